This is an optimization exercise on Yosys and OpenROAD, whose aim is small area, not a production implementation.
At most, simulation tests tie the RTL to the original design; equivalence was not proved.
The runs stand in the order in which they began. Some may have run side by side, so a run need not build on the results above it, and the first need not be the original design.
The series may have gaps, and a smaller design here may also do less where the tests do not look.
Only the layout flow was run in runs 1 to 5, 7, 8, 12, 16 to 18, 20, 22, 24, 25, 27, 28 and 30; the RTL was not checked for function there.
Power figures rest on the tool's default switching activity, not on a simulated workload.

==> flow/design.v <==
module ALU (
    input [15:0] A,
    input [15:0] B,
    input [2:0] ALU_CTRL,
    output reg [15:0] ALU_OUT,
    output FLAG
);
always @(*) begin
    case(ALU_CTRL)
    3'd0 : ALU_OUT=A+B;
    3'd1 : ALU_OUT=A-B;
    3'd2 : ALU_OUT=~A;
    3'd3 : ALU_OUT=A<<B;
    3'd4 : ALU_OUT=A>>B;
    3'd5 : ALU_OUT=A&B;
    3'd6 : ALU_OUT=A|B;
    3'd7 : ALU_OUT=(A>B)?(16'd1):(16'd0);
    default : ALU_OUT=A+B;
    endcase
end
assign FLAG = (ALU_OUT==16'd0)?(1'd1):(1'd0);
endmodule
module ALUCU (
    input [4-1:0] OPcode,
    input [2-1:0] ALU_OPcode,
    output reg[3-1:0] ALU_CTRL
);
wire [6-1:0] internal_op_line ;
assign internal_op_line = {ALU_OPcode , OPcode };
always @(internal_op_line) begin
    casex (internal_op_line)
    6'b10xxxx : ALU_CTRL=3'd0;
    6'b01xxxx : ALU_CTRL=3'd1;
    6'b000010 : ALU_CTRL=3'd0;
    6'b000011 : ALU_CTRL=3'd1;
    6'b000100 : ALU_CTRL=3'd2;
    6'b000101 : ALU_CTRL=3'd3;
    6'b000110 : ALU_CTRL=3'd4;
    6'b000111 : ALU_CTRL=3'd5;
    6'b001000 : ALU_CTRL=3'd6;
    6'b001001 : ALU_CTRL=3'd7;
        default: ALU_CTRL=3'd0;
    endcase
end
endmodule
module CONTROL_UNIT (
    input  [4-1:0] OPcode,
    output reg [8:0] CONTROL_PIPE,
    output reg [2-1:0] ALU_OP 
);                
    always @(*) begin
        case(OPcode) 
            4'b0000:   
            begin
                CONTROL_PIPE[5] = 1'b0;
                CONTROL_PIPE[4] = 1'b1;
                CONTROL_PIPE[6] = 1'b1;
                CONTROL_PIPE[7] = 1'b1;
                CONTROL_PIPE[2] = 1'b1;
                CONTROL_PIPE[3] = 1'b0;
                CONTROL_PIPE[1] = 1'b0;
                CONTROL_PIPE[8] = 1'b0;
                ALU_OP = 2'b10;
                CONTROL_PIPE[0] = 1'b0;   
            end
            4'b0001:   
            begin
                CONTROL_PIPE[5] = 1'b0;
                CONTROL_PIPE[4] = 1'b1;
                CONTROL_PIPE[6] = 1'b0;
                CONTROL_PIPE[7] = 1'b0;
                CONTROL_PIPE[2] = 1'b0;
                CONTROL_PIPE[3] = 1'b1;
                CONTROL_PIPE[1] = 1'b0;
                CONTROL_PIPE[8] = 1'b0;
                ALU_OP = 2'b10;
                CONTROL_PIPE[0] = 1'b0;   
            end
            4'b0010:   
            begin
                CONTROL_PIPE[5] = 1'b1;
                CONTROL_PIPE[4] = 1'b0;
                CONTROL_PIPE[6] = 1'b0;
                CONTROL_PIPE[7] = 1'b1;
                CONTROL_PIPE[2] = 1'b0;
                CONTROL_PIPE[3] = 1'b0;
                CONTROL_PIPE[1] = 1'b0;
                CONTROL_PIPE[8] = 1'b0;
                ALU_OP = 2'b00;
                CONTROL_PIPE[0] = 1'b0;   
            end
            4'b0011:   
            begin
                CONTROL_PIPE[5] = 1'b1;
                CONTROL_PIPE[4] = 1'b0;
                CONTROL_PIPE[6] = 1'b0;
                CONTROL_PIPE[7] = 1'b1;
                CONTROL_PIPE[2] = 1'b0;
                CONTROL_PIPE[3] = 1'b0;
                CONTROL_PIPE[1] = 1'b0;
                CONTROL_PIPE[8] = 1'b0;
                ALU_OP = 2'b00;
                CONTROL_PIPE[0] = 1'b0;   
            end
            4'b0100:   
            begin
                CONTROL_PIPE[5] = 1'b1;
                CONTROL_PIPE[4] = 1'b0;
                CONTROL_PIPE[6] = 1'b0;
                CONTROL_PIPE[7] = 1'b1;
                CONTROL_PIPE[2] = 1'b0;
                CONTROL_PIPE[3] = 1'b0;
                CONTROL_PIPE[1] = 1'b0;
                CONTROL_PIPE[8] = 1'b0;
                ALU_OP = 2'b00;
                CONTROL_PIPE[0] = 1'b0;   
            end
            4'b0101:   
            begin
                CONTROL_PIPE[5] = 1'b1;
                CONTROL_PIPE[4] = 1'b0;
                CONTROL_PIPE[6] = 1'b0;
                CONTROL_PIPE[7] = 1'b1;
                CONTROL_PIPE[2] = 1'b0;
                CONTROL_PIPE[3] = 1'b0;
                CONTROL_PIPE[1] = 1'b0;
                CONTROL_PIPE[8] = 1'b0;
                ALU_OP = 2'b00;
                CONTROL_PIPE[0] = 1'b0;   
            end
            4'b0110:   
            begin
                CONTROL_PIPE[5] = 1'b1;
                CONTROL_PIPE[4] = 1'b0;
                CONTROL_PIPE[6] = 1'b0;
                CONTROL_PIPE[7] = 1'b1;
                CONTROL_PIPE[2] = 1'b0;
                CONTROL_PIPE[3] = 1'b0;
                CONTROL_PIPE[1] = 1'b0;
                CONTROL_PIPE[8] = 1'b0;
                ALU_OP = 2'b00;
                CONTROL_PIPE[0] = 1'b0;   
            end
            4'b0111:   
            begin
                CONTROL_PIPE[5] = 1'b1;
                CONTROL_PIPE[4] = 1'b0;
                CONTROL_PIPE[6] = 1'b0;
                CONTROL_PIPE[7] = 1'b1;
                CONTROL_PIPE[2] = 1'b0;
                CONTROL_PIPE[3] = 1'b0;
                CONTROL_PIPE[1] = 1'b0;
                CONTROL_PIPE[8] = 1'b0;
                ALU_OP = 2'b00;
                CONTROL_PIPE[0] = 1'b0;   
            end
            4'b1000:   
            begin
                CONTROL_PIPE[5] = 1'b1;
                CONTROL_PIPE[4] = 1'b0;
                CONTROL_PIPE[6] = 1'b0;
                CONTROL_PIPE[7] = 1'b1;
                CONTROL_PIPE[2] = 1'b0;
                CONTROL_PIPE[3] = 1'b0;
                CONTROL_PIPE[1] = 1'b0;
                CONTROL_PIPE[8] = 1'b0;
                ALU_OP = 2'b00;
                CONTROL_PIPE[0] = 1'b0;   
            end
            4'b1001:   
            begin
                CONTROL_PIPE[5] = 1'b1;
                CONTROL_PIPE[4] = 1'b0;
                CONTROL_PIPE[6] = 1'b0;
                CONTROL_PIPE[7] = 1'b1;
                CONTROL_PIPE[2] = 1'b0;
                CONTROL_PIPE[3] = 1'b0;
                CONTROL_PIPE[1] = 1'b0;
                CONTROL_PIPE[8] = 1'b0;
                ALU_OP = 2'b00;
                CONTROL_PIPE[0] = 1'b0;   
            end
            4'b1011:   
            begin
                CONTROL_PIPE[5] = 1'b0;
                CONTROL_PIPE[4] = 1'b0;
                CONTROL_PIPE[6] = 1'b0;
                CONTROL_PIPE[7] = 1'b0;
                CONTROL_PIPE[2] = 1'b0;
                CONTROL_PIPE[3] = 1'b0;
                CONTROL_PIPE[1] = 1'b1;
                CONTROL_PIPE[8] = 1'b0;
                ALU_OP = 2'b01;
                CONTROL_PIPE[0] = 1'b0;   
            end
            4'b1100:   
            begin
                CONTROL_PIPE[5] = 1'b0;
                CONTROL_PIPE[4] = 1'b0;
                CONTROL_PIPE[6] = 1'b0;
                CONTROL_PIPE[7] = 1'b0;
                CONTROL_PIPE[2] = 1'b0;
                CONTROL_PIPE[3] = 1'b0;
                CONTROL_PIPE[1] = 1'b0;
                CONTROL_PIPE[8] = 1'b1;
                ALU_OP = 2'b01;
                CONTROL_PIPE[0] = 1'b0;   
            end
            4'b1101:   
            begin
                CONTROL_PIPE[5] = 1'b0;
                CONTROL_PIPE[4] = 1'b0;
                CONTROL_PIPE[6] = 1'b0;
                CONTROL_PIPE[7] = 1'b0;
                CONTROL_PIPE[2] = 1'b0;
                CONTROL_PIPE[3] = 1'b0;
                CONTROL_PIPE[1] = 1'b0;
                CONTROL_PIPE[8] = 1'b0;
                ALU_OP = 2'b00;
                CONTROL_PIPE[0] = 1'b1;   
            end   
            default: begin
                CONTROL_PIPE[5] = 1'b1;
                CONTROL_PIPE[4] = 1'b0;
                CONTROL_PIPE[6] = 1'b0;
                CONTROL_PIPE[7] = 1'b1;
                CONTROL_PIPE[2] = 1'b0;
                CONTROL_PIPE[3] = 1'b0;
                CONTROL_PIPE[1] = 1'b0;
                CONTROL_PIPE[8] = 1'b0;
                ALU_OP = 2'b00;
                CONTROL_PIPE[0] = 1'b0; 
            end
        endcase
    end
endmodule
module REG_FILE_MODULE (
    input clk,
    input rst,
    input reg_write_en,
    input [15:0] reg_write_data,
    input [3-1:0] reg_write_addr,
    input [3-1:0] reg_read_addr1,
    input [3-1:0] reg_read_addr2,
    output [15:0] reg_read_data1,
    output [15:0] reg_read_data2
);
reg [15:0] reg_array [8-1:0];
integer i;
always @(posedge clk) begin
    if (rst) begin
        for (i=0;i<(8);i=i+1) reg_array[i] <= 16'd0;  
    end
    else if(reg_write_en) reg_array[reg_write_addr]<=reg_write_data;
end
assign reg_read_data1=reg_array[reg_read_addr1];
assign reg_read_data2=reg_array[reg_read_addr2];
endmodule
module DATA_CONTROL (
    input clk,
    input rst,
    input wire [8:0] CONTROL_PIPE,
    output [16-1:0] PC_OUT,
    input  [16-1:0] INSTR_IN,
    output DMEM_WRITE_ENABLE,
    output DMEM_READ_ENABLE,
    output [16-1:0] DMEM_ADDR,
    output [16-1:0] DMEM_WRITE_DATA,
    input  [16-1:0] DMEM_READ_DATA,
    input [2-1:0] ALU_OPcode,
    output [4-1:0] OPcode
);  
    reg [16-1:0] pc_current;     
    wire [16-1:0] pc_exception;  
    wire [16-1:0] pc_next;
    wire [16-1:0] pc_jump_shift;
    wire [16-1:0] pc_bne;
    wire [16-1:0] pc_beq;
    wire [16-1:0]ext_im;
    wire [16-1:0] instruction;
    wire [16-1:0] mem_read_data;
    wire [3-1:0]write_addr;  
    wire [16-1:0] write_data;
    wire [16-1:0] read_data1;  
    wire [16-1:0] read_data2;
    wire [3-1:0] read_addr1; 
    wire [3-1:0] read_addr2;
    wire [16-1:0] second_data;
    wire [16-1:0]alu_out;
    wire [2:0] alu_control;
    wire flag;
    wire jump;
    wire beq;
    wire dat_mem_read_en;
    wire dat_mem_write_en;
    wire alu_src;
    wire reg_dst;
    wire mem_to_reg;
    wire write_enable;
    wire bne;
    assign jump = CONTROL_PIPE[0];
    assign beq  = CONTROL_PIPE[1];
    assign dat_mem_read_en= CONTROL_PIPE[2];
    assign dat_mem_write_en= CONTROL_PIPE[3];
    assign alu_src=CONTROL_PIPE[4];
    assign reg_dst=CONTROL_PIPE[5];
    assign mem_to_reg = CONTROL_PIPE[6];
    assign write_enable = CONTROL_PIPE[7];
    assign bne = CONTROL_PIPE[8];
    assign pc_next=pc_current+16'd2;  
    assign ext_im={{(16-6){instruction[6-1]}},instruction[6-1:0]};  
    assign pc_jump_shift = {pc_next[15:13],instruction[11:0],1'd0};  
    assign pc_bne = (bne&(~flag)==1'd1)?(pc_next + {ext_im[14:0],1'b0}):(pc_beq);  
    assign pc_beq = (beq&flag==1'd1)?(pc_next + {ext_im[14:0],1'b0}):(pc_next);  
    assign pc_exception=(jump == 1'b1) ? pc_jump_shift :  pc_bne;  
    assign second_data=(alu_src)?(ext_im):(read_data2);
    assign write_addr = (reg_dst==1'd1)?(instruction[5:3]):(instruction[8:6]);
    assign write_data=(mem_to_reg==1'd1)?(mem_read_data):(alu_out);
    assign OPcode = instruction[15:12];
    assign read_addr1=instruction[11:9];  
    assign read_addr2=instruction[8:6];
    always @(posedge clk) begin   
        if (rst) pc_current <= 16'd0;  
        else pc_current <= pc_exception;  
    end
    assign PC_OUT = pc_current;
    assign instruction = INSTR_IN;
    REG_FILE_MODULE gpr(
        .clk(clk),
        .rst(rst),
        .reg_write_en(write_enable),
        .reg_write_addr(write_addr),  
        .reg_write_data(write_data),  
        .reg_read_addr1(read_addr1),
        .reg_read_addr2(read_addr2),
        .reg_read_data1(read_data1),
        .reg_read_data2(read_data2)
    );
    ALU alu(
        .A(read_data1),
        .B(second_data),
        .ALU_CTRL(alu_control),
        .ALU_OUT(alu_out),
        .FLAG(flag)
    );
    ALUCU alucu(
        .OPcode(OPcode),
        .ALU_OPcode(ALU_OPcode),
        .ALU_CTRL(alu_control)
    );
    assign DMEM_WRITE_ENABLE = dat_mem_write_en;
    assign DMEM_READ_ENABLE = dat_mem_read_en;
    assign DMEM_ADDR = alu_out;
    assign DMEM_WRITE_DATA = read_data2;
    assign mem_read_data = (dat_mem_read_en==1'b1)?(DMEM_READ_DATA):(16'd0);
endmodule
module top_module (
    input clk,
    input rst,
    output [16-1:0] imem_addr,
    input  [16-1:0] imem_data,
    output dmem_we,
    output dmem_re,
    output [16-1:0] dmem_addr,
    output [16-1:0] dmem_wdata,
    input  [16-1:0] dmem_rdata
);
    wire [8:0] control_pipe;
    wire [2-1:0] alu_op_code;
    wire [4-1:0] opcode;
    DATA_CONTROL control(
        .clk(clk),
        .rst(rst),
        .PC_OUT(imem_addr),
        .INSTR_IN(imem_data),
        .DMEM_WRITE_ENABLE(dmem_we),
        .DMEM_READ_ENABLE(dmem_re),
        .DMEM_ADDR(dmem_addr),
        .DMEM_WRITE_DATA(dmem_wdata),
        .DMEM_READ_DATA(dmem_rdata),
        .CONTROL_PIPE(control_pipe),
        .ALU_OPcode(alu_op_code),
        .OPcode(opcode)
    );
    CONTROL_UNIT cu(
        .OPcode(opcode),
        .CONTROL_PIPE(control_pipe),
        .ALU_OP(alu_op_code)
    );
endmodule
==> flow/run.sh <==
#!/bin/bash
# synth_recipe.tcl (not shown) runs the flow's synth.tcl, then flattens the netlist and writes it again
# the make line also repeats each setting of config.mk as NAME=value (left out here)
make -C /OpenROAD-flow-scripts/flow DESIGN_CONFIG=/design/flow/config.mk WORK_HOME=/design/flow/orfs CLKGATE_MAP_FILE= SYNTH_SCRIPT=/design/flow/synth_recipe.tcl finish
==> flow/config.mk <==
export PLATFORM = sky130hd
export DESIGN_NAME = top_module
export DESIGN_NICKNAME = top_module
export VERILOG_FILES = /design/flow/design.v
export SDC_FILE = /design/flow/constraint.sdc
export NUM_CORES = 4
export LEC_CHECK = 0
export CAP_MARGIN = 20
export CORE_MARGIN = 2
export CORE_UTILIZATION = 40
export PLACE_DENSITY = 0.6
export SLEW_MARGIN = 20
==> flow/constraint.sdc <==
create_clock -name core_clock -period 6.5 [get_ports {clk}]
set_input_delay 1.3000 -clock core_clock [delete_from_list [all_inputs] [get_ports {clk}]]
set_output_delay 1.3000 -clock core_clock [all_outputs]
set_load 0.01 [all_outputs]
==> out/metrics.yaml, run 1 <==
r2r_slack_ns: 1.01
synthFlopType: "edfxtp_1"
multi_input_area_sq_um: 8310
holdPathEnd: "control.pc_current[15]$_SDFF_PP0_"
synth_edf_count: 128
die_h_um: 183
synth_area_leaders: "edfxtp_1 30%, mux4_2 8.8%, nor2_1 7.1%"
clkLatencyLatePin_ns: 0.42
yosysWarnings: 5
hold_path_class: "flip-flop to flip-flop"
grt_start_max_net_pins: 37
cp_cell_sequence: "buf_12 -> buf_12 -> buf_8 -> mux4_2 -> mux2_2 -> o21ai_2 -> ha_1 -> or4_4 -> a21oi_2 -> or3_4 -> a221oi_4 -> buf_4 -> a221o_1 -> a211o_1 -> dlygate4sd2_1"
yosysSeqAreaShare_pct: 32.5
fin_cells: 2108
cts_tree: "built"
cpMostUsedCell: "buf_12"
seq_area_sq_um: 4140
start_util_pct: 40.5
placed_cells: 2052
slowest_stage: "or4_4"
die_area_sq_um: 33300
yosysUniqueCellTypes: 88
cp-start-kind: "input port"
fill_cells: 2816
die_w_um: 183
place.gp.congestion: 0.999
grt_pass1_vias: 12739
cp.arrival_ns: 5.10
slew_violations: 0
setup_tns_ns: 0
status: "no timing/DRC/antenna violations"
wire_per_inst_um: 24.7
drv_cap: 0
final_core_util_pct: 55.2
fin_worst_skew_ns: 0.00785
tightest_slew_ns: 1.13
cts_buffers: 17
yosys.area.top_type_share_pct: 30.1
n_antenna_cell: 0
rr_worst_depth: 21
drt_iter0_drc: 1374
syn_area_per_cell_sq_um: 9.46
reg2reg_from: "control.gpr.reg_array[4][7]$_SDFFCE_PN0P_"
antenna_left: 0
setup_viol: 0
path_clk_slew_ns: 0.06
hold_viol: 0
crit_start: "imem_data[6]"
clockBufferDepth: 2
period_needed_ns: 6.40
syn-num-nets: 1448
relSlewSlack_pct: 24.3
placementRows: 65
synth_area_sq_um: 12800
cts_root_buf: "clkbuf_16"
synth_seq_cells: 143
hold_buffers: 0
wirelength_um: 52000
power.density_nw_per_um2: 237
crit_type: "input port to output pin"
portBuffers: 82
synth_top_cell_by_area: "edfxtp_1"
r2r_end: "control.pc_current[8]$_SDFF_PP0_"
cp_max_fo: 12
irDropWorstVdd_mv: 0.185
dpl-instance-area_sq_um: 16100
drt_first_pass_iters: 8
setup_slack_ns: 0.0950
viasPerCell: 6.07
critical-path-max-stage-delay_ns: 0.57
grt_usage_pct: 30.8
fmax_mhz: 156
synthCells: 1348
top_level_ports: 84
async_flop_share_pct: 0
min_delay_path_depth: 3
place_ws_ns: -0.631
clock-sinks: 143
final_nets: 1795
cp.required_ns: 5.20
p_leak_nw: 7.18
vias: 12803
end_kind: "output pin"
post-route-period-util_pct: 98.5
dp_hpwl_um: 39600
drive_gt1_share_pct: 31.7
final_design_area_no_fill_sq_um: 17400
grt_pass1_wl_um: 77000
core_area_sq_um: 31500
h-tree-depth: 4
syn_to_final_growth_pct: 36.1
route.detailed.drc: 0
grt_antenna_before_repair: 0
overflow: 0
hold_path.startpoint: "control.pc_current[15]$_SDFF_PP0_"
## logic make-up after synthesis
logic type	Yosys count	synth area share (%)
simple gates	472	17.3
mux	166	18.4
other cells	1	0.0294
xor+xnor	42	2.88
buf+inv	153	5.53
compound gates	305	16.8
flops	143	32.5
fa+ha+maj	66	6.65
## layout by cell type, fill, tap and decap left out, types with 15 or more instances in the layout
| cell type | instances |
|---|---|
| buf_4 | 322 |
| nor2_1 | 241 |
| a211oi_1 | 15 |
| xnor2_1 | 29 |
| clkdlybuf4s50_1 | 65 |
| nor3_1 | 19 |
| dfxtp_1 | 15 |
| o21ai_0 | 31 |
| clkbuf_16 | 19 |
| mux4_2 | 50 |
| edfxtp_1 | 128 |
| ha_1 | 56 |
| nor2b_1 | 16 |
| a21oi_1 | 59 |
| inv_1 | 58 |
| nand3_1 | 25 |
| nand2b_1 | 18 |
| mux2_2 | 24 |
| o22ai_1 | 23 |
| nand2_1 | 67 |
| mux2i_1 | 85 |
## how the worst max path moves through the flow
stage                                             to  cells past startpoint  slack, ns
global placement                        dmem_addr[9]                     18      -0.58
detailed placement                      dmem_addr[9]                     17      -0.63
finish                                 dmem_addr[13]                     15        0.1
global route                           dmem_addr[13]                     19      -0.02
CTS                                    dmem_addr[13]                     18       0.01
floorplan           control.pc_current[2]$_SDFF_PP0_                     23      -0.07
## layout make-up
| type | count | share of cell area (%) |
|---|---|---|
| inverters | 62 | 1.39 |
| clock buffers | 17 | 2.45 |
| repair buffers | 419 | 20.2 |
| clock inverters | 13 | 1.36 |
| well taps | 402 | 2.90 |
| multi-input cells | 1052 | 47.8 |
| flip-flops and latches | 143 | 23.9 |
## worst max-delay path, delay by kind of cell
family | cells | cell delay (ns)
buffers and inverters | 5 | 0.85
adder cells (fa/ha/maj) | 1 | 0.29
multiplexers | 2 | 0.85
AND/OR/NAND/NOR | 2 | 0.73
AO/OA/AOI/OAI | 5 | 1.06
## metrics by stage
step / power, mW / hold slack [ns]
3_3_place_gp: 2.89 / 0.650
6_report: 4.11 / 0.681
3_5_place_dp: 2.90 / 0.664
5_1_grt: 4.27 / 0.731
2_1_floorplan: 2.05 / 0.688
4_1_cts: 4.03 / 0.684
## per-layer routing
metal	vias up	global-route usage [%]	wire length, um
met5	-	0	0
met4	0	16.5	3000
met3	160	3.75	4130
met2	658	52.3	25100
met1	6251	38.4	19700
li1	5734	-	-
## what timing repair did
| item | 4_1_cts | 5_1_grt |
|---|---|---|
| resized for setup | 60 | 40 |
| buffers inserted | 6 | 18 |
| setup endpoints to repair | 28 | 25 |
| pin swaps | 9 | 12 |
| gates cloned | 0 | 2 |
## where the power goes
group	leakage (nW)	internal [mW]	switching [mW]
sequential	1.45	1.07	0.0448
combinational	5.41	0.872	1.02
clock	0.320	0.719	0.387
total	7.18	2.66	1.45
## cell usage after synthesis (15+ instances only)
| cell | instances |
|---|---|
| clkbuf_1 | 50 |
| nor2b_1 | 20 |
| nor2_1 | 243 |
| nand3_1 | 25 |
| ha_1 | 63 |
| mux2_2 | 26 |
| dfxtp_1 | 15 |
| o21ai_0 | 42 |
| o22ai_1 | 25 |
| mux4_2 | 50 |
| a21oi_1 | 63 |
| nand2b_1 | 21 |
| buf_2 | 21 |
| o221ai_1 | 15 |
| inv_1 | 60 |
| mux2i_1 | 86 |
| nor3_1 | 20 |
| edfxtp_1 | 128 |
| xnor2_1 | 29 |
| a211oi_1 | 19 |
| nand2_1 | 67 |
## flip-flops by register name (all words and copies together) (netlist names)
signal                 count
control.pc_current        15
control.gpr.reg_array    128
==> run 2, diff against run 1 <==
==> flow/design.v (replaced) <==
module REG_FILE_MODULE (
    input clk,
    input [7:0] we,           
    input [15:0] wd,
    input [7:0] ra1,          
    input [7:0] ra2,          
    output [15:0] rd1,
    output [15:0] rd2
);
reg [15:0] r0, r1, r2, r3, r4, r5, r6, r7;
always @(posedge clk) begin
    if (we[0]) r0 <= wd;
    if (we[1]) r1 <= wd;
    if (we[2]) r2 <= wd;
    if (we[3]) r3 <= wd;
    if (we[4]) r4 <= wd;
    if (we[5]) r5 <= wd;
    if (we[6]) r6 <= wd;
    if (we[7]) r7 <= wd;
end
assign rd1 = ({16{ra1[0]}} & r0) | ({16{ra1[1]}} & r1) | ({16{ra1[2]}} & r2) | ({16{ra1[3]}} & r3)
           | ({16{ra1[4]}} & r4) | ({16{ra1[5]}} & r5) | ({16{ra1[6]}} & r6) | ({16{ra1[7]}} & r7);
assign rd2 = ({16{ra2[0]}} & r0) | ({16{ra2[1]}} & r1) | ({16{ra2[2]}} & r2) | ({16{ra2[3]}} & r3)
           | ({16{ra2[4]}} & r4) | ({16{ra2[5]}} & r5) | ({16{ra2[6]}} & r6) | ({16{ra2[7]}} & r7);
endmodule
module top_module (
    input clk,
    input rst,
    output [15:0] imem_addr,
    input  [15:0] imem_data,
    output dmem_we,
    output dmem_re,
    output [15:0] dmem_addr,
    output [15:0] dmem_wdata,
    input  [15:0] dmem_rdata
);
    wire [15:0] ins = imem_data;
    wire [3:0] op = ins[15:12];
    wire [2:0] rs = ins[11:9];
    wire [2:0] rt = ins[8:6];
    wire [2:0] rd = ins[5:3];
    wire [15:0] sx = {{10{ins[5]}}, ins[5:0]};
    reg [15:1] pc;
    assign imem_addr = {pc, 1'b0};
    wire is_lw  = (op == 4'b0000);
    wire is_sw  = (op == 4'b0001);
    wire is_sub = (op == 4'b0011);
    wire is_not = (op == 4'b0100);
    wire is_shl = (op == 4'b0101);
    wire is_shr = (op == 4'b0110);
    wire is_and = (op == 4'b0111);
    wire is_or  = (op == 4'b1000);
    wire is_gt  = (op == 4'b1001);
    wire is_beq = (op == 4'b1011);
    wire is_bne = (op == 4'b1100);
    wire is_j   = (op == 4'b1101);
    wire is_mem = is_lw | is_sw;
    wire is_add = (op == 4'b0010) | (op == 4'b1010) | (op == 4'b1110) | (op == 4'b1111);
    wire wen = ~(is_sw | is_beq | is_bne | is_j);
    wire [15:0] a, b;
    wire [15:0] wd;
    wire [2:0] wa = is_lw ? rt : rd;
    wire [7:0] we, ra1, ra2;
    genvar g;
    generate for (g = 0; g < 8; g = g + 1) begin : dec
        assign we[g]  = rst | (wen & (wa == g));
        assign ra1[g] = (rs == g);
        assign ra2[g] = (rt == g);
    end endgenerate
    REG_FILE_MODULE gpr (
        .clk(clk), .we(we), .wd(wd), .ra1(ra1), .ra2(ra2), .rd1(a), .rd2(b)
    );
    wire sub = is_sub | is_gt;
    wire [15:0] bop = is_mem ? sx : b;
    wire [16:0] sum = {1'b0, a} + {1'b0, bop ^ {16{sub}}} + {16'd0, sub};
    wire eq = (a == b);
    wire gt = sum[16] & ~eq;       
    wire [15:0] arev, shin, shl, shrr;
    generate for (g = 0; g < 16; g = g + 1) begin : rev
        assign arev[g] = a[15-g];
        assign shrr[g] = shl[15-g];
    end endgenerate
    assign shin = is_shr ? arev : a;
    assign shl = shin << b[3:0];
    wire big = |b[15:4];
    wire [15:0] res =
          ({16{is_add | is_mem | is_sub}} & sum[15:0])
        | ({16{is_not}} & ~a)
        | ({16{is_shl & ~big}} & shl)
        | ({16{is_shr & ~big}} & shrr)
        | ({16{is_and}} & (a & b))
        | ({16{is_or}} & (a | b))
        | {15'd0, is_gt & gt};
    assign wd = rst ? 16'd0 : (is_lw ? dmem_rdata : res);
    assign dmem_we = is_sw;
    assign dmem_re = is_lw;
    assign dmem_addr = sum[15:0];
    assign dmem_wdata = b;
    wire taken = (is_beq & eq) | (is_bne & ~eq);
    wire [15:1] pcn = pc + (taken ? sx[14:0] : 15'd0) + 15'd1;
    always @(posedge clk) begin
        if (rst) pc <= 15'd0;
        else if (is_j) pc <= {pcn[15:13], ins[11:0]};
        else pc <= pcn;
    end
endmodule
==> run 2 against run 1 <==
  * Still clean
  * Cell area decreased by 18%
  * Critical path depth increased by 10
  * Flip-flop and latch count unchanged
  * Die area decreased by 14%
  * Register-to-register slack improved by 0.32 ns
  * Sequential share of layout area increased by 5.3 points
  * Clock power decreased by 6%
  * Global-route usage decreased by 4.8 points
  * Worst setup slack improved by 0.016 ns
  * Total power increased by 12%
  * Combinational power increased by about 20%
  * Routed wire length decreased by 28%
==> out/metrics.yaml, run 2 <==
p_leak_nw: 5.82  # -19%
hold_viol: 0  # unchanged
yosysUniqueCellTypes: 102  # +16%
placementRows: 60  # -7.7%
critical-path-max-stage-delay_ns: 0.41  # -0.16 ns
slowest_stage: "clkdlybuf4s50_1"
clockBufferDepth: 2  # unchanged
grt_usage_pct: 26.1  # -4.8 points
setup_slack_ns: 0.111  # +0.0156 ns
relSlewSlack_pct: 28.3  # +4.0 points
vias: 9714  # -24%
place_ws_ns: -0.582  # +0.0492 ns
p_comb_share_pct: 48.8  # +2.7 points
synth_area_sq_um: 11000  # -14%
cp_max_fo: 6  # -6
syn-num-nets: 1125  # -22%
synth_seq_cells: 143  # unchanged
synth_edf_count: 128  # unchanged
antenna_left: 0  # unchanged
tightest_slew_ns: 1.05  # -0.0871 ns
timing.critical_path.buf_inv: 6  # +1
power.density_nw_per_um2: 326  # +37%
drt_iter0_drc: 858  # -38%
layout_common_cells: "199 x buf_4, 128 x edfxtp_1, 82 x a21oi_1"
cpMostUsedCell: "buf_4"
yosysWarnings: 2  # -3
die_h_um: 169  # -7.2%
syn_to_final_growth_pct: 29.6
p_int_mw: 2.91  # +9.6%
fmax_mhz: 157  # +0.24%
irDropWorstVdd_mv: 0.173  # -6.2%
hold_buffers: 0  # unchanged
synthFlopType: "edfxtp_1"
synthCells: 1028  # -24%
grt_antenna_before_repair: 0  # unchanged
cts_buffers: 17  # unchanged
setup_viol: 0  # unchanged
synth_top_cell_by_area: "edfxtp_1"
cp-start-kind: "input port"
route.detailed.drc: 0  # unchanged
viasPerCell: 5.97  # -1.6%
period_needed_ns: 6.39  # -0.0156 ns
wirelength_um: 37200  # -28%
dp_hpwl_um: 28400  # -28%
crit_type: "input port to flip-flop"
post-route-period-util_pct: 98.3  # -0.24 points
sequentialPowerShare_pct: 28.7  # +1.7 points
yosys.area.top_type_share_pct: 35.1  # +5.0 points
grt_pass1_vias: 9708  # -24%
async_flop_share_pct: 0  # unchanged
h-tree-depth: 4  # unchanged
status: "no timing/DRC/antenna violations"
die_area_sq_um: 28700  # -14%
drv_cap: 0  # unchanged
yosysSeqAreaShare_pct: 37.8  # +5.4 points
n_antenna_cell: 0  # unchanged
overflow: 0  # unchanged
grt_start_max_net_pins: 28  # -24%
drt_first_pass_iters: 5  # -3
portBuffers: 82  # unchanged
total_power_mw: 4.62  # +12%
drive_gt1_share_pct: 29.3  # -2.4 points
place.gp.congestion: 0.967  # -3.2%
top_level_ports: 84  # unchanged
cp.required_ns: 6.82  # +1.62 ns
power.share.switching_pct: 36.9  # +1.6 points
synth.most_common_cell: "edfxtp_1"
cp_top_family: "compound AO/OA/AOI/OAI gates"
mostFrequentLayoutCell: "buf_4"
core_area_sq_um: 27000  # -14%
path_clk_slew_ns: 0.08  # +0.02 ns
end_kind: "flip-flop"
final_nets: 1369  # -24%
clkLatencyLatePin_ns: 0.43  # about the same
synth_top_cells_by_count: "128 x edfxtp_1, 84 x a21oi_1, 65 x nand2_1, 61 x ha_1, 59 x inv_1"
wire_per_inst_um: 22.9  # -7.2%
grt_pass1_wl_um: 56200  # -27%
synth_area_leaders: "edfxtp_1 35%, mux4_2 7.4%, ha_1 7.0%"
die_w_um: 169  # -7.2%
syn_area_per_cell_sq_um: 10.7  # +13%
final_design_area_no_fill_sq_um: 14200  # -18%
hold_path_class: "flip-flop to flip-flop"
hold_ws_ns: 0.581  # -0.0993 ns
p_sw_mw: 1.71  # +17%
cts_root_buf: "clkbuf_16"
slew_violations: 0  # unchanged
start_util_pct: 40.6  # +0.11 points
fin_worst_skew_ns: 0.0136  # +0.00577 ns
cp.arrival_ns: 6.70  # +1.60 ns
pwr-share-clk_pct: 22.5  # -4.4 points
cts_tree: "built"
dpl-instance-area_sq_um: 13300  # -17%
clock-sinks: 143  # unchanged
## run 2: what timing repair did
item | 4_1_cts | 5_1_grt
setup endpoints to repair | 13 | 27
pin swaps | 6 | 14
hold endpoints to repair | 0 | 0
cloned | 0 | 0
gates resized for setup | 22 | 32
setup buffers | 10 | 3
## run 2: worst paths after layout
kind,from,to,slack [ns],depth (start not counted)
hold reg to reg,pc[1]$_SDFF_PP0_,pc[1]$_SDFF_PP0_,0.58,3
setup reg to reg,gpr.r4[7]$_DFFE_PP_,pc[14]$_SDFF_PP0_,1.33,23
setup / recovery,imem_data[6],pc[14]$_SDFF_PP0_,0.11,25
hold / removal,pc[1]$_SDFF_PP0_,pc[1]$_SDFF_PP0_,0.58,3
## run 2: layer usage
metal | up-vias | routed length, um | GRT usage, %
met5 | - | 0 | 0
met4 | 0 | 1490 | 10.9
met3 | 80 | 2700 | 3.10
met2 | 454 | 17500 | 43.1
met1 | 4719 | 15500 | 34.8
li1 | 4461 | - | -
## run 2: area by class of cell
class | count | area (sq um)
fillers | 2382 | 12800
multi-input cells | 762 | 6360
flip-flops and latches | 143 | 4140
repair buffers | 287 | 2400
well taps | 341 | 427
clock buffers | 17 | 425
inverters | 61 | 238
clock inverters | 15 | 195
## run 2: kinds of logic after synthesis
kind of cell	count (synthesis)	share of synthesized area [%]
buffers and inverters	123	5.70
XOR/XNOR	37	2.96
AO/OA/AOI/OAI	305	19.0
other	1	0.0342
flip-flops	143	37.8
adder cells (fa/ha/maj)	63	7.33
AND/OR/NAND/NOR	259	12.7
multiplexers	97	14.4
## run 2: power groups by stage
stage / Sequential [mW] / Clock (mW) / Combinational, mW
5_1_grt: 1.34 / 1.09 / 2.41
2_1_floorplan: 1.31 / 0 / 1.10
4_1_cts: 1.32 / 1.06 / 2.19
3_3_place_gp: 1.33 / 0 / 2.10
3_5_place_dp: 1.34 / 0 / 2.11
6_report: 1.33 / 1.04 / 2.26
## run 2: stage by stage
step	TNS, ns	cells	utilization, %
after floorplan	0	1028	-
after global placement	-4.11	1581	49.5
after detailed placement	-5.95	1581	49.5
after CTS	-0.472	1623	52.2
after global routing	-0.0570	1626	52.7
final	0	1626	52.7
## run 2: tightest hold or removal path: cells and delay by family, from the launching register on
kind | cells | cell delay, ns
buf+inv | 1 | 0.05
compound gates | 1 | 0.05
flops | 1 | 0.32
fa+ha+maj | 1 | 0.12
==> run 3, diff against run 2 <==
--- a/flow/config.mk
+++ b/flow/config.mk
@@ -7,6 +7,7 @@
 export LEC_CHECK = 0
-export CAP_MARGIN = 20
+export CAP_MARGIN = 0
 export CORE_MARGIN = 2
-export CORE_UTILIZATION = 40
-export PLACE_DENSITY = 0.6
-export SLEW_MARGIN = 20
+export CORE_UTILIZATION = 60
+export GPL_TIMING_DRIVEN = 0
+export PLACE_DENSITY = 0.75
+export SLEW_MARGIN = 0
==> run 3 against run 2 <==
  * Non-clock buffer count down 120
  * Fmax shrank 0.12%
  * Critical path depth shrank 8
  * Sequential power is essentially flat
  * Area after synthesis did not move
  * Largest power group unchanged
==> out/metrics.yaml, run 3 <==
wirelength_um: 38600  # +3.8%
route.detailed.drc: 0  # unchanged
tightest_slew_ns: 1.37  # +0.325 ns
period_needed_ns: 6.40  # +0.00779 ns
grt_antenna_before_repair: 0  # unchanged
syn_to_final_growth_pct: 22.0
synth_area_sq_um: 11000  # unchanged
overflow: 0  # unchanged
yosysWarnings: 2  # unchanged
grt_pass1_vias: 9515  # -2.0%
yosys.area.top_type_share_pct: 35.1  # unchanged
power.density_nw_per_um2: 325  # about the same
placementRows: 49  # -18%
die_w_um: 139  # -18%
die_area_sq_um: 19400  # -33%
fmax_mhz: 156  # -0.12%
layout_common_cells: "128 x edfxtp_1, 79 x a21oi_1, 66 x clkdlybuf4s50_1"
mostFrequentLayoutCell: "edfxtp_1"
dp_hpwl_um: 28500  # +0.31%
grt_pass1_wl_um: 56800  # +1.1%
path_clk_slew_ns: 0.07  # about the same
irDropWorstVdd_mv: 0.370  # +110%
portBuffers: 80  # -2.4%
antenna_left: 0  # unchanged
syn_area_per_cell_sq_um: 10.7  # unchanged
core_area_sq_um: 18000  # -33%
post-route-period-util_pct: 98.4  # +0.12 points
cts_tree: "built"
status: "no timing/DRC/antenna violations"
synth_seq_cells: 143  # unchanged
cts_root_buf: "clkbuf_16"
place_ws_ns: -1.91  # -1.33 ns
fill_cells: 1249  # -48%
synthAdderAreaFrac_pct: 7.33  # unchanged
setup_viol: 0  # unchanged
h-tree-depth: 4  # unchanged
synthCells: 1028  # unchanged
synth_xor_area_share_pct: 2.96  # unchanged
fin_worst_skew_ns: 0.0107  # -0.00290 ns
hold_viol: 0  # unchanged
drv_cap: 0  # unchanged
synth_top_cells_by_count: "128 x edfxtp_1, 84 x a21oi_1, 65 x nand2_1, 61 x ha_1, 59 x inv_1"
cp.arrival_ns: 5.10  # -1.60 ns
synth.most_common_cell: "edfxtp_1"
synth-compound-area-share_pct: 19.0  # unchanged
vias: 9874  # +1.6%
clock-sinks: 143  # unchanged
wire_per_inst_um: 27.7  # +21%
final_core_util_pct: 74.4  # +22 points
synth_area_leaders: "edfxtp_1 35%, mux4_2 7.4%, ha_1 7.0%"
grt_start_max_net_pins: 18  # -36%
p_leak_nw: 5.28  # -9.3%
end_kind: "output pin"
start_util_pct: 61.0  # +20 points
yosysUniqueCellTypes: 102  # unchanged
final_nets: 1249  # -8.8%
cts_buffers: 17  # unchanged
viasPerCell: 7.08  # +19%
drive_gt1_share_pct: 22.1  # -7.3 points
cp.required_ns: 5.20  # -1.62 ns
place.gp.congestion: 1.03  # +6.3%
synthFlopType: "edfxtp_1"
setup_slack_ns: 0.103  # -0.00779 ns
clockBufferDepth: 2  # unchanged
crit_type: "input port to output pin"
async_flop_share_pct: 0  # unchanged
top_level_ports: 84  # unchanged
synth_mux_area_share_pct: 14.4  # unchanged
clkLatencyLatePin_ns: 0.43  # about the same
synth_top_family_by_area: "compound AO/OA/AOI/OAI gates"
die_h_um: 139  # -18%
synth_edf_count: 128  # unchanged
drt_iter0_drc: 1220  # +42%
hold_path_class: "flip-flop to flip-flop"
slew_violations: 0  # unchanged
drt_first_pass_iters: 9  # +4
cp-start-kind: "input port"
yosysSeqAreaShare_pct: 37.8  # unchanged
n_antenna_cell: 0  # unchanged
grt_usage_pct: 39.4  # +13 points
relSlewSlack_pct: 7.94  # -20 points
synth_top_cell_by_area: "edfxtp_1"
syn-num-nets: 1125  # unchanged
rsz0062_at_grt: "yes"
synth-simple-area-share_pct: 12.7  # unchanged
cp_max_fo: 10  # +4
run 3: cell counts after synthesis:
No cell type changed its count.
run 3: metrics by stage:
step           cells  hold WS, ns  total power [mW]  TNS [ns]  instance area [sq um]
3_3_place_gp    1337        0.569              3.09   -105.15                  12000
6_report        1394        0.589              4.34         0                  13400
5_1_grt         1394        0.627              4.49    -0.190                  13400
4_1_cts         1386        0.591              4.22         0                  13200
3_5_place_dp    1345        0.579              3.14   -117.41                  12200
2_1_floorplan   1028        0.596              2.41         0                  11000
run 3: cell families (layout without fill, tap and decap cells):
logic type / count (synthesis) / count (layout)
flip-flops: 143 / 143
multiplexers: 97 / 97
other: 1 / 1
AO/OA/AOI/OAI: 305 / 305
AND/OR/NAND/NOR: 259 / 259
buffers and inverters: 123 / 260
adder cells (fa/ha/maj): 63 / 63
XOR/XNOR: 37 / 37
run 3: path summary, 6_finish.rpt:
| kind | slack, ns | endpoint | from | cells past startpoint |
|---|---|---|---|---|
| setup / recovery | 0.10 | dmem_addr[14] | imem_data[10] | 17 |
| hold / removal | 0.59 | pc[1]$_SDFF_PP0_ | pc[1]$_SDFF_PP0_ | 3 |
| setup reg to reg | 0.95 | pc[14]$_SDFF_PP0_ | gpr.r2[0]$_DFFE_PP_ | 19 |
| hold reg to reg | 0.59 | pc[1]$_SDFF_PP0_ | pc[1]$_SDFF_PP0_ | 3 |
run 3: area by class of cell:
type | count | area [sq um] | share of cell area (%)
inverter | 61 | 248 | 1.85
clock buffer | 17 | 425 | 3.18
sequential | 143 | 4140 | 31.0
buffer | 60 | 483 | 3.62
timing repair buffer | 107 | 1090 | 8.14
multi-input combinational | 762 | 6500 | 48.6
tap | 229 | 287 | 2.15
clock inverter | 15 | 188 | 1.41
run 3: critical path, stage by stage:
cell and delay (ns):
clkdlybuf4s50_1 0.49, buf_4 0.23, buf_4 0.20, nor3b_1 0.26, a21oi_1 0.15, o22ai_4 0.29
inv_1 0.18, fa_2 0.40, nor2b_2 0.15, o21ai_2 0.09, a21boi_2 0.20, o21ai_2 0.12
a211oi_2 0.26, buf_4 0.17, o31ai_4 0.07, xnor2_2 0.23, dlygate4sd2_1 0.30
run 3: timing repair:
action	4_1_cts	5_1_grt
pin swaps	8	10
hold endpoints to repair	0	0
setup buffers	10	9
setup endpoints to repair	131	17
hold buffers	0	0
resized for setup	90	37
run 3: metal layers:
metal / GRT usage, % / share of wire (%) / up-vias
li1: - / - / 4234
met4: 20.1 / 5.2 / 0
met1: 49.9 / 36 / 4723
met3: 8.91 / 12 / 161
met2: 63.7 / 47 / 756
met5: 0 / 0 / -
run 3: power by group:
group	internal, mW	switching, mW
sequential	1.24	0.0923
combinational	0.849	1.16
clock	0.556	0.449
==> run 4, diff against run 3 <==
--- a/flow/config.mk
+++ b/flow/config.mk
@@ -7,7 +7,7 @@
 export LEC_CHECK = 0
-export CAP_MARGIN = 0
+export CAP_MARGIN = 20
 export CORE_MARGIN = 2
-export CORE_UTILIZATION = 60
+export CORE_UTILIZATION = 40
 export GPL_TIMING_DRIVEN = 0
-export PLACE_DENSITY = 0.75
-export SLEW_MARGIN = 0
+export PLACE_DENSITY = 0.6
+export SLEW_MARGIN = 20
==> run 4 against run 3 <==
  * Fmax grew 0.57%
  * Critical path depth grew 4
  * Die area grew 48%
  * Worst hold slack lost 0.0040 ns
  * First-iteration DRC count shrank 17%
  * Total power grew 4.1%
  * Critical endpoint is now pc[15]$_SDFF_PP0_
  * Final cell count grew 8.5%
  * Largest cell class unchanged
  * Clock power is essentially flat
  * Synthesized cell count is the same
  * Sequential share of layout area shrank 0.58 points
  * Utilization shrank 24 points
  * Clock-buffer cell count is the same
==> out/metrics.yaml, run 4 <==
relSlewSlack_pct: 30.4  # +22 points
cp_max_fo: 10  # unchanged
fin_cells: 1512  # +8.5%
clock-sinks: 143  # unchanged
synth_top_cells_by_count: "128 x edfxtp_1, 84 x a21oi_1, 65 x nand2_1, 61 x ha_1, 59 x inv_1"
r2r_slack_ns: 0.86  # -0.09 ns
yosysWarnings: 2  # unchanged
wirelength_um: 39500  # +2.3%
synth-simple-area-share_pct: 12.7  # unchanged
min_delay_path_depth: 3  # unchanged
synthFlopType: "edfxtp_1"
start_util_pct: 40.6  # -20 points
grt_usage_pct: 27.5  # -12 points
yosys.area.top_type_share_pct: 35.1  # unchanged
post-route-period-util_pct: 97.9  # -0.56 points
seq_area_sq_um: 4140  # unchanged
end_kind: "flip-flop"
dp_hpwl_um: 29400  # +3.4%
async_flop_share_pct: 0  # unchanged
core_area_sq_um: 27000  # +50%
grt_pass1_wl_um: 57900  # +2.0%
syn_area_per_cell_sq_um: 10.7  # unchanged
clkLatencyLatePin_ns: 0.44  # about the same
fill_cells: 2417  # +94%
hold_path_class: "flip-flop to flip-flop"
clockBufferDepth: 2  # unchanged
synth-compound-area-share_pct: 19.0  # unchanged
die_w_um: 169  # +22%
synth_area_leaders: "edfxtp_1 35%, mux4_2 7.4%, ha_1 7.0%"
crit_end: "pc[15]$_SDFF_PP0_"
antenna_left: 0  # unchanged
tightest_slew_ns: 1.04  # -0.337 ns
synthCells: 1028  # unchanged
cts_root_buf: "clkbuf_16"
grt_start_max_net_pins: 17  # -1
hold_buffers: 0  # unchanged
crit_start: "imem_data[10]"
top_level_ports: 84  # unchanged
h-tree-depth: 4  # unchanged
vias: 9504  # -3.7%
yosysUniqueCellTypes: 102  # unchanged
synth_mux_area_share_pct: 14.4  # unchanged
overflow: 0  # unchanged
placementRows: 60  # +22%
die_h_um: 169  # +22%
path_clk_slew_ns: 0.08  # about the same
status: "no timing/DRC/antenna violations"
drive_gt1_share_pct: 23.4  # +1.3 points
grt_pass1_vias: 9407  # -1.1%
synth_area_sq_um: 11000  # unchanged
fin_worst_skew_ns: 0.0168  # +0.00612 ns
synth_seq_cells: 143  # unchanged
syn-num-nets: 1125  # unchanged
setup_viol: 0  # unchanged
p_leak_nw: 5.30  # +0.36%
multi_input_area_sq_um: 6610  # +1.8%
viasPerCell: 6.29  # -11%
r2r_end: "gpr.r0[12]$_DFFE_PP_"
synth_top_cell_by_area: "edfxtp_1"
power.density_nw_per_um2: 332  # +2.1%
slew_violations: 0  # unchanged
hold_viol: 0  # unchanged
syn_to_final_growth_pct: 24.3
rr_worst_depth: 31  # +12
yosysSeqAreaShare_pct: 37.8  # unchanged
n_antenna_cell: 0  # unchanged
die_area_sq_um: 28700  # +48%
cp.required_ns: 6.79  # +1.59 ns
cp-start-kind: "input port"
layout_common_cells: "128 x edfxtp_1, 80 x a21oi_1, 68 x clkdlybuf4s50_1"
synth_top_family_by_area: "compound AO/OA/AOI/OAI gates"
place.gp.congestion: 0.957  # -7.0%
placed_cells: 1451  # +7.9%
fmax_mhz: 157  # +0.57%
grt_antenna_before_repair: 0  # unchanged
irDropWorstVdd_mv: 0.147  # -60%
drt_first_pass_iters: 5  # -4
wire_per_inst_um: 26.1  # -5.6%
cp.arrival_ns: 6.65  # +1.55 ns
reg2reg_from: "gpr.r5[0]$_DFFE_PP_"
synthAdderAreaFrac_pct: 7.33  # unchanged
period_needed_ns: 6.36  # -0.0364 ns
cts_buffers: 17  # unchanged
synth_edf_count: 128  # unchanged
route.detailed.drc: 0  # unchanged
synth_xor_area_share_pct: 2.96  # unchanged
final_core_util_pct: 50.5  # -24 points
final_nets: 1255  # +0.48%
mostFrequentLayoutCell: "edfxtp_1"
synth.most_common_cell: "edfxtp_1"
drv_cap: 0  # unchanged
portBuffers: 80  # unchanged
cts_tree: "built"
drt_iter0_drc: 1012  # -17%
crit_type: "input port to flip-flop"
## run 4: logic make-up (layout without fill, tap and decap cells)
logic type | count (synthesis) | count (layout)
adder cells (fa/ha/maj) | 63 | 63
XOR/XNOR | 37 | 37
other | 1 | 1
flip-flops | 143 | 143
buffers and inverters | 123 | 266
AND/OR/NAND/NOR | 259 | 259
AO/OA/AOI/OAI | 305 | 305
multiplexers | 97 | 97
## run 4: critical path: stages
cell and delay (ns):
clkdlybuf4s50_1 0.52, buf_4 0.22, nor2_1 0.14, a221oi_2 0.76, ha_1 0.38, nor4_2 0.31, nand4_1 0.29, a31o_2 0.37
nand3_1 0.09, ha_1 0.18, inv_1 0.06, fa_1 0.42, a21o_1 0.18, a21oi_1 0.21, o21ai_0 0.11, a21o_1 0.22
a21oi_2 0.21, o211ai_1 0.19, a41oi_1 0.27, xnor2_1 0.14, nor2_1 0.06
## run 4: area by class of cell
class	instances	area share (%)
buffer	60	3.58
clock buffer	17	3.12
clock inverter	15	1.42
inverter	61	1.79
multi-input combinational	762	48.6
sequential	143	30.4
tap	341	3.13
timing repair buffer	113	7.94
## run 4: report_power, final
group | internal, mW | switching (mW)
clock | 0.587 | 0.443
combinational | 0.960 | 1.21
sequential | 1.24 | 0.0828
total | 2.79 | 1.73
## run 4: worst min path at each step
stage	from	to	slack (ns)
4_1_cts	pc[1]$_SDFF_PP0_	pc[1]$_SDFF_PP0_	0.59
2_1_floorplan	pc[1]$_SDFF_PP0_	pc[1]$_SDFF_PP0_	0.60
3_5_place_dp	pc[1]$_SDFF_PP0_	pc[1]$_SDFF_PP0_	0.58
6_report	pc[1]$_SDFF_PP0_	pc[1]$_SDFF_PP0_	0.58
5_1_grt	pc[1]$_SDFF_PP0_	pc[1]$_SDFF_PP0_	0.63
3_3_place_gp	pc[1]$_SDFF_PP0_	pc[1]$_SDFF_PP0_	0.58
## run 4: timing repair
item | CTS | global route
buffers inserted | 22 | 9
resized for setup | 103 | 32
pin swaps | 9 | 12
setup endpoints to repair | 131 | 26
## run 4: metrics by stage
| step | worst slack (ns) | area, sq um | total power [mW] | hold slack [ns] | setup TNS (ns) |
|---|---|---|---|---|---|
| 4_1_cts | 0.00427 | 13400 | 4.41 | 0.591 | 0 |
| 6_report | 0.139 | 13600 | 4.52 | 0.585 | 0 |
| 5_1_grt | -0.0120 | 13600 | 4.72 | 0.632 | -0.0248 |
| 3_3_place_gp | -2.05 | 12200 | 3.13 | 0.581 | -134.03 |
| 2_1_floorplan | 0.445 | 11000 | 2.41 | 0.596 | 0 |
| 3_5_place_dp | -2.07 | 12300 | 3.16 | 0.580 | -128.33 |
## run 4: layer usage
metal / vias up / track usage [%] / wire length, um
met5: - / 0 / 0
met4: 0 / 11.3 / 1580
met3: 89 / 5.81 / 3360
met2: 493 / 45.5 / 18600
met1: 4676 / 35.2 / 16000
li1: 4246 / - / -
==> run 5, diff against run 4 <==
==> flow/flow/run.sh (new file) <==
#!/bin/bash
# Standard ORFS layout, except that the final ABC mapping in synthesis uses an
# area-oriented script (flow/area.abc). Everything before ABC (and so every
# register and its cell type) is the standard synthesis.
set -euo pipefail
HERE=$(pwd)
sed "s#SYNTH_SCRIPT=[^ ]*#SYNTH_SCRIPT=$HERE/flow/synth_area.tcl ADDER_MAP_FILE= SYNTH_OPERATIONS_ARGS=-noshare#" standard.sh > standard_area.sh
export AREA_ABC_SCRIPT=$HERE/flow/area.abc
bash standard_area.sh "$@" > flow_make.log 2>&1
==> flow/flow/area.abc (new file) <==
strash
dch
amap
==> flow/flow/synth_area.tcl (new file) <==
# synth_recipe.tcl with the final abc call redirected to an area script.
proc synth {args} { yosys synth -nofsm -noshare {*}$args }
proc abc {args} {
  set i [lsearch -exact $args -script]
  if { $i >= 0 } { lset args [expr { $i + 1 }] $::env(AREA_ABC_SCRIPT) }
  yosys abc {*}$args
}
source $::env(SCRIPTS_DIR)/synth.tcl
# left out here: clear keep_hierarchy, flatten, clean up, hide names made inside functions, write 1_2_yosys.v
==> flow/standard.sh (new file) <==
#!/bin/bash
# synth_recipe.tcl (not shown) runs the flow's synth.tcl, then flattens the netlist and writes it again
# the make line also repeats each setting of config.mk as NAME=value (left out here)
make -C /OpenROAD-flow-scripts/flow DESIGN_CONFIG=/design/flow/config.mk WORK_HOME=/design/flow/orfs CLKGATE_MAP_FILE= SYNTH_SCRIPT=/design/flow/synth_recipe.tcl "${@:-finish}"
removed: flow/run.sh
==> run 5 against run 4 <==
  * Highest routed layer unchanged
  * Die area down 19%
  * Sequential share of layout area is 1.9 points higher
  * Clock skew down 0.0029 ns
  * Utilization rose by 8.4 points
  * The layout now fails its checks (negative setup slack)
  * Non-clock buffer count grew 23
  * Cell area decreased by 5.9%
  * Critical path depth up 6
  * Clock power barely moved
==> out/metrics.yaml, run 5 <==
synth.most_common_cell: "clkinv_1"
final_design_area_no_fill_sq_um: 12800  # -5.9%
post-route-period-util_pct: 102  # +4.2 points
synth_top_cell_by_area: "edfxtp_1"
overflow: 0  # unchanged
portBuffers: 82  # +2.5%
top_level_ports: 84  # unchanged
slowest_stage: "nor4_4"
cp.arrival_ns: 5.33  # -1.32 ns
fin_worst_skew_ns: 0.0139  # -0.00294 ns
fmax_mhz: 151  # -4.1%
wire_per_inst_um: 23.2  # -11%
synthFlopType: "edfxtp_1"
syn_area_per_cell_sq_um: 8.40  # -21%
clockBufferDepth: 2  # unchanged
power.density_nw_per_um2: 278  # -16%
irDropWorstVdd_mv: 0.256  # +74%
cp-start-kind: "input port"
placementRows: 54  # -10%
start_util_pct: 40.5  # -0.10 points
relSlewSlack_pct: 34.5  # +4.1 points
drt_iter0_drc: 1080  # +6.7%
grt_antenna_before_repair: 0  # unchanged
hold_buffers: 0  # unchanged
dp_hpwl_um: 21000  # -29%
route.detailed.drc: 0  # unchanged
async_flop_share_pct: 0  # unchanged
yosysWarnings: 2  # unchanged
synth_seq_cells: 143  # unchanged
mostFrequentLayoutCell: "clkinv_1"
dpl-instance-area_sq_um: 10600  # -14%
vias: 9814  # +3.3%
hold_path_class: "flip-flop to flip-flop"
n_antenna_cell: 0  # unchanged
drive_gt1_share_pct: 22.4  # -0.98 points
viasPerCell: 6.29  # about the same
drt_first_pass_iters: 7  # +2
grt_start_max_net_pins: 26  # +9
antenna_left: 0  # unchanged
grt_usage_pct: 30.3  # +2.8 points
hold_viol: 0  # unchanged
yosys.area.top_type_share_pct: 43.6  # +8.5 points
cts_buffers: 17  # unchanged
slew_violations: 0  # unchanged
period_needed_ns: 6.63  # +0.270 ns
synth_area_sq_um: 8820  # -19%
syn_to_final_growth_pct: 45.3
cts_root_buf: "clkbuf_16"
clkLatencyLatePin_ns: 0.43  # about the same
grt_pass1_vias: 9010  # -4.2%
status: "finished with violations"
die_area_sq_um: 23300  # -19%
synthCells: 1050  # +2.1%
placed_cells: 1422  # -2.0%
h-tree-depth: 4  # unchanged
violations: "negative setup slack"
tightest_slew_ns: 0.974  # -0.0622 ns
cts_tree: "built"
rsz0062_at_grt: "yes"
cp.required_ns: 5.20  # -1.59 ns
grt_pass1_wl_um: 53700  # -7.4%
end_kind: "output pin"
cp_max_fo: 6  # -4
yosysSeqAreaShare_pct: 47.0  # +9.2 points
synth_top_cells_by_count: "192 x clkinv_1, 176 x o22ai_1, 153 x nor2_1, 128 x edfxtp_1, 61 x a21oi_1"
layout_common_cells: "176 x clkinv_1, 165 x o22ai_1, 144 x nor2_1"
die_w_um: 152  # -10%
yosysUniqueCellTypes: 40  # -61%
die_h_um: 152  # -10%
wirelength_um: 36100  # -8.6%
synth_area_leaders: "edfxtp_1 44%, o22ai_1 12%, clkinv_1 8.2%"
fin_cells: 1560  # +3.2%
final_nets: 1301  # +3.7%
syn-num-nets: 1084  # -3.6%
place.gp.congestion: 0.918  # -4.0%
p_leak_nw: 4.38  # -17%
crit_type: "input port to output pin"
setup_viol: 2  # +2
cpMostUsedCell: "a21oi_2"
critical-path-max-stage-delay_ns: 0.49  # -0.27 ns
setup_slack_ns: -0.131  # -0.270 ns
clock-sinks: 143  # unchanged
synth_edf_count: 128  # unchanged
drv_cap: 0  # unchanged
path_clk_slew_ns: 0.07  # about the same
core_area_sq_um: 21800  # -19%
==> run 5: cell type report <==
type,count,area [sq um]
Tap cell,280,350
Multi-Input combinational cell,716,5020
Clock buffer,18,429
Sequential cell,143,4140
Timing Repair inverter,1,5.00
Clock inverter,14,201
Fill cell,1907,8940
Buffer,1,7.51
Timing Repair Buffer,195,1850
Inverter,192,808
==> run 5: kinds of logic after synthesis <==
kind of cell           Yosys count  share of synthesized area (%)
DFF                            143                           47.0
buffers and inverters          193                           8.26
and+or+nand+nor                323                           16.3
AOI/OAI and AO/OA              390                           28.4
other                            1                         0.0425
==> run 5: through the flow <==
step | setup WS (ns) | total power, mW | utilization (%) | TNS, ns | hold slack, ns
5_1_grt | -0.277 | 3.70 | 58.9 | -0.697 | 0.676
3_3_place_gp | -3.13 | 2.26 | 47.3 | -318.88 | 0.617
3_5_place_dp | -2.87 | 2.30 | 48.7 | -187.65 | 0.640
2_1_floorplan | -0.237 | 1.87 | - | -0.262 | 0.627
4_1_cts | -0.0170 | 3.47 | 57.7 | -0.0170 | 0.653
6_report | -0.131 | 3.56 | 58.9 | -0.152 | 0.635
==> run 5: timing repair <==
action | CTS | global route
setup endpoints to repair | 112 | 23
pin swaps | 40 | 12
gates resized for setup | 141 | 47
buffers inserted | 88 | 15
cloned | 3 | 0
==> run 5: worst paths after layout <==
check	startpoint	endpoint	slack (ns)	depth (start not counted)
setup reg to reg	gpr.r7[1]$_DFFE_PP_	pc[14]$_SDFF_PP0_	1.12	26
hold / removal	pc[13]$_SDFF_PP0_	pc[14]$_SDFF_PP0_	0.63	2
setup / recovery	imem_data[6]	dmem_addr[15]	-0.13	27
hold reg to reg	pc[13]$_SDFF_PP0_	pc[14]$_SDFF_PP0_	0.63	2
==> run 5: worst max-delay path: cells and delay by family <==
family	cells	cell delay, ns
buffers and inverters	4	0.50
AND/OR/NAND/NOR	9	1.36
AO/OA/AOI/OAI	14	2.16
==> run 5: power breakdown <==
part           internal, mW  switching (mW)
combinational         0.520           0.802
clock                 0.650           0.408
sequential             1.14          0.0337
==> run 5: metal layers <==
layer	part of all wire [%]	routed length, um	track usage (%)
met1	41	14700	42.5
met2	44	16000	45.2
met3	11	4120	7.31
met4	3.5	1270	12.3
met5	0	0	0
==> run 6, diff against run 5 <==
==> flow/design.v (replaced) <==
module ALU_ADD (
    input [15:0] a,
    input [15:0] b,
    input ci,
    output [15:0] s,
    output co
);
wire [17:0] t = {1'b0, a, 1'b1} + {1'b0, b, ci};
assign s = t[16:1];
assign co = t[17];
endmodule
module ALU_SHIFT (
    input [15:0] a,
    input [3:0] n,
    input right,
    output [15:0] y           
);
wire [15:0] arev;
genvar g;
generate for (g = 0; g < 16; g = g + 1) begin : rev
    assign arev[g] = a[15-g];
end endgenerate
wire [15:0] x = right ? arev : a;
assign y = x << n;
endmodule
module ALU_RESULT (
    input [15:0] a,
    input [15:0] b,
    input [15:0] sum,
    input [15:0] sh,
    input [15:0] ld,
    input gt,
    input s_sum, s_not, s_shl, s_shr, s_and, s_or, s_gt, s_ld,
    output [15:0] y
);
wire [15:0] shrev;
genvar g;
generate for (g = 0; g < 16; g = g + 1) begin : rev
    assign shrev[g] = sh[15-g];
end endgenerate
assign y = ({16{s_sum}} & sum)
         | ({16{s_not}} & ~a)
         | ({16{s_shl}} & sh)
         | ({16{s_shr}} & shrev)
         | ({16{s_and}} & (a & b))
         | ({16{s_or}} & (a | b))
         | ({16{s_ld}} & ld)
         | {15'd0, s_gt & gt};
endmodule
module REG_FILE_MODULE (
    input clk,
    input [7:0] we,           
    input [15:0] wd,
    output [127:0] q          
);
reg [15:0] r0, r1, r2, r3, r4, r5, r6, r7;
always @(posedge clk) begin
    if (we[0]) r0 <= wd;
    if (we[1]) r1 <= wd;
    if (we[2]) r2 <= wd;
    if (we[3]) r3 <= wd;
    if (we[4]) r4 <= wd;
    if (we[5]) r5 <= wd;
    if (we[6]) r6 <= wd;
    if (we[7]) r7 <= wd;
end
assign q = {r7, r6, r5, r4, r3, r2, r1, r0};
endmodule
module RD_PORT (
    input [127:0] q,
    input [7:0] sel,
    output [15:0] d
);
integer i;
reg [15:0] t;
always @(*) begin
    t = 16'd0;
    for (i = 0; i < 8; i = i + 1) t = t | ({16{sel[i]}} & q[i*16 +: 16]);
end
assign d = t;
endmodule
module top_module (
    input clk,
    input rst,
    output [15:0] imem_addr,
    input  [15:0] imem_data,
    output dmem_we,
    output dmem_re,
    output [15:0] dmem_addr,
    output [15:0] dmem_wdata,
    input  [15:0] dmem_rdata
);
    wire [15:0] ins = imem_data;
    wire [3:0] op = ins[15:12];
    wire [2:0] rs = ins[11:9];
    wire [2:0] rt = ins[8:6];
    wire [2:0] rd = ins[5:3];
    wire [15:0] sx = {{10{ins[5]}}, ins[5:0]};
    reg [15:1] pc;
    assign imem_addr = {pc, 1'b0};
    wire is_lw  = (op == 4'b0000);
    wire is_sw  = (op == 4'b0001);
    wire is_sub = (op == 4'b0011);
    wire is_not = (op == 4'b0100);
    wire is_shl = (op == 4'b0101);
    wire is_shr = (op == 4'b0110);
    wire is_and = (op == 4'b0111);
    wire is_or  = (op == 4'b1000);
    wire is_gt  = (op == 4'b1001);
    wire is_beq = (op == 4'b1011);
    wire is_bne = (op == 4'b1100);
    wire is_j   = (op == 4'b1101);
    wire is_mem = is_lw | is_sw;
    wire is_add = (op == 4'b0010) | (op == 4'b1010) | (op == 4'b1110) | (op == 4'b1111);
    wire wen = ~(is_sw | is_beq | is_bne | is_j);
    wire [127:0] q;
    wire [15:0] a, b, wd;
    wire [2:0] wa = is_lw ? rt : rd;
    wire [7:0] we, ra1, ra2;
    genvar g;
    generate for (g = 0; g < 8; g = g + 1) begin : dec
        assign we[g]  = rst | (wen & (wa == g));
        assign ra1[g] = (rs == g);
        assign ra2[g] = (rt == g);
    end endgenerate
    REG_FILE_MODULE gpr (.clk(clk), .we(we), .wd(wd), .q(q));
    RD_PORT rp1 (.q(q), .sel(ra1), .d(a));
    RD_PORT rp2 (.q(q), .sel(ra2), .d(b));
    wire sub = is_sub | is_gt;
    wire [15:0] sum;
    wire co;
    ALU_ADD add (.a(a), .b((is_mem ? sx : b) ^ {16{sub}}), .ci(sub), .s(sum), .co(co));
    wire eq = (a == b);
    wire gt = co & ~eq;            
    wire [15:0] sh;
    ALU_SHIFT shf (.a(a), .n(b[3:0]), .right(is_shr), .y(sh));
    wire big = |b[15:4];
    wire nr = ~rst;
    ALU_RESULT resm (
        .a(a), .b(b), .sum(sum), .sh(sh), .ld(dmem_rdata), .gt(gt),
        .s_sum(nr & (is_add | is_sub)), .s_not(nr & is_not),
        .s_shl(nr & is_shl & ~big), .s_shr(nr & is_shr & ~big),
        .s_and(nr & is_and), .s_or(nr & is_or), .s_gt(nr & is_gt), .s_ld(nr & is_lw),
        .y(wd)
    );
    assign dmem_we = is_sw;
    assign dmem_re = is_lw;
    assign dmem_addr = sum;
    assign dmem_wdata = b;
    wire taken = (is_beq & eq) | (is_bne & ~eq);
    wire [16:0] pct = {1'b0, pc, 1'b1} + {1'b0, taken ? sx[14:0] : 15'd0, 1'b1};
    wire [15:1] pcn = pct[15:1];
    always @(posedge clk) begin
        if (rst) pc <= 15'd0;
        else if (is_j) pc <= {pcn[15:13], ins[11:0]};
        else pc <= pcn;
    end
endmodule
==> flow/run.sh (new file) <==
#!/bin/bash
# synth_recipe.tcl (not shown) runs the flow's synth.tcl, then flattens the netlist and writes it again
# the make line also repeats each setting of config.mk as NAME=value (left out here)
make -C /OpenROAD-flow-scripts/flow DESIGN_CONFIG=/design/flow/config.mk WORK_HOME=/design/flow/orfs CLKGATE_MAP_FILE= SYNTH_SCRIPT=/design/flow/synth_recipe.tcl finish
--- a/flow/config.mk
+++ b/flow/config.mk
@@ -13 +13,2 @@
 export SLEW_MARGIN = 20
+export SYNTH_HIERARCHICAL = 1
removed: flow/flow/run.sh
removed: flow/flow/area.abc
removed: flow/flow/synth_area.tcl
removed: flow/standard.sh
==> run 6 against run 5 <==
  * The run now finishes clean
  * Critical endpoint unchanged
  * Combinational power up 52%
  * First-iteration DRC count is 10% higher
  * Area after synthesis increased by 14%
  * Critical path type unchanged
  * Fmax grew 4.7%
  * Clock power fell by 9%
  * Critical path depth fell by 12
  * Highest routed layer unchanged
  * Non-clock buffer count is 3 higher
  * Global-route usage fell by 3.6 points
==> out/metrics.yaml, run 6 <==
status: "no timing/DRC/antenna violations"
synth_edf_count: 128  # unchanged
grt_pass1_vias: 8583  # -4.7%
end_kind: "output pin"
pwr-share-clk_pct: 21.9  # -7.9 points
dp_hpwl_um: 25000  # +19%
critical-path-max-stage-delay_ns: 0.57  # +0.08 ns
wl_met2_um: 16900  # +5.2%
synth_top_cells_by_count: "141 x a22oi_1, 128 x edfxtp_1, 57 x a21oi_1, 55 x nor2_1, 44 x nand2_1"
portBuffers: 74  # -9.8%
start_util_pct: 41.1  # +0.52 points
final_nets: 1153  # -11%
synth_top_cell_by_area: "edfxtp_1"
rsz0062_at_grt: "no"
wirelength_um: 35500  # -1.7%
drt_first_pass_iters: 8  # +1
fmax_mhz: 158  # +4.7%
syn_area_per_cell_sq_um: 10.6  # +26%
top_level_ports: 84  # unchanged
cp-start-kind: "input port"
p_leak_nw: 4.57  # +4.3%
yosysSeqAreaShare_pct: 41.3  # -5.7 points
hold_ws_ns: 0.602  # -0.0323 ns
viasPerCell: 6.29  # about the same
yosysWarnings: 9  # +7
core_area_sq_um: 24500  # +12%
cp.arrival_ns: 5.03  # -0.30 ns
mostFrequentLayoutCell: "a22oi_1"
hold_buffers: 0  # unchanged
drt_iter0_drc: 1193  # +10%
power.share.switching_pct: 38.7  # +3.7 points
vias: 8964  # -8.7%
cp_max_fo: 10  # +4
clock-sinks: 143  # unchanged
wl_met3_um: 3080  # -25%
cts_root_buf: "clkbuf_16"
die_w_um: 162  # +6.5%
grt_pass1_wl_um: 52200  # -2.7%
irDropWorstVdd_mv: 0.170  # -34%
cp_cell_sequence: "clkdlybuf4s15_2 -> inv_1 -> and3_1 -> buf_6 -> buf_6 -> a22oi_1 -> nand4_1 -> a21oi_1 -> xnor2_1 -> ha_1 -> nand4_1 -> or2_2 -> o21bai_1 -> xnor2_2 -> clkdlybuf4s50_1"
power.density_nw_per_um2: 361  # +30%
synthFlopType: "edfxtp_1"
n_antenna_cell: 0  # unchanged
syn-num-nets: 1012  # -6.6%
grt_start_max_net_pins: 17  # -35%
dpl-instance-area_sq_um: 11300  # +6.8%
clkLatencyLatePin_ns: 0.43  # about the same
syn_to_final_growth_pct: 22.2
grt_antenna_before_repair: 0  # unchanged
route.detailed.drc: 0  # unchanged
synth_seq_cells: 143  # unchanged
die_area_sq_um: 26400  # +14%
yosysUniqueCellTypes: 82  # +110%
final_design_area_no_fill_sq_um: 12300  # -4.2%
grt_usage_pct: 26.6  # -3.6 points
highest_layer: "met4"
relSlewSlack_pct: 39.6  # +5.0 points
crit_type: "input port to output pin"
antenna_left: 0  # unchanged
slew_violations: 0  # unchanged
drive_gt1_share_pct: 18.5  # -4.0 points
synth.most_common_cell: "a22oi_1"
synth_area_leaders: "edfxtp_1 38%, a22oi_1 11%, ha_1 3.7%"
place.gp.congestion: 0.941  # +2.4%
async_flop_share_pct: 0  # unchanged
layout_common_cells: "141 x a22oi_1, 128 x edfxtp_1, 70 x clkdlybuf4s50_1"
slowest_stage: "clkdlybuf4s50_1"
cts_tree: "built"
drv_cap: 0  # unchanged
cts_buffers: 17  # unchanged
synth_area_sq_um: 10000  # +14%
placementRows: 57  # +5.6%
path_clk_slew_ns: 0.07  # about the same
hold_path_class: "flip-flop to flip-flop"
post-route-period-util_pct: 97.4  # -4.6 points
hold_viol: 0  # unchanged
met1Wirelength_um: 14500  # -1.2%
period_needed_ns: 6.33  # -0.299 ns
sequentialPowerShare_pct: 32.6  # -0.5 points
setup_viol: 0  # -2
wire_per_inst_um: 24.9  # +7.6%
die_h_um: 162  # +6.5%
h-tree-depth: 4  # unchanged
p_comb_share_pct: 45.5  # +8.3 points
clockBufferDepth: 2  # unchanged
p_int_mw: 2.71  # +17%
tightest_slew_ns: 0.899  # -0.0744 ns
overflow: 0  # unchanged
synthCells: 946  # -9.9%
fin_worst_skew_ns: 0.0159  # +0.00201 ns
cp.required_ns: 5.20  # about the same
p_sw_mw: 1.71  # +38%
yosys.area.top_type_share_pct: 38.3  # -5.3 points
[run 6: cell count changes after synthesis, moves of 19 or more]
| cell | change |
|---|---|
| ha_1 | +30 |
| o21ai_0 | -43 |
| xor2_1 | +25 |
| a22oi_1 | +122 |
| nand4_1 | +34 |
| a21o_1 | +19 |
| nor4_1 | -33 |
| clkinv_1 | -191 |
| xnor2_1 | +31 |
| o22ai_1 | -175 |
| nor2_1 | -98 |
| buf_6 | +33 |
[run 6: worst paths after layout]
kind,slack (ns),end,from,cells after the start
hold reg to reg,0.60,pc[1]$_SDFF_PP0_,pc[1]$_SDFF_PP0_,3
hold / removal,0.60,pc[1]$_SDFF_PP0_,pc[1]$_SDFF_PP0_,3
setup / recovery,0.17,dmem_addr[15],imem_data[6],15
setup reg to reg,1.75,pc[15]$_SDFF_PP0_,gpr.r6[6]$_DFFE_PP_,16
[run 6: per-module statistics from Yosys, one instance, submodules excluded]
module           cells  flip-flops and latches  cell area [sq um]
top_module         301                      15               2140
ALU_ADD            107                       0                815
REG_FILE_MODULE    128                     128               3840
RD_PORT             96                       0                779
ALU_SHIFT          109                       0                985
ALU_RESULT         109                       0                704
[run 6: power by group through the flow]
stage	Clock (mW)	Combinational (mW)	Sequential (mW)
2_1_floorplan	0	1.12	1.43
3_3_place_gp	0	1.84	1.45
3_5_place_dp	0	1.84	1.46
4_1_cts	0.969	1.90	1.44
5_1_grt	1.01	2.13	1.47
6_report	0.968	2.01	1.44
[run 6: cell families after synthesis]
kind of cell | synth area share (%)
buffers and inverters | 6.91
muxes | 5.77
xor gates and xnor gates | 4.88
other | 0.0373
DFF | 41.3
AOI/OAI and AO/OA | 24.2
and+or+nand+nor | 12.9
adders and majority gates | 4.14
[run 6: metrics by stage]
step	TNS (ns)	setup WS [ns]	power [mW]	cells	util [%]
after detailed placement	-14.58	-1.01	3.30	1348	46.2
after global routing	0	0.0107	4.61	1424	50.2
after global placement	-15.33	-1.05	3.28	1344	45.7
final	0	0.168	4.42	1424	50.2
after CTS	0	0.00193	4.31	1396	49.2
after floorplan	0	0.914	2.55	946	-
[run 6: final cells by class]
| type | instances | area, sq um |
|---|---|---|
| plain buffers | 76 | 618 |
| clock buffers | 18 | 429 |
| clock inverters | 14 | 149 |
| fillers | 2246 | 12200 |
| inverters | 18 | 72.6 |
| multi-input cells | 708 | 5320 |
| flip-flops and latches | 143 | 4140 |
| well taps | 324 | 405 |
| repair buffers | 123 | 1140 |
[run 6: metal layers]
metal / up-vias / global-route usage (%)
met1: 4366 / 35.5
met4: 0 / 9.21
li1: 4067 / -
met2: 459 / 43.8
met5: - / 0
met3: 72 / 4.71
[run 6: worst max-delay path, delay by kind of cell]
kind	cells	cell delay [ns]
buffers and inverters	5	1.27
AND/OR/NAND/NOR	4	1.03
AO/OA/AOI/OAI	3	0.76
adder cells (fa/ha/maj)	1	0.39
XOR/XNOR	2	0.26
[run 6: what timing repair did]
action,4_1_cts,5_1_grt
setup endpoints to repair,19,15
resized for setup,11,8
setup buffers,17,28
endpoints found under the hold margin,0,0
pin swaps,15,11
==> run 7, diff against run 6 <==
--- a/flow/design.v
+++ b/flow/design.v
@@ -5,3 +5,4 @@
     output [15:0] s,
-    output co
+    output co,
+    output eq
 );
@@ -10,2 +11,3 @@
 assign co = t[17];
+assign eq = &(a ^ b);
 endmodule
@@ -52,2 +54,3 @@
     input [7:0] we,           
+    input [7:0] hold,         
     input [15:0] wd,
@@ -57,10 +60,10 @@
 always @(posedge clk) begin
-    if (we[0]) r0 <= wd;
-    if (we[1]) r1 <= wd;
-    if (we[2]) r2 <= wd;
-    if (we[3]) r3 <= wd;
-    if (we[4]) r4 <= wd;
-    if (we[5]) r5 <= wd;
-    if (we[6]) r6 <= wd;
-    if (we[7]) r7 <= wd;
+    r0 <= ({16{we[0]}} & wd) | ({16{hold[0]}} & r0);
+    r1 <= ({16{we[1]}} & wd) | ({16{hold[1]}} & r1);
+    r2 <= ({16{we[2]}} & wd) | ({16{hold[2]}} & r2);
+    r3 <= ({16{we[3]}} & wd) | ({16{hold[3]}} & r3);
+    r4 <= ({16{we[4]}} & wd) | ({16{hold[4]}} & r4);
+    r5 <= ({16{we[5]}} & wd) | ({16{hold[5]}} & r5);
+    r6 <= ({16{we[6]}} & wd) | ({16{hold[6]}} & r6);
+    r7 <= ({16{we[7]}} & wd) | ({16{hold[7]}} & r7);
 end
@@ -118,3 +121,3 @@
     wire [2:0] wa = is_lw ? rt : rd;
-    wire [7:0] we, ra1, ra2;
+    wire [7:0] we, hold, ra1, ra2;
     genvar g;
@@ -122,2 +125,3 @@
         assign we[g]  = rst | (wen & (wa == g));
+        assign hold[g] = ~rst & ~(wen & (wa == g));
         assign ra1[g] = (rs == g);
@@ -125,10 +129,9 @@
     end endgenerate
-    REG_FILE_MODULE gpr (.clk(clk), .we(we), .wd(wd), .q(q));
+    REG_FILE_MODULE gpr (.clk(clk), .we(we), .hold(hold), .wd(wd), .q(q));
     RD_PORT rp1 (.q(q), .sel(ra1), .d(a));
     RD_PORT rp2 (.q(q), .sel(ra2), .d(b));
-    wire sub = is_sub | is_gt;
+    wire sub = ~(is_add | is_mem);
     wire [15:0] sum;
-    wire co;
-    ALU_ADD add (.a(a), .b((is_mem ? sx : b) ^ {16{sub}}), .ci(sub), .s(sum), .co(co));
-    wire eq = (a == b);
+    wire co, eq;
+    ALU_ADD add (.a(a), .b((is_mem ? sx : b) ^ {16{sub}}), .ci(sub), .s(sum), .co(co), .eq(eq));
     wire gt = co & ~eq;            
==> flow/flow/run.sh (new file) <==
#!/bin/bash
# The standard layout (standard.sh) with three changes:
#  - synthesis: no full-adder extraction or Kogge-Stone adders, and the final
#    ABC mapping is for area (flow/area.abc) except for the modules in
#    SPEED_MODULES, which keep ORFS's own ABC script. Every step before ABC,
#    and so every register and its cell type, is the standard synthesis's;
#  - every port still gets a buffer, but a sky130_fd_sc_hd__buf_1.
# Output of the make run: flow_make.log (ORFS's own logs under orfs/logs).
set -euo pipefail
HERE=$(pwd)
sed "s#SYNTH_SCRIPT=[^ ]*#SYNTH_SCRIPT=$HERE/flow/synth_area.tcl ADDER_MAP_FILE= SYNTH_OPERATIONS_ARGS=-noshare#" standard.sh > standard_area.sh
export AREA_ABC_SCRIPT=$HERE/flow/area.abc
export SPEED_MODULES=""
export BUFFER_PORTS_ARGS="-buffer_cell sky130_fd_sc_hd__buf_1"
bash standard_area.sh "$@" > flow_make.log 2>&1
==> flow/flow/area.abc (new file) <==
strash
dch
amap
==> flow/flow/synth_area.tcl (new file) <==
# synth_recipe.tcl with the final abc call split: ORFS's script for the
# modules in SPEED_MODULES, then the area script for everything left.
proc synth {args} { yosys synth -nofsm -noshare {*}$args }
proc abc {args} {
  foreach m $::env(SPEED_MODULES) {
    yosys abc {*}$args $m
  }
  set i [lsearch -exact $args -script]
  if { $i >= 0 } { lset args [expr { $i + 1 }] $::env(AREA_ABC_SCRIPT) }
  yosys abc {*}$args
}
source $::env(SCRIPTS_DIR)/synth.tcl
# left out here: clear keep_hierarchy, flatten, clean up, hide names made inside functions, write 1_2_yosys.v
==> flow/standard.sh (new file) <==
#!/bin/bash
# synth_recipe.tcl (not shown) runs the flow's synth.tcl, then flattens the netlist and writes it again
# the make line also repeats each setting of config.mk as NAME=value (left out here)
make -C /OpenROAD-flow-scripts/flow DESIGN_CONFIG=/design/flow/config.mk WORK_HOME=/design/flow/orfs CLKGATE_MAP_FILE= SYNTH_SCRIPT=/design/flow/synth_recipe.tcl "${@:-finish}"
--- a/flow/config.mk
+++ b/flow/config.mk
@@ -10,2 +10,3 @@
 export CORE_UTILIZATION = 40
+export CTS_BUF_LIST = sky130_fd_sc_hd__clkbuf_8
 export GPL_TIMING_DRIVEN = 0
removed: flow/run.sh
==> run 7 against run 6 <==
  * Now fails the layout checks on negative setup slack
  * Worst setup slack worse by 0.21 ns
  * Clock skew is 0.0042 ns higher
  * Final cell count is 14% higher
  * Die area is 18% lower
  * Synthesized cell count is 20% higher
  * Total power is 26% lower
  * Non-clock buffer count is 16 lower
  * Global-route usage is 2.9 points higher
  * Utilization is 4.6 points higher
  * Worst hold slack worse by 0.11 ns
==> out/metrics.yaml, run 7 <==
clkLatencyLatePin_ns: 0.46  # +0.03 ns
syn-num-nets: 1168  # +15%
top_level_ports: 84  # unchanged
final_nets: 1374  # +19%
place.gp.congestion: 0.931  # -1.1%
n_antenna_cell: 0  # unchanged
crit_type: "input port to output pin"
status: "finished with violations"
start_util_pct: 40.7  # -0.35 points
fin_worst_skew_ns: 0.0201  # +0.00417 ns
cp-start-kind: "input port"
end_kind: "output pin"
async_flop_share_pct: 0  # unchanged
setup_slack_ns: -0.0441  # -0.212 ns
grt_start_max_net_pins: 24  # +7
vias: 10075  # +12%
yosys.area.top_type_share_pct: 34.8  # -3.5 points
die_w_um: 148  # -9.2%
setup_tns_ns: -0.0710  # -0.0710 ns
relSlewSlack_pct: 30.6  # -8.9 points
p_comb_share_pct: 41.5  # -4.0 points
placementRows: 52  # -8.8%
min_delay_path_depth: 2  # -1
fmax_mhz: 153  # -3.2%
cts_root_buf: "clkbuf_8"
yosysUniqueCellTypes: 36  # -56%
dp_hpwl_um: 22500  # -9.9%
synthFlopType: "dfxtp_1"
synth_edf_count: 0  # -100%
cts_buffers: 17  # unchanged
viasPerCell: 6.21  # -1.4%
clockBufferDepth: 2  # unchanged
drt_iter0_drc: 1067  # -11%
grt_usage_pct: 29.5  # +2.9 points
cp.required_ns: 5.20  # about the same
p_leak_nw: 4.00  # -12%
power.density_nw_per_um2: 296  # -18%
h-tree-depth: 4  # unchanged
cp_max_fo: 10  # unchanged
busiest_layer: "met2"
p_sw_mw: 1.41  # -18%
globalRouteMet3Util_pct: 4.60  # -0.11 points
drt_first_pass_iters: 5  # -3
hold_ws_ns: 0.488  # -0.115 ns
synth_area_leaders: "dfxtp_1 35%, o21ai_0 12%, nand2_1 8.8%"
rr_worst_depth: 28  # +12
grtUsageMet1_pct: 39.9  # +4.3 points
synth_top_cells_by_count: "198 x o21ai_0, 194 x nand2_1, 143 x dfxtp_1, 87 x nor2_1"
synth.most_common_cell: "o21ai_0"
power.share.switching_pct: 42.9  # +4.2 points
syn_to_final_growth_pct: 34.7
synth_area_sq_um: 8240  # -18%
irDropWorstVdd_mv: 0.130  # -24%
synthCells: 1134  # +20%
grtUsageMet2_pct: 47.4  # +3.5 points
path_clk_slew_ns: 0.08  # about the same
setup_viol: 3  # +3
synth_top_cell_by_area: "dfxtp_1"
wirelength_um: 33000  # -7.0%
antenna_left: 0  # unchanged
overflow: 0  # unchanged
syn_area_per_cell_sq_um: 7.26  # -32%
cts_tree: "built"
period_needed_ns: 6.54  # +0.212 ns
post-route-period-util_pct: 101  # +3.3 points
die_area_sq_um: 21800  # -18%
hold_viol: 0  # unchanged
wire_per_inst_um: 20.3  # -18%
final_core_util_pct: 54.8  # +4.6 points
fill_cells: 1979  # -12%
grt_pass1_vias: 9067  # +5.6%
clock-sinks: 143  # unchanged
tightest_slew_ns: 1.04  # +0.141 ns
layout_common_cells: "190 x nand2_1, 180 x o21ai_0, 143 x dfxtp_1"
slew_violations: 0  # unchanged
hold_path_class: "flip-flop to flip-flop"
yosysSeqAreaShare_pct: 34.8  # -6.5 points
drv_cap: 0  # unchanged
grt_pass1_wl_um: 50900  # -2.5%
portBuffers: 82  # +11%
violations: "negative setup slack"
sequentialPowerShare_pct: 36.0  # +3.4 points
route.detailed.drc: 0  # unchanged
mostFrequentLayoutCell: "nand2_1"
p_int_mw: 1.87  # -31%
yosysWarnings: 9  # unchanged
synth_seq_cells: 143  # unchanged
cp.arrival_ns: 5.24  # +0.21 ns
core_area_sq_um: 20200  # -17%
pwr-share-clk_pct: 22.5  # +0.6 points
drive_gt1_share_pct: 21.2  # +2.8 points
die_h_um: 148  # -9.2%
grt_antenna_before_repair: 0  # unchanged
-- run 7: cell count changes after synthesis, moves of 27 or more --
cell / change
nor2_1: +32
o22ai_1: +33
xnor2_1: -31
dfxtp_1: +128
clkinv_1: +77
ha_1: -30
a22oi_1: -63
nand4_1: -27
a22o_1: +36
o21ai_0: +182
edfxtp_1: -128
buf_6: -33
a221oi_1: +44
nand2_1: +150
-- run 7: repair_timing --
action / 4_1_cts / 5_1_grt
gates resized for setup: 94 / 79
endpoints found under the setup margin: 100 / 13
gates cloned: 4 / 1
hold buffers: 0 / 0
buffers inserted: 43 / 43
pin swaps: 24 / 35
-- run 7: power groups by stage --
| stage | clock (mW) | combinational [mW] | sequential, mW |
|---|---|---|---|
| final | 0.740 | 1.36 | 1.18 |
| after global routing | 0.784 | 1.47 | 1.20 |
| after CTS | 0.751 | 1.20 | 1.17 |
| after detailed placement | 0 | 1.08 | 1.18 |
| after global placement | 0 | 1.06 | 1.17 |
| after floorplan | 0 | 0.722 | 1.15 |
-- run 7: final timing paths --
kind                                          from  slack, ns            endpoint
worst min register to register  gpr.r0[14]$_DFF_P_       0.49  gpr.r0[14]$_DFF_P_
worst max-delay path                  imem_data[7]      -0.04       dmem_addr[15]
worst max register to register  gpr.r1[14]$_DFF_P_       1.26   pc[15]$_SDFF_PP0_
worst min-delay path            gpr.r0[14]$_DFF_P_       0.49  gpr.r0[14]$_DFF_P_
-- run 7: cells by family (layout without fill, tap and decap cells) --
family	Yosys count	after routing	synth area share, %
AO/OA/AOI/OAI	529	529	42.1
buffers and inverters	79	293	3.65
flip-flops	143	143	34.8
other	1	1	0.0455
AND/OR/NAND/NOR	382	387	19.5
-- run 7: Yosys stat by module (local to each module, per instance) --
| module | cells inside | times used | flip-flops and latches | area [sq um] |
|---|---|---|---|---|
| ALU_ADD | 108 | 1 | 0 | 508 |
| ALU_SHIFT | 94 | 1 | 0 | 578 |
| top_module | 256 | 1 | 15 | 1550 |
| RD_PORT | 80 | 2 | 0 | 601 |
| ALU_RESULT | 108 | 1 | 0 | 626 |
| REG_FILE_MODULE | 408 | 1 | 128 | 3770 |
-- run 7: critical path, cell delays in order --
cell	delay [ns]
buf_4	0.17
clkinv_4	0.11
nor3_4	0.05
buf_4	0.18
buf_4	0.15
a22oi_1	0.47
nand3_4	0.24
o22ai_2	0.23
o22ai_2	0.11
o21ai_2	0.29
clkinv_2	0.15
a31oi_4	0.25
o2111ai_4	0.18
inv_2	0.12
nor2_2	0.06
a311oi_4	0.33
o221a_1	0.33
o221ai_2	0.12
nand2_1	0.08
o21a_1	0.17
clkbuf_2	0.15
-- run 7: routing by layer --
metal	wire length, um	part of all wire [%]
met1	14600	44
met2	14900	45
met3	2380	7.2
met4	1130	3.4
met5	0	0
-- run 7: per-stage QoR --
stage / power (mW) / worst slack (ns) / cell area, sq um / std cells
after global placement: 2.23 / -2.71 / 9000 / 1486
after global routing: 3.45 / -0.103 / 11100 / 1623
after floorplan: 1.88 / 0.0323 / 8350 / 1134
after detailed placement: 2.25 / -2.53 / 9170 / 1499
after CTS: 3.12 / 0.0130 / 10500 / 1578
final: 3.28 / -0.0441 / 11100 / 1623
-- run 7: final cells by class --
class	count	area [sq um]	area share, %
flip-flops and latches	143	2860	25.8
clock inverters	15	174	1.57
clock buffers	17	234	2.11
inverters	78	320	2.89
plain buffers	1	7.51	0.0677
well taps	270	338	3.05
multi-input cells	917	6000	54.1
repair buffers	182	1160	10.5
==> run 8, diff against run 7 <==
==> flow/flow/area.abc (replaced) <==
strash
dch
amap
topo
upsize -D 4500
dnsize -D 4500
==> run 8 against run 7 <==
  * Now clean on timing, DRC and antenna
  * Worst hold slack better by 0.00054 ns
  * Non-clock buffer count is 12 lower
  * Final cell count is 0.74% lower
  * Clock-buffer cell count stayed put
  * Global-route usage is 0.50 points higher
  * Via count hardly changed
  * Critical path depth stayed put
  * Clock power is 3.0% lower
  * Area after synthesis stayed put
  * Cell area is 0.33% lower
  * Critical path type unchanged
  * Critical endpoint unchanged
  * Largest cell class unchanged
==> out/metrics.yaml, run 8 <==
fin_cells: 1611  # -0.74%
p_comb_share_pct: 41.1  # -0.4 points
syn_to_final_growth_pct: 34.2
drt_first_pass_iters: 7  # +2
total_power_mw: 3.23  # -1.6%
synth_top_cells_by_count: "198 x o21ai_0, 194 x nand2_1, 143 x dfxtp_1, 87 x nor2_1"
die_area_sq_um: 21800  # unchanged
placed_cells: 1500  # +0.067%
n_antenna_cell: 0  # unchanged
synth_edf_count: 0  # unchanged
overflow: 0  # unchanged
synth_area_leaders: "dfxtp_1 35%, o21ai_0 12%, nand2_1 8.8%"
syn-num-nets: 1168  # unchanged
wirelength_um: 34100  # +3.3%
vias: 10081  # +0.060%
synth_area_sq_um: 8240  # unchanged
yosysWarnings: 9  # unchanged
fmax_mhz: 157  # +2.5%
dpl-instance-area_sq_um: 9180  # about the same
grt_antenna_before_repair: 0  # unchanged
synthCells: 1134  # unchanged
period_needed_ns: 6.38  # -0.160 ns
place.gp.congestion: 0.930  # -0.13%
cts_buffers: 17  # unchanged
status: "no timing/DRC/antenna violations"
min_delay_path_depth: 2  # unchanged
final_nets: 1362  # -0.87%
yosysSeqAreaShare_pct: 34.8  # unchanged
synth_seq_cells: 143  # unchanged
cp-start-kind: "input port"
timing.critical_path.buf_inv: 8  # +1
setup_viol: 0  # -3
p_leak_nw: 3.94  # -1.6%
r2r_end: "pc[15]$_SDFF_PP0_"
hold_ws_ns: 0.488  # +0.000545 ns
top_level_ports: 84  # unchanged
holdPathEnd: "gpr.r5[14]$_DFF_P_"
relSlewSlack_pct: 33.2  # +2.5 points
synth.most_common_cell: "o21ai_0"
p_int_mw: 1.82  # -2.8%
cts_root_buf: "clkbuf_8"
rr_worst_depth: 28  # unchanged
wire_per_inst_um: 21.2  # +4.1%
cts_tree: "built"
clkLatencyLatePin_ns: 0.46  # about the same
grt_pass1_vias: 9134  # +0.74%
yosys.area.top_type_share_pct: 34.8  # unchanged
drt_iter0_drc: 1051  # -1.5%
sequentialPowerShare_pct: 36.7  # +0.7 points
antenna_left: 0  # unchanged
placementRows: 52  # unchanged
portBuffers: 82  # unchanged
p_sw_mw: 1.41  # +0.13%
start_util_pct: 40.7  # unchanged
cp.required_ns: 5.20  # about the same
path_clk_slew_ns: 0.08  # about the same
grt_start_max_net_pins: 24  # unchanged
cp.arrival_ns: 5.08  # -0.16 ns
end_kind: "output pin"
setup_slack_ns: 0.116  # +0.160 ns
layout_common_cells: "190 x nand2_1, 178 x o21ai_0, 143 x dfxtp_1"
async_flop_share_pct: 0  # unchanged
die_w_um: 148  # unchanged
synth_top_cell_by_area: "dfxtp_1"
synthFlopType: "dfxtp_1"
setup_tns_ns: 0  # +0.0710 ns
slowest_stage: "nor3_4"
clockBufferDepth: 2  # unchanged
drive_gt1_share_pct: 20.0  # -1.2 points
die_h_um: 148  # unchanged
hold_viol: 0  # unchanged
grt_usage_pct: 30.0  # +0.50 points
clock-sinks: 143  # unchanged
fin_worst_skew_ns: 0.0223  # +0.00217 ns
hold_buffers: 0  # unchanged
h-tree-depth: 4  # unchanged
power.share.switching_pct: 43.6  # +0.74 points
grt_pass1_wl_um: 51300  # +0.85%
cp_cell_sequence: "buf_2 -> clkinv_2 -> nor3_4 -> buf_4 -> buf_4 -> a221oi_1 -> nand3_2 -> nand2_1 -> o21ai_2 -> clkinv_2 -> a31oi_4 -> o2111ai_4 -> inv_2 -> nor2_1 -> a311oi_2 -> buf_4 -> o221a_4 -> o221ai_1 -> nand2_1 -> o21a_1 -> buf_1"
hold_path.startpoint: "gpr.r5[14]$_DFF_P_"
syn_area_per_cell_sq_um: 7.26  # unchanged
viasPerCell: 6.26  # +0.80%
mostFrequentLayoutCell: "nand2_1"
cpMostUsedCell: "buf_4"
cp_max_fo: 7  # -3
yosysUniqueCellTypes: 36  # unchanged
final_core_util_pct: 54.6  # -0.18 points
crit_type: "input port to output pin"
fill_cells: 1988  # +0.45%
r2r_slack_ns: 1.27  # about the same
critical-path-max-stage-delay_ns: 0.39  # -0.08 ns
core_area_sq_um: 20200  # unchanged
irDropWorstVdd_mv: 0.141  # +8.4%
cp_top_family: "buffers and inverters"
tightest_slew_ns: 1.00  # -0.0382 ns
post-route-period-util_pct: 98.2  # -2.5 points
final_design_area_no_fill_sq_um: 11100  # -0.33%
reg2reg_from: "gpr.r1[13]$_DFF_P_"
drv_cap: 0  # unchanged
place_ws_ns: -2.49  # +0.0380 ns
power.density_nw_per_um2: 292  # -1.2%
pwr-share-clk_pct: 22.2  # -0.3 points
dp_hpwl_um: 22400  # -0.40%
hold_path_class: "flip-flop to flip-flop"
slew_violations: 0  # unchanged
route.detailed.drc: 0  # unchanged
-- run 8: changes by cell type in the layout (fill, tap and decap cells not counted), sizes merged --
cell	delta
bufinv	-1
clkinv	+1
clkinvlp	-1
buf	-12
inv	+1
-- run 8: final cells by class --
cell class	instances	area [sq um]	share of cell area [%]
well taps	270	338	3.06
plain buffers	1	7.51	0.0679
clock inverters	15	169	1.53
flip-flops and latches	143	2860	25.9
repair buffers	170	1050	9.46
inverters	78	324	2.93
clock buffers	17	234	2.12
multi-input cells	917	6080	55.0
-- run 8: how the worst max path moves through the flow --
stage | to | startpoint | cells after the start
after detailed placement | pc[15]$_SDFF_PP0_ | imem_data[6] | 31
after global placement | pc[15]$_SDFF_PP0_ | imem_data[9] | 28
final | dmem_addr[15] | imem_data[10] | 21
after floorplan | pc[15]$_SDFF_PP0_ | imem_data[9] | 27
after global routing | pc[15]$_SDFF_PP0_ | imem_data[7] | 31
after CTS | dmem_addr[15] | imem_data[7] | 20
-- run 8: logic make-up after synthesis --
family / Yosys count / share of synthesized area [%]
other cells: 1 / 0.0455
compound gates: 529 / 42.1
buf+inv: 79 / 3.65
simple gates: 382 / 19.5
flops: 143 / 34.8
-- run 8: per-module statistics from Yosys, one instance, submodules excluded --
module           times used  cells
ALU_SHIFT                 1     94
RD_PORT                   2     80
ALU_RESULT                1    108
top_module                1    256
ALU_ADD                   1    108
REG_FILE_MODULE           1    408
-- run 8: power groups by stage --
stage               sequential, mW  combinational [mW]  clock (mW)
finish                        1.19                1.33       0.718
global route                  1.20                1.43       0.771
CTS                           1.17                1.17       0.728
detailed placement            1.17                1.07           0
global placement              1.17                1.05           0
floorplan                     1.15               0.722           0
-- run 8: per-layer routing --
metal	global-route usage (%)	wire length, um	vias to the layer above
met1	40.3	14500	4687
li1	-	-	4774
met4	9.57	981	0
met5	0	0	-
met2	49.4	15800	524
met3	5.06	2760	96
-- run 8: timing repair --
| item | in CTS | in global routing |
|---|---|---|
| cloned | 4 | 1 |
| setup buffers | 45 | 29 |
| resized for setup | 79 | 107 |
| setup endpoints to repair | 100 | 13 |
| pin swaps | 20 | 36 |
-- run 8: worst reg2reg max path: cells and delay by family (launching register included) --
family,cells,cell delay (ns)
buffers and inverters,1,0.09
AOI/OAI and AO/OA,11,2.32
DFF,1,0.33
and+or+nand+nor,16,2.36
==> run 9, diff against run 8 <==
--- a/flow/design.v
+++ b/flow/design.v
@@ -54,3 +54,2 @@
     input [7:0] we,           
-    input [7:0] hold,         
     input [15:0] wd,
@@ -60,10 +59,10 @@
 always @(posedge clk) begin
-    r0 <= ({16{we[0]}} & wd) | ({16{hold[0]}} & r0);
-    r1 <= ({16{we[1]}} & wd) | ({16{hold[1]}} & r1);
-    r2 <= ({16{we[2]}} & wd) | ({16{hold[2]}} & r2);
-    r3 <= ({16{we[3]}} & wd) | ({16{hold[3]}} & r3);
-    r4 <= ({16{we[4]}} & wd) | ({16{hold[4]}} & r4);
-    r5 <= ({16{we[5]}} & wd) | ({16{hold[5]}} & r5);
-    r6 <= ({16{we[6]}} & wd) | ({16{hold[6]}} & r6);
-    r7 <= ({16{we[7]}} & wd) | ({16{hold[7]}} & r7);
+    if (we[0]) r0 <= wd;
+    if (we[1]) r1 <= wd;
+    if (we[2]) r2 <= wd;
+    if (we[3]) r3 <= wd;
+    if (we[4]) r4 <= wd;
+    if (we[5]) r5 <= wd;
+    if (we[6]) r6 <= wd;
+    if (we[7]) r7 <= wd;
 end
@@ -121,3 +120,3 @@
     wire [2:0] wa = is_lw ? rt : rd;
-    wire [7:0] we, hold, ra1, ra2;
+    wire [7:0] we, ra1, ra2;
     genvar g;
@@ -125,3 +124,2 @@
         assign we[g]  = rst | (wen & (wa == g));
-        assign hold[g] = ~rst & ~(wen & (wa == g));
         assign ra1[g] = (rs == g);
@@ -129,3 +127,3 @@
     end endgenerate
-    REG_FILE_MODULE gpr (.clk(clk), .we(we), .hold(hold), .wd(wd), .q(q));
+    REG_FILE_MODULE gpr (.clk(clk), .we(we), .wd(wd), .q(q));
     RD_PORT rp1 (.q(q), .sel(ra1), .d(a));
==> run 9 against run 8 <==
  * Fmax grew 0.22%
  * Cell area shrank 0.41%
  * Worst hold slack gained 0.11 ns
  * Flip-flop and latch count is the same
  * Final cell count shrank 18%
  * Sequential power is essentially flat
  * Via count shrank 13%
  * Area after synthesis grew 0.17%
  * Critical path type unchanged
  * Critical endpoint unchanged
  * Largest cell class unchanged
==> out/metrics.yaml, run 9 <==
wirelength_um: 32100  # -5.9%
period_needed_ns: 6.37  # -0.0139 ns
async_flop_share_pct: 0  # unchanged
path_clk_slew_ns: 0.11  # +0.03 ns
drv_cap: 0  # unchanged
synth_top_cell_by_area: "edfxtp_1"
top_level_ports: 84  # unchanged
r2r_slack_ns: 1.28  # about the same
grt_pass1_vias: 8079  # -12%
clkLatencyLatePin_ns: 0.47  # about the same
wl_met2_um: 15600  # -1.7%
relSlewSlack_pct: 34.4  # +1.2 points
core_area_sq_um: 20200  # unchanged
h-tree-depth: 4  # unchanged
syn-num-nets: 874  # -25%
synth_area_sq_um: 8250  # +0.17%
hold_ws_ns: 0.599  # +0.110 ns
cp.required_ns: 5.20  # about the same
total_power_mw: 3.01  # -6.8%
post-route-period-util_pct: 98.0  # -0.21 points
synth_edf_count: 128  # +128
yosysWarnings: 9  # unchanged
tightest_slew_ns: 0.980  # -0.0220 ns
hold_path_class: "flip-flop to flip-flop"
die_w_um: 148  # about the same
multi_input_area_sq_um: 4750  # -22%
p_leak_nw: 3.82  # -3.1%
drive_gt1_share_pct: 25.4  # +5.4 points
synth.most_common_cell: "edfxtp_1"
final_design_area_no_fill_sq_um: 11000  # -0.41%
die_area_sq_um: 21800  # +0.16%
n_antenna_cell: 0  # unchanged
cts_root_buf: "clkbuf_8"
fin_worst_skew_ns: 0.0194  # -0.00285 ns
placementRows: 52  # unchanged
synth_top_cells_by_count: "128 x edfxtp_1, 79 x a22oi_1, 79 x nor2_1, 74 x o21ai_0, 67 x nand2_1"
layout_common_cells: "128 x edfxtp_1, 85 x buf_4, 74 x buf_1"
clock-sinks: 143  # unchanged
route.detailed.drc: 0  # unchanged
final_nets: 1078  # -21%
wl_met3_um: 2680  # -3.1%
cp.arrival_ns: 5.07  # about the same
status: "no timing/DRC/antenna violations"
overflow: 0  # unchanged
cts_tree: "built"
synth_area_leaders: "edfxtp_1 47%, a22oi_1 7.2%, o21ai_0 4.5%"
grt_start_max_net_pins: 23  # -4.2%
drt_first_pass_iters: 7  # unchanged
dp_hpwl_um: 21100  # -5.7%
vias: 8782  # -13%
grt_pass1_wl_um: 46300  # -9.8%
viasPerCell: 6.62  # +5.8%
yosysSeqAreaShare_pct: 50.2  # +15 points
drt_iter0_drc: 750  # -29%
dpl-instance-area_sq_um: 9350  # +1.8%
synthCells: 840  # -26%
yosys.area.top_type_share_pct: 46.6  # +12 points
fill_cells: 1797  # -9.6%
setup_viol: 0  # unchanged
end_kind: "output pin"
place_ws_ns: -2.54  # -0.0504 ns
fmax_mhz: 157  # +0.22%
cp-start-kind: "input port"
irDropWorstVdd_mv: 0.138  # -2.4%
setup_tns_ns: 0  # unchanged
cts_buffers: 17  # unchanged
grt_usage_pct: 28.0  # -2.0 points
grt_antenna_before_repair: 0  # unchanged
fin_cells: 1327  # -18%
highest_layer: "met4"
clockBufferDepth: 2  # unchanged
cp_max_fo: 7  # unchanged
portBuffers: 82  # unchanged
crit_type: "input port to output pin"
hold_viol: 0  # unchanged
cp_cell_sequence: "buf_2 -> clkinv_4 -> nor3_4 -> buf_4 -> a22oi_1 -> nand3_4 -> o22ai_1 -> o22ai_1 -> nand2_1 -> o21ai_2 -> clkinv_1 -> a31oi_4 -> o2111ai_2 -> inv_2 -> nor2_1 -> a311oi_2 -> buf_4 -> o221a_4 -> o221ai_2 -> nand2_1 -> o21a_1 -> buf_2"
place.gp.congestion: 0.923  # -0.67%
synthFlopType: "edfxtp_1"
slew_violations: 0  # unchanged
critical-path-max-stage-delay_ns: 0.31  # -0.08 ns
yosysUniqueCellTypes: 38  # +5.6%
final_core_util_pct: 54.4  # -0.22 points
syn_to_final_growth_pct: 33.4
mostFrequentLayoutCell: "edfxtp_1"
die_h_um: 148  # about the same
synth_seq_cells: 143  # unchanged
setup_slack_ns: 0.130  # +0.0139 ns
start_util_pct: 40.8  # +0.068 points
hold_buffers: 0  # unchanged
placed_cells: 1214  # -19%
wire_per_inst_um: 24.2  # +14%
syn_area_per_cell_sq_um: 9.82  # +35%
power.density_nw_per_um2: 273  # -6.5%
antenna_left: 0  # unchanged
met1Wirelength_um: 12600  # -13%
slowest_stage: "a31oi_4"
seq_area_sq_um: 4140  # +45%
-- run 9: changes by cell type in the layout (fill, tap and decap cells not counted), moves of 14 or more --
cell / delta
o21ai_0: -136
dfxtp_1: -128
o21ai_2: +14
nand2_1: -129
edfxtp_1: +128
clkinv_1: -30
-- run 9: per-layer routing --
metal  global-route usage (%)  vias up
met5                        0        -
met3                     4.81      128
met1                     35.6     4236
li1                         -     3938
met2                     47.3      480
met4                     11.5        0
-- run 9: kinds of logic (layout without fill, tap and decap cells) --
| group | Yosys count | count (layout) | synth area share, % |
|---|---|---|---|
| other | 1 | 1 | 0.0454 |
| flip-flops | 143 | 143 | 50.2 |
| AND/OR/NAND/NOR | 247 | 252 | 13.3 |
| buffers and inverters | 49 | 261 | 2.27 |
| AO/OA/AOI/OAI | 400 | 400 | 34.1 |
-- run 9: critical path, delay by kind of cell --
| kind | cells | cell delay (ns) |
|---|---|---|
| and+or+nand+nor | 5 | 0.75 |
| AOI/OAI and AO/OA | 10 | 1.78 |
| buffers and inverters | 7 | 1.22 |
-- run 9: timing repair --
item / 4_1_cts / 5_1_grt
pin swaps: 20 / 32
cloned: 3 / 2
endpoints found under the hold margin: 0 / 0
buffers inserted: 42 / 34
resized for setup: 73 / 84
endpoints found under the setup margin: 108 / 13
-- run 9: where the power goes --
part           internal (mW)  switching (mW)  leakage, nW  total, mW
sequential              1.16          0.0672         1.46       1.22
clock                  0.300           0.433        0.212      0.733
combinational          0.358           0.695         2.14       1.05
total                   1.81            1.19         3.82       3.01
-- run 9: cell type report --
cell class / count / area share, %
Clock inverter: 15 / 1.72
Multi-Input combinational cell: 653 / 43.1
Sequential cell: 143 / 37.6
Inverter: 48 / 1.90
Tap cell: 270 / 3.07
Timing Repair Buffer: 180 / 10.4
Clock buffer: 17 / 2.12
Buffer: 1 / 0.0682
-- run 9: final timing paths --
kind / depth (start not counted) / end / from
worst max-delay path: 22 / dmem_addr[15] / imem_data[8]
worst min-delay path: 2 / pc[14]$_SDFF_PP0_ / pc[13]$_SDFF_PP0_
worst max register to register: 24 / pc[15]$_SDFF_PP0_ / gpr.r1[12]$_DFFE_PP_
worst min register to register: 2 / pc[14]$_SDFF_PP0_ / pc[13]$_SDFF_PP0_
-- run 9: Yosys stat by module, one instance, submodules excluded --
module	copies in the design	flip-flops and latches
ALU_RESULT	1	0
ALU_SHIFT	1	0
ALU_ADD	1	0
RD_PORT	2	0
REG_FILE_MODULE	1	128
top_module	1	15
==> run 10, diff against run 9 <==
--- a/flow/config.mk
+++ b/flow/config.mk
@@ -14,2 +14 @@
 export SLEW_MARGIN = 20
-export SYNTH_HIERARCHICAL = 1
==> run 10 against run 9 <==
  * Now fails the layout checks on negative setup slack
  * Global-route usage rose by 3.5 points
  * Worst setup slack worse by 0.32 ns
  * Combinational power rose by 47%
  * Final cell count rose by 11%
  * Total power up 18%
  * Register-to-register slack got worse by 0.39 ns
==> out/metrics.yaml, run 10 <==
die_w_um: 151  # +2.6%
yosysWarnings: 3  # -6
n_antenna_cell: 0  # unchanged
drv_cap: 0  # unchanged
placementRows: 53  # +1.9%
async_flop_share_pct: 0  # unchanged
drt_first_pass_iters: 6  # -1
post-route-period-util_pct: 103  # +4.9 points
grt_antenna_before_repair: 0  # unchanged
cts_root_buf: "clkbuf_8"
drive_gt1_share_pct: 27.7  # +2.3 points
hold_ws_ns: 0.643  # +0.0440 ns
relSlewSlack_pct: 29.2  # -5.2 points
synthCells: 950  # +13%
grt_pass1_wl_um: 52500  # +13%
irDropWorstVdd_mv: 0.149  # +8.5%
core_area_sq_um: 21200  # +4.5%
synthAdderAreaFrac_pct: 0  # unchanged
setup_slack_ns: -0.189  # -0.319 ns
clock-sinks: 143  # unchanged
crit_type: "input port to output pin"
synth_xor_area_share_pct: 0  # unchanged
cts_buffers: 17  # unchanged
violations: "negative setup slack"
synth-compound-area-share_pct: 30.7  # -3.4 points
dp_hpwl_um: 23000  # +8.7%
path_clk_slew_ns: 0.09  # -0.02 ns
slew_violations: 0  # unchanged
end_kind: "output pin"
antenna_left: 0  # unchanged
wirelength_um: 36900  # +15%
synth_top_cell_by_area: "edfxtp_1"
mostFrequentLayoutCell: "clkinv_1"
cp.required_ns: 5.20  # about the same
die_h_um: 151  # +2.6%
overflow: 0  # unchanged
top_level_ports: 84  # unchanged
fin_worst_skew_ns: 0.0215  # +0.00213 ns
hold_viol: 0  # unchanged
clockBufferDepth: 2  # unchanged
synth_top_family_by_area: "compound AO/OA/AOI/OAI gates"
grt_usage_pct: 31.5  # +3.5 points
cp_max_fo: 6  # -1
tightest_slew_ns: 1.06  # +0.0781 ns
syn_area_per_cell_sq_um: 9.16  # -6.8%
p_leak_nw: 4.16  # +9.0%
yosys.area.top_type_share_pct: 44.2  # -2.4 points
layout_common_cells: "139 x clkinv_1, 128 x edfxtp_1, 108 x nor2_1"
grt_start_max_net_pins: 22  # -4.3%
hold_path_class: "flip-flop to flip-flop"
die_area_sq_um: 22900  # +5.3%
synth-simple-area-share_pct: 14.6  # +1.3 points
synth_area_leaders: "edfxtp_1 44%, o22ai_1 6.4%, clkinv_1 6.3%"
synth_seq_cells: 143  # unchanged
place_ws_ns: -1.97  # +0.571 ns
rsz0062_at_grt: "yes"
yosysSeqAreaShare_pct: 47.6  # -2.6 points
cts_tree: "built"
power.density_nw_per_um2: 297  # +8.7%
syn_to_final_growth_pct: 37.2
status: "finished with violations"
synthFlopType: "edfxtp_1"
clkLatencyLatePin_ns: 0.47  # about the same
fmax_mhz: 149  # -4.8%
syn-num-nets: 984  # +13%
drt_iter0_drc: 1138  # +52%
cp-start-kind: "input port"
final_nets: 1217  # +13%
vias: 9571  # +9.0%
synth_edf_count: 128  # unchanged
route.detailed.drc: 0  # unchanged
wire_per_inst_um: 25.1  # +3.8%
grt_pass1_vias: 8741  # +8.2%
synth_mux_area_share_pct: 0  # unchanged
period_needed_ns: 6.69  # +0.319 ns
h-tree-depth: 4  # unchanged
place.gp.congestion: 0.967  # +4.7%
start_util_pct: 41.1  # +0.34 points
synth_area_sq_um: 8700  # +5.4%
yosysUniqueCellTypes: 59  # +55%
cp.arrival_ns: 5.39  # +0.32 ns
portBuffers: 82  # unchanged
synth_top_cells_by_count: "147 x clkinv_1, 128 x edfxtp_1, 126 x nor2_1, 89 x o22ai_1, 58 x a21oi_1"
setup_viol: 5  # +5
synth.most_common_cell: "clkinv_1"
viasPerCell: 6.51  # -1.7%
[run 10: cell types whose count changed after synthesis, moves of 27 or more]
cell,change
clkinv_1,+99
a22oi_1,-64
o22ai_1,+50
nor2_1,+47
a221oi_1,-39
a22o_1,-32
a222oi_1,+27
o221ai_1,+27
[run 10: power by group]
| part | switching (mW) | internal [mW] |
|---|---|---|
| combinational | 0.957 | 0.581 |
| clock | 0.427 | 0.323 |
| sequential | 0.0545 | 1.20 |
| total | 1.44 | 2.11 |
[run 10: timing repair]
action                                  4_1_cts  5_1_grt
hold buffers                                  0        0
pin swaps                                    45       46
endpoints found under the setup margin       88       24
gates cloned                                  3        0
resized for setup                           133       72
setup buffers                                85       34
[run 10: routing by layer]
metal	part of all wire (%)	GRT usage (%)	wire [um]
met1	37	40.2	13700
met2	46	50.9	16900
met3	12	6.35	4340
met4	5.5	15.7	2050
met5	0	0	0
[run 10: through the flow]
| step | total power [mW] | cell area [sq um] | setup TNS, ns | util [%] | std cells |
|---|---|---|---|---|---|
| 2_1_floorplan | 1.99 | 8740 | -0.0250 | - | 950 |
| 3_3_place_gp | 2.36 | 9400 | -102.89 | 44.4 | 1307 |
| 4_1_cts | 3.38 | 11400 | -0.261 | 54.0 | 1440 |
| 6_report | 3.54 | 11900 | -0.525 | 56.4 | 1471 |
| 5_1_grt | 3.68 | 11900 | -1.89 | 56.4 | 1471 |
| 3_5_place_dp | 2.39 | 9750 | -96.45 | 46.1 | 1321 |
[run 10: worst paths after layout]
check	from	endpoint	slack, ns	depth (start not counted)
setup / recovery	imem_data[10]	dmem_addr[15]	-0.19	24
hold reg to reg	pc[13]$_SDFF_PP0_	pc[14]$_SDFF_PP0_	0.64	3
hold / removal	pc[13]$_SDFF_PP0_	pc[14]$_SDFF_PP0_	0.64	3
setup reg to reg	gpr.r0[14]$_DFFE_PP_	pc[15]$_SDFF_PP0_	0.89	28
[run 10: logic make-up after synthesis]
| family | Yosys count |
|---|---|
| buf+inv | 160 |
| simple gates | 267 |
| other cells | 1 |
| flops | 143 |
| compound gates | 379 |
[run 10: area by class of cell]
type | count | area, sq um
inverters | 159 | 652
multi-input cells | 649 | 4810
clock buffers | 17 | 234
flip-flops and latches | 143 | 4140
repair inverters | 1 | 6.26
plain buffers | 1 | 7.51
clock inverters | 15 | 161
fillers | 1849 | 9220
repair buffers | 211 | 1570
well taps | 275 | 344
[run 10: worst max-delay path, stage by stage]
cell	delay [ns]
buf_4	0.16
clkinv_2	0.13
nor3_4	0.08
buf_4	0.18
a222oi_1	0.40
o221ai_2	0.26
nor3_4	0.37
inv_2	0.10
nand2_1	0.11
clkinv_1	0.10
a21oi_2	0.20
o21ai_4	0.10
a21oi_2	0.16
o22ai_2	0.10
nand2_1	0.13
o21ai_2	0.08
clkinv_2	0.09
o22ai_4	0.08
a221oi_4	0.41
nor2_2	0.08
a2111oi_4	0.31
nor2_2	0.08
a21oi_2	0.20
buf_2	0.17
==> run 11, diff against run 10 <==
==> flow/flow/area.abc (replaced) <==
strash
dch
amap
--- a/flow/config.mk
+++ b/flow/config.mk
@@ -14 +14,2 @@
 export SLEW_MARGIN = 20
+export SYNTH_HIERARCHICAL = 1
==> run 11 against run 10 <==
  * Routed wire length is 14% lower
  * Largest cell class unchanged
  * Global-route usage is 2.7 points lower
  * Register-to-register slack better by 0.44 ns
  * Area after synthesis is 5.1% lower
  * Critical path type unchanged
  * Die area is 5.0% lower
  * Fmax is 5.2% higher
  * The run now finishes clean
  * Critical path depth is 3 lower
  * Utilization is 2.1 points lower
==> out/metrics.yaml, run 11 <==
status: "no timing/DRC/antenna violations"
placementRows: 52  # -1.9%
synth-compound-area-share_pct: 34.1  # +3.4 points
top_level_ports: 84  # unchanged
route.detailed.drc: 0  # unchanged
end_kind: "output pin"
async_flop_share_pct: 0  # unchanged
fmax_mhz: 157  # +5.2%
portBuffers: 82  # unchanged
overflow: 0  # unchanged
synth_top_family_by_area: "compound AO/OA/AOI/OAI gates"
drive_gt1_share_pct: 23.6  # -4.1 points
hold_viol: 0  # unchanged
synth_mux_area_share_pct: 0  # unchanged
synth_top_cells_by_count: "128 x edfxtp_1, 79 x a22oi_1, 79 x nor2_1, 74 x o21ai_0, 67 x nand2_1"
grt_pass1_vias: 8191  # -6.3%
post-route-period-util_pct: 97.8  # -5.1 points
dp_hpwl_um: 21200  # -7.8%
clockBufferDepth: 2  # unchanged
n_antenna_cell: 0  # unchanged
synth_xor_area_share_pct: 0  # unchanged
cp.arrival_ns: 5.06  # -0.33 ns
synth_top_cell_by_area: "edfxtp_1"
fill_cells: 1789  # -3.2%
drv_cap: 0  # unchanged
path_clk_slew_ns: 0.09  # about the same
placed_cells: 1216  # -7.9%
power.density_nw_per_um2: 271  # -8.8%
layout_common_cells: "128 x edfxtp_1, 77 x buf_4, 74 x buf_1"
period_needed_ns: 6.36  # -0.331 ns
die_h_um: 148  # -2.5%
yosysSeqAreaShare_pct: 50.2  # +2.6 points
wire_per_inst_um: 23.9  # -4.7%
hold_path_class: "flip-flop to flip-flop"
antenna_left: 0  # unchanged
synthCells: 840  # -12%
drt_first_pass_iters: 5  # -1
relSlewSlack_pct: 34.7  # +5.5 points
synth-simple-area-share_pct: 13.3  # -1.3 points
yosys.area.top_type_share_pct: 46.6  # +2.4 points
syn_area_per_cell_sq_um: 9.82  # +7.3%
crit_type: "input port to output pin"
grt_start_max_net_pins: 23  # +4.5%
grt_pass1_wl_um: 47600  # -9.3%
setup_viol: 0  # -5
irDropWorstVdd_mv: 0.122  # -18%
clock-sinks: 143  # unchanged
setup_tns_ns: 0  # +0.525 ns
grt_usage_pct: 28.7  # -2.7 points
start_util_pct: 40.8  # -0.34 points
grt_antenna_before_repair: 0  # unchanged
cp-start-kind: "input port"
wirelength_um: 31700  # -14%
synth_area_leaders: "edfxtp_1 47%, a22oi_1 7.2%, o21ai_0 4.5%"
p_leak_nw: 3.79  # -8.8%
synthFlopType: "edfxtp_1"
synth.most_common_cell: "edfxtp_1"
yosysWarnings: 9  # +6
yosysUniqueCellTypes: 38  # -36%
cp.required_ns: 5.20  # about the same
slew_violations: 0  # unchanged
core_area_sq_um: 20200  # -4.3%
synthAdderAreaFrac_pct: 0  # unchanged
synth_seq_cells: 143  # unchanged
fin_cells: 1324  # -10%
drt_iter0_drc: 883  # -22%
hold_buffers: 0  # unchanged
syn-num-nets: 874  # -11%
syn_to_final_growth_pct: 33.1
dpl-instance-area_sq_um: 9380  # -3.8%
synth_edf_count: 128  # unchanged
final_nets: 1075  # -12%
synth_area_sq_um: 8250  # -5.1%
cts_buffers: 17  # unchanged
place.gp.congestion: 0.934  # -3.4%
final_design_area_no_fill_sq_um: 11000  # -8.0%
h-tree-depth: 4  # unchanged
cp_max_fo: 9  # +3
die_w_um: 148  # -2.5%
clkLatencyLatePin_ns: 0.46  # about the same
cts_tree: "built"
vias: 8755  # -8.5%
tightest_slew_ns: 0.976  # -0.0825 ns
die_area_sq_um: 21800  # -5.0%
mostFrequentLayoutCell: "edfxtp_1"
cts_root_buf: "clkbuf_8"
viasPerCell: 6.61  # +1.6%
fin_worst_skew_ns: 0.0220  # +0.000428 ns
## run 11: changes by cell type after synthesis, moves of 32 or more
cell / change
clkinv_1: -99
o22ai_1: -50
a221oi_1: +39
nor2_1: -47
a22o_1: +32
a22oi_1: +64
## run 11: cell families (layout without fill, tap and decap cells)
logic type	count (synthesis)	in the layout
other cells	1	1
simple gates	247	252
flops	143	143
buf+inv	49	258
compound gates	400	400
## run 11: layer usage
metal  wire length [um]  vias up  share of wire [%]  GRT usage (%)
li1                   -     3926                  -              -
met1              12200     4253                 39           37.4
met2              15400      495                 49           48.5
met3               2990       81                9.4           4.14
met4               1110        0                3.5           11.5
met5                  0        -                  0              0
## run 11: metrics by stage
step                      setup WS, ns  util [%]  hold slack, ns  total power, mW
final                            0.141      54.3           0.599             2.97
after global routing           -0.0372      54.3           0.651             3.11
after CTS                       0.0158      52.3           0.630             2.89
after detailed placement         -2.70      46.3           0.612             2.08
after global placement           -2.73      44.5           0.581             2.04
after floorplan                 0.0202         -           0.618             1.77
## run 11: path summary, 6_finish.rpt
| check | end | from | depth (start not counted) | slack [ns] |
|---|---|---|---|---|
| worst max register to register | pc[15]$_SDFF_PP0_ | gpr.r1[14]$_DFFE_PP_ | 26 | 1.33 |
| worst min register to register | pc[14]$_SDFF_PP0_ | pc[13]$_SDFF_PP0_ | 2 | 0.60 |
| worst min-delay path | pc[14]$_SDFF_PP0_ | pc[13]$_SDFF_PP0_ | 2 | 0.60 |
| worst max-delay path | dmem_addr[15] | imem_data[10] | 21 | 0.14 |
## run 11: area by class of cell
cell class | instances | area (sq um) | area share (%)
Sequential cell | 143 | 4140 | 37.7
Multi-Input combinational cell | 653 | 4690 | 42.7
Tap cell | 270 | 338 | 3.08
Buffer | 1 | 7.51 | 0.0684
Inverter | 48 | 209 | 1.90
Clock inverter | 15 | 170 | 1.55
Clock buffer | 17 | 234 | 2.13
Timing Repair Buffer | 177 | 1190 | 10.8
## run 11: where the power goes
part | switching (mW) | leakage, nW | internal (mW) | total, mW
logic | 0.680 | 2.12 | 0.349 | 1.03
registers | 0.0667 | 1.46 | 1.16 | 1.22
clock network | 0.347 | 0.208 | 0.377 | 0.724
## run 11: timing repair
item,4_1_cts,5_1_grt
pin swaps,21,16
setup buffers,54,17
gates cloned,3,2
endpoints found under the setup margin,109,15
gates resized for setup,73,68
## run 11: worst max-delay path, cell delays in order
cell and delay (ns):
buf_2 0.24, clkinv_2 0.19, nor3_2 0.31, buf_4 0.24
buf_6 0.18, a22oi_1 0.08, nand3_1 0.28, nand2_1 0.14
o21ai_1 0.20, clkinv_1 0.21, a31oi_4 0.28, o2111ai_4 0.14
inv_2 0.09, nor2_1 0.05, a311oi_2 0.23, buf_4 0.17
o221a_4 0.20, o221ai_2 0.10, nand2_1 0.09, o21a_1 0.15
buf_2 0.16
## run 11: modules after synthesis, one instance, submodules excluded
module           cells inside  flops+latches
REG_FILE_MODULE           128            128
top_module                242             15
ALU_RESULT                108              0
RD_PORT                    80              0
ALU_SHIFT                  94              0
ALU_ADD                   108              0
==> run 12, diff against run 11 <==
--- a/flow/design.v
+++ b/flow/design.v
@@ -151,9 +151,25 @@
     wire taken = (is_beq & eq) | (is_bne & ~eq);
-    wire [16:0] pct = {1'b0, pc, 1'b1} + {1'b0, taken ? sx[14:0] : 15'd0, 1'b1};
-    wire [15:1] pcn = pct[15:1];
+    wire [15:1] pc_seq, pc_br;
+    PC_NEXT pcn (.pc(pc), .imm(ins[5:0]), .seq(pc_seq), .br(pc_br));
     always @(posedge clk) begin
         if (rst) pc <= 15'd0;
-        else if (is_j) pc <= {pcn[15:13], ins[11:0]};
-        else pc <= pcn;
+        else if (is_j) pc <= {pc_seq[15:13], ins[11:0]};
+        else if (taken) pc <= pc_br;
+        else pc <= pc_seq;
     end
 endmodule
+module PC_NEXT (
+    input [15:1] pc,
+    input [5:0] imm,
+    output [15:1] seq,
+    output [15:1] br
+);
+wire [8:0] hi = pc[15:7];
+wire [8:0] hi_inc = hi + 9'd1;
+wire [8:0] hi_dec = hi - 9'd1;
+wire [6:0] lo_seq = {1'b0, pc[6:1]} + 7'd1;
+wire [7:0] lo_brt = {1'b0, pc[6:1], 1'b1} + {1'b0, imm, 1'b1};
+wire [6:0] lo_br = lo_brt[7:1];
+assign seq = {lo_seq[6] ? hi_inc : hi, lo_seq[5:0]};
+assign br = {(lo_br[6] & ~imm[5]) ? hi_inc : ((~lo_br[6] & imm[5]) ? hi_dec : hi), lo_br[5:0]};
+endmodule
==> run 12 against run 11 <==
  * Cell area grew 1.6%
  * Sequential share of layout area shrank 0.59 points
  * Flip-flop and latch count unchanged
  * Non-clock buffer count unchanged
  * Register-to-register slack improved by 0.29 ns
  * Highest routed layer unchanged
  * Critical endpoint is now dmem_addr[13]
  * Clock power decreased by 2%
  * Largest power group unchanged
  * Worst hold slack better by 0.094 ns
  * Die area up 3.2%
  * Critical path type unchanged
==> out/metrics.yaml, run 12 <==
status: "no timing/DRC/antenna violations"
tightest_slew_ns: 1.11  # +0.133 ns
antenna_left: 0  # unchanged
hold_buffers: 0  # unchanged
cp.arrival_ns: 5.07  # about the same
setup_viol: 0  # unchanged
hold_viol: 0  # unchanged
synth_area_leaders: "edfxtp_1 45%, a22oi_1 7.1%, a221oi_1 4.9%"
final_core_util_pct: 53.2  # -1.0 points
viasPerCell: 6.54  # -1.2%
syn_area_per_cell_sq_um: 9.49  # -3.4%
wire_per_inst_um: 23.9  # -0.31%
die_w_um: 150  # +1.6%
yosysUniqueCellTypes: 38  # unchanged
clockBufferDepth: 2  # unchanged
syn_to_final_growth_pct: 30.9
wirelength_um: 33100  # +4.4%
power.density_nw_per_um2: 271  # about the same
cp.required_ns: 5.20  # about the same
clkLatencyLatePin_ns: 0.46  # about the same
fin_worst_skew_ns: 0.0157  # -0.00630 ns
n_antenna_cell: 0  # unchanged
fmax_mhz: 157  # -0.24%
portBuffers: 82  # unchanged
drt_first_pass_iters: 7  # +2
final_nets: 1133  # +5.4%
yosys.area.top_type_share_pct: 45.1  # -1.5 points
cts_buffers: 17  # unchanged
route.detailed.drc: 0  # unchanged
top_level_ports: 84  # unchanged
period_needed_ns: 6.37  # +0.0153 ns
grt_start_max_net_pins: 26  # +13%
synth_edf_count: 128  # unchanged
rsz0062_at_grt: "yes"
drive_gt1_share_pct: 20.5  # -3.1 points
crit_type: "input port to output pin"
cp_max_fo: 7  # -2
grt_antenna_before_repair: 0  # unchanged
grt_pass1_wl_um: 48100  # +1.1%
cp-start-kind: "input port"
cp_top_family: "compound AO/OA/AOI/OAI gates"
relSlewSlack_pct: 25.8  # -8.9 points
clock-sinks: 143  # unchanged
p_leak_nw: 3.85  # +1.6%
hold_path.startpoint: "pc[1]$_SDFF_PP0_"
path_clk_slew_ns: 0.08  # about the same
cts_root_buf: "clkbuf_8"
hold_path_class: "flip-flop to flip-flop"
post-route-period-util_pct: 98.1  # +0.23 points
h-tree-depth: 4  # unchanged
synth_seq_cells: 143  # unchanged
synth.most_common_cell: "edfxtp_1"
yosysSeqAreaShare_pct: 48.6  # -1.6 points
yosysWarnings: 9  # unchanged
dp_hpwl_um: 22300  # +5.5%
total_power_mw: 3.02  # +1.6%
final_design_area_no_fill_sq_um: 11200  # +1.6%
placementRows: 53  # +1.9%
end_kind: "output pin"
mostFrequentLayoutCell: "edfxtp_1"
vias: 9066  # +3.6%
synthFlopType: "edfxtp_1"
synth_area_sq_um: 8520  # +3.3%
hold_ws_ns: 0.693  # +0.0938 ns
place.gp.congestion: 0.989  # +5.9%
grt_pass1_vias: 8268  # +0.94%
cpMostUsedCell: "buf_4"
die_area_sq_um: 22500  # +3.2%
cp_cell_sequence: "buf_4 -> inv_8 -> nor3_4 -> buf_4 -> buf_4 -> a22o_1 -> a221oi_1 -> nand3_2 -> a22oi_1 -> nor2_1 -> a21oi_1 -> nand2_1 -> o21ai_0 -> clkinv_1 -> nand4_1 -> nor2_1 -> a311oi_2 -> o221a_1 -> buf_4 -> nor2_1 -> a21oi_2 -> buf_1"
crit_start: "imem_data[6]"
cts_tree: "built"
start_util_pct: 40.7  # -0.12 points
die_h_um: 150  # +1.6%
reg2reg_from: "gpr.r1[1]$_DFFE_PP_"
grt_usage_pct: 29.0  # +0.28 points
dpl-instance-area_sq_um: 9620  # +2.6%
synth_top_cells_by_count: "128 x edfxtp_1, 93 x nor2_1, 81 x a22oi_1, 76 x o21ai_0, 71 x nand2_1"
irDropWorstVdd_mv: 0.114  # -7.1%
layout_common_cells: "128 x edfxtp_1, 91 x nor2_1, 74 x buf_1"
synthCells: 898  # +6.9%
drv_cap: 0  # unchanged
overflow: 0  # unchanged
syn-num-nets: 932  # +6.6%
drt_iter0_drc: 805  # -8.8%
timing.critical_path.buf_inv: 7  # -1
critical-path-max-stage-delay_ns: 0.32  # about the same
synth_top_cell_by_area: "edfxtp_1"
slowest_stage: "o221a_1"
setup_tns_ns: 0  # unchanged
async_flop_share_pct: 0  # unchanged
slew_violations: 0  # unchanged
core_area_sq_um: 21000  # +3.6%
==> run 12: timing repair <==
action                                  CTS  global route
pin swaps                                21            10
cloned                                    3             2
gates resized for setup                  59            44
buffers inserted                         61            11
endpoints found under the setup margin   93             7
==> run 12: path summary, 6_finish.rpt <==
kind / end / slack (ns) / cells past startpoint
worst min register to register: pc[1]$_SDFF_PP0_ / 0.69 / 3
worst max-delay path: dmem_addr[13] / 0.13 / 22
worst min-delay path: pc[1]$_SDFF_PP0_ / 0.69 / 3
worst max register to register: gpr.r6[15]$_DFFE_PP_ / 1.62 / 23
==> run 12: cell type report <==
type                            instances  area (sq um)
Buffer                                  1          7.51
Clock buffer                           17           234
Clock inverter                         15           159
Fill cell                            1882          9800
Inverter                               59           245
Multi-Input combinational cell        700          4790
Sequential cell                       143          4140
Tap cell                              275           344
Timing Repair Buffer                  177          1230
==> run 12: modules after synthesis (local to each module, per instance) <==
module           copies in the design  cells  flip-flops and latches
REG_FILE_MODULE                     1    128                     128
top_module                          1    179                      15
ALU_RESULT                          1    108                       0
RD_PORT                             2     80                       0
PC_NEXT                             1    121                       0
ALU_SHIFT                           1     94                       0
ALU_ADD                             1    108                       0
==> run 12: metal layers <==
layer | up-vias | part of all wire, % | GRT usage [%]
li1 | 4148 | - | -
met1 | 4307 | 38 | 35.7
met2 | 485 | 47 | 48.3
met3 | 126 | 9.5 | 5.70
met4 | 0 | 5.3 | 15.2
met5 | - | 0 | 0
==> run 12: logic make-up after synthesis <==
group | count (synthesis) | synth area share [%]
AOI/OAI and AO/OA | 426 | 34.8
buffers and inverters | 60 | 2.69
DFF | 143 | 48.6
other | 1 | 0.0440
and+or+nand+nor | 268 | 13.8
==> run 12: power by group <==
| group | switching, mW | leakage, nW | total (mW) | internal, mW |
|---|---|---|---|---|
| clock | 0.361 | 0.194 | 0.706 | 0.345 |
| combinational | 0.726 | 2.20 | 1.10 | 0.369 |
| sequential | 0.0684 | 1.46 | 1.22 | 1.15 |
| total | 1.16 | 3.85 | 3.02 | 1.87 |
==> run 12: stage by stage <==
stage / cells / setup slack, ns
floorplan: 898 / 0.109
global placement: 1255 / -1.87
detailed placement: 1278 / -1.67
CTS: 1374 / 0.00122
global route: 1387 / -0.0792
finish: 1387 / 0.126
==> run 12: worst min-delay path, stage by stage (launching register included) <==
cell and delay, ns:
dfxtp_1 0.35, clkinv_1 0.08, o22ai_1 0.07, a21oi_1 0.15
==> run 13, diff against run 12 <==
--- a/flow/design.v
+++ b/flow/design.v
@@ -151,25 +151,9 @@
     wire taken = (is_beq & eq) | (is_bne & ~eq);
-    wire [15:1] pc_seq, pc_br;
-    PC_NEXT pcn (.pc(pc), .imm(ins[5:0]), .seq(pc_seq), .br(pc_br));
+    wire [16:0] pct = {1'b0, pc, 1'b1} + {1'b0, taken ? sx[14:0] : 15'd0, 1'b1};
+    wire [15:1] pcn = pct[15:1];
     always @(posedge clk) begin
         if (rst) pc <= 15'd0;
-        else if (is_j) pc <= {pc_seq[15:13], ins[11:0]};
-        else if (taken) pc <= pc_br;
-        else pc <= pc_seq;
+        else if (is_j) pc <= {pcn[15:13], ins[11:0]};
+        else pc <= pcn;
     end
 endmodule
-module PC_NEXT (
-    input [15:1] pc,
-    input [5:0] imm,
-    output [15:1] seq,
-    output [15:1] br
-);
-wire [8:0] hi = pc[15:7];
-wire [8:0] hi_inc = hi + 9'd1;
-wire [8:0] hi_dec = hi - 9'd1;
-wire [6:0] lo_seq = {1'b0, pc[6:1]} + 7'd1;
-wire [7:0] lo_brt = {1'b0, pc[6:1], 1'b1} + {1'b0, imm, 1'b1};
-wire [6:0] lo_br = lo_brt[7:1];
-assign seq = {lo_seq[6] ? hi_inc : hi, lo_seq[5:0]};
-assign br = {(lo_br[6] & ~imm[5]) ? hi_inc : ((~lo_br[6] & imm[5]) ? hi_dec : hi), lo_br[5:0]};
-endmodule
--- a/flow/config.mk
+++ b/flow/config.mk
@@ -9,6 +9,6 @@
 export CORE_MARGIN = 2
-export CORE_UTILIZATION = 40
+export CORE_UTILIZATION = 55
 export CTS_BUF_LIST = sky130_fd_sc_hd__clkbuf_8
 export GPL_TIMING_DRIVEN = 0
-export PLACE_DENSITY = 0.6
+export PLACE_DENSITY = 0.7
 export SLEW_MARGIN = 20
==> run 13 against run 12 <==
  * Now fails the layout checks on negative setup slack
  * Worst setup slack got worse by 0.20 ns
  * Fmax decreased by 3.0%
  * Global-route usage increased by 14 points
  * First-iteration DRC count increased by 97%
  * Sequential power about the same
  * Critical path depth decreased by 1
  * Final cell count decreased by 11%
  * Clock power about the same
  * Combinational power about the same
  * Cell area decreased by 3.5%
  * Die area decreased by 29%
  * Largest power group unchanged
==> out/metrics.yaml, run 13 <==
hold_buffers: 0  # unchanged
timing.critical_path.buf_inv: 5  # -2
setup_slack_ns: -0.0742  # -0.200 ns
power.density_nw_per_um2: 283  # +4.4%
hold_path_class: "flip-flop to flip-flop"
p_comb_share_pct: 36.6  # +0.4 points
irDropWorstVdd_mv: 0.173  # +52%
final_nets: 1068  # -5.7%
synth_area_leaders: "edfxtp_1 47%, a22oi_1 7.2%, o21ai_0 4.5%"
wl_met3_um: 5690  # +81%
post-route-period-util_pct: 101  # +3.1 points
yosysWarnings: 9  # unchanged
synthFlopType: "edfxtp_1"
route.detailed.drc: 0  # unchanged
grt_pass1_vias: 8419  # +1.8%
top_level_ports: 84  # unchanged
cp.depth: 21  # -4.5%
slowest_stage: "a311oi_2"
vias: 9572  # +5.6%
p_sw_mw: 1.22  # +5.7%
cp_cell_sequence: "clkbuf_4 -> clkinv_4 -> nor3_4 -> buf_4 -> a22oi_2 -> nand3_4 -> o22ai_1 -> o22ai_1 -> nand2_1 -> o21ai_2 -> o21ai_2 -> a31oi_4 -> o2111ai_2 -> inv_2 -> nor2_1 -> a311oi_2 -> o221a_1 -> o221ai_2 -> nand2_1 -> o21a_1 -> clkbuf_2"
cp_max_fo: 7  # unchanged
multi_input_area_sq_um: 4740  # -0.97%
drt_iter0_drc: 1582  # +97%
power.share.switching_pct: 40.1  # +1.9 points
r2r_end: "pc[15]$_SDFF_PP0_"
mostFrequentLayoutCell: "edfxtp_1"
path_clk_slew_ns: 0.09  # about the same
crit_start: "imem_data[8]"
highest_layer: "met4"
yosysSeqAreaShare_pct: 50.2  # +1.6 points
start_util_pct: 56.6  # +16 points
status: "finished with violations"
yosys.area.top_type_share_pct: 46.6  # +1.5 points
placementRows: 44  # -17%
clkLatencyLatePin_ns: 0.48  # +0.02 ns
cp_top_family: "compound AO/OA/AOI/OAI gates"
n_antenna_cell: 0  # unchanged
synth_area_sq_um: 8250  # -3.2%
die_w_um: 126  # -16%
synth.most_common_cell: "edfxtp_1"
grt_antenna_before_repair: 0  # unchanged
clockBufferDepth: 2  # unchanged
fin_worst_skew_ns: 0.0200  # +0.00433 ns
reg2reg_from: "gpr.r1[14]$_DFFE_PP_"
cts_buffers: 17  # unchanged
critical-path-max-stage-delay_ns: 0.37  # +0.05 ns
cts_root_buf: "clkbuf_8"
cp.arrival_ns: 5.27  # +0.20 ns
antenna_left: 0  # unchanged
async_flop_share_pct: 0  # unchanged
sequentialPowerShare_pct: 40.3  # about the same
syn_area_per_cell_sq_um: 9.82  # +3.5%
final_core_util_pct: 73.7  # +21 points
drt_first_pass_iters: 9  # +2
viasPerCell: 7.78  # +19%
crit_type: "input port to output pin"
end_kind: "output pin"
p_leak_nw: 3.74  # -2.9%
wl_met2_um: 15300  # -2.2%
grt_pass1_wl_um: 50800  # +5.6%
place.gp.congestion: 0.968  # -2.2%
relSlewSlack_pct: 26.9  # +1.0 points
h-tree-depth: 4  # unchanged
clock-sinks: 143  # unchanged
violations: "negative setup slack"
seq_area_sq_um: 4140  # unchanged
slew_violations: 0  # unchanged
fill_cells: 974  # -48%
synth_edf_count: 128  # unchanged
cts_tree: "built"
met1Wirelength_um: 12100  # -3.6%
hold_viol: 0  # unchanged
p_int_mw: 1.82  # -2.4%
overflow: 0  # unchanged
fmax_mhz: 152  # -3.0%
wire_per_inst_um: 29.3  # +23%
crit_end: "dmem_addr[15]"
wirelength_um: 36100  # +9.0%
yosysUniqueCellTypes: 38  # unchanged
dp_hpwl_um: 22000  # -1.6%
grt_start_max_net_pins: 22  # -15%
hold_ws_ns: 0.626  # -0.0668 ns
cp-start-kind: "input port"
grt_usage_pct: 42.6  # +14 points
die_area_sq_um: 16000  # -29%
syn-num-nets: 874  # -6.2%
die_h_um: 126  # -16%
synth_seq_cells: 143  # unchanged
rr_worst_depth: 25  # +8.7%
synthCells: 840  # -6.5%
drive_gt1_share_pct: 23.9  # +3.4 points
layout_common_cells: "128 x edfxtp_1, 76 x buf_4, 75 x buf_1"
tightest_slew_ns: 1.09  # -0.0156 ns
period_needed_ns: 6.57  # +0.200 ns
r2r_slack_ns: 1.20  # -0.42 ns
pwr-share-clk_pct: 23.1  # -0.3 points
setup_viol: 2  # +2
core_area_sq_um: 14600  # -30%
cp.required_ns: 5.20  # about the same
syn_to_final_growth_pct: 30.4
portBuffers: 82  # unchanged
synth_top_cell_by_area: "edfxtp_1"
synth_top_cells_by_count: "128 x edfxtp_1, 79 x a22oi_1, 79 x nor2_1, 74 x o21ai_0, 67 x nand2_1"
drv_cap: 0  # unchanged
-- run 13: cells by family (layout without fill, tap and decap cells) --
kind of cell | after synthesis | in the layout | share of synthesized area [%]
AOI/OAI and AO/OA | 400 | 400 | 34.1
buffers and inverters | 49 | 251 | 2.27
DFF | 143 | 143 | 50.2
other | 1 | 1 | 0.0454
and+or+nand+nor | 247 | 252 | 13.3
-- run 13: layout make-up --
type                       instances  area share, %
multi-input combinational        653           44.1
clock buffer                      17           2.17
buffer                             1         0.0698
inverter                          48           1.97
tap                              184           2.14
timing repair buffer             170           9.69
sequential                       143           38.5
clock inverter                    15           1.38
-- run 13: power by group through the flow --
stage / combinational [mW] / sequential [mW] / clock, mW
2_1_floorplan: 0.550 / 1.22 / 0
5_1_grt: 1.16 / 1.24 / 0.743
3_3_place_gp: 0.831 / 1.23 / 0
6_report: 1.11 / 1.23 / 0.703
4_1_cts: 0.944 / 1.22 / 0.700
3_5_place_dp: 0.870 / 1.23 / 0
-- run 13: per-module statistics from Yosys, one instance, submodules excluded --
| module | area [sq um] | flops+latches |
|---|---|---|
| REG_FILE_MODULE | 3840 | 128 |
| RD_PORT | 601 | 0 |
| ALU_SHIFT | 578 | 0 |
| ALU_ADD | 508 | 0 |
| top_module | 1500 | 15 |
| ALU_RESULT | 626 | 0 |
-- run 13: metal layers --
metal,track usage [%],vias up
met5,0,-
met4,25.6,0
met3,15.4,276
met2,63.3,928
met1,53.5,4463
li1,-,3905
-- run 13: worst min-delay path: cells and delay by family (launching register included) --
family / cells / cell delay (ns)
flops: 1 / 0.36
compound gates: 2 / 0.14
simple gates: 1 / 0.09
-- run 13: through the flow --
stage	power [mW]	setup WS, ns	instance area [sq um]	instances	setup TNS [ns]
final	3.05	-0.0742	10800	1231	-0.0793
after global routing	3.14	-0.159	10800	1231	-0.533
after CTS	2.86	-0.0492	10200	1202	-0.0833
after detailed placement	2.10	-2.54	9300	1131	-151.45
after global placement	2.06	-2.66	8890	1106	-168.73
after floorplan	1.77	0.0202	8350	840	0
-- run 13: how the worst min path moves through the flow --
stage | endpoint | cells after the start | start | slack [ns]
2_1_floorplan | pc[15]$_SDFF_PP0_ | 2 | pc[15]$_SDFF_PP0_ | 0.62
3_3_place_gp | pc[15]$_SDFF_PP0_ | 3 | pc[15]$_SDFF_PP0_ | 0.59
3_5_place_dp | pc[15]$_SDFF_PP0_ | 3 | pc[15]$_SDFF_PP0_ | 0.62
4_1_cts | pc[15]$_SDFF_PP0_ | 3 | pc[15]$_SDFF_PP0_ | 0.63
5_1_grt | pc[15]$_SDFF_PP0_ | 3 | pc[15]$_SDFF_PP0_ | 0.65
6_report | pc[15]$_SDFF_PP0_ | 3 | pc[15]$_SDFF_PP0_ | 0.63
-- run 13: timing repair --
action                     CTS  global route
pin swaps                   16            23
gates resized for setup     61            85
setup buffers               35            28
setup endpoints to repair  109            12
cloned                       4             1
==> run 14, diff against run 13 <==
--- a/flow/config.mk
+++ b/flow/config.mk
@@ -9,6 +9,7 @@
 export CORE_MARGIN = 2
-export CORE_UTILIZATION = 55
-export CTS_BUF_LIST = sky130_fd_sc_hd__clkbuf_8
+export CORE_UTILIZATION = 40
+export CTS_BUF_LIST = sky130_fd_sc_hd__clkbuf_4 sky130_fd_sc_hd__clkbuf_8
+export CTS_CLUSTER_SIZE = 8
 export GPL_TIMING_DRIVEN = 0
-export PLACE_DENSITY = 0.7
+export PLACE_DENSITY = 0.6
 export SLEW_MARGIN = 20
==> run 14 against run 13 <==
  * Now clean on timing, DRC and antenna
  * Utilization is 19 points lower
  * Final cell count is 7.6% higher
  * Combinational power is 7% lower
  * Die area is 36% higher
  * First-iteration DRC count is 42% lower
  * Cell area is 2.1% higher
  * Area after synthesis stayed put
  * Sequential power hardly changed
  * Clock skew is 0.00051 ns higher
  * Fmax is 3.4% higher
  * Global-route usage is 14 points lower
  * Critical endpoint is now dmem_addr[14]
  * Largest power group unchanged
  * Highest routed layer unchanged
==> out/metrics.yaml, run 14 <==
placementRows: 52  # +18%
relSlewSlack_pct: 32.7  # +5.8 points
mostFrequentLayoutCell: "edfxtp_1"
synth_seq_cells: 143  # unchanged
syn_to_final_growth_pct: 33.1
drv_cap: 0  # unchanged
clockBufferDepth: 2  # unchanged
die_w_um: 148  # +17%
post-route-period-util_pct: 97.8  # -3.3 points
slew_violations: 0  # unchanged
synth_top_cells_by_count: "128 x edfxtp_1, 79 x a22oi_1, 79 x nor2_1, 74 x o21ai_0, 67 x nand2_1"
place_ws_ns: -2.70  # -0.156 ns
grt_usage_pct: 28.8  # -14 points
cts_tree: "built"
min_delay_path_depth: 2  # -1
drt_iter0_drc: 913  # -42%
hold_viol: 0  # unchanged
die_area_sq_um: 21800  # +36%
irDropWorstVdd_mv: 0.123  # -29%
r2r_end: "pc[15]$_SDFF_PP0_"
route.detailed.drc: 0  # unchanged
core_area_sq_um: 20200  # +39%
hold_path_class: "flip-flop to flip-flop"
grt_pass1_vias: 8192  # -2.7%
setup_slack_ns: 0.141  # +0.216 ns
syn_area_per_cell_sq_um: 9.82  # unchanged
status: "no timing/DRC/antenna violations"
yosysWarnings: 9  # unchanged
path_clk_slew_ns: 0.09  # about the same
wire_per_inst_um: 24.0  # -18%
h-tree-depth: 4  # unchanged
holdPathEnd: "pc[14]$_SDFF_PP0_"
hold_ws_ns: 0.599  # -0.0269 ns
die_h_um: 148  # +17%
grt_pass1_wl_um: 47600  # -6.3%
yosys.area.top_type_share_pct: 46.6  # unchanged
yosysSeqAreaShare_pct: 50.2  # unchanged
fin_worst_skew_ns: 0.0205  # +0.000509 ns
top_level_ports: 84  # unchanged
cp.required_ns: 5.20  # about the same
synthCells: 840  # unchanged
synth_top_cell_by_area: "edfxtp_1"
cts_buffers: 17  # unchanged
async_flop_share_pct: 0  # unchanged
fin_cells: 1324  # +7.6%
cts_root_buf: "clkbuf_8"
fill_cells: 1787  # +83%
antenna_left: 0  # unchanged
cp-start-kind: "input port"
synth_edf_count: 128  # unchanged
place.gp.congestion: 0.934  # -3.5%
yosysUniqueCellTypes: 38  # unchanged
portBuffers: 82  # unchanged
synth.most_common_cell: "edfxtp_1"
overflow: 0  # unchanged
dp_hpwl_um: 21200  # -3.7%
clkLatencyLatePin_ns: 0.46  # -0.02 ns
reg2reg_from: "gpr.r1[14]$_DFFE_PP_"
wirelength_um: 31800  # -12%
crit_type: "input port to output pin"
final_nets: 1075  # +0.66%
setup_viol: 0  # -2
vias: 8746  # -8.6%
syn-num-nets: 874  # unchanged
synth_area_sq_um: 8250  # unchanged
clock-sinks: 143  # unchanged
p_leak_nw: 3.79  # +1.3%
rr_worst_depth: 26  # +4.0%
drt_first_pass_iters: 5  # -4
start_util_pct: 40.8  # -16 points
viasPerCell: 6.61  # -15%
r2r_slack_ns: 1.33  # +0.13 ns
hold_path.startpoint: "pc[13]$_SDFF_PP0_"
fmax_mhz: 157  # +3.4%
tightest_slew_ns: 1.01  # -0.0868 ns
cp.arrival_ns: 5.06  # -0.21 ns
layout_common_cells: "128 x edfxtp_1, 77 x buf_4, 74 x buf_1"
n_antenna_cell: 0  # unchanged
synth_area_leaders: "edfxtp_1 47%, a22oi_1 7.2%, o21ai_0 4.5%"
end_kind: "output pin"
synthFlopType: "edfxtp_1"
drive_gt1_share_pct: 23.8  # -0.064 points
cp_max_fo: 11  # +4
grt_start_max_net_pins: 23  # +4.5%
period_needed_ns: 6.36  # -0.216 ns
grt_antenna_before_repair: 0  # unchanged
placed_cells: 1216  # +7.5%
power.density_nw_per_um2: 272  # -3.8%
run 14: cell types whose count changed in the layout (fill, tap and decap cells not counted), moves of 4 or more:
cell and change:
o21ai_4 -6, buf_12 +5, inv_6 -5, nand3_1 +5, nand3_2 -5, buf_2 +4
buf_8 +4, clkinv_4 +4, inv_8 -4
run 14: cells by family (layout without fill, tap and decap cells):
logic type	count (synthesis)	in the layout	synth area share (%)
AO/OA/AOI/OAI	400	400	34.1
buffers and inverters	49	258	2.27
flip-flops	143	143	50.2
other	1	1	0.0454
AND/OR/NAND/NOR	247	252	13.3
run 14: Yosys stat by module, one instance, submodules excluded:
module           times used  area, sq um
ALU_ADD                   1          508
ALU_SHIFT                 1          578
top_module                1         1500
RD_PORT                   2          601
ALU_RESULT                1          626
REG_FILE_MODULE           1         3840
run 14: stage by stage:
step / setup TNS, ns / instance area [sq um] / util, % / total power [mW]
2_1_floorplan: 0 / 8350 / - / 1.77
3_3_place_gp: -182.03 / 9000 / 44.5 / 2.04
3_5_place_dp: -171.34 / 9380 / 46.3 / 2.08
4_1_cts: 0 / 10600 / 52.3 / 2.90
5_1_grt: -0.0684 / 11000 / 54.3 / 3.12
6_report: 0 / 11000 / 54.3 / 2.99
run 14: routing by layer:
metal  track usage, %  vias to the layer above  wire length, um
met3             4.14                       76             3090
met1             37.4                     4225            12200
met4             11.5                        0             1080
met5                0                        -                0
li1                 -                     3924                -
met2             48.5                      521            15400
run 14: layout make-up:
type                       instances  area (sq um)  share of cell area, %
buffer                             1          7.51                 0.0683
sequential                       143          4140                   37.7
inverter                          48           209                   1.90
clock buffer                      19           249                   2.27
timing repair buffer             177          1190                   10.8
clock inverter                    13           163                   1.48
multi-input combinational        653          4690                   42.7
tap                              270           338                   3.07
run 14: critical path: stages:
cell and delay [ns]:
buf_4 0.17, inv_4 0.13, nor3_4 0.06, buf_4 0.17
buf_12 0.15, a221oi_4 0.40, nand3_4 0.22, o22ai_1 0.23
o22ai_1 0.12, nand2_1 0.11, o21ai_2 0.09, o21ai_0 0.36
a31oi_4 0.09, o2111ai_4 0.22, inv_2 0.06, nor2_1 0.13
a311oi_2 0.06, buf_4 0.17, o221a_4 0.24, o21ai_1 0.16
nand2_1 0.07, o21ai_1 0.16, buf_2 0.18
run 14: worst max path at each step:
stage	from	to
2_1_floorplan	imem_data[6]	dmem_addr[14]
3_3_place_gp	imem_data[9]	pc[14]$_SDFF_PP0_
3_5_place_dp	imem_data[6]	pc[14]$_SDFF_PP0_
4_1_cts	imem_data[7]	pc[12]$_SDFF_PP0_
5_1_grt	imem_data[8]	pc[15]$_SDFF_PP0_
6_report	imem_data[7]	dmem_addr[14]
run 14: repair_timing:
item,4_1_cts,5_1_grt
hold buffers,0,0
resized for setup,73,68
endpoints found under the setup margin,109,15
setup buffers,54,17
pin swaps,21,16
gates cloned,3,2
run 14: report_power, final:
group          internal (mW)  leakage, nW  total [mW]  switching (mW)
clock                  0.389        0.207       0.739           0.350
sequential              1.16         1.46        1.22          0.0666
combinational          0.349         2.12        1.03           0.681
==> run 15, diff against run 14 <==
--- a/flow/design.v
+++ b/flow/design.v
@@ -53,3 +53,4 @@
     input clk,
-    input [7:0] we,           
+    input [7:0] wel,          
+    input [7:0] weh,          
     input [15:0] wd,
@@ -59,10 +60,18 @@
 always @(posedge clk) begin
-    if (we[0]) r0 <= wd;
-    if (we[1]) r1 <= wd;
-    if (we[2]) r2 <= wd;
-    if (we[3]) r3 <= wd;
-    if (we[4]) r4 <= wd;
-    if (we[5]) r5 <= wd;
-    if (we[6]) r6 <= wd;
-    if (we[7]) r7 <= wd;
+    if (wel[0]) r0[7:0] <= wd[7:0];
+    if (weh[0]) r0[15:8] <= wd[15:8];
+    if (wel[1]) r1[7:0] <= wd[7:0];
+    if (weh[1]) r1[15:8] <= wd[15:8];
+    if (wel[2]) r2[7:0] <= wd[7:0];
+    if (weh[2]) r2[15:8] <= wd[15:8];
+    if (wel[3]) r3[7:0] <= wd[7:0];
+    if (weh[3]) r3[15:8] <= wd[15:8];
+    if (wel[4]) r4[7:0] <= wd[7:0];
+    if (weh[4]) r4[15:8] <= wd[15:8];
+    if (wel[5]) r5[7:0] <= wd[7:0];
+    if (weh[5]) r5[15:8] <= wd[15:8];
+    if (wel[6]) r6[7:0] <= wd[7:0];
+    if (weh[6]) r6[15:8] <= wd[15:8];
+    if (wel[7]) r7[7:0] <= wd[7:0];
+    if (weh[7]) r7[15:8] <= wd[15:8];
 end
@@ -71,13 +80,26 @@
 module RD_PORT (
-    input [127:0] q,
+    input [63:0] q,           
     input [7:0] sel,
-    output [15:0] d
+    output [7:0] d
 );
 integer i;
-reg [15:0] t;
+reg [7:0] t;
 always @(*) begin
-    t = 16'd0;
-    for (i = 0; i < 8; i = i + 1) t = t | ({16{sel[i]}} & q[i*16 +: 16]);
+    t = 8'd0;
+    for (i = 0; i < 8; i = i + 1) t = t | ({8{sel[i]}} & q[i*8 +: 8]);
 end
 assign d = t;
+endmodule
+module DEC3 (
+    input [2:0] a,
+    output [7:0] y
+);
+assign y = 8'd1 << a;
+endmodule
+module DEC3E (
+    input [2:0] a,
+    input en,
+    output [7:0] y
+);
+assign y = {8{en}} & (8'd1 << a);
 endmodule
@@ -120,12 +142,20 @@
     wire [2:0] wa = is_lw ? rt : rd;
-    wire [7:0] we, ra1, ra2;
+    wire [7:0] wsell, wselh, ra1l, ra1h, ra2l, ra2h;
+    DEC3E dwl (.a(wa), .en(wen), .y(wsell));
+    DEC3E dwh (.a(wa), .en(wen), .y(wselh));
+    DEC3 d1l (.a(rs), .y(ra1l));
+    DEC3 d1h (.a(rs), .y(ra1h));
+    DEC3 d2l (.a(rt), .y(ra2l));
+    DEC3 d2h (.a(rt), .y(ra2h));
+    REG_FILE_MODULE gpr (.clk(clk), .wel(wsell | {8{rst}}), .weh(wselh | {8{rst}}), .wd(wd), .q(q));
+    wire [63:0] ql, qh;
     genvar g;
-    generate for (g = 0; g < 8; g = g + 1) begin : dec
-        assign we[g]  = rst | (wen & (wa == g));
-        assign ra1[g] = (rs == g);
-        assign ra2[g] = (rt == g);
+    generate for (g = 0; g < 8; g = g + 1) begin : split
+        assign ql[g*8 +: 8] = q[g*16 +: 8];
+        assign qh[g*8 +: 8] = q[g*16 + 8 +: 8];
     end endgenerate
-    REG_FILE_MODULE gpr (.clk(clk), .we(we), .wd(wd), .q(q));
-    RD_PORT rp1 (.q(q), .sel(ra1), .d(a));
-    RD_PORT rp2 (.q(q), .sel(ra2), .d(b));
+    RD_PORT rp1l (.q(ql), .sel(ra1l), .d(a[7:0]));
+    RD_PORT rp1h (.q(qh), .sel(ra1h), .d(a[15:8]));
+    RD_PORT rp2l (.q(ql), .sel(ra2l), .d(b[7:0]));
+    RD_PORT rp2h (.q(qh), .sel(ra2h), .d(b[15:8]));
     wire sub = ~(is_add | is_mem);
==> flow/flow/run.sh (replaced) <==
#!/bin/bash
# The standard layout (standard.sh) with two changes:
#  - synthesis (flow/synth_area.tcl): no full-adder extraction or Kogge-Stone
#    adders, and the final ABC mapping is for area: flow/area.abc, or the
#    script ABC_MODULE_SCRIPTS names for a module. Every step before ABC, and
#    so every register and its cell type, is the standard synthesis's;
#  - every port still gets a buffer, but a sky130_fd_sc_hd__buf_1.
# Output of the make run: flow_make.log (ORFS's own logs under orfs/logs).
set -euo pipefail
HERE=$(pwd)
sed "s#SYNTH_SCRIPT=[^ ]*#SYNTH_SCRIPT=$HERE/flow/synth_area.tcl ADDER_MAP_FILE= SYNTH_OPERATIONS_ARGS=-noshare#" standard.sh > standard_area.sh
export AREA_ABC_SCRIPT=$HERE/flow/area.abc
export ABC_MODULE_SCRIPTS="ALU_RESULT:$HERE/flow/nfa.abc RD_PORT:$HERE/flow/amap2.abc"
export BUFFER_PORTS_ARGS="-buffer_cell sky130_fd_sc_hd__buf_1"
bash standard_area.sh "$@" > flow_make.log 2>&1
==> flow/flow/amap2.abc (new file) <==
strash
ifraig
scorr
dc2
dch -f
amap
==> flow/flow/nfa.abc (new file) <==
&get -n
&st
&dch
&nf -a -R 1000
&put
==> flow/flow/synth_area.tcl (replaced) <==
# synth_recipe.tcl with the final abc call replaced: each module listed in
# ABC_MODULE_SCRIPTS (module:script pairs) is mapped with its own script,
# then everything left with AREA_ABC_SCRIPT.
proc synth {args} { yosys synth -nofsm -noshare {*}$args }
proc abc_with_script {script argv sel} {
  set i [lsearch -exact $argv -script]
  if { $i >= 0 } { lset argv [expr { $i + 1 }] $script }
  yosys abc {*}$argv {*}$sel
}
proc abc {args} {
  if { [info exists ::env(ABC_MODULE_SCRIPTS)] } {
    foreach pair $::env(ABC_MODULE_SCRIPTS) {
      lassign [split $pair :] m s
      abc_with_script $s $args [list $m]
    }
  }
  abc_with_script $::env(AREA_ABC_SCRIPT) $args {}
}
source $::env(SCRIPTS_DIR)/synth.tcl
# left out here: clear keep_hierarchy, flatten, clean up, hide names made inside functions, write 1_2_yosys.v
--- a/flow/config.mk
+++ b/flow/config.mk
@@ -10,4 +10,3 @@
 export CORE_UTILIZATION = 40
-export CTS_BUF_LIST = sky130_fd_sc_hd__clkbuf_4 sky130_fd_sc_hd__clkbuf_8
-export CTS_CLUSTER_SIZE = 8
+export CTS_BUF_LIST = sky130_fd_sc_hd__clkbuf_8
 export GPL_TIMING_DRIVEN = 0
==> run 15 against run 14 <==
  * Global-route usage increased by 0.29 points
  * Critical path depth decreased by 4
  * Utilization decreased by 2.1 points
  * Sequential power about the same
  * Worst hold slack improved by 0.0088 ns
  * Critical path type unchanged
  * Largest cell class unchanged
==> out/metrics.yaml, run 15 <==
status: "no timing/DRC/antenna violations"
rr_worst_depth: 23  # -12%
clkLatencyLatePin_ns: 0.47  # about the same
wirelength_um: 33200  # +4.2%
yosysUniqueCellTypes: 37  # -2.6%
synth_area_sq_um: 8440  # +2.2%
hold_ws_ns: 0.608  # +0.00876 ns
wire_per_inst_um: 24.1  # +0.52%
final_design_area_no_fill_sq_um: 10900  # -0.68%
hold_path_class: "flip-flop to flip-flop"
placementRows: 53  # +1.9%
holdPathEnd: "pc[15]$_SDFF_PP0_"
grt_pass1_wl_um: 47900  # +0.72%
fmax_mhz: 157  # about the same
synth_edf_count: 128  # unchanged
cp.required_ns: 5.20  # about the same
place.gp.congestion: 0.923  # -1.2%
core_area_sq_um: 20900  # +3.2%
grt_antenna_before_repair: 1  # +1
cts_tree: "built"
seq_area_sq_um: 4140  # unchanged
r2r_slack_ns: 1.24  # -0.09 ns
drt_iter0_drc: 1673  # +83%
yosysSeqAreaShare_pct: 49.1  # -1.1 points
synthCells: 899  # +7.0%
crit_type: "input port to output pin"
reg2reg_from: "gpr.r3[12]$_DFFE_PP_"
setup_viol: 0  # unchanged
dpl-instance-area_sq_um: 9340  # -0.37%
yosysWarnings: 9  # unchanged
slew_violations: 0  # unchanged
syn_to_final_growth_pct: 29.3
start_util_pct: 40.4  # -0.39 points
post-route-period-util_pct: 97.9  # about the same
synthFlopType: "edfxtp_1"
fill_cells: 1904  # +6.5%
yosys.area.top_type_share_pct: 45.6  # -1.0 points
vias: 9084  # +3.9%
route.detailed.drc: 0  # unchanged
p_leak_nw: 3.71  # -2.1%
grt_pass1_vias: 8006  # -2.3%
cts_root_buf: "clkbuf_8"
hold_viol: 0  # unchanged
synth_seq_cells: 143  # unchanged
total_power_mw: 3.05  # +2.0%
dp_hpwl_um: 21400  # +1.1%
drt_first_pass_iters: 12  # +7
clock-sinks: 143  # unchanged
cp_max_fo: 12  # +1
syn_area_per_cell_sq_um: 9.38  # -4.5%
fin_cells: 1373  # +3.7%
portBuffers: 82  # unchanged
async_flop_share_pct: 0  # unchanged
mostFrequentLayoutCell: "edfxtp_1"
irDropWorstVdd_mv: 0.165  # +34%
period_needed_ns: 6.36  # +0.00336 ns
drv_cap: 0  # unchanged
min_delay_path_depth: 3  # +1
top_level_ports: 84  # unchanged
synth_top_cells_by_count: "128 x edfxtp_1, 98 x nand2_1, 94 x nor2_1, 72 x o21ai_0, 67 x clkinv_1"
final_nets: 1119  # +4.1%
synth_area_leaders: "edfxtp_1 46%, a222oi_1 5.7%, a22oi_1 5.2%"
layout_common_cells: "128 x edfxtp_1, 96 x nand2_1, 87 x nor2_1"
die_h_um: 149  # +1.1%
die_w_um: 149  # +1.1%
syn-num-nets: 933  # +6.8%
hold_path.startpoint: "pc[15]$_SDFF_PP0_"
cp-start-kind: "input port"
overflow: 0  # unchanged
drive_gt1_share_pct: 19.5  # -4.3 points
tightest_slew_ns: 1.14  # +0.136 ns
n_antenna_cell: 0  # unchanged
multi_input_area_sq_um: 4750  # +1.3%
path_clk_slew_ns: 0.08  # about the same
critical-path-max-stage-delay_ns: 0.54  # +0.14 ns
fin_worst_skew_ns: 0.0289  # +0.00835 ns
relSlewSlack_pct: 23.1  # -9.6 points
antenna_left: 0  # unchanged
placed_cells: 1265  # +4.0%
setup_tns_ns: 0  # unchanged
viasPerCell: 6.62  # +0.16%
power.density_nw_per_um2: 280  # +2.7%
cp.arrival_ns: 5.06  # about the same
end_kind: "output pin"
cp_cell_sequence: "buf_8 -> nor3_4 -> a22oi_1 -> nand3_4 -> o22ai_2 -> o22ai_2 -> nand2_1 -> o21ai_2 -> clkinv_1 -> a31oi_4 -> o2111ai_2 -> inv_2 -> nor2_1 -> a311oi_2 -> o221a_1 -> o221ai_2 -> nand2_1 -> o21a_1 -> clkbuf_2"
cts_buffers: 17  # unchanged
h-tree-depth: 4  # unchanged
synth.most_common_cell: "edfxtp_1"
slowest_stage: "nor3_4"
clockBufferDepth: 2  # unchanged
r2r_end: "pc[15]$_SDFF_PP0_"
die_area_sq_um: 22300  # +2.2%
grt_usage_pct: 29.0  # +0.29 points
synth_top_cell_by_area: "edfxtp_1"
grt_start_max_net_pins: 39  # +70%
==> run 15: what timing repair did <==
item,CTS,global route
hold buffers,0,0
setup buffers,44,28
gates cloned,4,0
setup endpoints to repair,109,14
resized for setup,116,44
pin swaps,29,22
endpoints found under the hold margin,0,0
==> run 15: cell type report <==
| cell class | instances | share of cell area [%] |
|---|---|---|
| Multi-Input combinational cell | 692 | 43.5 |
| Timing Repair Buffer | 163 | 8.73 |
| Sequential cell | 143 | 38.0 |
| Tap cell | 275 | 3.15 |
| Buffer | 1 | 0.0688 |
| Clock buffer | 17 | 2.14 |
| Clock inverter | 15 | 1.78 |
| Inverter | 67 | 2.64 |
==> run 15: how the worst max path moves through the flow <==
stage | startpoint | end | cells past startpoint
after CTS | imem_data[6] | pc[15]$_SDFF_PP0_ | 28
after floorplan | imem_data[7] | dmem_addr[14] | 18
after global routing | imem_data[6] | dmem_addr[15] | 21
after global placement | imem_data[6] | pc[12]$_SDFF_PP0_ | 25
final | imem_data[8] | dmem_addr[15] | 19
after detailed placement | imem_data[6] | pc[14]$_SDFF_PP0_ | 27
==> run 15: power by group <==
group	switching, mW	internal [mW]	total, mW	leakage, nW
clock network	0.368	0.417	0.785	0.214
logic	0.708	0.339	1.05	2.04
registers	0.0628	1.16	1.22	1.46
total	1.14	1.91	3.05	3.71
==> run 15: cells by family (layout without fill, tap and decap cells) <==
logic type / Yosys count / after routing / synth area share (%)
AOI/OAI and AO/OA: 348 / 348 / 29.4
and+or+nand+nor: 339 / 343 / 18.3
DFF: 143 / 143 / 49.1
buffers and inverters: 68 / 263 / 3.07
other: 1 / 1 / 0.0444
==> run 15: modules after synthesis (local to each module, per instance) <==
module / cells / copies in the design / area [sq um] / flops+latches
REG_FILE_MODULE: 128 / 1 / 3840 / 128
top_module: 236 / 1 / 1420 / 15
ALU_RESULT: 97 / 1 / 607 / 0
ALU_SHIFT: 94 / 1 / 578 / 0
ALU_ADD: 108 / 1 / 508 / 0
RD_PORT: 40 / 4 / 287 / 0
DEC3E: 16 / 2 / 62.6 / 0
DEC3: 11 / 4 / 51.3 / 0
==> run 15: routing by layer <==
metal | vias to the layer above | GRT usage [%] | part of all wire, %
met5 | - | 0 | 0.039
met4 | 2 | 11.3 | 3.6
met1 | 4273 | 39.8 | 38
met2 | 650 | 45.3 | 45
li1 | 4073 | - | -
met3 | 86 | 5.93 | 13
==> run 15: per-stage QoR <==
step	setup WS (ns)	util [%]
floorplan	0.0715	-
global placement	-2.39	43.5
detailed placement	-2.31	44.7
CTS	0.000560	50.6
global route	-0.0915	52.2
finish	0.138	52.2
==> run 15: critical path, delay by kind of cell <==
kind                   cells  cell delay, ns
AOI/OAI and AO/OA         10            2.12
buffers and inverters      4            0.57
and+or+nand+nor            5            1.04
==> run 16, diff against run 15 <==
--- a/flow/design.v
+++ b/flow/design.v
@@ -84,9 +84,19 @@
 );
-integer i;
-reg [7:0] t;
-always @(*) begin
-    t = 8'd0;
-    for (i = 0; i < 8; i = i + 1) t = t | ({8{sel[i]}} & q[i*8 +: 8]);
-end
-assign d = t;
+genvar g;
+generate for (g = 0; g < 8; g = g + 1) begin : rbit
+    wire n0, n1, n2;
+    AOI222 x0 (.a1(sel[0]), .a2(q[0*8+g]), .b1(sel[1]), .b2(q[1*8+g]), .c1(sel[2]), .c2(q[2*8+g]), .y(n0));
+    AOI222 x1 (.a1(sel[3]), .a2(q[3*8+g]), .b1(sel[4]), .b2(q[4*8+g]), .c1(sel[5]), .c2(q[5*8+g]), .y(n1));
+    AOI22  x2 (.a1(sel[6]), .a2(q[6*8+g]), .b1(sel[7]), .b2(q[7*8+g]), .y(n2));
+    NAND3  x3 (.a(n0), .b(n1), .c(n2), .y(d[g]));
+end endgenerate
+endmodule
+module AOI222 (input a1, a2, b1, b2, c1, c2, output y);
+assign y = ~((a1 & a2) | (b1 & b2) | (c1 & c2));
+endmodule
+module AOI22 (input a1, a2, b1, b2, output y);
+assign y = ~((a1 & a2) | (b1 & b2));
+endmodule
+module NAND3 (input a, b, c, output y);
+assign y = ~(a & b & c);
 endmodule
==> run 16 against run 15 <==
  * Register-to-register slack better by 0.12 ns
  * First-iteration DRC count shrank 12%
  * Combinational power is essentially flat
  * Sequential share of layout area up 0.29 points
  * Critical path depth fell by 1
  * Cell area is 0.77% lower
  * Sequential power about the same
  * Synthesized cell count down 3.6%
  * Fmax up 0.64%
  * Critical path type unchanged
==> out/metrics.yaml, run 16 <==
placementRows: 52  # -1.9%
mostFrequentLayoutCell: "edfxtp_1"
tightest_slew_ns: 1.06  # -0.0855 ns
synth_top_cell_by_area: "edfxtp_1"
dpl-instance-area_sq_um: 9130  # -2.3%
drt_first_pass_iters: 8  # -4
yosys.area.top_type_share_pct: 46.1  # +0.57 points
cp_max_fo: 11  # -1
layout_common_cells: "128 x edfxtp_1, 88 x nor2_1, 80 x buf_4, 80 x a222oi_1, 74 x buf_1"
cp_cell_sequence: "clkbuf_4 -> clkinv_2 -> nor3_4 -> buf_4 -> a222oi_1 -> nand3_2 -> o21ai_2 -> o21ai_1 -> a31oi_4 -> o2111ai_2 -> inv_2 -> nor2_1 -> a311oi_2 -> o221a_1 -> o221ai_2 -> nand2_1 -> o21a_1 -> clkbuf_2"
relSlewSlack_pct: 28.8  # +5.8 points
status: "no timing/DRC/antenna violations"
yosysUniqueCellTypes: 37  # unchanged
irDropWorstVdd_mv: 0.135  # -18%
hold_viol: 0  # unchanged
grt_antenna_before_repair: 0  # -1
synthFlopType: "edfxtp_1"
start_util_pct: 40.9  # +0.52 points
cp_top_family: "compound AO/OA/AOI/OAI gates"
n_antenna_cell: 0  # unchanged
hold_path_class: "flip-flop to flip-flop"
synth.most_common_cell: "edfxtp_1"
synthCells: 867  # -3.6%
drt_iter0_drc: 1470  # -12%
highest_layer: "met4"
slew_violations: 0  # unchanged
slowest_stage: "a222oi_1"
yosysSeqAreaShare_pct: 49.7  # +0.62 points
setup_viol: 0  # unchanged
die_w_um: 148  # -0.61%
met1Wirelength_um: 12600  # +0.25%
fin_worst_skew_ns: 0.0283  # -0.000557 ns
cp.arrival_ns: 5.02  # -0.04 ns
wirelength_um: 32200  # -2.9%
syn-num-nets: 901  # -3.4%
syn_to_final_growth_pct: 30.0
synth_seq_cells: 143  # unchanged
die_h_um: 148  # -0.61%
cts_root_buf: "clkbuf_8"
portBuffers: 82  # unchanged
dp_hpwl_um: 21500  # +0.45%
wire_per_inst_um: 24.1  # -0.36%
synth_area_leaders: "edfxtp_1 46%, a222oi_1 9.6%, a22oi_1 6.0%"
total_power_mw: 2.97  # -2.5%
viasPerCell: 6.69  # +1.1%
cp-start-kind: "input port"
post-route-period-util_pct: 97.3  # -0.62 points
clockBufferDepth: 2  # unchanged
p_leak_nw: 3.71  # about the same
synth_edf_count: 128  # unchanged
antenna_left: 0  # unchanged
place.gp.congestion: 0.958  # +3.7%
grt_start_max_net_pins: 39  # unchanged
core_area_sq_um: 20400  # -2.5%
async_flop_share_pct: 0  # unchanged
fmax_mhz: 158  # +0.64%
syn_area_per_cell_sq_um: 9.61  # +2.4%
top_level_ports: 84  # unchanged
fill_cells: 1812  # -4.8%
cp.required_ns: 5.20  # about the same
crit_type: "input port to output pin"
overflow: 0  # unchanged
route.detailed.drc: 0  # unchanged
critical-path-max-stage-delay_ns: 0.47  # -0.07 ns
power.density_nw_per_um2: 275  # -1.8%
drv_cap: 0  # unchanged
timing.critical_path.buf_inv: 5  # +1
synth_area_sq_um: 8330  # -1.2%
end_kind: "output pin"
final_nets: 1089  # -2.7%
grt_pass1_wl_um: 47200  # -1.5%
final_design_area_no_fill_sq_um: 10800  # -0.77%
cts_tree: "built"
clock-sinks: 143  # unchanged
die_area_sq_um: 22000  # -1.2%
synth_top_cells_by_count: "128 x edfxtp_1, 94 x nor2_1, 80 x a222oi_1, 72 x o21ai_0"
grt_pass1_vias: 8125  # +1.5%
period_needed_ns: 6.32  # -0.0406 ns
grt_usage_pct: 28.4  # -0.61 points
clkLatencyLatePin_ns: 0.48  # about the same
wl_met2_um: 14900  # -0.42%
h-tree-depth: 4  # unchanged
yosysWarnings: 8  # -1
drive_gt1_share_pct: 21.7  # +2.2 points
cts_buffers: 17  # unchanged
path_clk_slew_ns: 0.10  # +0.02 ns
wl_met3_um: 3480  # -21%
vias: 8954  # -1.4%
[run 16: cell count changes in the layout (fill, tap and decap cells not counted), moves of 4 or more]
cell	delta
a22o_1	-20
a221oi_4	-4
nand3_1	+9
a221oi_1	-16
a22oi_1	+7
nand3_2	+11
nand2_1	-36
o21ai_1	-7
o21ai_0	+4
inv_6	+4
a222oi_1	+32
nand4_1	-17
[run 16: final timing paths]
check | from | end | slack (ns) | cells after the start
worst max-delay path | imem_data[9] | dmem_addr[15] | 0.18 | 18
worst min-delay path | pc[15]$_SDFF_PP0_ | pc[15]$_SDFF_PP0_ | 0.62 | 3
worst max register to register | gpr.r0[12]$_DFFE_PP_ | pc[15]$_SDFF_PP0_ | 1.36 | 23
worst min register to register | pc[15]$_SDFF_PP0_ | pc[15]$_SDFF_PP0_ | 0.62 | 3
[run 16: tightest hold or removal path, stage by stage (launching register included)]
cell      delay [ns]
dfxtp_1         0.36
a21oi_1         0.09
nor2_1          0.08
a211oi_1        0.05
[run 16: power by group]
group / internal [mW] / total (mW) / switching, mW
clock network: 0.315 / 0.715 / 0.400
registers: 1.15 / 1.21 / 0.0598
logic: 0.336 / 1.04 / 0.708
[run 16: cell families after synthesis]
kind of cell    synth area share [%]
compound gates                  30.2
buf+inv                         3.11
flops                           49.7
other cells                   0.0450
simple gates                    17.0
[run 16: modules after synthesis, one instance, submodules excluded, excerpt]
module | flip-flops and latches | area, sq um
ALU_RESULT | 0 | 607
top_module | 15 | 1420
ALU_SHIFT | 0 | 578
AOI22 | 0 | 7.51
ALU_ADD | 0 | 508
AOI222 | 0 | 10.0
REG_FILE_MODULE | 128 | 3840
NAND3 | 0 | 5.00
DEC3 | 0 | 51.3
DEC3E | 0 | 62.6
[run 16: area by class of cell]
type                    count  area (sq um)  share of cell area (%)
multi-input cells         660          4690                    43.3
flip-flops and latches    143          4140                    38.3
repair buffers            165           981                    9.06
well taps                 270           338                    3.12
inverters                  67           289                    2.67
clock buffers              17           234                    2.16
clock inverters            15           144                    1.33
plain buffers               1          7.51                  0.0693
[run 16: stage by stage]
step	cells	utilization, %	setup TNS [ns]	setup slack, ns	hold slack [ns]
2_1_floorplan	867	-	0	0.00270	0.618
3_3_place_gp	1219	44.1	-181.96	-2.30	0.605
3_5_place_dp	1225	44.8	-142.44	-2.14	0.614
4_1_cts	1307	50.9	0	0.0175	0.625
5_1_grt	1338	53.2	-0.138	-0.0513	0.669
6_report	1338	53.2	0	0.179	0.617
[run 16: layer usage]
metal	global-route usage [%]	vias up
met5	0	-
met4	11.0	0
met3	5.34	91
met2	45.7	582
met1	38.4	4281
li1	-	4000
[run 16: repair_timing]
item | in CTS | in global routing
cloned | 4 | 0
setup buffers | 46 | 31
pin swaps | 28 | 29
resized for setup | 116 | 56
hold endpoints to repair | 0 | 0
setup endpoints to repair | 113 | 14
hold buffers | 0 | 0
==> run 17, diff against run 16 <==
--- a/flow/flow/run.sh
+++ b/flow/flow/run.sh
@@ -1,3 +1,3 @@
 #!/bin/bash
-# The standard layout (standard.sh) with two changes:
+# The standard layout (standard.sh) with these changes:
 #  - synthesis (flow/synth_area.tcl): no full-adder extraction or Kogge-Stone
@@ -7,2 +7,3 @@
 #  - every port still gets a buffer, but a sky130_fd_sc_hd__buf_1.
+#  - clock tree synthesis without dummy loads (CTS_ARGS below).
 # Output of the make run: flow_make.log (ORFS's own logs under orfs/logs).
@@ -14,2 +15,3 @@
 export BUFFER_PORTS_ARGS="-buffer_cell sky130_fd_sc_hd__buf_1"
+export CTS_ARGS="-sink_clustering_enable -repair_clock_nets -dont_use_dummy_load -buf_list sky130_fd_sc_hd__clkbuf_8"
 bash standard_area.sh "$@" > flow_make.log 2>&1
--- a/flow/config.mk
+++ b/flow/config.mk
@@ -10,3 +10,2 @@
 export CORE_UTILIZATION = 40
-export CTS_BUF_LIST = sky130_fd_sc_hd__clkbuf_8
 export GPL_TIMING_DRIVEN = 0
==> run 17 against run 16 <==
  * Still clean on timing, DRC and antenna
  * Total power decreased by 6.3%
  * Combinational power is essentially flat
  * Routed wire length down 1.1%
  * Non-clock buffer count up 3
  * Sequential power barely moved
  * Global-route usage fell by 0.15 points
  * Flip-flop and latch count is the same
  * Critical endpoint unchanged
  * Highest routed layer unchanged
==> out/metrics.yaml, run 17 <==
synth_area_sq_um: 8330  # unchanged
clockBufferDepth: 2  # unchanged
start_util_pct: 40.9  # unchanged
hold_viol: 0  # unchanged
vias: 8968  # +0.16%
end_kind: "output pin"
yosys.area.top_type_share_pct: 46.1  # unchanged
n_antenna_cell: 0  # unchanged
power.density_nw_per_um2: 260  # -5.2%
drv_cap: 0  # unchanged
syn_area_per_cell_sq_um: 9.61  # unchanged
cts_tree: "built"
place_ws_ns: -2.14  # unchanged
irDropWorstVdd_mv: 0.137  # +1.6%
r2r_end: "pc[15]$_SDFF_PP0_"
rsz0062_at_grt: "yes"
hold_buffers: 0  # unchanged
synth_edf_count: 128  # unchanged
cp_max_fo: 11  # unchanged
cp.required_ns: 5.20  # about the same
placed_cells: 1225  # unchanged
syn_to_final_growth_pct: 28.5
grt_pass1_vias: 8111  # -0.17%
grt_pass1_wl_um: 47100  # -0.33%
async_flop_share_pct: 0  # unchanged
dp_hpwl_um: 21500  # unchanged
wire_per_inst_um: 24.0  # -0.24%
viasPerCell: 6.76  # +1.1%
antenna_left: 0  # unchanged
drt_first_pass_iters: 9  # +1
final_nets: 1092  # +0.28%
highest_layer: "met4"
reg2reg_from: "gpr.r3[12]$_DFFE_PP_"
fin_worst_skew_ns: 0.0468  # +0.0185 ns
synth_seq_cells: 143  # unchanged
clkLatencyLatePin_ns: 0.46  # -0.02 ns
slew_violations: 0  # unchanged
rr_worst_depth: 23  # unchanged
synth_area_leaders: "edfxtp_1 46%, a222oi_1 9.6%, a22oi_1 6.0%"
hold_path_class: "flip-flop to flip-flop"
place.gp.congestion: 0.958  # unchanged
path_clk_slew_ns: 0.10  # about the same
synthFlopType: "edfxtp_1"
crit_type: "input port to output pin"
die_area_sq_um: 22000  # unchanged
final_core_util_pct: 52.6  # -0.60 points
mostFrequentLayoutCell: "edfxtp_1"
final_design_area_no_fill_sq_um: 10700  # -1.1%
synthCells: 867  # unchanged
grt_antenna_before_repair: 0  # unchanged
tightest_slew_ns: 1.06  # +0.00354 ns
syn-num-nets: 901  # unchanged
route.detailed.drc: 0  # unchanged
die_h_um: 148  # unchanged
period_needed_ns: 6.36  # +0.0365 ns
p_leak_nw: 3.66  # -1.4%
met1Wirelength_um: 12300  # -2.8%
yosysWarnings: 8  # unchanged
setup_viol: 0  # unchanged
cts_buffers: 17  # unchanged
synth.most_common_cell: "edfxtp_1"
wirelength_um: 31800  # -1.1%
cp.arrival_ns: 5.06  # +0.04 ns
cp-start-kind: "input port"
yosysUniqueCellTypes: 37  # unchanged
drt_iter0_drc: 1718  # +17%
fin_cells: 1326  # -0.90%
r2r_slack_ns: 1.36  # about the same
core_area_sq_um: 20400  # unchanged
post-route-period-util_pct: 97.8  # +0.56 points
crit_start: "imem_data[10]"
crit_end: "dmem_addr[15]"
synth_top_cell_by_area: "edfxtp_1"
grt_start_max_net_pins: 39  # unchanged
die_w_um: 148  # unchanged
top_level_ports: 84  # unchanged
synth_top_cells_by_count: "128 x edfxtp_1, 94 x nor2_1, 80 x a222oi_1, 72 x o21ai_0"
status: "no timing/DRC/antenna violations"
wl_met2_um: 14700  # -1.3%
relSlewSlack_pct: 28.6  # -0.24 points
dpl-instance-area_sq_um: 9130  # unchanged
overflow: 0  # unchanged
placementRows: 52  # unchanged
setup_slack_ns: 0.142  # -0.0365 ns
wl_met3_um: 3640  # +4.7%
portBuffers: 82  # unchanged
yosysSeqAreaShare_pct: 49.7  # unchanged
grt_usage_pct: 28.3  # -0.15 points
hold_ws_ns: 0.615  # -0.00215 ns
clock-sinks: 143  # unchanged
drive_gt1_share_pct: 20.7  # -0.98 points
layout_common_cells: "128 x edfxtp_1, 88 x nor2_1, 82 x buf_4"
h-tree-depth: 4  # unchanged
cts_root_buf: "clkbuf_8"
fmax_mhz: 157  # -0.57%
==> run 17: cell types whose count changed in the layout (fill, tap and decap cells not counted), moves of 2 or more <==
cell     before  now
inv_6         5    0
inv_4         5    2
inv_8         4    1
buf_12        0    2
buf_4        80   82
nand3_1      35   33
nand3_2      16   18
==> run 17: worst min path at each step <==
stage               slack [ns]                 to         startpoint  cells after the start
detailed placement        0.61  pc[15]$_SDFF_PP0_  pc[15]$_SDFF_PP0_                      3
CTS                       0.63  pc[15]$_SDFF_PP0_  pc[15]$_SDFF_PP0_                      3
finish                    0.61  pc[15]$_SDFF_PP0_  pc[15]$_SDFF_PP0_                      3
global route              0.67  pc[15]$_SDFF_PP0_  pc[15]$_SDFF_PP0_                      3
global placement          0.61  pc[15]$_SDFF_PP0_  pc[15]$_SDFF_PP0_                      3
floorplan                 0.62  pc[15]$_SDFF_PP0_  pc[15]$_SDFF_PP0_                      2
==> run 17: modules after synthesis, one instance, submodules excluded, a selection <==
module / times used / flops+latches / cells / cell area, sq um
top_module: 1 / 15 / 236 / 1420
REG_FILE_MODULE: 1 / 128 / 128 / 3840
AOI222: 64 / 0 / 1 / 10.0
ALU_RESULT: 1 / 0 / 97 / 607
ALU_SHIFT: 1 / 0 / 94 / 578
NAND3: 32 / 0 / 1 / 5.00
DEC3E: 2 / 0 / 16 / 62.6
DEC3: 4 / 0 / 11 / 51.3
AOI22: 32 / 0 / 1 / 7.51
ALU_ADD: 1 / 0 / 108 / 508
==> run 17: area by class of cell <==
| cell class | count | area (sq um) |
|---|---|---|
| clock buffer | 17 | 234 |
| fill | 1825 | 9660 |
| tap | 270 | 338 |
| timing repair buffer | 168 | 1020 |
| inverter | 67 | 290 |
| multi-input combinational | 660 | 4680 |
| buffer | 1 | 7.51 |
| sequential | 143 | 4140 |
==> run 17: repair_timing <==
item	in CTS	in global routing
endpoints found under the setup margin	124	16
resized for setup	114	58
cloned	4	0
pin swaps	28	31
setup buffers	46	34
==> run 17: power by group <==
group	switching (mW)	internal [mW]	total, mW
Clock	0.300	0.230	0.531
Sequential	0.0593	1.16	1.22
Combinational	0.704	0.336	1.04
Total	1.06	1.72	2.79
==> run 17: metrics by stage <==
step	TNS, ns	power [mW]
6_report	0	2.79
5_1_grt	-0.0706	2.91
4_1_cts	0	2.69
3_5_place_dp	-142.44	2.08
3_3_place_gp	-181.96	2.07
2_1_floorplan	0	1.77
==> run 17: layer usage <==
metal	vias up	track usage (%)
met4	0	10.4
met2	564	45.9
met3	85	4.72
met1	4336	38.4
met5	-	0
li1	3983	-
==> run 17: critical path: stages <==
cell	delay (ns)
clkbuf_4	0.26
nor3_2	0.66
a222oi_1	0.25
nand3_1	0.36
nand2_1	0.17
o21ai_2	0.12
clkinv_2	0.11
a31oi_4	0.24
o2111ai_2	0.19
clkinv_1	0.11
nor2_1	0.06
a311oi_2	0.31
o221a_1	0.32
o221ai_1	0.15
nand2_1	0.10
o21a_1	0.16
clkbuf_2	0.16
==> run 17: logic make-up after synthesis <==
logic type / count (synthesis) / share of synthesized area [%]
AND/OR/NAND/NOR: 307 / 17.0
buffers and inverters: 68 / 3.11
other: 1 / 0.0450
AO/OA/AOI/OAI: 348 / 30.2
flip-flops: 143 / 49.7
==> run 18, diff against run 17 <==
--- a/flow/flow/run.sh
+++ b/flow/flow/run.sh
@@ -8,2 +8,4 @@
 #  - clock tree synthesis without dummy loads (CTS_ARGS below).
+#  - after the timing repair on global routing, downsize gates off the critical
+#    paths (RECOVER_POWER).
 # Output of the make run: flow_make.log (ORFS's own logs under orfs/logs).
@@ -16,2 +18,3 @@
 export CTS_ARGS="-sink_clustering_enable -repair_clock_nets -dont_use_dummy_load -buf_list sky130_fd_sc_hd__clkbuf_8"
+export RECOVER_POWER=100
 bash standard_area.sh "$@" > flow_make.log 2>&1
==> run 18 against run 17 <==
  * Clock skew unchanged
  * Worst hold slack unchanged
  * Highest routed layer unchanged
  * Worst setup slack unchanged
  * Area after synthesis unchanged
  * Still clean on timing, DRC and antenna
  * Global-route usage unchanged
  * Total power unchanged
==> out/metrics.yaml, run 18 <==
slew_violations: 0  # unchanged
synth_seq_cells: 143  # unchanged
cp-start-kind: "input port"
cp_max_fo: 11  # unchanged
cpMostUsedCell: "nand2_1"
clockBufferDepth: 2  # unchanged
dp_hpwl_um: 21500  # unchanged
fin_worst_skew_ns: 0.0468  # unchanged
period_needed_ns: 6.36  # unchanged
power.density_nw_per_um2: 260  # unchanged
grt_usage_pct: 28.3  # unchanged
synthCells: 867  # unchanged
drv_cap: 0  # unchanged
grt_pass1_wl_um: 47100  # unchanged
h-tree-depth: 4  # unchanged
p_leak_nw: 3.66  # unchanged
tightest_slew_ns: 1.06  # unchanged
setup_viol: 0  # unchanged
die_h_um: 148  # unchanged
start_util_pct: 40.9  # unchanged
yosysWarnings: 8  # unchanged
overflow: 0  # unchanged
portBuffers: 82  # unchanged
die_area_sq_um: 22000  # unchanged
end_kind: "output pin"
hold_viol: 0  # unchanged
clkLatencyLatePin_ns: 0.46  # about the same
crit_end: "dmem_addr[15]"
yosysUniqueCellTypes: 37  # unchanged
fmax_mhz: 157  # unchanged
grt_pass1_vias: 8111  # unchanged
viasPerCell: 6.76  # unchanged
clock-sinks: 143  # unchanged
wire_per_inst_um: 24.0  # about the same
yosys.area.top_type_share_pct: 46.1  # unchanged
slowest_stage: "nor3_2"
syn_area_per_cell_sq_um: 9.61  # unchanged
antenna_left: 0  # unchanged
crit_type: "input port to output pin"
relSlewSlack_pct: 28.6  # unchanged
final_nets: 1092  # unchanged
wirelength_um: 31800  # about the same
status: "no timing/DRC/antenna violations"
hold_path_class: "flip-flop to flip-flop"
drive_gt1_share_pct: 20.7  # unchanged
cts_buffers: 17  # unchanged
final_design_area_no_fill_sq_um: 10700  # unchanged
crit_start: "imem_data[10]"
r2r_end: "pc[15]$_SDFF_PP0_"
place.gp.congestion: 0.958  # unchanged
route.detailed.drc: 0  # unchanged
hold_path.startpoint: "pc[15]$_SDFF_PP0_"
total_power_mw: 2.79  # unchanged
reg2reg_from: "gpr.r3[12]$_DFFE_PP_"
drt_first_pass_iters: 9  # unchanged
cts_tree: "built"
synth_area_sq_um: 8330  # unchanged
path_clk_slew_ns: 0.10  # about the same
placementRows: 52  # unchanged
core_area_sq_um: 20400  # unchanged
die_w_um: 148  # unchanged
layout_common_cells: "128 x edfxtp_1, 88 x nor2_1, 82 x buf_4"
hold_ws_ns: 0.615  # unchanged
synth_edf_count: 128  # unchanged
cp.arrival_ns: 5.06  # about the same
cp_cell_sequence: "clkbuf_4 -> nor3_2 -> a222oi_1 -> nand3_1 -> nand2_1 -> o21ai_2 -> clkinv_2 -> a31oi_4 -> o2111ai_2 -> clkinv_1 -> nor2_1 -> a311oi_2 -> o221a_1 -> o221ai_1 -> nand2_1 -> o21a_1 -> clkbuf_2"
post-route-period-util_pct: 97.8  # unchanged
top_level_ports: 84  # unchanged
vias: 8968  # unchanged
dpl-instance-area_sq_um: 9130  # unchanged
grt_start_max_net_pins: 39  # unchanged
syn-num-nets: 901  # unchanged
irDropWorstVdd_mv: 0.137  # unchanged
synth_top_cells_by_count: "128 x edfxtp_1, 94 x nor2_1, 80 x a222oi_1, 72 x o21ai_0"
synth_area_leaders: "edfxtp_1 46%, a222oi_1 9.6%, a22oi_1 6.0%"
syn_to_final_growth_pct: 28.5  # unchanged
critical-path-max-stage-delay_ns: 0.66  # about the same
cp.required_ns: 5.20  # about the same
drt_iter0_drc: 1718  # unchanged
yosysSeqAreaShare_pct: 49.7  # unchanged
grt_antenna_before_repair: 0  # unchanged
hold_buffers: 0  # unchanged
synth.most_common_cell: "edfxtp_1"
r2r_slack_ns: 1.36  # about the same
async_flop_share_pct: 0  # unchanged
rsz0062_at_grt: "yes"
n_antenna_cell: 0  # unchanged
mostFrequentLayoutCell: "edfxtp_1"
synthFlopType: "edfxtp_1"
rr_worst_depth: 23  # unchanged
synth_top_cell_by_area: "edfxtp_1"
cts_root_buf: "clkbuf_8"
## run 18: cells by family (layout without fill, tap and decap cells)
logic type	Yosys count	count (layout)	synth area share, %
flip-flops	143	143	49.7
AO/OA/AOI/OAI	348	348	30.2
AND/OR/NAND/NOR	307	311	17.0
buffers and inverters	68	253	3.11
other	1	1	0.0450
## run 18: Yosys stat by module, one instance, submodules excluded, excerpt
module / flip-flops and latches / cell area, sq um / times used
top_module: 15 / 1420 / 1
NAND3: 0 / 5.00 / 32
DEC3: 0 / 51.3 / 4
ALU_ADD: 0 / 508 / 1
AOI22: 0 / 7.51 / 32
REG_FILE_MODULE: 128 / 3840 / 1
DEC3E: 0 / 62.6 / 2
AOI222: 0 / 10.0 / 64
ALU_RESULT: 0 / 607 / 1
ALU_SHIFT: 0 / 578 / 1
## run 18: metrics by stage
step | util (%) | cells | setup WS (ns) | TNS [ns]
floorplan | - | 867 | 0.00270 | 0
global placement | 44.1 | 1219 | -2.30 | -181.96
detailed placement | 44.8 | 1225 | -2.14 | -142.44
CTS | 50.2 | 1292 | 0.0124 | 0
global route | 52.6 | 1326 | -0.0533 | -0.0706
finish | 52.6 | 1326 | 0.142 | 0
## run 18: worst min path at each step
| stage | to | slack [ns] | cells after the start |
|---|---|---|---|
| 6_report | pc[15]$_SDFF_PP0_ | 0.61 | 3 |
| 2_1_floorplan | pc[15]$_SDFF_PP0_ | 0.62 | 2 |
| 5_1_grt | pc[15]$_SDFF_PP0_ | 0.67 | 3 |
| 3_5_place_dp | pc[15]$_SDFF_PP0_ | 0.61 | 3 |
| 4_1_cts | pc[15]$_SDFF_PP0_ | 0.63 | 3 |
| 3_3_place_gp | pc[15]$_SDFF_PP0_ | 0.61 | 3 |
## run 18: layout make-up
type,count,area (sq um)
plain buffers,1,7.51
clock buffers,17,234
fillers,1825,9660
inverters,67,290
multi-input cells,660,4680
flip-flops and latches,143,4140
well taps,270,338
repair buffers,168,1020
## run 18: critical path, delay by kind of cell
kind	cells	cell delay (ns)
compound gates	8	1.74
simple gates	5	1.35
buf+inv	4	0.64
## run 18: routing by layer
layer / routed length, um / GRT usage, % / up-vias
li1: - / - / 3983
met1: 12300 / 38.4 / 4336
met2: 14700 / 45.9 / 564
met3: 3640 / 4.72 / 85
met4: 1200 / 10.4 / 0
met5: 0 / 0 / -
## run 18: power breakdown
group,total (mW),leakage (nW),internal (mW),switching [mW]
Combinational,1.04,2.07,0.336,0.704
Sequential,1.22,1.46,1.16,0.0593
Clock,0.531,0.122,0.230,0.300
Total,2.79,3.66,1.72,1.06
## run 18: repair_timing
item	4_1_cts	5_1_grt
buffers inserted	46	34
resized for setup	114	58
pin swaps	28	31
setup endpoints to repair	124	16
cloned	4	0
==> run 19, diff against run 18 <==
--- a/flow/design.v
+++ b/flow/design.v
@@ -84,19 +84,9 @@
 );
-genvar g;
-generate for (g = 0; g < 8; g = g + 1) begin : rbit
-    wire n0, n1, n2;
-    AOI222 x0 (.a1(sel[0]), .a2(q[0*8+g]), .b1(sel[1]), .b2(q[1*8+g]), .c1(sel[2]), .c2(q[2*8+g]), .y(n0));
-    AOI222 x1 (.a1(sel[3]), .a2(q[3*8+g]), .b1(sel[4]), .b2(q[4*8+g]), .c1(sel[5]), .c2(q[5*8+g]), .y(n1));
-    AOI22  x2 (.a1(sel[6]), .a2(q[6*8+g]), .b1(sel[7]), .b2(q[7*8+g]), .y(n2));
-    NAND3  x3 (.a(n0), .b(n1), .c(n2), .y(d[g]));
-end endgenerate
-endmodule
-module AOI222 (input a1, a2, b1, b2, c1, c2, output y);
-assign y = ~((a1 & a2) | (b1 & b2) | (c1 & c2));
-endmodule
-module AOI22 (input a1, a2, b1, b2, output y);
-assign y = ~((a1 & a2) | (b1 & b2));
-endmodule
-module NAND3 (input a, b, c, output y);
-assign y = ~(a & b & c);
+integer i;
+reg [7:0] t;
+always @(*) begin
+    t = 8'd0;
+    for (i = 0; i < 8; i = i + 1) t = t | ({8{sel[i]}} & q[i*8 +: 8]);
+end
+assign d = t;
 endmodule
--- a/flow/flow/run.sh
+++ b/flow/flow/run.sh
@@ -8,4 +8,2 @@
 #  - clock tree synthesis without dummy loads (CTS_ARGS below).
-#  - after the timing repair on global routing, downsize gates off the critical
-#    paths (RECOVER_POWER).
 # Output of the make run: flow_make.log (ORFS's own logs under orfs/logs).
@@ -18,3 +16,2 @@
 export CTS_ARGS="-sink_clustering_enable -repair_clock_nets -dont_use_dummy_load -buf_list sky130_fd_sc_hd__clkbuf_8"
-export RECOVER_POWER=100
 bash standard_area.sh "$@" > flow_make.log 2>&1
==> run 19 against run 18 <==
  * Sequential power hardly changed
  * Flip-flop and latch count is the same
  * Total power down 0.43%
  * Cell area down 0.16%
  * Clock-buffer cell count unchanged
  * Clock power down 0.9%
  * Sequential share of layout area up 0.063 points
  * Clock skew decreased by 0.020 ns
  * Critical path depth rose by 4
  * Non-clock buffer count fell by 6
  * Worst setup slack better by 0.033 ns
  * Utilization fell by 1.4 points
  * Largest power group unchanged
  * Highest routed layer unchanged
==> out/metrics.yaml, run 19 <==
cp_cell_sequence: "buf_6 -> inv_4 -> nor3_4 -> a22oi_1 -> nand3_4 -> o22ai_1 -> nor2_1 -> a21oi_1 -> nand2_1 -> o21ai_2 -> o21ai_2 -> a31oi_4 -> o2111ai_2 -> inv_2 -> nor2_1 -> a311oi_2 -> o221a_1 -> o221ai_2 -> nand2_1 -> o21a_1 -> clkbuf_2"
reg2reg_from: "gpr.r0[11]$_DFFE_PP_"
grt_usage_pct: 28.9  # +0.61 points
hold_buffers: 0  # unchanged
syn-num-nets: 933  # +3.6%
clkLatencyLatePin_ns: 0.45  # about the same
synth_top_cells_by_count: "128 x edfxtp_1, 98 x nand2_1, 94 x nor2_1, 72 x o21ai_0, 67 x clkinv_1"
p_comb_share_pct: 37.1  # -0.2 points
clockBufferDepth: 2  # unchanged
overflow: 0  # unchanged
min_delay_path_depth: 3  # unchanged
timing.critical_path.buf_inv: 4  # unchanged
yosys.area.top_type_share_pct: 45.6  # -0.57 points
synth-compound-area-share_pct: 29.4  # -0.73 points
p_sw_mw: 1.06  # -0.40%
cts_buffers: 17  # unchanged
synth_xor_area_share_pct: 0  # unchanged
hold_path_class: "flip-flop to flip-flop"
slowest_stage: "a22oi_1"
cp_top_family: "compound AO/OA/AOI/OAI gates"
synth.most_common_cell: "edfxtp_1"
route.detailed.drc: 0  # unchanged
power.share.switching_pct: 38.2  # about the same
syn_area_per_cell_sq_um: 9.38  # -2.3%
mostFrequentLayoutCell: "edfxtp_1"
synthFlopType: "edfxtp_1"
viasPerCell: 6.66  # -1.5%
synthAdderAreaFrac_pct: 0  # unchanged
synth-simple-area-share_pct: 18.3  # +1.4 points
hold_viol: 0  # unchanged
layout_common_cells: "128 x edfxtp_1, 97 x nand2_1, 88 x nor2_1"
post-route-period-util_pct: 97.3  # -0.51 points
cp_max_fo: 12  # +1
drt_first_pass_iters: 6  # -3
r2r_slack_ns: 1.31  # -0.05 ns
cp.required_ns: 5.20  # about the same
synth_top_cell_by_area: "edfxtp_1"
grt_pass1_vias: 7974  # -1.7%
end_kind: "output pin"
wirelength_um: 33000  # +3.6%
async_flop_share_pct: 0  # unchanged
yosysUniqueCellTypes: 37  # unchanged
final_core_util_pct: 51.2  # -1.4 points
synth_top_family_by_area: "compound AO/OA/AOI/OAI gates"
die_area_sq_um: 22300  # +1.2%
synthCells: 899  # +3.7%
rr_worst_depth: 24  # +4.3%
path_clk_slew_ns: 0.07  # -0.03 ns
cp-start-kind: "input port"
crit_start: "imem_data[6]"
h-tree-depth: 4  # unchanged
slew_violations: 0  # unchanged
dp_hpwl_um: 21400  # -0.45%
pwr-share-clk_pct: 19.0  # about the same
critical-path-max-stage-delay_ns: 0.52  # -0.14 ns
die_h_um: 149  # +0.61%
status: "no timing/DRC/antenna violations"
tightest_slew_ns: 1.20  # +0.140 ns
power.density_nw_per_um2: 260  # -0.27%
p_int_mw: 1.71  # -0.45%
p_leak_nw: 3.62  # -1.1%
sequentialPowerShare_pct: 43.9  # +0.3 points
drv_cap: 0  # unchanged
final_nets: 1120  # +2.6%
synth_area_leaders: "edfxtp_1 46%, a222oi_1 5.7%, a22oi_1 5.2%"
placementRows: 53  # +1.9%
period_needed_ns: 6.32  # -0.0330 ns
yosysSeqAreaShare_pct: 49.1  # -0.62 points
grt_pass1_wl_um: 47700  # +1.4%
hold_ws_ns: 0.605  # -0.0101 ns
hold_path.startpoint: "pc[15]$_SDFF_PP0_"
clock-sinks: 143  # unchanged
core_area_sq_um: 20900  # +2.6%
fin_worst_skew_ns: 0.0269  # -0.0199 ns
cp.arrival_ns: 5.02  # -0.04 ns
synth_edf_count: 128  # unchanged
vias: 9049  # +0.90%
setup_slack_ns: 0.175  # +0.0330 ns
start_util_pct: 40.4  # -0.52 points
wire_per_inst_um: 24.3  # +1.1%
yosysWarnings: 9  # +1
fmax_mhz: 158  # +0.52%
n_antenna_cell: 0  # unchanged
die_w_um: 149  # +0.61%
crit_type: "input port to output pin"
antenna_left: 0  # unchanged
cts_tree: "built"
grt_start_max_net_pins: 39  # unchanged
syn_to_final_growth_pct: 26.7
rsz0062_at_grt: "yes"
portBuffers: 82  # unchanged
relSlewSlack_pct: 19.2  # -9.4 points
synth_mux_area_share_pct: 0  # unchanged
synth_area_sq_um: 8440  # +1.3%
place_ws_ns: -2.31  # -0.170 ns
synth_seq_cells: 143  # unchanged
place.gp.congestion: 0.923  # -3.6%
grt_antenna_before_repair: 0  # unchanged
r2r_end: "pc[15]$_SDFF_PP0_"
cts_root_buf: "clkbuf_8"
cp.depth: 21  # +4
drive_gt1_share_pct: 18.3  # -2.5 points
holdPathEnd: "pc[15]$_SDFF_PP0_"
top_level_ports: 84  # unchanged
irDropWorstVdd_mv: 0.136  # -0.86%
drt_iter0_drc: 1586  # -7.7%
setup_viol: 0  # unchanged
==> run 19: cell types whose count changed after synthesis, sizes merged, moves of 16 or more <==
cell    previous run  this run
a22o               1        21
nand4             17        33
nand2             62        98
a222oi            80        48
a221oi             1        21
nand3             51        31
==> run 19: worst max-delay path by stage <==
stage                              endpoint  slack (ns)
after global routing          dmem_addr[15]       -0.08
after detailed placement  pc[14]$_SDFF_PP0_       -2.31
after global placement    pc[12]$_SDFF_PP0_       -2.39
after CTS                     dmem_addr[15]       0.001
final                         dmem_addr[15]        0.18
after floorplan               dmem_addr[14]        0.07
==> run 19: cells by family after synthesis <==
family / Yosys count
AOI/OAI and AO/OA: 348
and+or+nand+nor: 339
DFF: 143
other: 1
buffers and inverters: 68
==> run 19: Yosys stat by module (local to each module, per instance) <==
module	cell area, sq um	copies in the design	flops+latches	cells inside
ALU_ADD	508	1	0	108
DEC3E	62.6	2	0	16
ALU_RESULT	607	1	0	97
ALU_SHIFT	578	1	0	94
DEC3	51.3	4	0	11
RD_PORT	287	4	0	40
top_module	1420	1	15	236
REG_FILE_MODULE	3840	1	128	128
==> run 19: worst min-delay path: stages, from the launching register on <==
cell and delay [ns]:
dfxtp_1 0.35, a21oi_1 0.09, nor2_1 0.08, a211oi_1 0.04
==> run 19: repair_timing <==
action,in CTS,in global routing
gates resized for setup,117,31
setup endpoints to repair,117,14
pin swaps,29,21
buffers inserted,47,24
hold endpoints to repair,0,0
gates cloned,4,2
==> run 19: stage by stage <==
| stage | setup TNS (ns) | power, mW | instances | cell area (sq um) |
|---|---|---|---|---|
| 3_5_place_dp | -148.41 | 2.09 | 1265 | 9340 |
| 4_1_cts | 0 | 2.69 | 1333 | 10400 |
| 2_1_floorplan | 0 | 1.77 | 899 | 8440 |
| 3_3_place_gp | -171.42 | 2.07 | 1256 | 9100 |
| 5_1_grt | -0.330 | 2.90 | 1359 | 10700 |
| 6_report | 0 | 2.77 | 1359 | 10700 |
==> run 19: routing by layer <==
| layer | up-vias | track usage (%) | wire length [um] |
|---|---|---|---|
| met5 | - | 0 | 0 |
| met1 | 4252 | 39.2 | 12900 |
| met3 | 81 | 6.76 | 4060 |
| met4 | 0 | 11.8 | 1120 |
| li1 | 4068 | - | - |
| met2 | 648 | 44.7 | 14900 |
==> run 19: cell type report <==
class,instances,area (sq um)
repair buffers,162,945
fillers,1923,10200
clock buffers,17,234
multi-input cells,694,4730
inverters,67,285
plain buffers,1,7.51
flip-flops and latches,143,4140
well taps,275,344
==> run 19: power by group through the flow <==
stage	logic [mW]	clock network [mW]	registers [mW]
after floorplan	0.554	0	1.22
after global placement	0.846	0	1.23
after detailed placement	0.857	0	1.23
after CTS	0.946	0.534	1.21
after global routing	1.10	0.573	1.23
final	1.03	0.526	1.22
==> run 20, diff against run 19 <==
--- a/flow/design.v
+++ b/flow/design.v
@@ -84,9 +84,19 @@
 );
-integer i;
-reg [7:0] t;
-always @(*) begin
-    t = 8'd0;
-    for (i = 0; i < 8; i = i + 1) t = t | ({8{sel[i]}} & q[i*8 +: 8]);
-end
-assign d = t;
+genvar g;
+generate for (g = 0; g < 8; g = g + 1) begin : rbit
+    wire n0, n1, n2;
+    AOI222 x0 (.a1(sel[0]), .a2(q[0*8+g]), .b1(sel[1]), .b2(q[1*8+g]), .c1(sel[2]), .c2(q[2*8+g]), .y(n0));
+    AOI222 x1 (.a1(sel[3]), .a2(q[3*8+g]), .b1(sel[4]), .b2(q[4*8+g]), .c1(sel[5]), .c2(q[5*8+g]), .y(n1));
+    AOI22  x2 (.a1(sel[6]), .a2(q[6*8+g]), .b1(sel[7]), .b2(q[7*8+g]), .y(n2));
+    NAND3  x3 (.a(n0), .b(n1), .c(n2), .y(d[g]));
+end endgenerate
+endmodule
+module AOI222 (input a1, a2, b1, b2, c1, c2, output y);
+assign y = ~((a1 & a2) | (b1 & b2) | (c1 & c2));
+endmodule
+module AOI22 (input a1, a2, b1, b2, output y);
+assign y = ~((a1 & a2) | (b1 & b2));
+endmodule
+module NAND3 (input a, b, c, output y);
+assign y = ~(a & b & c);
 endmodule
--- a/flow/flow/run.sh
+++ b/flow/flow/run.sh
@@ -16,2 +16,3 @@
 export CTS_ARGS="-sink_clustering_enable -repair_clock_nets -dont_use_dummy_load -buf_list sky130_fd_sc_hd__clkbuf_8"
+export SETUP_MOVE_SEQUENCE="unbuffer,sizeup,swap"
 bash standard_area.sh "$@" > flow_make.log 2>&1
==> run 20 against run 19 <==
  * Now fails the layout checks on negative setup slack
  * Worst setup slack worse by 0.21 ns
  * Die area down 1.2%
  * First-iteration DRC count down 15%
  * Global-route usage down 2.1 points
  * Utilization down 1.5 points
  * Via count down 5.8%
==> out/metrics.yaml, run 20 <==
setup_tns_ns: -0.0321  # -0.0321 ns
synth_area_leaders: "edfxtp_1 46%, a222oi_1 9.6%, a22oi_1 6.0%"
dpl-instance-area_sq_um: 9130  # -2.3%
grtUsageMet2_pct: 44.7  # -0.047 points
die_h_um: 148  # -0.61%
final_core_util_pct: 49.7  # -1.5 points
yosysWarnings: 8  # -1
irDropWorstVdd_mv: 0.139  # +2.8%
cts_root_buf: "clkbuf_8"
drv_cap: 0  # unchanged
end_kind: "output pin"
p_leak_nw: 3.21  # -11%
hold_ws_ns: 0.615  # +0.0105 ns
grtUsageMet1_pct: 35.7  # -3.5 points
min_delay_path_depth: 3  # unchanged
mostFrequentLayoutCell: "edfxtp_1"
wire_per_inst_um: 24.2  # -0.40%
tightest_slew_ns: 1.06  # -0.141 ns
busiest_layer: "met2"
setup_viol: 1  # +1
reg2reg_from: "gpr.r3[0]$_DFFE_PP_"
globalRouteMet3Util_pct: 4.39  # -2.4 points
crit_type: "input port to output pin"
yosysUniqueCellTypes: 37  # unchanged
power.density_nw_per_um2: 269  # +3.7%
vias: 8524  # -5.8%
async_flop_share_pct: 0  # unchanged
placed_cells: 1225  # -3.2%
fin_worst_skew_ns: 0.0454  # +0.0186 ns
grt_start_max_net_pins: 39  # unchanged
cpMostUsedCell: "o21ai_4"
grt_pass1_vias: 7835  # -1.7%
syn-num-nets: 901  # -3.4%
cts_tree: "built"
relSlewSlack_pct: 28.7  # +9.5 points
synth_top_cells_by_count: "128 x edfxtp_1, 94 x nor2_1, 80 x a222oi_1, 72 x o21ai_0"
layout_common_cells: "128 x edfxtp_1, 85 x nor2_1, 80 x a222oi_1"
cp.arrival_ns: 5.23  # +0.21 ns
syn_area_per_cell_sq_um: 9.61  # +2.4%
antenna_left: 0  # unchanged
r2r_slack_ns: 1.11  # -0.20 ns
clockBufferDepth: 2  # unchanged
start_util_pct: 40.9  # +0.52 points
rr_worst_depth: 23  # -4.2%
synth_area_sq_um: 8330  # -1.2%
yosys.area.top_type_share_pct: 46.1  # +0.57 points
drt_iter0_drc: 1352  # -15%
final_design_area_no_fill_sq_um: 10100  # -5.3%
grt_antenna_before_repair: 0  # unchanged
placementRows: 52  # -1.9%
hold_path.startpoint: "pc[15]$_SDFF_PP0_"
synth_top_cell_by_area: "edfxtp_1"
holdPathEnd: "pc[15]$_SDFF_PP0_"
route.detailed.drc: 0  # unchanged
cts_buffers: 17  # unchanged
dp_hpwl_um: 21500  # +0.45%
grt_usage_pct: 26.8  # -2.1 points
period_needed_ns: 6.53  # +0.207 ns
hold_path_class: "flip-flop to flip-flop"
viasPerCell: 6.86  # +3.1%
h-tree-depth: 4  # unchanged
synthCells: 867  # -3.6%
critical-path-max-stage-delay_ns: 0.57  # +0.05 ns
die_area_sq_um: 22000  # -1.2%
place_ws_ns: -2.14  # +0.170 ns
clock-sinks: 143  # unchanged
portBuffers: 82  # unchanged
post-route-period-util_pct: 100  # +3.2 points
yosysSeqAreaShare_pct: 49.7  # +0.62 points
violations: "negative setup slack"
hold_viol: 0  # unchanged
r2r_end: "pc[14]$_SDFF_PP0_"
rsz0062_at_grt: "yes"
cp-start-kind: "input port"
die_w_um: 148  # -0.61%
n_antenna_cell: 0  # unchanged
synthFlopType: "edfxtp_1"
overflow: 0  # unchanged
cp_max_fo: 23  # +11
syn_to_final_growth_pct: 21.5
fin_cells: 1242  # -8.6%
synth.most_common_cell: "edfxtp_1"
final_nets: 1008  # -10%
synth_edf_count: 128  # unchanged
synth_seq_cells: 143  # unchanged
status: "finished with violations"
drt_first_pass_iters: 8  # +2
clkLatencyLatePin_ns: 0.45  # about the same
setup_slack_ns: -0.0321  # -0.207 ns
cp.required_ns: 5.20  # about the same
slowest_stage: "a222oi_1"
total_power_mw: 2.72  # -1.8%
grt_pass1_wl_um: 44800  # -6.1%
path_clk_slew_ns: 0.10  # +0.03 ns
cp_cell_sequence: "buf_16 -> clkinv_8 -> nor3_4 -> a222oi_1 -> nand3_4 -> o22ai_4 -> nor2_2 -> a21oi_2 -> nand2_2 -> o21ai_4 -> o21ai_4 -> a31oi_4 -> o2111ai_2 -> inv_2 -> nor2_4 -> a311oi_4 -> o221a_4 -> o221ai_2 -> nand2_1 -> o21a_1 -> buf_6"
wirelength_um: 30000  # -9.0%
slew_violations: 0  # unchanged
drive_gt1_share_pct: 14.1  # -4.2 points
core_area_sq_um: 20400  # -2.5%
top_level_ports: 84  # unchanged
fmax_mhz: 153  # -3.2%
place.gp.congestion: 0.958  # +3.7%
## run 20: cell types whose count changed after synthesis
cell,delta
a221oi_1,-20
nand3_1,+20
nand4_1,-16
nand2_1,-36
a22oi_1,+8
a22o_1,-20
a222oi_1,+32
## run 20: how the worst max path moves through the flow
stage / slack (ns) / to / startpoint
floorplan: 0.003 / dmem_addr[14] / imem_data[7]
global placement: -2.30 / pc[15]$_SDFF_PP0_ / imem_data[7]
detailed placement: -2.14 / pc[15]$_SDFF_PP0_ / imem_data[14]
CTS: 0.005 / dmem_addr[15] / imem_data[8]
global route: -0.18 / dmem_addr[15] / imem_data[7]
finish: -0.03 / dmem_addr[15] / imem_data[7]
## run 20: worst max-delay path: cells and delay by family
kind / cells / cell delay, ns
AO/OA/AOI/OAI: 11 / 2.61
buffers and inverters: 4 / 0.48
AND/OR/NAND/NOR: 6 / 0.79
## run 20: final cells by class
| class | instances | area (sq um) |
|---|---|---|
| Multi-Input combinational cell | 656 | 4650 |
| Sequential cell | 143 | 4140 |
| Clock buffer | 17 | 234 |
| Inverter | 67 | 317 |
| Tap cell | 270 | 338 |
| Timing Repair Buffer | 88 | 434 |
| Fill cell | 1872 | 10200 |
| Buffer | 1 | 7.51 |
## run 20: timing repair
action | CTS | global route
endpoints found under the setup margin | 124 | 15
pin swaps | 21 | 26
hold buffers | 0 | 0
setup buffers | 0 | 0
gates resized for setup | 125 | 69
## run 20: power breakdown
group	leakage, nW	internal [mW]	switching [mW]	total [mW]
Clock	0.122	0.231	0.293	0.523
Combinational	1.63	0.299	0.691	0.989
Sequential	1.46	1.16	0.0564	1.21
Total	3.21	1.69	1.04	2.72
## run 20: cells by family (layout without fill, tap and decap cells)
family,after synthesis,after routing,share of synthesized area [%]
AOI/OAI and AO/OA,348,348,30.2
buffers and inverters,68,173,3.11
DFF,143,143,49.7
other,1,1,0.0450
and+or+nand+nor,307,307,17.0
## run 20: per-module statistics from Yosys, one instance, submodules excluded, a selection
module           area (sq um)  flip-flops and latches
ALU_SHIFT                 578                       0
AOI22                    7.51                       0
top_module               1420                      15
ALU_RESULT                607                       0
DEC3                     51.3                       0
AOI222                   10.0                       0
REG_FILE_MODULE          3840                     128
DEC3E                    62.6                       0
NAND3                    5.00                       0
ALU_ADD                   508                       0
## run 20: layer usage
layer,wire length (um),up-vias,part of all wire [%]
li1,-,3820,-
met1,12000,4132,40
met2,14400,505,48
met3,2860,67,9.5
met4,831,0,2.8
met5,0,-,0
==> run 21, diff against run 20 <==
--- a/flow/design.v
+++ b/flow/design.v
@@ -12,2 +12,9 @@
 assign eq = &(a ^ b);
+endmodule
+module ADDR_ADD (
+    input [15:0] a,
+    input [5:0] imm,
+    output [15:0] s
+);
+assign s = a + {{10{imm[5]}}, imm};
 endmodule
@@ -170,6 +177,8 @@
     RD_PORT rp2h (.q(qh), .sel(ra2h), .d(b[15:8]));
-    wire sub = ~(is_add | is_mem);
+    wire sub = ~is_add;
     wire [15:0] sum;
     wire co, eq;
-    ALU_ADD add (.a(a), .b((is_mem ? sx : b) ^ {16{sub}}), .ci(sub), .s(sum), .co(co), .eq(eq));
+    ALU_ADD add (.a(a), .b(b ^ {16{sub}}), .ci(sub), .s(sum), .co(co), .eq(eq));
+    wire [15:0] maddr;
+    ADDR_ADD aadd (.a(a), .imm(ins[5:0]), .s(maddr));
     wire gt = co & ~eq;            
@@ -188,3 +197,3 @@
     assign dmem_re = is_lw;
-    assign dmem_addr = sum;
+    assign dmem_addr = maddr;
     assign dmem_wdata = b;
==> run 21 against run 20 <==
  * Now clean on timing, DRC and antenna
  * Flip-flop and latch count is the same
  * Synthesized cell count is 9.7% higher
  * First-iteration DRC count is 22% lower
  * Routed wire length decreased by 4.7%
  * Utilization down 1.3 points
  * Combinational power shrank 11%
  * Clock power is essentially flat
  * Register-to-register slack improved by 0.14 ns
  * Non-clock buffer count fell by 2
  * Via count rose by 0.56%
  * Clock-buffer cell count stayed put
  * Global-route usage down 2.4 points
  * Largest power group unchanged
==> out/metrics.yaml, run 21 <==
grt_start_max_net_pins: 38  # -2.6%
start_util_pct: 41.1  # +0.20 points
viasPerCell: 6.45  # -6.0%
cp-start-kind: "input port"
cp.arrival_ns: 5.02  # -0.21 ns
syn_area_per_cell_sq_um: 9.15  # -4.8%
dp_hpwl_um: 20900  # -2.8%
fmax_mhz: 158  # +3.4%
p_sw_mw: 0.955  # -8.1%
hold_path_class: "flip-flop to flip-flop"
total_power_mw: 2.59  # -5.0%
wirelength_um: 28600  # -4.7%
wire_per_inst_um: 21.5  # -11%
cts_setup_buffers: 0  # unchanged
synth.most_common_cell: "edfxtp_1"
relSlewSlack_pct: 23.7  # -5.0 points
grt_pass1_wl_um: 42200  # -5.8%
top_level_ports: 84  # unchanged
syn-num-nets: 985  # +9.3%
yosys.area.top_type_share_pct: 44.2  # -1.9 points
yosysWarnings: 8  # unchanged
p_int_mw: 1.63  # -3.0%
drv_cap: 0  # unchanged
fin_worst_skew_ns: 0.0321  # -0.0133 ns
p_comb_share_pct: 34.0  # -2.3 points
hold_buffers: 0  # unchanged
crit_type: "input port to output pin"
n_antenna_cell: 0  # unchanged
grt_pass1_vias: 7455  # -4.9%
synth_area_leaders: "edfxtp_1 44%, a222oi_1 9.2%, o21ai_0 5.5%"
clockBufferDepth: 2  # unchanged
hold_viol: 0  # unchanged
synthCells: 951  # +9.7%
sequentialPowerShare_pct: 45.9  # +1.4 points
synth_seq_cells: 143  # unchanged
cts_buffers: 17  # unchanged
die_area_sq_um: 22900  # +4.3%
period_needed_ns: 6.32  # -0.214 ns
clock-sinks: 143  # unchanged
dpl-instance-area_sq_um: 9410  # +3.0%
grt_antenna_before_repair: 0  # unchanged
synth_top_cell_by_area: "edfxtp_1"
clkLatencyLatePin_ns: 0.45  # about the same
r2r_slack_ns: 1.25  # +0.14 ns
synth_area_sq_um: 8700  # +4.4%
rsz0062_at_grt: "yes"
yosysSeqAreaShare_pct: 47.6  # -2.1 points
placementRows: 53  # +1.9%
cp.required_ns: 5.20  # about the same
status: "no timing/DRC/antenna violations"
cts_root_buf: "clkbuf_8"
slew_violations: 0  # unchanged
portBuffers: 82  # unchanged
yosysUniqueCellTypes: 39  # +5.4%
overflow: 0  # unchanged
power.share.switching_pct: 36.9  # -1.3 points
drt_iter0_drc: 1056  # -22%
layout_common_cells: "128 x edfxtp_1, 111 x nor2_1, 90 x o21ai_0"
synth_top_cells_by_count: "128 x edfxtp_1, 114 x nor2_1, 96 x o21ai_0, 83 x nand2_1, 80 x a222oi_1"
fill_cells: 2034  # +8.7%
final_design_area_no_fill_sq_um: 10200  # +1.2%
antenna_left: 0  # unchanged
end_kind: "output pin"
place.gp.congestion: 0.874  # -8.7%
grt_usage_pct: 24.5  # -2.4 points
synthFlopType: "edfxtp_1"
core_area_sq_um: 21200  # +3.9%
drt_first_pass_iters: 9  # +1
post-route-period-util_pct: 97.2  # -3.3 points
route.detailed.drc: 0  # unchanged
drive_gt1_share_pct: 10.1  # -4.0 points
mostFrequentLayoutCell: "edfxtp_1"
syn_to_final_growth_pct: 17.8
die_w_um: 151  # +2.1%
pwr-share-clk_pct: 20.1  # +0.9 points
vias: 8572  # +0.56%
irDropWorstVdd_mv: 0.105  # -25%
path_clk_slew_ns: 0.08  # -0.02 ns
synth_edf_count: 128  # unchanged
cp_max_fo: 11  # -52%
setup_viol: 0  # -1
async_flop_share_pct: 0  # unchanged
die_h_um: 151  # +2.1%
tightest_slew_ns: 1.14  # +0.0825 ns
final_nets: 1090  # +8.1%
power.density_nw_per_um2: 253  # -6.1%
h-tree-depth: 4  # unchanged
cts_tree: "built"
p_leak_nw: 3.30  # +2.9%
## run 21: timing repair
item	CTS	global route
endpoints found under the setup margin	103	43
cloned	0	0
resized for setup	96	41
pin swaps	4	16
## run 21: logic make-up after synthesis
logic type | after synthesis | synth area share [%]
AND/OR/NAND/NOR | 356 | 18.6
other | 1 | 0.0431
flip-flops | 143 | 47.6
buffers and inverters | 74 | 3.24
AO/OA/AOI/OAI | 377 | 30.5
## run 21: through the flow
stage               instances  hold slack, ns  util [%]  setup TNS (ns)  worst slack, ns
CTS                      1329           0.573      47.5        -0.00248         -0.00248
global placement         1308           0.559      44.2         -110.60            -2.20
finish                   1329           0.568      48.4               0            0.182
detailed placement       1312           0.566      44.5         -116.98            -2.16
floorplan                 951           0.558         -               0            0.224
global route             1329           0.610      48.4         -0.0798          -0.0423
## run 21: per-layer routing
| metal | vias up | share of wire, % | routed length [um] | track usage (%) |
|---|---|---|---|---|
| li1 | 4103 | - | - | - |
| met1 | 4024 | 44 | 12500 | 34.5 |
| met2 | 412 | 46 | 13100 | 39.0 |
| met3 | 33 | 8.7 | 2480 | 3.71 |
| met4 | 0 | 2.0 | 572 | 7.48 |
| met5 | - | 0 | 0 | 0 |
## run 21: layout make-up
cell class                 instances  area, sq um  share of cell area (%)
clock buffer                      17          234                    2.28
timing repair buffer              86          388                    3.79
buffer                             1         7.51                  0.0733
sequential                       143         4140                    40.5
inverter                          73          288                    2.81
multi-input combinational        734         4840                    47.2
tap                              275          344                    3.36
## run 21: path summary, 6_finish.rpt
path,cells after the start,to,startpoint
max,18,dmem_addr[15],imem_data[10]
min,2,pc[14]$_SDFF_PP0_,pc[13]$_SDFF_PP0_
max reg2reg,24,pc[15]$_SDFF_PP0_,gpr.r0[3]$_DFFE_PP_
min reg2reg,2,pc[14]$_SDFF_PP0_,pc[13]$_SDFF_PP0_
## run 21: power by group through the flow
stage	logic (mW)	registers (mW)	clock network (mW)
after floorplan	0.559	1.19	0
after global placement	0.804	1.20	0
after detailed placement	0.812	1.20	0
after CTS	0.843	1.19	0.532
after global routing	0.966	1.20	0.566
final	0.880	1.19	0.521
## run 21: modules after synthesis, one instance, submodules excluded, excerpt
module	cells inside	flops+latches	times used
top_module	229	15	1
AOI22	1	0	32
DEC3	11	0	4
DEC3E	16	0	2
ALU_SHIFT	94	0	1
REG_FILE_MODULE	128	128	1
AOI222	1	0	64
ALU_ADD	108	0	1
## run 21: worst max-delay path, stage by stage
cell,delay [ns]
buf_6,0.21
nor3_2,0.15
a222oi_1,0.63
nand3_2,0.37
nand2_1,0.22
o21ai_1,0.14
o21ai_2,0.23
a31oi_2,0.15
clkinv_1,0.08
a31oi_2,0.12
or4_1,0.42
o2111a_1,0.18
o311ai_2,0.27
nand2_1,0.10
o21ai_0,0.11
nand2_1,0.07
o21ai_0,0.08
buf_1,0.18
==> run 22, diff against run 21 <==
--- a/flow/design.v
+++ b/flow/design.v
@@ -12,9 +12,2 @@
 assign eq = &(a ^ b);
-endmodule
-module ADDR_ADD (
-    input [15:0] a,
-    input [5:0] imm,
-    output [15:0] s
-);
-assign s = a + {{10{imm[5]}}, imm};
 endmodule
@@ -177,8 +170,6 @@
     RD_PORT rp2h (.q(qh), .sel(ra2h), .d(b[15:8]));
-    wire sub = ~is_add;
+    wire sub = ~(is_add | is_mem);
     wire [15:0] sum;
     wire co, eq;
-    ALU_ADD add (.a(a), .b(b ^ {16{sub}}), .ci(sub), .s(sum), .co(co), .eq(eq));
-    wire [15:0] maddr;
-    ADDR_ADD aadd (.a(a), .imm(ins[5:0]), .s(maddr));
+    ALU_ADD add (.a(a), .b((is_mem ? sx : b) ^ {16{sub}}), .ci(sub), .s(sum), .co(co), .eq(eq));
     wire gt = co & ~eq;            
@@ -197,3 +188,3 @@
     assign dmem_re = is_lw;
-    assign dmem_addr = maddr;
+    assign dmem_addr = sum;
     assign dmem_wdata = b;
--- a/flow/flow/run.sh
+++ b/flow/flow/run.sh
@@ -16,3 +16,3 @@
 export CTS_ARGS="-sink_clustering_enable -repair_clock_nets -dont_use_dummy_load -buf_list sky130_fd_sc_hd__clkbuf_8"
-export SETUP_MOVE_SEQUENCE="unbuffer,sizeup,swap"
+export SETUP_MOVE_SEQUENCE="unbuffer,sizeup,swap,buffer"
 bash standard_area.sh "$@" > flow_make.log 2>&1
==> run 22 against run 21 <==
  * Cell area rose by 2.1%
  * Clock-buffer cell count did not move
  * Via count rose by 1.5%
  * Flip-flop and latch count did not move
  * Utilization rose by 2.9 points
  * Still clean
  * Highest routed layer unchanged
  * Synthesized cell count fell by 8.8%
  * Worst setup slack got worse by 0.083 ns
  * Largest power group unchanged
  * Final cell count fell by 3.3%
  * Total power rose by 6.8%
  * Sequential power barely moved
  * Sequential share of layout area fell by 0.81 points
==> out/metrics.yaml, run 22 <==
status: "no timing/DRC/antenna violations"
core_area_sq_um: 20400  # -3.7%
setup_viol: 0  # unchanged
final_core_util_pct: 51.3  # +2.9 points
syn_area_per_cell_sq_um: 9.61  # +5.1%
synthCells: 867  # -8.8%
die_w_um: 148  # -2.1%
yosysSeqAreaShare_pct: 49.7  # +2.1 points
rr_worst_depth: 23  # -4.2%
synth_area_sq_um: 8330  # -4.2%
grt_usage_pct: 27.2  # +2.8 points
power.density_nw_per_um2: 264  # +4.6%
synth.most_common_cell: "edfxtp_1"
async_flop_share_pct: 0  # unchanged
busiest_layer: "met2"
drt_first_pass_iters: 7  # -2
hold_viol: 0  # unchanged
reg2reg_from: "gpr.r0[2]$_DFFE_PP_"
mostFrequentLayoutCell: "edfxtp_1"
crit_end: "dmem_addr[15]"
clockBufferDepth: 2  # unchanged
place_ws_ns: -2.14  # +0.0123 ns
setup_tns_ns: 0  # unchanged
synth_seq_cells: 143  # unchanged
grt_pass1_wl_um: 45400  # +7.6%
fill_cells: 1826  # -10%
synth_top_cells_by_count: "128 x edfxtp_1, 94 x nor2_1, 80 x a222oi_1, 72 x o21ai_0"
fmax_mhz: 156  # -1.3%
globalRouteMet3Util_pct: 3.83  # +0.12 points
grt_pass1_vias: 7909  # +6.1%
grt_start_max_net_pins: 39  # +2.6%
place.gp.congestion: 0.958  # +9.6%
total_power_mw: 2.76  # +6.8%
placementRows: 52  # -1.9%
seq_area_sq_um: 4140  # unchanged
cts_tree: "built"
r2r_slack_ns: 1.09  # -0.16 ns
layout_common_cells: "128 x edfxtp_1, 86 x nor2_1, 80 x a222oi_1"
synth_edf_count: 128  # unchanged
dp_hpwl_um: 21500  # +2.9%
yosysUniqueCellTypes: 37  # -5.1%
grtUsageMet2_pct: 45.0  # +6.1 points
wire_per_inst_um: 23.9  # +11%
cts_root_buf: "clkbuf_8"
start_util_pct: 40.9  # -0.20 points
clock-sinks: 143  # unchanged
r2r_end: "pc[15]$_SDFF_PP0_"
path_clk_slew_ns: 0.10  # +0.02 ns
relSlewSlack_pct: 28.2  # +4.6 points
drv_cap: 0  # unchanged
cp.required_ns: 5.20  # about the same
vias: 8702  # +1.5%
syn_to_final_growth_pct: 25.5
portBuffers: 82  # unchanged
top_level_ports: 84  # unchanged
die_area_sq_um: 22000  # -4.1%
hold_path_class: "flip-flop to flip-flop"
antenna_left: 0  # unchanged
yosysWarnings: 8  # unchanged
yosys.area.top_type_share_pct: 46.1  # +1.9 points
min_delay_path_depth: 3  # +1
route.detailed.drc: 0  # unchanged
setup_slack_ns: 0.0980  # -0.0835 ns
fin_worst_skew_ns: 0.0461  # +0.0140 ns
wirelength_um: 30700  # +7.2%
end_kind: "output pin"
p_leak_nw: 3.41  # +3.5%
post-route-period-util_pct: 98.5  # +1.3 points
crit_start: "imem_data[6]"
clkLatencyLatePin_ns: 0.45  # about the same
drt_iter0_drc: 1518  # +44%
cp.arrival_ns: 5.10  # +0.08 ns
tightest_slew_ns: 1.07  # -0.0759 ns
grtUsageMet1_pct: 36.8  # +2.3 points
overflow: 0  # unchanged
synth_area_leaders: "edfxtp_1 46%, a222oi_1 9.6%, a22oi_1 6.0%"
cts_buffers: 17  # unchanged
h-tree-depth: 4  # unchanged
crit_type: "input port to output pin"
drive_gt1_share_pct: 17.5  # +7.5 points
multi_input_area_sq_um: 4640  # -4.1%
cp_max_fo: 22  # +11
n_antenna_cell: 0  # unchanged
slew_violations: 0  # unchanged
cp-start-kind: "input port"
irDropWorstVdd_mv: 0.140  # +34%
period_needed_ns: 6.40  # +0.0835 ns
grt_antenna_before_repair: 0  # unchanged
synth_top_cell_by_area: "edfxtp_1"
final_nets: 1051  # -3.6%
synthFlopType: "edfxtp_1"
syn-num-nets: 901  # -8.5%
viasPerCell: 6.77  # +5.0%
die_h_um: 148  # -2.1%
## run 22: changes by cell type after synthesis, sizes merged, moves of 2 or more
cell | before | now
nor2 | 114 | 94
a211oi | 1 | 3
or2 | 25 | 21
o311ai | 2 | 0
o22ai | 28 | 37
a22oi | 61 | 67
clkinv | 73 | 67
a21oi | 60 | 48
nand2 | 83 | 62
o21ai | 96 | 72
o21a | 8 | 2
a31oi | 6 | 4
## run 22: timing repair
item	CTS	global route
resized for setup	121	63
endpoints found under the setup margin	124	14
endpoints found under the hold margin	0	0
gates cloned	0	0
setup buffers	25	18
hold buffers	0	0
pin swaps	27	24
## run 22: worst max-delay path, stage by stage
cell	delay, ns
buf_16	0.14
clkinv_8	0.07
nor3_4	0.04
buf_6	0.12
a222oi_1	0.59
nand3_4	0.40
o22ai_4	0.27
o22ai_2	0.12
o21ai_2	0.22
clkinv_2	0.13
a31oi_4	0.26
o2111ai_4	0.15
inv_2	0.10
nor2_2	0.04
a311oi_2	0.26
o221a_2	0.32
o221ai_2	0.13
nand2_1	0.09
o21a_1	0.18
buf_6	0.12
## run 22: layout make-up
cell class                 instances  share of cell area, %
buffer                             1                 0.0718
tap                              270                   3.23
clock buffer                      17                   2.24
multi-input combinational        656                   44.4
sequential                       143                   39.6
inverter                          67                   2.96
timing repair buffer             131                   7.47
## run 22: worst min path at each step
stage / start / end / slack (ns)
2_1_floorplan: pc[15]$_SDFF_PP0_ / pc[15]$_SDFF_PP0_ / 0.62
3_3_place_gp: pc[15]$_SDFF_PP0_ / pc[15]$_SDFF_PP0_ / 0.61
3_5_place_dp: pc[15]$_SDFF_PP0_ / pc[15]$_SDFF_PP0_ / 0.61
4_1_cts: pc[15]$_SDFF_PP0_ / pc[15]$_SDFF_PP0_ / 0.63
5_1_grt: pc[15]$_SDFF_PP0_ / pc[15]$_SDFF_PP0_ / 0.67
6_report: pc[15]$_SDFF_PP0_ / pc[15]$_SDFF_PP0_ / 0.61
## run 22: logic make-up after synthesis
group / share of synthesized area (%)
other cells: 0.0450
flops: 49.7
buf+inv: 3.11
simple gates: 17.0
compound gates: 30.2
## run 22: power by group
group / switching (mW) / leakage, nW / internal, mW / total [mW]
clock: 0.297 / 0.122 / 0.230 / 0.527
combinational: 0.697 / 1.83 / 0.327 / 1.02
sequential: 0.0573 / 1.46 / 1.16 / 1.21
## run 22: modules after synthesis, one instance, submodules excluded, a selection
module | area, sq um | times used
AOI222 | 10.0 | 64
ALU_SHIFT | 578 | 1
ALU_ADD | 508 | 1
ALU_RESULT | 607 | 1
DEC3 | 51.3 | 4
AOI22 | 7.51 | 32
DEC3E | 62.6 | 2
REG_FILE_MODULE | 3840 | 1
NAND3 | 5.00 | 32
top_module | 1420 | 1
## run 22: metal layers
| metal | up-vias | part of all wire [%] |
|---|---|---|
| met5 | - | 0 |
| met4 | 0 | 3.4 |
| met3 | 85 | 9.7 |
| met2 | 537 | 47 |
| met1 | 4175 | 39 |
| li1 | 3905 | - |
## run 22: through the flow
stage / instances / hold slack (ns) / instance area, sq um
global route: 1285 / 0.670 / 10500
finish: 1285 / 0.614 / 10500
detailed placement: 1225 / 0.614 / 9130
CTS: 1267 / 0.625 / 10000
global placement: 1219 / 0.605 / 8980
floorplan: 867 / 0.618 / 8330
==> run 23, diff against run 22 <==
--- a/flow/design.v
+++ b/flow/design.v
@@ -12,2 +12,9 @@
 assign eq = &(a ^ b);
+endmodule
+module ADDR_ADD (
+    input [15:0] a,
+    input [5:0] imm,
+    output [15:0] s
+);
+assign s = a + {{10{imm[5]}}, imm};
 endmodule
@@ -170,6 +177,8 @@
     RD_PORT rp2h (.q(qh), .sel(ra2h), .d(b[15:8]));
-    wire sub = ~(is_add | is_mem);
+    wire sub = ~is_add;
     wire [15:0] sum;
     wire co, eq;
-    ALU_ADD add (.a(a), .b((is_mem ? sx : b) ^ {16{sub}}), .ci(sub), .s(sum), .co(co), .eq(eq));
+    ALU_ADD add (.a(a), .b(b ^ {16{sub}}), .ci(sub), .s(sum), .co(co), .eq(eq));
+    wire [15:0] maddr;
+    ADDR_ADD aadd (.a(a), .imm(ins[5:0]), .s(maddr));
     wire gt = co & ~eq;            
@@ -188,3 +197,3 @@
     assign dmem_re = is_lw;
-    assign dmem_addr = sum;
+    assign dmem_addr = maddr;
     assign dmem_wdata = b;
--- a/flow/flow/run.sh
+++ b/flow/flow/run.sh
@@ -8,2 +8,3 @@
 #  - clock tree synthesis without dummy loads (CTS_ARGS below).
+#  - timing repair by resizing and pin swaps only (SETUP_MOVE_SEQUENCE).
 # Output of the make run: flow_make.log (ORFS's own logs under orfs/logs).
@@ -16,3 +17,3 @@
 export CTS_ARGS="-sink_clustering_enable -repair_clock_nets -dont_use_dummy_load -buf_list sky130_fd_sc_hd__clkbuf_8"
-export SETUP_MOVE_SEQUENCE="unbuffer,sizeup,swap,buffer"
+export SETUP_MOVE_SEQUENCE="unbuffer,sizeup,swap"
 bash standard_area.sh "$@" > flow_make.log 2>&1
==> run 23 against run 22 <==
  * Still clean on timing, DRC and antenna
  * Final cell count rose by 3.4%
  * Via count fell by 1.5%
  * Utilization fell by 2.9 points
  * Die area rose by 4.3%
  * Sequential share of layout area rose by 0.81 points
  * Clock power fell by 1%
  * First-iteration DRC count fell by 30%
  * Critical path depth fell by 2
  * Non-clock buffer count fell by 45
  * Flip-flop and latch count did not move
  * Routed wire length fell by 6.7%
  * Combinational power fell by 14%
  * Critical endpoint unchanged
  * Largest power group unchanged
  * Highest routed layer unchanged
==> out/metrics.yaml, run 23 <==
die_area_sq_um: 22900  # +4.3%
die_w_um: 151  # +2.1%
cts_root_buf: "clkbuf_8"
relSlewSlack_pct: 23.7  # -4.6 points
vias: 8572  # -1.5%
slew_violations: 0  # unchanged
hold_ws_ns: 0.568  # -0.0464 ns
synth_edf_count: 128  # unchanged
die_h_um: 151  # +2.1%
wire_per_inst_um: 21.5  # -9.8%
start_util_pct: 41.1  # +0.20 points
p_comb_share_pct: 34.0  # -3.1 points
layout_common_cells: "128 x edfxtp_1, 111 x nor2_1, 90 x o21ai_0"
yosysSeqAreaShare_pct: 47.6  # -2.1 points
rsz0062_at_grt: "yes"
drv_cap: 0  # unchanged
cp_max_fo: 11  # -50%
cts_tree: "built"
portBuffers: 82  # unchanged
viasPerCell: 6.45  # -4.8%
place.gp.congestion: 0.874  # -8.7%
clkLatencyLatePin_ns: 0.45  # about the same
p_sw_mw: 0.955  # -9.1%
crit_type: "input port to output pin"
clock-sinks: 143  # unchanged
cp-start-kind: "input port"
dp_hpwl_um: 20900  # -2.8%
p_leak_nw: 3.30  # -3.4%
hold_buffers: 0  # unchanged
synth_seq_cells: 143  # unchanged
synth.most_common_cell: "edfxtp_1"
p_int_mw: 1.63  # -4.7%
hold_viol: 0  # unchanged
synthFlopType: "edfxtp_1"
cts_buffers: 17  # unchanged
grt_antenna_before_repair: 0  # unchanged
period_needed_ns: 6.32  # -0.0835 ns
cp_top_family: "compound AO/OA/AOI/OAI gates"
grt_start_max_net_pins: 38  # -2.6%
total_power_mw: 2.59  # -6.4%
path_clk_slew_ns: 0.08  # -0.02 ns
tightest_slew_ns: 1.14  # +0.0759 ns
fin_cells: 1329  # +3.4%
grt_pass1_wl_um: 42200  # -7.1%
post-route-period-util_pct: 97.2  # -1.3 points
hold_path_class: "flip-flop to flip-flop"
placementRows: 53  # +1.9%
sequentialPowerShare_pct: 45.9  # +2.0 points
end_kind: "output pin"
top_level_ports: 84  # unchanged
dpl-instance-area_sq_um: 9410  # +3.0%
synth_area_sq_um: 8700  # +4.4%
yosysUniqueCellTypes: 39  # +5.4%
drt_iter0_drc: 1056  # -30%
placed_cells: 1312  # +7.1%
grt_usage_pct: 24.5  # -2.8 points
async_flop_share_pct: 0  # unchanged
final_core_util_pct: 48.4  # -2.9 points
cpMostUsedCell: "nand2_1"
synth_area_leaders: "edfxtp_1 44%, a222oi_1 9.2%, o21ai_0 5.5%"
setup_slack_ns: 0.182  # +0.0835 ns
yosys.area.top_type_share_pct: 44.2  # -1.9 points
synthCells: 951  # +9.7%
syn_area_per_cell_sq_um: 9.15  # -4.8%
slowest_stage: "a222oi_1"
final_nets: 1090  # +3.7%
irDropWorstVdd_mv: 0.105  # -25%
place_ws_ns: -2.16  # -0.0123 ns
setup_viol: 0  # unchanged
grt_pass1_vias: 7455  # -5.7%
setup_tns_ns: 0  # unchanged
wirelength_um: 28600  # -6.7%
antenna_left: 0  # unchanged
clockBufferDepth: 2  # unchanged
syn_to_final_growth_pct: 17.8
drt_first_pass_iters: 9  # +2
n_antenna_cell: 0  # unchanged
power.density_nw_per_um2: 253  # -4.4%
yosysWarnings: 8  # unchanged
synth_top_cell_by_area: "edfxtp_1"
syn-num-nets: 985  # +9.3%
timing.critical_path.buf_inv: 3  # -3
cp.arrival_ns: 5.02  # -0.08 ns
status: "no timing/DRC/antenna violations"
pwr-share-clk_pct: 20.1  # +1.0 points
route.detailed.drc: 0  # unchanged
synth_top_cells_by_count: "128 x edfxtp_1, 114 x nor2_1, 96 x o21ai_0, 83 x nand2_1, 80 x a222oi_1"
core_area_sq_um: 21200  # +3.9%
cp_cell_sequence: "buf_6 -> nor3_2 -> a222oi_1 -> nand3_2 -> nand2_1 -> o21ai_1 -> o21ai_2 -> a31oi_2 -> clkinv_1 -> a31oi_2 -> or4_1 -> o2111a_1 -> o311ai_2 -> nand2_1 -> o21ai_0 -> nand2_1 -> o21ai_0 -> buf_1"
critical-path-max-stage-delay_ns: 0.63  # +0.04 ns
power.share.switching_pct: 36.9  # -1.1 points
mostFrequentLayoutCell: "edfxtp_1"
cts_setup_buffers: 0  # -100%
fmax_mhz: 158  # +1.3%
fin_worst_skew_ns: 0.0321  # -0.0140 ns
cp.required_ns: 5.20  # about the same
final_design_area_no_fill_sq_um: 10200  # -2.0%
h-tree-depth: 4  # unchanged
overflow: 0  # unchanged
drive_gt1_share_pct: 10.1  # -7.5 points
-- run 23: logic make-up after synthesis --
logic type,after synthesis,share of synthesized area (%)
buf+inv,74,3.24
flops,143,47.6
simple gates,356,18.6
compound gates,377,30.5
other cells,1,0.0431
-- run 23: per-layer routing --
metal  part of all wire [%]  vias up  global-route usage [%]
met5                      0        -                       0
met4                    2.0        0                    7.48
met3                    8.7       33                    3.71
met2                     46      412                    39.0
met1                     44     4024                    34.5
li1                       -     4103                       -
-- run 23: what timing repair did --
item                       CTS  global route
setup endpoints to repair  103            43
gates resized for setup     96            41
pin swaps                    4            16
-- run 23: worst min-delay path, stage by stage (launching register included) --
cell,delay (ns)
dfxtp_1,0.33
nand2_1,0.11
a311oi_1,0.09
-- run 23: final timing paths --
kind,from,end,slack [ns],depth (start not counted)
max,imem_data[10],dmem_addr[15],0.18,18
min,pc[13]$_SDFF_PP0_,pc[14]$_SDFF_PP0_,0.57,2
max reg2reg,gpr.r0[3]$_DFFE_PP_,pc[15]$_SDFF_PP0_,1.25,24
min reg2reg,pc[13]$_SDFF_PP0_,pc[14]$_SDFF_PP0_,0.57,2
-- run 23: power groups by stage --
stage                     Sequential [mW]  Clock, mW  Combinational (mW)
after detailed placement             1.20          0               0.812
final                                1.19      0.521               0.880
after CTS                            1.19      0.532               0.843
after global placement               1.20          0               0.804
after global routing                 1.20      0.566               0.966
after floorplan                      1.19          0               0.559
-- run 23: cell type report --
cell class,instances,area (sq um)
flip-flops and latches,143,4140
inverters,73,288
multi-input cells,734,4840
repair buffers,86,388
clock buffers,17,234
plain buffers,1,7.51
well taps,275,344
fillers,2034,10900
-- run 23: Yosys stat by module (local to each module, per instance), a selection --
module | flip-flops and latches | area [sq um]
REG_FILE_MODULE | 128 | 3840
top_module | 15 | 1350
ALU_RESULT | 0 | 607
ALU_SHIFT | 0 | 578
ALU_ADD | 0 | 508
ADDR_ADD | 0 | 439
DEC3E | 0 | 62.6
DEC3 | 0 | 51.3
AOI222 | 0 | 10.0
AOI22 | 0 | 7.51
NAND3 | 0 | 5.00
==> run 24, diff against run 23 <==
--- a/flow/design.v
+++ b/flow/design.v
@@ -60,4 +60,3 @@
     input clk,
-    input [7:0] wel,          
-    input [7:0] weh,          
+    input [7:0] we,           
     input [15:0] wd,
@@ -67,18 +66,10 @@
 always @(posedge clk) begin
-    if (wel[0]) r0[7:0] <= wd[7:0];
-    if (weh[0]) r0[15:8] <= wd[15:8];
-    if (wel[1]) r1[7:0] <= wd[7:0];
-    if (weh[1]) r1[15:8] <= wd[15:8];
-    if (wel[2]) r2[7:0] <= wd[7:0];
-    if (weh[2]) r2[15:8] <= wd[15:8];
-    if (wel[3]) r3[7:0] <= wd[7:0];
-    if (weh[3]) r3[15:8] <= wd[15:8];
-    if (wel[4]) r4[7:0] <= wd[7:0];
-    if (weh[4]) r4[15:8] <= wd[15:8];
-    if (wel[5]) r5[7:0] <= wd[7:0];
-    if (weh[5]) r5[15:8] <= wd[15:8];
-    if (wel[6]) r6[7:0] <= wd[7:0];
-    if (weh[6]) r6[15:8] <= wd[15:8];
-    if (wel[7]) r7[7:0] <= wd[7:0];
-    if (weh[7]) r7[15:8] <= wd[15:8];
+    if (we[0]) r0 <= wd;
+    if (we[1]) r1 <= wd;
+    if (we[2]) r2 <= wd;
+    if (we[3]) r3 <= wd;
+    if (we[4]) r4 <= wd;
+    if (we[5]) r5 <= wd;
+    if (we[6]) r6 <= wd;
+    if (we[7]) r7 <= wd;
 end
@@ -87,12 +78,12 @@
 module RD_PORT (
-    input [63:0] q,           
+    input [127:0] q,
     input [7:0] sel,
-    output [7:0] d
+    output [15:0] d
 );
 genvar g;
-generate for (g = 0; g < 8; g = g + 1) begin : rbit
+generate for (g = 0; g < 16; g = g + 1) begin : rbit
     wire n0, n1, n2;
-    AOI222 x0 (.a1(sel[0]), .a2(q[0*8+g]), .b1(sel[1]), .b2(q[1*8+g]), .c1(sel[2]), .c2(q[2*8+g]), .y(n0));
-    AOI222 x1 (.a1(sel[3]), .a2(q[3*8+g]), .b1(sel[4]), .b2(q[4*8+g]), .c1(sel[5]), .c2(q[5*8+g]), .y(n1));
-    AOI22  x2 (.a1(sel[6]), .a2(q[6*8+g]), .b1(sel[7]), .b2(q[7*8+g]), .y(n2));
+    AOI222 x0 (.a1(sel[0]), .a2(q[0*16+g]), .b1(sel[1]), .b2(q[1*16+g]), .c1(sel[2]), .c2(q[2*16+g]), .y(n0));
+    AOI222 x1 (.a1(sel[3]), .a2(q[3*16+g]), .b1(sel[4]), .b2(q[4*16+g]), .c1(sel[5]), .c2(q[5*16+g]), .y(n1));
+    AOI22  x2 (.a1(sel[6]), .a2(q[6*16+g]), .b1(sel[7]), .b2(q[7*16+g]), .y(n2));
     NAND3  x3 (.a(n0), .b(n1), .c(n2), .y(d[g]));
@@ -108,15 +99,2 @@
 assign y = ~(a & b & c);
-endmodule
-module DEC3 (
-    input [2:0] a,
-    output [7:0] y
-);
-assign y = 8'd1 << a;
-endmodule
-module DEC3E (
-    input [2:0] a,
-    input en,
-    output [7:0] y
-);
-assign y = {8{en}} & (8'd1 << a);
 endmodule
@@ -159,20 +137,12 @@
     wire [2:0] wa = is_lw ? rt : rd;
-    wire [7:0] wsell, wselh, ra1l, ra1h, ra2l, ra2h;
-    DEC3E dwl (.a(wa), .en(wen), .y(wsell));
-    DEC3E dwh (.a(wa), .en(wen), .y(wselh));
-    DEC3 d1l (.a(rs), .y(ra1l));
-    DEC3 d1h (.a(rs), .y(ra1h));
-    DEC3 d2l (.a(rt), .y(ra2l));
-    DEC3 d2h (.a(rt), .y(ra2h));
-    REG_FILE_MODULE gpr (.clk(clk), .wel(wsell | {8{rst}}), .weh(wselh | {8{rst}}), .wd(wd), .q(q));
-    wire [63:0] ql, qh;
+    wire [7:0] we, ra1, ra2;
     genvar g;
-    generate for (g = 0; g < 8; g = g + 1) begin : split
-        assign ql[g*8 +: 8] = q[g*16 +: 8];
-        assign qh[g*8 +: 8] = q[g*16 + 8 +: 8];
+    generate for (g = 0; g < 8; g = g + 1) begin : dec
+        assign we[g]  = rst | (wen & (wa == g));
+        assign ra1[g] = (rs == g);
+        assign ra2[g] = (rt == g);
     end endgenerate
-    RD_PORT rp1l (.q(ql), .sel(ra1l), .d(a[7:0]));
-    RD_PORT rp1h (.q(qh), .sel(ra1h), .d(a[15:8]));
-    RD_PORT rp2l (.q(ql), .sel(ra2l), .d(b[7:0]));
-    RD_PORT rp2h (.q(qh), .sel(ra2h), .d(b[15:8]));
+    REG_FILE_MODULE gpr (.clk(clk), .we(we), .wd(wd), .q(q));
+    RD_PORT rp1 (.q(q), .sel(ra1), .d(a));
+    RD_PORT rp2 (.q(q), .sel(ra2), .d(b));
     wire sub = ~is_add;
==> run 24 against run 23 <==
  * Combinational power grew 5.8%
  * Sequential share of layout area shrank 0.31 points
  * Register-to-register slack gained 0.10 ns
  * Routed wire length grew 4.3%
  * Critical path depth grew 1
  * First-iteration DRC count grew 21%
  * Non-clock buffer count grew 19
  * Critical endpoint unchanged
  * Largest power group unchanged
==> out/metrics.yaml, run 24 <==
path_clk_slew_ns: 0.08  # about the same
power.density_nw_per_um2: 255  # +0.90%
grt_usage_pct: 26.4  # +1.9 points
period_needed_ns: 6.31  # -0.0129 ns
drive_gt1_share_pct: 16.2  # +6.1 points
place.gp.congestion: 0.912  # +4.3%
crit_type: "input port to output pin"
route.detailed.drc: 0  # unchanged
grtUsageMet2_pct: 39.9  # +0.95 points
synth_top_cell_by_area: "edfxtp_1"
irDropWorstVdd_mv: 0.185  # +77%
cp.arrival_ns: 5.01  # about the same
post-route-period-util_pct: 97.0  # -0.20 points
cts_tree: "built"
globalRouteMet3Util_pct: 5.23  # +1.5 points
p_leak_nw: 3.41  # +3.2%
drv_cap: 0  # unchanged
placementRows: 53  # unchanged
top_level_ports: 84  # unchanged
grt_pass1_vias: 7454  # -0.013%
slew_violations: 0  # unchanged
wirelength_um: 29800  # +4.3%
yosys.area.top_type_share_pct: 45.5  # +1.3 points
setup_tns_ns: 0  # unchanged
busiest_layer: "met2"
total_power_mw: 2.63  # +1.7%
status: "no timing/DRC/antenna violations"
cts_setup_buffers: 0  # unchanged
synth_top_cells_by_count: "128 x edfxtp_1, 97 x o21ai_0, 89 x nor2_1, 80 x a222oi_1, 71 x nand2_1"
critical-path-max-stage-delay_ns: 0.44  # -0.19 ns
dpl-instance-area_sq_um: 9550  # +1.6%
synthFlopType: "edfxtp_1"
cp_max_fo: 10  # -1
cp.depth: 19  # +1
syn-num-nets: 915  # -7.1%
cts_root_buf: "clkbuf_8"
rsz0062_at_grt: "yes"
n_antenna_cell: 0  # unchanged
drt_first_pass_iters: 7  # -2
layout_common_cells: "128 x edfxtp_1, 83 x nor2_1, 80 x a222oi_1"
synth_area_sq_um: 8440  # -2.9%
tightest_slew_ns: 1.03  # -0.109 ns
vias: 8513  # -0.69%
die_w_um: 149  # -1.4%
grt_antenna_before_repair: 0  # unchanged
synth_area_leaders: "edfxtp_1 46%, a222oi_1 9.5%, o21ai_0 5.8%"
dp_hpwl_um: 21200  # +1.5%
grtUsageMet1_pct: 38.3  # +3.8 points
mostFrequentLayoutCell: "edfxtp_1"
syn_area_per_cell_sq_um: 9.58  # +4.8%
synth.most_common_cell: "edfxtp_1"
hold_path_class: "flip-flop to flip-flop"
async_flop_share_pct: 0  # unchanged
synthCells: 881  # -7.4%
cp-start-kind: "input port"
final_design_area_no_fill_sq_um: 10300  # +0.78%
wire_per_inst_um: 23.4  # +8.5%
portBuffers: 82  # unchanged
relSlewSlack_pct: 31.2  # +7.5 points
grt_pass1_wl_um: 43900  # +4.0%
viasPerCell: 6.66  # +3.3%
min_delay_path_depth: 3  # +1
die_h_um: 149  # -1.4%
fin_worst_skew_ns: 0.0320  # -0.0000719 ns
timing.critical_path.buf_inv: 5  # +2
grt_start_max_net_pins: 35  # -7.9%
syn_to_final_growth_pct: 22.3
hold_viol: 0  # unchanged
yosysSeqAreaShare_pct: 49.1  # +1.4 points
synth_edf_count: 128  # unchanged
yosysWarnings: 8  # unchanged
overflow: 0  # unchanged
cp_cell_sequence: "clkbuf_4 -> clkinvlp_4 -> nor3_2 -> buf_4 -> buf_6 -> a222oi_1 -> nand3_2 -> nand2_2 -> o21ai_1 -> o311ai_2 -> a31oi_4 -> or4_1 -> o2111a_2 -> o311ai_4 -> nand2_1 -> o21ai_0 -> nand2_1 -> o21ai_0 -> buf_1"
cp_top_family: "compound AO/OA/AOI/OAI gates"
cts_buffers: 17  # unchanged
clock-sinks: 143  # unchanged
fmax_mhz: 159  # +0.20%
end_kind: "output pin"
h-tree-depth: 4  # unchanged
die_area_sq_um: 22300  # -2.9%
start_util_pct: 40.4  # -0.70 points
slowest_stage: "a222oi_1"
cp.required_ns: 5.20  # about the same
core_area_sq_um: 20900  # -1.3%
antenna_left: 0  # unchanged
clockBufferDepth: 2  # unchanged
setup_viol: 0  # unchanged
drt_iter0_drc: 1282  # +21%
synth_seq_cells: 143  # unchanged
rr_worst_depth: 23  # -4.2%
final_nets: 1039  # -4.7%
yosysUniqueCellTypes: 39  # unchanged
clkLatencyLatePin_ns: 0.45  # about the same
-- run 24: cell count changes in the layout (fill, tap and decap cells not counted), sizes merged, moves of 5 or more --
cell / delta
nor2: -25
nor3: -19
buf: +18
or2: -14
clkinv: -12
nand2: -12
a22oi: -11
o221a: +10
inv: +5
-- run 24: area by class of cell --
class | count | area [sq um]
Timing Repair Buffer | 105 | 602
Clock buffer | 17 | 234
Buffer | 1 | 7.51
Fill cell | 1946 | 10600
Inverter | 66 | 274
Tap cell | 275 | 344
Multi-Input combinational cell | 671 | 4720
Sequential cell | 143 | 4140
-- run 24: path summary, 6_finish.rpt --
path	startpoint	endpoint	slack (ns)
worst max-delay path	imem_data[9]	dmem_addr[15]	0.19
worst min-delay path	pc[15]$_SDFF_PP0_	pc[15]$_SDFF_PP0_	0.62
worst max register to register	gpr.r3[13]$_DFFE_PP_	pc[15]$_SDFF_PP0_	1.35
worst min register to register	pc[15]$_SDFF_PP0_	pc[15]$_SDFF_PP0_	0.62
-- run 24: per-module statistics from Yosys (local to each module, per instance), a selection --
| module | cells | times used | area [sq um] | flops+latches |
|---|---|---|---|---|
| REG_FILE_MODULE | 128 | 1 | 3840 | 128 |
| top_module | 235 | 1 | 1430 | 15 |
| ALU_RESULT | 97 | 1 | 607 | 0 |
| ALU_SHIFT | 94 | 1 | 578 | 0 |
| ALU_ADD | 108 | 1 | 508 | 0 |
| ADDR_ADD | 91 | 1 | 439 | 0 |
| AOI222 | 1 | 64 | 10.0 | 0 |
| AOI22 | 1 | 32 | 7.51 | 0 |
| NAND3 | 1 | 32 | 5.00 | 0 |
-- run 24: per-layer routing --
| metal | vias up | part of all wire, % | routed length (um) |
|---|---|---|---|
| li1 | 3926 | - | - |
| met1 | 4058 | 43 | 12800 |
| met2 | 484 | 44 | 13100 |
| met3 | 45 | 11 | 3240 |
| met4 | 0 | 2.1 | 625 |
| met5 | - | 0 | 0 |
-- run 24: cells by family after synthesis --
kind of cell    Yosys count  synth area share, %
compound gates          388                 32.8
simple gates            282                 15.1
flops                   143                 49.1
buf+inv                  67                 3.02
other cells               1               0.0444
-- run 24: power by group --
| part | switching, mW | leakage, nW | internal [mW] |
|---|---|---|---|
| combinational | 0.639 | 1.81 | 0.292 |
| clock | 0.283 | 0.122 | 0.230 |
| sequential | 0.0510 | 1.48 | 1.14 |
-- run 24: worst min-delay path, delay by kind of cell, from the launching register on --
family	cells	cell delay (ns)
simple gates	1	0.09
compound gates	2	0.14
flops	1	0.35
-- run 24: per-stage QoR --
step           hold WS, ns  std cells  utilization (%)  setup slack [ns]
6_report             0.617       1278             49.4             0.194
5_1_grt              0.659       1278             49.4           -0.0307
4_1_cts              0.616       1278             47.7           0.00594
3_5_place_dp         0.596       1261             45.7             -2.11
3_3_place_gp         0.585       1238             43.8             -2.62
2_1_floorplan        0.618        881                -            0.0321
-- run 24: repair_timing --
action,4_1_cts,5_1_grt
endpoints found under the setup margin,91,51
resized for setup,54,93
hold buffers,0,0
pin swaps,15,56
==> run 25, diff against run 24 <==
--- a/flow/design.v
+++ b/flow/design.v
@@ -60,3 +60,4 @@
     input clk,
-    input [7:0] we,           
+    input [7:0] wel,          
+    input [7:0] weh,          
     input [15:0] wd,
@@ -66,10 +67,18 @@
 always @(posedge clk) begin
-    if (we[0]) r0 <= wd;
-    if (we[1]) r1 <= wd;
-    if (we[2]) r2 <= wd;
-    if (we[3]) r3 <= wd;
-    if (we[4]) r4 <= wd;
-    if (we[5]) r5 <= wd;
-    if (we[6]) r6 <= wd;
-    if (we[7]) r7 <= wd;
+    if (wel[0]) r0[7:0] <= wd[7:0];
+    if (weh[0]) r0[15:8] <= wd[15:8];
+    if (wel[1]) r1[7:0] <= wd[7:0];
+    if (weh[1]) r1[15:8] <= wd[15:8];
+    if (wel[2]) r2[7:0] <= wd[7:0];
+    if (weh[2]) r2[15:8] <= wd[15:8];
+    if (wel[3]) r3[7:0] <= wd[7:0];
+    if (weh[3]) r3[15:8] <= wd[15:8];
+    if (wel[4]) r4[7:0] <= wd[7:0];
+    if (weh[4]) r4[15:8] <= wd[15:8];
+    if (wel[5]) r5[7:0] <= wd[7:0];
+    if (weh[5]) r5[15:8] <= wd[15:8];
+    if (wel[6]) r6[7:0] <= wd[7:0];
+    if (weh[6]) r6[15:8] <= wd[15:8];
+    if (wel[7]) r7[7:0] <= wd[7:0];
+    if (weh[7]) r7[15:8] <= wd[15:8];
 end
@@ -78,12 +87,12 @@
 module RD_PORT (
-    input [127:0] q,
+    input [63:0] q,           
     input [7:0] sel,
-    output [15:0] d
+    output [7:0] d
 );
 genvar g;
-generate for (g = 0; g < 16; g = g + 1) begin : rbit
+generate for (g = 0; g < 8; g = g + 1) begin : rbit
     wire n0, n1, n2;
-    AOI222 x0 (.a1(sel[0]), .a2(q[0*16+g]), .b1(sel[1]), .b2(q[1*16+g]), .c1(sel[2]), .c2(q[2*16+g]), .y(n0));
-    AOI222 x1 (.a1(sel[3]), .a2(q[3*16+g]), .b1(sel[4]), .b2(q[4*16+g]), .c1(sel[5]), .c2(q[5*16+g]), .y(n1));
-    AOI22  x2 (.a1(sel[6]), .a2(q[6*16+g]), .b1(sel[7]), .b2(q[7*16+g]), .y(n2));
+    AOI222 x0 (.a1(sel[0]), .a2(q[0*8+g]), .b1(sel[1]), .b2(q[1*8+g]), .c1(sel[2]), .c2(q[2*8+g]), .y(n0));
+    AOI222 x1 (.a1(sel[3]), .a2(q[3*8+g]), .b1(sel[4]), .b2(q[4*8+g]), .c1(sel[5]), .c2(q[5*8+g]), .y(n1));
+    AOI22  x2 (.a1(sel[6]), .a2(q[6*8+g]), .b1(sel[7]), .b2(q[7*8+g]), .y(n2));
     NAND3  x3 (.a(n0), .b(n1), .c(n2), .y(d[g]));
@@ -99,2 +108,22 @@
 assign y = ~(a & b & c);
+endmodule
+module DEC3 (
+    input [2:0] a,
+    input [2:0] an,           
+    output [7:0] y
+);
+genvar k;
+generate for (k = 0; k < 8; k = k + 1) begin : d
+    AND3 g (.a(k & 1 ? a[0] : an[0]), .b(k & 2 ? a[1] : an[1]), .c(k & 4 ? a[2] : an[2]), .y(y[k]));
+end endgenerate
+endmodule
+module AND3 (input a, b, c, output y);
+assign y = a & b & c;
+endmodule
+module DEC3E (
+    input [2:0] a,
+    input en,
+    output [7:0] y
+);
+assign y = {8{en}} & (8'd1 << a);
 endmodule
@@ -137,12 +166,20 @@
     wire [2:0] wa = is_lw ? rt : rd;
-    wire [7:0] we, ra1, ra2;
+    wire [7:0] wsell, wselh, ra1l, ra1h, ra2l, ra2h;
+    DEC3E dwl (.a(wa), .en(wen), .y(wsell));
+    DEC3E dwh (.a(wa), .en(wen), .y(wselh));
+    DEC3 d1l (.a(rs), .an(~rs), .y(ra1l));
+    DEC3 d1h (.a(rs), .an(~rs), .y(ra1h));
+    DEC3 d2l (.a(rt), .an(~rt), .y(ra2l));
+    DEC3 d2h (.a(rt), .an(~rt), .y(ra2h));
+    REG_FILE_MODULE gpr (.clk(clk), .wel(wsell | {8{rst}}), .weh(wselh | {8{rst}}), .wd(wd), .q(q));
+    wire [63:0] ql, qh;
     genvar g;
-    generate for (g = 0; g < 8; g = g + 1) begin : dec
-        assign we[g]  = rst | (wen & (wa == g));
-        assign ra1[g] = (rs == g);
-        assign ra2[g] = (rt == g);
+    generate for (g = 0; g < 8; g = g + 1) begin : split
+        assign ql[g*8 +: 8] = q[g*16 +: 8];
+        assign qh[g*8 +: 8] = q[g*16 + 8 +: 8];
     end endgenerate
-    REG_FILE_MODULE gpr (.clk(clk), .we(we), .wd(wd), .q(q));
-    RD_PORT rp1 (.q(q), .sel(ra1), .d(a));
-    RD_PORT rp2 (.q(q), .sel(ra2), .d(b));
+    RD_PORT rp1l (.q(ql), .sel(ra1l), .d(a[7:0]));
+    RD_PORT rp1h (.q(qh), .sel(ra1h), .d(a[15:8]));
+    RD_PORT rp2l (.q(ql), .sel(ra2l), .d(b[7:0]));
+    RD_PORT rp2h (.q(qh), .sel(ra2h), .d(b[15:8]));
     wire sub = ~is_add;
==> run 25 against run 24 <==
  * Cell area is 3.0% lower
  * Synthesized cell count is 7.0% higher
  * Non-clock buffer count is 20 lower
  * Worst setup slack better by 0.15 ns
  * Area after synthesis is 3.2% higher
  * Critical path depth stayed put
  * First-iteration DRC count is 4.9% lower
  * Sequential share of layout area is 1.2 points higher
  * Clock skew is 0.0034 ns higher
==> out/metrics.yaml, run 25 <==
status: "no timing/DRC/antenna violations"
mostFrequentLayoutCell: "edfxtp_1"
r2r_end: "pc[15]$_SDFF_PP0_"
setup_viol: 0  # unchanged
antenna_left: 0  # unchanged
wirelength_um: 28100  # -5.8%
cts_buffers: 17  # unchanged
setup_slack_ns: 0.348  # +0.154 ns
fin_worst_skew_ns: 0.0354  # +0.00336 ns
die_h_um: 152  # +1.5%
viasPerCell: 6.38  # -4.3%
clockBufferDepth: 2  # unchanged
hold_ws_ns: 0.565  # -0.0512 ns
syn_to_final_growth_pct: 15.0
cp-start-kind: "input port"
path_clk_slew_ns: 0.08  # about the same
yosysWarnings: 8  # unchanged
fin_cells: 1320  # +3.3%
place.gp.congestion: 0.963  # +5.7%
period_needed_ns: 6.15  # -0.154 ns
tightest_slew_ns: 1.12  # +0.0843 ns
met1Wirelength_um: 12200  # -5.0%
irDropWorstVdd_mv: 0.134  # -28%
syn_area_per_cell_sq_um: 9.24  # -3.6%
drv_cap: 0  # unchanged
multi_input_area_sq_um: 4640  # -1.6%
grt_pass1_wl_um: 42000  # -4.4%
fill_cells: 2023  # +4.0%
crit_type: "input port to output pin"
syn-num-nets: 977  # +6.8%
r2r_slack_ns: 1.41  # +0.06 ns
min_delay_path_depth: 2  # -1
drt_iter0_drc: 1219  # -4.9%
synth_area_sq_um: 8710  # +3.2%
cp_top_family: "compound AO/OA/AOI/OAI gates"
reg2reg_from: "gpr.r0[11]$_DFFE_PP_"
final_nets: 1081  # +4.0%
rr_worst_depth: 26  # +13%
portBuffers: 82  # unchanged
top_level_ports: 84  # unchanged
hold_viol: 0  # unchanged
yosysUniqueCellTypes: 40  # +2.6%
hold_path_class: "flip-flop to flip-flop"
total_power_mw: 2.57  # -2.2%
grt_antenna_before_repair: 0  # unchanged
vias: 8415  # -1.2%
drt_first_pass_iters: 6  # -1
layout_common_cells: "128 x edfxtp_1, 108 x nor2_1, 80 x a222oi_1"
p_leak_nw: 3.35  # -1.7%
relSlewSlack_pct: 24.9  # -6.3 points
grt_usage_pct: 24.3  # -2.0 points
h-tree-depth: 4  # unchanged
slew_violations: 0  # unchanged
dp_hpwl_um: 21000  # -0.97%
synth_top_cells_by_count: "128 x edfxtp_1, 115 x nor2_1, 93 x o21ai_0, 80 x a222oi_1, 80 x nand2_1"
wl_met2_um: 12400  # -5.5%
clock-sinks: 143  # unchanged
hold_buffers: 0  # unchanged
synthCells: 943  # +7.0%
synth_top_cell_by_area: "edfxtp_1"
synth_area_leaders: "edfxtp_1 44%, a222oi_1 9.2%, o21ai_0 5.3%"
yosys.area.top_type_share_pct: 44.1  # -1.4 points
wl_met3_um: 2730  # -16%
end_kind: "output pin"
synth_seq_cells: 143  # unchanged
seq_area_sq_um: 4140  # unchanged
async_flop_share_pct: 0  # unchanged
holdPathEnd: "pc[14]$_SDFF_PP0_"
power.density_nw_per_um2: 257  # +0.80%
die_area_sq_um: 23000  # +3.1%
start_util_pct: 41.0  # +0.63 points
grt_pass1_vias: 7390  # -0.86%
die_w_um: 152  # +1.5%
timing.critical_path.buf_inv: 4  # -1
synth.most_common_cell: "edfxtp_1"
fmax_mhz: 163  # +2.5%
core_area_sq_um: 21200  # +1.6%
post-route-period-util_pct: 94.6  # -2.4 points
cts_root_buf: "clkbuf_8"
clkLatencyLatePin_ns: 0.45  # about the same
cp_max_fo: 10  # unchanged
cp_cell_sequence: "buf_6 -> inv_4 -> and3_4 -> a222oi_1 -> nand3_2 -> nand2_1 -> o21ai_0 -> o21ai_0 -> a31oi_4 -> clkinv_1 -> a31oi_1 -> or4_1 -> o2111a_2 -> o311ai_4 -> nand2_1 -> o21ai_2 -> nand2_1 -> o21ai_0 -> buf_2"
drive_gt1_share_pct: 9.86  # -6.3 points
placementRows: 53  # unchanged
highest_layer: "met4"
yosysSeqAreaShare_pct: 47.6  # -1.5 points
route.detailed.drc: 0  # unchanged
placed_cells: 1303  # +3.3%
wire_per_inst_um: 21.3  # -8.8%
cp.required_ns: 5.20  # about the same
cp.arrival_ns: 4.85  # -0.16 ns
place_ws_ns: -2.21  # -0.101 ns
grt_start_max_net_pins: 38  # +8.6%
critical-path-max-stage-delay_ns: 0.46  # +0.02 ns
cts_tree: "built"
hold_path.startpoint: "pc[13]$_SDFF_PP0_"
synthFlopType: "edfxtp_1"
synth_edf_count: 128  # unchanged
slowest_stage: "a222oi_1"
overflow: 0  # unchanged
n_antenna_cell: 0  # unchanged
## run 25: how the worst max path moves through the flow
stage / from / cells past startpoint / slack [ns] / end
detailed placement: imem_data[8] / 26 / -2.21 / pc[15]$_SDFF_PP0_
finish: imem_data[9] / 19 / 0.35 / dmem_addr[15]
global placement: imem_data[8] / 26 / -2.19 / pc[15]$_SDFF_PP0_
global route: imem_data[8] / 28 / -0.03 / pc[15]$_SDFF_PP0_
floorplan: imem_data[6] / 24 / 0.17 / pc[15]$_SDFF_PP0_
CTS: imem_data[8] / 29 / -0.08 / pc[15]$_SDFF_PP0_
## run 25: cell type report
| cell class | instances | area share [%] |
|---|---|---|
| sequential | 143 | 41.4 |
| inverter | 68 | 2.70 |
| tap | 275 | 3.44 |
| buffer | 1 | 0.0750 |
| multi-input combinational | 731 | 46.4 |
| timing repair buffer | 85 | 3.70 |
| clock buffer | 17 | 2.34 |
## run 25: cells by family after synthesis
group,after synthesis,synth area share [%]
flops,143,47.6
compound gates,377,30.5
simple gates,353,18.9
other cells,1,0.0431
buf+inv,69,3.02
## run 25: per-layer routing
layer,up-vias,global-route usage (%)
li1,4066,-
met4,0,7.96
met1,3866,34.6
met2,439,37.8
met5,-,0
met3,44,4.19
## run 25: where the power goes
| part | switching (mW) | internal, mW | leakage (nW) |
|---|---|---|---|
| clock | 0.286 | 0.230 | 0.122 |
| combinational | 0.600 | 0.270 | 1.75 |
| sequential | 0.0511 | 1.14 | 1.47 |
| total | 0.937 | 1.64 | 3.35 |
## run 25: worst reg2reg max path, cell delays in order, from the launching register on
cell      delay (ns)
edfxtp_1        0.40
a222oi_1        0.52
nand3_2         0.25
nor2_1          0.15
a21oi_1         0.08
nand2_1         0.13
o21ai_1         0.12
or2_1           0.26
nor3_1          0.19
nand2_1         0.12
nor3_4          0.34
inv_2           0.08
o22ai_4         0.23
nor2b_1         0.10
nand2_1         0.09
o21ai_0         0.13
o21ai_1         0.28
a31oi_2         0.18
nor4_2          0.28
nor3_2          0.10
nor3_2          0.15
a31oi_1         0.12
nor2_1          0.16
inv_2           0.06
o211ai_1        0.19
o21ai_0         0.11
nor2b_1         0.13
## run 25: timing repair
action / in CTS / in global routing
endpoints found under the setup margin: 102 / 60
pin swaps: 8 / 42
resized for setup: 46 / 83
buffers inserted: 0 / 0
## run 25: through the flow
| stage | area (sq um) | TNS (ns) | util [%] |
|---|---|---|---|
| 5_1_grt | 10000 | -0.0299 | 47.2 |
| 4_1_cts | 9790 | -0.0766 | 46.1 |
| 3_3_place_gp | 9360 | -116.08 | 44.1 |
| 3_5_place_dp | 9410 | -118.70 | 44.3 |
| 2_1_floorplan | 8710 | 0 | - |
| 6_report | 10000 | 0 | 47.2 |
## run 25: modules after synthesis, one instance, submodules excluded, a selection
| module | area (sq um) | cells | flops+latches | times used |
|---|---|---|---|---|
| ADDR_ADD | 439 | 91 | 0 | 1 |
| AOI222 | 10.0 | 1 | 0 | 64 |
| ALU_SHIFT | 578 | 94 | 0 | 1 |
| AND3 | 6.26 | 1 | 0 | 32 |
| ALU_RESULT | 607 | 97 | 0 | 1 |
| ALU_ADD | 508 | 108 | 0 | 1 |
| REG_FILE_MODULE | 3840 | 128 | 128 | 1 |
==> run 26, diff against run 25 <==
--- a/flow/design.v
+++ b/flow/design.v
@@ -111,12 +111,5 @@
     input [2:0] a,
-    input [2:0] an,           
     output [7:0] y
 );
-genvar k;
-generate for (k = 0; k < 8; k = k + 1) begin : d
-    AND3 g (.a(k & 1 ? a[0] : an[0]), .b(k & 2 ? a[1] : an[1]), .c(k & 4 ? a[2] : an[2]), .y(y[k]));
-end endgenerate
-endmodule
-module AND3 (input a, b, c, output y);
-assign y = a & b & c;
+assign y = 8'd1 << a;
 endmodule
@@ -169,6 +162,6 @@
     DEC3E dwh (.a(wa), .en(wen), .y(wselh));
-    DEC3 d1l (.a(rs), .an(~rs), .y(ra1l));
-    DEC3 d1h (.a(rs), .an(~rs), .y(ra1h));
-    DEC3 d2l (.a(rt), .an(~rt), .y(ra2l));
-    DEC3 d2h (.a(rt), .an(~rt), .y(ra2h));
+    DEC3 d1l (.a(rs), .y(ra1l));
+    DEC3 d1h (.a(rs), .y(ra1h));
+    DEC3 d2l (.a(rt), .y(ra2l));
+    DEC3 d2h (.a(rt), .y(ra2h));
     REG_FILE_MODULE gpr (.clk(clk), .wel(wsell | {8{rst}}), .weh(wselh | {8{rst}}), .wd(wd), .q(q));
--- a/flow/config.mk
+++ b/flow/config.mk
@@ -11,3 +11,3 @@
 export GPL_TIMING_DRIVEN = 0
-export PLACE_DENSITY = 0.6
+export PLACE_DENSITY = 0.72
 export SLEW_MARGIN = 20
==> run 26 against run 25 <==
  * Still clean on timing, DRC and antenna
  * Combinational power rose by 2%
  * Clock power fell by 1%
  * Clock-buffer cell count did not move
  * Largest cell class unchanged
  * Highest routed layer unchanged
==> out/metrics.yaml, run 26 <==
route.detailed.drc: 0  # unchanged
die_area_sq_um: 22900  # -0.14%
clock-sinks: 143  # unchanged
grt_pass1_vias: 7688  # +4.0%
yosysUniqueCellTypes: 39  # -2.5%
vias: 8801  # +4.6%
tightest_slew_ns: 1.06  # -0.0595 ns
portBuffers: 82  # unchanged
synth_seq_cells: 143  # unchanged
start_util_pct: 41.1  # +0.070 points
core_area_sq_um: 21200  # -0.31%
grt_pass1_wl_um: 42400  # +0.99%
cp.required_ns: 6.53  # +1.33 ns
viasPerCell: 6.62  # +3.8%
grt_antenna_before_repair: 0  # unchanged
crit_type: "input port to flip-flop"
antenna_left: 0  # unchanged
synth.most_common_cell: "edfxtp_1"
hold_viol: 0  # unchanged
syn-num-nets: 985  # +0.82%
p_leak_nw: 3.34  # -0.31%
dp_hpwl_um: 20600  # -2.0%
cp_top_family: "compound AO/OA/AOI/OAI gates"
power.density_nw_per_um2: 251  # -2.3%
post-route-period-util_pct: 95.7  # +1.0 points
grt_usage_pct: 24.5  # +0.23 points
final_nets: 1091  # +0.93%
n_antenna_cell: 0  # unchanged
drv_cap: 0  # unchanged
clkLatencyLatePin_ns: 0.46  # about the same
fmax_mhz: 161  # -1.1%
irDropWorstVdd_mv: 0.114  # -15%
synth_area_sq_um: 8700  # -0.14%
grtUsageMet1_pct: 32.3  # -2.3 points
fill_cells: 1893  # -6.4%
setup_viol: 0  # unchanged
slowest_stage: "a222oi_1"
drt_first_pass_iters: 9  # +3
cp-start-kind: "input port"
globalRouteMet3Util_pct: 6.29  # +2.1 points
overflow: 0  # unchanged
total_power_mw: 2.59  # +0.45%
setup_slack_ns: 0.281  # -0.0664 ns
placementRows: 53  # unchanged
synth_top_cells_by_count: "128 x edfxtp_1, 114 x nor2_1, 96 x o21ai_0, 83 x nand2_1, 80 x a222oi_1"
synth_top_cell_by_area: "edfxtp_1"
end_kind: "flip-flop"
synth_area_leaders: "edfxtp_1 44%, a222oi_1 9.2%, o21ai_0 5.5%"
place.gp.congestion: 0.928  # -3.6%
async_flop_share_pct: 0  # unchanged
status: "no timing/DRC/antenna violations"
h-tree-depth: 4  # unchanged
grtUsageMet2_pct: 38.9  # +1.1 points
slew_violations: 0  # unchanged
syn_to_final_growth_pct: 18.4
hold_path_class: "flip-flop to flip-flop"
yosysWarnings: 8  # unchanged
grt_start_max_net_pins: 38  # unchanged
cp_cell_sequence: "buf_8 -> clkinv_2 -> nor3_4 -> a222oi_1 -> nand3_4 -> nor2_1 -> a21oi_1 -> o21ai_0 -> clkinv_1 -> a31oi_2 -> o2111ai_1 -> clkinv_1 -> nor2_1 -> a311oi_1 -> o221a_1 -> o221ai_1 -> o21a_1 -> a222oi_1 -> nand4_1"
wire_per_inst_um: 21.5  # +1.1%
layout_common_cells: "128 x edfxtp_1, 106 x nor2_1, 87 x o21ai_0"
wirelength_um: 28600  # +1.8%
die_h_um: 151  # about the same
synth_edf_count: 128  # unchanged
yosysSeqAreaShare_pct: 47.6  # +0.068 points
dpl-instance-area_sq_um: 9410  # about the same
cp.arrival_ns: 6.25  # +1.40 ns
cts_tree: "built"
fin_cells: 1330  # +0.76%
busiest_layer: "met2"
synthFlopType: "edfxtp_1"
drt_iter0_drc: 1330  # +9.1%
cts_buffers: 17  # unchanged
path_clk_slew_ns: 0.08  # about the same
drive_gt1_share_pct: 11.5  # +1.6 points
final_design_area_no_fill_sq_um: 10300  # +2.8%
yosys.area.top_type_share_pct: 44.2  # +0.063 points
cts_root_buf: "clkbuf_8"
cp_max_fo: 22  # +12
placed_cells: 1313  # +0.77%
syn_area_per_cell_sq_um: 9.15  # -0.98%
die_w_um: 151  # about the same
critical-path-max-stage-delay_ns: 0.60  # +0.14 ns
timing.critical_path.buf_inv: 4  # unchanged
period_needed_ns: 6.22  # +0.0664 ns
fin_worst_skew_ns: 0.0339  # -0.00146 ns
relSlewSlack_pct: 28.8  # +3.9 points
top_level_ports: 84  # unchanged
clockBufferDepth: 2  # unchanged
place_ws_ns: -1.89  # +0.314 ns
synthCells: 951  # +0.85%
hold_buffers: 0  # unchanged
mostFrequentLayoutCell: "edfxtp_1"
==> run 26: changes by cell type after synthesis, sizes merged <==
cell    previous run  this run
o21ai             93        96
nor2             115       114
nor3              12        45
nand2             80        83
and3              32         0
o22ai             31        28
clkinv            68        73
==> run 26: area by class of cell <==
cell class | count | area (sq um) | area share, %
buffer | 1 | 7.51 | 0.0729
clock buffer | 17 | 234 | 2.27
inverter | 73 | 302 | 2.93
multi-input combinational | 734 | 4860 | 47.2
sequential | 143 | 4140 | 40.2
tap | 275 | 344 | 3.34
timing repair buffer | 87 | 403 | 3.91
==> run 26: final timing paths <==
path | cells past startpoint | startpoint | slack [ns] | end
max | 19 | imem_data[7] | 0.28 | gpr.r6[15]$_DFFE_PP_
min | 2 | pc[13]$_SDFF_PP0_ | 0.58 | pc[14]$_SDFF_PP0_
max reg2reg | 16 | gpr.r0[0]$_DFFE_PP_ | 1.20 | gpr.r6[15]$_DFFE_PP_
min reg2reg | 2 | pc[13]$_SDFF_PP0_ | 0.58 | pc[14]$_SDFF_PP0_
==> run 26: report_power, final <==
part / switching (mW) / internal, mW
logic: 0.616 / 0.269
registers: 0.0530 / 1.14
clock network: 0.281 / 0.230
==> run 26: cell families (layout without fill, tap and decap cells) <==
| kind of cell | after synthesis | after routing | synth area share (%) |
|---|---|---|---|
| buffers and inverters | 74 | 178 | 3.24 |
| flip-flops | 143 | 143 | 47.6 |
| other | 1 | 1 | 0.0431 |
| AND/OR/NAND/NOR | 356 | 356 | 18.6 |
| AO/OA/AOI/OAI | 377 | 377 | 30.5 |
==> run 26: metrics by stage <==
step | setup TNS (ns) | util [%] | hold WS [ns]
floorplan | 0 | - | 0.558
global placement | -89.41 | 44.2 | 0.538
detailed placement | -99.56 | 44.5 | 0.569
CTS | -0.0614 | 47.5 | 0.575
global route | -0.197 | 48.7 | 0.627
finish | 0 | 48.7 | 0.585
==> run 26: modules after synthesis, one instance, submodules excluded, excerpt <==
| module | times used | cell area (sq um) | flops+latches |
|---|---|---|---|
| REG_FILE_MODULE | 1 | 3840 | 128 |
| ADDR_ADD | 1 | 439 | 0 |
| DEC3 | 4 | 51.3 | 0 |
| ALU_SHIFT | 1 | 578 | 0 |
| top_module | 1 | 1350 | 15 |
| AOI22 | 32 | 7.51 | 0 |
| AOI222 | 64 | 10.0 | 0 |
| NAND3 | 32 | 5.00 | 0 |
| ALU_ADD | 1 | 508 | 0 |
| ALU_RESULT | 1 | 607 | 0 |
==> run 26: worst reg2reg max path, cell delays in order (launching register included) <==
cell and delay (ns):
edfxtp_1 0.39, a222oi_1 0.58, nand3_4 0.39, a21oi_1 0.30
nand2_1 0.09, o21ai_1 0.15, o21ai_0 0.22, a31oi_2 0.39
o2111ai_1 0.25, clkinv_1 0.12, nor2_1 0.05, a311oi_1 0.42
o221a_1 0.35, o221ai_1 0.14, o21a_1 0.21, a222oi_1 0.38
nand4_1 0.44
==> run 26: routing by layer <==
layer | share of wire, % | vias up | wire, um
li1 | - | 4100 | -
met4 | 3.3 | 0 | 947
met5 | 0 | - | 0
met3 | 13 | 73 | 3590
met1 | 39 | 4068 | 11100
met2 | 45 | 560 | 13000
==> run 26: timing repair <==
action,in CTS,in global routing
pin swaps,0,42
resized for setup,100,66
endpoints found under the setup margin,95,52
buffers inserted,0,0
==> run 27, diff against run 26 <==
--- a/flow/design.v
+++ b/flow/design.v
@@ -24,11 +24,40 @@
     input right,
-    output [15:0] y           
-);
-wire [15:0] arev;
+    output [15:0] yn          
+);
+wire rn = ~right;
+wire [3:0] nn = ~n;
+wire [15:0] xn, y1, y2n, y3;
 genvar g;
-generate for (g = 0; g < 16; g = g + 1) begin : rev
-    assign arev[g] = a[15-g];
-end endgenerate
-wire [15:0] x = right ? arev : a;
-assign y = x << n;
+generate for (g = 0; g < 16; g = g + 1) begin : st
+    MUXI m0 (.s(right), .sn(rn), .d0(a[g]), .d1(a[15-g]), .yn(xn[g]));
+    if (g >= 1) begin : s1
+        MUXI m1 (.s(n[0]), .sn(nn[0]), .d0(xn[g]), .d1(xn[g-1]), .yn(y1[g]));
+    end else begin : z1
+        NOR2 z (.a(n[0]), .b(xn[g]), .y(y1[g]));
+    end
+    if (g >= 2) begin : s2
+        MUXI m2 (.s(n[1]), .sn(nn[1]), .d0(y1[g]), .d1(y1[g-2]), .yn(y2n[g]));
+    end else begin : z2
+        NAND2 z (.a(nn[1]), .b(y1[g]), .y(y2n[g]));
+    end
+    if (g >= 4) begin : s4
+        MUXI m4 (.s(n[2]), .sn(nn[2]), .d0(y2n[g]), .d1(y2n[g-4]), .yn(y3[g]));
+    end else begin : z4
+        NOR2 z (.a(n[2]), .b(y2n[g]), .y(y3[g]));
+    end
+    if (g >= 8) begin : s8
+        MUXI m8 (.s(n[3]), .sn(nn[3]), .d0(y3[g]), .d1(y3[g-8]), .yn(yn[g]));
+    end else begin : z8
+        NAND2 z (.a(nn[3]), .b(y3[g]), .y(yn[g]));
+    end
+end endgenerate
+endmodule
+module MUXI (input s, sn, d0, d1, output yn);
+assign yn = ~((s | d0) & (sn | d1));
+endmodule
+module NOR2 (input a, b, output y);
+assign y = ~(a | b);
+endmodule
+module NAND2 (input a, b, output y);
+assign y = ~(a & b);
 endmodule
@@ -38,3 +67,3 @@
     input [15:0] sum,
-    input [15:0] sh,
+    input [15:0] shn,         
     input [15:0] ld,
@@ -44,2 +73,3 @@
 );
+wire [15:0] sh = ~shn;
 wire [15:0] shrev;
@@ -111,5 +141,12 @@
     input [2:0] a,
+    input [2:0] an,           
     output [7:0] y
 );
-assign y = 8'd1 << a;
+genvar k;
+generate for (k = 0; k < 8; k = k + 1) begin : d
+    AND3 g (.a(k & 1 ? a[0] : an[0]), .b(k & 2 ? a[1] : an[1]), .c(k & 4 ? a[2] : an[2]), .y(y[k]));
+end endgenerate
+endmodule
+module AND3 (input a, b, c, output y);
+assign y = a & b & c;
 endmodule
@@ -162,6 +199,6 @@
     DEC3E dwh (.a(wa), .en(wen), .y(wselh));
-    DEC3 d1l (.a(rs), .y(ra1l));
-    DEC3 d1h (.a(rs), .y(ra1h));
-    DEC3 d2l (.a(rt), .y(ra2l));
-    DEC3 d2h (.a(rt), .y(ra2h));
+    DEC3 d1l (.a(rs), .an(~rs), .y(ra1l));
+    DEC3 d1h (.a(rs), .an(~rs), .y(ra1h));
+    DEC3 d2l (.a(rt), .an(~rt), .y(ra2l));
+    DEC3 d2h (.a(rt), .an(~rt), .y(ra2h));
     REG_FILE_MODULE gpr (.clk(clk), .wel(wsell | {8{rst}}), .weh(wselh | {8{rst}}), .wd(wd), .q(q));
@@ -184,4 +221,4 @@
     wire gt = co & ~eq;            
-    wire [15:0] sh;
-    ALU_SHIFT shf (.a(a), .n(b[3:0]), .right(is_shr), .y(sh));
+    wire [15:0] shn;
+    ALU_SHIFT shf (.a(a), .n(b[3:0]), .right(is_shr), .yn(shn));
     wire big = |b[15:4];
@@ -189,3 +226,3 @@
     ALU_RESULT resm (
-        .a(a), .b(b), .sum(sum), .sh(sh), .ld(dmem_rdata), .gt(gt),
+        .a(a), .b(b), .sum(sum), .shn(shn), .ld(dmem_rdata), .gt(gt),
         .s_sum(nr & (is_add | is_sub)), .s_not(nr & is_not),
--- a/flow/flow/run.sh
+++ b/flow/flow/run.sh
@@ -14,3 +14,3 @@
 export AREA_ABC_SCRIPT=$HERE/flow/area.abc
-export ABC_MODULE_SCRIPTS="ALU_RESULT:$HERE/flow/nfa.abc RD_PORT:$HERE/flow/amap2.abc"
+export ABC_MODULE_SCRIPTS="ALU_RESULT:$HERE/flow/nfa2.abc"
 export BUFFER_PORTS_ARGS="-buffer_cell sky130_fd_sc_hd__buf_1"
==> flow/flow/nfa2.abc (new file) <==
&get -n
&st
&synch2
&nf -a -R 1000
&put
--- a/flow/config.mk
+++ b/flow/config.mk
@@ -11,3 +11,3 @@
 export GPL_TIMING_DRIVEN = 0
-export PLACE_DENSITY = 0.72
+export PLACE_DENSITY = 0.6
 export SLEW_MARGIN = 20
removed: flow/flow/amap2.abc
removed: flow/flow/nfa.abc
==> run 27 against run 26 <==
  * Still clean on timing, DRC and antenna
  * Utilization is 0.88 points lower
  * Sequential power hardly changed
  * Fmax is 2.8% lower
  * Total power is 1.4% higher
  * Synthesized cell count is 0.21% higher
  * First-iteration DRC count is 1.1% lower
  * Sequential share of layout area is 0.87 points higher
  * Largest power group unchanged
  * Highest routed layer unchanged
==> out/metrics.yaml, run 27 <==
status: "no timing/DRC/antenna violations"
setup_tns_ns: 0  # unchanged
cp_cell_sequence: "buf_8 -> inv_4 -> and3_2 -> a222oi_1 -> nand3_2 -> nand2_4 -> o21ai_4 -> o21ai_4 -> a31oi_4 -> inv_2 -> a31oi_4 -> or4_1 -> o2111a_2 -> o311ai_4 -> nand2_2 -> o21ai_2 -> nand2_1 -> o21ai_1 -> buf_2"
cp-start-kind: "input port"
end_kind: "output pin"
fin_cells: 1330  # unchanged
irDropWorstVdd_mv: 0.0988  # -13%
yosys.area.top_type_share_pct: 44.5  # +0.26 points
dp_hpwl_um: 20800  # +1.2%
synth_top_cells_by_count: "128 x edfxtp_1, 107 x o21ai_0, 105 x nand2_1, 103 x nor2_1, 79 x a222oi_1"
cp_max_fo: 10  # -55%
wl_met2_um: 13200  # +1.5%
final_nets: 1091  # unchanged
synth_seq_cells: 143  # unchanged
synthFlopType: "edfxtp_1"
drv_cap: 0  # unchanged
grt_antenna_before_repair: 0  # unchanged
mostFrequentLayoutCell: "edfxtp_1"
slew_violations: 0  # unchanged
clockBufferDepth: 2  # unchanged
clock-sinks: 143  # unchanged
portBuffers: 82  # unchanged
cp.arrival_ns: 5.10  # -1.15 ns
n_antenna_cell: 0  # unchanged
grt_pass1_wl_um: 42200  # -0.47%
drive_gt1_share_pct: 10.7  # -0.76 points
hold_path_class: "flip-flop to flip-flop"
rsz0062_at_grt: "yes"
overflow: 0  # unchanged
slowest_stage: "a222oi_1"
met1Wirelength_um: 12500  # +13%
fin_worst_skew_ns: 0.0316  # -0.00234 ns
grt_start_max_net_pins: 38  # unchanged
wirelength_um: 28700  # about the same
synth_area_sq_um: 8650  # -0.59%
die_w_um: 151  # -0.29%
hold_viol: 0  # unchanged
path_clk_slew_ns: 0.09  # about the same
synth.most_common_cell: "edfxtp_1"
cts_root_buf: "clkbuf_8"
syn-num-nets: 987  # +0.20%
route.detailed.drc: 0  # unchanged
synthCells: 953  # +0.21%
grt_usage_pct: 24.7  # +0.15 points
cts_setup_buffers: 0  # unchanged
top_level_ports: 84  # unchanged
setup_viol: 0  # unchanged
die_h_um: 151  # -0.29%
yosysWarnings: 8  # unchanged
relSlewSlack_pct: 27.5  # -1.3 points
period_needed_ns: 6.40  # +0.177 ns
die_area_sq_um: 22800  # -0.57%
hold_ws_ns: 0.569  # -0.0160 ns
p_leak_nw: 3.39  # +1.7%
yosysSeqAreaShare_pct: 47.9  # +0.28 points
wire_per_inst_um: 21.5  # about the same
h-tree-depth: 4  # unchanged
place.gp.congestion: 0.931  # +0.27%
vias: 8579  # -2.5%
critical-path-max-stage-delay_ns: 0.65  # +0.05 ns
post-route-period-util_pct: 98.4  # +2.7 points
grt_pass1_vias: 7501  # -2.4%
clkLatencyLatePin_ns: 0.45  # about the same
drt_iter0_drc: 1315  # -1.1%
synth_top_cell_by_area: "edfxtp_1"
syn_area_per_cell_sq_um: 9.07  # -0.80%
drt_first_pass_iters: 9  # unchanged
cts_tree: "built"
antenna_left: 0  # unchanged
place_ws_ns: -2.32  # -0.421 ns
hold_path.startpoint: "pc[13]$_SDFF_PP0_"
final_core_util_pct: 47.8  # -0.88 points
yosysUniqueCellTypes: 35  # -10%
reg2reg_from: "gpr.r0[2]$_DFFE_PP_"
synth_area_leaders: "edfxtp_1 44%, a222oi_1 9.1%, o21ai_0 6.2%"
placed_cells: 1313  # unchanged
core_area_sq_um: 21100  # -0.31%
syn_to_final_growth_pct: 16.6
placementRows: 53  # unchanged
async_flop_share_pct: 0  # unchanged
crit_type: "input port to output pin"
tightest_slew_ns: 1.08  # +0.0204 ns
start_util_pct: 41.0  # -0.11 points
highest_layer: "met4"
synth_edf_count: 128  # unchanged
setup_slack_ns: 0.104  # -0.177 ns
power.density_nw_per_um2: 260  # +3.6%
crit_start: "imem_data[9]"
fmax_mhz: 156  # -2.8%
wl_met3_um: 2440  # -32%
viasPerCell: 6.45  # -2.5%
cp.required_ns: 5.20  # -1.33 ns
layout_common_cells: "128 x edfxtp_1, 100 x nand2_1, 93 x nor2_1"
cts_buffers: 17  # unchanged
run 27: what timing repair did:
| item | 4_1_cts | 5_1_grt |
|---|---|---|
| pin swaps | 14 | 45 |
| gates resized for setup | 60 | 90 |
| hold buffers | 0 | 0 |
| setup endpoints to repair | 101 | 37 |
run 27: path summary, 6_finish.rpt:
kind	to	slack [ns]	cells after the start
worst max-delay path	dmem_addr[15]	0.10	19
worst min register to register	pc[14]$_SDFF_PP0_	0.57	2
worst max register to register	gpr.r7[0]$_DFFE_PP_	1.22	19
worst min-delay path	pc[14]$_SDFF_PP0_	0.57	2
run 27: kinds of logic after synthesis:
family	after synthesis	share of synthesized area, %
AO/OA/AOI/OAI	396	31.0
other	1	0.0434
buffers and inverters	71	3.13
AND/OR/NAND/NOR	342	17.9
flip-flops	143	47.9
run 27: worst max-delay path: cells and delay by family:
| family | cells | cell delay (ns) |
|---|---|---|
| compound gates | 9 | 1.82 |
| buf+inv | 4 | 0.42 |
| simple gates | 6 | 1.52 |
run 27: area by class of cell:
type	count	area (sq um)
flip-flops and latches	143	4140
multi-input cells	739	4670
inverters	70	285
fillers	2026	11000
repair buffers	85	390
plain buffers	1	7.51
clock buffers	17	234
well taps	275	344
run 27: Yosys stat by module (local to each module, per instance), a selection:
| module | flops+latches | times used | cells inside |
|---|---|---|---|
| ALU_SHIFT | 0 | 1 | 5 |
| ADDR_ADD | 0 | 1 | 91 |
| NOR2 | 0 | 5 | 1 |
| NAND2 | 0 | 10 | 1 |
| MUXI | 0 | 65 | 1 |
| AOI22 | 0 | 32 | 1 |
| ALU_ADD | 0 | 1 | 108 |
| AOI222 | 0 | 64 | 1 |
| REG_FILE_MODULE | 128 | 1 | 128 |
| AND3 | 0 | 32 | 1 |
| ALU_RESULT | 0 | 1 | 116 |
run 27: through the flow:
step	total power, mW	cell area [sq um]
6_report	2.62	10100
5_1_grt	2.77	10100
4_1_cts	2.56	9770
3_5_place_dp	2.03	9350
3_3_place_gp	2.02	9300
2_1_floorplan	1.77	8650
run 27: report_power, final:
group / total [mW] / switching (mW) / internal (mW)
Sequential: 1.20 / 0.0538 / 1.14
Clock: 0.509 / 0.279 / 0.230
Combinational: 0.916 / 0.635 / 0.281
Total: 2.62 / 0.968 / 1.65
run 27: metal layers:
layer / track usage [%] / up-vias
met1: 34.3 / 4068
li1: - / 4083
met4: 7.48 / 0
met5: 0 / -
met2: 38.8 / 392
met3: 5.39 / 36
==> run 28, diff against run 27 <==
--- a/flow/design.v
+++ b/flow/design.v
@@ -24,40 +24,11 @@
     input right,
-    output [15:0] yn          
-);
-wire rn = ~right;
-wire [3:0] nn = ~n;
-wire [15:0] xn, y1, y2n, y3;
+    output [15:0] y           
+);
+wire [15:0] arev;
 genvar g;
-generate for (g = 0; g < 16; g = g + 1) begin : st
-    MUXI m0 (.s(right), .sn(rn), .d0(a[g]), .d1(a[15-g]), .yn(xn[g]));
-    if (g >= 1) begin : s1
-        MUXI m1 (.s(n[0]), .sn(nn[0]), .d0(xn[g]), .d1(xn[g-1]), .yn(y1[g]));
-    end else begin : z1
-        NOR2 z (.a(n[0]), .b(xn[g]), .y(y1[g]));
-    end
-    if (g >= 2) begin : s2
-        MUXI m2 (.s(n[1]), .sn(nn[1]), .d0(y1[g]), .d1(y1[g-2]), .yn(y2n[g]));
-    end else begin : z2
-        NAND2 z (.a(nn[1]), .b(y1[g]), .y(y2n[g]));
-    end
-    if (g >= 4) begin : s4
-        MUXI m4 (.s(n[2]), .sn(nn[2]), .d0(y2n[g]), .d1(y2n[g-4]), .yn(y3[g]));
-    end else begin : z4
-        NOR2 z (.a(n[2]), .b(y2n[g]), .y(y3[g]));
-    end
-    if (g >= 8) begin : s8
-        MUXI m8 (.s(n[3]), .sn(nn[3]), .d0(y3[g]), .d1(y3[g-8]), .yn(yn[g]));
-    end else begin : z8
-        NAND2 z (.a(nn[3]), .b(y3[g]), .y(yn[g]));
-    end
-end endgenerate
-endmodule
-module MUXI (input s, sn, d0, d1, output yn);
-assign yn = ~((s | d0) & (sn | d1));
-endmodule
-module NOR2 (input a, b, output y);
-assign y = ~(a | b);
-endmodule
-module NAND2 (input a, b, output y);
-assign y = ~(a & b);
+generate for (g = 0; g < 16; g = g + 1) begin : rev
+    assign arev[g] = a[15-g];
+end endgenerate
+wire [15:0] x = right ? arev : a;
+assign y = x << n;
 endmodule
@@ -67,3 +38,3 @@
     input [15:0] sum,
-    input [15:0] shn,         
+    input [15:0] sh,
     input [15:0] ld,
@@ -73,3 +44,2 @@
 );
-wire [15:0] sh = ~shn;
 wire [15:0] shrev;
@@ -154,6 +124,14 @@
     input [2:0] a,
+    input [2:0] an,           
     input en,
+    input rst,
     output [7:0] y
 );
-assign y = {8{en}} & (8'd1 << a);
+genvar k;
+generate for (k = 0; k < 8; k = k + 1) begin : d
+    A41O g (.a1(k & 1 ? a[0] : an[0]), .a2(k & 2 ? a[1] : an[1]), .a3(k & 4 ? a[2] : an[2]), .a4(en), .b1(rst), .y(y[k]));
+end endgenerate
+endmodule
+module A41O (input a1, a2, a3, a4, b1, output y);
+assign y = (a1 & a2 & a3 & a4) | b1;
 endmodule
@@ -197,4 +175,4 @@
     wire [7:0] wsell, wselh, ra1l, ra1h, ra2l, ra2h;
-    DEC3E dwl (.a(wa), .en(wen), .y(wsell));
-    DEC3E dwh (.a(wa), .en(wen), .y(wselh));
+    DEC3E dwl (.a(wa), .an(~wa), .en(wen), .rst(rst), .y(wsell));
+    DEC3E dwh (.a(wa), .an(~wa), .en(wen), .rst(rst), .y(wselh));
     DEC3 d1l (.a(rs), .an(~rs), .y(ra1l));
@@ -203,3 +181,3 @@
     DEC3 d2h (.a(rt), .an(~rt), .y(ra2h));
-    REG_FILE_MODULE gpr (.clk(clk), .wel(wsell | {8{rst}}), .weh(wselh | {8{rst}}), .wd(wd), .q(q));
+    REG_FILE_MODULE gpr (.clk(clk), .wel(wsell), .weh(wselh), .wd(wd), .q(q));
     wire [63:0] ql, qh;
@@ -221,4 +199,4 @@
     wire gt = co & ~eq;            
-    wire [15:0] shn;
-    ALU_SHIFT shf (.a(a), .n(b[3:0]), .right(is_shr), .yn(shn));
+    wire [15:0] sh;
+    ALU_SHIFT shf (.a(a), .n(b[3:0]), .right(is_shr), .y(sh));
     wire big = |b[15:4];
@@ -226,3 +204,3 @@
     ALU_RESULT resm (
-        .a(a), .b(b), .sum(sum), .shn(shn), .ld(dmem_rdata), .gt(gt),
+        .a(a), .b(b), .sum(sum), .sh(sh), .ld(dmem_rdata), .gt(gt),
         .s_sum(nr & (is_add | is_sub)), .s_not(nr & is_not),
--- a/flow/flow/run.sh
+++ b/flow/flow/run.sh
@@ -14,3 +14,3 @@
 export AREA_ABC_SCRIPT=$HERE/flow/area.abc
-export ABC_MODULE_SCRIPTS="ALU_RESULT:$HERE/flow/nfa2.abc"
+export ABC_MODULE_SCRIPTS="ALU_RESULT:$HERE/flow/nfa.abc RD_PORT:$HERE/flow/amap2.abc"
 export BUFFER_PORTS_ARGS="-buffer_cell sky130_fd_sc_hd__buf_1"
==> flow/flow/amap2.abc (new file) <==
strash
ifraig
scorr
dc2
dch -f
amap
==> flow/flow/nfa.abc (new file) <==
&get -n
&st
&dch
&nf -a -R 1000
&put
removed: flow/flow/nfa2.abc
==> run 28 against run 27 <==
  * Flip-flop and latch count is the same
  * Utilization shrank 0.65 points
  * Combinational power shrank 4.3%
  * Fmax grew 2.9%
  * Final cell count shrank 3.8%
  * Total power shrank 1.5%
  * Clock skew grew 0.018 ns
  * Largest cell class unchanged
  * Largest power group unchanged
==> out/metrics.yaml, run 28 <==
antenna_left: 0  # unchanged
irDropWorstVdd_mv: 0.114  # +15%
hold_path_class: "flip-flop to flip-flop"
grt_usage_pct: 24.4  # -0.25 points
slowest_stage: "a222oi_1"
yosysUniqueCellTypes: 40  # +14%
fin_worst_skew_ns: 0.0495  # +0.0178 ns
p_leak_nw: 3.36  # -0.94%
synth_area_leaders: "edfxtp_1 44%, a222oi_1 9.3%, o21ai_0 5.3%"
globalRouteMet3Util_pct: 4.58  # -0.81 points
cp.required_ns: 5.20  # about the same
top_level_ports: 84  # unchanged
relSlewSlack_pct: 24.4  # -3.2 points
final_nets: 1040  # -4.7%
cts_tree: "built"
overflow: 0  # unchanged
wirelength_um: 28200  # -1.5%
setup_viol: 0  # unchanged
syn-num-nets: 935  # -5.3%
cts_root_buf: "clkbuf_8"
period_needed_ns: 6.22  # -0.178 ns
sequentialPowerShare_pct: 46.1  # +0.4 points
hold_viol: 0  # unchanged
p_int_mw: 1.64  # -1.0%
synth_top_cell_by_area: "edfxtp_1"
status: "no timing/DRC/antenna violations"
n_antenna_cell: 0  # unchanged
power.share.switching_pct: 36.6  # -0.33 points
grt_start_max_net_pins: 35  # -7.9%
synth_top_cells_by_count: "128 x edfxtp_1, 92 x o21ai_0, 86 x nor2_1, 80 x a222oi_1, 70 x nand2_1"
dpl-instance-area_sq_um: 9360  # +0.17%
async_flop_share_pct: 0  # unchanged
clkLatencyLatePin_ns: 0.47  # +0.02 ns
yosysSeqAreaShare_pct: 47.9  # about the same
drt_first_pass_iters: 9  # unchanged
total_power_mw: 2.58  # -1.5%
clockBufferDepth: 2  # unchanged
timing.critical_path.buf_inv: 4  # unchanged
yosysWarnings: 8  # unchanged
cp-start-kind: "input port"
multi_input_area_sq_um: 4610  # -1.4%
placementRows: 53  # unchanged
grtUsageMet2_pct: 38.2  # -0.61 points
h-tree-depth: 4  # unchanged
drt_iter0_drc: 1013  # -23%
cts_setup_buffers: 0  # unchanged
dp_hpwl_um: 21100  # +1.4%
wire_per_inst_um: 22.1  # +2.5%
synthFlopType: "edfxtp_1"
slew_violations: 0  # unchanged
vias: 8350  # -2.7%
yosys.area.top_type_share_pct: 44.4  # about the same
holdPathEnd: "pc[14]$_SDFF_PP0_"
cp.arrival_ns: 4.92  # -0.18 ns
die_area_sq_um: 22800  # about the same
grtUsageMet1_pct: 33.3  # -0.97 points
grt_pass1_wl_um: 41800  # -0.90%
start_util_pct: 40.9  # -0.099 points
r2r_end: "gpr.r5[15]$_DFFE_PP_"
cp_top_family: "compound AO/OA/AOI/OAI gates"
p_comb_share_pct: 34.0  # -0.9 points
layout_common_cells: "128 x edfxtp_1, 81 x nor2_1, 80 x a222oi_1"
die_h_um: 151  # about the same
route.detailed.drc: 0  # unchanged
portBuffers: 82  # unchanged
setup_tns_ns: 0  # unchanged
p_sw_mw: 0.945  # -2.4%
synthCells: 901  # -5.5%
pwr-share-clk_pct: 20.0  # +0.6 points
fmax_mhz: 161  # +2.9%
hold_path.startpoint: "pc[13]$_SDFF_PP0_"
die_w_um: 151  # about the same
fill_cells: 2024  # -0.099%
synth.most_common_cell: "edfxtp_1"
syn_area_per_cell_sq_um: 9.60  # +5.8%
core_area_sq_um: 21200  # +0.31%
synth_area_sq_um: 8650  # about the same
min_delay_path_depth: 2  # unchanged
busiest_layer: "met2"
clock-sinks: 143  # unchanged
syn_to_final_growth_pct: 15.3
mostFrequentLayoutCell: "edfxtp_1"
reg2reg_from: "gpr.r0[0]$_DFFE_PP_"
r2r_slack_ns: 1.33  # +0.11 ns
grt_pass1_vias: 7541  # +0.53%
crit_type: "input port to output pin"
post-route-period-util_pct: 95.7  # -2.7 points
power.density_nw_per_um2: 259  # -0.49%
synth_seq_cells: 143  # unchanged
end_kind: "output pin"
cp_max_fo: 9  # -1
synth_edf_count: 128  # unchanged
viasPerCell: 6.53  # +1.2%
final_core_util_pct: 47.2  # -0.65 points
place.gp.congestion: 0.937  # +0.73%
seq_area_sq_um: 4140  # unchanged
drv_cap: 0  # unchanged
tightest_slew_ns: 1.13  # +0.0574 ns
cts_buffers: 17  # unchanged
drive_gt1_share_pct: 10.5  # -0.25 points
rsz0062_at_grt: "yes"
rr_worst_depth: 18  # -1
cp_cell_sequence: "clkbuf_4 -> inv_4 -> and3_4 -> a222oi_1 -> nand3_2 -> nand2_2 -> o21ai_2 -> o21ai_2 -> a31oi_4 -> clkinv_1 -> a31oi_2 -> or4_1 -> o2111a_2 -> o311ai_2 -> nand2_1 -> o21ai_1 -> nand2_1 -> o21ai_0 -> buf_2"
grt_antenna_before_repair: 0  # unchanged
path_clk_slew_ns: 0.10  # about the same
final_design_area_no_fill_sq_um: 9970  # -1.0%
critical-path-max-stage-delay_ns: 0.54  # -0.11 ns
-- run 28: routing by layer --
layer  routed length (um)  vias to the layer above
met1                12200                     3901
li1                     -                     4009
met2                12500                      381
met5                    0                        -
met4                 1040                        0
met3                 2430                       59
-- run 28: cells by family after synthesis --
group | share of synthesized area, %
AO/OA/AOI/OAI | 33.2
buffers and inverters | 2.99
flip-flops | 47.9
other | 0.0433
AND/OR/NAND/NOR | 15.9
-- run 28: how the worst max path moves through the flow --
stage	cells past startpoint	slack, ns	from	end
6_report	19	0.28	imem_data[11]	dmem_addr[15]
5_1_grt	21	-0.01	imem_data[7]	gpr.r3[15]$_DFFE_PP_
4_1_cts	19	0.008	imem_data[11]	dmem_addr[15]
3_5_place_dp	27	-2.38	imem_data[6]	pc[15]$_SDFF_PP0_
3_3_place_gp	27	-2.31	imem_data[6]	pc[15]$_SDFF_PP0_
2_1_floorplan	26	0.24	imem_data[6]	pc[15]$_SDFF_PP0_
-- run 28: worst reg2reg max path, stage by stage (launching register included) --
cell	delay [ns]
edfxtp_1	0.39
a222oi_1	0.55
nand3_4	0.37
nor2_1	0.20
a21oi_1	0.08
nand2_1	0.13
o21ai_2	0.11
o21ai_1	0.41
a31oi_2	0.22
o2111ai_1	0.41
clkinv_1	0.19
nor2_1	0.18
a311oi_2	0.09
o221a_1	0.30
o221ai_1	0.21
nand2_1	0.10
o21a_1	0.12
a222oi_1	0.33
nand4_1	0.37
-- run 28: repair_timing --
action	4_1_cts	5_1_grt
resized for setup	53	73
pin swaps	11	35
hold buffers	0	0
setup endpoints to repair	111	44
-- run 28: through the flow --
step           cells  hold WS (ns)  worst slack [ns]
2_1_floorplan    901         0.558             0.243
3_3_place_gp    1258         0.545             -2.31
3_5_place_dp    1262         0.553             -2.38
4_1_cts         1279         0.567           0.00793
5_1_grt         1279         0.584           -0.0103
6_report        1279         0.570             0.282
-- run 28: final cells by class --
type	count	area share, %
clock buffer	17	2.35
tap	275	3.45
buffer	1	0.0753
sequential	143	41.5
timing repair buffer	86	3.71
multi-input combinational	690	46.2
inverter	67	2.67
-- run 28: power groups by stage --
stage	Clock, mW	Combinational [mW]	Sequential [mW]
finish	0.515	0.877	1.19
floorplan	0	0.559	1.19
global route	0.565	0.962	1.20
CTS	0.530	0.839	1.19
global placement	0	0.809	1.20
detailed placement	0	0.815	1.20
-- run 28: per-module statistics from Yosys, one instance, submodules excluded, a selection --
module      cell area, sq um  flops+latches  times used
AOI222                  10.0              0          64
ALU_ADD                  508              0           1
top_module              1270             15           1
NAND3                   5.00              0          32
ALU_SHIFT                578              0           1
ADDR_ADD                 439              0           1
A41O                    10.0              0          16
AOI22                   7.51              0          32
AND3                    6.26              0          32
ALU_RESULT               607              0           1
==> run 29, diff against run 28 <==
--- a/flow/design.v
+++ b/flow/design.v
@@ -24,11 +24,40 @@
     input right,
-    output [15:0] y           
-);
-wire [15:0] arev;
+    output [15:0] yn          
+);
+wire rn = ~right;
+wire [3:0] nn = ~n;
+wire [15:0] xn, y1, y2n, y3;
 genvar g;
-generate for (g = 0; g < 16; g = g + 1) begin : rev
-    assign arev[g] = a[15-g];
-end endgenerate
-wire [15:0] x = right ? arev : a;
-assign y = x << n;
+generate for (g = 0; g < 16; g = g + 1) begin : st
+    MUXI m0 (.s(right), .sn(rn), .d0(a[g]), .d1(a[15-g]), .yn(xn[g]));
+    if (g >= 1) begin : s1
+        MUXI m1 (.s(n[0]), .sn(nn[0]), .d0(xn[g]), .d1(xn[g-1]), .yn(y1[g]));
+    end else begin : z1
+        NOR2 z (.a(n[0]), .b(xn[g]), .y(y1[g]));
+    end
+    if (g >= 2) begin : s2
+        MUXI m2 (.s(n[1]), .sn(nn[1]), .d0(y1[g]), .d1(y1[g-2]), .yn(y2n[g]));
+    end else begin : z2
+        NAND2 z (.a(nn[1]), .b(y1[g]), .y(y2n[g]));
+    end
+    if (g >= 4) begin : s4
+        MUXI m4 (.s(n[2]), .sn(nn[2]), .d0(y2n[g]), .d1(y2n[g-4]), .yn(y3[g]));
+    end else begin : z4
+        NOR2 z (.a(n[2]), .b(y2n[g]), .y(y3[g]));
+    end
+    if (g >= 8) begin : s8
+        MUXI m8 (.s(n[3]), .sn(nn[3]), .d0(y3[g]), .d1(y3[g-8]), .yn(yn[g]));
+    end else begin : z8
+        NAND2 z (.a(nn[3]), .b(y3[g]), .y(yn[g]));
+    end
+end endgenerate
+endmodule
+module MUXI (input s, sn, d0, d1, output yn);
+assign yn = ~((s | d0) & (sn | d1));
+endmodule
+module NOR2 (input a, b, output y);
+assign y = ~(a | b);
+endmodule
+module NAND2 (input a, b, output y);
+assign y = ~(a & b);
 endmodule
@@ -38,3 +67,3 @@
     input [15:0] sum,
-    input [15:0] sh,
+    input [15:0] shn,         
     input [15:0] ld,
@@ -44,2 +73,3 @@
 );
+wire [15:0] sh = ~shn;
 wire [15:0] shrev;
@@ -199,4 +229,4 @@
     wire gt = co & ~eq;            
-    wire [15:0] sh;
-    ALU_SHIFT shf (.a(a), .n(b[3:0]), .right(is_shr), .y(sh));
+    wire [15:0] shn;
+    ALU_SHIFT shf (.a(a), .n(b[3:0]), .right(is_shr), .yn(shn));
     wire big = |b[15:4];
@@ -204,3 +234,3 @@
     ALU_RESULT resm (
-        .a(a), .b(b), .sum(sum), .sh(sh), .ld(dmem_rdata), .gt(gt),
+        .a(a), .b(b), .sum(sum), .shn(shn), .ld(dmem_rdata), .gt(gt),
         .s_sum(nr & (is_add | is_sub)), .s_not(nr & is_not),
--- a/flow/flow/run.sh
+++ b/flow/flow/run.sh
@@ -14,3 +14,3 @@
 export AREA_ABC_SCRIPT=$HERE/flow/area.abc
-export ABC_MODULE_SCRIPTS="ALU_RESULT:$HERE/flow/nfa.abc RD_PORT:$HERE/flow/amap2.abc"
+export ABC_MODULE_SCRIPTS="ALU_RESULT:$HERE/flow/nfa2.abc"
 export BUFFER_PORTS_ARGS="-buffer_cell sky130_fd_sc_hd__buf_1"
==> flow/flow/nfa2.abc (new file) <==
&get -n
&st
&synch2
&nf -a -R 1000
&put
removed: flow/flow/amap2.abc
removed: flow/flow/nfa.abc
==> run 29 against run 28 <==
  * Still clean on timing, DRC and antenna
  * Clock-buffer cell count unchanged
  * Area after synthesis decreased by 0.74%
  * Register-to-register slack got worse by 0.14 ns
  * First-iteration DRC count increased by 11%
  * Total power increased by 1.1%
  * Clock skew decreased by 0.0042 ns
  * Combinational power increased by 2%
  * Non-clock buffer count unchanged
  * Critical path depth increased by 3
  * Global-route usage decreased by 0.13 points
  * Sequential power about the same
  * Largest power group unchanged
  * Highest routed layer unchanged
==> out/metrics.yaml, run 29 <==
setup_viol: 0  # unchanged
h-tree-depth: 4  # unchanged
cp.depth: 22  # +3
grt_start_max_net_pins: 35  # unchanged
cts_tree: "built"
synthCells: 911  # +1.1%
end_kind: "flip-flop"
drv_cap: 0  # unchanged
synth_top_cell_by_area: "edfxtp_1"
cts_buffers: 17  # unchanged
grt_antenna_before_repair: 1  # +1
yosysSeqAreaShare_pct: 48.3  # +0.36 points
yosys.area.top_type_share_pct: 44.8  # +0.33 points
cp_cell_sequence: "buf_4 -> inv_4 -> and3_4 -> a222oi_1 -> nand3_4 -> a21oi_4 -> nand2_1 -> o21ai_4 -> o21ai_2 -> a31oi_4 -> o2111ai_2 -> clkinv_1 -> nor2_1 -> a311oi_2 -> o221a_1 -> o221ai_1 -> nand2_1 -> o21ai_0 -> nor2b_1 -> a222oi_1 -> o2111a_2 -> o211ai_1"
setup_slack_ns: 0.169  # -0.113 ns
clkLatencyLatePin_ns: 0.46  # about the same
grt_pass1_vias: 7518  # -0.30%
die_w_um: 151  # -0.36%
syn_area_per_cell_sq_um: 9.43  # -1.8%
cp_max_fo: 22  # +13
grt_usage_pct: 24.3  # -0.13 points
fmax_mhz: 158  # -1.8%
overflow: 0  # unchanged
cp_top_family: "compound AO/OA/AOI/OAI gates"
mostFrequentLayoutCell: "edfxtp_1"
wl_met2_um: 12600  # +0.97%
clock-sinks: 143  # unchanged
drt_iter0_drc: 1124  # +11%
cts_root_buf: "clkbuf_8"
wire_per_inst_um: 21.6  # -2.1%
slowest_stage: "a222oi_1"
relSlewSlack_pct: 25.0  # +0.60 points
seq_area_sq_um: 4140  # unchanged
multi_input_area_sq_um: 4570  # -0.87%
drt_first_pass_iters: 7  # -2
n_antenna_cell: 0  # unchanged
slew_violations: 0  # unchanged
fill_cells: 1974  # -2.5%
wl_met3_um: 2110  # -13%
crit_type: "input port to flip-flop"
top_level_ports: 84  # unchanged
async_flop_share_pct: 0  # unchanged
die_area_sq_um: 22700  # -0.71%
synth.most_common_cell: "edfxtp_1"
synth_seq_cells: 143  # unchanged
power.density_nw_per_um2: 263  # +1.5%
viasPerCell: 6.50  # -0.42%
die_h_um: 151  # -0.36%
layout_common_cells: "128 x edfxtp_1, 93 x nand2_1, 89 x o21ai_0"
placementRows: 53  # unchanged
start_util_pct: 40.9  # -0.046 points
hold_path_class: "flip-flop to flip-flop"
synth_top_cells_by_count: "128 x edfxtp_1, 106 x o21ai_0, 95 x nand2_1, 79 x a222oi_1"
clockBufferDepth: 2  # unchanged
route.detailed.drc: 0  # unchanged
highest_layer: "met4"
p_leak_nw: 3.37  # +0.29%
place.gp.congestion: 0.880  # -6.1%
place_ws_ns: -2.24  # +0.149 ns
synth_area_leaders: "edfxtp_1 45%, a222oi_1 9.2%, o21ai_0 6.2%"
irDropWorstVdd_mv: 0.117  # +3.2%
cp-start-kind: "input port"
synth_edf_count: 128  # unchanged
portBuffers: 82  # unchanged
path_clk_slew_ns: 0.08  # -0.02 ns
rr_worst_depth: 19  # +1
yosysWarnings: 8  # unchanged
fin_worst_skew_ns: 0.0453  # -0.00416 ns
min_delay_path_depth: 2  # unchanged
antenna_left: 0  # unchanged
period_needed_ns: 6.33  # +0.113 ns
cp.arrival_ns: 6.41  # +1.49 ns
final_core_util_pct: 47.3  # +0.11 points
core_area_sq_um: 21000  # -0.63%
vias: 8380  # +0.36%
synth_area_sq_um: 8590  # -0.74%
cp.required_ns: 6.58  # +1.38 ns
drive_gt1_share_pct: 10.7  # +0.19 points
post-route-period-util_pct: 97.4  # +1.7 points
hold_viol: 0  # unchanged
syn_to_final_growth_pct: 15.7
final_nets: 1050  # +0.96%
grt_pass1_wl_um: 41600  # -0.60%
tightest_slew_ns: 1.12  # -0.0132 ns
syn-num-nets: 945  # +1.1%
status: "no timing/DRC/antenna violations"
critical-path-max-stage-delay_ns: 0.59  # +0.05 ns
met1Wirelength_um: 12100  # -0.81%
synthFlopType: "edfxtp_1"
hold_buffers: 0  # unchanged
timing.critical_path.buf_inv: 3  # -1
dp_hpwl_um: 20800  # -1.4%
wirelength_um: 27900  # -1.3%
yosysUniqueCellTypes: 36  # -10%
cts_setup_buffers: 0  # unchanged
==> run 29: changes by cell type in the layout (fill, tap and decap cells not counted), sizes merged, moves of 3 or more <==
cell	previous run	this run
a21oi	61	50
a22oi	50	33
a31oi	6	21
nand2	70	95
nand4	18	2
nor2	86	74
nor3	11	8
o21ai	92	106
o22a	17	0
o22ai	31	74
o32ai	5	1
==> run 29: Yosys stat by module, one instance, submodules excluded, a selection <==
module	flops+latches	cells	area (sq um)	copies in the design
AND3	0	1	6.26	32
NAND2	0	1	3.75	10
top_module	15	207	1270	1
A41O	0	1	10.0	16
NOR2	0	1	3.75	5
ALU_RESULT	0	116	639	1
NAND3	0	1	5.00	32
ADDR_ADD	0	91	439	1
REG_FILE_MODULE	128	128	3840	1
==> run 29: path summary, 6_finish.rpt <==
check | to | slack [ns] | startpoint
setup / recovery | gpr.r3[0]$_DFFE_PP_ | 0.17 | imem_data[6]
hold / removal | pc[14]$_SDFF_PP0_ | 0.58 | pc[13]$_SDFF_PP0_
setup reg to reg | gpr.r3[0]$_DFFE_PP_ | 1.19 | gpr.r0[2]$_DFFE_PP_
hold reg to reg | pc[14]$_SDFF_PP0_ | 0.58 | pc[13]$_SDFF_PP0_
==> run 29: final cells by class <==
type                    count  area share (%)
repair buffers             86            3.63
multi-input cells         698            46.0
well taps                 275            3.46
flip-flops and latches    143            41.7
inverters                  69            2.78
plain buffers               1          0.0756
clock buffers              17            2.36
==> run 29: metal layers <==
layer / vias up / global-route usage (%)
li1: 4024 / -
met4: 0 / 11.2
met5: - / 0
met1: 3962 / 32.5
met3: 42 / 4.24
met2: 352 / 38.4
==> run 29: worst min-delay path: stages (launching register included) <==
cell and delay (ns):
dfxtp_1 0.33, nand2_1 0.11, a311oi_1 0.09
==> run 29: power by group <==
part           switching (mW)  total, mW  internal, mW  leakage (nW)
registers              0.0562       1.20          1.14          1.46
logic                   0.617      0.892         0.275          1.79
clock network           0.287      0.517         0.230         0.122
==> run 29: kinds of logic after synthesis <==
logic type / count (synthesis) / share of synthesized area, %
AOI/OAI and AO/OA: 414 / 33.7
and+or+nand+nor: 283 / 14.9
other: 1 / 0.0437
buffers and inverters: 70 / 3.10
DFF: 143 / 48.3
==> run 29: what timing repair did <==
action	4_1_cts	5_1_grt
endpoints found under the setup margin	87	19
pin swaps	17	46
gates resized for setup	64	70
==> run 29: through the flow <==
stage / setup TNS, ns / instance area (sq um) / power (mW) / instances / hold slack [ns]
4_1_cts: -0.0271 / 9730 / 2.58 / 1289 / 0.579
5_1_grt: -0.0187 / 9930 / 2.76 / 1289 / 0.609
2_1_floorplan: 0 / 8590 / 1.78 / 911 / 0.558
6_report: 0 / 9930 / 2.61 / 1289 / 0.579
3_5_place_dp: -113.77 / 9290 / 2.03 / 1272 / 0.558
3_3_place_gp: -109.84 / 9240 / 2.02 / 1268 / 0.554
==> run 30, diff against run 29 <==
--- a/flow/design.v
+++ b/flow/design.v
@@ -20,2 +20,24 @@
 endmodule
+module PC_INC (
+    input [15:1] pc,
+    input [5:0] imm,
+    input taken,
+    output [15:1] n
+);
+wire [5:0] x = taken ? imm : 6'd0;
+wire sgn = taken & imm[5];
+wire [6:0] lo = {1'b0, pc[6:1]} + {1'b0, x} + 7'd1;
+wire inc = lo[6] & ~sgn;
+wire dec = ~lo[6] & sgn;
+wire [9:0] ci, bi;
+assign ci[0] = inc;
+assign bi[0] = dec;
+genvar g;
+generate for (g = 0; g < 9; g = g + 1) begin : hi
+    assign n[g+7] = pc[g+7] ^ ci[g] ^ bi[g];
+    assign ci[g+1] = ci[g] & pc[g+7];
+    assign bi[g+1] = bi[g] & ~pc[g+7];
+end endgenerate
+assign n[6:1] = lo[5:0];
+endmodule
 module ALU_SHIFT (
@@ -24,40 +46,11 @@
     input right,
-    output [15:0] yn          
-);
-wire rn = ~right;
-wire [3:0] nn = ~n;
-wire [15:0] xn, y1, y2n, y3;
-genvar g;
-generate for (g = 0; g < 16; g = g + 1) begin : st
-    MUXI m0 (.s(right), .sn(rn), .d0(a[g]), .d1(a[15-g]), .yn(xn[g]));
-    if (g >= 1) begin : s1
-        MUXI m1 (.s(n[0]), .sn(nn[0]), .d0(xn[g]), .d1(xn[g-1]), .yn(y1[g]));
-    end else begin : z1
-        NOR2 z (.a(n[0]), .b(xn[g]), .y(y1[g]));
-    end
-    if (g >= 2) begin : s2
-        MUXI m2 (.s(n[1]), .sn(nn[1]), .d0(y1[g]), .d1(y1[g-2]), .yn(y2n[g]));
-    end else begin : z2
-        NAND2 z (.a(nn[1]), .b(y1[g]), .y(y2n[g]));
-    end
-    if (g >= 4) begin : s4
-        MUXI m4 (.s(n[2]), .sn(nn[2]), .d0(y2n[g]), .d1(y2n[g-4]), .yn(y3[g]));
-    end else begin : z4
-        NOR2 z (.a(n[2]), .b(y2n[g]), .y(y3[g]));
-    end
-    if (g >= 8) begin : s8
-        MUXI m8 (.s(n[3]), .sn(nn[3]), .d0(y3[g]), .d1(y3[g-8]), .yn(yn[g]));
-    end else begin : z8
-        NAND2 z (.a(nn[3]), .b(y3[g]), .y(yn[g]));
-    end
-end endgenerate
-endmodule
-module MUXI (input s, sn, d0, d1, output yn);
-assign yn = ~((s | d0) & (sn | d1));
-endmodule
-module NOR2 (input a, b, output y);
-assign y = ~(a | b);
-endmodule
-module NAND2 (input a, b, output y);
-assign y = ~(a & b);
+    output [15:0] y           
+);
+wire [15:0] arev;
+genvar g;
+generate for (g = 0; g < 16; g = g + 1) begin : rev
+    assign arev[g] = a[15-g];
+end endgenerate
+wire [15:0] x = right ? arev : a;
+assign y = x << n;
 endmodule
@@ -67,3 +60,3 @@
     input [15:0] sum,
-    input [15:0] shn,         
+    input [15:0] sh,
     input [15:0] ld,
@@ -73,3 +66,2 @@
 );
-wire [15:0] sh = ~shn;
 wire [15:0] shrev;
@@ -183,3 +175,2 @@
     wire [2:0] rd = ins[5:3];
-    wire [15:0] sx = {{10{ins[5]}}, ins[5:0]};
     reg [15:1] pc;
@@ -229,4 +220,4 @@
     wire gt = co & ~eq;            
-    wire [15:0] shn;
-    ALU_SHIFT shf (.a(a), .n(b[3:0]), .right(is_shr), .yn(shn));
+    wire [15:0] sh;
+    ALU_SHIFT shf (.a(a), .n(b[3:0]), .right(is_shr), .y(sh));
     wire big = |b[15:4];
@@ -234,3 +225,3 @@
     ALU_RESULT resm (
-        .a(a), .b(b), .sum(sum), .shn(shn), .ld(dmem_rdata), .gt(gt),
+        .a(a), .b(b), .sum(sum), .sh(sh), .ld(dmem_rdata), .gt(gt),
         .s_sum(nr & (is_add | is_sub)), .s_not(nr & is_not),
@@ -245,4 +236,4 @@
     wire taken = (is_beq & eq) | (is_bne & ~eq);
-    wire [16:0] pct = {1'b0, pc, 1'b1} + {1'b0, taken ? sx[14:0] : 15'd0, 1'b1};
-    wire [15:1] pcn = pct[15:1];
+    wire [15:1] pcn;
+    PC_INC pci (.pc(pc), .imm(ins[5:0]), .taken(taken), .n(pcn));
     always @(posedge clk) begin
--- a/flow/flow/run.sh
+++ b/flow/flow/run.sh
@@ -14,3 +14,3 @@
 export AREA_ABC_SCRIPT=$HERE/flow/area.abc
-export ABC_MODULE_SCRIPTS="ALU_RESULT:$HERE/flow/nfa2.abc"
+export ABC_MODULE_SCRIPTS="ALU_RESULT:$HERE/flow/nfa.abc RD_PORT:$HERE/flow/amap2.abc"
 export BUFFER_PORTS_ARGS="-buffer_cell sky130_fd_sc_hd__buf_1"
==> flow/flow/amap2.abc (new file) <==
strash
ifraig
scorr
dc2
dch -f
amap
==> flow/flow/nfa.abc (new file) <==
&get -n
&st
&dch
&nf -a -R 1000
&put
removed: flow/flow/nfa2.abc
==> run 30 against run 29 <==
  * Sequential share of layout area is 1.4 points lower
  * Total power rose by 3.5%
  * Via count is 0.25% higher
  * Critical endpoint is now pc[15]$_SDFF_PP0_
  * Final cell count rose by 0.16%
  * Clock power shrank 2%
  * Register-to-register slack lost 0.14 ns
  * Clock-buffer cell count did not move
  * Utilization rose by 1.5 points
  * First-iteration DRC count rose by 15%
==> out/metrics.yaml, run 30 <==
syn_area_per_cell_sq_um: 9.49  # +0.65%
wire_per_inst_um: 22.2  # +2.7%
cp.arrival_ns: 6.67  # +0.26 ns
dp_hpwl_um: 21400  # +2.6%
slew_violations: 0  # unchanged
fin_worst_skew_ns: 0.0381  # -0.00719 ns
core_area_sq_um: 21100  # +0.32%
yosys.area.top_type_share_pct: 44.7  # -0.091 points
path_clk_slew_ns: 0.09  # about the same
grt_usage_pct: 25.2  # +0.91 points
status: "no timing/DRC/antenna violations"
final_core_util_pct: 48.7  # +1.5 points
final_nets: 1052  # +0.19%
async_flop_share_pct: 0  # unchanged
drt_first_pass_iters: 8  # +1
synth_top_cells_by_count: "128 x edfxtp_1, 95 x o21ai_0, 91 x nor2_1, 80 x a222oi_1, 78 x nand2_1"
wirelength_um: 28700  # +2.9%
yosysSeqAreaShare_pct: 48.2  # -0.098 points
relSlewSlack_pct: 46.3  # +21 points
place.gp.congestion: 0.896  # +1.9%
synthFlopType: "edfxtp_1"
grt_pass1_wl_um: 43400  # +4.4%
setup_viol: 0  # unchanged
critical-path-max-stage-delay_ns: 0.46  # -0.13 ns
placed_cells: 1273  # +0.079%
synth.most_common_cell: "edfxtp_1"
cts_buffers: 17  # unchanged
synth_area_sq_um: 8610  # +0.20%
clockBufferDepth: 2  # unchanged
synthCells: 907  # -0.44%
synth_area_leaders: "edfxtp_1 45%, a222oi_1 9.3%, o21ai_0 5.5%"
hold_path_class: "flip-flop to flip-flop"
fmax_mhz: 158  # about the same
crit_type: "input port to flip-flop"
cts_setup_buffers: 0  # unchanged
rsz0062_at_grt: "yes"
cts_tree: "built"
synth_seq_cells: 143  # unchanged
power.density_nw_per_um2: 263  # about the same
synth_edf_count: 128  # unchanged
syn_to_final_growth_pct: 19.4
drive_gt1_share_pct: 15.7  # +5.1 points
cp_max_fo: 10  # -55%
syn-num-nets: 941  # -0.42%
h-tree-depth: 4  # unchanged
start_util_pct: 40.8  # -0.045 points
grt_pass1_vias: 7757  # +3.2%
die_w_um: 151  # about the same
drv_cap: 0  # unchanged
grt_antenna_before_repair: 0  # -1
post-route-period-util_pct: 97.3  # about the same
cp.required_ns: 6.85  # +0.27 ns
top_level_ports: 84  # unchanged
overflow: 0  # unchanged
drt_iter0_drc: 1289  # +15%
synth_top_cell_by_area: "edfxtp_1"
die_h_um: 151  # about the same
slowest_stage: "a222oi_1"
final_design_area_no_fill_sq_um: 10300  # +3.4%
setup_tns_ns: 0  # unchanged
mostFrequentLayoutCell: "edfxtp_1"
cts_root_buf: "clkbuf_8"
placementRows: 53  # unchanged
cpMostUsedCell: "nand2_2"
hold_viol: 0  # unchanged
viasPerCell: 6.51  # about the same
clkLatencyLatePin_ns: 0.44  # -0.02 ns
clock-sinks: 143  # unchanged
die_area_sq_um: 22700  # +0.19%
tightest_slew_ns: 0.804  # -0.317 ns
grt_start_max_net_pins: 26  # -26%
yosysWarnings: 8  # unchanged
dpl-instance-area_sq_um: 9410  # +1.2%
vias: 8401  # +0.25%
fin_cells: 1291  # +0.16%
yosysUniqueCellTypes: 41  # +14%
antenna_left: 0  # unchanged
period_needed_ns: 6.33  # -0.00486 ns
route.detailed.drc: 0  # unchanged
end_kind: "flip-flop"
n_antenna_cell: 0  # unchanged
cp-start-kind: "input port"
irDropWorstVdd_mv: 0.105  # -11%
layout_common_cells: "128 x edfxtp_1, 80 x a222oi_1, 76 x nor2_1"
portBuffers: 82  # unchanged
p_leak_nw: 3.52  # +4.5%
## run 30: changes by cell type after synthesis, moves of 9 or more
cell | previous run | this run
o221a_1 | 11 | 2
o21ai_0 | 106 | 95
nand4_1 | 2 | 17
a31oi_1 | 21 | 5
o22a_1 | 0 | 17
a22oi_1 | 33 | 56
nor2_1 | 74 | 91
o22ai_1 | 74 | 32
nand2_1 | 95 | 78
## run 30: worst max-delay path: cells and delay by family
kind,cells,cell delay [ns]
AOI/OAI and AO/OA,10,1.53
and+or+nand+nor,22,3.35
buffers and inverters,6,0.49
## run 30: timing repair
item                       in CTS  in global routing
resized for setup              76                129
hold buffers                    0                  0
pin swaps                      27                 75
setup endpoints to repair      98                 44
## run 30: cell families (layout without fill, tap and decap cells)
logic type	count (synthesis)	in the layout	share of synthesized area, %
buffers and inverters	72	181	3.18
other	1	1	0.0436
AND/OR/NAND/NOR	302	302	16.2
AO/OA/AOI/OAI	389	389	32.4
flip-flops	143	143	48.2
## run 30: layout make-up
cell class	instances	area [sq um]
fill	1996	10800
buffer	1	7.51
multi-input combinational	692	4740
timing repair buffer	92	492
inverter	71	315
tap	275	344
sequential	143	4140
clock buffer	17	234
## run 30: layer usage
layer | wire length [um] | share of wire [%] | GRT usage (%) | vias up
met5 | 0 | 0 | 0 | -
met4 | 878 | 3.1 | 9.63 | 0
met3 | 2450 | 8.5 | 4.06 | 57
met2 | 12900 | 45 | 39.6 | 426
met1 | 12400 | 43 | 35.1 | 3913
li1 | - | - | - | 4005
## run 30: metrics by stage
stage	power [mW]	worst slack, ns	hold WS [ns]
after floorplan	1.81	-0.0491	0.657
after global placement	2.09	-1.83	0.633
after detailed placement	2.11	-1.82	0.636
after CTS	2.64	0.00129	0.645
after global routing	2.86	-0.152	0.742
final	2.70	0.174	0.699
## run 30: report_power, final
group / total [mW] / internal, mW / switching, mW
logic: 0.976 / 0.308 / 0.668
registers: 1.22 / 1.16 / 0.0595
clock network: 0.509 / 0.230 / 0.279
total: 2.70 / 1.69 / 1.01
## run 30: path summary, 6_finish.rpt
check	start	slack, ns	cells past startpoint	to
max	imem_data[8]	0.17	38	pc[15]$_SDFF_PP0_
min	pc[7]$_SDFF_PP0_	0.70	3	pc[7]$_SDFF_PP0_
max reg2reg	gpr.r0[2]$_DFFE_PP_	1.05	34	pc[15]$_SDFF_PP0_
min reg2reg	pc[7]$_SDFF_PP0_	0.70	3	pc[7]$_SDFF_PP0_
## run 30: Yosys stat by module (local to each module, per instance), a selection
module / flops+latches / cells inside
AOI222: 0 / 1
REG_FILE_MODULE: 128 / 128
A41O: 0 / 1
AND3: 0 / 1
ALU_SHIFT: 0 / 94
ALU_RESULT: 0 / 97
PC_INC: 0 / 87
top_module: 15 / 126
NAND3: 0 / 1
ALU_ADD: 0 / 108
ADDR_ADD: 0 / 91
AOI22: 0 / 1
==> run 31, diff against run 30 <==
==> flow/design.v: back to that of run 29 <==
--- a/flow/flow/run.sh
+++ b/flow/flow/run.sh
@@ -14,3 +14,3 @@
 export AREA_ABC_SCRIPT=$HERE/flow/area.abc
-export ABC_MODULE_SCRIPTS="ALU_RESULT:$HERE/flow/nfa.abc RD_PORT:$HERE/flow/amap2.abc"
+export ABC_MODULE_SCRIPTS="ALU_RESULT:$HERE/flow/nfa2.abc"
 export BUFFER_PORTS_ARGS="-buffer_cell sky130_fd_sc_hd__buf_1"
==> flow/flow/nfa2.abc (new file) <==
&get -n
&st
&synch2
&nf -a -R 1000
&put
--- a/flow/config.mk
+++ b/flow/config.mk
@@ -9,3 +9,3 @@
 export CORE_MARGIN = 2
-export CORE_UTILIZATION = 40
+export CORE_UTILIZATION = 47
 export GPL_TIMING_DRIVEN = 0
removed: flow/flow/amap2.abc
removed: flow/flow/nfa.abc
==> run 31 against run 30 <==
  * Critical path type unchanged
  * Still clean on timing, DRC and antenna
  * First-iteration DRC count is 6.1% lower
  * Global-route usage is 2.4 points higher
  * Die area is 15% lower
  * Critical endpoint is now gpr.r4[0]$_DFFE_PP_
  * Worst hold slack worse by 0.13 ns
==> out/metrics.yaml, run 31 <==
status: "no timing/DRC/antenna violations"
overflow: 0  # unchanged
synth_top_cell_by_area: "edfxtp_1"
hold_ws_ns: 0.569  # -0.129 ns
core_area_sq_um: 18000  # -15%
drive_gt1_share_pct: 12.7  # -3.0 points
final_core_util_pct: 55.7  # +7.0 points
antenna_left: 0  # unchanged
drt_iter0_drc: 1210  # -6.1%
p_leak_nw: 3.41  # -3.3%
path_clk_slew_ns: 0.09  # about the same
hold_viol: 0  # unchanged
h-tree-depth: 4  # unchanged
clock-sinks: 143  # unchanged
setup_viol: 0  # unchanged
final_nets: 1049  # -0.29%
drt_first_pass_iters: 9  # +1
place.gp.congestion: 0.943  # +5.2%
cp-start-kind: "input port"
start_util_pct: 47.8  # +7.0 points
synthFlopType: "edfxtp_1"
wirelength_um: 27300  # -4.8%
clkLatencyLatePin_ns: 0.45  # about the same
yosysSeqAreaShare_pct: 48.3  # +0.098 points
synth_edf_count: 128  # unchanged
yosys.area.top_type_share_pct: 44.8  # +0.091 points
cp.arrival_ns: 6.31  # -0.36 ns
drv_cap: 0  # unchanged
synthCells: 911  # +0.44%
cp.required_ns: 6.54  # -0.31 ns
cts_buffers: 17  # unchanged
post-route-period-util_pct: 96.4  # -0.91 points
syn_to_final_growth_pct: 16.6
slew_violations: 0  # unchanged
irDropWorstVdd_mv: 0.155  # +48%
synth_area_leaders: "edfxtp_1 45%, a222oi_1 9.2%, o21ai_0 6.2%"
setup_tns_ns: 0  # unchanged
viasPerCell: 6.69  # +2.8%
mostFrequentLayoutCell: "edfxtp_1"
clockBufferDepth: 2  # unchanged
top_level_ports: 84  # unchanged
cts_setup_buffers: 0  # unchanged
tightest_slew_ns: 1.23  # +0.427 ns
hold_path_class: "flip-flop to flip-flop"
synth_seq_cells: 143  # unchanged
critical-path-max-stage-delay_ns: 0.61  # +0.15 ns
power.density_nw_per_um2: 263  # about the same
cp_top_family: "compound AO/OA/AOI/OAI gates"
portBuffers: 82  # unchanged
wire_per_inst_um: 22.0  # -1.0%
synth_top_cells_by_count: "128 x edfxtp_1, 106 x o21ai_0, 95 x nand2_1, 79 x a222oi_1"
crit_type: "input port to flip-flop"
die_area_sq_um: 19400  # -15%
dpl-instance-area_sq_um: 9230  # -1.8%
yosysUniqueCellTypes: 36  # -12%
synth.most_common_cell: "edfxtp_1"
vias: 8306  # -1.1%
timing.critical_path.buf_inv: 4  # -2
grt_pass1_vias: 7393  # -4.7%
cp_cell_sequence: "buf_6 -> clkinvlp_4 -> and3_4 -> a222oi_1 -> nand3_4 -> a21oi_4 -> nand2_1 -> o21ai_4 -> clkinv_1 -> a31oi_4 -> o2111ai_4 -> clkinv_1 -> nor2_1 -> a311oi_2 -> o221a_1 -> o221ai_2 -> nand2_1 -> o21ai_0 -> nor2b_1 -> a222oi_1 -> o2111a_1 -> o211ai_1"
slowest_stage: "a222oi_1"
cts_root_buf: "clkbuf_8"
grt_usage_pct: 27.6  # +2.4 points
n_antenna_cell: 0  # unchanged
cp_max_fo: 20  # +10
grt_antenna_before_repair: 0  # unchanged
relSlewSlack_pct: 17.9  # -28 points
synth_area_sq_um: 8590  # -0.20%
placementRows: 49  # -7.5%
grt_pass1_wl_um: 41500  # -4.3%
die_h_um: 139  # -7.6%
final_design_area_no_fill_sq_um: 10000  # -2.6%
syn_area_per_cell_sq_um: 9.43  # -0.64%
end_kind: "flip-flop"
cts_tree: "built"
dp_hpwl_um: 20000  # -6.5%
period_needed_ns: 6.27  # -0.0592 ns
grt_start_max_net_pins: 35  # +35%
layout_common_cells: "128 x edfxtp_1, 88 x nand2_1, 81 x o21ai_0"
yosysWarnings: 8  # unchanged
syn-num-nets: 945  # +0.43%
async_flop_share_pct: 0  # unchanged
route.detailed.drc: 0  # unchanged
die_w_um: 139  # -7.6%
fmax_mhz: 160  # +0.94%
fin_worst_skew_ns: 0.0337  # -0.00438 ns
run 31: report_power, final:
group | leakage (nW) | switching, mW | total, mW | internal (mW)
clock | 0.122 | 0.283 | 0.513 | 0.230
sequential | 1.46 | 0.0561 | 1.20 | 1.14
combinational | 1.83 | 0.633 | 0.919 | 0.286
run 31: logic make-up after synthesis:
group / Yosys count / share of synthesized area [%]
buf+inv: 70 / 3.10
other cells: 1 / 0.0437
compound gates: 414 / 33.7
flops: 143 / 48.3
simple gates: 283 / 14.9
run 31: cell type report:
cell class / instances / area (sq um)
multi-input combinational: 698 / 4700
clock buffer: 17 / 234
sequential: 143 / 4140
fill: 1686 / 7950
buffer: 1 / 7.51
inverter: 69 / 275
tap: 229 / 287
timing repair buffer: 85 / 360
run 31: worst reg2reg max path, cell delays in order (launching register included):
cell       delay (ns)
edfxtp_1         0.40
a222oi_1         0.63
nand3_4          0.38
a21oi_4          0.30
nand2_1          0.16
o21ai_4          0.12
clkinv_1         0.15
a31oi_4          0.30
o2111ai_4        0.17
clkinv_1         0.11
nor2_1           0.05
a311oi_2         0.39
o221a_1          0.33
o221ai_2         0.12
nand2_1          0.09
o21ai_0          0.07
nor2b_1          0.13
a222oi_1         0.34
o2111a_1         0.27
o211ai_1         0.31
run 31: metrics by stage:
stage                     power, mW  instances  worst slack (ns)
final                          2.63       1242             0.233
after global routing           2.78       1242           -0.0290
after CTS                      2.56       1242           -0.0305
after detailed placement       2.03       1225             -2.27
after global placement         2.02       1222             -2.23
after floorplan                1.78        911            0.0610
run 31: per-module statistics from Yosys, one instance, submodules excluded, a selection:
module	flops+latches	cell area (sq um)	copies in the design	cells inside
top_module	15	1270	1	207
MUXI	0	6.26	65	1
A41O	0	10.0	16	1
ALU_ADD	0	508	1	108
ADDR_ADD	0	439	1	91
AOI22	0	7.51	32	1
AND3	0	6.26	32	1
NAND2	0	3.75	10	1
NOR2	0	3.75	5	1
REG_FILE_MODULE	128	3840	1	128
ALU_RESULT	0	639	1	116
ALU_SHIFT	0	18.8	1	5
AOI222	0	10.0	64	1
NAND3	0	5.00	32	1
run 31: routing by layer:
metal	vias up	GRT usage, %	wire, um	part of all wire (%)
met4	0	8.51	502	1.8
met2	365	42.1	12400	45
met3	26	4.42	2020	7.4
li1	4020	-	-	-
met1	3895	40.7	12400	45
met5	-	0	0	0
run 31: worst paths after layout:
path / startpoint / end / slack [ns] / cells after the start
max reg2reg: gpr.r0[1]$_DFFE_PP_ / gpr.r4[0]$_DFFE_PP_ / 1.28 / 19
min reg2reg: pc[13]$_SDFF_PP0_ / pc[14]$_SDFF_PP0_ / 0.57 / 2
max: imem_data[8] / gpr.r4[0]$_DFFE_PP_ / 0.23 / 22
min: pc[13]$_SDFF_PP0_ / pc[14]$_SDFF_PP0_ / 0.57 / 2
run 31: timing repair:
item / 4_1_cts / 5_1_grt
gates resized for setup: 53 / 116
endpoints found under the setup margin: 77 / 37
pin swaps: 10 / 60
hold buffers: 0 / 0
gates cloned: 0 / 0
==> run 32, diff against run 31 <==
--- a/flow/config.mk
+++ b/flow/config.mk
@@ -7,8 +7,8 @@
 export LEC_CHECK = 0
-export CAP_MARGIN = 20
+export CAP_MARGIN = 10
 export CORE_MARGIN = 2
-export CORE_UTILIZATION = 47
+export CORE_UTILIZATION = 40
 export GPL_TIMING_DRIVEN = 0
 export PLACE_DENSITY = 0.6
-export SLEW_MARGIN = 20
+export SLEW_MARGIN = 10
 export SYNTH_HIERARCHICAL = 1
==> run 32 against run 31 <==
  * Flip-flop and latch count is the same
  * Via count grew 2.0%
  * Fmax shrank 0.84%
  * Routed wire length grew 2.4%
  * Die area grew 17%
  * Area after synthesis is the same
  * Worst setup slack lost 0.053 ns
  * Clock power is essentially flat
  * Clock-buffer cell count is the same
  * Total power shrank 0.74%
  * Global-route usage shrank 3.4 points
  * Worst hold slack gained 0.023 ns
  * Critical path type unchanged
  * Critical endpoint is now gpr.r5[0]$_DFFE_PP_
  * Highest routed layer unchanged
==> out/metrics.yaml, run 32 <==
grt_pass1_wl_um: 41400  # -0.18%
relSlewSlack_pct: 17.2  # -0.71 points
dp_hpwl_um: 20800  # +4.4%
grt_antenna_before_repair: 1  # +1
async_flop_share_pct: 0  # unchanged
clock-sinks: 143  # unchanged
fin_cells: 1288  # +3.7%
drv_cap: 0  # unchanged
slew_violations: 0  # unchanged
r2r_slack_ns: 1.18  # -0.10 ns
vias: 8471  # +2.0%
clockBufferDepth: 2  # unchanged
irDropWorstVdd_mv: 0.112  # -27%
tightest_slew_ns: 1.24  # +0.00604 ns
drt_first_pass_iters: 9  # unchanged
fmax_mhz: 158  # -0.84%
post-route-period-util_pct: 97.2  # +0.82 points
setup_viol: 0  # unchanged
synth_top_cells_by_count: "128 x edfxtp_1, 106 x o21ai_0, 95 x nand2_1, 79 x a222oi_1"
start_util_pct: 40.9  # -7.0 points
die_h_um: 151  # +8.2%
crit_type: "input port to flip-flop"
placementRows: 53  # +8.2%
core_area_sq_um: 21000  # +17%
cp-start-kind: "input port"
hold_path_class: "flip-flop to flip-flop"
yosysSeqAreaShare_pct: 48.3  # unchanged
grt_usage_pct: 24.2  # -3.4 points
wirelength_um: 28000  # +2.4%
power.density_nw_per_um2: 263  # about the same
cts_tree: "built"
total_power_mw: 2.61  # -0.74%
cp.arrival_ns: 6.40  # +0.09 ns
yosysWarnings: 8  # unchanged
die_w_um: 151  # +8.2%
syn_to_final_growth_pct: 15.7
yosys.area.top_type_share_pct: 44.8  # unchanged
overflow: 0  # unchanged
synth_edf_count: 128  # unchanged
hold_buffers: 0  # unchanged
viasPerCell: 6.58  # -1.7%
route.detailed.drc: 0  # unchanged
synth.most_common_cell: "edfxtp_1"
syn_area_per_cell_sq_um: 9.43  # unchanged
status: "no timing/DRC/antenna violations"
layout_common_cells: "128 x edfxtp_1, 91 x nand2_1, 90 x o21ai_0"
synth_top_cell_by_area: "edfxtp_1"
grt_pass1_vias: 7451  # +0.78%
period_needed_ns: 6.32  # +0.0532 ns
hold_viol: 0  # unchanged
yosysUniqueCellTypes: 36  # unchanged
synth_area_sq_um: 8590  # unchanged
cts_setup_buffers: 0  # unchanged
cts_buffers: 17  # unchanged
synthFlopType: "edfxtp_1"
p_leak_nw: 3.38  # -0.84%
clkLatencyLatePin_ns: 0.46  # about the same
path_clk_slew_ns: 0.08  # about the same
n_antenna_cell: 0  # unchanged
h-tree-depth: 4  # unchanged
synthCells: 911  # unchanged
final_core_util_pct: 47.3  # -8.4 points
syn-num-nets: 945  # unchanged
cp.required_ns: 6.58  # +0.04 ns
drive_gt1_share_pct: 10.8  # -2.0 points
setup_tns_ns: 0  # unchanged
wire_per_inst_um: 21.7  # -1.2%
placed_cells: 1271  # +3.8%
synth_area_leaders: "edfxtp_1 45%, a222oi_1 9.2%, o21ai_0 6.2%"
cp_max_fo: 22  # +10%
fin_worst_skew_ns: 0.0426  # +0.00892 ns
drt_iter0_drc: 1003  # -17%
grt_start_max_net_pins: 35  # unchanged
cts_root_buf: "clkbuf_8"
synth_seq_cells: 143  # unchanged
top_level_ports: 84  # unchanged
place.gp.congestion: 0.880  # -6.7%
die_area_sq_um: 22700  # +17%
final_nets: 1049  # unchanged
portBuffers: 82  # unchanged
end_kind: "flip-flop"
mostFrequentLayoutCell: "edfxtp_1"
antenna_left: 0  # unchanged
-- run 32: logic make-up after synthesis --
group / after synthesis / share of synthesized area [%]
AO/OA/AOI/OAI: 414 / 33.7
flip-flops: 143 / 48.3
AND/OR/NAND/NOR: 283 / 14.9
other: 1 / 0.0437
buffers and inverters: 70 / 3.10
-- run 32: worst paths after layout --
kind / from / to / cells past startpoint
hold / removal: pc[13]$_SDFF_PP0_ / pc[14]$_SDFF_PP0_ / 2
setup reg to reg: gpr.r0[3]$_DFFE_PP_ / gpr.r5[0]$_DFFE_PP_ / 19
hold reg to reg: pc[13]$_SDFF_PP0_ / pc[14]$_SDFF_PP0_ / 2
setup / recovery: imem_data[6] / gpr.r5[0]$_DFFE_PP_ / 22
-- run 32: worst max-delay path, cell delays in order --
cell and delay [ns]:
buf_4 0.20, inv_4 0.09, and3_4 0.23, a222oi_1 0.59, nand3_4 0.39, nor2_4 0.24
a21oi_4 0.06, o21ai_4 0.25, o21ai_2 0.13, a31oi_4 0.28, o2111ai_4 0.17, clkinv_1 0.11
nor2_1 0.06, a311oi_2 0.35, o221a_1 0.32, o221ai_1 0.16, nand2_1 0.11, o21ai_0 0.14
nor2b_1 0.17, a222oi_1 0.42, o2111a_2 0.34, o211ai_1 0.28
-- run 32: layout make-up --
cell class                 count  area, sq um
buffer                         1         7.51
multi-input combinational    698         4580
fill                        2028        11100
sequential                   143         4140
clock buffer                  17          234
tap                          275          344
inverter                      69          277
timing repair buffer          85          355
-- run 32: timing repair --
| action | in CTS | in global routing |
|---|---|---|
| setup endpoints to repair | 95 | 27 |
| endpoints found under the hold margin | 0 | 0 |
| resized for setup | 63 | 72 |
| pin swaps | 19 | 41 |
-- run 32: power breakdown --
| part | switching, mW | internal (mW) |
|---|---|---|
| Clock | 0.283 | 0.230 |
| Sequential | 0.0554 | 1.14 |
| Combinational | 0.622 | 0.277 |
-- run 32: through the flow --
stage | hold slack, ns | cell area [sq um] | setup slack, ns
4_1_cts | 0.596 | 9720 | 0.00515
3_5_place_dp | 0.575 | 9290 | -2.24
6_report | 0.592 | 9940 | 0.180
3_3_place_gp | 0.554 | 9240 | -2.21
5_1_grt | 0.613 | 9940 | -0.0118
2_1_floorplan | 0.558 | 8590 | 0.0610
-- run 32: modules after synthesis, one instance, submodules excluded, a selection --
| module | cells | area (sq um) | flip-flops and latches |
|---|---|---|---|
| REG_FILE_MODULE | 128 | 3840 | 128 |
| top_module | 207 | 1270 | 15 |
| ALU_RESULT | 116 | 639 | 0 |
| ALU_ADD | 108 | 508 | 0 |
| ADDR_ADD | 91 | 439 | 0 |
| ALU_SHIFT | 5 | 18.8 | 0 |
| A41O | 1 | 10.0 | 0 |
| AOI222 | 1 | 10.0 | 0 |
| AOI22 | 1 | 7.51 | 0 |
| AND3 | 1 | 6.26 | 0 |
| MUXI | 1 | 6.26 | 0 |
| NAND3 | 1 | 5.00 | 0 |
| NAND2 | 1 | 3.75 | 0 |
| NOR2 | 1 | 3.75 | 0 |
-- run 32: metal layers --
metal,routed length [um],vias up,track usage (%)
met3,2130,44,4.42
li1,-,4017,-
met4,923,0,10.5
met5,0,-,0
met2,12800,368,38.1
met1,12100,4042,32.7
==> run 33, diff against run 32 <==
--- a/flow/flow/run.sh
+++ b/flow/flow/run.sh
@@ -14,3 +14,3 @@
 export AREA_ABC_SCRIPT=$HERE/flow/area.abc
-export ABC_MODULE_SCRIPTS="ALU_RESULT:$HERE/flow/nfa2.abc"
+export ABC_MODULE_SCRIPTS="ALU_RESULT:$HERE/flow/nfa2.abc ADDR_ADD:$HERE/flow/amap2.abc top_module:$HERE/flow/amap2.abc"
 export BUFFER_PORTS_ARGS="-buffer_cell sky130_fd_sc_hd__buf_1"
==> flow/flow/amap2.abc (new file) <==
strash
ifraig
scorr
dc2
dch -f
amap
--- a/flow/config.mk
+++ b/flow/config.mk
@@ -7,3 +7,3 @@
 export LEC_CHECK = 0
-export CAP_MARGIN = 10
+export CAP_MARGIN = 20
 export CORE_MARGIN = 2
@@ -12,3 +12,3 @@
 export PLACE_DENSITY = 0.6
-export SLEW_MARGIN = 10
+export SLEW_MARGIN = 20
 export SYNTH_HIERARCHICAL = 1
==> run 33 against run 32 <==
  * The layout now fails its checks (negative setup slack)
  * Highest routed layer unchanged
  * Worst setup slack lost 0.77 ns
  * Clock power shrank 1%
  * Flip-flop and latch count is the same
  * Routed wire length is essentially flat
  * Largest power group unchanged
  * Cell area shrank 0.81%
  * Worst hold slack lost 0.13 ns
  * Fmax shrank 11%
  * Critical endpoint is now dmem_addr[15]
  * Synthesized cell count shrank 0.33%
  * Die area shrank 0.56%
  * Non-clock buffer count is the same
  * Utilization shrank 0.23 points
  * Clock-buffer cell count is the same
==> out/metrics.yaml, run 33 <==
status: "finished with violations"
violations: "negative setup slack"
die_w_um: 150  # -0.28%
placementRows: 53  # unchanged
overflow: 0  # unchanged
p_leak_nw: 3.35  # -0.81%
cts_buffers: 17  # unchanged
synth_top_cell_by_area: "edfxtp_1"
hold_viol: 0  # unchanged
cp.required_ns: 5.20  # -1.38 ns
grt_pass1_wl_um: 42000  # +1.4%
cts_root_buf: "clkbuf_8"
wire_per_inst_um: 21.7  # +0.17%
grt_pass1_vias: 7452  # +0.013%
path_clk_slew_ns: 0.09  # about the same
core_area_sq_um: 21000  # -0.32%
clockBufferDepth: 2  # unchanged
relSlewSlack_pct: 24.4  # +7.2 points
synth_seq_cells: 143  # unchanged
yosysWarnings: 8  # unchanged
synthCells: 908  # -0.33%
cts_tree: "built"
critical-path-max-stage-delay_ns: 0.56  # -0.03 ns
yosysSeqAreaShare_pct: 48.5  # +0.28 points
rr_worst_depth: 33  # +14
dp_hpwl_um: 21000  # +0.71%
hold_ws_ns: 0.462  # -0.130 ns
die_area_sq_um: 22500  # -0.56%
syn_area_per_cell_sq_um: 9.40  # -0.24%
multi_input_area_sq_um: 4360  # -4.8%
viasPerCell: 6.45  # -1.9%
synth_xor_area_share_pct: 0  # unchanged
crit_type: "input port to output pin"
rsz0062_at_grt: "yes"
final_core_util_pct: 47.1  # -0.23 points
clock-sinks: 143  # unchanged
power.density_nw_per_um2: 266  # +1.3%
synth_top_cells_by_count: "128 x edfxtp_1, 116 x o21ai_0, 110 x nand2_1, 81 x clkinv_1, 79 x a222oi_1"
start_util_pct: 40.8  # -0.10 points
fill_cells: 2007  # -1.0%
crit_end: "dmem_addr[15]"
drt_first_pass_iters: 6  # -3
hold_buffers: 0  # unchanged
tightest_slew_ns: 1.13  # -0.108 ns
top_level_ports: 84  # unchanged
min_delay_path_depth: 2  # unchanged
synth_mux_area_share_pct: 0  # unchanged
crit_start: "imem_data[10]"
placed_cells: 1268  # -0.24%
final_design_area_no_fill_sq_um: 9860  # -0.81%
fmax_mhz: 141  # -11%
syn-num-nets: 942  # -0.32%
synth_area_sq_um: 8540  # -0.57%
synth-simple-area-share_pct: 13.7  # -1.2 points
h-tree-depth: 4  # unchanged
layout_common_cells: "128 x edfxtp_1, 107 x nand2_1, 92 x o21ai_0"
grt_start_max_net_pins: 34  # -2.9%
drive_gt1_share_pct: 9.80  # -0.96 points
wirelength_um: 27900  # about the same
synth_area_leaders: "edfxtp_1 45%, a222oi_1 9.3%, o21ai_0 6.8%"
grt_antenna_before_repair: 0  # -1
syn_to_final_growth_pct: 15.5
r2r_end: "pc[15]$_SDFF_PP0_"
synthFlopType: "edfxtp_1"
yosysUniqueCellTypes: 32  # -11%
drt_iter0_drc: 1267  # +26%
vias: 8294  # -2.1%
route.detailed.drc: 0  # unchanged
synth.most_common_cell: "edfxtp_1"
place.gp.congestion: 0.944  # +7.3%
cp-start-kind: "input port"
synth_top_family_by_area: "compound AO/OA/AOI/OAI gates"
clkLatencyLatePin_ns: 0.44  # -0.02 ns
setup_slack_ns: -0.595  # -0.775 ns
grt_usage_pct: 24.6  # +0.35 points
setup_viol: 14  # +14
die_h_um: 150  # -0.28%
fin_cells: 1285  # -0.23%
reg2reg_from: "gpr.r0[14]$_DFFE_PP_"
wl_met3_um: 2060  # -3.2%
async_flop_share_pct: 0  # unchanged
synth-compound-area-share_pct: 34.1  # +0.34 points
mostFrequentLayoutCell: "edfxtp_1"
hold_path_class: "flip-flop to flip-flop"
slew_violations: 0  # unchanged
dpl-instance-area_sq_um: 9250  # -0.38%
seq_area_sq_um: 4140  # unchanged
irDropWorstVdd_mv: 0.119  # +6.1%
synth_edf_count: 128  # unchanged
portBuffers: 82  # unchanged
drv_cap: 0  # unchanged
r2r_slack_ns: 0.69  # -0.49 ns
fin_worst_skew_ns: 0.0397  # -0.00298 ns
n_antenna_cell: 0  # unchanged
synthAdderAreaFrac_pct: 0  # unchanged
end_kind: "output pin"
yosys.area.top_type_share_pct: 45.0  # +0.26 points
wl_met2_um: 12900  # +1.0%
post-route-period-util_pct: 109  # +12 points
cp.arrival_ns: 5.79  # -0.61 ns
slowest_stage: "a222oi_1"
highest_layer: "met4"
period_needed_ns: 7.09  # +0.775 ns
cpMostUsedCell: "nand2_1"
cp_max_fo: 9  # -59%
setup_tns_ns: -1.89  # -1.89 ns
met1Wirelength_um: 12500  # +2.9%
final_nets: 1046  # -0.29%
antenna_left: 0  # unchanged
run 33: per-stage QoR:
stage	power, mW	setup WS (ns)
after floorplan	1.79	0.0140
after global placement	2.05	-2.08
after detailed placement	2.06	-2.23
after CTS	2.60	-0.604
after global routing	2.78	-0.881
final	2.62	-0.595
run 33: area by class of cell:
class / instances / share of cell area, %
sequential: 143 / 42.0
tap: 275 / 3.49
clock buffer: 17 / 2.37
timing repair buffer: 85 / 4.11
buffer: 1 / 0.0761
multi-input combinational: 683 / 44.2
inverter: 81 / 3.71
run 33: worst min path at each step:
| stage | from | endpoint |
|---|---|---|
| 4_1_cts | pc[15]$_SDFF_PP0_ | pc[15]$_SDFF_PP0_ |
| 5_1_grt | pc[15]$_SDFF_PP0_ | pc[15]$_SDFF_PP0_ |
| 3_5_place_dp | pc[15]$_SDFF_PP0_ | pc[15]$_SDFF_PP0_ |
| 3_3_place_gp | pc[15]$_SDFF_PP0_ | pc[15]$_SDFF_PP0_ |
| 2_1_floorplan | pc[15]$_SDFF_PP0_ | pc[15]$_SDFF_PP0_ |
| 6_report | pc[15]$_SDFF_PP0_ | pc[15]$_SDFF_PP0_ |
run 33: kinds of logic (layout without fill, tap and decap cells):
| family | count (synthesis) | count (layout) |
|---|---|---|
| DFF | 143 | 143 |
| other | 1 | 1 |
| and+or+nand+nor | 262 | 262 |
| buffers and inverters | 82 | 184 |
| AOI/OAI and AO/OA | 420 | 420 |
run 33: worst max-delay path: cells and delay by family:
family / cells / cell delay [ns]
buf+inv: 5 / 0.57
simple gates: 11 / 1.56
compound gates: 13 / 2.33
run 33: repair_timing:
item                                    CTS  global route
endpoints found under the setup margin   69            44
buffers inserted                          0             0
gates cloned                              0             0
pin swaps                                28            42
gates resized for setup                  86            47
run 33: power by group:
part | switching, mW | internal, mW | total, mW
clock | 0.278 | 0.230 | 0.508
sequential | 0.0583 | 1.15 | 1.21
combinational | 0.620 | 0.284 | 0.904
run 33: per-module statistics from Yosys, one instance, submodules excluded, a selection:
| module | cells inside | copies in the design | flops+latches |
|---|---|---|---|
| ADDR_ADD | 79 | 1 | 0 |
| ALU_ADD | 108 | 1 | 0 |
| AOI22 | 1 | 32 | 0 |
| NAND2 | 1 | 10 | 0 |
| NAND3 | 1 | 32 | 0 |
| NOR2 | 1 | 5 | 0 |
run 33: layer usage:
metal  vias to the layer above  global-route usage, %
met5                         -                      0
met4                         0                   6.93
met3                        28                   3.30
met2                       358                   40.3
met1                      3922                   34.2
li1                       3986                      -

what the ideal ports hide:
How much do the figures lean on ideal ports? The routed layouts below were timed once more, with nothing changed but the port constraints.
Step 1 (the two cells are an assumption about what drives the block):
set clk [get_ports {clk}]
set_driving_cell -lib_cell sky130_fd_sc_hd__clkbuf_16 $clk
set_driving_cell -lib_cell sky130_fd_sc_hd__buf_2 [delete_from_list [all_inputs] $clk]
Step 2 also shifts input and output timing later by t, the mid clock arrival at the registers, as if the neighbouring blocks saw the same clock.
a / b / c = no drivers / after step 1 / after step 2; a / b = the first two.
| run | t, ns | slack for setup (ns) | worst setup path at the end | worst slew at a driven data input, ns |
|---|---|---|---|---|
| run 1 | 0.463 | 0.095 / 0.030 / -0.224 | input to register | 0.08 |
| run 2 | 0.472 | 0.111 / 0.105 / -0.336 | input to register | 0.05 |
| run 3 | 0.476 | 0.103 / 0.079 / -0.319 | input to register | 0.04 |
| run 4 | 0.477 | 0.139 / 0.143 / -0.316 | input to register | 0.05 |
| run 5 | 0.469 | -0.131 / -0.197 / -0.234 | input to register | 0.06 |
| run 6 | 0.473 | 0.168 / 0.136 / 0.093 | input to register | 0.05 |
| run 7 | 0.495 | -0.044 / -0.075 / -0.307 | input to register | 0.05 |
| run 8 | 0.497 | 0.116 / 0.093 / -0.168 | input to register | 0.05 |
| run 9 | 0.502 | 0.130 / 0.106 / -0.309 | input to register | 0.05 |
| run 10 | 0.501 | -0.189 / -0.226 / -0.549 | input to register | 0.10 |
| run 11 | 0.490 | 0.141 / 0.119 / -0.191 | input to register | 0.05 |
| run 12 | 0.498 | 0.126 / 0.103 / 0.103 | input to output | 0.05 |
| run 13 | 0.509 | -0.074 / -0.101 / -0.294 | input to register | 0.04 |
| run 14 | 0.493 | 0.141 / 0.114 / -0.194 | input to register | 0.05 |
| run 15 | 0.498 | 0.138 / 0.091 / -0.246 | input to register | 0.05 |
| run 16 | 0.508 | 0.179 / 0.147 / -0.065 | input to register | 0.05 |
| run 17 | 0.480 | 0.142 / 0.117 / -0.100 | input to register | 0.06 |
| run 18 | 0.480 | 0.142 / 0.117 / -0.100 | input to register | 0.06 |
| run 19 | 0.482 | 0.175 / 0.141 / -0.187 | input to register | 0.05 |
| run 20 | 0.469 | -0.032 / -0.094 / -0.183 | input to register | 0.08 |
| run 21 | 0.469 | 0.182 / 0.144 / -0.091 | input to register | 0.05 |
| run 22 | 0.474 | 0.098 / 0.016 / -0.251 | input to register | 0.08 |
| run 23 | 0.469 | 0.182 / 0.144 / -0.091 | input to register | 0.05 |
| run 24 | 0.476 | 0.194 / 0.173 / -0.256 | input to register | 0.07 |
| run 25 | 0.475 | 0.348 / 0.311 / -0.059 | input to register | 0.05 |
| run 26 | 0.484 | 0.281 / 0.244 / -0.200 | input to register | 0.06 |
| run 27 | 0.481 | 0.104 / 0.054 / -0.232 | input to register | 0.06 |
| run 28 | 0.488 | 0.282 / 0.228 / -0.118 | input to register | 0.05 |
| run 29 | 0.479 | 0.169 / 0.179 / -0.300 | input to register | 0.05 |
| run 30 | 0.464 | 0.174 / 0.133 / -0.331 | input to register | 0.08 |
| run 31 | 0.476 | 0.233 / 0.239 / -0.237 | input to register | 0.04 |
| run 32 | 0.473 | 0.180 / 0.175 / -0.290 | input to register | 0.05 |
| run 33 | 0.461 | -0.595 / -0.655 / -0.749 | input to register | 0.06 |
Met with ideal ports but missed after step 2: setup timing in 25 of these runs. For run 30, which loses most, drivers alone change the setup slack by -0.041 ns; drivers and shift together by -0.505 ns.
